Background: an optimization exercise with open tools, aiming at small area, a short achievable clock period and few clock cycles. Do not read the settings as production practice. RTL that was checked went through simulation tests only; none was proved equivalent to the original. Runs are listed by start time; runs that overlapped did not see each other's results, and the first one shown may already differ from the original design. The series may have gaps, and a smaller design here may also do less where the tests do not look. Only the layout flow was run in runs 3, 4, 7, 9 to 19 and 27 to 30; the RTL was not checked for function there. Power figures rest on the tool's default switching activity, not on a simulated workload.

==> flow/run.sh <==
#!/bin/bash
# synth_recipe.tcl (not shown) runs the flow's synth.tcl, then flattens the netlist and writes it again
# the make line also repeats each setting of config.mk as NAME=value (left out here)
make -C /OpenROAD-flow-scripts/flow DESIGN_CONFIG=/design/flow/config.mk WORK_HOME=/design/flow/orfs CLKGATE_MAP_FILE= SYNTH_SCRIPT=/design/flow/synth_recipe.tcl finish
==> flow/config.mk <==
export PLATFORM = sky130hd
export DESIGN_NAME = algo_3_final
export DESIGN_NICKNAME = algo_3_final
export VERILOG_FILES = /design/flow/design.v
export SDC_FILE = /design/flow/constraint.sdc
export NUM_CORES = 4
export LEC_CHECK = 0
export CAP_MARGIN = 20
export CORE_MARGIN = 2
export CORE_UTILIZATION = 40
export SLEW_MARGIN = 20
==> flow/constraint.sdc <==
create_clock -name core_clock -period 5.5 [get_ports {clk}]
set_input_delay 1.1000 -clock core_clock [delete_from_list [all_inputs] [get_ports {clk}]]
set_output_delay 1.1000 -clock core_clock [all_outputs]
set_load 0.01 [all_outputs]
==> flow/design.v <==
module algo_3_final (
    input  wire        clk,
    input  wire        reset,       
    input  wire        trigger,     
    input  wire        pix_valid,
    input  wire [7:0]  pix_data,
    output wire        pix_ready,
    input  wire [10:0] data_ram_i,
    output reg  [10:0] data_ram_o,
    output reg  [10:0] addr_ram,
    output reg         we,
    input  wire [13:0] data_ram_energia_i,
    output reg  [13:0] data_ram_energia_o,
    output reg  [10:0] addr_ram_energia,
    input  wire [5:0]  data_ram_cantidad_i,
    output reg  [5:0]  data_ram_cantidad_o,
    output reg  [10:0] addr_ram_cantidad,
    output reg         fin_signal
);
  localparam integer UMBRAL = 0;      
  localparam integer PIXELS = 7081;   
  localparam integer ANCHO  = 97;     
  localparam [4:0] S_ERASE          = 5'd0,
                   S_ESC_ERASE_1    = 5'd1,
                   S_ESC_ERASE_2    = 5'd2,
                   S_NUEVO_PIX      = 5'd3,
                   S_DIR_ANTERIOR   = 5'd4,
                   S_LEC_ANTERIOR   = 5'd5,
                   S_DIR_ANCHO_1    = 5'd6,
                   S_LEC_ANCHO_1    = 5'd7,
                   S_DIR_ANCHO_2    = 5'd8,
                   S_LEC_ANCHO_2    = 5'd9,
                   S_DIR_ANCHO_3    = 5'd10,
                   S_LEC_ANCHO_3    = 5'd11,
                   S_CASOS          = 5'd12,
                   S_DIR_CANT_ENER  = 5'd13,
                   S_LEC_CANT_ENER  = 5'd14,
                   S_ESCRITURA_1    = 5'd15,
                   S_ESCRITURA_2    = 5'd16,
                   S_INC_INDICE     = 5'd17,
                   S_FIN            = 5'd18;
  reg [4:0]  state;
  reg [10:0] data_a_escribir;
  reg [10:0] dir_mem, dir_mem_1, dir_mem_2, dir_mem_3;
  reg [12:0] pix_count_int;
  reg [10:0] reg_anterior, reg_ancho_1, reg_ancho_2, reg_ancho_3;
  reg        ignorar_ancho_1, ignorar_anterior;
  reg [10:0] indice;
  reg [7:0]  pix_data_reg;
  reg [10:0] dir_energia;
  reg [5:0]  cantidad_temp;
  reg [13:0] energia_temp;
  reg [10:0] cuenta;
  reg [10:0] cuenta_pixel;
  reg [10:0] eventos;
  wire frame_open = (pix_count_int < PIXELS);
  assign pix_ready = (state == S_NUEVO_PIX) && frame_open;
  wire accept = pix_ready && pix_valid;
  wire [10:0] max1 = (reg_ancho_1 < reg_ancho_2) ? reg_ancho_2 : reg_ancho_1;
  wire [10:0] max2 = (reg_ancho_3 < reg_anterior) ? reg_anterior : reg_ancho_3;
  wire [10:0] maximo = (max1 > max2) ? max1 : max2;
  always @(posedge clk) begin
    if (!reset || trigger) begin
      state            <= S_ERASE;
      cuenta           <= 11'd0;
      cuenta_pixel     <= 11'd0;
      pix_count_int    <= 13'd0;
      eventos          <= 11'd1;
      indice           <= 11'd0;
      ignorar_ancho_1  <= 1'b0;
      ignorar_anterior <= 1'b0;
      dir_mem          <= 11'd0;
      dir_energia      <= 11'd0;
      data_a_escribir  <= 11'd0;
      dir_mem_1        <= 11'd1;
      dir_mem_2        <= 11'd1;
      dir_mem_3        <= 11'd1;
    end else begin
      case (state)
        S_ERASE: begin
          if (cuenta < 11'd2047) begin
            cuenta          <= cuenta + 11'd1;
            state           <= S_ESC_ERASE_1;
            indice          <= indice + 11'd1;
            data_a_escribir <= 11'd0;
          end else begin
            indice <= 11'd1;
            cuenta <= 11'd1;
            state  <= S_NUEVO_PIX;
          end
        end
        S_ESC_ERASE_1: state <= S_ESC_ERASE_2;
        S_ESC_ERASE_2: state <= S_ERASE;
        S_NUEVO_PIX: begin
          if (frame_open) begin
            if (pix_valid) begin
              pix_count_int <= pix_count_int + 13'd1;
              if (pix_data > UMBRAL) begin
                state <= S_DIR_ANCHO_2;
              end else begin
                data_a_escribir <= 11'd0;
                state           <= S_ESCRITURA_1;
              end
              if (cuenta_pixel + 11'd1 == ANCHO) begin
                cuenta_pixel    <= cuenta_pixel + 11'd1;
                ignorar_ancho_1 <= 1'b1;
              end else if (cuenta_pixel + 11'd1 == ANCHO + 1) begin
                cuenta_pixel     <= 11'd1;
                ignorar_anterior <= 1'b1;
              end else begin
                cuenta_pixel <= cuenta_pixel + 11'd1;
              end
            end
          end else begin
            state <= S_FIN;
          end
        end
        S_DIR_ANCHO_2: begin
          if (indice + 11'd2 > ANCHO + 2) dir_mem_2 <= indice - ANCHO;
          else                            dir_mem_2 <= indice + 11'd2;
          state <= S_LEC_ANCHO_2;
        end
        S_LEC_ANCHO_2: begin
          if (cuenta + 11'd1 < 11'd3) begin
            cuenta <= cuenta + 11'd1;
          end else begin
            cuenta <= 11'd1;
            state  <= S_DIR_ANCHO_1;
          end
        end
        S_DIR_ANCHO_1: begin
          if (indice + 11'd3 > ANCHO + 2) dir_mem_1 <= indice - (ANCHO - 1);
          else                            dir_mem_1 <= indice + 11'd3;
          state <= S_LEC_ANCHO_1;
        end
        S_LEC_ANCHO_1: begin
          if (cuenta + 11'd1 < 11'd3) begin
            cuenta <= cuenta + 11'd1;
          end else begin
            cuenta <= 11'd1;
            state  <= S_DIR_ANCHO_3;
          end
        end
        S_DIR_ANCHO_3: begin
          if (indice + 11'd1 > ANCHO + 2) dir_mem_3 <= indice - (ANCHO + 1);
          else                            dir_mem_3 <= indice + 11'd1;
          state <= S_LEC_ANCHO_3;
        end
        S_LEC_ANCHO_3: begin
          if (cuenta + 11'd1 < 11'd3) begin
            cuenta <= cuenta + 11'd1;
          end else begin
            cuenta <= 11'd1;
            state  <= S_DIR_ANTERIOR;
          end
        end
        S_DIR_ANTERIOR: begin
          if (indice == 11'd1) dir_mem <= ANCHO + 1;
          else                 dir_mem <= indice - 11'd1;
          state <= S_LEC_ANTERIOR;
        end
        S_LEC_ANTERIOR: begin
          if (cuenta + 11'd1 < 11'd3) begin
            cuenta <= cuenta + 11'd1;
          end else begin
            cuenta <= 11'd1;
            state  <= S_CASOS;
          end
        end
        S_CASOS: begin
          if (reg_anterior != 11'd0 || reg_ancho_1 != 11'd0 ||
              reg_ancho_2 != 11'd0 || reg_ancho_3 != 11'd0) begin
            data_a_escribir <= maximo;
          end else begin
            data_a_escribir <= eventos;
            eventos         <= eventos + 11'd1;
          end
          state <= S_DIR_CANT_ENER;
        end
        S_DIR_CANT_ENER: begin
          dir_energia <= data_a_escribir;
          state       <= S_LEC_CANT_ENER;
        end
        S_LEC_CANT_ENER: begin
          if (cuenta + 11'd1 < 11'd3) begin
            cuenta <= cuenta + 11'd1;
          end else begin
            cuenta <= 11'd1;
            state  <= S_ESCRITURA_1;
          end
        end
        S_ESCRITURA_1: state <= S_ESCRITURA_2;
        S_ESCRITURA_2: state <= S_INC_INDICE;
        S_INC_INDICE: begin
          if (indice == ANCHO + 2) indice <= 11'd1;
          else                     indice <= indice + 11'd1;
          ignorar_ancho_1  <= 1'b0;
          ignorar_anterior <= 1'b0;
          state            <= S_NUEVO_PIX;
        end
        S_FIN: state <= S_FIN;
        default: state <= S_FIN;
      endcase
    end
  end
  always @(posedge clk) begin
    if (!reset) begin
      reg_ancho_1   <= 11'd0;
      reg_ancho_2   <= 11'd0;
      reg_ancho_3   <= 11'd0;
      reg_anterior  <= 11'd0;
      pix_data_reg  <= 8'd0;
      energia_temp  <= 14'd0;
      cantidad_temp <= 6'd0;
    end else begin
      if (!trigger && accept && pix_data > UMBRAL)
        pix_data_reg <= pix_data;
      case (state)
        S_LEC_ANCHO_2: reg_ancho_2 <= data_ram_i;
        S_LEC_ANCHO_1: reg_ancho_1 <= ignorar_ancho_1 ? 11'd0 : data_ram_i;
        S_LEC_ANCHO_3: reg_ancho_3 <= ignorar_anterior ? 11'd0 : data_ram_i;
        S_LEC_ANTERIOR: reg_anterior <= ignorar_anterior ? 11'd0 : data_ram_i;
        S_LEC_CANT_ENER: begin
          energia_temp  <= data_ram_energia_i;
          cantidad_temp <= data_ram_cantidad_i;
        end
        default: ;
      endcase
    end
  end
  always @(*) begin
    data_ram_o          = 11'd0;
    addr_ram            = 11'd0;
    we                  = 1'b0;
    data_ram_energia_o  = 14'd0;
    addr_ram_energia    = 11'd0;
    data_ram_cantidad_o = 6'd0;
    addr_ram_cantidad   = 11'd0;
    fin_signal          = 1'b0;
    case (state)
      S_ERASE, S_ESC_ERASE_1, S_ESC_ERASE_2: begin
        data_ram_o          = data_a_escribir;
        addr_ram            = indice;
        we                  = 1'b1;
        data_ram_energia_o  = {3'd0, data_a_escribir};
        addr_ram_energia    = indice;
        data_ram_cantidad_o = data_a_escribir[5:0];
        addr_ram_cantidad   = indice;
      end
      S_DIR_ANCHO_2, S_LEC_ANCHO_2: addr_ram = dir_mem_2;
      S_DIR_ANCHO_1, S_LEC_ANCHO_1: addr_ram = dir_mem_1;
      S_DIR_ANCHO_3, S_LEC_ANCHO_3: addr_ram = dir_mem_3;
      S_DIR_ANTERIOR, S_LEC_ANTERIOR: addr_ram = dir_mem;
      S_DIR_CANT_ENER, S_LEC_CANT_ENER: begin
        addr_ram          = indice;
        addr_ram_energia  = dir_energia;
        addr_ram_cantidad = dir_energia;
      end
      S_ESCRITURA_1, S_ESCRITURA_2: begin
        data_ram_o          = data_a_escribir;
        addr_ram            = indice;
        we                  = 1'b1;
        data_ram_energia_o  = energia_temp + {6'd0, pix_data_reg};
        addr_ram_energia    = dir_energia;
        data_ram_cantidad_o = cantidad_temp + 6'd1;
        addr_ram_cantidad   = dir_energia;
      end
      S_FIN: fin_signal = 1'b1;
      default: ;
    endcase
  end
endmodule
==> flow_metrics.tcl, run 1 <==
set metrics [dict create \
    status "finished clean" \
    seq_area_frac_synth 0.316 \
    hold_viol 0 \
    ir_drop_mv 0.211 \
    drtAntennaViolNets 0 \
    grt_antenna_before_repair 0 \
    ys_types 79 \
    routedWlPerCell_um 18.6 \
    cts_resized 0 \
    dpl_cell_area_um2 14100 \
    avgSynthCellArea_um2 7.78 \
    grt_overflow 0 \
    synth-async-reset-ratio 0 \
    fp.dieW_um 183 \
    rows 65 \
    cts_tree "done" \
    p_seq_frac 0.458 \
    critPathMaxFanout 23 \
    hold_buffers 0 \
    setup_viol 0 \
    clkTransAtPathRegs_ns 0.06 \
    start_util 0.406 \
    design_area_um2 14900 \
    leakage_nw 5.27 \
    vias 12200 \
    power_frac_comb 0.045 \
    gp_congestion 0.914 \
    grt_pass1_vias 11700 \
    final.setup.tns_ns 0 \
    port_buffers 109 \
    p_switching_mw 0.722 \
    dr_wl_met2_mm 18.1 \
    largest_reg_flops 14 \
    cts_root_buf "clkbuf_16" \
    top_layer_used "met4" \
    netlist_instances 1646 \
    grt_start_max_net_pins 74 \
    core_area_um2 31600 \
    instances_no_fill 2103 \
    worst_pin_slew_ns 1.04 \
    critPathLaunchType "flop" \
    yosysWarnings 1 \
    ys_ff_latch 202 \
    hold_class "flop to flop" \
    drv_cap 0 \
    grt_pass1_wl_mm 63.3 \
    cts-htree-levels 1 \
    cts.sinks 202 \
    insertion_delay_ns 0.53 \
    vias_per_cell 5.78 \
    fin_skew_ns 0.0211 \
    placed_cells 2062 \
    route.detailed.drc 0 \
    final_cell_mix "nand2_1, dfxtp_1, a21oi_1" \
    area_growth_syn_to_layout_pct 16.0 \
    io_pins 110 \
    wirelength_met1_mm 17.8 \
    clock.fmax_ghz 0.204 \
    reg2reg_slack_ns 1.19 \
    power_density_nw_per_um2 217 \
    finalHoldWorstSlack_ns 0.453 \
    syn_area_um2 12800 \
    relSlewSlack 0.302 \
    wl_met3_mm 2.03 \
    finalMaxSlewViolations 0 \
    cp-end-kind "output pin" \
    routed_wl_mm 39.1 \
    intPower_mw 2.50 \
    finalCritPeriodShare 0.892 \
    p_clk_frac 0.497 \
    required_ns 4.40 \
    final_layout_size_suffix_gt1_frac 0.0476 \
    clockBufferDepth 3 \
    synth-main-ff-cell "dfxtp_1" \
    drtIter0Drc 964 \
    critical_path_arrival_ns 3.81 \
    path_class "flop to output pin" \
    finalCriticalPeriod_ns 4.91 \
    cts_inserted_buffers 24 \
    finalWorstSetupSlack_ns 0.593 \
    largestRegisters "energia_temp (14), pix_count_int (13)" \
    layout_commonest_cell "nand2_1" \
    place_ws_ns 1.20 \
    rsz0062_at_grt "no" \
    antenna_cells 0 \
    synth_edf_count 0 \
    nNetsFinal 1786 \
    die_area_um2 33500 \
    swShare 0.224 \
    grt_usage 0.233 \
    dp_hpwl_mm 28.3 \
    fp.dieH_um 183 \
    cts_setup_buffers 0 \
    drtPass1Iterations 5 \
    top_register "energia_temp" \
]
-- worst max-delay path, stage by stage (launching register included) --
cell and delay [ns]:
dfxtp_1 0.57, inv_1 0.11, nor3_1 0.46, nand2_1 0.59, nand2_1 0.62, a22oi_1 0.25
nand3_1 0.13, clkdlybuf4s50_1 0.54
-- stage by stage --
| step | utilization | power, mW |
|---|---|---|
| after floorplan | - | 1.58 |
| after global placement | 0.445 | 1.65 |
| after detailed placement | 0.445 | 1.65 |
| after CTS | 0.471 | 3.26 |
| after global routing | 0.471 | 3.32 |
| final | 0.471 | 3.22 |
-- Yosys cell counts (13+ instances only) --
cell type,instances,area [µm²]
and3_1,22,138
xnor2_1,44,385
nand3_1,74,370
a22o_1,16,140
ha_1,56,701
o211ai_1,26,195
o2111ai_1,14,123
nor3b_1,38,285
mux2i_1,49,490
nor3_1,32,160
a21boi_0,23,173
nand2_1,211,792
inv_1,41,154
xor2_1,39,342
or3_1,20,125
nand4_1,21,131
nor2b_1,72,450
clkbuf_1,83,312
a21o_1,18,135
buf_2,13,65.1
nor2_1,123,462
nor4_1,17,106
a22oi_1,45,338
o21ai_0,75,375
dfxtp_1,202,4040
a21oi_1,125,626
-- cell type report --
type | instances | area, µm²
multi-input cells | 1285 | 8110
fillers | 3175 | 16700
inverters | 43 | 161
flip-flops and latches | 202 | 4040
clock inverters | 1 | 5.00
repair buffers | 130 | 1240
clock buffers | 40 | 792
well taps | 402 | 503
-- cell families (layout without fill, tap and decap cells) --
kind of cell	Yosys count	in the layout	share of synthesized area
AND/OR/NAND/NOR	689	689	0.273
buffers and inverters	159	214	0.0522
XOR/XNOR	83	83	0.0568
AO/OA/AOI/OAI	407	407	0.207
multiplexers	49	49	0.0383
flip-flops	202	202	0.316
adder cells (fa/ha/maj)	57	57	0.0563
-- layer usage --
metal  global-route usage  vias to the layer above
li1                     -                     5956
met1                0.306                     5772
met2                0.392                      347
met3               0.0342                       76
met4               0.0765                        0
met5                    0                        -
-- power by group through the flow --
stage,clock (mW),sequential [mW],combinational (mW)
2_1_floorplan,0,1.50,0.0819
3_3_place_gp,0,1.51,0.145
3_5_place_dp,0,1.51,0.144
4_1_cts,1.64,1.47,0.145
5_1_grt,1.69,1.47,0.156
6_report,1.60,1.47,0.145
-- path summary, 6_finish.rpt --
path / from / to / cells after the start
worst max-delay path: state[2]$_SDFFE_PP0P_ / addr_ram[1] / 7
worst min-delay path: dir_mem_2[10]$_SDFFE_PP0P_ / dir_mem_2[10]$_SDFFE_PP0P_ / 2
worst max register to register: reg_ancho_2[8]$_SDFFE_PN0P_ / data_a_escribir[5]$_SDFFE_PP0P_ / 16
worst min register to register: dir_mem_2[10]$_SDFFE_PP0P_ / dir_mem_2[10]$_SDFFE_PP0P_ / 2
Testbench counts, summed over its fixed seeds: cycles 874,568.
==> inputs of run 2 (changes only) <==
==> flow/design.v (replaced) <==
module algo_3_final (
    input  wire        clk,
    input  wire        reset,       
    input  wire        trigger,     
    input  wire        pix_valid,
    input  wire [7:0]  pix_data,
    output wire        pix_ready,
    input  wire [10:0] data_ram_i,
    output reg  [10:0] data_ram_o,
    output reg  [10:0] addr_ram,
    output reg         we,
    input  wire [13:0] data_ram_energia_i,
    output reg  [13:0] data_ram_energia_o,
    output reg  [10:0] addr_ram_energia,
    input  wire [5:0]  data_ram_cantidad_i,
    output reg  [5:0]  data_ram_cantidad_o,
    output reg  [10:0] addr_ram_cantidad,
    output reg         fin_signal
);
  localparam integer PIXELS  = 7081;
  localparam integer ANCHO   = 97;
  localparam integer RING    = 99;     
  localparam integer DLY     = 92;     
  localparam [10:0]  SCRATCH = 11'd127;
  wire restart = !reset || trigger;
  reg        fin;
  reg [12:0] rem;         
  reg        open;        
  reg [1:0]  st;          
  reg        fwr;         
  reg        e_lab;       
  reg [13:0] e_data;
  reg [5:0]  c_data;
  reg [10:0] label_r;     
  reg [10:0] lab2;        
  reg        lab1z, lab2z;
  reg [10:0] U, UR, M3;   
  reg        M3z;
  reg [10:0] s0, s1, s2;  
  reg [1:0]  cidx, uidx;
  reg        cap, cap_ok;
  reg [6:0]  wptr;
  reg        filled;
  reg [6:0]  col;         
  reg        mL;          
  reg [6:0]  ring;        
  reg        i1;          
  reg [10:0] nxt;         
  reg        wrapped;
  reg [11:0] cf;          
  wire ready_int = !fin && (st == 2'd0 || st == 2'd3) && open;
  assign pix_ready = ready_int;
  wire proc = ready_int && pix_valid;
  wire        vnz  = |pix_data;
  wire [10:0] lft  = mL ? 11'd0 : (i1 ? lab2 : label_r);
  wire        lftz = mL | (i1 ? lab2z : lab1z);
  wire        allz = lftz & M3z;
  wire [10:0] mx   = (lft > M3) ? lft : M3;
  wire [10:0] lab  = !vnz ? 11'd0 : (allz ? nxt : mx);
  wire        labz = !vnz | (allz & (nxt == 11'd0));
  wire        op_new = vnz & allz & !wrapped;
  wire        op_rmw = vnz & !labz & !op_new;
  reg  [10:0] s;
  always @(*) begin
    case (uidx)
      2'd0: s = s0;
      2'd1: s = s1;
      default: s = s2;
    endcase
  end
  wire        mUL_n = (col == 7'd97);
  wire        mUR_n = (col == 7'd96);
  wire [10:0] a = mUL_n ? 11'd0 : U;
  wire [10:0] b = UR;
  wire [10:0] c = mUR_n ? 11'd0 : s;
  wire        ab = a < b, ac = a < c, bc = b < c;
  wire [10:0] m3n = (!ab && !ac) ? a : (!bc ? b : c);
  wire       we_now   = !fin && (st != 2'd1);
  wire       clear_now = we_now && !e_lab && !cf[11];
  wire [11:0] cf_a    = cf + {11'd0, clear_now};
  wire       alloc    = proc && vnz && allz;
  always @(*) begin
    we                  = we_now;
    addr_ram            = fwr ? {4'd0, wptr} : SCRATCH;
    data_ram_o          = label_r;
    addr_ram_energia    = e_lab ? label_r : cf[10:0];
    addr_ram_cantidad   = e_lab ? label_r : cf[10:0];
    data_ram_energia_o  = e_lab ? e_data : 14'd0;
    data_ram_cantidad_o = e_lab ? c_data : 6'd0;
    fin_signal          = fin;
  end
  wire [11:0] cf_n = (alloc && cf_a == {1'b0, nxt}) ? cf_a + 12'd1 : cf_a;
  always @(posedge clk) begin
    if (restart) begin
      fin <= 1'b0; rem <= PIXELS[12:0]; open <= 1'b1;
      st <= 2'd0; fwr <= 1'b0; e_lab <= 1'b0;
      e_data <= 14'd0; c_data <= 6'd0;
      label_r <= 11'd0; lab2 <= 11'd0; lab1z <= 1'b1; lab2z <= 1'b1;
      U <= 11'd0; UR <= 11'd0; M3 <= 11'd0; M3z <= 1'b1;
      s0 <= 11'd0; s1 <= 11'd0; s2 <= 11'd0;
      cidx <= 2'd0; uidx <= 2'd0; cap <= 1'b0; cap_ok <= 1'b0;
      wptr <= 7'd0; filled <= 1'b0;
      col <= 7'd1; mL <= 1'b1; ring <= 7'd1; i1 <= 1'b1;
      nxt <= 11'd1; wrapped <= 1'b0; cf <= 12'd1;
    end else begin
      cf <= cf_n;
      cap <= fwr;
      cap_ok <= filled;
      if (cap) begin
        case (cidx)
          2'd0: s0 <= cap_ok ? data_ram_i : 11'd0;
          2'd1: s1 <= cap_ok ? data_ram_i : 11'd0;
          default: s2 <= cap_ok ? data_ram_i : 11'd0;
        endcase
        cidx <= (cidx == 2'd2) ? 2'd0 : cidx + 2'd1;
      end
      if (fwr) begin
        if (wptr == DLY - 1) begin wptr <= 7'd0; filled <= 1'b1; end
        else wptr <= wptr + 7'd1;
      end
      if (proc) begin
        rem   <= rem - 13'd1;
        open  <= (rem != 13'd1);
        label_r <= lab; lab1z <= labz;
        lab2 <= label_r; lab2z <= lab1z;
        U <= UR; UR <= s;
        M3 <= m3n; M3z <= (m3n == 11'd0);
        uidx <= (uidx == 2'd2) ? 2'd0 : uidx + 2'd1;
        col  <= (col == 7'd97) ? 7'd1 : col + 7'd1;
        mL   <= (col == 7'd97);
        ring <= (ring == RING) ? 7'd1 : ring + 7'd1;
        i1   <= (ring == RING);
        if (alloc) begin
          nxt <= nxt + 11'd1;
          if (nxt == 11'd2047) wrapped <= 1'b1;
        end
        e_data <= {6'd0, pix_data};
        c_data <= 6'd1;
        st    <= op_rmw ? 2'd1 : 2'd0;
        fwr   <= !op_rmw;
        e_lab <= op_new | op_rmw;
      end else begin
        case (st)
          2'd1: begin st <= 2'd2; fwr <= 1'b1; e_lab <= 1'b0; end
          2'd2: begin
            st <= 2'd3; fwr <= 1'b0; e_lab <= 1'b1;
            e_data <= data_ram_energia_i + e_data;
            c_data <= data_ram_cantidad_i + 6'd1;
          end
          default: begin st <= 2'd0; fwr <= 1'b0; e_lab <= 1'b0; end
        endcase
      end
      if (!fin && !open && (st == 2'd0 || st == 2'd3) && cf_n[11])
        fin <= 1'b1;
    end
  end
endmodule
==> run 2 against run 1 <==
Against the previous run:
- still clean on timing, DRC and antenna
- die area shrank 14%
- core utilization shrank 0.066 points
- worst setup slack gained 0.69 ns
- worst hold slack gained 0.0013 ns
- global-route usage shrank 3.9 points
- combinational power grew 57%
- flip-flop and latch count shrank 18
- fmax grew 16%
- clock skew shrank 0.0071 ns
- sequential share of layout area grew 1.9 points
- sequential power shrank 7%
- highest routed layer unchanged
==> flow_metrics.tcl, run 2 <==
set metrics [dict create \
    drv_cap 0 \
    critPathLaunchType "flop" \
    final_cell_mix "nand2_1, dfxtp_1, nor2_1" \
    area_growth_syn_to_layout_pct 15.6 \
    synthTopCellsByArea "dfxtp_1, ha_1, nand2_1" \
    synth_most_common_cell "nand2_1" \
    finalCriticalPeriod_ns 4.22 \
    netlist.area_leader.share 0.337 \
    antenna_cells 0 \
    top_register "e_data" \
    rsz0062_at_grt "no" \
    nNetsFinal 1513 \
    hold_viol 0 \
    synth_edf_count 0 \
    rows 60 \
    vias_per_cell 5.42 \
    r2r_start "col[2]$_SDFFE_PP0P_" \
    finalHoldWorstSlack_ns 0.455 \
    ys_types 75 \
    largest_reg_flops 14 \
    insertion_delay_ns 0.44 \
    drtAntennaViolNets 0 \
    synth-async-reset-ratio 0 \
    critPathMaxFanout 16 \
    clock.fmax_ghz 0.237 \
    critical_path_arrival_ns 4.57 \
    ys_ff_latch 184 \
    clkTransAtPathRegs_ns 0.07 \
    final_layout_size_suffix_gt1_frac 0.0545 \
    synthTopCellsByCount "nand2_1, dfxtp_1, nor2_1" \
    grt_use_met3 0.0271 \
    required_ns 5.85 \
    cp-end-kind "flop" \
    fill_cells 2682 \
    fin_skew_ns 0.0139 \
    route.detailed.drc 0 \
    drtPass1Iterations 5 \
    layout_commonest_cell "nand2_1" \
    finalMaxSlewViolations 0 \
    fp.dieH_um 169 \
    finalCritPeriodShare 0.767 \
    clockBufferDepth 2 \
    use_met1 0.250 \
    cts_setup_buffers 0 \
    top_usage_layer "met2" \
    instances_no_fill 1754 \
    grt_pass1_vias 9069 \
    cts_resized 0 \
    cp-startpoint "col[2]$_SDFFE_PP0P_" \
    status "finished clean" \
    yosys.area.top_type "dfxtp_1" \
    power_density_nw_per_um2 222 \
    drtIter0Drc 692 \
    io_pins 110 \
    utilization 0.470 \
    port_buffers 105 \
    vias 9515 \
    grt_pass1_wl_mm 45.8 \
    relSlewSlack 0.316 \
    gp_congestion 0.917 \
    fp.dieW_um 169 \
    hold_class "flop to flop" \
    ir_drop_mv 0.169 \
    grt_overflow 0 \
    grt_usage 0.194 \
    die_area_um2 28700 \
    worst_pin_slew_ns 1.03 \
    cts.sinks 184 \
    start_util 0.407 \
    core_area_um2 26900 \
    grt_antenna_before_repair 0 \
    synth-main-ff-cell "dfxtp_1" \
    leakage_nw 4.50 \
    netlist_instances 1362 \
    routedWlPerCell_um 15.7 \
    dp_hpwl_mm 19.5 \
    routed_wl_mm 27.6 \
    path_class "flop to flop" \
    hp-start "s2[4]$_SDFFE_PP0P_" \
    use_met2 0.341 \
    yosysWarnings 1 \
    largestRegisters "e_data (14), rem (13), cf (12)" \
    placed_cells 1722 \
    grt_start_max_net_pins 83 \
    cts-htree-levels 4 \
    setup_viol 0 \
    cts_inserted_buffers 17 \
    avgSynthCellArea_um2 8.03 \
    final.setup.tns_ns 0 \
    hold_buffers 0 \
    cts_root_buf "clkbuf_16" \
    cts_tree "done" \
    seq_area_frac_synth 0.337 \
    syn_area_um2 10900 \
]
## run 2: power breakdown
part	internal (mW)	switching (mW)	total, mW
sequential	1.34	0.0200	1.36
clock	0.613	0.605	1.22
combinational	0.0985	0.130	0.228
## run 2: cell families (layout without fill, tap and decap cells)
logic type,Yosys count,in the layout,synth area share
simple gates,579,579,0.257
compound gates,248,248,0.139
flops,184,184,0.337
buf+inv,142,190,0.0573
xor+xnor,74,74,0.0678
fa+ha+maj,70,70,0.0808
mux,64,64,0.0611
other cells,1,4,0.000343
## run 2: area by class of cell
cell class | count | area, µm² | share of cell area
clock buffer | 18 | 439 | 0.0348
clock inverter | 14 | 134 | 0.0106
inverter | 44 | 165 | 0.0131
multi-input combinational | 1039 | 6660 | 0.527
sequential | 184 | 3680 | 0.292
tap | 341 | 427 | 0.0338
timing repair buffer | 114 | 1130 | 0.0895
## run 2: worst paths after layout
path	to	slack (ns)	cells after the start
worst max-delay path	M3z$_SDFFE_PP1P_	1.28	11
worst min-delay path	s2[4]$_SDFFE_PP0P_	0.45	2
worst max register to register	M3z$_SDFFE_PP1P_	1.28	11
worst min register to register	s2[4]$_SDFFE_PP0P_	0.45	2
## run 2: metrics by stage
stage	cell area (µm²)	total power, mW	worst slack [ns]
4_1_cts	12600	2.84	1.34
6_report	12600	2.81	1.28
2_1_floorplan	10900	1.54	2.22
3_5_place_dp	12100	1.62	1.45
3_3_place_gp	12100	1.62	1.54
5_1_grt	12600	2.91	1.05
## run 2: metal layers
metal | vias up | wire [µm]
li1 | 4828 | -
met1 | 4490 | 13000
met2 | 165 | 13300
met3 | 32 | 888
met4 | 0 | 379
met5 | - | 0
## run 2: critical path, cell delays in order, from the launching register on
cell and delay, ns:
dfxtp_1 0.36, nor4b_4 0.33, nand3_1 0.46, and2_1 0.40, ha_1 0.31, a21o_1 0.20, a211oi_1 0.43, o211ai_1 0.21
o211ai_2 0.73, mux2i_1 0.36, nand2_1 0.09, o31ai_1 0.25
Testbench counts for the RTL of run 2, summed over its fixed seeds: cycles 172,970.
==> inputs of run 3 (changes only) <==
==> flow/design.v (replaced) <==
module algo_3_final (
    input  wire        clk,
    input  wire        reset,       
    input  wire        trigger,     
    input  wire        pix_valid,
    input  wire [7:0]  pix_data,
    output wire        pix_ready,
    input  wire [10:0] data_ram_i,
    output wire [10:0] data_ram_o,
    output wire [10:0] addr_ram,
    output wire        we,
    input  wire [13:0] data_ram_energia_i,
    output wire [13:0] data_ram_energia_o,
    output wire [10:0] addr_ram_energia,
    input  wire [5:0]  data_ram_cantidad_i,
    output wire [5:0]  data_ram_cantidad_o,
    output wire [10:0] addr_ram_cantidad,
    output wire        fin_signal
);
  localparam integer PIXELS  = 7081;
  localparam integer RING    = 99;     
  localparam integer DLY     = 92;     
  localparam [6:0]   SCRATCH = 7'd127;
  wire restart = !reset || trigger;
  reg        fin, rdy, we_r;
  reg [12:0] rem;         
  reg        open;        
  reg [7:0]  vb;          
  reg        vb_valid;
  reg [1:0]  st;          
  reg        fwr;         
  reg        clr;         
  reg [6:0]  a_f;
  reg [10:0] a_e;
  reg [13:0] d_e;
  reg [5:0]  d_c;
  reg [10:0] label_r;     
  reg [10:0] lab2;        
  reg        lab1z, lab2z;
  reg [10:0] U, UR, M3;   
  reg        M3z;
  reg [10:0] s0, s1, s2;  
  reg [2:0]  cidx, uidx;  
  reg        cap, cap_ok, ok1;
  reg [6:0]  wptr;
  reg        filled;
  reg [6:0]  col;         
  reg        mL;          
  reg        mULn, mURn;  
  reg [6:0]  ring;        
  reg        i1;          
  reg [10:0] nxt;         
  reg        wrapped;
  reg [11:0] cf;          
  assign pix_ready           = rdy;
  assign we                  = we_r;
  assign fin_signal          = fin;
  assign data_ram_o          = label_r;
  assign addr_ram            = {4'd0, a_f};
  assign addr_ram_energia    = a_e;
  assign addr_ram_cantidad   = a_e;
  assign data_ram_energia_o  = d_e;
  assign data_ram_cantidad_o = d_c;
  wire accept = pix_valid && rdy;
  wire can    = (st == 2'd0) || (st == 2'd3);
  wire proc   = vb_valid && can;
  wire        vnz   = |vb;
  wire [10:0] lft   = i1 ? lab2 : label_r;
  wire        gt1   = label_r > M3;
  wire        gt2   = lab2 > M3;
  wire        gt    = !mL && (i1 ? gt2 : gt1);
  wire        lftz  = mL | (i1 ? lab2z : lab1z);
  wire        allz  = lftz & M3z;
  wire        selmx = vnz & !allz;
  wire        selnx = vnz & allz;
  wire [10:0] lab   = (selmx & gt) ? lft :
                      selmx ? M3 : (selnx ? nxt : 11'd0);
  wire        labz  = !vnz | (allz & (nxt == 11'd0));
  wire        op_new = vnz & allz & !wrapped;
  wire        op_rmw = vnz & !labz & !op_new;
  wire        p_new  = proc & op_new;
  wire        p_rmw  = proc & op_rmw;
  wire        alloc  = proc & vnz & allz;
  wire [10:0] s = ({11{uidx[0]}} & s0) | ({11{uidx[1]}} & s1) | ({11{uidx[2]}} & s2);
  wire [10:0] a = mULn ? 11'd0 : U;
  wire [10:0] b = UR;
  wire [10:0] c = mURn ? 11'd0 : s;
  wire        ab = a < b, ac = a < c, bc = b < c;
  wire [10:0] m3n = (!ab && !ac) ? a : (!bc ? b : c);
  wire        eqr   = (cf == {1'b0, nxt});
  wire [11:0] cf_n  = cf + {11'd0, clr | (alloc & eqr)};
  wire [1:0]  st_n  = p_rmw ? 2'd1 : (st == 2'd1) ? 2'd2 : (st == 2'd2) ? 2'd3 : 2'd0;
  wire        fin_n = fin | (!open && !vb_valid && can && cf_n[11]);
  wire        we_n  = !fin_n && (st_n != 2'd1);
  wire        lab_n = p_new | p_rmw;              
  wire        lbr_n = (st == 2'd2);               
  wire        fwr_n = (proc & !op_rmw) | (st == 2'd1);
  wire        vbv_n = accept | (vb_valid & !proc);
  wire        open_n = open & !(accept & (rem == 13'd1));
  wire        clr_n = we_n & !lab_n & !lbr_n & (st_n != 2'd2) & !cf_n[11];
  always @(posedge clk) begin
    if (restart) begin
      fin <= 1'b0; rdy <= 1'b1; we_r <= 1'b1;
      rem <= PIXELS[12:0]; open <= 1'b1;
      vb <= 8'd0; vb_valid <= 1'b0;
      st <= 2'd0; fwr <= 1'b0; clr <= 1'b1;
      a_f <= SCRATCH; a_e <= 11'd1; d_e <= 14'd0; d_c <= 6'd0;
      label_r <= 11'd0; lab2 <= 11'd0; lab1z <= 1'b1; lab2z <= 1'b1;
      U <= 11'd0; UR <= 11'd0; M3 <= 11'd0; M3z <= 1'b1;
      s0 <= 11'd0; s1 <= 11'd0; s2 <= 11'd0;
      cidx <= 3'b001; uidx <= 3'b001; cap <= 1'b0; cap_ok <= 1'b0; ok1 <= 1'b0;
      wptr <= 7'd0; filled <= 1'b0;
      col <= 7'd1; mL <= 1'b1; mULn <= 1'b0; mURn <= 1'b0;
      ring <= 7'd1; i1 <= 1'b1;
      nxt <= 11'd1; wrapped <= 1'b0; cf <= 12'd1;
    end else begin
      if (accept) begin
        vb  <= pix_data;
        rem <= rem - 13'd1;
      end
      vb_valid <= vbv_n;
      open     <= open_n;
      rdy      <= !fin_n && open_n && (!vbv_n || st_n == 2'd0 || st_n == 2'd3);
      fin      <= fin_n;
      we_r     <= we_n;
      st       <= st_n;
      cf       <= cf_n;
      clr      <= clr_n;
      fwr <= fwr_n;
      ok1 <= filled;
      a_f <= fwr_n ? wptr : SCRATCH;
      if (fwr_n) begin
        if (wptr == DLY - 1) begin wptr <= 7'd0; filled <= 1'b1; end
        else wptr <= wptr + 7'd1;
      end
      a_e <= lab_n ? lab : (lbr_n ? label_r : cf_n[10:0]);
      if (lab_n) begin
        d_e <= {6'd0, vb};
        d_c <= 6'd1;
      end else if (st == 2'd2) begin
        d_e <= data_ram_energia_i + d_e;
        d_c <= data_ram_cantidad_i + 6'd1;
      end else if (st != 2'd1) begin
        d_e <= 14'd0;
        d_c <= 6'd0;
      end
      cap    <= fwr;
      cap_ok <= ok1;
      if (cap) begin
        if (cidx[0]) s0 <= cap_ok ? data_ram_i : 11'd0;
        if (cidx[1]) s1 <= cap_ok ? data_ram_i : 11'd0;
        if (cidx[2]) s2 <= cap_ok ? data_ram_i : 11'd0;
        cidx <= {cidx[1:0], cidx[2]};
      end
      if (proc) begin
        label_r <= lab; lab1z <= labz;
        lab2 <= label_r; lab2z <= lab1z;
        U <= UR; UR <= s;
        M3 <= m3n; M3z <= (m3n == 11'd0);
        uidx <= {uidx[1:0], uidx[2]};
        col  <= (col == 7'd97) ? 7'd1 : col + 7'd1;
        mL   <= (col == 7'd97);
        mULn <= (col == 7'd96);
        mURn <= (col == 7'd95);
        ring <= (ring == RING) ? 7'd1 : ring + 7'd1;
        i1   <= (ring == RING);
        if (alloc) begin
          nxt <= nxt + 11'd1;
          if (nxt == 11'd2047) wrapped <= 1'b1;
        end
      end
    end
  end
endmodule
--- a/flow/config.mk
+++ b/flow/config.mk
@@ -10,2 +10,3 @@
 export CORE_UTILIZATION = 40
+export SETUP_SLACK_MARGIN = 3.0
 export SLEW_MARGIN = 20
==> run 3 against run 2 <==
Against the previous run:
- flip-flop and latch count increased by 34
- critical endpoint unchanged
- final area increased by 19%
- fmax increased by 20%
- combinational power increased by 23%
- wire length increased by 18%
- die area increased by 3.1%
- sequential share of layout area increased by 0.53 points
- critical path depth increased by 2
- via count increased by 7.7%
- synthesized cell count increased by 1.5%
- non-clock buffer count increased by 79
- cell count increased by 9.4%
- largest cell class unchanged
==> flow_metrics.tcl, run 3 <==
set metrics [dict create \
    drv_cap 0 \
    port_buffers 105 \
    fp.dieH_um 172 \
    cts_tree "done" \
    finalHoldWorstSlack_ns 0.436 \
    power_mw 3.52 \
    ys_ff_latch 218 \
    critPathMaxFanout 7 \
    fill_cells 2589 \
    netlist.area_leader.share 0.387 \
    hp-start "ok1$_SDFF_PP0_" \
    gp_congestion 0.883 \
    grt_pass1_vias 9620 \
    crit_chain "buf_6, buf_4, a222oi_1, or2_2, ha_1, nor4b_1, o211ai_1, a221oi_2, a21oi_2, buf_6, mux2_4, or4_4, o31ai_2" \
    final.setup.tns_ns 0 \
    seq_area_frac_synth 0.387 \
    routed_wl_mm 32.7 \
    yosys.area.top_type "dfxtp_1" \
    antenna_cells 0 \
    layout_commonest_cell "nor2_1" \
    clockBufferDepth 3 \
    clkTransAtPathRegs_ns 0.07 \
    rows 61 \
    status "finished clean" \
    slowest_delay_ns 0.53 \
    relSlewSlack 0.464 \
    die_area_um2 29600 \
    cp.buffers_inverters 3 \
    worstHoldPathCells 1 \
    grt_start_max_net_pins 50 \
    crit_family "simple AND/OR/NAND/NOR gates" \
    yosysWarnings 1 \
    worst_pin_slew_ns 0.802 \
    hold_class "flop to flop" \
    netlist_instances 1382 \
    crit_top_cell "buf_6" \
    critical_path_arrival_ns 3.96 \
    r2r_start "uidx[2]$_SDFFE_PP0P_" \
    largest_reg_flops 14 \
    finalMaxSlewViolations 0 \
    critPathLaunchType "flop" \
    rsz0062_at_grt "yes" \
    reg2reg_slack_ns 1.98 \
    insertion_delay_ns 0.53 \
    r2r_cells 13 \
    worstHoldEndpoint "cap_ok$_SDFF_PP0_" \
    dpl_cell_area_um2 12700 \
    cts_inserted_buffers 25 \
    fp.dieW_um 172 \
    finalCritPeriodShare 0.640 \
    clock.fmax_ghz 0.284 \
    grt_usage 0.213 \
    cts.sinks 218 \
    route.detailed.drc 0 \
    area_growth_syn_to_layout_pct 32.8 \
    synthTopCellsByArea "dfxtp_1, ha_1, a21oi_1" \
    setup_viol 0 \
    fin_skew_ns 0.0138 \
    avgSynthCellArea_um2 8.16 \
    crit_path_top_delay_cell "or4_4" \
    synth-async-reset-ratio 0 \
    r2r-end "M3z$_SDFFE_PP1P_" \
    vias_per_cell 5.34 \
    grt_pass1_wl_mm 51.0 \
    drtPass1Iterations 5 \
    path_class "flop to flop" \
    ir_drop_mv 0.203 \
    top_register "d_e" \
    routedWlPerCell_um 17.0 \
    cp-end-kind "flop" \
    synth_most_common_cell "dfxtp_1" \
    finalCriticalPeriod_ns 3.52 \
    drtAntennaViolNets 0 \
    cts-htree-levels 1 \
    final_layout_size_suffix_gt1_frac 0.204 \
    nNetsFinal 1646 \
    required_ns 5.94 \
    synth-main-ff-cell "dfxtp_1" \
    drtIter0Drc 683 \
    cts_root_buf "clkbuf_16" \
    io_pins 110 \
    grt_antenna_before_repair 0 \
    core_area_um2 27800 \
    hold_viol 0 \
    leakage_nw 5.80 \
    vias 10200 \
    synthTopCellsByCount "dfxtp_1, nor2_1, nand2_1" \
    design_area_um2 15000 \
    dp_hpwl_mm 20.8 \
    largestRegisters "d_e (14), rem (13), cf (12)" \
    grt_overflow 0 \
    ys_types 63 \
    synth_edf_count 0 \
    start_util 0.406 \
    power_density_nw_per_um2 235 \
    syn_area_um2 11300 \
    final_cell_mix "nor2_1, dfxtp_1, nand2_1" \
]
## run 3: changes by cell type after synthesis, moves of 11 or more
cell | previous run | this run
nor2b_1 | 9 | 30
nand4_1 | 44 | 19
dfxtp_1 | 184 | 218
and2_1 | 37 | 7
nand3_1 | 77 | 32
nor3_1 | 25 | 14
o31ai_1 | 3 | 15
a21oi_1 | 116 | 149
ha_1 | 69 | 80
nor2_1 | 121 | 183
nand2_1 | 193 | 179
a222oi_1 | 0 | 11
mux2i_1 | 47 | 22
## run 3: layer usage
layer / up-vias / GRT usage / share of wire
li1: 5093 / - / -
met1: 4861 / 0.277 / 0.45
met2: 228 / 0.375 / 0.48
met3: 67 / 0.0249 / 0.041
met4: 0 / 0.0570 / 0.026
met5: - / 0 / 0
## run 3: worst max-delay path by stage
| stage | cells after the start | from | slack (ns) | endpoint |
|---|---|---|---|---|
| global route | 14 | uidx[2]$_SDFFE_PP0P_ | 1.84 | M3z$_SDFFE_PP1P_ |
| finish | 13 | uidx[2]$_SDFFE_PP0P_ | 1.98 | M3z$_SDFFE_PP1P_ |
| detailed placement | 13 | i1$_SDFFE_PP1P_ | 1.63 | clr$_SDFF_PP1_ |
| global placement | 13 | i1$_SDFFE_PP1P_ | 1.71 | clr$_SDFF_PP1_ |
| floorplan | 14 | uidx[2]$_SDFFE_PP0P_ | 2.24 | M3z$_SDFFE_PP1P_ |
| CTS | 13 | uidx[2]$_SDFFE_PP0P_ | 2.01 | M3z$_SDFFE_PP1P_ |
## run 3: per-stage QoR
stage               worst slack (ns)  cells   util
detailed placement              1.63   1786  0.457
floorplan                       2.24   1385      -
global route                    1.84   1918  0.539
CTS                             2.01   1896  0.521
finish                          1.98   1918  0.539
global placement                1.71   1786  0.457
## run 3: cell type report
| cell class | count | area [µm²] | area share |
|---|---|---|---|
| Inverter | 51 | 191 | 0.0128 |
| Tap cell | 378 | 473 | 0.0316 |
| Clock inverter | 13 | 108 | 0.00718 |
| Multi-Input combinational cell | 1033 | 7320 | 0.489 |
| Clock buffer | 32 | 702 | 0.0469 |
| Timing Repair Buffer | 193 | 1740 | 0.116 |
| Sequential cell | 218 | 4450 | 0.297 |
## run 3: worst reg2reg max path, cell delays in order (launching register included)
cell	delay, ns
dfxtp_4	0.39
buf_6	0.12
buf_4	0.11
a222oi_1	0.11
or2_2	0.34
ha_1	0.23
nor4b_1	0.33
o211ai_1	0.21
a221oi_2	0.30
a21oi_2	0.09
buf_6	0.15
mux2_4	0.30
or4_4	0.53
o31ai_2	0.23
## run 3: timing repair
item	in CTS	in global routing
setup buffers	59	21
endpoints found under the setup margin	156	73
hold buffers	0	0
cloned	6	1
resized for setup	200	83
pin swaps	49	48
## run 3: logic make-up after synthesis
family                   count (synthesis)  synth area share
adder cells (fa/ha/maj)                 81            0.0905
XOR/XNOR                                64            0.0497
multiplexers                            35            0.0325
other                                    1          0.000333
flip-flops                             218             0.387
AO/OA/AOI/OAI                          301             0.168
AND/OR/NAND/NOR                        542             0.219
buffers and inverters                  140            0.0530
## run 3: power breakdown
group | total (mW) | switching (mW) | leakage (nW) | internal, mW
Combinational | 0.281 | 0.153 | 3.61 | 0.129
Clock | 1.64 | 0.684 | 0.405 | 0.952
Sequential | 1.60 | 0.0155 | 1.78 | 1.58
==> inputs of run 4 (changes only) <==
--- a/flow/config.mk
+++ b/flow/config.mk
@@ -10,3 +10,2 @@
 export CORE_UTILIZATION = 40
-export SETUP_SLACK_MARGIN = 3.0
 export SLEW_MARGIN = 20
==> run 4 against run 3 <==
Against the previous run:
- via count down 5.2%
- highest routed layer unchanged
- total power up 3.8%
- sequential power about the same
- global-route usage down 2.1 points
- worst hold slack worse by 0.010 ns
- core utilization down 5.7 points
- still clean on timing, DRC and antenna
- clock power up 12%
==> flow_metrics.tcl, run 4 <==
set metrics [dict create \
    status "finished clean" \
    worstHoldPathCells 1 \
    cp-end-kind "flop" \
    hold_viol 0 \
    fp.dieH_um 172 \
    reg2reg_slack_ns 1.33 \
    yosys.area.top_type "dfxtp_1" \
    leakage_nw 4.87 \
    critPathLaunchType "flop" \
    core_area_um2 27800 \
    port_buffers 105 \
    grt_antenna_before_repair 0 \
    r2r-end "M3z$_SDFFE_PP1P_" \
    vias 9718 \
    nNetsFinal 1560 \
    io_pins 110 \
    hp-start "fwr$_SDFF_PP0_" \
    grt_pass1_vias 9219 \
    drtPass1Iterations 6 \
    cts.sinks 218 \
    final_cell_mix "dfxtp_1, nor2_1, nand2_1" \
    grt_pass1_wl_mm 46.8 \
    avgSynthCellArea_um2 8.16 \
    path_class "flop to flop" \
    seq_area_frac_synth 0.387 \
    cts_tree "done" \
    cts-htree-levels 1 \
    netlist_instances 1382 \
    synthTopCellsByArea "dfxtp_1, ha_1, a21oi_1" \
    rsz0062_at_grt "no" \
    antenna_cells 0 \
    clockBufferDepth 3 \
    r2r_cells 11 \
    worstHoldEndpoint "cap$_SDFF_PP0_" \
    ys_ff_latch 218 \
    cts_root_buf "clkbuf_16" \
    setup_viol 0 \
    ys_types 63 \
    start_util 0.406 \
    vias_per_cell 5.31 \
    insertion_delay_ns 0.52 \
    clock.fmax_ghz 0.240 \
    fin_skew_ns 0.0110 \
    grt_overflow 0 \
    routed_wl_mm 28.6 \
    dp_hpwl_mm 20.2 \
    grt_usage 0.192 \
    critPathMaxFanout 13 \
    relSlewSlack 0.316 \
    layout_commonest_cell "dfxtp_1" \
    routedWlPerCell_um 15.6 \
    utilization 0.483 \
    top_register "d_e" \
    yosysWarnings 1 \
    netlist.area_leader.share 0.387 \
    critical_path_arrival_ns 4.60 \
    die_area_um2 29600 \
    gp_congestion 0.851 \
    required_ns 5.93 \
    area_growth_syn_to_layout_pct 18.9 \
    power_mw 3.65 \
    rows 61 \
    largest_reg_flops 14 \
    finalCritPeriodShare 0.758 \
    drv_cap 0 \
    synthTopCellsByCount "dfxtp_1, nor2_1, nand2_1" \
    synth-async-reset-ratio 0 \
    cts_inserted_buffers 25 \
    clkTransAtPathRegs_ns 0.06 \
    finalMaxSlewViolations 0 \
    ir_drop_mv 0.204 \
    synth_most_common_cell "dfxtp_1" \
    r2r_start "uidx[2]$_SDFFE_PP0P_" \
    worst_pin_slew_ns 1.00 \
    largestRegisters "d_e (14), rem (13), cf (12)" \
    hold_buffers 0 \
    drtAntennaViolNets 0 \
    final_layout_size_suffix_gt1_frac 0.0482 \
    synth-main-ff-cell "dfxtp_1" \
    power_density_nw_per_um2 272 \
    fp.dieW_um 172 \
    cts_setup_buffers 0 \
    syn_area_um2 11300 \
    grt_start_max_net_pins 125 \
    hold_class "flop to flop" \
    drtIter0Drc 699 \
    synth_edf_count 0 \
    cts_resized 0 \
    final.setup.tns_ns 0 \
    route.detailed.drc 0 \
    finalCriticalPeriod_ns 4.17 \
]
==> run 4: worst max-delay path: stages, from the launching register on <==
cell	delay, ns
dfxtp_1	0.60
a222oi_1	0.22
or2_2	0.36
ha_1	0.29
and4_1	0.18
o211ai_1	0.09
o211ai_1	0.29
a221oi_2	0.09
a21oi_1	0.80
mux2_2	0.43
or4_1	0.51
o31ai_1	0.22
==> run 4: kinds of logic (layout without fill, tap and decap cells) <==
group / Yosys count / in the layout / share of synthesized area
buffers and inverters: 140 / 207 / 0.0530
and+or+nand+nor: 542 / 542 / 0.219
other: 1 / 4 / 0.000333
xor gates and xnor gates: 64 / 64 / 0.0497
muxes: 35 / 35 / 0.0325
AOI/OAI and AO/OA: 301 / 301 / 0.168
DFF: 218 / 218 / 0.387
adders and majority gates: 81 / 81 / 0.0905
==> run 4: worst max path at each step <==
stage / from / end / slack (ns)
6_report: uidx[2]$_SDFFE_PP0P_ / M3z$_SDFFE_PP1P_ / 1.33
5_1_grt: uidx[2]$_SDFFE_PP0P_ / M3z$_SDFFE_PP1P_ / 1.08
4_1_cts: uidx[2]$_SDFFE_PP0P_ / M3z$_SDFFE_PP1P_ / 1.39
3_5_place_dp: uidx[2]$_SDFFE_PP0P_ / M3z$_SDFFE_PP1P_ / 1.37
3_3_place_gp: data_ram_energia_i[0] / d_e[12]$_SDFFE_PP0P_ / 1.51
2_1_floorplan: uidx[2]$_SDFFE_PP0P_ / M3z$_SDFFE_PP1P_ / 2.02
==> run 4: final cells by class <==
class                   count  area [µm²]
repair buffers            113        1120
clock buffers              31         698
inverters                  51         191
well taps                 378         473
clock inverters            12         215
fillers                  2713       14400
flip-flops and latches    218        4360
multi-input cells        1027        6340
==> run 4: stage by stage <==
stage / std cells / area [µm²] / hold slack, ns / worst slack, ns
after floorplan: 1385 / 11300 / 0.405 / 2.02
after detailed placement: 1787 / 12500 / 0.413 / 1.37
after global placement: 1787 / 12500 / 0.409 / 1.51
after global routing: 1830 / 13400 / 0.445 / 1.08
final: 1830 / 13400 / 0.426 / 1.33
after CTS: 1830 / 13400 / 0.430 / 1.39
==> run 4: layer usage <==
| layer | global-route usage | up-vias | share of wire |
|---|---|---|---|
| li1 | - | 4900 | - |
| met3 | 0.0259 | 57 | 0.040 |
| met4 | 0.0607 | 0 | 0.026 |
| met1 | 0.267 | 4560 | 0.48 |
| met5 | 0 | - | 0 |
| met2 | 0.310 | 201 | 0.45 |
==> run 4: where the power goes <==
part	switching, mW	leakage [nW]	total, mW	internal [mW]
sequential	0.0127	1.76	1.60	1.59
clock	0.667	0.446	1.84	1.17
combinational	0.118	2.66	0.205	0.0866
total	0.798	4.87	3.65	2.85
==> inputs of run 5 (changes only) <==
--- a/flow/design.v
+++ b/flow/design.v
@@ -23,3 +23,4 @@
   localparam [6:0]   SCRATCH = 7'd127;
-  wire restart = !reset || trigger;
+  reg  restart;
+  always @(posedge clk) restart <= !reset || trigger;
   reg        fin, rdy, we_r;
@@ -39,6 +40,11 @@
   reg        lab1z, lab2z;
-  reg [10:0] U, UR, M3;   
+  reg [10:0] R1;          
+  reg        R1z;
+  reg [10:0] PP;          
+  reg        PPz;
+  reg [10:0] M3;          
   reg        M3z;
-  reg [10:0] s0, s1, s2;  
-  reg [2:0]  cidx, uidx;  
+  reg [10:0] q0, q1, q2;  
+  reg        q0z, q1z, q2z;
+  reg [1:0]  qn;          
   reg        cap, cap_ok, ok1;
@@ -48,3 +54,3 @@
   reg        mL;          
-  reg        mULn, mURn;  
+  reg        mURn;        
   reg [6:0]  ring;        
@@ -54,5 +60,5 @@
   reg [11:0] cf;          
-  assign pix_ready           = rdy;
+  assign pix_ready           = rdy && !restart;
   assign we                  = we_r;
-  assign fin_signal          = fin;
+  assign fin_signal          = fin && !restart;
   assign data_ram_o          = label_r;
@@ -63,3 +69,3 @@
   assign data_ram_cantidad_o = d_c;
-  wire accept = pix_valid && rdy;
+  wire accept = pix_valid && rdy;    
   wire can    = (st == 2'd0) || (st == 2'd3);
@@ -83,8 +89,12 @@
   wire        alloc  = proc & vnz & allz;
-  wire [10:0] s = ({11{uidx[0]}} & s0) | ({11{uidx[1]}} & s1) | ({11{uidx[2]}} & s2);
-  wire [10:0] a = mULn ? 11'd0 : U;
-  wire [10:0] b = UR;
-  wire [10:0] c = mURn ? 11'd0 : s;
-  wire        ab = a < b, ac = a < c, bc = b < c;
-  wire [10:0] m3n = (!ab && !ac) ? a : (!bc ? b : c);
+  wire [10:0] sm  = mURn ? 11'd0 : q0;
+  wire        smz = mURn | q0z;
+  wire [10:0] m3n = (PP < sm) ? sm : PP;
+  wire        m3z = PPz & smz;
+  wire [10:0] r1m = mURn ? 11'd0 : R1;
+  wire        r1mz = mURn | R1z;
+  wire [10:0] ppn = (r1m < q0) ? q0 : r1m;
+  wire        ppz = r1mz & q0z;
+  wire [10:0] din  = cap_ok ? data_ram_i : 11'd0;
+  wire        dinz = (din == 11'd0);
   wire        eqr   = (cf == {1'b0, nxt});
@@ -108,7 +118,7 @@
       label_r <= 11'd0; lab2 <= 11'd0; lab1z <= 1'b1; lab2z <= 1'b1;
-      U <= 11'd0; UR <= 11'd0; M3 <= 11'd0; M3z <= 1'b1;
-      s0 <= 11'd0; s1 <= 11'd0; s2 <= 11'd0;
-      cidx <= 3'b001; uidx <= 3'b001; cap <= 1'b0; cap_ok <= 1'b0; ok1 <= 1'b0;
+      R1 <= 11'd0; R1z <= 1'b1; PP <= 11'd0; PPz <= 1'b1; M3 <= 11'd0; M3z <= 1'b1;
+      q0 <= 11'd0; q1 <= 11'd0; q2 <= 11'd0; q0z <= 1'b1; q1z <= 1'b1; q2z <= 1'b1;
+      qn <= 2'd3; cap <= 1'b0; cap_ok <= 1'b0; ok1 <= 1'b0;
       wptr <= 7'd0; filled <= 1'b0;
-      col <= 7'd1; mL <= 1'b1; mULn <= 1'b0; mURn <= 1'b0;
+      col <= 7'd1; mL <= 1'b1; mURn <= 1'b0;
       ring <= 7'd1; i1 <= 1'b1;
@@ -148,7 +158,11 @@
       cap_ok <= ok1;
+      qn <= qn + {1'b0, cap} - {1'b0, proc};
+      if (proc) begin
+        q0 <= q1; q0z <= q1z;
+        q1 <= q2; q1z <= q2z;
+      end
       if (cap) begin
-        if (cidx[0]) s0 <= cap_ok ? data_ram_i : 11'd0;
-        if (cidx[1]) s1 <= cap_ok ? data_ram_i : 11'd0;
-        if (cidx[2]) s2 <= cap_ok ? data_ram_i : 11'd0;
-        cidx <= {cidx[1:0], cidx[2]};
+        if (qn == {1'b0, proc}) begin q0 <= din; q0z <= dinz; end
+        if (qn == 2'd1 + {1'b0, proc}) begin q1 <= din; q1z <= dinz; end
+        if (qn == 2'd2 + {1'b0, proc}) begin q2 <= din; q2z <= dinz; end
       end
@@ -157,8 +171,7 @@
         lab2 <= label_r; lab2z <= lab1z;
-        U <= UR; UR <= s;
-        M3 <= m3n; M3z <= (m3n == 11'd0);
-        uidx <= {uidx[1:0], uidx[2]};
+        R1 <= q0; R1z <= q0z;
+        PP <= ppn; PPz <= ppz;
+        M3 <= m3n; M3z <= m3z;
         col  <= (col == 7'd97) ? 7'd1 : col + 7'd1;
         mL   <= (col == 7'd97);
-        mULn <= (col == 7'd96);
         mURn <= (col == 7'd95);
--- a/flow/config.mk
+++ b/flow/config.mk
@@ -10,2 +10,3 @@
 export CORE_UTILIZATION = 40
+export SETUP_SLACK_MARGIN = 3.4
 export SLEW_MARGIN = 20
==> run 5 against run 4 <==
Against the previous run:
- synthesized cell count is 1.7% higher
- still clean
- critical endpoint is now rdy$_SDFF_PP1_
- worst hold slack better by 0.014 ns
- first-iteration DRC count is 2.9% lower
- largest cell class unchanged
==> flow_metrics.tcl, run 5 <==
set metrics [dict create \
    status "finished clean" \
    power_density_nw_per_um2 223 \
    drtPass1Iterations 5 \
    synthTopCellsByCount "dfxtp_1, nand2_1, nor2_1" \
    avgSynthCellArea_um2 8.15 \
    area_growth_syn_to_layout_pct 43.2 \
    ys_ff_latch 219 \
    rows 61 \
    clockBufferDepth 3 \
    syn_area_um2 11500 \
    rsz0062_at_grt "yes" \
    finalMaxSlewViolations 0 \
    route.detailed.drc 0 \
    clkTransAtPathRegs_ns 0.06 \
    fp.dieH_um 173 \
    instances_no_fill 1985 \
    final_layout_size_suffix_gt1_frac 0.353 \
    layout_commonest_cell "nand2_1" \
    routed_wl_mm 34.0 \
    cts_tree "done" \
    hold_class "flop to flop" \
    grt_pass1_wl_mm 52.6 \
    grt_usage 0.210 \
    vias_per_cell 5.43 \
    top_register "d_e" \
    drtAntennaViolNets 0 \
    fp.dieW_um 173 \
    yosys.area.top_type "dfxtp_1" \
    synth-async-reset-ratio 0 \
    die_area_um2 30000 \
    cts_inserted_buffers 25 \
    cts_root_buf "clkbuf_16" \
    required_ns 5.93 \
    placed_cells 1801 \
    gp_congestion 0.803 \
    fin_skew_ns 0.00926 \
    relSlewSlack 0.479 \
    drv_cap 0 \
    seq_area_frac_synth 0.382 \
    critPathLaunchType "flop" \
    drtIter0Drc 679 \
    hold_viol 0 \
    antenna_cells 0 \
    critPathMaxFanout 4 \
    synthTopCellsByArea "dfxtp_1, ha_1, nand2_1" \
    path_class "flop to flop" \
    yosysWarnings 1 \
    critical_path_arrival_ns 2.86 \
    io_pins 110 \
    largest_reg_flops 14 \
    vias 10800 \
    grt_overflow 0 \
    netlist.area_leader.share 0.382 \
    final_cell_mix "nand2_1, nor2_1, dfxtp_1" \
    dp_hpwl_mm 19.2 \
    finalCritPeriodShare 0.442 \
    cp-end-kind "flop" \
    final.setup.tns_ns 0 \
    synth_most_common_cell "dfxtp_1" \
    ys_types 70 \
    port_buffers 105 \
    cts-htree-levels 1 \
    leakage_nw 6.22 \
    cts.sinks 219 \
    clock.fmax_ghz 0.412 \
    synth-main-ff-cell "dfxtp_1" \
    netlist_instances 1406 \
    largestRegisters "d_e (14), rem (13), cf (12)" \
    grt_pass1_vias 10100 \
    utilization 0.586 \
    insertion_delay_ns 0.53 \
    nNetsFinal 1704 \
    synth_edf_count 0 \
    routedWlPerCell_um 17.1 \
    finalCriticalPeriod_ns 2.43 \
    ir_drop_mv 0.190 \
    setup_viol 0 \
    core_area_um2 28000 \
    worst_pin_slew_ns 0.782 \
    grt_antenna_before_repair 0 \
    start_util 0.409 \
    grt_start_max_net_pins 101 \
]
==> run 5: cells by family (layout without fill, tap and decap cells) <==
| family | after synthesis | after routing | synth area share |
|---|---|---|---|
| fa+ha+maj | 72 | 72 | 0.0792 |
| simple gates | 553 | 560 | 0.229 |
| xor+xnor | 64 | 64 | 0.0489 |
| flops | 219 | 219 | 0.382 |
| buf+inv | 144 | 332 | 0.0546 |
| compound gates | 330 | 333 | 0.185 |
| other cells | 1 | 4 | 0.000327 |
| mux | 23 | 23 | 0.0206 |
==> run 5: per-stage QoR <==
| stage | setup slack [ns] | total power, mW | hold slack [ns] | cell area [µm²] |
|---|---|---|---|---|
| floorplan | 2.76 | 1.81 | 0.414 | 12000 |
| global placement | 1.85 | 1.89 | 0.421 | 13000 |
| detailed placement | 1.73 | 1.89 | 0.429 | 13000 |
| CTS | 3.07 | 3.67 | 0.444 | 15500 |
| global route | 2.98 | 3.78 | 0.458 | 16400 |
| finish | 3.07 | 3.66 | 0.440 | 16400 |
==> run 5: final timing paths <==
kind | start | cells after the start | slack (ns) | end
min | fwr$_SDFF_PP0_ | 1 | 0.44 | cap$_SDFF_PP0_
min reg2reg | fwr$_SDFF_PP0_ | 1 | 0.44 | cap$_SDFF_PP0_
max reg2reg | st[0]$_SDFF_PP0_ | 13 | 3.07 | rdy$_SDFF_PP1_
max | st[0]$_SDFF_PP0_ | 13 | 3.07 | rdy$_SDFF_PP1_
==> run 5: power breakdown <==
part	leakage, nW	internal, mW	switching (mW)
Clock	0.426	1.04	0.678
Combinational	3.98	0.153	0.183
Sequential	1.81	1.59	0.0191
==> run 5: repair_timing <==
action,4_1_cts,5_1_grt
hold buffers,0,0
endpoints found under the setup margin,257,168
resized for setup,540,165
buffers inserted,97,26
pin swaps,87,68
cloned,11,5
==> run 5: final cells by class <==
cell class / instances / area (µm²)
clock buffers: 39 / 800
repair buffers: 243 / 2180
flip-flops and latches: 219 / 4560
fillers: 2454 / 11600
inverters: 44 / 175
well taps: 378 / 473
clock inverters: 6 / 61.3
multi-input cells: 1056 / 8170
==> run 5: per-layer routing <==
layer  global-route usage  share of wire  vias to the layer above
li1                     -              -                     5302
met1                0.272           0.45                     5116
met2                0.353           0.48                      289
met3               0.0316          0.046                       68
met4               0.0766          0.030                        0
met5                    0              0                        -
==> run 5: critical path, cell delays in order (launching register included) <==
cell      delay, ns
dfxtp_2        0.34
inv_2          0.04
ha_4           0.28
nand2_8        0.07
nor3b_4        0.23
a31o_2         0.21
ha_4           0.15
nand3_4        0.08
nor2_4         0.12
nand3_2        0.12
xor2_2         0.18
nor2_2         0.08
a31o_4         0.23
a311oi_1       0.19
Testbench counts for the RTL of run 5, summed over its fixed seeds: cycles 173,018.
==> inputs of run 6 (changes only) <==
--- a/flow/config.mk
+++ b/flow/config.mk
@@ -9,4 +9,4 @@
 export CORE_MARGIN = 2
-export CORE_UTILIZATION = 40
-export SETUP_SLACK_MARGIN = 3.4
+export CORE_UTILIZATION = 65
+export SETUP_SLACK_MARGIN = 3.0
 export SLEW_MARGIN = 20
==> run 6 against run 5 <==
Against the previous run:
- core utilization increased by 25 points
- combinational power decreased by 15%
- sequential power about the same
- critical path depth increased by 1
- critical path type unchanged
- largest cell class unchanged
- largest power group unchanged
==> flow_metrics.tcl, run 6 <==
set metrics [dict create \
    path_class "flop to flop" \
    fp.dieW_um 137 \
    vias 10900 \
    clock.fmax_ghz 0.379 \
    cts_inserted_buffers 24 \
    hp-start "fwr$_SDFF_PP0_" \
    leakage_nw 5.75 \
    multi_input_area_um2 7210 \
    netlist_instances 1406 \
    drtPass1Iterations 5 \
    ir_drop_mv 0.293 \
    ys_types 70 \
    fill_cells 1064 \
    grt_usage 0.317 \
    grt_pass1_vias 9941 \
    largest_reg_flops 14 \
    cp-end-kind "flop" \
    hold_buffers 0 \
    gp_congestion 0.906 \
    layout_commonest_cell "nand2_1" \
    status "finished clean" \
    die_area_um2 18700 \
    setup_viol 0 \
    clkTransAtPathRegs_ns 0.06 \
    avgSynthCellArea_um2 8.15 \
    final_cell_mix "nand2_1, dfxtp_1, nor2_1" \
    routedWlPerCell_um 18.6 \
    instances_no_fill 1751 \
    seq_area_frac_synth 0.382 \
    clockBufferDepth 3 \
    reg2reg_slack_ns 2.86 \
    worstHoldEndpoint "cap$_SDFF_PP0_" \
    seqCellArea_um2 4450 \
    syn_area_um2 11500 \
    required_ns 5.87 \
    vias_per_cell 6.23 \
    synthTopCellsByArea "dfxtp_1, ha_1, nand2_1" \
    synth_edf_count 0 \
    relSlewSlack 0.360 \
    yosysWarnings 1 \
    cp-startpoint "st[0]$_SDFF_PP0_" \
    io_pins 110 \
    synth_most_common_cell "dfxtp_1" \
    synthTopCellsByCount "dfxtp_1, nand2_1, nor2_1" \
    ys_ff_latch 219 \
    yosys.area.top_type "dfxtp_1" \
    routed_wl_mm 32.6 \
    drv_cap 0 \
    antenna_cells 0 \
    r2r-end "a_e[9]$_SDFF_PP0_" \
    final.setup.tns_ns 0 \
    rows 48 \
    critPathMaxFanout 7 \
    fp.dieH_um 137 \
    fin_skew_ns 0.0210 \
    worstHoldPathCells 1 \
    critical_path_arrival_ns 3.01 \
    drtAntennaViolNets 0 \
    cts_tree "done" \
    largestRegisters "d_e (14), rem (13), cf (12)" \
    core_area_um2 17300 \
    power_density_nw_per_um2 245 \
    hold_viol 0 \
    finalHoldWorstSlack_ns 0.436 \
    finalMaxSlewViolations 0 \
    grt_antenna_before_repair 0 \
    r2r_start "st[0]$_SDFF_PP0_" \
    grt_pass1_wl_mm 48.4 \
    netlist.area_leader.share 0.382 \
    worst_pin_slew_ns 0.947 \
    dp_hpwl_mm 18.6 \
    critPathLaunchType "flop" \
    finalCriticalPeriod_ns 2.64 \
    hold_class "flop to flop" \
    grt_overflow 0 \
    cts-htree-levels 1 \
    top_register "d_e" \
    start_util 0.663 \
    placed_cells 1650 \
    synth-main-ff-cell "dfxtp_1" \
    finalCritPeriodShare 0.480 \
    insertion_delay_ns 0.53 \
    cts_root_buf "clkbuf_16" \
    cts.sinks 219 \
    synth-async-reset-ratio 0 \
    drtIter0Drc 901 \
    route.detailed.drc 0 \
    nNetsFinal 1626 \
    rsz0062_at_grt "yes" \
    final_layout_size_suffix_gt1_frac 0.173 \
    r2r_cells 14 \
    port_buffers 105 \
    area_growth_syn_to_layout_pct 26.9 \
    grt_start_max_net_pins 77 \
]
## run 6: logic make-up after synthesis
kind of cell	after synthesis	share of synthesized area
flops	219	0.382
buf+inv	144	0.0546
other cells	1	0.000327
compound gates	330	0.185
mux	23	0.0206
xor+xnor	64	0.0489
simple gates	553	0.229
fa+ha+maj	72	0.0792
## run 6: how the worst max path moves through the flow
stage	end	slack, ns	cells past startpoint
global route	a_e[9]$_SDFF_PP0_	2.73	14
floorplan	d_e[12]$_SDFFE_PP0P_	2.76	9
CTS	rdy$_SDFF_PP1_	2.85	12
detailed placement	d_e[12]$_SDFFE_PP0P_	2.03	10
finish	a_e[9]$_SDFF_PP0_	2.86	14
global placement	d_e[12]$_SDFFE_PP0P_	2.05	10
## run 6: cell type report
type	count	area share
Timing Repair Buffer	171	0.111
Clock buffer	34	0.0473
Clock inverter	7	0.00834
Sequential cell	219	0.306
Tap cell	225	0.0194
Inverter	44	0.0119
Multi-Input combinational cell	1051	0.496
## run 6: critical path, stage by stage, from the launching register on
cell and delay, ns:
dfxtp_2 0.36, inv_2 0.05, ha_4 0.29, nand2_8 0.09
nor3b_4 0.25, a31o_2 0.21, ha_4 0.16, nand3_4 0.08
nor2_4 0.17, buf_6 0.12, nand4_1 0.11, xor2_1 0.23
nor2_1 0.08, a21oi_1 0.17, o211ai_1 0.13
## run 6: stage by stage
stage               power [mW]  cell area, µm²  utilization  worst slack (ns)
finish                    3.56           14500        0.841              2.86
global route              3.64           14500        0.841              2.73
CTS                       3.54           13900        0.803              2.85
detailed placement        1.87           12600        0.730              2.03
global placement          1.87           12600        0.730              2.05
floorplan                 1.80           11700            -              2.76
## run 6: what timing repair did
item,CTS,global route
buffers inserted,23,28
resized for setup,129,114
pin swaps,27,53
endpoints found under the setup margin,182,116
cloned,5,4
## run 6: where the power goes
| part | internal (mW) | switching [mW] |
|---|---|---|
| Sequential | 1.60 | 0.0176 |
| Combinational | 0.125 | 0.161 |
| Clock | 1.01 | 0.649 |
## run 6: routing by layer
layer  part of all wire  track usage  vias up
li1                   -            -     5136
met1               0.41        0.410     5170
met2               0.48        0.544      490
met3              0.069       0.0456      108
met4              0.038        0.107        0
met5                  0            0        -
==> inputs of run 7 (changes only) <==
--- a/flow/design.v
+++ b/flow/design.v
@@ -22,3 +22,28 @@
   localparam integer DLY     = 92;     
-  localparam [6:0]   SCRATCH = 7'd127;
+  localparam [6:0]   SCRATCH = 7'd0;     
+  function [6:0] step7(input [6:0] x);
+    step7 = {x[5:0], x[6] ^ x[5]};
+  endfunction
+  function [12:0] step13(input [12:0] x);
+    step13 = {x[11:0], x[12] ^ x[3] ^ x[2] ^ x[0]};
+  endfunction
+  function [6:0] after7(input integer n);
+    integer k;
+    begin
+      after7 = 7'd1;
+      for (k = 0; k < n; k = k + 1) after7 = step7(after7);
+    end
+  endfunction
+  function [12:0] after13(input integer n);
+    integer k;
+    begin
+      after13 = 13'd1;
+      for (k = 0; k < n; k = k + 1) after13 = step13(after13);
+    end
+  endfunction
+  localparam [6:0]  COL95  = after7(94);         
+  localparam [6:0]  COL97  = after7(96);
+  localparam [6:0]  RINGE  = after7(RING - 1);   
+  localparam [6:0]  WPTRE  = after7(DLY - 1);    
+  localparam [12:0] REM1   = after13(PIXELS - 1);  
   reg  restart;
@@ -50,3 +75,3 @@
   reg        cap, cap_ok, ok1;
-  reg [6:0]  wptr;
+  reg [6:0]  wptr;        
   reg        filled;
@@ -100,5 +125,7 @@
   wire        eqr   = (cf == {1'b0, nxt});
-  wire [11:0] cf_n  = cf + {11'd0, clr | (alloc & eqr)};
   wire [1:0]  st_n  = p_rmw ? 2'd1 : (st == 2'd1) ? 2'd2 : (st == 2'd2) ? 2'd3 : 2'd0;
-  wire        fin_n = fin | (!open && !vb_valid && can && cf_n[11]);
+  wire        cfinc = clr | (alloc & eqr);
+  wire [11:0] cf_n  = cf + {11'd0, cfinc};
+  wire        cfd_n = cf[11] | (&cf[10:0] & cfinc);    
+  wire        fin_n = fin | (!open && !vb_valid && can && cfd_n);
   wire        we_n  = !fin_n && (st_n != 2'd1);
@@ -108,16 +135,14 @@
   wire        vbv_n = accept | (vb_valid & !proc);
-  wire        open_n = open & !(accept & (rem == 13'd1));
-  wire        clr_n = we_n & !lab_n & !lbr_n & (st_n != 2'd2) & !cf_n[11];
+  wire        open_n = open & !(accept & (rem == REM1));
+  wire        clr_n = we_n & !lab_n & !lbr_n & (st_n != 2'd2) & !cfd_n;
   always @(posedge clk) begin
     if (restart) begin
-      fin <= 1'b0; rdy <= 1'b1; we_r <= 1'b1;
-      rem <= PIXELS[12:0]; open <= 1'b1;
-      vb <= 8'd0; vb_valid <= 1'b0;
-      st <= 2'd0; fwr <= 1'b0; clr <= 1'b1;
-      a_f <= SCRATCH; a_e <= 11'd1; d_e <= 14'd0; d_c <= 6'd0;
-      label_r <= 11'd0; lab2 <= 11'd0; lab1z <= 1'b1; lab2z <= 1'b1;
+      fin <= 1'b0; rdy <= 1'b1;
+      rem <= 13'd1; open <= 1'b1;
+      vb_valid <= 1'b0;
+      st <= 2'd0; fwr <= 1'b0; clr <= 1'b0;
       R1 <= 11'd0; R1z <= 1'b1; PP <= 11'd0; PPz <= 1'b1; M3 <= 11'd0; M3z <= 1'b1;
       q0 <= 11'd0; q1 <= 11'd0; q2 <= 11'd0; q0z <= 1'b1; q1z <= 1'b1; q2z <= 1'b1;
-      qn <= 2'd3; cap <= 1'b0; cap_ok <= 1'b0; ok1 <= 1'b0;
-      wptr <= 7'd0; filled <= 1'b0;
+      qn <= 2'd3; cap <= 1'b0;
+      wptr <= 7'd1; filled <= 1'b0;
       col <= 7'd1; mL <= 1'b1; mURn <= 1'b0;
@@ -126,11 +151,7 @@
     end else begin
-      if (accept) begin
-        vb  <= pix_data;
-        rem <= rem - 13'd1;
-      end
+      if (accept) rem <= step13(rem);
       vb_valid <= vbv_n;
       open     <= open_n;
-      rdy      <= !fin_n && open_n && (!vbv_n || st_n == 2'd0 || st_n == 2'd3);
+      rdy      <= open_n && (!vbv_n || st_n == 2'd0 || st_n == 2'd3);
       fin      <= fin_n;
-      we_r     <= we_n;
       st       <= st_n;
@@ -139,22 +160,8 @@
       fwr <= fwr_n;
-      ok1 <= filled;
-      a_f <= fwr_n ? wptr : SCRATCH;
       if (fwr_n) begin
-        if (wptr == DLY - 1) begin wptr <= 7'd0; filled <= 1'b1; end
-        else wptr <= wptr + 7'd1;
-      end
-      a_e <= lab_n ? lab : (lbr_n ? label_r : cf_n[10:0]);
-      if (lab_n) begin
-        d_e <= {6'd0, vb};
-        d_c <= 6'd1;
-      end else if (st == 2'd2) begin
-        d_e <= data_ram_energia_i + d_e;
-        d_c <= data_ram_cantidad_i + 6'd1;
-      end else if (st != 2'd1) begin
-        d_e <= 14'd0;
-        d_c <= 6'd0;
-      end
-      cap    <= fwr;
-      cap_ok <= ok1;
-      qn <= qn + {1'b0, cap} - {1'b0, proc};
+        if (wptr == WPTRE) begin wptr <= 7'd1; filled <= 1'b1; end
+        else wptr <= step7(wptr);
+      end
+      cap <= fwr;
+      qn  <= qn + {1'b0, cap} - {1'b0, proc};
       if (proc) begin
@@ -169,4 +176,2 @@
       if (proc) begin
-        label_r <= lab; lab1z <= labz;
-        lab2 <= label_r; lab2z <= lab1z;
         R1 <= q0; R1z <= q0z;
@@ -174,7 +179,7 @@
         M3 <= m3n; M3z <= m3z;
-        col  <= (col == 7'd97) ? 7'd1 : col + 7'd1;
-        mL   <= (col == 7'd97);
-        mURn <= (col == 7'd95);
-        ring <= (ring == RING) ? 7'd1 : ring + 7'd1;
-        i1   <= (ring == RING);
+        col  <= (col == COL97) ? 7'd1 : step7(col);
+        mL   <= (col == COL97);
+        mURn <= (col == COL95);
+        ring <= (ring == RINGE) ? 7'd1 : step7(ring);
+        i1   <= (ring == RINGE);
         if (alloc) begin
@@ -186,2 +191,24 @@
   end
+  always @(posedge clk) begin
+    if (accept) vb <= pix_data;
+    we_r   <= we_n;
+    ok1    <= filled;
+    cap_ok <= ok1;
+    a_f    <= fwr_n ? wptr : SCRATCH;
+    a_e    <= lab_n ? lab : (lbr_n ? label_r : cf_n[10:0]);
+    if (lab_n) begin
+      d_e <= {6'd0, vb};
+      d_c <= 6'd1;
+    end else if (st == 2'd2) begin
+      d_e <= data_ram_energia_i + d_e;
+      d_c <= data_ram_cantidad_i + 6'd1;
+    end else if (st != 2'd1) begin
+      d_e <= 14'd0;
+      d_c <= 6'd0;
+    end
+    if (proc) begin
+      label_r <= lab; lab1z <= labz;
+      lab2 <= label_r; lab2z <= lab1z;
+    end
+  end
 endmodule
--- a/flow/config.mk
+++ b/flow/config.mk
@@ -9,3 +9,3 @@
 export CORE_MARGIN = 2
-export CORE_UTILIZATION = 65
+export CORE_UTILIZATION = 40
 export SETUP_SLACK_MARGIN = 3.0
==> run 7 against run 6 <==
Against the previous run:
- core utilization down 32 points
- final area down 1.1%
- register-to-register slack better by 0.02 ns
- cell count up 1.7%
- largest cell class unchanged
- largest power group unchanged
==> flow_metrics.tcl, run 7 <==
set metrics [dict create \
    status "finished clean" \
    grt_overflow 0 \
    synth_edf_count 40 \
    route.detailed.drc 0 \
    routedWlPerCell_um 16.5 \
    yosysWarnings 1 \
    layout_commonest_cell "nand2_1" \
    nNetsFinal 1493 \
    multi_input_area_um2 6470 \
    critPathLaunchType "flop" \
    critical_path_arrival_ns 3.03 \
    clkTransAtPathRegs_ns 0.06 \
    start_util 0.405 \
    cts.sinks 219 \
    seqCellArea_um2 4820 \
    setup_viol 0 \
    grt_use_met3 0.0232 \
    crit_chain "inv_2, ha_4, nand2_4, a21o_4, nor2_4, a31o_4, ha_4, ha_4, and4_4, nand4_1, xnor2_1, mux2_4, a32oi_1, o31ai_1" \
    die_area_um2 29300 \
    synth-main-ff-cell "dfxtp_1" \
    dp_hpwl_mm 18.1 \
    design_area_um2 14400 \
    insertion_delay_ns 0.54 \
    hold_class "flop to flop" \
    path_class "flop to flop" \
    ys_types 72 \
    cts-htree-levels 1 \
    routed_wl_mm 29.3 \
    grt_pass1_vias 8926 \
    required_ns 5.91 \
    cts_inserted_buffers 26 \
    cts_root_buf "clkbuf_16" \
    use_met2 0.329 \
    worst_pin_slew_ns 0.795 \
    yosys.area.top_type "dfxtp_1" \
    finalCritPeriodShare 0.476 \
    final_layout_size_suffix_gt1_frac 0.171 \
    seq_area_frac_synth 0.428 \
    grt_pass1_wl_mm 46.6 \
    top_register "d_e" \
    ys_ff_latch 219 \
    grt_antenna_before_repair 0 \
    avgSynthCellArea_um2 8.83 \
    largest_reg_flops 14 \
    antenna_cells 0 \
    place_ws_ns 2.28 \
    cts_tree "done" \
    finalMaxSlewViolations 0 \
    finalWorstSetupSlack_ns 2.88 \
    drv_cap 0 \
    port_buffers 105 \
    netlist.area_leader.share 0.320 \
    instances_no_fill 1781 \
    final_cell_mix "nand2_1, dfxtp_1, a21oi_1" \
    drtIter0Drc 625 \
    netlist_instances 1267 \
    drtPass1Iterations 5 \
    synth_most_common_cell "nand2_1" \
    power_density_nw_per_um2 258 \
    leakage_nw 5.60 \
    core_area_um2 27600 \
    dpl_cell_area_um2 12500 \
    final.setup.tns_ns 0 \
    finalCriticalPeriod_ns 2.62 \
    clockBufferDepth 3 \
    synthTopCellsByArea "dfxtp_1, edfxtp_1, ha_1" \
    vias 9425 \
    ir_drop_mv 0.197 \
    placed_cells 1672 \
    crit_top_cell "ha_4" \
    fp.dieW_um 171 \
    io_pins 110 \
    clock.fmax_ghz 0.382 \
    relSlewSlack 0.470 \
    fill_cells 2598 \
    gp_congestion 0.831 \
    rsz0062_at_grt "yes" \
    crit_path_top_delay_cell "dfxtp_2" \
    grt_start_max_net_pins 82 \
    drtAntennaViolNets 0 \
    top_usage_layer "met2" \
    critPathMaxFanout 3 \
    cp-end-kind "flop" \
    vias_per_cell 5.29 \
    rows 61 \
    syn_area_um2 11200 \
    grt_usage 0.195 \
    hold_viol 0 \
    synthTopCellsByCount "nand2_1, dfxtp_1, a21oi_1" \
    use_met1 0.265 \
    slowest_delay_ns 0.33 \
    fp.dieH_um 171 \
    largestRegisters "d_e (14), rem (13), cf (12)" \
    synth-async-reset-ratio 0 \
    fin_skew_ns 0.0125 \
    area_growth_syn_to_layout_pct 28.6 \
]
-- run 7: cell count changes in the layout (fill, tap and decap cells not counted), sizes merged, moves of 10 or more --
cell         delta
mux2           +13
dfxtp          -40
or3            -13
dlygate4sd2    +17
nand2          +14
or4            -10
a211oi         -20
edfxtp         +40
nor2           -78
inv            +10
a21boi         -11
xor2           -11
-- run 7: what timing repair did --
| item | CTS | global route |
|---|---|---|
| hold buffers | 0 | 0 |
| pin swaps | 23 | 29 |
| cloned | 4 | 1 |
| resized for setup | 101 | 87 |
| setup buffers | 30 | 27 |
| endpoints found under the setup margin | 168 | 80 |
-- run 7: through the flow --
step | power [mW] | utilization | hold WS, ns
after floorplan | 1.85 | - | 0.310
after global placement | 1.93 | 0.452 | 0.316
after detailed placement | 1.93 | 0.452 | 0.317
after CTS | 3.72 | 0.499 | 0.332
after global routing | 3.83 | 0.521 | 0.354
final | 3.71 | 0.521 | 0.327
-- run 7: logic make-up (layout without fill, tap and decap cells) --
| kind of cell | after synthesis | after routing | share of synthesized area |
|---|---|---|---|
| AOI/OAI and AO/OA | 302 | 305 | 0.176 |
| xor gates and xnor gates | 47 | 47 | 0.0368 |
| adders and majority gates | 66 | 66 | 0.0745 |
| buffers and inverters | 140 | 269 | 0.0548 |
| DFF | 219 | 219 | 0.428 |
| muxes | 38 | 38 | 0.0360 |
| other | 1 | 4 | 0.000335 |
| and+or+nand+nor | 454 | 455 | 0.194 |
-- run 7: where the power goes --
| group | internal [mW] | switching [mW] | total, mW |
|---|---|---|---|
| combinational | 0.125 | 0.152 | 0.277 |
| sequential | 1.65 | 0.0171 | 1.67 |
| clock | 1.06 | 0.699 | 1.76 |
-- run 7: cell type report --
cell class,instances,share of cell area
multi-input cells,915,0.450
flip-flops and latches,219,0.335
repair buffers,167,0.106
clock buffers,37,0.0531
well taps,378,0.0329
inverters,54,0.0145
clock inverters,10,0.00852
repair inverters,1,0.000348
-- run 7: layer usage --
| metal | vias to the layer above | wire [µm] |
|---|---|---|
| met5 | - | 0 |
| met4 | 0 | 665 |
| met3 | 46 | 1320 |
| met2 | 224 | 13600 |
| met1 | 4439 | 13700 |
| li1 | 4716 | - |
-- run 7: worst paths after layout --
path / startpoint / cells after the start / to / slack, ns
worst max-delay path: st[0]$_SDFF_PP0_ / 14 / a_e[10]$_DFF_P_ / 2.88
worst min-delay path: ok1$_DFF_P_ / 0 / cap_ok$_DFF_P_ / 0.33
worst max register to register: st[0]$_SDFF_PP0_ / 14 / a_e[10]$_DFF_P_ / 2.88
worst min register to register: ok1$_DFF_P_ / 0 / cap_ok$_DFF_P_ / 0.33
-- run 7: worst max-delay path: cells and delay by family (launching register included) --
family | cells | cell delay (ns)
xor+xnor | 1 | 0.16
mux | 1 | 0.26
flops | 1 | 0.33
compound gates | 4 | 0.63
buf+inv | 1 | 0.04
simple gates | 4 | 0.54
fa+ha+maj | 3 | 0.55
==> inputs of run 8 (changes only) <==
==> flow/design.v: back to that of run 5 <==
==> run 8 against run 7 <==
Against the previous run:
- wire length rose by 5.9%
- still clean on timing, DRC and antenna
- largest power group unchanged
- synthesized cell count grew 11%
- combinational power is 3% higher
- fmax rose by 4.3%
- core utilization is 0.33 points higher
- highest routed layer unchanged
- critical path depth decreased by 2
- total power is 4.2% lower
- worst hold slack gained 0.11 ns
==> flow_metrics.tcl, run 8 <==
set metrics [dict create \
    r2r-end "rdy$_SDFF_PP1_" \
    netlist_instances 1406 \
    endpoint "d_e[10]$_SDFFE_PP0P_" \
    cts_root_buf "clkbuf_16" \
    seq_area_frac_synth 0.382 \
    required_ns 5.90 \
    path_class "input pin to flop" \
    design_area_um2 14700 \
    port_buffers 105 \
    drv_cap 0 \
    synth-main-ff-cell "dfxtp_1" \
    leakage_nw 5.62 \
    critPathLaunchType "input pin" \
    power_density_nw_per_um2 242 \
    drtAntennaViolNets 0 \
    rows 61 \
    grt_usage 0.192 \
    final_cell_mix "nand2_1, dfxtp_1, nor2_1" \
    syn_area_um2 11500 \
    drtIter0Drc 740 \
    ys_types 70 \
    synth_most_common_cell "dfxtp_1" \
    core_area_um2 28000 \
    gp_congestion 0.847 \
    clockBufferDepth 3 \
    yosys.area.top_type "dfxtp_1" \
    fill_cells 2654 \
    top_register "d_e" \
    seqCellArea_um2 4450 \
    fin_skew_ns 0.0125 \
    critical_path_arrival_ns 2.91 \
    r2r_cells 13 \
    die_area_um2 30000 \
    grt_antenna_before_repair 0 \
    reg2reg_slack_ns 3.05 \
    rsz0062_at_grt "yes" \
    finalCriticalPeriod_ns 2.51 \
    synth_edf_count 0 \
    finalMaxSlewViolations 0 \
    routedWlPerCell_um 16.4 \
    cts_tree "done" \
    relSlewSlack 0.334 \
    area_growth_syn_to_layout_pct 28.0 \
    largest_reg_flops 14 \
    netlist.area_leader.share 0.382 \
    ir_drop_mv 0.187 \
    synthTopCellsByArea "dfxtp_1, ha_1, nand2_1" \
    r2r_start "st[0]$_SDFF_PP0_" \
    hold_viol 0 \
    clkTransAtPathRegs_ns 0.06 \
    worst_pin_slew_ns 0.995 \
    layout_commonest_cell "nand2_1" \
    multi_input_area_um2 7250 \
    dp_hpwl_mm 19.6 \
    vias 10300 \
    hold_class "flop to flop" \
    cp-startpoint "data_ram_energia_i[0]" \
    largestRegisters "d_e (14), rem (13), cf (12)" \
    synthTopCellsByCount "dfxtp_1, nand2_1, nor2_1" \
    grt_overflow 0 \
    grt_pass1_vias 9657 \
    routed_wl_mm 31.1 \
    nNetsFinal 1618 \
    synth-async-reset-ratio 0 \
    fp.dieW_um 173 \
    setup_viol 0 \
    finalCritPeriodShare 0.456 \
    ys_ff_latch 219 \
    status "finished clean" \
    grt_start_max_net_pins 98 \
    grt_pass1_wl_mm 49.0 \
    drtPass1Iterations 5 \
    start_util 0.409 \
    route.detailed.drc 0 \
    cts-htree-levels 1 \
    insertion_delay_ns 0.52 \
    antenna_cells 0 \
    dpl_cell_area_um2 12800 \
    cts.sinks 219 \
    cts_inserted_buffers 25 \
    avgSynthCellArea_um2 8.15 \
    fp.dieH_um 173 \
    yosysWarnings 1 \
    final_layout_size_suffix_gt1_frac 0.175 \
    cp-end-kind "flop" \
    critPathMaxFanout 2 \
    io_pins 110 \
    vias_per_cell 5.41 \
    final.setup.tns_ns 0 \
    clock.fmax_ghz 0.398 \
]
-- run 8: how the worst min path moves through the flow --
| stage | startpoint | to | slack [ns] | cells past startpoint |
|---|---|---|---|---|
| finish | fwr$_SDFF_PP0_ | cap$_SDFF_PP0_ | 0.43 | 1 |
| global route | ok1$_SDFF_PP0_ | cap_ok$_SDFF_PP0_ | 0.45 | 1 |
| CTS | fwr$_SDFF_PP0_ | cap$_SDFF_PP0_ | 0.44 | 1 |
| detailed placement | fwr$_SDFF_PP0_ | cap$_SDFF_PP0_ | 0.43 | 1 |
| global placement | fwr$_SDFF_PP0_ | cap$_SDFF_PP0_ | 0.42 | 1 |
| floorplan | fwr$_SDFF_PP0_ | cap$_SDFF_PP0_ | 0.41 | 1 |
-- run 8: timing repair --
action / 4_1_cts / 5_1_grt
gates resized for setup: 164 / 100
setup endpoints to repair: 192 / 96
hold buffers: 0 / 0
gates cloned: 5 / 3
hold endpoints to repair: 0 / 0
pin swaps: 42 / 48
setup buffers: 27 / 19
-- run 8: kinds of logic (layout without fill, tap and decap cells) --
group	after synthesis	after routing	synth area share
flip-flops	219	219	0.382
adder cells (fa/ha/maj)	72	72	0.0792
XOR/XNOR	64	64	0.0489
AO/OA/AOI/OAI	330	331	0.185
buffers and inverters	144	249	0.0546
other	1	4	0.000327
AND/OR/NAND/NOR	553	556	0.229
multiplexers	23	23	0.0206
-- run 8: worst max-delay path: stages --
cell	delay (ns)
buf_6	0.10
ha_4	0.16
fa_2	0.35
a21oi_2	0.18
nor2_2	0.07
nor3_2	0.26
o31ai_4	0.12
buf_4	0.14
buf_4	0.12
xor2_1	0.13
a22oi_1	0.13
nor2_1	0.06
-- run 8: power breakdown --
| part | switching (mW) | internal [mW] |
|---|---|---|
| Sequential | 0.0169 | 1.60 |
| Combinational | 0.158 | 0.127 |
| Clock | 0.658 | 0.991 |
-- run 8: per-stage QoR --
step                hold slack [ns]  total power [mW]  setup slack, ns   util  cells
floorplan                     0.414              1.80             2.76      -   1409
global placement              0.419              1.88             1.60  0.457   1800
detailed placement            0.426              1.88             1.51  0.457   1800
CTS                           0.440              3.56             3.00  0.503   1874
global route                  0.454              3.68             2.88  0.524   1896
finish                        0.433              3.55             2.99  0.524   1896
-- run 8: layer usage --
| metal | global-route usage | share of wire | up-vias |
|---|---|---|---|
| met2 | 0.328 | 0.47 | 261 |
| met4 | 0.0530 | 0.025 | 0 |
| met3 | 0.0274 | 0.052 | 59 |
| met5 | 0 | 0 | - |
| met1 | 0.255 | 0.45 | 4827 |
| li1 | - | - | 5110 |
-- run 8: cell type report --
cell class                      instances  share of cell area
Clock buffer                           35              0.0486
Clock inverter                          7             0.00639
Inverter                               44              0.0116
Multi-Input combinational cell       1050               0.494
Sequential cell                       219               0.303
Tap cell                              378              0.0322
Timing Repair Buffer                  163               0.104
Testbench counts for the RTL of run 8, summed over its fixed seeds: cycles 173,018.
==> inputs of run 9 (changes only) <==
--- a/flow/design.v
+++ b/flow/design.v
@@ -22,3 +22,27 @@
   localparam integer DLY     = 92;     
-  localparam [6:0]   SCRATCH = 7'd127;
+  function [6:0] step7(input [6:0] x);
+    step7 = {x[5:0], x[6] ^ x[5]};
+  endfunction
+  function [12:0] step13(input [12:0] x);
+    step13 = {x[11:0], x[12] ^ x[3] ^ x[2] ^ x[0]};
+  endfunction
+  function [6:0] after7(input integer n);
+    integer k;
+    begin
+      after7 = 7'd1;
+      for (k = 0; k < n; k = k + 1) after7 = step7(after7);
+    end
+  endfunction
+  function [12:0] after13(input integer n);
+    integer k;
+    begin
+      after13 = 13'd1;
+      for (k = 0; k < n; k = k + 1) after13 = step13(after13);
+    end
+  endfunction
+  localparam [6:0]  COL95  = after7(94);         
+  localparam [6:0]  COL97  = after7(96);
+  localparam [6:0]  RINGE  = after7(RING - 1);   
+  localparam [6:0]  WPTRE  = after7(DLY - 1);    
+  localparam [12:0] REM1   = after13(PIXELS - 1);  
   reg  restart;
@@ -33,3 +57,2 @@
   reg        clr;         
-  reg [6:0]  a_f;
   reg [10:0] a_e;
@@ -40,2 +63,3 @@
   reg        lab1z, lab2z;
+  reg        G, G2;       
   reg [10:0] R1;          
@@ -49,4 +73,4 @@
   reg [1:0]  qn;          
-  reg        cap, cap_ok, ok1;
-  reg [6:0]  wptr;
+  reg        cap, cap_ok;
+  reg [6:0]  wptr;        
   reg        filled;
@@ -64,3 +88,3 @@
   assign data_ram_o          = label_r;
-  assign addr_ram            = {4'd0, a_f};
+  assign addr_ram            = {4'd0, wptr & {7{fwr}}};    
   assign addr_ram_energia    = a_e;
@@ -74,5 +98,3 @@
   wire [10:0] lft   = i1 ? lab2 : label_r;
-  wire        gt1   = label_r > M3;
-  wire        gt2   = lab2 > M3;
-  wire        gt    = !mL && (i1 ? gt2 : gt1);
+  wire        gt    = !mL && (i1 ? G2 : G);      
   wire        lftz  = mL | (i1 ? lab2z : lab1z);
@@ -93,2 +115,7 @@
   wire        m3z = PPz & smz;
+  wire        cL  = (label_r > PP) && (label_r > sm);
+  wire        cL2 = (lab2 > PP) && (lab2 > sm);
+  wire        cM  = (M3 > PP) && (M3 > sm);
+  wire        cN  = (nxt > PP) && (nxt > sm);
+  wire        gn  = !vnz ? 1'b0 : allz ? cN : gt ? (i1 ? cL2 : cL) : cM;
   wire [10:0] r1m = mURn ? 11'd0 : R1;
@@ -99,6 +126,11 @@
   wire        dinz = (din == 11'd0);
+  wire [8:0]  e_lo  = {1'b0, data_ram_energia_i[7:0]} + {1'b0, d_e[7:0]};
+  wire [5:0]  e_hi1 = data_ram_energia_i[13:8] + 6'd1;
   wire        eqr   = (cf == {1'b0, nxt});
-  wire [11:0] cf_n  = cf + {11'd0, clr | (alloc & eqr)};
   wire [1:0]  st_n  = p_rmw ? 2'd1 : (st == 2'd1) ? 2'd2 : (st == 2'd2) ? 2'd3 : 2'd0;
-  wire        fin_n = fin | (!open && !vb_valid && can && cf_n[11]);
+  wire        cfinc = clr | (alloc & eqr);
+  wire [11:0] cf_p1 = cf + 12'd1;
+  wire [11:0] cf_n  = cfinc ? cf_p1 : cf;
+  wire        cfd_n = cf[11] | (&cf[10:0] & cfinc);    
+  wire        fin_n = fin | (!open && !vb_valid && can && cfd_n);
   wire        we_n  = !fin_n && (st_n != 2'd1);
@@ -108,16 +140,14 @@
   wire        vbv_n = accept | (vb_valid & !proc);
-  wire        open_n = open & !(accept & (rem == 13'd1));
-  wire        clr_n = we_n & !lab_n & !lbr_n & (st_n != 2'd2) & !cf_n[11];
+  wire        open_n = open & !(accept & (rem == REM1));
+  wire        clr_n = we_n & !lab_n & !lbr_n & (st_n != 2'd2) & !cfd_n;
   always @(posedge clk) begin
     if (restart) begin
-      fin <= 1'b0; rdy <= 1'b1; we_r <= 1'b1;
-      rem <= PIXELS[12:0]; open <= 1'b1;
-      vb <= 8'd0; vb_valid <= 1'b0;
-      st <= 2'd0; fwr <= 1'b0; clr <= 1'b1;
-      a_f <= SCRATCH; a_e <= 11'd1; d_e <= 14'd0; d_c <= 6'd0;
-      label_r <= 11'd0; lab2 <= 11'd0; lab1z <= 1'b1; lab2z <= 1'b1;
+      fin <= 1'b0; rdy <= 1'b1;
+      rem <= 13'd1; open <= 1'b1;
+      vb_valid <= 1'b0;
+      st <= 2'd0; fwr <= 1'b0; clr <= 1'b0;
       R1 <= 11'd0; R1z <= 1'b1; PP <= 11'd0; PPz <= 1'b1; M3 <= 11'd0; M3z <= 1'b1;
       q0 <= 11'd0; q1 <= 11'd0; q2 <= 11'd0; q0z <= 1'b1; q1z <= 1'b1; q2z <= 1'b1;
-      qn <= 2'd3; cap <= 1'b0; cap_ok <= 1'b0; ok1 <= 1'b0;
-      wptr <= 7'd0; filled <= 1'b0;
+      qn <= 2'd3; cap <= 1'b0;
+      wptr <= 7'd1; filled <= 1'b0;
       col <= 7'd1; mL <= 1'b1; mURn <= 1'b0;
@@ -126,11 +156,7 @@
     end else begin
-      if (accept) begin
-        vb  <= pix_data;
-        rem <= rem - 13'd1;
-      end
+      if (accept) rem <= step13(rem);
       vb_valid <= vbv_n;
       open     <= open_n;
-      rdy      <= !fin_n && open_n && (!vbv_n || st_n == 2'd0 || st_n == 2'd3);
+      rdy      <= open_n && (!vbv_n || st_n == 2'd0 || st_n == 2'd3);
       fin      <= fin_n;
-      we_r     <= we_n;
       st       <= st_n;
@@ -139,22 +165,8 @@
       fwr <= fwr_n;
-      ok1 <= filled;
-      a_f <= fwr_n ? wptr : SCRATCH;
-      if (fwr_n) begin
-        if (wptr == DLY - 1) begin wptr <= 7'd0; filled <= 1'b1; end
-        else wptr <= wptr + 7'd1;
-      end
-      a_e <= lab_n ? lab : (lbr_n ? label_r : cf_n[10:0]);
-      if (lab_n) begin
-        d_e <= {6'd0, vb};
-        d_c <= 6'd1;
-      end else if (st == 2'd2) begin
-        d_e <= data_ram_energia_i + d_e;
-        d_c <= data_ram_cantidad_i + 6'd1;
-      end else if (st != 2'd1) begin
-        d_e <= 14'd0;
-        d_c <= 6'd0;
-      end
-      cap    <= fwr;
-      cap_ok <= ok1;
-      qn <= qn + {1'b0, cap} - {1'b0, proc};
+      if (fwr) begin
+        if (wptr == WPTRE) begin wptr <= 7'd1; filled <= 1'b1; end
+        else wptr <= step7(wptr);
+      end
+      cap <= fwr;
+      qn  <= qn + {1'b0, cap} - {1'b0, proc};
       if (proc) begin
@@ -169,4 +181,2 @@
       if (proc) begin
-        label_r <= lab; lab1z <= labz;
-        lab2 <= label_r; lab2z <= lab1z;
         R1 <= q0; R1z <= q0z;
@@ -174,7 +184,7 @@
         M3 <= m3n; M3z <= m3z;
-        col  <= (col == 7'd97) ? 7'd1 : col + 7'd1;
-        mL   <= (col == 7'd97);
-        mURn <= (col == 7'd95);
-        ring <= (ring == RING) ? 7'd1 : ring + 7'd1;
-        i1   <= (ring == RING);
+        col  <= (col == COL97) ? 7'd1 : step7(col);
+        mL   <= (col == COL97);
+        mURn <= (col == COL95);
+        ring <= (ring == RINGE) ? 7'd1 : step7(ring);
+        i1   <= (ring == RINGE);
         if (alloc) begin
@@ -186,2 +196,24 @@
   end
+  always @(posedge clk) begin
+    if (accept) vb <= pix_data;
+    we_r   <= we_n;
+    cap_ok <= filled;
+    a_e    <= lab_n ? lab : (lbr_n ? label_r : cf_n[10:0]);
+    if (lab_n) begin
+      d_e <= {6'd0, vb};
+      d_c <= 6'd1;
+    end else if (st == 2'd2) begin
+      d_e <= {e_lo[8] ? e_hi1 : data_ram_energia_i[13:8], e_lo[7:0]};
+      d_c <= data_ram_cantidad_i + 6'd1;
+    end else if (st != 2'd1) begin
+      d_e <= 14'd0;
+      d_c <= 6'd0;
+    end
+    if (proc) begin
+      label_r <= lab; lab1z <= labz;
+      lab2 <= label_r; lab2z <= lab1z;
+      G  <= gn;
+      G2 <= cL;
+    end
+  end
 endmodule
--- a/flow/config.mk
+++ b/flow/config.mk
@@ -10,3 +10,3 @@
 export CORE_UTILIZATION = 40
-export SETUP_SLACK_MARGIN = 3.0
+export SETUP_SLACK_MARGIN = 3.2
 export SLEW_MARGIN = 20
==> run 9 against run 8 <==
Against the previous run:
- worst hold slack got worse by 0.082 ns
- worst setup slack got worse by 0.14 ns
- still clean
- critical path type unchanged
- flip-flop and latch count fell by 6
- synthesized cell count rose by 1.1%
- fmax fell by 5.4%
- cell count rose by 4.4%
- register-to-register slack barely moved
==> flow_metrics.tcl, run 9 <==
set metrics [dict create \
    cts-htree-levels 1 \
    rows 64 \
    drv_cap 0 \
    seq_area_frac_synth 0.381 \
    drtAntennaViolNets 0 \
    path_class "input pin to flop" \
    final.setup.tns_ns 0 \
    required_ns 5.92 \
    largest_reg_flops 14 \
    syn_area_um2 12300 \
    finalCritPeriodShare 0.483 \
    avgSynthCellArea_um2 8.64 \
    setup_viol 0 \
    clkTransAtPathRegs_ns 0.06 \
    fp.dieW_um 179 \
    final_cell_mix "nand2_1, dfxtp_1, nor2_1" \
    synthTopCellsByCount "nand2_1, dfxtp_1, a21oi_1, nor2_1, ha_1" \
    layout_commonest_cell "nand2_1" \
    fp.dieH_um 179 \
    cts_inserted_buffers 25 \
    leakage_nw 6.17 \
    ys_types 77 \
    routedWlPerCell_um 18.0 \
    yosys.area.top_type "dfxtp_1" \
    synth-main-ff-cell "dfxtp_1" \
    routed_wl_mm 35.6 \
    grt_start_max_net_pins 81 \
    start_util 0.404 \
    finalCriticalPeriod_ns 2.65 \
    dp_hpwl_mm 22.2 \
    largestRegisters "d_e (14), rem (13), cf (12)" \
    netlist_instances 1421 \
    die_area_um2 32100 \
    critical_path_arrival_ns 3.08 \
    drtPass1Iterations 5 \
    grt_pass1_vias 10500 \
    critPathLaunchType "input pin" \
    ir_drop_mv 0.258 \
    route.detailed.drc 0 \
    yosysWarnings 1 \
    synthTopCellsByArea "dfxtp_1, ha_1, edfxtp_1" \
    synth_edf_count 42 \
    cts.sinks 213 \
    cp-startpoint "data_ram_energia_i[0]" \
    finalMaxSlewViolations 0 \
    nNetsFinal 1734 \
    hold_buffers 0 \
    cp-end-kind "flop" \
    hold_viol 0 \
    hold_class "flop to flop" \
    insertion_delay_ns 0.54 \
    reg2reg_slack_ns 3.04 \
    top_register "d_e" \
    ys_ff_latch 213 \
    drtIter0Drc 725 \
    fin_skew_ns 0.0134 \
    cts_tree "done" \
    worst_pin_slew_ns 0.919 \
    grt_antenna_before_repair 1 \
    gp_congestion 0.857 \
    port_buffers 105 \
    vias_per_cell 5.65 \
    rsz0062_at_grt "yes" \
    utilization 0.522 \
    power_density_nw_per_um2 229 \
    netlist.area_leader.share 0.279 \
    hp-start "filled$_SDFFE_PP0P_" \
    relSlewSlack 0.387 \
    core_area_um2 30400 \
    status "finished clean" \
    r2r_start "d_e[0]$_DFFE_PP_" \
    cts_root_buf "clkbuf_16" \
    grt_overflow 0 \
    grt_pass1_wl_mm 54.7 \
    clockBufferDepth 3 \
    clock.fmax_ghz 0.377 \
    grt_usage 0.212 \
    synth_most_common_cell "nand2_1" \
    critPathMaxFanout 3 \
    area_growth_syn_to_layout_pct 29.3 \
    synth-async-reset-ratio 0 \
    io_pins 110 \
    final_layout_size_suffix_gt1_frac 0.192 \
    vias 11200 \
]
## run 9: cell types whose count changed after synthesis, sizes merged, moves of 13 or more
| cell | change |
|---|---|
| a221oi | -16 |
| dfxtp | -48 |
| edfxtp | +42 |
| ha | +55 |
| nand3 | +22 |
| nor2 | -36 |
| nor3 | +14 |
| nor4 | +13 |
| or3 | -18 |
## run 9: worst max-delay path, cell delays in order
cell and delay [ns]:
buf_6 0.09, ha_4 0.15, fa_2 0.34, a21oi_2 0.14
nor2b_2 0.06, a311o_1 0.28, o31a_1 0.38, mux2_4 0.33
a22oi_2 0.14, nor2_1 0.06
## run 9: worst paths after layout
path | cells after the start | endpoint
worst max register to register | 9 | d_e[9]$_SDFFE_PP0P_
worst max-delay path | 10 | d_e[9]$_SDFFE_PP0P_
worst min register to register | 0 | cap_ok$_DFF_P_
worst min-delay path | 0 | cap_ok$_DFF_P_
## run 9: area by class of cell
class / count / area [µm²]
timing repair buffer: 194 / 1770
tap: 396 / 495
clock inverter: 8 / 83.8
inverter: 44 / 185
antenna: 1 / 2.50
timing repair inverter: 1 / 7.51
fill: 2844 / 14600
multi-input combinational: 1085 / 7880
clock buffer: 38 / 734
sequential: 213 / 4720
## run 9: stage by stage
| stage | setup slack (ns) | instances | total power [mW] | instance area (µm²) | hold WS, ns |
|---|---|---|---|---|---|
| after floorplan | 2.43 | 1424 | 1.84 | 12300 | 0.331 |
| after global placement | 1.82 | 1845 | 1.94 | 13500 | 0.340 |
| after detailed placement | 1.79 | 1845 | 1.94 | 13500 | 0.339 |
| after CTS | 2.86 | 1943 | 3.63 | 15100 | 0.352 |
| after global routing | 2.79 | 1980 | 3.76 | 15900 | 0.361 |
| final | 2.85 | 1980 | 3.63 | 15900 | 0.351 |
## run 9: layer usage
layer / vias up / part of all wire / global-route usage
met2: 298 / 0.47 / 0.345
met5: - / 0 / 0
li1: 5397 / - / -
met3: 59 / 0.049 / 0.0267
met4: 0 / 0.028 / 0.0696
met1: 5442 / 0.46 / 0.290
## run 9: logic make-up after synthesis
logic type / Yosys count / share of synthesized area
xor+xnor: 51 / 0.0364
fa+ha+maj: 127 / 0.130
simple gates: 564 / 0.222
flops: 213 / 0.381
compound gates: 303 / 0.159
other cells: 1 / 0.000305
mux: 29 / 0.0243
buf+inv: 133 / 0.0462
## run 9: repair_timing
| action | in CTS | in global routing |
|---|---|---|
| buffers inserted | 46 | 30 |
| hold endpoints to repair | 0 | 0 |
| gates cloned | 6 | 6 |
| gates resized for setup | 255 | 101 |
| setup endpoints to repair | 240 | 100 |
| pin swaps | 26 | 48 |
## run 9: power by group
group          internal (mW)  switching [mW]  leakage [nW]
combinational          0.162           0.193          3.97
sequential              1.61          0.0241          1.81
clock                  0.971           0.667         0.397
==> inputs of run 10 (changes only) <==
--- a/flow/design.v
+++ b/flow/design.v
@@ -63,3 +63,2 @@
   reg        lab1z, lab2z;
-  reg        G, G2;       
   reg [10:0] R1;          
@@ -98,3 +97,5 @@
   wire [10:0] lft   = i1 ? lab2 : label_r;
-  wire        gt    = !mL && (i1 ? G2 : G);      
+  wire        gt1   = label_r > M3;
+  wire        gt2   = lab2 > M3;
+  wire        gt    = !mL && (i1 ? gt2 : gt1);
   wire        lftz  = mL | (i1 ? lab2z : lab1z);
@@ -115,7 +116,2 @@
   wire        m3z = PPz & smz;
-  wire        cL  = (label_r > PP) && (label_r > sm);
-  wire        cL2 = (lab2 > PP) && (lab2 > sm);
-  wire        cM  = (M3 > PP) && (M3 > sm);
-  wire        cN  = (nxt > PP) && (nxt > sm);
-  wire        gn  = !vnz ? 1'b0 : allz ? cN : gt ? (i1 ? cL2 : cL) : cM;
   wire [10:0] r1m = mURn ? 11'd0 : R1;
@@ -126,4 +122,2 @@
   wire        dinz = (din == 11'd0);
-  wire [8:0]  e_lo  = {1'b0, data_ram_energia_i[7:0]} + {1'b0, d_e[7:0]};
-  wire [5:0]  e_hi1 = data_ram_energia_i[13:8] + 6'd1;
   wire        eqr   = (cf == {1'b0, nxt});
@@ -205,3 +199,3 @@
     end else if (st == 2'd2) begin
-      d_e <= {e_lo[8] ? e_hi1 : data_ram_energia_i[13:8], e_lo[7:0]};
+      d_e <= data_ram_energia_i + d_e;
       d_c <= data_ram_cantidad_i + 6'd1;
@@ -214,4 +208,2 @@
       lab2 <= label_r; lab2z <= lab1z;
-      G  <= gn;
-      G2 <= cL;
     end
--- a/flow/config.mk
+++ b/flow/config.mk
@@ -10,3 +10,3 @@
 export CORE_UTILIZATION = 40
-export SETUP_SLACK_MARGIN = 3.2
+export SETUP_SLACK_MARGIN = 3.0
 export SLEW_MARGIN = 20
==> run 10 against run 9 <==
Against the previous run:
- critical path depth is the same
- area after synthesis shrank 11%
- critical path type is now flop to flop
- synthesized cell count shrank 14%
- via count shrank 18%
- worst hold slack lost 0.0024 ns
- sequential power is essentially flat
- flip-flop and latch count shrank 2
- clock power is essentially flat
- final area shrank 11%
==> flow_metrics.tcl, run 10 <==
set metrics [dict create \
    grt_start_max_net_pins 84 \
    cts.sinks 211 \
    place_ws_ns 2.01 \
    synth-main-ff-cell "dfxtp_1" \
    leakage_nw 5.49 \
    grt_antenna_before_repair 0 \
    power_density_nw_per_um2 252 \
    synthTopCellsByArea "dfxtp_1, edfxtp_1, ha_1" \
    relSlewSlack 0.430 \
    worst_pin_slew_ns 0.854 \
    antenna_cells 0 \
    fin_skew_ns 0.0278 \
    largestRegisters "d_e (14), rem (13), cf (12)" \
    netlist.area_leader.share 0.314 \
    ys_ff_latch 211 \
    final.setup.tns_ns 0 \
    syn_area_um2 10900 \
    critPathMaxFanout 7 \
    gp_congestion 0.834 \
    finalWorstSetupSlack_ns 2.95 \
    rsz0062_at_grt "yes" \
    cts_root_buf "clkbuf_16" \
    netlist_instances 1228 \
    cts_inserted_buffers 24 \
    critical_path_arrival_ns 2.95 \
    drv_cap 0 \
    required_ns 5.90 \
    instances_no_fill 1709 \
    path_class "flop to flop" \
    routed_wl_mm 27.9 \
    largest_reg_flops 14 \
    grt_usage 0.192 \
    rows 60 \
    port_buffers 105 \
    grt_pass1_vias 8730 \
    top_register "d_e" \
    cts_tree "done" \
    placed_cells 1600 \
    grt_overflow 0 \
    utilization 0.523 \
    seqCellArea_um2 4640 \
    nNetsFinal 1458 \
    drtIter0Drc 525 \
    avgSynthCellArea_um2 8.87 \
    dp_hpwl_mm 17.6 \
    final_layout_size_suffix_gt1_frac 0.157 \
    start_util 0.405 \
    finalCritPeriodShare 0.463 \
    synth_edf_count 40 \
    finalMaxSlewViolations 0 \
    critPathLaunchType "flop" \
    ir_drop_mv 0.213 \
    die_area_um2 28600 \
    route.detailed.drc 0 \
    synth_most_common_cell "dfxtp_1" \
    drtPass1Iterations 4 \
    clkTransAtPathRegs_ns 0.06 \
    seq_area_frac_synth 0.425 \
    power_mw 3.54 \
    vias_per_cell 5.37 \
    fp.dieH_um 169 \
    layout_commonest_cell "nand2_1" \
    cp-end-kind "flop" \
    insertion_delay_ns 0.53 \
    core_area_um2 26900 \
    multi_input_area_um2 6270 \
    hold_class "flop to flop" \
    status "finished clean" \
    yosys.area.top_type "dfxtp_1" \
    drtAntennaViolNets 0 \
    clockBufferDepth 3 \
    fill_cells 2509 \
    yosysWarnings 1 \
    vias 9170 \
    finalCriticalPeriod_ns 2.55 \
    fp.dieW_um 169 \
    ys_types 68 \
    synthTopCellsByCount "dfxtp_1, nand2_1, a21oi_1" \
    synth-async-reset-ratio 0 \
    setup_viol 0 \
    grt_pass1_wl_mm 45.4 \
    routedWlPerCell_um 16.3 \
    area_growth_syn_to_layout_pct 29.0 \
    cts-htree-levels 1 \
    io_pins 110 \
    clock.fmax_ghz 0.393 \
    hold_viol 0 \
    final_cell_mix "nand2_1, dfxtp_1, a21oi_1" \
]
[run 10: path summary, 6_finish.rpt]
check | start | end | slack [ns] | cells after the start
worst max-delay path | label_r[5]$_DFFE_PN_ | a_e[10]$_DFF_P_ | 2.95 | 10
worst min-delay path | filled$_SDFFE_PP0P_ | cap_ok$_DFF_P_ | 0.35 | 0
worst max register to register | label_r[5]$_DFFE_PN_ | a_e[10]$_DFF_P_ | 2.95 | 10
worst min register to register | filled$_SDFFE_PP0P_ | cap_ok$_DFF_P_ | 0.35 | 0
[run 10: metrics by stage]
stage	hold WS [ns]	instance area, µm²
3_5_place_dp	0.342	12100
6_report	0.349	14100
4_1_cts	0.348	13700
3_3_place_gp	0.340	12100
2_1_floorplan	0.331	10900
5_1_grt	0.357	14100
[run 10: layout make-up]
class,count,share of cell area
clock buffer,29,0.0455
clock inverter,15,0.0116
inverter,52,0.0150
multi-input combinational,884,0.446
sequential,211,0.330
tap,341,0.0304
timing repair buffer,175,0.120
timing repair inverter,2,0.000979
[run 10: kinds of logic (layout without fill, tap and decap cells)]
logic type               after synthesis  after routing  share of synthesized area
XOR/XNOR                              42             42                     0.0338
AND/OR/NAND/NOR                      421            422                      0.181
buffers and inverters                138            273                     0.0558
multiplexers                          52             52                     0.0488
adder cells (fa/ha/maj)               65             65                     0.0754
AO/OA/AOI/OAI                        298            299                      0.180
other                                  1              4                   0.000344
flip-flops                           211            211                      0.425
[run 10: where the power goes]
| part | switching (mW) | internal, mW |
|---|---|---|
| Sequential | 0.0194 | 1.59 |
| Combinational | 0.157 | 0.141 |
| Clock | 0.653 | 0.970 |
[run 10: routing by layer]
metal / vias to the layer above / track usage / part of all wire
li1: 4591 / - / -
met1: 4341 / 0.270 / 0.47
met2: 192 / 0.309 / 0.46
met3: 46 / 0.0264 / 0.043
met4: 0 / 0.0520 / 0.024
met5: - / 0 / 0
[run 10: worst max-delay path, cell delays in order (launching register included)]
cell      delay, ns
edfxtp_1       0.39
buf_4          0.18
ha_1           0.31
a21o_1         0.16
a21oi_1        0.17
nor2_1         0.07
o41ai_2        0.39
a211oi_4       0.14
buf_12         0.17
mux2i_4        0.18
mux2_4         0.28
[run 10: repair_timing]
| item | CTS | global route |
|---|---|---|
| resized for setup | 137 | 81 |
| setup endpoints to repair | 175 | 102 |
| cloned | 5 | 0 |
| pin swaps | 31 | 36 |
| hold buffers | 0 | 0 |
| buffers inserted | 49 | 11 |
==> inputs of run 11 (changes only) <==
--- a/flow/config.mk
+++ b/flow/config.mk
@@ -10,2 +10,3 @@
 export CORE_UTILIZATION = 40
+export CTS_BUF_LIST = sky130_fd_sc_hd__clkbuf_4 sky130_fd_sc_hd__clkbuf_8
 export SETUP_SLACK_MARGIN = 3.0
==> run 11 against run 10 <==
Against the previous run:
- sequential share of layout area decreased by 0.59 points
- largest cell class unchanged
- combinational power increased by 3%
- via count increased by 2.0%
- total power increased by 1.5%
- cell count increased by 2.2%
- fmax increased by 1.5%
- synthesized cell count unchanged
- flip-flop and latch count unchanged
- first-iteration DRC count increased by 2.5%
- global-route usage increased by 0.34 points
- critical path depth unchanged
- core utilization increased by 0.95 points
==> flow_metrics.tcl, run 11 <==
set metrics [dict create \
    grt_usage 0.195 \
    route.detailed.drc 0 \
    grt_overflow 0 \
    cts_inserted_buffers 40 \
    hold_class "flop to flop" \
    finalWorstSetupSlack_ns 2.99 \
    r2r_start "label_r[1]$_DFFE_PN_" \
    clkTransAtPathRegs_ns 0.06 \
    final.setup.tns_ns 0 \
    ir_drop_mv 0.149 \
    fp.dieW_um 169 \
    crit_chain "buf_6, ha_4, fa_2, a21o_1, a311o_1, a31oi_4, a21oi_2, xor2_1, a22oi_1, nor2_1" \
    seq_area_frac_synth 0.425 \
    hp-start "filled$_SDFFE_PP0P_" \
    cts_tree "done" \
    yosys.area.top_type "dfxtp_1" \
    drtAntennaViolNets 0 \
    start_util 0.405 \
    vias_per_cell 5.36 \
    top_register "d_e" \
    drtIter0Drc 538 \
    nNetsFinal 1482 \
    ys_types 68 \
    grt_pass1_vias 8936 \
    slowest_delay_ns 0.36 \
    leakage_nw 5.48 \
    design_area_um2 14300 \
    core_area_um2 26900 \
    syn_area_um2 10900 \
    status "finished clean" \
    setup_viol 0 \
    drtPass1Iterations 5 \
    largestRegisters "d_e (14), rem (13), cf (12)" \
    gp_congestion 0.834 \
    clock.fmax_ghz 0.399 \
    synthTopCellsByCount "dfxtp_1, nand2_1, a21oi_1" \
    hold_viol 0 \
    grt_antenna_before_repair 0 \
    hold_buffers 0 \
    place_ws_ns 2.01 \
    die_area_um2 28600 \
    final_layout_size_suffix_gt1_frac 0.194 \
    routed_wl_mm 29.1 \
    critPathLaunchType "input pin" \
    power_density_nw_per_um2 251 \
    avgSynthCellArea_um2 8.87 \
    fp.dieH_um 169 \
    antenna_cells 0 \
    finalCriticalPeriod_ns 2.51 \
    dp_hpwl_mm 17.6 \
    dpl_cell_area_um2 12100 \
    grt_start_max_net_pins 84 \
    critical_path_arrival_ns 2.93 \
    drv_cap 0 \
    cts-htree-levels 2 \
    relSlewSlack 0.427 \
    fin_skew_ns 0.0273 \
    port_buffers 105 \
    finalCritPeriodShare 0.456 \
    yosysWarnings 1 \
    synth_edf_count 40 \
    synth_most_common_cell "dfxtp_1" \
    vias 9352 \
    ys_ff_latch 211 \
    grt_pass1_wl_mm 46.3 \
    critPathMaxFanout 2 \
    netlist.area_leader.share 0.314 \
    clockBufferDepth 3 \
    synth-main-ff-cell "dfxtp_1" \
    io_pins 110 \
    synthTopCellsByArea "dfxtp_1, edfxtp_1, ha_1" \
    insertion_delay_ns 0.54 \
    required_ns 5.92 \
    area_growth_syn_to_layout_pct 31.4 \
    synth-async-reset-ratio 0 \
    largest_reg_flops 14 \
    cts_root_buf "clkbuf_8" \
    layout_commonest_cell "nand2_1" \
    path_class "input pin to flop" \
    worst_pin_slew_ns 0.860 \
    cp-end-kind "flop" \
    cts.sinks 211 \
    netlist_instances 1228 \
    routedWlPerCell_um 16.7 \
    finalMaxSlewViolations 0 \
    crit_path_top_delay_cell "fa_2" \
    rows 60 \
    cp-startpoint "data_ram_energia_i[0]" \
    final_cell_mix "nand2_1, dfxtp_1, a21oi_1" \
    rsz0062_at_grt "yes" \
]
## run 11: cell counts after synthesis
No cell type changed its count.
## run 11: cell type report
cell class                 instances  area, µm²
timing repair inverter             2       16.3
tap                              341        427
multi-input combinational        886       6410
sequential                       211       4640
timing repair buffer             181       1710
fill                            2509      12600
inverter                          52        211
clock inverter                    11       85.1
clock buffer                      62        803
## run 11: power by group
| part | internal [mW] | switching, mW |
|---|---|---|
| combinational | 0.144 | 0.164 |
| clock | 0.980 | 0.687 |
| sequential | 1.60 | 0.0201 |
| total | 2.72 | 0.871 |
## run 11: logic make-up after synthesis
kind of cell / count (synthesis) / share of synthesized area
AND/OR/NAND/NOR: 421 / 0.181
multiplexers: 52 / 0.0488
AO/OA/AOI/OAI: 298 / 0.180
other: 1 / 0.000344
XOR/XNOR: 42 / 0.0338
adder cells (fa/ha/maj): 65 / 0.0754
flip-flops: 211 / 0.425
buffers and inverters: 138 / 0.0558
## run 11: worst max-delay path, delay by kind of cell
kind | cells | cell delay, ns
AOI/OAI and AO/OA | 5 | 1.02
adders and majority gates | 2 | 0.51
xor gates and xnor gates | 1 | 0.15
buffers and inverters | 1 | 0.09
and+or+nand+nor | 1 | 0.05
## run 11: path summary, 6_finish.rpt
path         cells after the start  slack (ns)              endpoint
max                             10        2.99  d_e[12]$_SDFFE_PP0P_
min                              0        0.33        cap_ok$_DFF_P_
max reg2reg                     10        3.02        a_e[7]$_DFF_P_
min reg2reg                      0        0.33        cap_ok$_DFF_P_
## run 11: metal layers
metal	GRT usage	part of all wire	vias to the layer above	wire length [µm]
met1	0.275	0.48	4436	13800
met5	0	0	-	0
li1	-	-	4649	-
met4	0.0557	0.021	0	612
met2	0.310	0.46	211	13400
met3	0.0311	0.043	56	1250
## run 11: what timing repair did
item | in CTS | in global routing
cloned | 6 | 2
setup endpoints to repair | 184 | 82
resized for setup | 134 | 103
setup buffers | 48 | 17
pin swaps | 28 | 54
## run 11: per-stage QoR
| stage | instances | hold WS, ns | power (mW) | utilization |
|---|---|---|---|---|
| 2_1_floorplan | 1231 | 0.331 | 1.79 | - |
| 3_3_place_gp | 1600 | 0.340 | 1.88 | 0.450 |
| 3_5_place_dp | 1600 | 0.342 | 1.88 | 0.450 |
| 4_1_cts | 1727 | 0.322 | 3.60 | 0.508 |
| 5_1_grt | 1746 | 0.335 | 3.74 | 0.532 |
| 6_report | 1746 | 0.331 | 3.59 | 0.532 |
==> inputs of run 12 (changes only) <==
--- a/flow/config.mk
+++ b/flow/config.mk
@@ -7,2 +7,3 @@
 export LEC_CHECK = 0
+export ABC_AREA = 1
 export CAP_MARGIN = 20
@@ -10,3 +11,2 @@
 export CORE_UTILIZATION = 40
-export CTS_BUF_LIST = sky130_fd_sc_hd__clkbuf_4 sky130_fd_sc_hd__clkbuf_8
 export SETUP_SLACK_MARGIN = 3.0
==> run 12 against run 11 <==
Against the previous run:
- still clean on timing, DRC and antenna
- critical endpoint is now addr_ram_energia[5]
- sequential share of layout area is 1.4 points higher
- critical path type is now flop to output pin
- largest cell class unchanged
- flip-flop and latch count unchanged
- critical path depth is 9 lower
==> flow_metrics.tcl, run 12 <==
set metrics [dict create \
    r2r_cells 12 \
    synth_edf_count 40 \
    cts_root_buf "clkbuf_16" \
    grt_overflow 0 \
    synthTopCellsByCount "nand2_1, inv_1, dfxtp_1" \
    worstHoldPathCells 0 \
    largest_reg_flops 14 \
    avgSynthCellArea_um2 7.38 \
    placed_cells 1945 \
    synth_most_common_cell "nand2_1" \
    hp-start "filled$_SDFFE_PP0P_" \
    io_pins 110 \
    cts_inserted_buffers 25 \
    nNetsFinal 1729 \
    drv_cap 0 \
    cts.sinks 211 \
    start_util 0.408 \
    yosysWarnings 1 \
    power_mw 3.47 \
    fp.dieH_um 173 \
    ys_types 47 \
    netlist_instances 1541 \
    antenna_cells 0 \
    synthTopCellsByArea "dfxtp_1, nand2_1, edfxtp_1" \
    ys_ff_latch 211 \
    fp.dieW_um 173 \
    ir_drop_mv 0.173 \
    hold_class "flop to flop" \
    crit_cells 1 \
    design_area_um2 13700 \
    crit_path_top_delay_cell "clkdlybuf4s50_1" \
    grt_pass1_wl_mm 46.7 \
    use_met1 0.235 \
    setup_viol 0 \
    cp.buffers_inverters 1 \
    layout_commonest_cell "nand2_1" \
    final.setup.tns_ns 0 \
    yosys.area.top_type "dfxtp_1" \
    top_usage_layer "met2" \
    crit_family "buffers and inverters" \
    cp-startpoint "a_e[5]$_DFF_P_" \
    grt_usage 0.187 \
    use_met2 0.325 \
    gp_congestion 0.883 \
    grt_pass1_vias 9492 \
    final_layout_size_suffix_gt1_frac 0.0843 \
    cts_tree "done" \
    route.detailed.drc 0 \
    dpl_cell_area_um2 12500 \
    clockBufferDepth 3 \
    slowest_delay_ns 0.53 \
    finalMaxSlewViolations 0 \
    worst_pin_slew_ns 0.649 \
    rsz0062_at_grt "yes" \
    vias_per_cell 5.08 \
    clkTransAtPathRegs_ns 0.06 \
    netlist.area_leader.share 0.301 \
    grt_antenna_before_repair 0 \
    finalCriticalPeriod_ns 2.47 \
    critPathMaxFanout 2 \
    finalCritPeriodShare 0.448 \
    area_growth_syn_to_layout_pct 20.3 \
    drtPass1Iterations 8 \
    top_register "d_e" \
    synth-async-reset-ratio 0 \
    reg2reg_slack_ns 3.11 \
    syn_area_um2 11400 \
    core_area_um2 27900 \
    routed_wl_mm 29.2 \
    path_class "flop to output pin" \
    synth-main-ff-cell "dfxtp_1" \
    cts-htree-levels 1 \
    fin_skew_ns 0.0160 \
    vias 10200 \
    r2r_start "label_r[2]$_DFFE_PN_" \
    hold_viol 0 \
    utilization 0.491 \
    instances_no_fill 2015 \
    hold_buffers 0 \
    critical_path_arrival_ns 1.37 \
    drtIter0Drc 848 \
    clock.fmax_ghz 0.406 \
    grt_start_max_net_pins 76 \
    critPathLaunchType "flop" \
    port_buffers 105 \
    seq_area_frac_synth 0.407 \
    leakage_nw 5.95 \
    crit_chain "clkdlybuf4s50_1" \
    status "finished clean" \
    rows 61 \
    final_cell_mix "nand2_1, inv_1, dfxtp_1" \
    drtAntennaViolNets 0 \
    power_density_nw_per_um2 253 \
    routedWlPerCell_um 14.5 \
    cp-end-kind "output pin" \
    relSlewSlack 0.567 \
    largestRegisters "d_e (14), rem (13), cf (12)" \
    required_ns 4.40 \
    die_area_um2 29800 \
    grt_use_met3 0.0295 \
    insertion_delay_ns 0.52 \
    dp_hpwl_mm 19.9 \
]
==> run 12: cell types whose count changed after synthesis, sizes merged, moves of 27 or more <==
cell and change:
nand2 +205, mux2i -45, a21oi +52, nor2 -27, o21ai +109, nand3 +71
inv +139
==> run 12: final timing paths <==
path | to
max | addr_ram_energia[5]
min | cap_ok$_DFF_P_
max reg2reg | label_r[3]$_DFFE_PN_
min reg2reg | cap_ok$_DFF_P_
==> run 12: cell type report <==
class                      instances  area (µm²)
clock inverter                    10         100
sequential                       211        4640
fill                            2746       14200
clock buffer                      33         676
timing repair inverter             3        22.5
multi-input combinational       1058        5780
inverter                         191         737
timing repair buffer             131        1250
tap                              378         473
==> run 12: power breakdown <==
group	switching (mW)	total (mW)	leakage [nW]	internal [mW]
clock network	0.639	1.59	0.372	0.949
registers	0.0172	1.61	1.79	1.60
logic	0.164	0.266	3.79	0.101
==> run 12: metal layers <==
metal / up-vias / part of all wire
met5: - / 0
met4: 0 / 0.032
met3: 55 / 0.054
met2: 296 / 0.47
met1: 4628 / 0.44
li1: 5249 / -
==> run 12: timing repair <==
| item | in CTS | in global routing |
|---|---|---|
| endpoints found under the setup margin | 161 | 95 |
| hold endpoints to repair | 0 | 0 |
| resized for setup | 84 | 25 |
| gates cloned | 2 | 4 |
| setup buffers | 12 | 9 |
| pin swaps | 2 | 6 |
==> run 12: logic make-up after synthesis <==
| logic type | count (synthesis) | synth area share |
|---|---|---|
| AO/OA/AOI/OAI | 344 | 0.161 |
| XOR/XNOR | 18 | 0.0139 |
| adder cells (fa/ha/maj) | 65 | 0.0722 |
| buffers and inverters | 278 | 0.104 |
| flip-flops | 211 | 0.407 |
| multiplexers | 1 | 0.000880 |
| other | 1 | 0.000330 |
| AND/OR/NAND/NOR | 623 | 0.241 |
==> run 12: metrics by stage <==
step	setup slack (ns)	hold WS (ns)
global placement	2.42	0.384
detailed placement	2.37	0.376
CTS	2.94	0.382
global route	2.96	0.397
finish	3.03	0.376
floorplan	3.02	0.331
==> inputs of run 13 (changes only) <==
--- a/flow/design.v
+++ b/flow/design.v
@@ -63,2 +63,3 @@
   reg        lab1z, lab2z;
+  reg        G, G2;       
   reg [10:0] R1;          
@@ -97,5 +98,3 @@
   wire [10:0] lft   = i1 ? lab2 : label_r;
-  wire        gt1   = label_r > M3;
-  wire        gt2   = lab2 > M3;
-  wire        gt    = !mL && (i1 ? gt2 : gt1);
+  wire        gt    = !mL && (i1 ? G2 : G);      
   wire        lftz  = mL | (i1 ? lab2z : lab1z);
@@ -116,2 +115,7 @@
   wire        m3z = PPz & smz;
+  wire        cL  = (label_r > PP) && (label_r > sm);
+  wire        cL2 = (lab2 > PP) && (lab2 > sm);
+  wire        cM  = (M3 > PP) && (M3 > sm);
+  wire        cN  = (nxt > PP) && (nxt > sm);
+  wire        gn  = !vnz ? 1'b0 : allz ? cN : gt ? (i1 ? cL2 : cL) : cM;
   wire [10:0] r1m = mURn ? 11'd0 : R1;
@@ -122,2 +126,4 @@
   wire        dinz = (din == 11'd0);
+  wire [8:0]  e_lo  = {1'b0, data_ram_energia_i[7:0]} + {1'b0, d_e[7:0]};
+  wire [5:0]  e_hi1 = data_ram_energia_i[13:8] + 6'd1;
   wire        eqr   = (cf == {1'b0, nxt});
@@ -199,3 +205,3 @@
     end else if (st == 2'd2) begin
-      d_e <= data_ram_energia_i + d_e;
+      d_e <= {e_lo[8] ? e_hi1 : data_ram_energia_i[13:8], e_lo[7:0]};
       d_c <= data_ram_cantidad_i + 6'd1;
@@ -208,2 +214,4 @@
       lab2 <= label_r; lab2z <= lab1z;
+      G  <= gn;
+      G2 <= cL;
     end
--- a/flow/config.mk
+++ b/flow/config.mk
@@ -11,3 +11,3 @@
 export CORE_UTILIZATION = 40
-export SETUP_SLACK_MARGIN = 3.0
+export SETUP_SLACK_MARGIN = 3.2
 export SLEW_MARGIN = 20
==> run 13 against run 12 <==
Against the previous run:
- highest routed layer unchanged
- clock skew decreased by 0.0015 ns
- flip-flop and latch count increased by 2
- critical path depth increased by 4
- clock power increased by 5%
- worst setup slack improved by 0.024 ns
- final area increased by 19%
- synthesized cell count increased by 11%
==> flow_metrics.tcl, run 13 <==
set metrics [dict create \
    top_register "d_e" \
    finalCriticalPeriod_ns 2.44 \
    rsz0062_at_grt "yes" \
    vias_per_cell 5.26 \
    drtAntennaViolNets 0 \
    start_util 0.403 \
    routed_wl_mm 37.3 \
    worstHoldEndpoint "cap_ok$_DFF_P_" \
    cts_root_buf "clkbuf_16" \
    ys_ff_latch 213 \
    grt_overflow 0 \
    synth_edf_count 42 \
    hold_class "flop to flop" \
    grt_pass1_wl_mm 57.5 \
    setup_viol 0 \
    syn_area_um2 12600 \
    cts_tree "done" \
    crit_path_top_delay_cell "dfxtp_4" \
    clock.fmax_ghz 0.410 \
    r2r-end "M3[4]$_SDFFE_PP0N_" \
    finalMaxSlewViolations 0 \
    fp.dieW_um 182 \
    area_growth_syn_to_layout_pct 29.4 \
    utilization 0.521 \
    final.setup.tns_ns 0 \
    core_area_um2 31300 \
    nNetsFinal 2049 \
    synth_most_common_cell "nand2_1" \
    synth-main-ff-cell "dfxtp_1" \
    finalWorstSetupSlack_ns 3.06 \
    worstHoldPathCells 0 \
    largestRegisters "d_e (14), rem (13), cf (12)" \
    placed_cells 2142 \
    cp-end-kind "output pin" \
    hold_viol 0 \
    grt_usage 0.212 \
    r2r_cells 10 \
    cts_inserted_buffers 25 \
    status "finished clean" \
    critPathLaunchType "flop" \
    rows 65 \
    seq_area_frac_synth 0.372 \
    layout_commonest_cell "nand2_1" \
    grt_pass1_vias 11100 \
    ys_types 50 \
    instances_no_fill 2300 \
    crit_chain "buf_12, buf_6, nand2_4, inv_2, buf_6" \
    largest_reg_flops 14 \
    yosys.area.top_type "dfxtp_1" \
    power_density_nw_per_um2 223 \
    netlist.area_leader.share 0.272 \
    dpl_cell_area_um2 13800 \
    final_layout_size_suffix_gt1_frac 0.183 \
    r2r_start "mURn$_SDFFE_PP0N_" \
    routedWlPerCell_um 16.2 \
    hp-start "filled$_SDFFE_PP0P_" \
    required_ns 4.40 \
    crit_top_cell "buf_6" \
    leakage_nw 6.98 \
    finalCritPeriodShare 0.444 \
    clockBufferDepth 3 \
    dp_hpwl_mm 24.4 \
    place_ws_ns 2.33 \
    slowest_delay_ns 0.35 \
    antenna_cells 0 \
    cts.sinks 213 \
    route.detailed.drc 0 \
    path_class "flop to output pin" \
    grt_antenna_before_repair 0 \
    port_buffers 105 \
    finalHoldWorstSlack_ns 0.352 \
    relSlewSlack 0.475 \
    worst_pin_slew_ns 0.787 \
    ir_drop_mv 0.223 \
    gp_congestion 0.899 \
    vias 12100 \
    reg2reg_slack_ns 3.20 \
    die_area_um2 33000 \
    power_mw 3.63 \
    critical_path_arrival_ns 1.34 \
    clkTransAtPathRegs_ns 0.06 \
    synthTopCellsByCount "nand2_1, inv_1, a21oi_1" \
    fp.dieH_um 182 \
    grt_start_max_net_pins 80 \
    critPathMaxFanout 6 \
    yosysWarnings 1 \
    drv_cap 0 \
    io_pins 110 \
    netlist_instances 1706 \
    synth-async-reset-ratio 0 \
    avgSynthCellArea_um2 7.39 \
    cts-htree-levels 1 \
    drtIter0Drc 894 \
    design_area_um2 16300 \
    drtPass1Iterations 5 \
    synthTopCellsByArea "dfxtp_1, ha_1, nand2_1" \
    fin_skew_ns 0.0145 \
    final_cell_mix "nand2_1, inv_1, a21oi_1" \
    insertion_delay_ns 0.54 \
]
-- run 13: changes by cell type in the layout (fill, tap and decap cells not counted), moves of 21 or more --
cell	change
nand3_1	-40
o21ai_1	+22
buf_4	+54
buf_6	+30
ha_1	+47
o21ai_0	+21
nor2_1	+48
dlygate4sd2_1	-28
-- run 13: power breakdown --
group | switching (mW) | total (mW) | internal (mW)
registers | 0.0220 | 1.64 | 1.62
logic | 0.187 | 0.326 | 0.139
clock network | 0.675 | 1.67 | 0.994
-- run 13: cells by family (layout without fill, tap and decap cells) --
group,count (synthesis),after routing,synth area share
and+or+nand+nor,666,673,0.226
AOI/OAI and AO/OA,407,407,0.172
buffers and inverters,275,457,0.0916
DFF,213,213,0.372
adders and majority gates,127,127,0.127
xor gates and xnor gates,17,17,0.0124
other,1,4,0.000297
-- run 13: timing repair --
| item | CTS | global route |
|---|---|---|
| buffers inserted | 63 | 35 |
| endpoints found under the setup margin | 238 | 147 |
| hold buffers | 0 | 0 |
| cloned | 6 | 8 |
| pin swaps | 21 | 40 |
| gates resized for setup | 225 | 159 |
-- run 13: final cells by class --
| type | count | area, µm² |
|---|---|---|
| clock buffer | 37 | 712 |
| fill | 2908 | 15000 |
| clock inverter | 9 | 110 |
| sequential | 213 | 4710 |
| timing repair buffer | 208 | 1840 |
| timing repair inverter | 7 | 52.6 |
| multi-input combinational | 1228 | 7570 |
| tap | 402 | 503 |
| inverter | 196 | 816 |
-- run 13: worst max-delay path: cells and delay by family (launching register included) --
kind	cells	cell delay (ns)
buf+inv	4	0.40
flops	1	0.35
simple gates	1	0.06
-- run 13: how the worst max path moves through the flow --
| stage | end | from | cells after the start |
|---|---|---|---|
| floorplan | d_e[11]$_SDFFE_PP0P_ | data_ram_energia_i[0] | 10 |
| CTS | addr_ram[2] | fwr$_SDFF_PP0_ | 5 |
| global route | addr_ram[0] | fwr$_SDFF_PP0_ | 5 |
| global placement | d_e[11]$_SDFFE_PP0P_ | data_ram_energia_i[0] | 11 |
| finish | addr_ram[0] | fwr$_SDFF_PP0_ | 5 |
| detailed placement | d_e[11]$_SDFFE_PP0P_ | data_ram_energia_i[0] | 11 |
-- run 13: per-layer routing --
layer / share of wire / track usage / wire length [µm] / vias to the layer above
met3: 0.048 / 0.0243 / 1790 / 64
met1: 0.45 / 0.290 / 16800 / 5661
met2: 0.48 / 0.358 / 17800 / 329
met5: 0 / 0 / 0 / -
met4: 0.026 / 0.0540 / 957 / 0
li1: - / - / - / 6033
==> inputs of run 14 (changes only) <==
--- a/flow/design.v
+++ b/flow/design.v
@@ -27,2 +27,52 @@
     step13 = {x[11:0], x[12] ^ x[3] ^ x[2] ^ x[0]};
+  endfunction
+  function gt11(input [10:0] a, input [10:0] b);
+    reg [15:0] g0, l0;
+    reg [7:0]  g1, l1;
+    reg [3:0]  g2, l2;
+    reg [1:0]  g3, l3;
+    integer k;
+    begin
+      g0 = {5'd0, a} & ~{5'd0, b};
+      l0 = ~{5'd0, a} & {5'd0, b};
+      for (k = 0; k < 8; k = k + 1) begin
+        g1[k] = g0[2*k+1] | (~l0[2*k+1] & g0[2*k]);
+        l1[k] = l0[2*k+1] | (~g0[2*k+1] & l0[2*k]);
+      end
+      for (k = 0; k < 4; k = k + 1) begin
+        g2[k] = g1[2*k+1] | (~l1[2*k+1] & g1[2*k]);
+        l2[k] = l1[2*k+1] | (~g1[2*k+1] & l1[2*k]);
+      end
+      for (k = 0; k < 2; k = k + 1) begin
+        g3[k] = g2[2*k+1] | (~l2[2*k+1] & g2[2*k]);
+        l3[k] = l2[2*k+1] | (~g2[2*k+1] & l2[2*k]);
+      end
+      gt11 = g3[1] | (~l3[1] & g3[0]);
+    end
+  endfunction
+  function [11:0] inc12(input [11:0] x);
+    reg [11:0] a;
+    integer k, d;
+    begin
+      a = x;
+      for (d = 1; d < 12; d = d * 2)
+        for (k = 11; k >= d; k = k - 1)
+          a[k] = a[k] & a[k-d];
+      inc12 = x ^ {a[10:0], 1'b1};
+    end
+  endfunction
+  function [8:0] add8(input [7:0] x, input [7:0] y);
+    reg [7:0] g, p, pp;
+    integer k, d;
+    begin
+      g = x & y;
+      p = x ^ y;
+      pp = p;
+      for (d = 1; d < 8; d = d * 2)
+        for (k = 7; k >= d; k = k - 1) begin
+          g[k]  = g[k] | (pp[k] & g[k-d]);
+          pp[k] = pp[k] & pp[k-d];
+        end
+      add8 = {g[7], p ^ {g[6:0], 1'b0}};
+    end
   endfunction
@@ -113,8 +163,8 @@
   wire        smz = mURn | q0z;
-  wire [10:0] m3n = (PP < sm) ? sm : PP;
+  wire [10:0] m3n = gt11(sm, PP) ? sm : PP;
   wire        m3z = PPz & smz;
-  wire        cL  = (label_r > PP) && (label_r > sm);
-  wire        cL2 = (lab2 > PP) && (lab2 > sm);
-  wire        cM  = (M3 > PP) && (M3 > sm);
-  wire        cN  = (nxt > PP) && (nxt > sm);
+  wire        cL  = gt11(label_r, PP) && gt11(label_r, sm);
+  wire        cL2 = gt11(lab2, PP) && gt11(lab2, sm);
+  wire        cM  = gt11(M3, PP) && gt11(M3, sm);
+  wire        cN  = gt11(nxt, PP) && gt11(nxt, sm);
   wire        gn  = !vnz ? 1'b0 : allz ? cN : gt ? (i1 ? cL2 : cL) : cM;
@@ -122,3 +172,3 @@
   wire        r1mz = mURn | R1z;
-  wire [10:0] ppn = (r1m < q0) ? q0 : r1m;
+  wire [10:0] ppn = gt11(q0, r1m) ? q0 : r1m;
   wire        ppz = r1mz & q0z;
@@ -126,4 +176,6 @@
   wire        dinz = (din == 11'd0);
-  wire [8:0]  e_lo  = {1'b0, data_ram_energia_i[7:0]} + {1'b0, d_e[7:0]};
-  wire [5:0]  e_hi1 = data_ram_energia_i[13:8] + 6'd1;
+  wire [8:0]  e_lo  = add8(data_ram_energia_i[7:0], d_e[7:0]);
+  wire [11:0] e_hi  = inc12({6'd0, data_ram_energia_i[13:8]});
+  wire [5:0]  e_hi1 = e_hi[5:0];
+  wire [11:0] c_p1  = inc12({6'd0, data_ram_cantidad_i});
   wire        eqr   = (cf == {1'b0, nxt});
@@ -131,4 +183,5 @@
   wire        cfinc = clr | (alloc & eqr);
-  wire [11:0] cf_p1 = cf + 12'd1;
+  wire [11:0] cf_p1 = inc12(cf);
   wire [11:0] cf_n  = cfinc ? cf_p1 : cf;
+  wire [11:0] nxt_p1 = inc12({1'b0, nxt});
   wire        cfd_n = cf[11] | (&cf[10:0] & cfinc);    
@@ -190,3 +243,3 @@
         if (alloc) begin
-          nxt <= nxt + 11'd1;
+          nxt <= nxt_p1[10:0];
           if (nxt == 11'd2047) wrapped <= 1'b1;
@@ -206,3 +259,3 @@
       d_e <= {e_lo[8] ? e_hi1 : data_ram_energia_i[13:8], e_lo[7:0]};
-      d_c <= data_ram_cantidad_i + 6'd1;
+      d_c <= c_p1[5:0];
     end else if (st != 2'd1) begin
==> run 14 against run 13 <==
Against the previous run:
- still clean
- critical path depth is the same
- die area decreased by 5.1%
- cell count fell by 0.26%
- non-clock buffer count is 43 lower
- worst hold slack improved by 0.00063 ns
- core utilization shrank 2.4 points
- area after synthesis is 5.2% lower
- wire length down 5.3%
- fmax is 1.9% higher
- total power is 0.67% lower
- critical path type unchanged
- largest cell class unchanged
==> flow_metrics.tcl, run 14 <==
set metrics [dict create \
    syn_area_um2 12000 \
    yosys.area.top_type "dfxtp_1" \
    antenna_cells 0 \
    nNetsFinal 1948 \
    vias_per_cell 5.19 \
    synth-async-reset-ratio 0 \
    start_util 0.404 \
    finalMaxSlewViolations 0 \
    synth_compound_area_frac 0.172 \
    gp_congestion 0.857 \
    final_cell_mix "nand2_1, inv_1, dfxtp_1" \
    clockBufferDepth 3 \
    cts_root_buf "clkbuf_16" \
    port_buffers 105 \
    drtPass1Iterations 5 \
    rsz0062_at_grt "yes" \
    synthTopCellsByCount "nand2_1, inv_1, dfxtp_1" \
    synthAdderAreaFrac 0.0205 \
    leakage_nw 6.41 \
    grt_antenna_before_repair 0 \
    synthMuxAreaShare 0 \
    netlist_instances 1777 \
    layout_commonest_cell "nand2_1" \
    fin_skew_ns 0.0128 \
    core_area_um2 29600 \
    relSlewSlack 0.503 \
    r2r_cells 11 \
    rows 63 \
    hold_viol 0 \
    synth_edf_count 42 \
    worstHoldPathCells 0 \
    status "finished clean" \
    utilization 0.497 \
    netlist.area_leader.share 0.286 \
    power_mw 3.61 \
    path_class "flop to output pin" \
    routed_wl_mm 35.3 \
    drv_cap 0 \
    grt_usage 0.224 \
    ys_ff_latch 213 \
    setup_viol 0 \
    insertion_delay_ns 0.53 \
    ir_drop_mv 0.171 \
    yosysWarnings 1 \
    route.detailed.drc 0 \
    ys_types 49 \
    io_pins 110 \
    area_growth_syn_to_layout_pct 23.0 \
    cp-end-kind "output pin" \
    synth_top_family_by_area "simple AND/OR/NAND/NOR gates" \
    fp.dieW_um 177 \
    avgSynthCellArea_um2 6.72 \
    hold_buffers 0 \
    finalCriticalPeriod_ns 2.40 \
    worst_pin_slew_ns 0.743 \
    die_area_um2 31300 \
    cts_tree "done" \
    finalCritPeriodShare 0.436 \
    critPathLaunchType "flop" \
    finalHoldWorstSlack_ns 0.352 \
    drtIter0Drc 973 \
    grt_overflow 0 \
    power_density_nw_per_um2 246 \
    clock.fmax_ghz 0.417 \
    required_ns 4.40 \
    hold_class "flop to flop" \
    seq_area_frac_synth 0.392 \
    grt_start_max_net_pins 82 \
    synth-main-ff-cell "dfxtp_1" \
    final.setup.tns_ns 0 \
    vias 11900 \
    largestRegisters "d_e (14), rem (13), cf (12)" \
    synthTopCellsByArea "dfxtp_1, nand2_1, edfxtp_1" \
    synth-xor-area-share 0.0147 \
    critical_path_arrival_ns 1.30 \
    synth_most_common_cell "nand2_1" \
    cts.sinks 213 \
    critPathMaxFanout 5 \
    grt_pass1_vias 11100 \
    clkTransAtPathRegs_ns 0.05 \
    dp_hpwl_mm 24.4 \
    fill_cells 2986 \
    final_layout_size_suffix_gt1_frac 0.121 \
    cts-htree-levels 1 \
    largest_reg_flops 14 \
    routedWlPerCell_um 15.4 \
    fp.dieH_um 177 \
    drtAntennaViolNets 0 \
    synth_simple_gate_area_share 0.294 \
    grt_pass1_wl_mm 57.1 \
    cts_inserted_buffers 25 \
    top_register "d_e" \
]
-- run 14: cell count changes in the layout (fill, tap and decap cells not counted), sizes merged, moves of 10 or more --
cell and delta:
a31oi +19, buf -45, a21oi -32, o21ai -38, o211ai +10, nand2 +113, nand3 +61, o22ai +10
nor2 +11, ha -108
-- run 14: path summary, 6_finish.rpt --
check / from / endpoint / slack, ns
max: fwr$_SDFF_PP0_ / addr_ram[3] / 3.10
min: filled$_SDFFE_PP0P_ / cap_ok$_DFF_P_ / 0.35
max reg2reg: st[0]$_SDFF_PP0_ / cf[11]$_SDFFE_PP0N_ / 3.29
min reg2reg: filled$_SDFFE_PP0P_ / cap_ok$_DFF_P_ / 0.35
-- run 14: area by class of cell --
| cell class | count | area, µm² | share of cell area |
|---|---|---|---|
| Multi-Input combinational cell | 1269 | 6390 | 0.435 |
| Timing Repair Buffer | 165 | 1420 | 0.0968 |
| Inverter | 212 | 837 | 0.0570 |
| Tap cell | 390 | 488 | 0.0332 |
| Clock inverter | 10 | 111 | 0.00758 |
| Sequential cell | 213 | 4700 | 0.320 |
| Clock buffer | 35 | 746 | 0.0507 |
-- run 14: cell families after synthesis --
group,after synthesis
AOI/OAI and AO/OA,380
xor gates and xnor gates,20
and+or+nand+nor,843
DFF,213
buffers and inverters,301
other,1
adders and majority gates,19
-- run 14: layer usage --
| layer | routed length [µm] | GRT usage |
|---|---|---|
| met5 | 0 | 0 |
| met4 | 840 | 0.0582 |
| met3 | 2160 | 0.0316 |
| met2 | 16600 | 0.379 |
| met1 | 15700 | 0.300 |
-- run 14: what timing repair did --
action / CTS / global route
gates resized for setup: 194 / 66
endpoints found under the setup margin: 217 / 140
pin swaps: 18 / 17
gates cloned: 2 / 3
buffers inserted: 37 / 15
-- run 14: critical path: stages (launching register included) --
cell and delay, ns:
dfxtp_4 0.36, buf_6 0.12, buf_6 0.10, nand2_2 0.05, inv_2 0.04, buf_6 0.11
-- run 14: power by group --
part / total [mW] / internal [mW] / leakage, nW / switching (mW)
Combinational: 0.263 / 0.110 / 4.20 / 0.153
Clock: 1.71 / 1.04 / 0.417 / 0.670
Sequential: 1.64 / 1.62 / 1.80 / 0.0210
Total: 3.61 / 2.77 / 6.41 / 0.844
-- run 14: per-stage QoR --
stage,std cells,worst slack [ns],cell area (µm²)
after CTS,2276,3.03,14400
after global routing,2294,3.07,14700
after floorplan,1780,2.97,12000
after global placement,2191,1.96,13100
after detailed placement,2192,1.95,13100
final,2294,3.10,14700
==> inputs of run 15 (changes only) <==
--- a/flow/design.v
+++ b/flow/design.v
@@ -28,52 +28,2 @@
   endfunction
-  function gt11(input [10:0] a, input [10:0] b);
-    reg [15:0] g0, l0;
-    reg [7:0]  g1, l1;
-    reg [3:0]  g2, l2;
-    reg [1:0]  g3, l3;
-    integer k;
-    begin
-      g0 = {5'd0, a} & ~{5'd0, b};
-      l0 = ~{5'd0, a} & {5'd0, b};
-      for (k = 0; k < 8; k = k + 1) begin
-        g1[k] = g0[2*k+1] | (~l0[2*k+1] & g0[2*k]);
-        l1[k] = l0[2*k+1] | (~g0[2*k+1] & l0[2*k]);
-      end
-      for (k = 0; k < 4; k = k + 1) begin
-        g2[k] = g1[2*k+1] | (~l1[2*k+1] & g1[2*k]);
-        l2[k] = l1[2*k+1] | (~g1[2*k+1] & l1[2*k]);
-      end
-      for (k = 0; k < 2; k = k + 1) begin
-        g3[k] = g2[2*k+1] | (~l2[2*k+1] & g2[2*k]);
-        l3[k] = l2[2*k+1] | (~g2[2*k+1] & l2[2*k]);
-      end
-      gt11 = g3[1] | (~l3[1] & g3[0]);
-    end
-  endfunction
-  function [11:0] inc12(input [11:0] x);
-    reg [11:0] a;
-    integer k, d;
-    begin
-      a = x;
-      for (d = 1; d < 12; d = d * 2)
-        for (k = 11; k >= d; k = k - 1)
-          a[k] = a[k] & a[k-d];
-      inc12 = x ^ {a[10:0], 1'b1};
-    end
-  endfunction
-  function [8:0] add8(input [7:0] x, input [7:0] y);
-    reg [7:0] g, p, pp;
-    integer k, d;
-    begin
-      g = x & y;
-      p = x ^ y;
-      pp = p;
-      for (d = 1; d < 8; d = d * 2)
-        for (k = 7; k >= d; k = k - 1) begin
-          g[k]  = g[k] | (pp[k] & g[k-d]);
-          pp[k] = pp[k] & pp[k-d];
-        end
-      add8 = {g[7], p ^ {g[6:0], 1'b0}};
-    end
-  endfunction
   function [6:0] after7(input integer n);
@@ -104,3 +54,4 @@
   reg        vb_valid;
-  reg [1:0]  st;          
+  reg [2:0]  st;          
+  reg        cr;          
   reg        fwr;         
@@ -144,3 +95,3 @@
   wire accept = pix_valid && rdy;    
-  wire can    = (st == 2'd0) || (st == 2'd3);
+  wire can    = (st == 3'd0) || (st == 3'd4);
   wire proc   = vb_valid && can;
@@ -163,8 +114,8 @@
   wire        smz = mURn | q0z;
-  wire [10:0] m3n = gt11(sm, PP) ? sm : PP;
+  wire [10:0] m3n = (PP < sm) ? sm : PP;
   wire        m3z = PPz & smz;
-  wire        cL  = gt11(label_r, PP) && gt11(label_r, sm);
-  wire        cL2 = gt11(lab2, PP) && gt11(lab2, sm);
-  wire        cM  = gt11(M3, PP) && gt11(M3, sm);
-  wire        cN  = gt11(nxt, PP) && gt11(nxt, sm);
+  wire        cL  = (label_r > PP) && (label_r > sm);
+  wire        cL2 = (lab2 > PP) && (lab2 > sm);
+  wire        cM  = (M3 > PP) && (M3 > sm);
+  wire        cN  = (nxt > PP) && (nxt > sm);
   wire        gn  = !vnz ? 1'b0 : allz ? cN : gt ? (i1 ? cL2 : cL) : cM;
@@ -172,3 +123,3 @@
   wire        r1mz = mURn | R1z;
-  wire [10:0] ppn = gt11(q0, r1m) ? q0 : r1m;
+  wire [10:0] ppn = (r1m < q0) ? q0 : r1m;
   wire        ppz = r1mz & q0z;
@@ -176,21 +127,18 @@
   wire        dinz = (din == 11'd0);
-  wire [8:0]  e_lo  = add8(data_ram_energia_i[7:0], d_e[7:0]);
-  wire [11:0] e_hi  = inc12({6'd0, data_ram_energia_i[13:8]});
-  wire [5:0]  e_hi1 = e_hi[5:0];
-  wire [11:0] c_p1  = inc12({6'd0, data_ram_cantidad_i});
+  wire [8:0]  e_lo  = {1'b0, data_ram_energia_i[7:0]} + {1'b0, d_e[7:0]};
   wire        eqr   = (cf == {1'b0, nxt});
-  wire [1:0]  st_n  = p_rmw ? 2'd1 : (st == 2'd1) ? 2'd2 : (st == 2'd2) ? 2'd3 : 2'd0;
+  wire [2:0]  st_n  = p_rmw ? 3'd1 : (st == 3'd1) ? 3'd2 : (st == 3'd2) ? 3'd3 :
+                      (st == 3'd3) ? 3'd4 : 3'd0;
   wire        cfinc = clr | (alloc & eqr);
-  wire [11:0] cf_p1 = inc12(cf);
+  wire [11:0] cf_p1 = cf + 12'd1;
   wire [11:0] cf_n  = cfinc ? cf_p1 : cf;
-  wire [11:0] nxt_p1 = inc12({1'b0, nxt});
   wire        cfd_n = cf[11] | (&cf[10:0] & cfinc);    
   wire        fin_n = fin | (!open && !vb_valid && can && cfd_n);
-  wire        we_n  = !fin_n && (st_n != 2'd1);
+  wire        we_n  = !fin_n && (st_n != 3'd1);
   wire        lab_n = p_new | p_rmw;              
-  wire        lbr_n = (st == 2'd2);               
-  wire        fwr_n = (proc & !op_rmw) | (st == 2'd1);
+  wire        lbr_n = (st == 3'd3);               
+  wire        fwr_n = (proc & !op_rmw) | (st == 3'd1);
   wire        vbv_n = accept | (vb_valid & !proc);
   wire        open_n = open & !(accept & (rem == REM1));
-  wire        clr_n = we_n & !lab_n & !lbr_n & (st_n != 2'd2) & !cfd_n;
+  wire        clr_n = we_n & !lab_n & !lbr_n & (st_n != 3'd2) & (st_n != 3'd3) & !cfd_n;
   always @(posedge clk) begin
@@ -200,3 +148,3 @@
       vb_valid <= 1'b0;
-      st <= 2'd0; fwr <= 1'b0; clr <= 1'b0;
+      st <= 3'd0; fwr <= 1'b0; clr <= 1'b0;
       R1 <= 11'd0; R1z <= 1'b1; PP <= 11'd0; PPz <= 1'b1; M3 <= 11'd0; M3z <= 1'b1;
@@ -212,3 +160,3 @@
       open     <= open_n;
-      rdy      <= open_n && (!vbv_n || st_n == 2'd0 || st_n == 2'd3);
+      rdy      <= open_n && (!vbv_n || st_n == 3'd0 || st_n == 3'd4);
       fin      <= fin_n;
@@ -243,3 +191,3 @@
         if (alloc) begin
-          nxt <= nxt_p1[10:0];
+          nxt <= nxt + 11'd1;
           if (nxt == 11'd2047) wrapped <= 1'b1;
@@ -257,6 +205,9 @@
       d_c <= 6'd1;
-    end else if (st == 2'd2) begin
-      d_e <= {e_lo[8] ? e_hi1 : data_ram_energia_i[13:8], e_lo[7:0]};
-      d_c <= c_p1[5:0];
-    end else if (st != 2'd1) begin
+    end else if (st == 3'd2) begin
+      d_e <= {data_ram_energia_i[13:8], e_lo[7:0]};
+      cr  <= e_lo[8];
+      d_c <= data_ram_cantidad_i + 6'd1;
+    end else if (st == 3'd3) begin
+      d_e[13:8] <= d_e[13:8] + {5'd0, cr};
+    end else if (st != 3'd1) begin
       d_e <= 14'd0;
--- a/flow/config.mk
+++ b/flow/config.mk
@@ -11,3 +11,3 @@
 export CORE_UTILIZATION = 40
-export SETUP_SLACK_MARGIN = 3.2
+export SETUP_SLACK_MARGIN = 3.4
 export SLEW_MARGIN = 20
==> run 15 against run 14 <==
Against the previous run:
- highest routed layer unchanged
- core utilization rose by 4.7 points
- largest cell class unchanged
- clock skew is 0.0016 ns higher
- sequential power barely moved
==> flow_metrics.tcl, run 15 <==
set metrics [dict create \
    status "finished clean" \
    synthTopCellsByArea "dfxtp_1, ha_1, nand2_1" \
    finalMaxSlewViolations 0 \
    cts_tree "done" \
    gp_congestion 0.902 \
    rows 64 \
    grt_usage 0.217 \
    drv_cap 0 \
    synthTopCellsByCount "nand2_1, a21oi_1, dfxtp_1" \
    grt_overflow 0 \
    p_switching_mw 0.920 \
    grt_start_max_net_pins 79 \
    hold_viol 0 \
    top_usage_layer "met2" \
    io_pins 110 \
    cts_inserted_buffers 26 \
    swShare 0.245 \
    largestRegisters "d_e (14), rem (13), cf (12)" \
    insertion_delay_ns 0.54 \
    vias 12100 \
    fp.dieH_um 180 \
    power_frac_comb 0.090 \
    vias_per_cell 5.37 \
    clock.fmax_ghz 0.428 \
    grt_antenna_before_repair 0 \
    avgSynthCellArea_um2 7.49 \
    rsz0062_at_grt "yes" \
    final_cell_mix "nand2_1, a21oi_1, inv_1" \
    critPathLaunchType "flop" \
    cts_root_buf "clkbuf_16" \
    critical_path_arrival_ns 1.24 \
    syn_area_um2 12400 \
    fill_cells 2811 \
    reg2reg_slack_ns 3.18 \
    synth_edf_count 43 \
    top_register "d_e" \
    drtAntennaViolNets 0 \
    power_mw 3.76 \
    r2r_cells 19 \
    grt_pass1_wl_mm 58.3 \
    p_clk_frac 0.470 \
    power_density_nw_per_um2 226 \
    cts-htree-levels 1 \
    port_buffers 105 \
    relSlewSlack 0.522 \
    hold_buffers 0 \
    cp-end-kind "output pin" \
    clkTransAtPathRegs_ns 0.06 \
    r2r-end "wptr[2]$_SDFFE_PP0P_" \
    worstHoldPathCells 0 \
    setup_viol 0 \
    fin_skew_ns 0.0145 \
    drtIter0Drc 897 \
    dp_hpwl_mm 24.1 \
    required_ns 4.40 \
    finalCriticalPeriod_ns 2.34 \
    drtPass1Iterations 5 \
    p_seq_frac 0.440 \
    synth-main-ff-cell "dfxtp_1" \
    seq_area_frac_synth 0.381 \
    ys_ff_latch 215 \
    antenna_cells 0 \
    cp-startpoint "fwr$_SDFF_PP0_" \
    critPathMaxFanout 7 \
    layout_commonest_cell "nand2_1" \
    grt_use_met3 0.0275 \
    fp.dieW_um 180 \
    use_met1 0.294 \
    use_met2 0.359 \
    route.detailed.drc 0 \
    ys_types 51 \
    start_util 0.407 \
    die_area_um2 32500 \
    netlist_instances 1661 \
    finalCritPeriodShare 0.425 \
    cts.sinks 215 \
    area_growth_syn_to_layout_pct 33.7 \
    r2r_start "fwr$_SDFF_PP0_" \
    ir_drop_mv 0.263 \
    netlist.area_leader.share 0.277 \
    synth-async-reset-ratio 0 \
    intPower_mw 2.84 \
    nNetsFinal 2006 \
    largest_reg_flops 14 \
    routedWlPerCell_um 16.8 \
    synth_most_common_cell "nand2_1" \
    core_area_um2 30600 \
    path_class "flop to output pin" \
    leakage_nw 7.01 \
    yosysWarnings 1 \
    final_layout_size_suffix_gt1_frac 0.242 \
    final.setup.tns_ns 0 \
    endpoint "addr_ram[3]" \
    routed_wl_mm 38.0 \
    yosys.area.top_type "dfxtp_1" \
    grt_pass1_vias 11300 \
    hold_class "flop to flop" \
    clockBufferDepth 3 \
    worst_pin_slew_ns 0.715 \
]
==> run 15: logic make-up after synthesis <==
logic type / share of synthesized area
xor+xnor: 0.0106
compound gates: 0.173
fa+ha+maj: 0.126
other cells: 0.000301
flops: 0.381
simple gates: 0.222
buf+inv: 0.0877
==> run 15: per-layer routing <==
layer / wire (µm) / share of wire
met5: 0 / 0
met2: 17800 / 0.47
met3: 2200 / 0.058
met1: 16700 / 0.44
met4: 1310 / 0.034
==> run 15: critical path: stages (launching register included) <==
cell	delay (ns)
dfxtp_4	0.39
buf_6	0.12
nand2_4	0.04
inv_4	0.06
buf_6	0.09
==> run 15: worst min-delay path by stage <==
| stage | startpoint | end |
|---|---|---|
| final | filled$_SDFFE_PP0P_ | cap_ok$_DFF_P_ |
| after global placement | filled$_SDFFE_PP0P_ | cap_ok$_DFF_P_ |
| after detailed placement | filled$_SDFFE_PP0P_ | cap_ok$_DFF_P_ |
| after CTS | filled$_SDFFE_PP0P_ | cap_ok$_DFF_P_ |
| after global routing | filled$_SDFFE_PP0P_ | cap_ok$_DFF_P_ |
| after floorplan | filled$_SDFFE_PP0P_ | cap_ok$_DFF_P_ |
==> run 15: per-stage QoR <==
step	instance area (µm²)	utilization	hold slack (ns)	cells	worst slack [ns]
global route	16600	0.544	0.358	2254	3.10
finish	16600	0.544	0.350	2254	3.16
detailed placement	13700	0.447	0.341	2089	2.41
global placement	13700	0.447	0.342	2089	2.44
CTS	15500	0.507	0.353	2219	3.15
floorplan	12500	-	0.331	1664	3.00
==> run 15: what timing repair did <==
action	in CTS	in global routing
endpoints found under the setup margin	223	203
pin swaps	28	50
gates resized for setup	418	186
gates cloned	13	5
setup buffers	69	30
==> run 15: power groups by stage <==
stage / Combinational (mW) / Sequential (mW) / Clock (mW)
after global placement: 0.241 / 1.69 / 0
after CTS: 0.294 / 1.65 / 1.80
after detailed placement: 0.244 / 1.69 / 0
after global routing: 0.370 / 1.66 / 1.87
final: 0.338 / 1.65 / 1.77
after floorplan: 0.165 / 1.68 / 0
==> run 15: layout make-up <==
type / instances / area, µm² / area share
Sequential cell: 215 / 4800 / 0.288
Timing Repair Buffer: 214 / 2000 / 0.120
Inverter: 177 / 711 / 0.0427
Clock buffer: 38 / 766 / 0.0460
Tap cell: 396 / 495 / 0.0298
Clock inverter: 10 / 131 / 0.00790
Multi-Input combinational cell: 1197 / 7690 / 0.462
Timing Repair inverter: 7 / 47.5 / 0.00286
==> inputs of run 16 (changes only) <==
==> flow/design.v: back to that of run 10 <==
--- a/flow/config.mk
+++ b/flow/config.mk
@@ -11,3 +11,3 @@
 export CORE_UTILIZATION = 40
-export SETUP_SLACK_MARGIN = 3.4
+export SETUP_SLACK_MARGIN = 3.3
 export SLEW_MARGIN = 20
==> run 16 against run 15 <==
Against the previous run:
- still clean on timing, DRC and antenna
- worst hold slack better by 0.037 ns
- non-clock buffer count shrank 26
- worst setup slack gained 0.048 ns
- die area down 8.4%
- count of clock-buffer cells in the layout is 7 lower
- flip-flop and latch count fell by 4
- cell count fell by 7.5%
- critical path depth down 1
- synthesized cell count decreased by 7.2%
- first-iteration DRC count down 17%
- largest power group unchanged
==> flow_metrics.tcl, run 16 <==
set metrics [dict create \
    synth-async-reset-ratio 0 \
    hold_class "flop to flop" \
    die_area_um2 29800 \
    status "finished clean" \
    ys_types 47 \
    grt_antenna_before_repair 0 \
    largest_reg_flops 14 \
    finalWorstSetupSlack_ns 3.21 \
    crit_path_top_delay_cell "dfxtp_4" \
    nNetsFinal 1796 \
    layout_commonest_cell "nand2_1" \
    p_clk_frac 0.481 \
    drtAntennaViolNets 0 \
    vias_per_cell 5.09 \
    drv_cap 0 \
    cp-end-kind "output pin" \
    power_density_nw_per_um2 251 \
    hold_viol 0 \
    synth-main-ff-cell "dfxtp_1" \
    clkTransAtPathRegs_ns 0.06 \
    routed_wl_mm 32.6 \
    ys_ff_latch 211 \
    vias 10600 \
    finalMaxSlewViolations 0 \
    intPower_mw 2.88 \
    area_growth_syn_to_layout_pct 32.0 \
    synth_most_common_cell "nand2_1" \
    finalHoldWorstSlack_ns 0.387 \
    clock.fmax_ghz 0.437 \
    final_cell_mix "nand2_1, inv_1, dfxtp_1" \
    port_buffers 105 \
    required_ns 4.40 \
    seq_area_frac_synth 0.407 \
    avgSynthCellArea_um2 7.38 \
    grt_overflow 0 \
    fin_skew_ns 0.0112 \
    yosysWarnings 1 \
    dp_hpwl_mm 19.6 \
    fp.dieH_um 173 \
    placed_cells 1944 \
    yosys.area.top_type "dfxtp_1" \
    route.detailed.drc 0 \
    path_class "flop to output pin" \
    syn_area_um2 11400 \
    swShare 0.235 \
    critical_path_arrival_ns 1.19 \
    rows 61 \
    cts_tree "done" \
    synthTopCellsByCount "nand2_1, inv_1, dfxtp_1" \
    core_area_um2 27900 \
    p_switching_mw 0.887 \
    ir_drop_mv 0.205 \
    drtPass1Iterations 5 \
    place_ws_ns 2.42 \
    cts_root_buf "clkbuf_16" \
    insertion_delay_ns 0.52 \
    routedWlPerCell_um 15.7 \
    leakage_nw 6.29 \
    finalCriticalPeriod_ns 2.29 \
    p_seq_frac 0.428 \
    critPathLaunchType "flop" \
    netlist.area_leader.share 0.301 \
    grt_start_max_net_pins 80 \
    start_util 0.408 \
    antenna_cells 0 \
    rsz0062_at_grt "yes" \
    final_layout_size_suffix_gt1_frac 0.238 \
    grt_pass1_vias 10200 \
    clockBufferDepth 3 \
    synth_edf_count 40 \
    cts_inserted_buffers 25 \
    crit_chain "inv_1, nor2_4, buf_6" \
    gp_congestion 0.863 \
    worst_pin_slew_ns 0.783 \
    drtIter0Drc 746 \
    cts.sinks 211 \
    relSlewSlack 0.477 \
    cts-htree-levels 1 \
    synthTopCellsByArea "dfxtp_1, nand2_1, edfxtp_1" \
    largestRegisters "d_e (14), rem (13), cf (12)" \
    io_pins 110 \
    instances_no_fill 2084 \
    grt_usage 0.206 \
    top_register "d_e" \
    critPathMaxFanout 2 \
    fp.dieW_um 173 \
    final.setup.tns_ns 0 \
    grt_pass1_wl_mm 51.3 \
    finalCritPeriodShare 0.416 \
    power_frac_comb 0.091 \
    setup_viol 0 \
    slowest_delay_ns 0.39 \
    netlist_instances 1541 \
]
run 16: cell types whose count changed after synthesis, sizes merged, moves of 15 or more:
cell	delta
ha	-60
a21oi	-30
o21ai	-27
nor2	-20
inv	+15
o22ai	+15
run 16: kinds of logic (layout without fill, tap and decap cells):
| family | after synthesis | in the layout | share of synthesized area |
|---|---|---|---|
| other cells | 1 | 4 | 0.000330 |
| fa+ha+maj | 65 | 65 | 0.0722 |
| xor+xnor | 18 | 18 | 0.0139 |
| flops | 211 | 211 | 0.407 |
| compound gates | 344 | 344 | 0.161 |
| simple gates | 623 | 634 | 0.241 |
| buf+inv | 278 | 429 | 0.104 |
| mux | 1 | 1 | 0.000880 |
run 16: what timing repair did:
item | CTS | global route
pin swaps | 24 | 55
endpoints found under the setup margin | 232 | 148
gates cloned | 12 | 7
setup buffers | 54 | 22
resized for setup | 307 | 171
hold buffers | 0 | 0
run 16: final cells by class:
cell class	instances	area, µm²
Inverter	191	739
Clock buffer	31	709
Fill cell	2632	12800
Tap cell	378	473
Timing Repair Buffer	188	1680
Multi-Input combinational cell	1066	6520
Clock inverter	14	200
Timing Repair inverter	5	40.0
Sequential cell	211	4660
run 16: layer usage:
layer | GRT usage | part of all wire
met1 | 0.257 | 0.44
met2 | 0.362 | 0.49
met3 | 0.0290 | 0.041
met4 | 0.0737 | 0.034
met5 | 0 | 0
run 16: critical path, delay by kind of cell, from the launching register on:
| kind | cells | cell delay [ns] |
|---|---|---|
| DFF | 1 | 0.39 |
| buffers and inverters | 2 | 0.18 |
| and+or+nand+nor | 1 | 0.10 |
run 16: worst paths after layout:
check / startpoint / to / slack [ns] / cells past startpoint
worst max-delay path: rdy$_SDFF_PP1_ / pix_ready / 3.21 / 3
worst min-delay path: filled$_SDFFE_PP0P_ / cap_ok$_DFF_P_ / 0.39 / 0
worst max register to register: label_r[9]$_DFFE_PN_ / label_r[6]$_DFFE_PN_ / 3.28 / 12
worst min register to register: filled$_SDFFE_PP0P_ / cap_ok$_DFF_P_ / 0.39 / 0
run 16: power groups by stage:
stage	clock network, mW	registers, mW	logic [mW]
floorplan	0	1.65	0.179
global placement	0	1.65	0.255
detailed placement	0	1.65	0.258
CTS	1.84	1.61	0.296
global route	1.91	1.62	0.373
finish	1.81	1.61	0.342
run 16: stage by stage:
step                      instance area (µm²)  power (mW)  utilization
after detailed placement                12600        1.91        0.452
after floorplan                         11500        1.83            -
final                                   15000        3.77        0.539
after CTS                               14300        3.75        0.515
after global placement                  12600        1.90        0.452
after global routing                    15000        3.90        0.539
==> inputs of run 17 (changes only) <==
--- a/flow/config.mk
+++ b/flow/config.mk
@@ -8,6 +8,6 @@
 export ABC_AREA = 1
-export CAP_MARGIN = 20
+export CAP_MARGIN = 0
 export CORE_MARGIN = 2
 export CORE_UTILIZATION = 40
-export SETUP_SLACK_MARGIN = 3.3
-export SLEW_MARGIN = 20
+export SETUP_SLACK_MARGIN = 3.0
+export SLEW_MARGIN = 0
==> run 17 against run 16 <==
Against the previous run:
- still clean
- register-to-register slack lost 0.11 ns
- first-iteration DRC count grew 6.2%
- die area is the same
- sequential power is essentially flat
- wire length shrank 9.1%
- combinational power shrank about 20%
- synthesized cell count is the same
- final area shrank 7.6%
- worst setup slack lost 0.16 ns
- critical endpoint is now data_ram_o[2]
- largest power group unchanged
==> flow_metrics.tcl, run 17 <==
set metrics [dict create \
    insertion_delay_ns 0.52 \
    ys_ff_latch 211 \
    fill_cells 2704 \
    grt_pass1_vias 9537 \
    netlist.area_leader.share 0.301 \
    synth-main-ff-cell "dfxtp_1" \
    ir_drop_mv 0.242 \
    critPathLaunchType "flop" \
    cp-end-kind "output pin" \
    worstHoldPathCells 0 \
    syn_area_um2 11400 \
    io_pins 110 \
    port_buffers 105 \
    clock.fmax_ghz 0.408 \
    ys_types 47 \
    required_ns 4.40 \
    slowest_delay_ns 0.49 \
    dp_hpwl_mm 19.8 \
    utilization 0.498 \
    path_class "flop to output pin" \
    seq_area_frac_synth 0.407 \
    nNetsFinal 1736 \
    clkTransAtPathRegs_ns 0.06 \
    r2r_cells 12 \
    cts_inserted_buffers 25 \
    start_util 0.408 \
    setup_viol 0 \
    fin_skew_ns 0.0164 \
    final_layout_size_suffix_gt1_frac 0.0906 \
    vias_per_cell 5.06 \
    synth-async-reset-ratio 0 \
    layout_commonest_cell "nand2_1" \
    fp.dieW_um 173 \
    synthTopCellsByCount "nand2_1, inv_1, dfxtp_1" \
    drtAntennaViolNets 0 \
    avgSynthCellArea_um2 7.38 \
    gp_congestion 0.883 \
    routed_wl_mm 29.7 \
    cp.buffers_inverters 1 \
    placed_cells 1944 \
    leakage_nw 6.09 \
    top_register "d_e" \
    fp.dieH_um 173 \
    instances_no_fill 2023 \
    rows 61 \
    design_area_um2 13900 \
    rsz0062_at_grt "yes" \
    vias 10200 \
    critical_path_arrival_ns 1.35 \
    hold_class "flop to flop" \
    drv_cap 0 \
    power_density_nw_per_um2 259 \
    yosysWarnings 1 \
    antenna_cells 0 \
    dpl_cell_area_um2 12500 \
    final.setup.tns_ns 0 \
    clockBufferDepth 3 \
    crit_family "flip-flops" \
    grt_usage 0.191 \
    drtPass1Iterations 5 \
    finalWorstSetupSlack_ns 3.05 \
    finalMaxSlewViolations 0 \
    cts_tree "done" \
    relSlewSlack 0.576 \
    grt_antenna_before_repair 0 \
    final_cell_mix "nand2_1, inv_1, dfxtp_1" \
    crit_cells 1 \
    largestRegisters "d_e (14), rem (13), cf (12)" \
    status "finished clean" \
    synthTopCellsByArea "dfxtp_1, nand2_1, edfxtp_1" \
    cts.sinks 211 \
    finalHoldWorstSlack_ns 0.375 \
    place_ws_ns 2.38 \
    hold_viol 0 \
    grt_pass1_wl_mm 47.5 \
    synth_edf_count 40 \
    worst_pin_slew_ns 0.636 \
    drtIter0Drc 792 \
    synth_most_common_cell "nand2_1" \
    core_area_um2 27900 \
    largest_reg_flops 14 \
    route.detailed.drc 0 \
    grt_start_max_net_pins 76 \
    finalCritPeriodShare 0.446 \
    die_area_um2 29800 \
    critPathMaxFanout 4 \
    netlist_instances 1541 \
    power_mw 3.60 \
    routedWlPerCell_um 14.7 \
    yosys.area.top_type "dfxtp_1" \
    cts-htree-levels 1 \
    grt_overflow 0 \
    crit_chain "dlygate4sd2_1" \
    crit_path_top_delay_cell "edfxtp_1" \
    cts_root_buf "clkbuf_16" \
    hold_buffers 0 \
    area_growth_syn_to_layout_pct 21.9 \
    finalCriticalPeriod_ns 2.45 \
]
[run 17: cells by family (layout without fill, tap and decap cells)]
kind of cell	after synthesis	after routing	share of synthesized area
and+or+nand+nor	623	626	0.241
other	1	4	0.000330
xor gates and xnor gates	18	18	0.0139
buffers and inverters	278	376	0.104
muxes	1	1	0.000880
adders and majority gates	65	65	0.0722
DFF	211	211	0.407
AOI/OAI and AO/OA	344	344	0.161
[run 17: routing by layer]
metal / global-route usage / vias to the layer above / part of all wire / routed length, µm
li1: - / 5264 / - / -
met1: 0.243 / 4669 / 0.45 / 13500
met2: 0.331 / 242 / 0.47 / 14000
met3: 0.0262 / 52 / 0.043 / 1270
met4: 0.0670 / 0 / 0.031 / 922
met5: 0 / - / 0 / 0
[run 17: layout make-up]
class | count | area, µm² | area share
flip-flops and latches | 211 | 4640 | 0.334
repair buffers | 137 | 1350 | 0.0971
inverters | 191 | 737 | 0.0531
multi-input cells | 1058 | 5790 | 0.418
clock buffers | 34 | 689 | 0.0497
repair inverters | 4 | 32.5 | 0.00235
well taps | 378 | 473 | 0.0341
clock inverters | 10 | 164 | 0.0118
[run 17: worst paths after layout]
path / start / end / slack, ns
max: label_r[2]$_DFFE_PN_ / data_ram_o[2] / 3.05
min: filled$_SDFFE_PP0P_ / cap_ok$_DFF_P_ / 0.38
max reg2reg: mURn$_SDFFE_PP0N_ / PP[7]$_SDFFE_PP0N_ / 3.17
min reg2reg: filled$_SDFFE_PP0P_ / cap_ok$_DFF_P_ / 0.38
[run 17: where the power goes]
group	leakage [nW]	switching [mW]	total, mW	internal, mW
Combinational	3.88	0.168	0.272	0.104
Sequential	1.79	0.0173	1.61	1.60
Clock	0.414	0.649	1.71	1.06
Total	6.09	0.834	3.60	2.77
[run 17: what timing repair did]
action                                  4_1_cts  5_1_grt
buffers inserted                             14       14
gates cloned                                  4        3
gates resized for setup                      85       27
pin swaps                                     3        9
endpoints found under the setup margin      172       95
==> inputs of run 18 (changes only) <==
--- a/flow/design.v
+++ b/flow/design.v
@@ -27,2 +27,26 @@
     step13 = {x[11:0], x[12] ^ x[3] ^ x[2] ^ x[0]};
+  endfunction
+  function gt11(input [10:0] a, input [10:0] b);
+    reg [15:0] g0, l0;
+    reg [7:0]  g1, l1;
+    reg [3:0]  g2, l2;
+    reg [1:0]  g3, l3;
+    integer k;
+    begin
+      g0 = {5'd0, a} & ~{5'd0, b};
+      l0 = ~{5'd0, a} & {5'd0, b};
+      for (k = 0; k < 8; k = k + 1) begin
+        g1[k] = g0[2*k+1] | (~l0[2*k+1] & g0[2*k]);
+        l1[k] = l0[2*k+1] | (~g0[2*k+1] & l0[2*k]);
+      end
+      for (k = 0; k < 4; k = k + 1) begin
+        g2[k] = g1[2*k+1] | (~l1[2*k+1] & g1[2*k]);
+        l2[k] = l1[2*k+1] | (~g1[2*k+1] & l1[2*k]);
+      end
+      for (k = 0; k < 2; k = k + 1) begin
+        g3[k] = g2[2*k+1] | (~l2[2*k+1] & g2[2*k]);
+        l3[k] = l2[2*k+1] | (~g2[2*k+1] & l2[2*k]);
+      end
+      gt11 = g3[1] | (~l3[1] & g3[0]);
+    end
   endfunction
@@ -97,4 +121,4 @@
   wire [10:0] lft   = i1 ? lab2 : label_r;
-  wire        gt1   = label_r > M3;
-  wire        gt2   = lab2 > M3;
+  wire        gt1   = gt11(label_r, M3);
+  wire        gt2   = gt11(lab2, M3);
   wire        gt    = !mL && (i1 ? gt2 : gt1);
@@ -114,3 +138,3 @@
   wire        smz = mURn | q0z;
-  wire [10:0] m3n = (PP < sm) ? sm : PP;
+  wire [10:0] m3n = gt11(sm, PP) ? sm : PP;
   wire        m3z = PPz & smz;
@@ -118,3 +142,3 @@
   wire        r1mz = mURn | R1z;
-  wire [10:0] ppn = (r1m < q0) ? q0 : r1m;
+  wire [10:0] ppn = gt11(q0, r1m) ? q0 : r1m;
   wire        ppz = r1mz & q0z;
--- a/flow/config.mk
+++ b/flow/config.mk
@@ -8,3 +8,3 @@
 export ABC_AREA = 1
-export CAP_MARGIN = 0
+export CAP_MARGIN = 20
 export CORE_MARGIN = 2
@@ -12,2 +12,2 @@
 export SETUP_SLACK_MARGIN = 3.0
-export SLEW_MARGIN = 0
+export SLEW_MARGIN = 20
==> run 18 against run 17 <==
Against the previous run:
- core utilization down 0.37 points
- wire length decreased by 3.4%
- via count is 1.9% lower
- clock skew decreased by 0.0090 ns
- clock power barely moved
- first-iteration DRC count down 5.9%
- sequential power about the same
- still clean
- global-route usage increased by 0.072 points
- critical endpoint is now addr_ram_cantidad[3]
- worst setup slack worse by 0.023 ns
- sequential share of layout area up 1.5 points
- highest routed layer unchanged
- area after synthesis is 3.9% lower
- critical path type unchanged
==> flow_metrics.tcl, run 18 <==
set metrics [dict create \
    finalCriticalPeriod_ns 2.48 \
    die_area_um2 28700 \
    synth-main-ff-cell "dfxtp_1" \
    critPathMaxFanout 2 \
    seq_area_frac_synth 0.423 \
    insertion_delay_ns 0.52 \
    fp.dieH_um 169 \
    port_buffers 105 \
    hold_viol 0 \
    grt_antenna_before_repair 0 \
    cts.sinks 211 \
    instances_no_fill 1947 \
    grt_overflow 0 \
    drv_cap 0 \
    cts_root_buf "clkbuf_16" \
    clockBufferDepth 3 \
    clock.fmax_ghz 0.404 \
    yosys.area.top_type "dfxtp_1" \
    power_mw 3.55 \
    ys_ff_latch 211 \
    relSlewSlack 0.439 \
    cts_inserted_buffers 25 \
    critPathLaunchType "flop" \
    finalWorstSetupSlack_ns 3.02 \
    synth_edf_count 40 \
    cts-htree-levels 1 \
    final_cell_mix "nand2_1, inv_1, dfxtp_1" \
    setup_viol 0 \
    hold_buffers 0 \
    core_area_um2 26900 \
    start_util 0.407 \
    grt_start_max_net_pins 88 \
    vias 10000 \
    grt_usage 0.192 \
    cp.buffers_inverters 1 \
    antenna_cells 0 \
    synth-async-reset-ratio 0 \
    drtPass1Iterations 5 \
    ys_types 52 \
    power_density_nw_per_um2 267 \
    fp.dieW_um 169 \
    drtAntennaViolNets 0 \
    gp_congestion 0.894 \
    finalMaxSlewViolations 0 \
    slowest_delay_ns 0.53 \
    leakage_nw 5.63 \
    fin_skew_ns 0.00743 \
    synth_most_common_cell "nand2_1" \
    utilization 0.494 \
    routedWlPerCell_um 14.7 \
    cts_tree "done" \
    worst_pin_slew_ns 0.837 \
    fill_cells 2704 \
    vias_per_cell 5.15 \
    final.setup.tns_ns 0 \
    final_layout_size_suffix_gt1_frac 0.0853 \
    io_pins 110 \
    grt_pass1_wl_mm 46.1 \
    crit_chain "clkdlybuf4s50_1" \
    largest_reg_flops 14 \
    grt_pass1_vias 9296 \
    ir_drop_mv 0.259 \
    crit_path_top_delay_cell "clkdlybuf4s50_1" \
    area_growth_syn_to_layout_pct 21.5 \
    crit_family "buffers and inverters" \
    yosysWarnings 1 \
    status "finished clean" \
    placed_cells 1877 \
    routed_wl_mm 28.7 \
    critical_path_arrival_ns 1.38 \
    dp_hpwl_mm 19.0 \
    hold_class "flop to flop" \
    nNetsFinal 1653 \
    drtIter0Drc 745 \
    avgSynthCellArea_um2 7.26 \
    path_class "flop to output pin" \
    clkTransAtPathRegs_ns 0.06 \
    rows 60 \
    finalCritPeriodShare 0.450 \
    netlist_instances 1505 \
    place_ws_ns 2.38 \
    required_ns 4.40 \
    top_register "d_e" \
    syn_area_um2 10900 \
    cp-end-kind "output pin" \
    netlist.area_leader.share 0.313 \
    rsz0062_at_grt "yes" \
    layout_commonest_cell "nand2_1" \
    synthTopCellsByArea "dfxtp_1, nand2_1, edfxtp_1" \
    synthTopCellsByCount "nand2_1, dfxtp_1, inv_1" \
    largestRegisters "d_e (14), rem (13), cf (12)" \
    route.detailed.drc 0 \
]
## run 18: area by class of cell
class	instances	area, µm²	area share
multi-input cells	1039	5390	0.406
flip-flops and latches	211	4630	0.349
repair buffers	132	1280	0.0966
clock buffers	33	707	0.0532
inverters	177	686	0.0516
well taps	341	427	0.0321
clock inverters	13	148	0.0111
repair inverters	1	7.51	0.000565
## run 18: per-layer routing
layer,global-route usage,share of wire,routed length [µm],vias to the layer above
li1,-,-,-,5155
met3,0.0238,0.048,1390,48
met1,0.260,0.46,13300,4559
met2,0.321,0.46,13300,266
met5,0,0,0,-
met4,0.0557,0.024,684,0
## run 18: what timing repair did
item	in CTS	in global routing
resized for setup	79	43
buffers inserted	14	6
cloned	0	4
setup endpoints to repair	178	117
pin swaps	4	5
## run 18: worst paths after layout
| path | startpoint | to | slack [ns] | cells after the start |
|---|---|---|---|---|
| worst max-delay path | a_e[3]$_DFF_P_ | addr_ram_cantidad[3] | 3.02 | 1 |
| worst min-delay path | filled$_SDFFE_PP0P_ | cap_ok$_DFF_P_ | 0.36 | 0 |
| worst max register to register | st[0]$_SDFF_PP0_ | q1[3]$_SDFF_PP0_ | 3.03 | 11 |
| worst min register to register | filled$_SDFFE_PP0P_ | cap_ok$_DFF_P_ | 0.36 | 0 |
## run 18: logic make-up after synthesis
logic type                 share of synthesized area
buffers and inverters                         0.0997
other                                       0.000343
adders and majority gates                     0.0270
xor gates and xnor gates                      0.0208
AOI/OAI and AO/OA                              0.165
and+or+nand+nor                                0.264
DFF                                            0.423
## run 18: metrics by stage
stage / hold WS (ns) / instance area [µm²]
floorplan: 0.331 / 11000
global placement: 0.354 / 12000
detailed placement: 0.349 / 12100
CTS: 0.363 / 13000
global route: 0.373 / 13300
finish: 0.360 / 13300
## run 18: where the power goes
part / switching (mW) / internal (mW)
registers: 0.0181 / 1.60
logic: 0.130 / 0.0929
clock network: 0.662 / 1.04
total: 0.810 / 2.74
==> inputs of run 19 (changes only) <==
--- a/flow/design.v
+++ b/flow/design.v
@@ -27,26 +27,2 @@
     step13 = {x[11:0], x[12] ^ x[3] ^ x[2] ^ x[0]};
-  endfunction
-  function gt11(input [10:0] a, input [10:0] b);
-    reg [15:0] g0, l0;
-    reg [7:0]  g1, l1;
-    reg [3:0]  g2, l2;
-    reg [1:0]  g3, l3;
-    integer k;
-    begin
-      g0 = {5'd0, a} & ~{5'd0, b};
-      l0 = ~{5'd0, a} & {5'd0, b};
-      for (k = 0; k < 8; k = k + 1) begin
-        g1[k] = g0[2*k+1] | (~l0[2*k+1] & g0[2*k]);
-        l1[k] = l0[2*k+1] | (~g0[2*k+1] & l0[2*k]);
-      end
-      for (k = 0; k < 4; k = k + 1) begin
-        g2[k] = g1[2*k+1] | (~l1[2*k+1] & g1[2*k]);
-        l2[k] = l1[2*k+1] | (~g1[2*k+1] & l1[2*k]);
-      end
-      for (k = 0; k < 2; k = k + 1) begin
-        g3[k] = g2[2*k+1] | (~l2[2*k+1] & g2[2*k]);
-        l3[k] = l2[2*k+1] | (~g2[2*k+1] & l2[2*k]);
-      end
-      gt11 = g3[1] | (~l3[1] & g3[0]);
-    end
   endfunction
@@ -121,4 +97,4 @@
   wire [10:0] lft   = i1 ? lab2 : label_r;
-  wire        gt1   = gt11(label_r, M3);
-  wire        gt2   = gt11(lab2, M3);
+  wire        gt1   = label_r > M3;
+  wire        gt2   = lab2 > M3;
   wire        gt    = !mL && (i1 ? gt2 : gt1);
@@ -138,3 +114,3 @@
   wire        smz = mURn | q0z;
-  wire [10:0] m3n = gt11(sm, PP) ? sm : PP;
+  wire [10:0] m3n = (PP < sm) ? sm : PP;
   wire        m3z = PPz & smz;
@@ -142,3 +118,3 @@
   wire        r1mz = mURn | R1z;
-  wire [10:0] ppn = gt11(q0, r1m) ? q0 : r1m;
+  wire [10:0] ppn = (r1m < q0) ? q0 : r1m;
   wire        ppz = r1mz & q0z;
--- a/flow/config.mk
+++ b/flow/config.mk
@@ -13 +13,2 @@
 export SLEW_MARGIN = 20
+export TNS_END_PERCENT = 10
==> run 19 against run 18 <==
Against the previous run:
- still clean
- synthesized cell count increased by 2.4%
- final area up 2.6%
- combinational power is 18% higher
- clock power hardly changed
- cell count rose by 3.0%
- critical path depth up 2
- worst hold slack gained 0.024 ns
- count of clock-buffer cells in the layout grew 7
- wire length shrank 0.54%
- core utilization fell by 0.52 points
- non-clock buffer count decreased by 13
==> flow_metrics.tcl, run 19 <==
set metrics [dict create \
    status "finished clean" \
    fp.dieW_um 173 \
    ys_ff_latch 211 \
    start_util 0.408 \
    final_cell_mix "nand2_1, inv_1, dfxtp_1" \
    clockBufferDepth 3 \
    r2r_cells 10 \
    synthTopCellsByCount "nand2_1, inv_1, dfxtp_1" \
    slowest_delay_ns 0.53 \
    ys_types 47 \
    grt_start_max_net_pins 80 \
    cts-htree-levels 1 \
    rsz0062_at_grt "yes" \
    yosys.area.top_type "dfxtp_1" \
    routed_wl_mm 28.5 \
    antenna_cells 0 \
    netlist.area_leader.share 0.301 \
    synth_most_common_cell "nand2_1" \
    path_class "flop to output pin" \
    synthTopCellsByArea "dfxtp_1, nand2_1, edfxtp_1" \
    layout_commonest_cell "nand2_1" \
    insertion_delay_ns 0.52 \
    largestRegisters "d_e (14), rem (13), cf (12)" \
    routedWlPerCell_um 14.2 \
    drtAntennaViolNets 0 \
    finalHoldWorstSlack_ns 0.384 \
    rows 61 \
    synth-main-ff-cell "dfxtp_1" \
    synth_edf_count 40 \
    required_ns 4.40 \
    cts_inserted_buffers 26 \
    finalMaxSlewViolations 0 \
    grt_pass1_vias 9180 \
    reg2reg_slack_ns 2.87 \
    final.setup.tns_ns 0 \
    grt_usage 0.182 \
    ir_drop_mv 0.231 \
    fp.dieH_um 173 \
    worst_pin_slew_ns 0.802 \
    core_area_um2 27900 \
    avgSynthCellArea_um2 7.38 \
    top_register "d_e" \
    cts.sinks 211 \
    hold_buffers 0 \
    grt_pass1_wl_mm 46.0 \
    port_buffers 105 \
    netlist_instances 1541 \
    final_layout_size_suffix_gt1_frac 0.0725 \
    critPathLaunchType "flop" \
    route.detailed.drc 0 \
    vias 10100 \
    leakage_nw 5.66 \
    fin_skew_ns 0.0221 \
    die_area_um2 29800 \
    relSlewSlack 0.462 \
    vias_per_cell 5.01 \
    drv_cap 0 \
    drtIter0Drc 683 \
    synth-async-reset-ratio 0 \
    r2r-end "q1[5]$_SDFF_PP0_" \
    cts_root_buf "clkbuf_16" \
    syn_area_um2 11400 \
    cp-startpoint "fwr$_SDFF_PP0_" \
    finalCriticalPeriod_ns 2.72 \
    cp-end-kind "output pin" \
    critPathMaxFanout 11 \
    r2r_start "st[0]$_SDFF_PP0_" \
    crit_chain "nand2_1, inv_1, clkdlybuf4s50_1" \
    dp_hpwl_mm 19.5 \
    endpoint "addr_ram[0]" \
    clock.fmax_ghz 0.368 \
    yosysWarnings 1 \
    design_area_um2 13600 \
    nNetsFinal 1717 \
    dpl_cell_area_um2 12500 \
    area_growth_syn_to_layout_pct 19.8 \
    critical_path_arrival_ns 1.62 \
    seq_area_frac_synth 0.407 \
    clkTransAtPathRegs_ns 0.06 \
    power_density_nw_per_um2 262 \
    crit_path_top_delay_cell "clkdlybuf4s50_1" \
    drtPass1Iterations 5 \
    io_pins 110 \
    hold_class "flop to flop" \
    grt_antenna_before_repair 0 \
    largest_reg_flops 14 \
    gp_congestion 0.898 \
    hold_viol 0 \
    cts_tree "done" \
    grt_overflow 0 \
    setup_viol 0 \
    finalCritPeriodShare 0.494 \
]
## run 19: cell count changes after synthesis, sizes merged, moves of 11 or more
cell,before,now
nand2,347,369
nor2,85,74
nand4,22,36
nand3,149,98
inv,174,191
ha,22,64
a21oi,153,166
## run 19: worst max-delay path: cells and delay by family, from the launching register on
family / cells / cell delay, ns
buf+inv: 2 / 0.60
flops: 1 / 0.41
simple gates: 1 / 0.09
## run 19: how the worst min path moves through the flow
| stage | cells after the start | startpoint | slack, ns | to |
|---|---|---|---|---|
| 3_3_place_gp | 0 | filled$_SDFFE_PP0P_ | 0.39 | cap_ok$_DFF_P_ |
| 4_1_cts | 0 | filled$_SDFFE_PP0P_ | 0.39 | cap_ok$_DFF_P_ |
| 6_report | 0 | filled$_SDFFE_PP0P_ | 0.38 | cap_ok$_DFF_P_ |
| 5_1_grt | 0 | filled$_SDFFE_PP0P_ | 0.40 | cap_ok$_DFF_P_ |
| 3_5_place_dp | 0 | filled$_SDFFE_PP0P_ | 0.38 | cap_ok$_DFF_P_ |
| 2_1_floorplan | 0 | filled$_SDFFE_PP0P_ | 0.33 | cap_ok$_DFF_P_ |
## run 19: area by class of cell
type / instances / area, µm²
repair buffers: 119 / 1190
repair inverters: 1 / 7.51
clock buffers: 40 / 805
clock inverters: 6 / 58.8
flip-flops and latches: 211 / 4630
well taps: 378 / 473
multi-input cells: 1059 / 5720
inverters: 191 / 733
fillers: 2722 / 14200
## run 19: routing by layer
layer	global-route usage	share of wire
met1	0.247	0.47
met2	0.309	0.47
met3	0.0215	0.046
met4	0.0424	0.017
met5	0	0
## run 19: timing repair
action,4_1_cts,5_1_grt
resized for setup,14,18
buffers inserted,2,6
setup endpoints to repair,148,158
pin swaps,1,6
cloned,1,4
## run 19: stage by stage
stage	worst slack [ns]	total power [mW]	util	cells
final	2.78	3.58	0.489	2005
after global routing	2.68	3.71	0.489	2005
after CTS	2.77	3.61	0.483	1995
after detailed placement	2.32	1.90	0.448	1946
after global placement	2.37	1.90	0.448	1946
after floorplan	2.91	1.82	-	1544
## run 19: kinds of logic (layout without fill, tap and decap cells)
logic type      after synthesis  after routing  synth area share
other cells                   1              4          0.000330
mux                           1              1          0.000880
xor+xnor                     18             18            0.0139
buf+inv                     278            357             0.104
flops                       211            211             0.407
compound gates              344            344             0.161
fa+ha+maj                    65             65            0.0722
simple gates                623            627             0.241
## run 19: where the power goes
group	total (mW)	leakage (nW)	switching [mW]	internal, mW
logic	0.263	3.44	0.161	0.102
registers	1.62	1.79	0.0173	1.60
clock network	1.70	0.430	0.650	1.05
total	3.58	5.66	0.829	2.75
==> inputs of run 20 (changes only) <==
--- a/flow/design.v
+++ b/flow/design.v
@@ -27,2 +27,26 @@
     step13 = {x[11:0], x[12] ^ x[3] ^ x[2] ^ x[0]};
+  endfunction
+  function gt11(input [10:0] a, input [10:0] b);
+    reg [15:0] g0, l0;
+    reg [7:0]  g1, l1;
+    reg [3:0]  g2, l2;
+    reg [1:0]  g3, l3;
+    integer k;
+    begin
+      g0 = {5'd0, a} & ~{5'd0, b};
+      l0 = ~{5'd0, a} & {5'd0, b};
+      for (k = 0; k < 8; k = k + 1) begin
+        g1[k] = g0[2*k+1] | (~l0[2*k+1] & g0[2*k]);
+        l1[k] = l0[2*k+1] | (~g0[2*k+1] & l0[2*k]);
+      end
+      for (k = 0; k < 4; k = k + 1) begin
+        g2[k] = g1[2*k+1] | (~l1[2*k+1] & g1[2*k]);
+        l2[k] = l1[2*k+1] | (~g1[2*k+1] & l1[2*k]);
+      end
+      for (k = 0; k < 2; k = k + 1) begin
+        g3[k] = g2[2*k+1] | (~l2[2*k+1] & g2[2*k]);
+        l3[k] = l2[2*k+1] | (~g2[2*k+1] & l2[2*k]);
+      end
+      gt11 = g3[1] | (~l3[1] & g3[0]);
+    end
   endfunction
@@ -71,3 +95,3 @@
   reg        q0z, q1z, q2z;
-  reg [1:0]  qn;          
+  reg [3:0]  qn;          
   reg        cap, cap_ok;
@@ -93,3 +117,3 @@
   wire accept = pix_valid && rdy;    
-  wire can    = (st == 2'd0) || (st == 2'd3);
+  reg  can;               
   wire proc   = vb_valid && can;
@@ -97,4 +121,4 @@
   wire [10:0] lft   = i1 ? lab2 : label_r;
-  wire        gt1   = label_r > M3;
-  wire        gt2   = lab2 > M3;
+  wire        gt1   = gt11(label_r, M3);
+  wire        gt2   = gt11(lab2, M3);
   wire        gt    = !mL && (i1 ? gt2 : gt1);
@@ -114,3 +138,3 @@
   wire        smz = mURn | q0z;
-  wire [10:0] m3n = (PP < sm) ? sm : PP;
+  wire [10:0] m3n = gt11(sm, PP) ? sm : PP;
   wire        m3z = PPz & smz;
@@ -118,3 +142,3 @@
   wire        r1mz = mURn | R1z;
-  wire [10:0] ppn = (r1m < q0) ? q0 : r1m;
+  wire [10:0] ppn = gt11(q0, r1m) ? q0 : r1m;
   wire        ppz = r1mz & q0z;
@@ -144,3 +168,3 @@
       q0 <= 11'd0; q1 <= 11'd0; q2 <= 11'd0; q0z <= 1'b1; q1z <= 1'b1; q2z <= 1'b1;
-      qn <= 2'd3; cap <= 1'b0;
+      qn <= 4'b1000; cap <= 1'b0; can <= 1'b1;
       wptr <= 7'd1; filled <= 1'b0;
@@ -164,3 +188,5 @@
       cap <= fwr;
-      qn  <= qn + {1'b0, cap} - {1'b0, proc};
+      can <= (st_n == 2'd0) || (st_n == 2'd3);
+      if (cap && !proc) qn <= {qn[2:0], 1'b0};
+      if (proc && !cap) qn <= {1'b0, qn[3:1]};
       if (proc) begin
@@ -170,5 +196,5 @@
       if (cap) begin
-        if (qn == {1'b0, proc}) begin q0 <= din; q0z <= dinz; end
-        if (qn == 2'd1 + {1'b0, proc}) begin q1 <= din; q1z <= dinz; end
-        if (qn == 2'd2 + {1'b0, proc}) begin q2 <= din; q2z <= dinz; end
+        if (proc ? qn[1] : qn[0]) begin q0 <= din; q0z <= dinz; end
+        if (proc ? qn[2] : qn[1]) begin q1 <= din; q1z <= dinz; end
+        if (proc ? qn[3] : qn[2]) begin q2 <= din; q2z <= dinz; end
       end
--- a/flow/config.mk
+++ b/flow/config.mk
@@ -13,2 +13 @@
 export SLEW_MARGIN = 20
-export TNS_END_PERCENT = 10
==> run 20 against run 19 <==
Against the previous run:
- sequential share of layout area increased by 1.4 points
- largest cell class unchanged
- area after synthesis shrank 2.7%
- critical path depth shrank 1
- critical endpoint is now fin_signal
- largest power group is now sequential cells
==> flow_metrics.tcl, run 20 <==
set metrics [dict create \
    crit_chain "nor2_2, dlygate4sd2_1" \
    relSlewSlack 0.484 \
    vias 10200 \
    power_mw 3.36 \
    synth_edf_count 40 \
    netlist_instances 1552 \
    vias_per_cell 5.11 \
    finalCritPeriodShare 0.444 \
    routedWlPerCell_um 14.3 \
    drtAntennaViolNets 0 \
    place_ws_ns 2.19 \
    start_util 0.409 \
    drv_cap 0 \
    yosys.area.top_type "dfxtp_1" \
    nNetsFinal 1706 \
    route.detailed.drc 0 \
    cts.sinks 214 \
    r2r_cells 12 \
    ys_ff_latch 214 \
    power_density_nw_per_um2 254 \
    cp.buffers_inverters 1 \
    grt_pass1_vias 9056 \
    netlist.area_leader.share 0.315 \
    grt_usage 0.190 \
    synthTopCellsByArea "dfxtp_1, nand2_1, edfxtp_1" \
    ir_drop_mv 0.230 \
    finalWorstSetupSlack_ns 3.06 \
    hp-start "filled$_SDFFE_PP0P_" \
    wirelength_met1_mm 13.6 \
    critical_path_arrival_ns 1.34 \
    crit_path_top_delay_cell "dfxtp_4" \
    drtPass1Iterations 5 \
    port_buffers 105 \
    hold_buffers 0 \
    rows 60 \
    avgSynthCellArea_um2 7.13 \
    required_ns 4.40 \
    io_pins 110 \
    die_area_um2 29000 \
    insertion_delay_ns 0.53 \
    fill_cells 2728 \
    slowest_delay_ns 0.41 \
    finalCriticalPeriod_ns 2.44 \
    r2r_start "label_r[5]$_DFFE_PN_" \
    grt_overflow 0 \
    status "finished clean" \
    final.setup.tns_ns 0 \
    worst_pin_slew_ns 0.775 \
    grt_antenna_before_repair 0 \
    setup_viol 0 \
    top_layer_used "met4" \
    fp.dieH_um 170 \
    wl_met3_mm 1.28 \
    leakage_nw 5.79 \
    yosysWarnings 1 \
    gp_congestion 0.907 \
    instances_no_fill 1994 \
    area_growth_syn_to_layout_pct 19.8 \
    utilization 0.490 \
    drtIter0Drc 534 \
    fp.dieW_um 170 \
    antenna_cells 0 \
    rsz0062_at_grt "no" \
    hold_class "flop to flop" \
    critPathMaxFanout 12 \
    synth-main-ff-cell "dfxtp_1" \
    core_area_um2 27000 \
    ys_types 46 \
    largest_reg_flops 14 \
    finalMaxSlewViolations 0 \
    top_register "d_e" \
    routed_wl_mm 28.6 \
    fin_skew_ns 0.00900 \
    hold_viol 0 \
    layout_commonest_cell "nand2_1" \
    dp_hpwl_mm 19.5 \
    cts_tree "done" \
    syn_area_um2 11100 \
    cts_root_buf "clkbuf_16" \
    cts_inserted_buffers 24 \
    cp-startpoint "restart$_DFF_P_" \
    clkTransAtPathRegs_ns 0.06 \
    crit_family "flip-flops" \
    largestRegisters "d_e (14), rem (13), cf (12)" \
    endpoint "fin_signal" \
    clock.fmax_ghz 0.409 \
    synthTopCellsByCount "nand2_1, inv_1, dfxtp_1" \
    cp-end-kind "output pin" \
    critPathLaunchType "flop" \
    clockBufferDepth 3 \
    synth_most_common_cell "nand2_1" \
    final_layout_size_suffix_gt1_frac 0.0750 \
    reg2reg_slack_ns 3.19 \
    grt_start_max_net_pins 107 \
    r2r-end "label_r[1]$_DFFE_PN_" \
    path_class "flop to output pin" \
    final_cell_mix "nand2_1, inv_1, dfxtp_1" \
    placed_cells 1925 \
    seq_area_frac_synth 0.423 \
    crit_cells 2 \
    cts-htree-levels 1 \
    dr_wl_met2_mm 13.1 \
    synth-async-reset-ratio 0 \
    grt_pass1_wl_mm 45.3 \
]
run 20: how the worst min path moves through the flow:
stage	endpoint	slack (ns)	cells after the start
finish	cap_ok$_DFF_P_	0.38	0
global route	cap_ok$_DFF_P_	0.39	0
CTS	cap_ok$_DFF_P_	0.38	0
detailed placement	cap_ok$_DFF_P_	0.37	0
global placement	cap_ok$_DFF_P_	0.37	0
floorplan	cap_ok$_DFF_P_	0.33	0
run 20: worst register-to-register path: cells and delay by family (launching register included):
family	cells	cell delay, ns
buf+inv	2	0.25
compound gates	1	0.20
flops	1	0.41
simple gates	9	1.19
run 20: per-layer routing:
layer | vias to the layer above | GRT usage
li1 | 5293 | -
met1 | 4613 | 0.262
met2 | 234 | 0.310
met3 | 45 | 0.0279
met4 | 0 | 0.0528
met5 | - | 0
run 20: where the power goes:
| group | switching, mW | internal (mW) | total (mW) |
|---|---|---|---|
| combinational | 0.131 | 0.0868 | 0.218 |
| clock | 0.638 | 0.869 | 1.51 |
| sequential | 0.0176 | 1.62 | 1.64 |
run 20: logic make-up (layout without fill, tap and decap cells):
| kind of cell | after synthesis | in the layout | share of synthesized area |
|---|---|---|---|
| simple gates | 653 | 653 | 0.251 |
| compound gates | 370 | 370 | 0.178 |
| buf+inv | 264 | 362 | 0.0986 |
| flops | 214 | 214 | 0.423 |
| fa+ha+maj | 25 | 25 | 0.0289 |
| xor+xnor | 25 | 25 | 0.0198 |
| other cells | 1 | 4 | 0.000339 |
run 20: area by class of cell:
type,count,area [µm²],area share
multi-input cells,1077,5430,0.410
repair buffers,137,1250,0.0945
well taps,341,427,0.0322
clock buffers,36,696,0.0525
repair inverters,3,20.0,0.00151
flip-flops and latches,214,4700,0.354
inverters,181,697,0.0526
clock inverters,5,36.3,0.00274
run 20: timing repair:
action | CTS | global route
setup buffers | 17 | 8
endpoints found under the setup margin | 128 | 79
pin swaps | 0 | 3
gates resized for setup | 71 | 38
cloned | 3 | 0
run 20: metrics by stage:
stage / area [µm²] / hold WS, ns
2_1_floorplan: 11100 / 0.331
3_3_place_gp: 12200 / 0.369
3_5_place_dp: 12200 / 0.373
4_1_cts: 13100 / 0.384
5_1_grt: 13300 / 0.391
6_report: 13300 / 0.377
Testbench counts for the RTL of run 20, summed over its fixed seeds: cycles 173,018.
==> inputs of run 21 (changes only) <==
--- a/flow/design.v
+++ b/flow/design.v
@@ -25,5 +25,2 @@
   endfunction
-  function [12:0] step13(input [12:0] x);
-    step13 = {x[11:0], x[12] ^ x[3] ^ x[2] ^ x[0]};
-  endfunction
   function gt11(input [10:0] a, input [10:0] b);
@@ -59,10 +56,4 @@
   endfunction
-  function [12:0] after13(input integer n);
-    integer k;
-    begin
-      after13 = 13'd1;
-      for (k = 0; k < n; k = k + 1) after13 = step13(after13);
-    end
-  endfunction
   localparam [6:0]  COL95  = after7(94);         
+  localparam [6:0]  COL96  = after7(95);
   localparam [6:0]  COL97  = after7(96);
@@ -70,3 +61,3 @@
   localparam [6:0]  WPTRE  = after7(DLY - 1);    
-  localparam [12:0] REM1   = after13(PIXELS - 1);  
+  localparam [6:0]  ROWL   = after7(PIXELS / 97 - 1);   
   reg  restart;
@@ -74,4 +65,5 @@
   reg        fin, rdy, we_r;
-  reg [12:0] rem;         
-  reg        open;        
+  reg [6:0]  row;         
+  reg        last1;       
+  reg        done;        
   reg [7:0]  vb;          
@@ -152,3 +144,3 @@
   wire        cfd_n = cf[11] | (&cf[10:0] & cfinc);    
-  wire        fin_n = fin | (!open && !vb_valid && can && cfd_n);
+  wire        fin_n = fin | (done && can && cfd_n);
   wire        we_n  = !fin_n && (st_n != 2'd1);
@@ -158,3 +150,5 @@
   wire        vbv_n = accept | (vb_valid & !proc);
-  wire        open_n = open & !(accept & (rem == REM1));
+  wire        last1_n = last1 | (proc && row == ROWL && col == COL96);
+  wire        done_n  = done | (proc && last1);
+  wire        open_n  = !(done_n || (last1_n && vbv_n));
   wire        clr_n = we_n & !lab_n & !lbr_n & (st_n != 2'd2) & !cfd_n;
@@ -163,3 +157,3 @@
       fin <= 1'b0; rdy <= 1'b1;
-      rem <= 13'd1; open <= 1'b1;
+      row <= 7'd1; last1 <= 1'b0; done <= 1'b0;
       vb_valid <= 1'b0;
@@ -174,5 +168,5 @@
     end else begin
-      if (accept) rem <= step13(rem);
       vb_valid <= vbv_n;
-      open     <= open_n;
+      last1    <= last1_n;
+      done     <= done_n;
       rdy      <= open_n && (!vbv_n || st_n == 2'd0 || st_n == 2'd3);
@@ -205,2 +199,3 @@
         col  <= (col == COL97) ? 7'd1 : step7(col);
+        if (col == COL97) row <= step7(row);
         mL   <= (col == COL97);
==> run 21 against run 20 <==
Against the previous run:
- still clean on timing, DRC and antenna
- first-iteration DRC count is 19% higher
- synthesized cell count is 1.5% lower
- fmax up 0.17%
- core utilization about the same
- combinational power is 5% lower
- worst hold slack improved by 0.025 ns
- critical path type unchanged
- critical endpoint is now addr_ram[0]
- largest cell class unchanged
- largest power group is now the clock network
==> flow_metrics.tcl, run 21 <==
set metrics [dict create \
    rows 60 \
    final_cell_mix "nand2_1, inv_1, dfxtp_1" \
    synthTopCellsByCount "nand2_1, inv_1, dfxtp_1" \
    die_area_um2 28700 \
    power_mw 3.63 \
    grt_usage 0.194 \
    clkTransAtPathRegs_ns 0.06 \
    nNetsFinal 1673 \
    avgSynthCellArea_um2 7.17 \
    routedWlPerCell_um 14.5 \
    ys_types 52 \
    leakage_nw 5.64 \
    start_util 0.406 \
    cp-end-kind "output pin" \
    fill_cells 2707 \
    hold_class "flop to flop" \
    synth-async-reset-ratio 0 \
    hold_viol 0 \
    status "finished clean" \
    final.setup.tns_ns 0 \
    rsz0062_at_grt "yes" \
    route.detailed.drc 0 \
    top_register "d_e" \
    hold_buffers 0 \
    cts_root_buf "clkbuf_16" \
    synth-main-ff-cell "dfxtp_1" \
    hp-start "filled$_SDFFE_PP0P_" \
    seq_area_frac_synth 0.419 \
    grt_overflow 0 \
    placed_cells 1903 \
    yosysWarnings 1 \
    ir_drop_mv 0.199 \
    port_buffers 105 \
    r2r-end "d_e[0]$_DFFE_PP_" \
    critPathLaunchType "flop" \
    gp_congestion 0.913 \
    grt_pass1_vias 8965 \
    io_pins 110 \
    insertion_delay_ns 0.54 \
    synth_most_common_cell "nand2_1" \
    largestRegisters "d_e (14), cf (12)" \
    worstHoldEndpoint "cap_ok$_DFF_P_" \
    yosys.area.top_type "dfxtp_1" \
    required_ns 4.40 \
    core_area_um2 27000 \
    relSlewSlack 0.459 \
    netlist.area_leader.share 0.309 \
    fp.dieH_um 169 \
    crit_path_top_delay_cell "dfxtp_4" \
    drtPass1Iterations 5 \
    synthTopCellsByArea "dfxtp_1, nand2_1, edfxtp_1" \
    cp.buffers_inverters 2 \
    slowest_delay_ns 0.40 \
    layout_commonest_cell "nand2_1" \
    setup_viol 0 \
    dp_hpwl_mm 19.9 \
    grt_pass1_wl_mm 46.1 \
    grt_antenna_before_repair 0 \
    drtAntennaViolNets 0 \
    antenna_cells 0 \
    cts_tree "done" \
    crit_chain "nand2_1, inv_1, dlygate4sd2_1" \
    vias 10100 \
    power_density_nw_per_um2 275 \
    finalCritPeriodShare 0.443 \
    worstHoldPathCells 0 \
    fin_skew_ns 0.0111 \
    vias_per_cell 5.12 \
    clockBufferDepth 3 \
    reg2reg_slack_ns 3.17 \
    synth_edf_count 40 \
    cts.sinks 209 \
    cts_inserted_buffers 26 \
    largest_reg_flops 14 \
    design_area_um2 13200 \
    netlist_instances 1528 \
    instances_no_fill 1966 \
    drv_cap 0 \
    finalCriticalPeriod_ns 2.44 \
    dpl_cell_area_um2 12100 \
    ys_ff_latch 209 \
    path_class "flop to output pin" \
    final_layout_size_suffix_gt1_frac 0.0763 \
    worst_pin_slew_ns 0.812 \
    syn_area_um2 11000 \
    finalMaxSlewViolations 0 \
    r2r_cells 11 \
    fp.dieW_um 169 \
    critical_path_arrival_ns 1.34 \
    r2r_start "vb[4]$_DFFE_PP_" \
    drtIter0Drc 633 \
    routed_wl_mm 28.6 \
    area_growth_syn_to_layout_pct 20.5 \
    grt_start_max_net_pins 107 \
    cts-htree-levels 1 \
    critPathMaxFanout 9 \
    crit_family "flip-flops" \
    clock.fmax_ghz 0.410 \
]
-- run 21: cell count changes after synthesis, moves of 5 or more --
cell,delta
nor2_1,-11
dfxtp_1,-5
clkbuf_1,-17
nand2_2,+10
a21oi_1,-5
o21ai_0,-14
inv_1,-9
-- run 21: cell type report --
type	instances	area, µm²	share of cell area
Timing Repair Buffer	126	1160	0.0877
Clock buffer	34	772	0.0585
Sequential cell	209	4600	0.348
Clock inverter	14	175	0.0133
Multi-Input combinational cell	1064	5390	0.408
Tap cell	341	427	0.0323
Inverter	178	684	0.0518
-- run 21: routing by layer --
layer	global-route usage	up-vias	part of all wire
li1	-	5198	-
met1	0.276	4554	0.48
met2	0.306	273	0.44
met3	0.0313	39	0.055
met4	0.0509	0	0.021
met5	0	-	0
-- run 21: how the worst max path moves through the flow --
| stage | end | from | cells after the start |
|---|---|---|---|
| 4_1_cts | d_e[8]$_SDFFE_PP0P_ | data_ram_energia_i[0] | 10 |
| 3_3_place_gp | d_e[10]$_SDFFE_PP0P_ | data_ram_energia_i[0] | 10 |
| 5_1_grt | d_e[9]$_SDFFE_PP0P_ | data_ram_energia_i[3] | 11 |
| 6_report | addr_ram[0] | fwr$_SDFF_PP0_ | 3 |
| 3_5_place_dp | d_e[10]$_SDFFE_PP0P_ | data_ram_energia_i[0] | 10 |
| 2_1_floorplan | d_e[12]$_SDFFE_PP0P_ | data_ram_energia_i[0] | 9 |
-- run 21: cell families (layout without fill, tap and decap cells) --
| logic type | count (synthesis) | after routing | synth area share |
|---|---|---|---|
| AND/OR/NAND/NOR | 652 | 652 | 0.257 |
| AO/OA/AOI/OAI | 356 | 356 | 0.173 |
| buffers and inverters | 258 | 352 | 0.0999 |
| flip-flops | 209 | 209 | 0.419 |
| XOR/XNOR | 26 | 26 | 0.0208 |
| adder cells (fa/ha/maj) | 25 | 25 | 0.0292 |
| other | 1 | 4 | 0.000342 |
| multiplexers | 1 | 1 | 0.000914 |
-- run 21: through the flow --
| step | util | setup WS (ns) | hold slack, ns |
|---|---|---|---|
| detailed placement | 0.448 | 2.40 | 0.395 |
| global route | 0.490 | 2.95 | 0.420 |
| floorplan | - | 3.03 | 0.331 |
| global placement | 0.448 | 2.42 | 0.396 |
| finish | 0.490 | 3.06 | 0.402 |
| CTS | 0.486 | 3.03 | 0.412 |
-- run 21: worst register-to-register path, delay by kind of cell (launching register included) --
| kind | cells | cell delay (ns) |
|---|---|---|
| and+or+nand+nor | 9 | 1.47 |
| buffers and inverters | 2 | 0.17 |
| DFF | 1 | 0.42 |
-- run 21: repair_timing --
item                       in CTS  in global routing
setup endpoints to repair     129                 70
buffers inserted               14                  1
pin swaps                       2                  5
gates resized for setup        78                 28
-- run 21: power by group --
part	internal (mW)	leakage, nW	switching, mW	total [mW]
clock	1.13	0.473	0.696	1.83
sequential	1.58	1.76	0.0154	1.60
combinational	0.0808	3.40	0.126	0.207
Testbench counts for the RTL of run 21, summed over its fixed seeds: cycles 173,018.
==> inputs of run 22 (changes only) <==
--- a/flow/config.mk
+++ b/flow/config.mk
@@ -11,2 +11,4 @@
 export CORE_UTILIZATION = 40
+export CTS_CLUSTER_DIAMETER = 100
+export CTS_CLUSTER_SIZE = 30
 export SETUP_SLACK_MARGIN = 3.0
==> run 22 against run 21 <==
Against the previous run:
- still clean
- die area did not move
- clock skew increased by 0.019 ns
- total power fell by 25%
- wire length shrank 0.75%
- core utilization decreased by 1.6 points
- clock power is about 50% lower
==> flow_metrics.tcl, run 22 <==
set metrics [dict create \
    ys_types 52 \
    core_area_um2 27000 \
    vias 9982 \
    crit_path_top_delay_cell "clkdlybuf4s50_1" \
    instances_no_fill 1938 \
    cp-startpoint "fwr$_SDFF_PP0_" \
    grt_antenna_before_repair 0 \
    synthTopCellsByCount "nand2_1, inv_1, dfxtp_1" \
    netlist_instances 1528 \
    final.setup.tns_ns 0 \
    fp.dieW_um 169 \
    synth-main-ff-cell "dfxtp_1" \
    layout_commonest_cell "nand2_1" \
    crit_family "buffers and inverters" \
    finalHoldWorstSlack_ns 0.414 \
    dpl_cell_area_um2 12100 \
    relSlewSlack 0.448 \
    ir_drop_mv 0.195 \
    place_ws_ns 2.40 \
    slowest_delay_ns 0.52 \
    seq_area_frac_synth 0.419 \
    cp-end-kind "output pin" \
    design_area_um2 12800 \
    largestRegisters "d_e (14), cf (12)" \
    critPathMaxFanout 9 \
    grt_start_max_net_pins 107 \
    cts_inserted_buffers 11 \
    area_growth_syn_to_layout_pct 16.6 \
    crit_chain "nand2_1, inv_1, clkdlybuf4s50_1" \
    cts.sinks 209 \
    routedWlPerCell_um 14.6 \
    nNetsFinal 1662 \
    drtIter0Drc 773 \
    required_ns 4.40 \
    grt_pass1_vias 8822 \
    finalWorstSetupSlack_ns 2.83 \
    synth_most_common_cell "nand2_1" \
    ys_ff_latch 209 \
    grt_pass1_wl_mm 45.6 \
    placed_cells 1903 \
    syn_area_um2 11000 \
    routed_wl_mm 28.3 \
    yosysWarnings 1 \
    final_cell_mix "nand2_1, inv_1, dfxtp_1" \
    fin_skew_ns 0.0304 \
    drtPass1Iterations 5 \
    endpoint "addr_ram[0]" \
    top_register "d_e" \
    port_buffers 105 \
    status "finished clean" \
    yosys.area.top_type "dfxtp_1" \
    r2r_cells 11 \
    critPathLaunchType "flop" \
    finalCritPeriodShare 0.485 \
    finalMaxSlewViolations 0 \
    final_layout_size_suffix_gt1_frac 0.0664 \
    reg2reg_slack_ns 3.16 \
    r2r-end "d_e[6]$_DFFE_PP_" \
    utilization 0.474 \
    synth-async-reset-ratio 0 \
    cts_root_buf "clkbuf_16" \
    antenna_cells 0 \
    hold_class "flop to flop" \
    hold_buffers 0 \
    synthTopCellsByArea "dfxtp_1, nand2_1, edfxtp_1" \
    gp_congestion 0.913 \
    clkTransAtPathRegs_ns 0.11 \
    worst_pin_slew_ns 0.828 \
    start_util 0.406 \
    power_mw 2.73 \
    rsz0062_at_grt "yes" \
    grt_overflow 0 \
    hold_viol 0 \
    crit_cells 3 \
    io_pins 110 \
    fp.dieH_um 169 \
    leakage_nw 5.57 \
    insertion_delay_ns 0.49 \
    rows 60 \
    clockBufferDepth 3 \
    vias_per_cell 5.15 \
    die_area_um2 28700 \
    route.detailed.drc 0 \
    setup_viol 0 \
    cts_tree "done" \
    critical_path_arrival_ns 1.57 \
    largest_reg_flops 14 \
    grt_usage 0.192 \
    drtAntennaViolNets 0 \
    drv_cap 0 \
    cp.buffers_inverters 2 \
    netlist.area_leader.share 0.309 \
    power_density_nw_per_um2 214 \
    path_class "flop to output pin" \
    cts-htree-levels 1 \
    synth_edf_count 40 \
    dp_hpwl_mm 19.9 \
    finalCriticalPeriod_ns 2.67 \
    r2r_start "vb[4]$_DFFE_PP_" \
    avgSynthCellArea_um2 7.17 \
    clock.fmax_ghz 0.375 \
]
[run 22: cell count changes in the layout (fill, tap and decap cells not counted), sizes merged]
cell / previous run / this run
clkdlybuf4s50: 41 / 54
clkdlybuf4s15: 1 / 0
bufinv: 3 / 0
clkbuf: 35 / 13
dlygate4sd2: 61 / 28
dlymetal6s2s: 1 / 23
buf: 21 / 25
clkinv: 11 / 3
[run 22: timing repair]
item	in CTS	in global routing
pin swaps	4	9
buffers inserted	18	1
gates resized for setup	46	54
setup endpoints to repair	108	96
[run 22: worst reg2reg max path, cell delays in order (launching register included)]
cell	delay (ns)
edfxtp_1	0.44
nor2_1	0.13
nand3_1	0.14
or2_1	0.37
nand2_4	0.19
nand2_2	0.09
inv_2	0.06
nand2_2	0.08
nand2_8	0.14
inv_8	0.11
nor2_4	0.16
nand2_2	0.16
[run 22: cell type report]
class | count | area, µm²
sequential | 209 | 4600
clock buffer | 13 | 293
clock inverter | 3 | 35.0
fill | 2725 | 14200
inverter | 178 | 684
multi-input combinational | 1064 | 5440
timing repair buffer | 130 | 1290
tap | 341 | 427
[run 22: cells by family after synthesis]
| kind of cell | count (synthesis) | synth area share |
|---|---|---|
| flip-flops | 209 | 0.419 |
| AO/OA/AOI/OAI | 356 | 0.173 |
| adder cells (fa/ha/maj) | 25 | 0.0292 |
| buffers and inverters | 258 | 0.0999 |
| other | 1 | 0.000342 |
| AND/OR/NAND/NOR | 652 | 0.257 |
| multiplexers | 1 | 0.000914 |
| XOR/XNOR | 26 | 0.0208 |
[run 22: worst min-delay path by stage]
stage | from | to | cells past startpoint
detailed placement | filled$_SDFFE_PP0P_ | cap_ok$_DFF_P_ | 0
CTS | filled$_SDFFE_PP0P_ | cap_ok$_DFF_P_ | 0
floorplan | filled$_SDFFE_PP0P_ | cap_ok$_DFF_P_ | 0
global route | filled$_SDFFE_PP0P_ | cap_ok$_DFF_P_ | 0
global placement | filled$_SDFFE_PP0P_ | cap_ok$_DFF_P_ | 0
finish | filled$_SDFFE_PP0P_ | cap_ok$_DFF_P_ | 0
[run 22: layer usage]
metal  global-route usage  wire (µm)
met1                0.277      13800
met2                0.305      12800
met3               0.0243       1290
met4               0.0450        427
met5                    0          0
[run 22: power breakdown]
group | internal (mW) | switching [mW]
clock network | 0.397 | 0.524
registers | 1.58 | 0.0156
logic | 0.0856 | 0.128
total | 2.06 | 0.668
==> inputs of run 23 (changes only) <==
--- a/flow/config.mk
+++ b/flow/config.mk
@@ -11,5 +11,3 @@
 export CORE_UTILIZATION = 40
-export CTS_CLUSTER_DIAMETER = 100
-export CTS_CLUSTER_SIZE = 30
-export SETUP_SLACK_MARGIN = 3.0
+export SETUP_SLACK_MARGIN = 3.15
 export SLEW_MARGIN = 20
==> run 23 against run 22 <==
Against the previous run:
- final area up 5.1%
- synthesized cell count unchanged
- clock power up 75%
- cell count up 2.0%
- critical path depth down 2
- area after synthesis unchanged
- worst setup slack better by 0.33 ns
- register-to-register slack better by 0.14 ns
- critical endpoint is now data_ram_energia_o[3]
- clock skew down 0.018 ns
- non-clock buffer count up 12
- combinational power up 6%
- still clean
- highest routed layer unchanged
- largest power group is now the clock network
==> flow_metrics.tcl, run 23 <==
set metrics [dict create \
    power_density_nw_per_um2 255 \
    final_cell_mix "nand2_1, inv_1, dfxtp_1" \
    swShare 0.229 \
    finalCritPeriodShare 0.426 \
    finalCriticalPeriod_ns 2.34 \
    grt_usage 0.195 \
    worst_pin_slew_ns 0.879 \
    finalMaxSlewViolations 0 \
    layout_commonest_cell "nand2_1" \
    p_seq_frac 0.465 \
    grt_overflow 0 \
    hold_buffers 0 \
    cts-htree-levels 1 \
    synth_edf_count 40 \
    route.detailed.drc 0 \
    dp_hpwl_mm 19.9 \
    seq_area_frac_synth 0.419 \
    intPower_mw 2.64 \
    top_register "d_e" \
    power_mw 3.42 \
    cts_inserted_buffers 24 \
    r2r_cells 11 \
    largest_reg_flops 14 \
    yosys.area.top_type "dfxtp_1" \
    grt_start_max_net_pins 83 \
    synth_most_common_cell "nand2_1" \
    fin_skew_ns 0.0127 \
    routed_wl_mm 28.5 \
    cts_tree "done" \
    rows 60 \
    path_class "flop to output pin" \
    place_ws_ns 2.43 \
    vias 10100 \
    grt_antenna_before_repair 0 \
    avgSynthCellArea_um2 7.17 \
    drtAntennaViolNets 0 \
    drtIter0Drc 719 \
    antenna_cells 0 \
    clockBufferDepth 3 \
    synth-async-reset-ratio 0 \
    synthTopCellsByCount "nand2_1, inv_1, dfxtp_1" \
    vias_per_cell 5.11 \
    crit_path_top_delay_cell "edfxtp_1" \
    power_frac_comb 0.066 \
    cp-end-kind "output pin" \
    p_clk_frac 0.469 \
    area_growth_syn_to_layout_pct 22.5 \
    clkTransAtPathRegs_ns 0.06 \
    crit_chain "dlygate4sd2_1" \
    grt_pass1_vias 9188 \
    netlist.area_leader.share 0.309 \
    clock.fmax_ghz 0.427 \
    synth-main-ff-cell "dfxtp_1" \
    final.setup.tns_ns 0 \
    synthTopCellsByArea "dfxtp_1, nand2_1, edfxtp_1" \
    ys_types 52 \
    rsz0062_at_grt "yes" \
    critical_path_arrival_ns 1.24 \
    largestRegisters "d_e (14), cf (12)" \
    cts_root_buf "clkbuf_16" \
    hold_class "flop to flop" \
    cts.sinks 209 \
    setup_viol 0 \
    p_switching_mw 0.785 \
    start_util 0.406 \
    grt_pass1_wl_mm 46.5 \
    drtPass1Iterations 5 \
    ir_drop_mv 0.185 \
    io_pins 110 \
    nNetsFinal 1687 \
    yosysWarnings 1 \
    required_ns 4.40 \
    insertion_delay_ns 0.52 \
    netlist_instances 1528 \
    cp.buffers_inverters 1 \
    gp_congestion 0.896 \
    syn_area_um2 11000 \
    status "finished clean" \
    ys_ff_latch 209 \
    leakage_nw 5.70 \
    critPathMaxFanout 2 \
    slowest_delay_ns 0.42 \
    utilization 0.498 \
    port_buffers 105 \
    routedWlPerCell_um 14.4 \
    relSlewSlack 0.414 \
    crit_family "flip-flops" \
    fp.dieH_um 169 \
    finalWorstSetupSlack_ns 3.16 \
    worstHoldPathCells 0 \
    fp.dieW_um 169 \
    final_layout_size_suffix_gt1_frac 0.104 \
    drv_cap 0 \
    critPathLaunchType "flop" \
    crit_cells 1 \
    die_area_um2 28700 \
    hold_viol 0 \
    core_area_um2 27000 \
]
## run 23: cell counts after synthesis
Identical to the previous run, type by type.
## run 23: per-layer routing
metal,track usage,share of wire
met2,0.317,0.46
met1,0.275,0.48
met4,0.0479,0.018
met5,0,0
met3,0.0252,0.046
## run 23: cell type report
type / instances / area (µm²)
fill: 2672 / 13500
clock inverter: 8 / 95.1
sequential: 209 / 4590
inverter: 178 / 702
multi-input combinational: 1064 / 5610
clock buffer: 34 / 691
tap: 341 / 427
timing repair buffer: 142 / 1300
## run 23: cell families (layout without fill, tap and decap cells)
group                    after synthesis  after routing  synth area share
other                                  1              4          0.000342
multiplexers                           1              1          0.000914
AO/OA/AOI/OAI                        356            356             0.173
adder cells (fa/ha/maj)               25             25            0.0292
AND/OR/NAND/NOR                      652            652             0.257
buffers and inverters                258            362            0.0999
flip-flops                           209            209             0.419
XOR/XNOR                              26             26            0.0208
## run 23: path summary, 6_finish.rpt
check / to / slack, ns / from
setup reg to reg: d_e[0]$_DFFE_PP_ / 3.30 / vb[4]$_DFFE_PP_
hold / removal: cap_ok$_DFF_P_ / 0.40 / filled$_SDFFE_PP0P_
hold reg to reg: cap_ok$_DFF_P_ / 0.40 / filled$_SDFFE_PP0P_
setup / recovery: data_ram_energia_o[3] / 3.16 / d_e[3]$_DFFE_PP_
## run 23: repair_timing
| action | in CTS | in global routing |
|---|---|---|
| buffers inserted | 19 | 12 |
| endpoints found under the setup margin | 224 | 80 |
| cloned | 0 | 0 |
| gates resized for setup | 128 | 68 |
| pin swaps | 4 | 21 |
## run 23: stage by stage
stage,cell area [µm²],hold WS [ns],instances
after global routing,13400,0.404,1976
final,13400,0.402,1976
after floorplan,11000,0.331,1531
after global placement,12100,0.411,1903
after detailed placement,12100,0.396,1903
after CTS,13000,0.404,1964
## run 23: power groups by stage
| stage | combinational (mW) | clock, mW | sequential, mW |
|---|---|---|---|
| 6_report | 0.225 | 1.61 | 1.59 |
| 5_1_grt | 0.249 | 1.71 | 1.60 |
| 4_1_cts | 0.207 | 1.65 | 1.59 |
| 3_5_place_dp | 0.200 | 0 | 1.63 |
| 3_3_place_gp | 0.198 | 0 | 1.63 |
| 2_1_floorplan | 0.124 | 0 | 1.63 |
==> inputs of run 24 (changes only) <==
--- a/flow/config.mk
+++ b/flow/config.mk
@@ -11,3 +11,3 @@
 export CORE_UTILIZATION = 40
-export SETUP_SLACK_MARGIN = 3.15
+export SETUP_SLACK_MARGIN = 3.22
 export SLEW_MARGIN = 20
==> run 24 against run 23 <==
Against the previous run:
- clock skew fell by 0.0023 ns
- core utilization grew 0.66 points
- still clean
- global-route usage up 0.13 points
- area after synthesis unchanged
- count of clock-buffer cells in the layout unchanged
- largest cell class unchanged
- total power up 2.7%
==> flow_metrics.tcl, run 24 <==
set metrics [dict create \
    yosysWarnings 1 \
    synth_most_common_cell "nand2_1" \
    place_ws_ns 2.41 \
    vias 10300 \
    finalCritPeriodShare 0.427 \
    power_frac_comb 0.066 \
    swShare 0.233 \
    start_util 0.406 \
    rows 60 \
    fp.dieW_um 169 \
    synth-async-reset-ratio 0 \
    utilization 0.505 \
    power_density_nw_per_um2 259 \
    antenna_cells 0 \
    nNetsFinal 1696 \
    dp_hpwl_mm 19.6 \
    area_growth_syn_to_layout_pct 24.1 \
    drtIter0Drc 673 \
    insertion_delay_ns 0.52 \
    die_area_um2 28700 \
    cts_root_buf "clkbuf_16" \
    clockBufferDepth 3 \
    cts_tree "done" \
    cts.sinks 209 \
    synth-main-ff-cell "dfxtp_1" \
    fill_cells 2619 \
    top_register "d_e" \
    hold_class "flop to flop" \
    hold_buffers 0 \
    crit_path_top_delay_cell "dfxtp_4" \
    reg2reg_slack_ns 3.32 \
    yosys.area.top_type "dfxtp_1" \
    wirelength_met1_mm 13.8 \
    drtPass1Iterations 5 \
    critical_path_arrival_ns 1.25 \
    routedWlPerCell_um 14.7 \
    final_layout_size_suffix_gt1_frac 0.130 \
    vias_per_cell 5.16 \
    cts-htree-levels 1 \
    worst_pin_slew_ns 0.833 \
    clkTransAtPathRegs_ns 0.06 \
    cp.buffers_inverters 3 \
    largestRegisters "d_e (14), cf (12)" \
    crit_chain "buf_4, nand2_1, inv_2, buf_6" \
    finalCriticalPeriod_ns 2.35 \
    synthTopCellsByCount "nand2_1, inv_1, dfxtp_1" \
    synth_edf_count 40 \
    largest_reg_flops 14 \
    route.detailed.drc 0 \
    wl_met3_mm 1.48 \
    drv_cap 0 \
    top_layer_used "met4" \
    grt_pass1_wl_mm 46.7 \
    slowest_delay_ns 0.37 \
    clock.fmax_ghz 0.425 \
    grt_usage 0.196 \
    fin_skew_ns 0.0104 \
    grt_pass1_vias 9343 \
    p_clk_frac 0.481 \
    p_switching_mw 0.821 \
    drtAntennaViolNets 0 \
    finalWorstSetupSlack_ns 3.15 \
    syn_area_um2 11000 \
    hold_viol 0 \
    crit_family "flip-flops" \
    multi_input_area_um2 5670 \
    dr_wl_met2_mm 13.4 \
    final_cell_mix "nand2_1, inv_1, dfxtp_1" \
    leakage_nw 5.73 \
    critPathMaxFanout 6 \
    path_class "flop to output pin" \
    cts_inserted_buffers 25 \
    seq_area_frac_synth 0.419 \
    netlist.area_leader.share 0.309 \
    ys_types 52 \
    routed_wl_mm 29.1 \
    fp.dieH_um 169 \
    core_area_um2 27000 \
    seqCellArea_um2 4610 \
    grt_antenna_before_repair 0 \
    required_ns 4.40 \
    relSlewSlack 0.445 \
    setup_viol 0 \
    finalMaxSlewViolations 0 \
    rsz0062_at_grt "yes" \
    port_buffers 105 \
    layout_commonest_cell "nand2_1" \
    critPathLaunchType "flop" \
    status "finished clean" \
    io_pins 110 \
    intPower_mw 2.70 \
    grt_start_max_net_pins 77 \
    final.setup.tns_ns 0 \
    gp_congestion 0.890 \
    grt_overflow 0 \
    ys_ff_latch 209 \
    synthTopCellsByArea "dfxtp_1, nand2_1, edfxtp_1" \
    netlist_instances 1528 \
    p_seq_frac 0.453 \
    avgSynthCellArea_um2 7.17 \
    cp-end-kind "output pin" \
    ir_drop_mv 0.235 \
]
## run 24: cell count changes in the layout (fill, tap and decap cells not counted), sizes merged, moves of 2 or more
cell / before / now
clkbuf: 35 / 44
clkdlybuf4s50: 33 / 31
bufinv: 2 / 4
clkinv: 6 / 10
buf: 46 / 64
dlygate4sd2: 46 / 29
## run 24: cells by family after synthesis
logic type	Yosys count	share of synthesized area
xor gates and xnor gates	26	0.0208
adders and majority gates	25	0.0292
muxes	1	0.000914
AOI/OAI and AO/OA	356	0.173
other	1	0.000342
DFF	209	0.419
and+or+nand+nor	652	0.257
buffers and inverters	258	0.0999
## run 24: layer usage
| layer | GRT usage | vias to the layer above |
|---|---|---|
| li1 | - | 5253 |
| met1 | 0.276 | 4695 |
| met2 | 0.322 | 273 |
| met3 | 0.0247 | 31 |
| met4 | 0.0453 | 0 |
| met5 | 0 | - |
## run 24: metrics by stage
| step | std cells | instance area (µm²) | hold WS, ns | total power [mW] |
|---|---|---|---|---|
| after global placement | 1904 | 12100 | 0.407 | 1.83 |
| after CTS | 1969 | 13200 | 0.415 | 3.53 |
| after floorplan | 1531 | 11000 | 0.331 | 1.75 |
| final | 1988 | 13600 | 0.415 | 3.52 |
| after global routing | 1988 | 13600 | 0.407 | 3.63 |
| after detailed placement | 1904 | 12100 | 0.399 | 1.83 |
## run 24: power groups by stage
stage	Clock [mW]	Combinational, mW	Sequential (mW)
2_1_floorplan	0	0.126	1.63
5_1_grt	1.78	0.255	1.59
6_report	1.69	0.233	1.59
3_3_place_gp	0	0.201	1.63
4_1_cts	1.72	0.214	1.59
3_5_place_dp	0	0.202	1.63
## run 24: cell type report
cell class,count,area share
Tap cell,341,0.0314
Clock inverter,12,0.0107
Inverter,178,0.0532
Multi-Input combinational cell,1064,0.417
Sequential cell,209,0.339
Timing Repair Buffer,150,0.0983
Clock buffer,34,0.0507
## run 24: final timing paths
path	end	cells past startpoint	startpoint
setup / recovery	addr_ram[3]	4	fwr$_SDFF_PP0_
setup reg to reg	d_e[2]$_DFFE_PP_	11	vb[4]$_DFFE_PP_
hold / removal	cap_ok$_DFF_P_	0	filled$_SDFFE_PP0P_
hold reg to reg	cap_ok$_DFF_P_	0	filled$_SDFFE_PP0P_
## run 24: timing repair
action,CTS,global route
resized for setup,183,85
endpoints found under the setup margin,203,98
buffers inserted,19,18
cloned,0,1
pin swaps,3,14
endpoints found under the hold margin,0,0
==> inputs of run 25 (changes only) <==
--- a/flow/config.mk
+++ b/flow/config.mk
@@ -11,3 +11,3 @@
 export CORE_UTILIZATION = 40
-export SETUP_SLACK_MARGIN = 3.22
+export SETUP_SLACK_MARGIN = 3.3
 export SLEW_MARGIN = 20
==> run 25 against run 24 <==
Against the previous run:
- still clean
- cell count is 0.55% higher
- total power is 5.9% lower
- sequential power hardly changed
- die area stayed put
- global-route usage is 0.33 points higher
- fmax is 1.2% higher
- critical path type unchanged
- critical endpoint is now addr_ram[5]
==> flow_metrics.tcl, run 25 <==
set metrics [dict create \
    status "finished clean" \
    grt_usage 0.199 \
    critPathLaunchType "flop" \
    syn_area_um2 11000 \
    port_buffers 105 \
    required_ns 4.40 \
    area_growth_syn_to_layout_pct 23.2 \
    dp_hpwl_mm 19.9 \
    synth-async-reset-ratio 0 \
    avgSynthCellArea_um2 7.17 \
    final_layout_size_suffix_gt1_frac 0.167 \
    largest_reg_flops 14 \
    design_area_um2 13500 \
    synth_most_common_cell "nand2_1" \
    gp_congestion 0.866 \
    vias 10200 \
    synth-xor-area-share 0.0208 \
    synth_simple_gate_area_share 0.257 \
    drtPass1Iterations 4 \
    synthTopCellsByArea "dfxtp_1, nand2_1, edfxtp_1" \
    layout_commonest_cell "nand2_1" \
    synthTopCellsByCount "nand2_1, inv_1, dfxtp_1" \
    fp.dieW_um 169 \
    vias_per_cell 5.12 \
    path_class "flop to output pin" \
    clockBufferDepth 3 \
    rsz0062_at_grt "yes" \
    nNetsFinal 1709 \
    place_ws_ns 2.28 \
    ir_drop_mv 0.223 \
    final_cell_mix "nand2_1, inv_1, a21oi_1" \
    hold_class "flop to flop" \
    clock.fmax_ghz 0.431 \
    synth_top_family_by_area "simple AND/OR/NAND/NOR gates" \
    netlist.area_leader.share 0.309 \
    top_register "d_e" \
    finalCritPeriodShare 0.422 \
    synth_edf_count 40 \
    rows 60 \
    relSlewSlack 0.549 \
    fin_skew_ns 0.0142 \
    top_usage_layer "met2" \
    routed_wl_mm 29.2 \
    power_mw 3.31 \
    antenna_cells 0 \
    r2r-end "label_r[0]$_DFFE_PN_" \
    synth_compound_area_frac 0.173 \
    cp-startpoint "fwr$_SDFF_PP0_" \
    synth-main-ff-cell "dfxtp_1" \
    use_met2 0.326 \
    drtAntennaViolNets 0 \
    placed_cells 1902 \
    synthMuxAreaShare 0.000914 \
    cts-htree-levels 1 \
    cts_root_buf "clkbuf_16" \
    io_pins 110 \
    grt_use_met3 0.0222 \
    drv_cap 0 \
    critPathMaxFanout 7 \
    start_util 0.406 \
    fp.dieH_um 169 \
    synthAdderAreaFrac 0.0292 \
    setup_viol 0 \
    clkTransAtPathRegs_ns 0.06 \
    endpoint "addr_ram[5]" \
    use_met1 0.281 \
    yosys.area.top_type "dfxtp_1" \
    insertion_delay_ns 0.53 \
    finalCriticalPeriod_ns 2.32 \
    seq_area_frac_synth 0.419 \
    ys_ff_latch 209 \
    die_area_um2 28700 \
    critical_path_arrival_ns 1.22 \
    grt_pass1_wl_mm 47.1 \
    finalMaxSlewViolations 0 \
    r2r_start "label_r[9]$_DFFE_PN_" \
    leakage_nw 5.64 \
    yosysWarnings 1 \
    largestRegisters "d_e (14), cf (12)" \
    cts.sinks 209 \
    instances_no_fill 1999 \
    drtIter0Drc 674 \
    cts_tree "done" \
    hold_viol 0 \
    cts_inserted_buffers 24 \
    hold_buffers 0 \
    utilization 0.501 \
    dpl_cell_area_um2 12200 \
    reg2reg_slack_ns 3.44 \
    finalWorstSetupSlack_ns 3.18 \
    r2r_cells 9 \
    routedWlPerCell_um 14.6 \
    final.setup.tns_ns 0 \
    netlist_instances 1528 \
    ys_types 52 \
    route.detailed.drc 0 \
    grt_start_max_net_pins 77 \
    grt_antenna_before_repair 0 \
    core_area_um2 27000 \
    worst_pin_slew_ns 0.677 \
    power_density_nw_per_um2 245 \
    fill_cells 2642 \
    grt_pass1_vias 9284 \
    finalHoldWorstSlack_ns 0.402 \
    cp-end-kind "output pin" \
    grt_overflow 0 \
]
run 25: cell counts after synthesis:
No cell type changed its count.
run 25: how the worst min path moves through the flow:
stage	slack (ns)	to	cells after the start	startpoint
4_1_cts	0.41	cap_ok$_DFF_P_	0	filled$_SDFFE_PP0P_
2_1_floorplan	0.33	cap_ok$_DFF_P_	0	filled$_SDFFE_PP0P_
3_3_place_gp	0.41	cap_ok$_DFF_P_	0	filled$_SDFFE_PP0P_
3_5_place_dp	0.40	cap_ok$_DFF_P_	0	filled$_SDFFE_PP0P_
6_report	0.40	cap_ok$_DFF_P_	0	filled$_SDFFE_PP0P_
5_1_grt	0.40	cap_ok$_DFF_P_	0	filled$_SDFFE_PP0P_
run 25: kinds of logic (layout without fill, tap and decap cells):
| logic type | after synthesis | count (layout) |
|---|---|---|
| other | 1 | 4 |
| buffers and inverters | 258 | 385 |
| AOI/OAI and AO/OA | 356 | 356 |
| DFF | 209 | 209 |
| xor gates and xnor gates | 26 | 26 |
| adders and majority gates | 25 | 25 |
| muxes | 1 | 1 |
| and+or+nand+nor | 652 | 652 |
run 25: timing repair:
action                                  4_1_cts  5_1_grt
endpoints found under the setup margin      248      156
buffers inserted                             33       20
gates resized for setup                     295       75
gates cloned                                  0        1
pin swaps                                    18       17
run 25: final cells by class:
cell class | instances | area [µm²] | area share
repair buffers | 164 | 1310 | 0.0967
clock buffers | 35 | 672 | 0.0498
multi-input cells | 1064 | 5700 | 0.423
well taps | 341 | 427 | 0.0316
clock inverters | 8 | 50.0 | 0.00371
inverters | 178 | 719 | 0.0533
flip-flops and latches | 209 | 4620 | 0.342
run 25: per-layer routing:
metal / share of wire / wire (µm) / vias to the layer above
met1: 0.49 / 14200 / 4698
met3: 0.037 / 1090 / 50
met5: 0 / 0 / -
met4: 0.023 / 682 / 0
met2: 0.45 / 13300 / 211
li1: - / - / 5267
run 25: critical path, cell delays in order (launching register included):
cell and delay [ns]:
dfxtp_4 0.39, buf_6 0.12, nand2_4 0.04, inv_2 0.05, buf_6 0.09
run 25: report_power, final:
group / total [mW] / internal (mW) / switching (mW)
logic: 0.238 / 0.0992 / 0.139
clock network: 1.48 / 0.845 / 0.630
registers: 1.59 / 1.58 / 0.0155
total: 3.31 / 2.52 / 0.785
==> inputs of run 26 (changes only) <==
--- a/flow/config.mk
+++ b/flow/config.mk
@@ -10,3 +10,3 @@
 export CORE_MARGIN = 2
-export CORE_UTILIZATION = 40
+export CORE_UTILIZATION = 55
 export SETUP_SLACK_MARGIN = 3.3
==> run 26 against run 25 <==
Against the previous run:
- cell count shrank 2.9%
- via count rose by 3.5%
- critical endpoint is now addr_ram[6]
- flip-flop and latch count did not move
- worst setup slack improved by 0.032 ns
- first-iteration DRC count grew 21%
- worst hold slack lost 0.025 ns
- critical path depth is the same
- still clean on timing, DRC and antenna
- core utilization rose by 20 points
==> flow_metrics.tcl, run 26 <==
set metrics [dict create \
    synthTopCellsByArea "dfxtp_1, nand2_1, edfxtp_1" \
    synth-xor-area-share 0.0208 \
    syn_area_um2 11000 \
    fp.dieW_um 145 \
    wirelength_met1_mm 13.4 \
    final_layout_size_suffix_gt1_frac 0.179 \
    worst_pin_slew_ns 0.575 \
    cts-htree-levels 1 \
    io_pins 110 \
    power_density_nw_per_um2 244 \
    ys_types 52 \
    cts_tree "done" \
    start_util 0.561 \
    netlist_instances 1528 \
    crit_path_top_delay_cell "dfxtp_4" \
    place_ws_ns 2.36 \
    finalCriticalPeriod_ns 2.29 \
    routed_wl_mm 30.2 \
    seq_area_frac_synth 0.419 \
    top_layer_used "met4" \
    critPathLaunchType "flop" \
    slowest_delay_ns 0.40 \
    area_growth_syn_to_layout_pct 24.7 \
    synth_compound_area_frac 0.173 \
    dp_hpwl_mm 19.6 \
    synthMuxAreaShare 0.000914 \
    synth_top_family_by_area "simple AND/OR/NAND/NOR gates" \
    status "finished clean" \
    leakage_nw 5.74 \
    largestRegisters "d_e (14), cf (12)" \
    avgSynthCellArea_um2 7.17 \
    netlist.area_leader.share 0.309 \
    synth_simple_gate_area_share 0.257 \
    utilization 0.700 \
    insertion_delay_ns 0.52 \
    synthTopCellsByCount "nand2_1, inv_1, dfxtp_1" \
    drtAntennaViolNets 0 \
    crit_top_cell "buf_6" \
    largest_reg_flops 14 \
    fin_skew_ns 0.0167 \
    finalWorstSetupSlack_ns 3.21 \
    design_area_um2 13700 \
    final.setup.tns_ns 0 \
    critPathMaxFanout 7 \
    critical_path_arrival_ns 1.19 \
    nNetsFinal 1729 \
    port_buffers 105 \
    rsz0062_at_grt "yes" \
    clkTransAtPathRegs_ns 0.06 \
    yosysWarnings 1 \
    top_register "d_e" \
    cts_inserted_buffers 24 \
    grt_usage 0.269 \
    synthAdderAreaFrac 0.0292 \
    ys_ff_latch 209 \
    finalCritPeriodShare 0.416 \
    dr_wl_met2_mm 14.2 \
    grt_pass1_wl_mm 47.9 \
    path_class "flop to output pin" \
    grt_overflow 0 \
    cp.buffers_inverters 3 \
    crit_family "flip-flops" \
    drtPass1Iterations 6 \
    vias 10600 \
    layout_commonest_cell "nand2_1" \
    grt_start_max_net_pins 77 \
    seqCellArea_um2 4620 \
    dpl_cell_area_um2 12100 \
    required_ns 4.40 \
    die_area_um2 21100 \
    synth-async-reset-ratio 0 \
    route.detailed.drc 0 \
    clockBufferDepth 3 \
    synth_edf_count 40 \
    antenna_cells 0 \
    rows 51 \
    vias_per_cell 5.46 \
    cts_root_buf "clkbuf_16" \
    ir_drop_mv 0.249 \
    multi_input_area_um2 5750 \
    fp.dieH_um 145 \
    core_area_um2 19500 \
    hold_viol 0 \
    crit_chain "buf_6, nand2_2, inv_2, buf_6" \
    grt_pass1_vias 9580 \
    fill_cells 1666 \
    routedWlPerCell_um 15.5 \
    synth-main-ff-cell "dfxtp_1" \
    yosys.area.top_type "dfxtp_1" \
    wl_met3_mm 1.77 \
    relSlewSlack 0.616 \
    clock.fmax_ghz 0.437 \
    setup_viol 0 \
    final_cell_mix "nand2_1, inv_1, a21oi_1" \
    grt_antenna_before_repair 0 \
    gp_congestion 0.894 \
    synth_most_common_cell "nand2_1" \
    cts.sinks 209 \
    drv_cap 0 \
    finalMaxSlewViolations 0 \
    cp-end-kind "output pin" \
    hold_class "flop to flop" \
    drtIter0Drc 815 \
]
[run 26: where the power goes]
part	total [mW]	switching, mW	internal [mW]
sequential	1.59	0.0158	1.58
clock	1.49	0.629	0.859
combinational	0.251	0.145	0.107
[run 26: worst paths after layout]
| kind | depth (start not counted) | start | end | slack (ns) |
|---|---|---|---|---|
| hold reg to reg | 0 | filled$_SDFFE_PP0P_ | cap_ok$_DFF_P_ | 0.38 |
| setup / recovery | 4 | fwr$_SDFF_PP0_ | addr_ram[6] | 3.21 |
| hold / removal | 0 | filled$_SDFFE_PP0P_ | cap_ok$_DFF_P_ | 0.38 |
| setup reg to reg | 10 | label_r[9]$_DFFE_PN_ | label_r[7]$_DFFE_PN_ | 3.30 |
[run 26: logic make-up after synthesis]
family / Yosys count
buffers and inverters: 258
flip-flops: 209
AO/OA/AOI/OAI: 356
AND/OR/NAND/NOR: 652
other: 1
adder cells (fa/ha/maj): 25
multiplexers: 1
XOR/XNOR: 26
[run 26: timing repair]
action	in CTS	in global routing
gates resized for setup	288	83
gates cloned	1	3
pin swaps	17	28
setup buffers	33	36
setup endpoints to repair	247	171
hold buffers	0	0
[run 26: area by class of cell]
type                       count  area share
multi-input combinational   1066       0.421
inverter                     178      0.0527
clock buffer                  35      0.0499
tap                          265      0.0243
sequential                   209       0.338
clock inverter                 6     0.00330
timing repair buffer         182       0.111
[run 26: metrics by stage]
stage	hold slack, ns	total power [mW]	std cells
floorplan	0.331	1.76	1531
global placement	0.385	1.83	1827
detailed placement	0.376	1.84	1827
CTS	0.386	3.32	1902
global route	0.391	3.43	1941
finish	0.377	3.33	1941
[run 26: per-layer routing]
metal  up-vias  global-route usage
li1       5322                   -
met1      4876               0.369
met2       335               0.447
met3        56              0.0327
met4         0              0.0799
met5         -                   0
==> inputs of run 27 (changes only) <==
--- a/flow/design.v
+++ b/flow/design.v
@@ -144,3 +144,3 @@
   wire        cfd_n = cf[11] | (&cf[10:0] & cfinc);    
-  wire        fin_n = fin | (done && can && cfd_n);
+  wire        fin_n = fin | (done && (st == 2'd0 || st == 2'd3) && cfd_n);
   wire        we_n  = !fin_n && (st_n != 2'd1);
@@ -150,2 +150,4 @@
   wire        vbv_n = accept | (vb_valid & !proc);
+  wire        vbz_n = accept ? (pix_data == 8'd0) : (vb == 8'd0);
+  wire        can_n = (st_n == 2'd0) || (st_n == 2'd3) || (st_n == 2'd2 && vbz_n);
   wire        last1_n = last1 | (proc && row == ROWL && col == COL96);
@@ -171,3 +173,3 @@
       done     <= done_n;
-      rdy      <= open_n && (!vbv_n || st_n == 2'd0 || st_n == 2'd3);
+      rdy      <= open_n && (!vbv_n || can_n);
       fin      <= fin_n;
@@ -182,3 +184,3 @@
       cap <= fwr;
-      can <= (st_n == 2'd0) || (st_n == 2'd3);
+      can <= can_n;
       if (cap && !proc) qn <= {qn[2:0], 1'b0};
--- a/flow/config.mk
+++ b/flow/config.mk
@@ -10,4 +10,4 @@
 export CORE_MARGIN = 2
-export CORE_UTILIZATION = 55
-export SETUP_SLACK_MARGIN = 3.3
+export CORE_UTILIZATION = 40
+export SETUP_SLACK_MARGIN = 3.15
 export SLEW_MARGIN = 20
==> run 27 against run 26 <==
Against the previous run:
- still clean
- area after synthesis shrank 0.46%
- worst hold slack improved by 0.025 ns
- count of clock-buffer cells in the layout up 2
- critical path depth fell by 3
- final area fell by 0.62%
- first-iteration DRC count shrank 4.0%
- core utilization decreased by 19 points
==> flow_metrics.tcl, run 27 <==
set metrics [dict create \
    cp-end-kind "output pin" \
    hold_viol 0 \
    clockBufferDepth 3 \
    yosys.area.top_type "dfxtp_1" \
    die_area_um2 28600 \
    gp_congestion 0.863 \
    critPathMaxFanout 2 \
    synthTopCellsByCount "nand2_1, dfxtp_1, inv_1" \
    swShare 0.225 \
    utilization 0.505 \
    insertion_delay_ns 0.53 \
    synth-main-ff-cell "dfxtp_1" \
    fp.dieH_um 169 \
    grt_start_max_net_pins 80 \
    start_util 0.406 \
    grt_usage 0.196 \
    relSlewSlack 0.548 \
    routedWlPerCell_um 14.6 \
    route.detailed.drc 0 \
    vias 10300 \
    status "finished clean" \
    grt_antenna_before_repair 0 \
    seq_area_frac_synth 0.420 \
    rows 60 \
    hold_class "flop to flop" \
    slowest_delay_ns 0.46 \
    cts_inserted_buffers 25 \
    cts_root_buf "clkbuf_16" \
    drv_cap 0 \
    ys_types 52 \
    fin_skew_ns 0.0150 \
    dp_hpwl_mm 19.7 \
    cts_tree "done" \
    path_class "flop to output pin" \
    intPower_mw 2.72 \
    crit_chain "clkdlybuf4s15_1" \
    cts.sinks 209 \
    cts-htree-levels 1 \
    grt_overflow 0 \
    critPathLaunchType "flop" \
    synth_most_common_cell "nand2_1" \
    critical_path_arrival_ns 1.24 \
    top_usage_layer "met2" \
    finalCritPeriodShare 0.426 \
    use_met2 0.329 \
    antenna_cells 0 \
    cp.buffers_inverters 1 \
    grt_pass1_vias 9352 \
    final_cell_mix "nand2_1, dfxtp_1, inv_1" \
    clkTransAtPathRegs_ns 0.06 \
    top_register "d_e" \
    leakage_nw 5.79 \
    io_pins 110 \
    power_density_nw_per_um2 258 \
    netlist_instances 1529 \
    fp.dieW_um 169 \
    drtIter0Drc 782 \
    crit_path_top_delay_cell "edfxtp_1" \
    fill_cells 2659 \
    largestRegisters "d_e (14), cf (12)" \
    port_buffers 105 \
    synth_edf_count 40 \
    vias_per_cell 5.16 \
    core_area_um2 26900 \
    final.setup.tns_ns 0 \
    avgSynthCellArea_um2 7.13 \
    nNetsFinal 1702 \
    grt_pass1_wl_mm 46.8 \
    netlist.area_leader.share 0.310 \
    power_frac_comb 0.064 \
    worst_pin_slew_ns 0.677 \
    rsz0062_at_grt "yes" \
    finalMaxSlewViolations 0 \
    final_layout_size_suffix_gt1_frac 0.117 \
    setup_viol 0 \
    synthTopCellsByArea "dfxtp_1, nand2_1, edfxtp_1" \
    syn_area_um2 10900 \
    yosysWarnings 1 \
    use_met1 0.263 \
    p_clk_frac 0.482 \
    largest_reg_flops 14 \
    area_growth_syn_to_layout_pct 24.5 \
    ir_drop_mv 0.195 \
    grt_use_met3 0.0253 \
    routed_wl_mm 29.1 \
    finalCriticalPeriod_ns 2.34 \
    p_seq_frac 0.454 \
    p_switching_mw 0.791 \
    crit_family "flip-flops" \
    ys_ff_latch 209 \
    drtPass1Iterations 6 \
    clock.fmax_ghz 0.427 \
    layout_commonest_cell "nand2_1" \
    drtAntennaViolNets 0 \
    required_ns 4.40 \
    synth-async-reset-ratio 0 \
]
[run 27: area by class of cell]
class,instances,area (µm²),area share
timing repair buffer,155,1390,0.103
multi-input combinational,1069,5640,0.415
clock inverter,9,126,0.00931
clock buffer,37,721,0.0531
sequential,209,4600,0.339
inverter,176,673,0.0496
tap,341,427,0.0314
[run 27: cell families (layout without fill, tap and decap cells)]
group	after synthesis	count (layout)	share of synthesized area
AOI/OAI and AO/OA	341	341	0.167
xor gates and xnor gates	25	25	0.0201
adders and majority gates	23	23	0.0271
buffers and inverters	255	377	0.0963
DFF	209	209	0.420
muxes	2	2	0.00184
other	1	4	0.000344
and+or+nand+nor	673	674	0.267
[run 27: timing repair]
item	CTS	global route
setup buffers	26	17
hold buffers	0	0
setup endpoints to repair	173	98
endpoints found under the hold margin	0	0
gates cloned	0	1
resized for setup	145	70
pin swaps	5	27
[run 27: power by group through the flow]
stage	clock network [mW]	logic (mW)	registers (mW)
after global routing	1.79	0.248	1.59
after global placement	0	0.195	1.63
after detailed placement	0	0.197	1.63
after CTS	1.73	0.208	1.59
after floorplan	0	0.122	1.63
final	1.69	0.226	1.59
[run 27: worst paths after layout]
| check | start | end | slack [ns] | cells after the start |
|---|---|---|---|---|
| setup / recovery | d_e[7]$_DFFE_PP_ | data_ram_energia_o[7] | 3.16 | 1 |
| hold / removal | filled$_SDFFE_PP0P_ | cap_ok$_DFF_P_ | 0.40 | 0 |
| setup reg to reg | nxt[1]$_SDFFE_PP0P_ | rdy$_SDFF_PP1_ | 3.27 | 16 |
| hold reg to reg | filled$_SDFFE_PP0P_ | cap_ok$_DFF_P_ | 0.40 | 0 |
[run 27: routing by layer]
layer,vias to the layer above,part of all wire
li1,5274,-
met1,4711,0.45
met2,248,0.47
met3,62,0.044
met4,0,0.030
met5,-,0
[run 27: stage by stage]
step                total power [mW]  area (µm²)  worst slack (ns)  instances  hold slack, ns
floorplan                       1.75       10900              2.97       1532           0.331
global placement                1.82       12100              2.41       1906           0.398
detailed placement              1.83       12100              2.38       1906           0.391
CTS                             3.53       13200              3.11       1978           0.412
global route                    3.64       13600              3.12       1996           0.411
finish                          3.51       13600              3.16       1996           0.402
==> inputs of run 28 (changes only) <==
--- a/flow/config.mk
+++ b/flow/config.mk
@@ -11,3 +11,3 @@
 export CORE_UTILIZATION = 40
-export SETUP_SLACK_MARGIN = 3.15
+export SETUP_SLACK_MARGIN = 3.3
 export SLEW_MARGIN = 20
==> run 28 against run 27 <==
Against the previous run:
- still clean on timing, DRC and antenna
- flip-flop and latch count unchanged
- clock power down 9%
- combinational power up 8.8%
- critical path depth up 3
- sequential power about the same
- fmax up 0.93%
- worst hold slack worse by 0.010 ns
- sequential share of layout area down 0.23 points
- core utilization up 0.61 points
- wire length up 2.8%
- highest routed layer unchanged
==> flow_metrics.tcl, run 28 <==
set metrics [dict create \
    worst_pin_slew_ns 0.624 \
    final_cell_mix "nand2_1, inv_1, dfxtp_1" \
    power_density_nw_per_um2 245 \
    largestRegisters "d_e (14), cf (12)" \
    setup_viol 0 \
    clockBufferDepth 3 \
    synthTopCellsByCount "nand2_1, dfxtp_1, inv_1" \
    grt_pass1_vias 9300 \
    relSlewSlack 0.580 \
    ys_types 52 \
    cts_inserted_buffers 23 \
    p_clk_frac 0.454 \
    drtPass1Iterations 5 \
    route.detailed.drc 0 \
    synth-main-ff-cell "dfxtp_1" \
    netlist.area_leader.share 0.310 \
    hold_class "flop to flop" \
    cts_root_buf "clkbuf_16" \
    grt_start_max_net_pins 65 \
    insertion_delay_ns 0.52 \
    critical_path_arrival_ns 1.22 \
    crit_path_top_delay_cell "dfxtp_4" \
    yosysWarnings 1 \
    cts.sinks 209 \
    port_buffers 105 \
    multi_input_area_um2 5760 \
    vias_per_cell 5.19 \
    seqCellArea_um2 4620 \
    start_util 0.406 \
    rows 60 \
    die_area_um2 28600 \
    cp.buffers_inverters 3 \
    intPower_mw 2.58 \
    hold_buffers 0 \
    path_class "flop to output pin" \
    vias 10500 \
    hold_viol 0 \
    cts_tree "done" \
    power_frac_comb 0.073 \
    finalCriticalPeriod_ns 2.32 \
    netlist_instances 1529 \
    synth_simple_gate_area_share 0.267 \
    instances_no_fill 2022 \
    placed_cells 1906 \
    area_growth_syn_to_layout_pct 26.0 \
    wl_met3_mm 1.68 \
    synthTopCellsByArea "dfxtp_1, nand2_1, edfxtp_1" \
    synth-async-reset-ratio 0 \
    synth_top_family_by_area "simple AND/OR/NAND/NOR gates" \
    seq_area_frac_synth 0.420 \
    grt_antenna_before_repair 0 \
    synthAdderAreaFrac 0.0271 \
    utilization 0.511 \
    synthMuxAreaShare 0.00184 \
    synth_most_common_cell "nand2_1" \
    gp_congestion 0.859 \
    routed_wl_mm 29.9 \
    routedWlPerCell_um 14.8 \
    ir_drop_mv 0.205 \
    status "finished clean" \
    fin_skew_ns 0.00788 \
    wirelength_met1_mm 13.2 \
    critPathLaunchType "flop" \
    final.setup.tns_ns 0 \
    layout_commonest_cell "nand2_1" \
    dr_wl_met2_mm 14.3 \
    synth_compound_area_frac 0.167 \
    nNetsFinal 1730 \
    drtIter0Drc 766 \
    fp.dieW_um 169 \
    syn_area_um2 10900 \
    avgSynthCellArea_um2 7.13 \
    grt_overflow 0 \
    swShare 0.234 \
    finalMaxSlewViolations 0 \
    crit_top_cell "buf_6" \
    cts-htree-levels 1 \
    largest_reg_flops 14 \
    drv_cap 0 \
    synth-xor-area-share 0.0201 \
    crit_family "flip-flops" \
    io_pins 110 \
    p_seq_frac 0.473 \
    finalCritPeriodShare 0.422 \
    ys_ff_latch 209 \
    synth_edf_count 40 \
    top_register "d_e" \
    clkTransAtPathRegs_ns 0.06 \
    fp.dieH_um 169 \
    critPathMaxFanout 7 \
    antenna_cells 0 \
    leakage_nw 5.82 \
    required_ns 4.40 \
    grt_usage 0.199 \
    cp-end-kind "output pin" \
    grt_pass1_wl_mm 47.1 \
    final_layout_size_suffix_gt1_frac 0.183 \
    top_layer_used "met4" \
    yosys.area.top_type "dfxtp_1" \
    slowest_delay_ns 0.40 \
    rsz0062_at_grt "yes" \
    crit_chain "buf_6, nand2_4, inv_2, buf_6" \
    core_area_um2 26900 \
    dp_hpwl_mm 19.6 \
    p_switching_mw 0.787 \
    fill_cells 2688 \
    clock.fmax_ghz 0.431 \
    drtAntennaViolNets 0 \
]
run 28: cells by family (layout without fill, tap and decap cells):
kind of cell,after synthesis,in the layout
simple gates,673,674
compound gates,341,341
buf+inv,255,403
flops,209,209
xor+xnor,25,25
fa+ha+maj,23,23
mux,2,2
other cells,1,4
run 28: worst reg2reg max path, stage by stage (launching register included):
cell,delay (ns)
dfxtp_4,0.36
inv_4,0.06
ha_4,0.12
nand2_2,0.05
nor3_2,0.20
nand2_1,0.10
nand2_2,0.10
nand2_4,0.07
buf_4,0.13
inv_2,0.04
nand2_1,0.12
nand2_8,0.16
inv_12,0.09
nor2_4,0.16
buf_6,0.15
nand4_1,0.07
nor2_1,0.10
run 28: routing by layer:
layer  GRT usage  up-vias
met5           0        -
met4      0.0505        0
met3      0.0299       49
met2       0.342      308
met1       0.262     4798
li1            -     5342
run 28: path summary, 6_finish.rpt:
check / from / endpoint / slack (ns) / cells after the start
worst max-delay path: fwr$_SDFF_PP0_ / addr_ram[5] / 3.18 / 4
worst min-delay path: filled$_SDFFE_PP0P_ / cap_ok$_DFF_P_ / 0.39 / 0
worst max register to register: nxt[0]$_SDFFE_PP1P_ / clr$_SDFF_PP0_ / 3.34 / 16
worst min register to register: filled$_SDFFE_PP0P_ / cap_ok$_DFF_P_ / 0.39 / 0
run 28: what timing repair did:
item / CTS / global route
setup endpoints to repair: 242 / 168
gates resized for setup: 279 / 107
pin swaps: 17 / 28
buffers inserted: 37 / 34
gates cloned: 2 / 1
run 28: final cells by class:
cell class	count	share of cell area
multi-input combinational	1069	0.419
sequential	209	0.336
timing repair buffer	185	0.109
inverter	176	0.0502
clock buffer	36	0.0491
tap	341	0.0310
clock inverter	6	0.00501
run 28: metrics by stage:
step | total power [mW] | hold slack (ns) | setup WS [ns] | cell area, µm²
after detailed placement | 1.83 | 0.377 | 2.37 | 12200
final | 3.36 | 0.391 | 3.18 | 13700
after global routing | 3.49 | 0.403 | 3.12 | 13700
after floorplan | 1.75 | 0.331 | 2.97 | 11000
after global placement | 1.83 | 0.385 | 2.37 | 12200
after CTS | 3.38 | 0.389 | 3.15 | 13300
run 28: power groups by stage:
stage,logic (mW),registers [mW],clock network (mW)
2_1_floorplan,0.126,1.63,0
3_3_place_gp,0.199,1.63,0
3_5_place_dp,0.201,1.63,0
4_1_cts,0.223,1.59,1.57
5_1_grt,0.268,1.59,1.63
6_report,0.246,1.59,1.53
==> inputs of run 29 (changes only) <==
--- a/flow/config.mk
+++ b/flow/config.mk
@@ -11,3 +11,3 @@
 export CORE_UTILIZATION = 40
-export SETUP_SLACK_MARGIN = 3.3
+export SETUP_SLACK_MARGIN = 3.4
 export SLEW_MARGIN = 20
==> run 29 against run 28 <==
Against the previous run:
- still clean
- combinational power up 4%
- first-iteration DRC count up 38%
- synthesized cell count unchanged
- clock power up 5%
- final area up 2.9%
- sequential power about the same
- fmax down 1.3%
- flip-flop and latch count unchanged
- die area unchanged
- via count down 0.39%
- critical path type unchanged
==> flow_metrics.tcl, run 29 <==
set metrics [dict create \
    status "finished clean" \
    synthTopCellsByCount "nand2_1, dfxtp_1, inv_1" \
    grt_pass1_vias 9402 \
    slowest_delay_ns 0.41 \
    required_ns 4.40 \
    netlist.area_leader.share 0.310 \
    seq_area_frac_synth 0.420 \
    critical_path_arrival_ns 1.25 \
    ir_drop_mv 0.292 \
    hold_viol 0 \
    netlist_instances 1529 \
    p_clk_frac 0.464 \
    setup_viol 0 \
    fp.dieH_um 169 \
    fp.dieW_um 169 \
    grt_start_max_net_pins 80 \
    largestRegisters "d_e (14), cf (12)" \
    dp_hpwl_mm 19.8 \
    routed_wl_mm 30.2 \
    die_area_um2 28600 \
    critPathLaunchType "flop" \
    worst_pin_slew_ns 0.603 \
    synthTopCellsByArea "dfxtp_1, nand2_1, edfxtp_1" \
    avgSynthCellArea_um2 7.13 \
    finalHoldWorstSlack_ns 0.388 \
    final.setup.tns_ns 0 \
    r2r_start "vb[5]$_DFFE_PP_" \
    hold_buffers 0 \
    worstHoldPathCells 0 \
    fill_cells 2578 \
    leakage_nw 5.98 \
    crit_path_top_delay_cell "dfxtp_4" \
    crit_chain "buf_6, nand2_4, inv_2, buf_6" \
    clkTransAtPathRegs_ns 0.06 \
    routedWlPerCell_um 14.8 \
    io_pins 110 \
    crit_family "flip-flops" \
    vias_per_cell 5.12 \
    vias 10500 \
    intPower_mw 2.65 \
    final_cell_mix "nand2_1, inv_1, a21oi_1" \
    port_buffers 105 \
    clockBufferDepth 3 \
    hp-start "filled$_SDFFE_PP0P_" \
    utilization 0.526 \
    area_growth_syn_to_layout_pct 29.7 \
    core_area_um2 26900 \
    r2r_cells 15 \
    gp_congestion 0.910 \
    antenna_cells 0 \
    ys_ff_latch 209 \
    cts_root_buf "clkbuf_16" \
    cts.sinks 209 \
    synth_most_common_cell "nand2_1" \
    power_frac_comb 0.074 \
    grt_antenna_before_repair 0 \
    yosysWarnings 1 \
    synth-async-reset-ratio 0 \
    ys_types 52 \
    final_layout_size_suffix_gt1_frac 0.212 \
    cts-htree-levels 1 \
    path_class "flop to output pin" \
    hold_class "flop to flop" \
    nNetsFinal 1750 \
    top_register "d_e" \
    syn_area_um2 10900 \
    insertion_delay_ns 0.54 \
    p_switching_mw 0.800 \
    r2r-end "rdy$_SDFF_PP1_" \
    drtIter0Drc 1054 \
    grt_overflow 0 \
    power_mw 3.45 \
    drtAntennaViolNets 0 \
    route.detailed.drc 0 \
    clock.fmax_ghz 0.425 \
    cts_inserted_buffers 25 \
    finalCritPeriodShare 0.428 \
    grt_pass1_wl_mm 47.8 \
    start_util 0.406 \
    layout_commonest_cell "nand2_1" \
    power_density_nw_per_um2 244 \
    crit_top_cell "buf_6" \
    drv_cap 0 \
    reg2reg_slack_ns 3.44 \
    rsz0062_at_grt "yes" \
    rows 60 \
    grt_usage 0.201 \
    largest_reg_flops 14 \
    cts_tree "done" \
    synth_edf_count 40 \
    critPathMaxFanout 8 \
    yosys.area.top_type "dfxtp_1" \
    p_seq_frac 0.462 \
    finalCriticalPeriod_ns 2.35 \
    dpl_cell_area_um2 12200 \
    design_area_um2 14100 \
    relSlewSlack 0.598 \
    synth-main-ff-cell "dfxtp_1" \
    fin_skew_ns 0.0107 \
    worstHoldEndpoint "cap_ok$_DFF_P_" \
    cp-end-kind "output pin" \
    drtPass1Iterations 6 \
    swShare 0.232 \
    finalMaxSlewViolations 0 \
    cp.buffers_inverters 3 \
]
-- run 29: cell counts after synthesis --
No cell type changed its count.
-- run 29: how the worst max path moves through the flow --
stage / startpoint / endpoint / depth (start not counted)
after CTS: fwr$_SDFF_PP0_ / addr_ram[5] / 4
after global routing: fwr$_SDFF_PP0_ / addr_ram[5] / 4
final: fwr$_SDFF_PP0_ / addr_ram[5] / 4
after global placement: data_ram_energia_i[0] / d_e[10]$_SDFFE_PP0P_ / 10
after detailed placement: data_ram_energia_i[0] / d_e[10]$_SDFFE_PP0P_ / 10
after floorplan: data_ram_energia_i[0] / d_e[6]$_DFFE_PP_ / 9
-- run 29: per-stage QoR --
| stage | setup WS [ns] | std cells |
|---|---|---|
| 2_1_floorplan | 2.97 | 1532 |
| 3_3_place_gp | 2.36 | 1906 |
| 3_5_place_dp | 2.38 | 1906 |
| 4_1_cts | 3.12 | 2000 |
| 5_1_grt | 3.09 | 2042 |
| 6_report | 3.15 | 2042 |
-- run 29: per-layer routing --
| layer | share of wire | track usage | routed length (µm) |
|---|---|---|---|
| met1 | 0.46 | 0.273 | 13800 |
| met2 | 0.46 | 0.334 | 14000 |
| met3 | 0.051 | 0.0269 | 1550 |
| met4 | 0.028 | 0.0647 | 852 |
| met5 | 0 | 0 | 0 |
-- run 29: worst register-to-register path, delay by kind of cell (launching register included) --
kind	cells	cell delay (ns)
buffers and inverters	3	0.17
AO/OA/AOI/OAI	1	0.13
flip-flops	1	0.38
adder cells (fa/ha/maj)	1	0.19
AND/OR/NAND/NOR	10	1.06
-- run 29: what timing repair did --
item,CTS,global route
gates cloned,2,2
setup buffers,48,40
resized for setup,374,111
pin swaps,21,46
setup endpoints to repair,223,147
-- run 29: cell type report --
| class | instances | area, µm² | area share |
|---|---|---|---|
| timing repair inverter | 1 | 8.76 | 0.000619 |
| inverter | 176 | 688 | 0.0487 |
| timing repair buffer | 202 | 1740 | 0.123 |
| sequential | 209 | 4640 | 0.328 |
| multi-input combinational | 1069 | 5860 | 0.414 |
| tap | 341 | 427 | 0.0302 |
| clock inverter | 8 | 101 | 0.00717 |
| clock buffer | 36 | 687 | 0.0486 |
-- run 29: power groups by stage --
stage / Sequential, mW / Combinational [mW] / Clock, mW
2_1_floorplan: 1.63 / 0.126 / 0
3_3_place_gp: 1.63 / 0.200 / 0
3_5_place_dp: 1.63 / 0.201 / 0
4_1_cts: 1.59 / 0.223 / 1.64
5_1_grt: 1.59 / 0.280 / 1.70
6_report: 1.59 / 0.256 / 1.60
-- run 29: kinds of logic after synthesis --
group | after synthesis | share of synthesized area
AOI/OAI and AO/OA | 341 | 0.167
xor gates and xnor gates | 25 | 0.0201
adders and majority gates | 23 | 0.0271
buffers and inverters | 255 | 0.0963
DFF | 209 | 0.420
muxes | 2 | 0.00184
other | 1 | 0.000344
and+or+nand+nor | 673 | 0.267
==> inputs of run 30 (changes only) <==
--- a/flow/config.mk
+++ b/flow/config.mk
@@ -11,3 +11,3 @@
 export CORE_UTILIZATION = 40
-export SETUP_SLACK_MARGIN = 3.4
+export SETUP_SLACK_MARGIN = 3.25
 export SLEW_MARGIN = 20
==> run 30 against run 29 <==
Against the previous run:
- register-to-register slack lost 0.22 ns
- clock skew is essentially flat
- die area is the same
- non-clock buffer count shrank 37
- combinational power shrank 7.8%
- synthesized cell count is the same
- sequential power is essentially flat
- final area shrank 3.1%
- sequential share of layout area grew 0.86 points
==> flow_metrics.tcl, run 30 <==
set metrics [dict create \
    status "finished clean" \
    hp-start "filled$_SDFFE_PP0P_" \
    grt_overflow 0 \
    power_density_nw_per_um2 254 \
    worstHoldEndpoint "cap_ok$_DFF_P_" \
    finalMaxSlewViolations 0 \
    hold_viol 0 \
    drtAntennaViolNets 0 \
    synth_compound_area_frac 0.167 \
    cp.buffers_inverters 3 \
    rsz0062_at_grt "yes" \
    rows 60 \
    largest_reg_flops 14 \
    final_cell_mix "nand2_1, dfxtp_1, inv_1" \
    r2r-end "rdy$_SDFF_PP1_" \
    slowest_delay_ns 0.37 \
    synthMuxAreaShare 0.00184 \
    cp-startpoint "fwr$_SDFF_PP0_" \
    synthAdderAreaFrac 0.0271 \
    syn_area_um2 10900 \
    synthTopCellsByArea "dfxtp_1, nand2_1, edfxtp_1" \
    finalCritPeriodShare 0.422 \
    nNetsFinal 1715 \
    critPathLaunchType "flop" \
    finalCriticalPeriod_ns 2.32 \
    synth-xor-area-share 0.0201 \
    clockBufferDepth 3 \
    grt_usage 0.198 \
    io_pins 110 \
    relSlewSlack 0.586 \
    p_seq_frac 0.457 \
    synth_edf_count 40 \
    p_clk_frac 0.475 \
    clock.fmax_ghz 0.431 \
    vias_per_cell 5.14 \
    r2r_cells 15 \
    fill_cells 2661 \
    synth_most_common_cell "nand2_1" \
    drtPass1Iterations 7 \
    top_register "d_e" \
    seq_area_frac_synth 0.420 \
    cts-htree-levels 1 \
    ir_drop_mv 0.311 \
    critPathMaxFanout 7 \
    cts_root_buf "clkbuf_16" \
    routed_wl_mm 30.0 \
    yosysWarnings 1 \
    port_buffers 105 \
    intPower_mw 2.67 \
    grt_pass1_vias 9219 \
    cts_tree "done" \
    setup_viol 0 \
    routedWlPerCell_um 14.9 \
    worst_pin_slew_ns 0.621 \
    die_area_um2 28600 \
    dpl_cell_area_um2 12100 \
    leakage_nw 5.77 \
    swShare 0.234 \
    antenna_cells 0 \
    grt_start_max_net_pins 80 \
    avgSynthCellArea_um2 7.13 \
    drv_cap 0 \
    area_growth_syn_to_layout_pct 25.6 \
    utilization 0.510 \
    power_frac_comb 0.068 \
    fp.dieW_um 169 \
    clkTransAtPathRegs_ns 0.06 \
    netlist.area_leader.share 0.310 \
    crit_family "flip-flops" \
    insertion_delay_ns 0.53 \
    r2r_start "vb[5]$_DFFE_PP_" \
    synth_simple_gate_area_share 0.267 \
    grt_pass1_wl_mm 46.6 \
    crit_top_cell "buf_6" \
    worstHoldPathCells 0 \
    drtIter0Drc 877 \
    cts_inserted_buffers 25 \
    start_util 0.406 \
    p_switching_mw 0.816 \
    gp_congestion 0.889 \
    netlist_instances 1529 \
    final_layout_size_suffix_gt1_frac 0.149 \
    synthTopCellsByCount "nand2_1, dfxtp_1, inv_1" \
    reg2reg_slack_ns 3.22 \
    crit_path_top_delay_cell "dfxtp_4" \
    final.setup.tns_ns 0 \
    yosys.area.top_type "dfxtp_1" \
    layout_commonest_cell "nand2_1" \
    ys_types 52 \
    vias 10300 \
    largestRegisters "d_e (14), cf (12)" \
    synth-async-reset-ratio 0 \
    ys_ff_latch 209 \
    hold_class "flop to flop" \
    design_area_um2 13700 \
    crit_chain "buf_6, nand2_4, inv_2, buf_6" \
    cts.sinks 209 \
    required_ns 4.40 \
    fp.dieH_um 169 \
    route.detailed.drc 0 \
    cp-end-kind "output pin" \
    path_class "flop to output pin" \
    dp_hpwl_mm 19.8 \
    core_area_um2 26900 \
    critical_path_arrival_ns 1.22 \
    fin_skew_ns 0.0109 \
    synth_top_family_by_area "simple AND/OR/NAND/NOR gates" \
    synth-main-ff-cell "dfxtp_1" \
    grt_antenna_before_repair 0 \
]
==> run 30: area by class of cell <==
type                            count  area [µm²]  area share
Clock buffer                       35         703      0.0513
Clock inverter                     11         121     0.00886
Inverter                          176         684      0.0500
Multi-Input combinational cell   1070        5720       0.417
Sequential cell                   209        4610       0.337
Tap cell                          341         427      0.0311
Timing Repair Buffer              165        1420       0.104
Timing Repair inverter              2        15.0     0.00110
==> run 30: power groups by stage <==
stage	sequential [mW]	clock (mW)	combinational, mW
floorplan	1.63	0	0.125
global route	1.59	1.75	0.258
global placement	1.63	0	0.199
detailed placement	1.63	0	0.200
CTS	1.59	1.69	0.217
finish	1.59	1.65	0.236
==> run 30: cell families after synthesis <==
| kind of cell | Yosys count |
|---|---|
| AOI/OAI and AO/OA | 341 |
| xor gates and xnor gates | 25 |
| adders and majority gates | 23 |
| buffers and inverters | 255 |
| DFF | 209 |
| muxes | 2 |
| other | 1 |
| and+or+nand+nor | 673 |
==> run 30: repair_timing <==
item                       in CTS  in global routing
hold buffers                    0                  0
resized for setup             223                 92
gates cloned                    0                  4
pin swaps                      17                 28
setup buffers                  39                 16
setup endpoints to repair     189                155
==> run 30: how the worst max path moves through the flow <==
stage	end	depth (start not counted)
finish	addr_ram[0]	4
CTS	fin_signal	3
detailed placement	d_e[12]$_SDFFE_PP0P_	10
floorplan	d_e[6]$_DFFE_PP_	9
global route	rdy$_SDFF_PP1_	15
global placement	d_e[10]$_SDFFE_PP0P_	10
==> run 30: per-stage QoR <==
stage / instances / worst slack [ns] / hold slack [ns] / power [mW]
final: 2009 / 3.18 / 0.372 / 3.48
after detailed placement: 1904 / 2.37 / 0.364 / 1.83
after CTS: 1989 / 3.07 / 0.380 / 3.50
after floorplan: 1532 / 2.97 / 0.331 / 1.75
after global placement: 1904 / 2.35 / 0.371 / 1.83
after global routing: 2009 / 3.11 / 0.389 / 3.60
==> run 30: routing by layer <==
| layer | vias up | track usage | share of wire |
|---|---|---|---|
| li1 | 5308 | - | - |
| met4 | 0 | 0.0591 | 0.028 |
| met1 | 4688 | 0.263 | 0.45 |
| met2 | 269 | 0.339 | 0.47 |
| met5 | - | 0 | 0 |
| met3 | 58 | 0.0255 | 0.046 |
==> inputs of run 31 (changes only) <==
--- a/flow/design.v
+++ b/flow/design.v
@@ -62,4 +62,5 @@
   localparam [6:0]  ROWL   = after7(PIXELS / 97 - 1);   
+  wire rst_in = !reset || trigger;
   reg  restart;
-  always @(posedge clk) restart <= !reset || trigger;
+  always @(posedge clk) restart <= rst_in;
   reg        fin, rdy, we_r;
@@ -89,2 +90,3 @@
   reg        cap, cap_ok;
+  reg [6:0]  a_f;         
   reg [6:0]  wptr;        
@@ -99,7 +101,7 @@
   reg [11:0] cf;          
-  assign pix_ready           = rdy && !restart;
+  assign pix_ready           = rdy;
   assign we                  = we_r;
-  assign fin_signal          = fin && !restart;
+  assign fin_signal          = fin;
   assign data_ram_o          = label_r;
-  assign addr_ram            = {4'd0, wptr & {7{fwr}}};    
+  assign addr_ram            = {4'd0, a_f};    
   assign addr_ram_energia    = a_e;
@@ -138,2 +140,3 @@
   wire        dinz = (din == 11'd0);
+  wire [6:0]  wptr_n = !fwr ? wptr : (wptr == WPTRE) ? 7'd1 : step7(wptr);
   wire        eqr   = (cf == {1'b0, nxt});
@@ -158,3 +161,3 @@
     if (restart) begin
-      fin <= 1'b0; rdy <= 1'b1;
+      fin <= 1'b0; rdy <= !rst_in;
       row <= 7'd1; last1 <= 1'b0; done <= 1'b0;
@@ -173,4 +176,4 @@
       done     <= done_n;
-      rdy      <= open_n && (!vbv_n || can_n);
-      fin      <= fin_n;
+      rdy      <= !rst_in && open_n && (!vbv_n || can_n);
+      fin      <= !rst_in && fin_n;
       st       <= st_n;
@@ -179,6 +182,4 @@
       fwr <= fwr_n;
-      if (fwr) begin
-        if (wptr == WPTRE) begin wptr <= 7'd1; filled <= 1'b1; end
-        else wptr <= step7(wptr);
-      end
+      wptr <= wptr_n;
+      if (fwr && wptr == WPTRE) filled <= 1'b1;
       cap <= fwr;
@@ -217,2 +218,3 @@
     cap_ok <= filled;
+    a_f    <= fwr_n ? wptr_n : 7'd0;
     a_e    <= lab_n ? lab : (lbr_n ? label_r : cf_n[10:0]);
--- a/flow/config.mk
+++ b/flow/config.mk
@@ -11,3 +11,3 @@
 export CORE_UTILIZATION = 40
-export SETUP_SLACK_MARGIN = 3.25
+export SETUP_SLACK_MARGIN = 3.4
 export SLEW_MARGIN = 20
==> run 31 against run 30 <==
Against the previous run:
- still clean
- non-clock buffer count rose by 24
- fmax rose by 3.6%
- total power is 5.0% lower
- clock skew increased by 0.0066 ns
- worst hold slack got worse by 0.0056 ns
- global-route usage barely moved
- cell count rose by 1.2%
- sequential share of layout area rose by 0.29 points
- first-iteration DRC count rose by 1.8%
- final area rose by 2.6%
- wire length grew 0.87%
- critical path depth down 3
- largest cell class unchanged
- largest power group is now sequential cells
==> flow_metrics.tcl, run 31 <==
set metrics [dict create \
    status "finished clean" \
    power_density_nw_per_um2 235 \
    synthTopCellsByCount "nand2_1, dfxtp_1, inv_1" \
    yosysWarnings 1 \
    grt_antenna_before_repair 0 \
    synth-main-ff-cell "dfxtp_1" \
    clock.fmax_ghz 0.446 \
    drtPass1Iterations 5 \
    antenna_cells 0 \
    crit_family "flip-flops" \
    p_seq_frac 0.490 \
    fill_cells 2594 \
    drv_cap 0 \
    final_layout_size_suffix_gt1_frac 0.198 \
    layout_commonest_cell "nand2_1" \
    ir_drop_mv 0.210 \
    hold_viol 0 \
    area_growth_syn_to_layout_pct 27.6 \
    cp.buffers_inverters 1 \
    avgSynthCellArea_um2 7.17 \
    cts_root_buf "clkbuf_16" \
    fp.dieW_um 170 \
    cts_tree "done" \
    slowest_delay_ns 0.45 \
    insertion_delay_ns 0.53 \
    dp_hpwl_mm 19.7 \
    start_util 0.408 \
    required_ns 4.40 \
    rsz0062_at_grt "yes" \
    top_register "d_e" \
    grt_overflow 0 \
    design_area_um2 14100 \
    clockBufferDepth 3 \
    netlist_instances 1536 \
    vias 10600 \
    p_clk_frac 0.459 \
    cts.sinks 216 \
    rows 60 \
    worst_pin_slew_ns 0.567 \
    clkTransAtPathRegs_ns 0.06 \
    swShare 0.222 \
    dpl_cell_area_um2 12300 \
    cp-end-kind "output pin" \
    critPathMaxFanout 2 \
    largestRegisters "d_e (14), cf (12)" \
    drtAntennaViolNets 0 \
    drtIter0Drc 893 \
    nNetsFinal 1744 \
    synthTopCellsByArea "dfxtp_1, nand2_1, edfxtp_1" \
    relSlewSlack 0.622 \
    cts-htree-levels 1 \
    path_class "flop to output pin" \
    synth-xor-area-share 0.0183 \
    grt_start_max_net_pins 83 \
    route.detailed.drc 0 \
    core_area_um2 27000 \
    synth_edf_count 40 \
    p_switching_mw 0.733 \
    multi_input_area_um2 5920 \
    synth_compound_area_frac 0.168 \
    crit_path_top_delay_cell "edfxtp_1" \
    vias_per_cell 5.20 \
    setup_viol 0 \
    synth_simple_gate_area_share 0.262 \
    synth_most_common_cell "nand2_1" \
    leakage_nw 5.87 \
    ys_types 52 \
    cts_inserted_buffers 24 \
    fin_skew_ns 0.0175 \
    yosys.area.top_type "dfxtp_1" \
    synth-async-reset-ratio 0 \
    io_pins 110 \
    seq_area_frac_synth 0.429 \
    final_cell_mix "nand2_1, inv_1, dfxtp_1" \
    syn_area_um2 11000 \
    synthMuxAreaShare 0.00182 \
    final.setup.tns_ns 0 \
    finalCritPeriodShare 0.407 \
    critical_path_arrival_ns 1.14 \
    finalMaxSlewViolations 0 \
    routed_wl_mm 30.2 \
    hold_class "flop to flop" \
    crit_chain "buf_2" \
    ys_ff_latch 216 \
    synthAdderAreaFrac 0.0268 \
    largest_reg_flops 14 \
    grt_pass1_wl_mm 47.3 \
    power_frac_comb 0.051 \
    fp.dieH_um 170 \
    critPathLaunchType "flop" \
    grt_usage 0.199 \
    synth_top_family_by_area "simple AND/OR/NAND/NOR gates" \
    netlist.area_leader.share 0.320 \
    die_area_um2 28900 \
    seqCellArea_um2 4770 \
    intPower_mw 2.57 \
    grt_pass1_vias 9627 \
    finalCriticalPeriod_ns 2.24 \
    gp_congestion 0.848 \
    port_buffers 105 \
    routedWlPerCell_um 14.9 \
]
-- run 31: cell types whose count changed after synthesis, moves of 4 or more --
cell | previous run | this run
o21ai_0 | 128 | 137
clkbuf_1 | 37 | 45
dfxtp_1 | 169 | 176
buf_1 | 10 | 5
a31oi_1 | 5 | 9
buf_2 | 14 | 10
inv_2 | 6 | 2
xnor2_1 | 9 | 5
-- run 31: cell families after synthesis --
| group | Yosys count |
|---|---|
| compound gates | 349 |
| xor+xnor | 23 |
| fa+ha+maj | 23 |
| buf+inv | 252 |
| flops | 216 |
| mux | 2 |
| other cells | 1 |
| simple gates | 670 |
-- run 31: final timing paths --
path	slack, ns	end	cells after the start	startpoint
max	3.26	data_ram_o[4]	1	label_r[4]$_DFFE_PN_
min	0.37	cap_ok$_DFF_P_	0	filled$_SDFFE_PP0P_
max reg2reg	3.42	rdy$_DFF_P_	16	nxt[1]$_SDFFE_PP0P_
min reg2reg	0.37	cap_ok$_DFF_P_	0	filled$_SDFFE_PP0P_
-- run 31: cell type report --
cell class              instances  share of cell area
clock inverters                 6             0.00463
repair buffers                189               0.108
clock buffers                  34              0.0475
multi-input cells            1072               0.421
inverters                     173              0.0487
well taps                     341              0.0303
flip-flops and latches        216               0.339
repair inverters                2            0.000979
-- run 31: power by group through the flow --
| stage | combinational [mW] | sequential (mW) | clock, mW |
|---|---|---|---|
| final | 0.168 | 1.62 | 1.52 |
| after floorplan | 0.0767 | 1.66 | 0 |
| after CTS | 0.147 | 1.62 | 1.56 |
| after detailed placement | 0.139 | 1.66 | 0 |
| after global routing | 0.183 | 1.62 | 1.62 |
| after global placement | 0.138 | 1.66 | 0 |
-- run 31: routing by layer --
| layer | vias up | GRT usage | part of all wire |
|---|---|---|---|
| li1 | 5374 | - | - |
| met1 | 4868 | 0.268 | 0.46 |
| met2 | 284 | 0.333 | 0.47 |
| met3 | 52 | 0.0272 | 0.054 |
| met4 | 0 | 0.0546 | 0.024 |
| met5 | - | 0 | 0 |
-- run 31: per-stage QoR --
stage / power [mW] / setup WS [ns] / hold slack (ns) / util / instances
global route: 3.43 / 3.20 / 0.373 / 0.520 / 2033
global placement: 1.80 / 2.34 / 0.358 / 0.454 / 1913
detailed placement: 1.80 / 2.34 / 0.354 / 0.454 / 1913
floorplan: 1.74 / 2.95 / 0.331 / - / 1539
finish: 3.31 / 3.26 / 0.366 / 0.520 / 2033
CTS: 3.33 / 3.23 / 0.362 / 0.496 / 2002
-- run 31: what timing repair did --
action | in CTS | in global routing
hold buffers | 0 | 0
endpoints found under the hold margin | 0 | 0
buffers inserted | 47 | 30
endpoints found under the setup margin | 220 | 172
cloned | 2 | 1
pin swaps | 33 | 53
gates resized for setup | 368 | 118
Testbench counts for the RTL of run 31, summed over its fixed seeds: cycles 171,814.
==> inputs of run 32 (changes only) <==
--- a/flow/config.mk
+++ b/flow/config.mk
@@ -11,3 +11,3 @@
 export CORE_UTILIZATION = 40
-export SETUP_SLACK_MARGIN = 3.4
+export SETUP_SLACK_MARGIN = 3.3
 export SLEW_MARGIN = 20
==> run 32 against run 31 <==
Against the previous run:
- still clean
- non-clock buffer count down 27
- wire length is 4.0% lower
- combinational power decreased by 9%
- flip-flop and latch count stayed put
- worst setup slack better by 0.0021 ns
- clock power increased by 4%
- core utilization down 1.7 points
- register-to-register slack worse by 0.11 ns
==> flow_metrics.tcl, run 32 <==
set metrics [dict create \
    status "finished clean" \
    setup_viol 0 \
    fill_cells 2632 \
    synth_edf_count 40 \
    crit_path_top_delay_cell "edfxtp_1" \
    r2r_start "vb[3]$_DFFE_PP_" \
    netlist_instances 1536 \
    syn_area_um2 11000 \
    crit_family "flip-flops" \
    routed_wl_mm 29.0 \
    ir_drop_mv 0.207 \
    final_cell_mix "nand2_1, dfxtp_1, inv_1" \
    worstHoldPathCells 0 \
    yosys.area.top_type "dfxtp_1" \
    required_ns 4.40 \
    drtIter0Drc 777 \
    hold_viol 0 \
    worstHoldEndpoint "cap_ok$_DFF_P_" \
    relSlewSlack 0.378 \
    fp.dieH_um 170 \
    cp.buffers_inverters 1 \
    layout_commonest_cell "nand2_1" \
    critical_path_arrival_ns 1.14 \
    synthTopCellsByCount "nand2_1, dfxtp_1, inv_1" \
    final.setup.tns_ns 0 \
    utilization 0.503 \
    hold_class "flop to flop" \
    finalCritPeriodShare 0.407 \
    cts_root_buf "clkbuf_16" \
    core_area_um2 27000 \
    path_class "flop to output pin" \
    grt_pass1_wl_mm 46.5 \
    avgSynthCellArea_um2 7.17 \
    cts-htree-levels 1 \
    leakage_nw 5.68 \
    largestRegisters "d_e (14), cf (12)" \
    grt_overflow 0 \
    fp.dieW_um 170 \
    synthTopCellsByArea "dfxtp_1, nand2_1, edfxtp_1" \
    dpl_cell_area_um2 12300 \
    antenna_cells 0 \
    finalCriticalPeriod_ns 2.24 \
    power_mw 3.36 \
    clkTransAtPathRegs_ns 0.06 \
    cp-end-kind "output pin" \
    drv_cap 0 \
    drtAntennaViolNets 0 \
    final_layout_size_suffix_gt1_frac 0.157 \
    worst_pin_slew_ns 0.932 \
    route.detailed.drc 0 \
    top_register "d_e" \
    rsz0062_at_grt "yes" \
    ys_ff_latch 216 \
    drtPass1Iterations 5 \
    vias_per_cell 5.15 \
    synth-async-reset-ratio 0 \
    start_util 0.408 \
    io_pins 110 \
    fin_skew_ns 0.00988 \
    r2r_cells 15 \
    finalHoldWorstSlack_ns 0.370 \
    port_buffers 105 \
    clockBufferDepth 3 \
    nNetsFinal 1715 \
    slowest_delay_ns 0.44 \
    netlist.area_leader.share 0.320 \
    seq_area_frac_synth 0.429 \
    cts.sinks 216 \
    critPathLaunchType "flop" \
    crit_chain "buf_2" \
    cts_tree "done" \
    grt_usage 0.194 \
    grt_start_max_net_pins 101 \
    cts_inserted_buffers 24 \
    gp_congestion 0.855 \
    largest_reg_flops 14 \
    hp-start "filled$_SDFFE_PP0P_" \
    grt_antenna_before_repair 0 \
    design_area_um2 13600 \
    clock.fmax_ghz 0.447 \
    rows 60 \
    finalMaxSlewViolations 0 \
    yosysWarnings 1 \
    dp_hpwl_mm 19.5 \
    ys_types 52 \
    power_density_nw_per_um2 247 \
    area_growth_syn_to_layout_pct 23.5 \
    insertion_delay_ns 0.53 \
    hold_buffers 0 \
    reg2reg_slack_ns 3.31 \
    synth-main-ff-cell "dfxtp_1" \
    r2r-end "rdy$_DFF_P_" \
    routedWlPerCell_um 14.5 \
    critPathMaxFanout 2 \
    synth_most_common_cell "nand2_1" \
    die_area_um2 28900 \
    grt_pass1_vias 9404 \
    vias 10300 \
]
## run 32: cell counts after synthesis
No cell type changed its count.
## run 32: kinds of logic (layout without fill, tap and decap cells)
group | count (synthesis) | after routing | synth area share
flip-flops | 216 | 216 | 0.429
AND/OR/NAND/NOR | 670 | 671 | 0.262
AO/OA/AOI/OAI | 349 | 349 | 0.168
adder cells (fa/ha/maj) | 23 | 23 | 0.0268
buffers and inverters | 252 | 377 | 0.0938
other | 1 | 4 | 0.000340
XOR/XNOR | 23 | 23 | 0.0183
multiplexers | 2 | 2 | 0.00182
## run 32: report_power, final
group	internal [mW]	total (mW)	switching, mW
registers	1.62	1.62	0.00661
clock network	0.931	1.58	0.647
logic	0.0659	0.153	0.0876
## run 32: worst max path at each step
stage / start / endpoint / slack (ns) / cells after the start
floorplan: data_ram_energia_i[0] / d_e[6]$_DFFE_PP_ / 2.95 / 8
global placement: data_ram_energia_i[0] / d_e[8]$_SDFFE_PP0P_ / 2.34 / 10
detailed placement: data_ram_energia_i[0] / d_e[10]$_SDFFE_PP0P_ / 2.30 / 10
CTS: d_e[7]$_DFFE_PP_ / data_ram_energia_o[7] / 3.23 / 1
global route: nxt[0]$_SDFFE_PP1P_ / rdy$_DFF_P_ / 3.16 / 16
finish: label_r[3]$_DFFE_PN_ / data_ram_o[3] / 3.26 / 1
## run 32: metrics by stage
step,std cells,setup slack (ns)
floorplan,1539,2.95
global placement,1913,2.34
detailed placement,1913,2.30
CTS,1992,3.23
global route,2006,3.16
finish,2006,3.26
## run 32: per-layer routing
layer  global-route usage  share of wire  vias to the layer above
li1                     -              -                     5315
met3               0.0281          0.048                       55
met4               0.0606          0.028                        0
met1                0.264           0.46                     4720
met5                    0              0                        -
met2                0.319           0.46                      250
## run 32: layout make-up
| class | instances | area [µm²] | area share |
|---|---|---|---|
| Clock buffer | 35 | 703 | 0.0517 |
| Clock inverter | 7 | 70.1 | 0.00515 |
| Inverter | 173 | 669 | 0.0492 |
| Multi-Input combinational cell | 1072 | 5680 | 0.418 |
| Sequential cell | 216 | 4750 | 0.349 |
| Tap cell | 341 | 427 | 0.0314 |
| Timing Repair Buffer | 162 | 1300 | 0.0956 |
## run 32: repair_timing
| item | CTS | global route |
|---|---|---|
| setup buffers | 37 | 12 |
| cloned | 0 | 2 |
| setup endpoints to repair | 252 | 180 |
| pin swaps | 26 | 20 |
| resized for setup | 284 | 71 |
==> inputs of run 33 (changes only) <==
--- a/flow/config.mk
+++ b/flow/config.mk
@@ -11,3 +11,3 @@
 export CORE_UTILIZATION = 40
-export SETUP_SLACK_MARGIN = 3.3
+export SETUP_SLACK_MARGIN = 3.2
 export SLEW_MARGIN = 20
==> run 33 against run 32 <==
Against the previous run:
- still clean
- cell count shrank 0.40%
- count of clock-buffer cells in the layout rose by 1
- synthesized cell count is the same
- worst setup slack lost 0.066 ns
- die area did not move
- via count decreased by 0.27%
- clock power is 5% higher
- clock skew rose by 0.0063 ns
- largest cell class unchanged
==> flow_metrics.tcl, run 33 <==
set metrics [dict create \
    status "finished clean" \
    synth_edf_count 40 \
    hold_viol 0 \
    setup_viol 0 \
    place_ws_ns 2.34 \
    finalCritPeriodShare 0.419 \
    insertion_delay_ns 0.54 \
    placed_cells 1913 \
    yosysWarnings 1 \
    ys_ff_latch 216 \
    avgSynthCellArea_um2 7.17 \
    drtAntennaViolNets 0 \
    antenna_cells 0 \
    power_mw 3.44 \
    hp-start "filled$_SDFFE_PP0P_" \
    critPathMaxFanout 3 \
    io_pins 110 \
    finalWorstSetupSlack_ns 3.20 \
    grt_pass1_vias 9502 \
    largest_reg_flops 14 \
    path_class "flop to output pin" \
    crit_cells 1 \
    clockBufferDepth 3 \
    slowest_delay_ns 0.41 \
    instances_no_fill 1998 \
    vias_per_cell 5.16 \
    final.setup.tns_ns 0 \
    cts_inserted_buffers 25 \
    grt_pass1_wl_mm 46.7 \
    critical_path_arrival_ns 1.20 \
    crit_path_top_delay_cell "dfxtp_1" \
    nNetsFinal 1705 \
    synth-async-reset-ratio 0 \
    clkTransAtPathRegs_ns 0.06 \
    design_area_um2 13500 \
    netlist.area_leader.share 0.320 \
    grt_antenna_before_repair 0 \
    rsz0062_at_grt "yes" \
    cts_tree "done" \
    die_area_um2 28900 \
    crit_chain "clkdlybuf4s15_1" \
    finalCriticalPeriod_ns 2.30 \
    syn_area_um2 11000 \
    drv_cap 0 \
    clock.fmax_ghz 0.434 \
    reg2reg_slack_ns 3.30 \
    gp_congestion 0.864 \
    critPathLaunchType "flop" \
    seq_area_frac_synth 0.429 \
    r2r_cells 16 \
    ir_drop_mv 0.212 \
    power_density_nw_per_um2 254 \
    grt_start_max_net_pins 99 \
    ys_types 52 \
    synthTopCellsByArea "dfxtp_1, nand2_1, edfxtp_1" \
    endpoint "data_ram_energia_o[9]" \
    fp.dieW_um 170 \
    fin_skew_ns 0.0162 \
    top_register "d_e" \
    vias 10300 \
    cp-startpoint "d_e[9]$_SDFFE_PP0P_" \
    r2r-end "rdy$_DFF_P_" \
    required_ns 4.40 \
    finalMaxSlewViolations 0 \
    routedWlPerCell_um 14.3 \
    rows 60 \
    cts_root_buf "clkbuf_16" \
    routed_wl_mm 28.5 \
    drtIter0Drc 804 \
    synth-main-ff-cell "dfxtp_1" \
    fp.dieH_um 170 \
    largestRegisters "d_e (14), cf (12)" \
    port_buffers 105 \
    cts-htree-levels 1 \
    grt_overflow 0 \
    synth_most_common_cell "nand2_1" \
    drtPass1Iterations 5 \
    r2r_start "nxt[0]$_SDFFE_PP1P_" \
    relSlewSlack 0.383 \
    utilization 0.500 \
    final_cell_mix "nand2_1, dfxtp_1, inv_1" \
    crit_family "flip-flops" \
    dp_hpwl_mm 19.3 \
    yosys.area.top_type "dfxtp_1" \
    leakage_nw 5.72 \
    route.detailed.drc 0 \
    worst_pin_slew_ns 0.926 \
    fill_cells 2724 \
    finalHoldWorstSlack_ns 0.365 \
    area_growth_syn_to_layout_pct 22.6 \
    layout_commonest_cell "nand2_1" \
    core_area_um2 27000 \
    synthTopCellsByCount "nand2_1, dfxtp_1, inv_1" \
    cp.buffers_inverters 1 \
    final_layout_size_suffix_gt1_frac 0.112 \
    dpl_cell_area_um2 12300 \
    netlist_instances 1536 \
    cp-end-kind "output pin" \
    hold_class "flop to flop" \
    grt_usage 0.194 \
    start_util 0.408 \
    cts.sinks 216 \
]
==> run 33: cell count changes in the layout (fill, tap and decap cells not counted), sizes merged <==
cell           before  now
dlygate4sd2         8   43
clkinv             10    9
bufinv              1    2
buf                94   60
dlymetal6s2s        2    3
clkdlybuf4s50      31   32
clkdlybuf4s15      14    6
clkbuf             48   43
inv               169  171
==> run 33: area by class of cell <==
type	instances	area, µm²	area share
Sequential cell	216	4740	0.351
Multi-Input combinational cell	1072	5590	0.414
Clock buffer	36	707	0.0523
Inverter	173	662	0.0490
Timing Repair Buffer	151	1270	0.0939
Tap cell	341	427	0.0316
Clock inverter	9	116	0.00862
==> run 33: metal layers <==
| metal | part of all wire | global-route usage | routed length, µm |
|---|---|---|---|
| met1 | 0.47 | 0.265 | 13300 |
| met2 | 0.46 | 0.321 | 13000 |
| met3 | 0.050 | 0.0277 | 1440 |
| met4 | 0.026 | 0.0580 | 731 |
| met5 | 0 | 0 | 0 |
==> run 33: worst register-to-register path, stage by stage, from the launching register on <==
cell and delay (ns):
dfxtp_4 0.36, inv_2 0.06, ha_1 0.14, nand2_1 0.06
nor3_2 0.16, nand3_1 0.11, o21ai_2 0.19, inv_2 0.08
nand3_4 0.07, inv_1 0.05, or2_4 0.23, inv_2 0.05
ha_2 0.26, inv_2 0.05, nand2_1 0.06, a21boi_1 0.13
nor3_1 0.05
==> run 33: repair_timing <==
| item | CTS | global route |
|---|---|---|
| setup endpoints to repair | 172 | 106 |
| pin swaps | 20 | 19 |
| gates resized for setup | 152 | 59 |
| buffers inserted | 31 | 8 |
| hold buffers | 0 | 0 |
| gates cloned | 0 | 1 |
==> run 33: cell families (layout without fill, tap and decap cells) <==
logic type,after synthesis,after routing,share of synthesized area
fa+ha+maj,23,23,0.0268
other cells,1,4,0.000340
compound gates,349,349,0.168
flops,216,216,0.429
mux,2,2,0.00182
buf+inv,252,369,0.0938
xor+xnor,23,23,0.0183
simple gates,670,671,0.262
==> run 33: report_power, final <==
part	internal [mW]	switching, mW
Clock	0.993	0.671
Combinational	0.0632	0.0843
Sequential	1.62	0.00618
==> run 33: worst min path at each step <==
stage,end,slack [ns],depth (start not counted)
final,cap_ok$_DFF_P_,0.37,0
after global routing,cap_ok$_DFF_P_,0.38,0
after CTS,cap_ok$_DFF_P_,0.37,0
after detailed placement,cap_ok$_DFF_P_,0.35,0
after global placement,cap_ok$_DFF_P_,0.36,0
after floorplan,cap_ok$_DFF_P_,0.33,0

-- what the ideal ports hide --
No port has a modelled driver above. Below, the same layouts with a new extraction and two added sets of constraints. Step 1: set_driving_cell puts a clkbuf_16 on clk and a buf_2 on each other input, an assumption about the parent block. Step 2 moves the port delays by t, midway between the first and last clock arrival at a register: inputs arrive t later, outputs are due t later. That takes back most of the time a late clock gives input paths. a / b / c = no drivers / after step 1 / after step 2; a / b = the first two.
run	t (ns)	setup WS [ns]	slew at the worst register clock pin (ns)	worst slew at a driven data input, ns	pins driven straight from the clock port
run 1	0.577	0.593 / 0.539 / 1.116	0.06 / 0.06	0.05	1
run 2	0.476	1.283 / 1.283 / 1.283	0.08 / 0.08	0.06	1
run 3	0.566	1.981 / 1.981 / 1.981	0.07 / 0.07	0.04	1
run 4	0.561	1.329 / 1.329 / 1.329	0.06 / 0.06	0.04	1
run 5	0.575	3.071 / 3.071 / 2.518	0.06 / 0.06	0.05	1
run 6	0.564	2.863 / 2.863 / 2.504	0.06 / 0.06	0.05	1
run 7	0.579	2.881 / 2.881 / 2.523	0.06 / 0.06	0.04	1
run 8	0.559	2.989 / 2.991 / 2.432	0.06 / 0.06	0.06	1
run 9	0.582	2.845 / 2.863 / 2.281	0.06 / 0.06	0.04	1
run 10	0.566	2.954 / 2.954 / 2.450	0.06 / 0.06	0.06	1
run 11	0.566	2.992 / 2.977 / 2.437	0.06 / 0.06	0.06	1
run 12	0.560	3.035 / 2.989 / 2.547	0.06 / 0.06	0.06	1
run 13	0.581	3.059 / 3.009 / 2.748	0.06 / 0.06	0.04	1
run 14	0.575	3.105 / 3.049 / 2.714	0.06 / 0.06	0.04	1
run 15	0.583	3.162 / 3.112 / 2.818	0.06 / 0.06	0.05	1
run 16	0.567	3.210 / 3.161 / 2.817	0.06 / 0.06	0.05	1
run 17	0.564	3.047 / 3.000 / 2.536	0.06 / 0.06	0.06	1
run 18	0.567	3.024 / 2.978 / 2.571	0.06 / 0.06	0.04	1
run 19	0.556	2.784 / 2.738 / 2.319	0.06 / 0.06	0.04	1
run 20	0.571	3.057 / 3.007 / 2.527	0.06 / 0.06	0.04	1
run 21	0.586	3.061 / 3.010 / 2.516	0.06 / 0.06	0.04	1
run 22	0.526	2.830 / 2.779 / 2.563	0.12 / 0.12	0.04	1
run 23	0.562	3.159 / 3.110 / 2.727	0.07 / 0.07	0.05	1
run 24	0.567	3.150 / 3.102 / 2.788	0.06 / 0.06	0.04	1
run 25	0.565	3.178 / 3.132 / 2.780	0.06 / 0.06	0.05	1
run 26	0.560	3.210 / 3.162 / 2.805	0.07 / 0.07	0.05	1
run 27	0.568	3.158 / 3.111 / 2.667	0.06 / 0.06	0.04	1
run 28	0.567	3.179 / 3.131 / 2.805	0.06 / 0.06	0.04	1
run 29	0.580	3.148 / 3.098 / 2.836	0.06 / 0.06	0.04	1
run 30	0.569	3.178 / 3.132 / 2.763	0.06 / 0.06	0.03	1
run 31	0.568	3.259 / 3.211 / 2.767	0.06 / 0.06	0.05	1
run 32	0.568	3.261 / 3.214 / 2.780	0.06 / 0.06	0.05	1
run 33	0.577	3.195 / 3.149 / 2.684	0.06 / 0.06	0.04	1
After both steps setup and hold are still met in every run listed. The setup slack of run 9, which loses most, moves by +0.018 ns with the drivers and by -0.564 ns with both steps.
